Source: an optimization exercise on an open RTL-to-GDS flow (aim: small area and a short achievable clock period). Production flows keep margins and buffers that such runs may drop.
Where RTL was checked, it was by simulation tests only, not by an equivalence proof against the original.
Order is by start time. A run may have started before the one above it ended, and the first run may already hold edits.
Not every run is shown, and edits may drop behaviour that the tests do not exercise.
The RTL of runs 5 to 9, 11, 14 to 18, 22 to 24, 28, 30 to 33, 36 to 38, 41 and 43 to 47 was laid out without a check of its function.
Power figures rest on the tool's default switching activity, not on a simulated workload.

==> design.v <==
module movavg(
    input logic clk,
    input logic reset,
    input logic [63:0] din,
    output logic [63:0] dout
);
   logic [63:0] 	tap1, tap1_next;
   logic [63:0] 	tap2, tap2_next;
   logic [63:0] 	tap3, tap3_next;
   always_ff @(posedge clk) begin
      if (reset) begin
         tap1 <= 64'h0;
         tap2 <= 64'h0;
         tap3 <= 64'h0;
      end else begin
         tap1 <= tap1_next;
         tap2 <= tap2_next;
         tap3 <= tap3_next;
      end 
   end
   logic [63:0] doutreg;
   always_comb begin
      doutreg   = din + tap1 + tap2 + tap3;
      tap1_next = din;
      tap2_next = tap1;
      tap3_next = tap2;
   end
   assign dout = doutreg;
endmodule
==> run.sh <==
#!/bin/bash
# synth_recipe.tcl (not shown) runs the flow's synth.tcl, then flattens the netlist and writes it again
# the make line also repeats each setting of config.mk as NAME=value (left out here)
make -C /OpenROAD-flow-scripts/flow DESIGN_CONFIG=/design/flow/config.mk WORK_HOME=/design/flow/orfs CLKGATE_MAP_FILE= SYNTH_SCRIPT=/design/flow/synth_recipe.tcl finish
==> config.mk <==
export PLATFORM = sky130hd
export DESIGN_NAME = movavg
export DESIGN_NICKNAME = movavg
export VERILOG_FILES = /design/flow/design.v
export SDC_FILE = /design/flow/constraint.sdc
export NUM_CORES = 4
export LEC_CHECK = 0
export CAP_MARGIN = 20
export CORE_MARGIN = 2
export CORE_UTILIZATION = 40
export SLEW_MARGIN = 20
==> constraint.sdc <==
create_clock -name core_clock -period 7.5 [get_ports {clk}]
set_input_delay 1.5000 -clock core_clock [delete_from_list [all_inputs] [get_ports {clk}]]
set_output_delay 1.5000 -clock core_clock [all_outputs]
set_load 0.01 [all_outputs]
==> flow_summary.json, run 1 <==
{
  "synth.cell_area_um2": 12400,
  "global_route.usage.total": 0.172,
  "drc_errors": 0,
  "crit_chain": "clkdlybuf4s50_1, inv_1, fa_1, fa_1, inv_1, ha_1, and4_1, nand2_1, or3_1, or3_4, a21oi_2, o21ai_2, o31ai_4, o311a_1, clkdlybuf4s50_1",
  "max_capacitance_violation_total": 0,
  "grt_antenna_before_repair": 1,
  "clkLatencyLatePin_ps": 450,
  "dr.first_iter.drc_count": 438,
  "die_height_um": 180,
  "io-pin-count": 130,
  "core_um2": 30500,
  "hold_path.class": "register to register",
  "synth_enable_flop_cells": 0,
  "yosys.cell_types.count": 62,
  "power.density_nw_per_um2": 238,
  "result_of_the_run": "no timing/DRC/antenna violations",
  "postRouteWirelength_mm": 26.8,
  "area_delta_synth_final_pct": 23.9,
  "rr_worst_depth": 1,
  "nets": 1880,
  "finalWeightedCongestion": 0.860,
  "number_of_h_tree_branching_levels": 4,
  "floorplan.rows": 64,
  "port_buffers": 129,
  "crit_reg_reg_endpoint": "tap3[62]",
  "initial_core_util": 0.405,
  "worst_setup_hold_path_clk_slew_ps": 80,
  "fin_skew_ps": 6.23,
  "yosys.area.top_type_share": 0.311,
  "final.min_clock_period_ps": 7360,
  "timing.critical_path.fanout_max": 4,
  "fp.dieW_um": 180,
  "critical_path_launch_point_type": "input port",
  "rsz0062_at_grt": "yes",
  "routed_via_density": 4.59,
  "clk_root_buffer_cell": "sky130_fd_sc_hd__clkbuf_16",
  "crit_required_ps": 6000,
  "worst_path_max_delay_cell": "sky130_fd_sc_hd__clkdlybuf4s50_1",
  "global_route_wire_length_before_repair_mm": 45.6,
  "grt_remaining_overflow": 0,
  "vdd_drop_max_mv": 0.156,
  "worst_slew_pin_slew_ps": 819,
  "leak_pwr_nw": 7.17,
  "finalPower_mw": 3.65,
  "tritoncts": "yes",
  "ys.flop_type": "sky130_fd_sc_hd__dfxtp_1",
  "timing.final.hold_violations": 0,
  "holdCritStartpoint": "tap2[15]",
  "final_setup_violations": 0,
  "wl_per_cell_um": 13.2,
  "worst-r2r-setup-slack_ps": 6900,
  "slowest_delay_ps": 550,
  "synth.yosys.seq_area_share": 0.311,
  "drtPass1Iterations": 4,
  "antenna_violating_nets_post_route": 0,
  "ys.warnings.count": 1,
  "largest_net_degree_at_the_start_of_global_routing": 106,
  "timing.critical_path.to_type": "primary output",
  "slew-limit-headroom": 0.449,
  "instance_count_of_the_mapped_netlist": 1441,
  "synth_area_leader": "sky130_fd_sc_hd__dfxtp_1",
  "ys_top_cells_by_area": "sky130_fd_sc_hd__dfxtp_1 (31%), sky130_fd_sc_hd__fa_1 (20%), sky130_fd_sc_hd__inv_1 (11%)",
  "dp_worst_setup_slack_ps": -215,
  "synth.net_count": 1696,
  "cts_sinks": 192,
  "drive_above_1_share": 0.100,
  "place.detailed.hpwl_mm": 21.6,
  "cts.path.max_buffers": 2,
  "number_of_cts_inserted_buffers": 17,
  "maxSlewViolCount": 0,
  "synth-async-reset-ratio": 0,
  "instances_no_fill": 2035,
  "placed_cells_incl_taps": 1999,
  "vias": 9339,
  "layout_worst_path_cycle_share": 0.981,
  "first_global_vias": 9451,
  "worst_hold_path.endpoint": "tap3[15]",
  "crit_arrival_ps": 5860,
  "syn_area_per_cell_um2": 8.58,
  "die-area_um2": 32300,
  "holdPathStages": 2,
  "criticalPathCategory": "input port to primary output",
  "synth_seq_cells": 192,
  "reg_to_reg_critical_path_startpoint": "tap2[62]",
  "achievable-frequency_mhz": 136,
  "final_critical_path_setup_slack_ps": 141
}
==> worst max path at each step <==
stage	from	end	slack, ps	cells past startpoint
global route	din[18]	dout[56]	-70	16
detailed placement	din[2]	dout[61]	-210	16
finish	din[18]	dout[56]	140	15
CTS	din[2]	dout[36]	3	17
global placement	din[5]	dout[62]	-190	17
floorplan	din[1]	dout[61]	1070	13
==> layout make-up <==
type                    count  area, um2
fillers                  2952      15200
multi-input cells         835       7070
flip-flops and latches    192       3840
repair buffers            213       1950
inverters                 366       1370
well taps                 396        495
clock buffers              17        425
clock inverters            15        173
diodes                      1       2.50
==> per-layer routing <==
layer | GRT usage | routed length [um] | up-vias
met5 | 0 | 0 | -
li1 | - | - | 4763
met1 | 0.233 | 13000 | 4405
met2 | 0.280 | 12400 | 146
met4 | 0.0546 | 467 | 0
met3 | 0.0322 | 855 | 25
==> worst max-delay path: cells and delay by family <==
kind	cells	cell delay, ps
and+or+nand+nor	4	1040
buffers and inverters	4	1110
adders and majority gates	3	1350
AOI/OAI and AO/OA	4	850
==> placed cells by master (no fill, tap or decap), types with 4 or more instances in the layout <==
cell | netlist | layout
sky130_fd_sc_hd__a21o_1 | 20 | 20
sky130_fd_sc_hd__a21oi_1 | 90 | 88
sky130_fd_sc_hd__a21oi_2 | 5 | 6
sky130_fd_sc_hd__a31oi_1 | 6 | 5
sky130_fd_sc_hd__buf_4 | 0 | 83
sky130_fd_sc_hd__clkbuf_16 | 0 | 17
sky130_fd_sc_hd__clkdlybuf4s50_1 | 0 | 103
sky130_fd_sc_hd__dfxtp_1 | 192 | 192
sky130_fd_sc_hd__dlygate4sd2_1 | 0 | 7
sky130_fd_sc_hd__dlymetal6s2s_1 | 0 | 15
sky130_fd_sc_hd__fa_1 | 126 | 126
sky130_fd_sc_hd__ha_1 | 63 | 61
sky130_fd_sc_hd__inv_1 | 366 | 366
sky130_fd_sc_hd__inv_8 | 0 | 5
sky130_fd_sc_hd__nand2_1 | 53 | 53
sky130_fd_sc_hd__nand2b_1 | 7 | 7
sky130_fd_sc_hd__nand3_1 | 11 | 11
sky130_fd_sc_hd__nand4_1 | 26 | 26
sky130_fd_sc_hd__nor2_1 | 200 | 200
sky130_fd_sc_hd__nor2b_1 | 24 | 24
sky130_fd_sc_hd__nor3_1 | 8 | 7
sky130_fd_sc_hd__o211ai_1 | 4 | 4
sky130_fd_sc_hd__o21a_1 | 6 | 6
sky130_fd_sc_hd__o21ai_0 | 39 | 38
sky130_fd_sc_hd__o21ai_1 | 8 | 5
sky130_fd_sc_hd__o21ai_2 | 3 | 6
sky130_fd_sc_hd__o21bai_1 | 14 | 14
sky130_fd_sc_hd__o31ai_1 | 5 | 5
sky130_fd_sc_hd__xnor2_1 | 42 | 40
sky130_fd_sc_hd__xor2_1 | 21 | 21
==> metrics by stage <==
stage	area [um2]	utilization	setup TNS, ps	hold slack (ps)
after detailed placement	14600	0.477	-1810	445
after floorplan	12400	-	0	434
after global placement	14600	0.477	-1470	437
after CTS	15200	0.499	0	451
final	15300	0.502	0	451
after global routing	15300	0.502	-108	473
==> state kept, by name, summed over array words and instances, names as in the netlist <==
signal,count
tap2,64
tap1,64
tap3,64
==> Yosys cell counts (14+ instances only) <==
cell type	instances
sky130_fd_sc_hd__nand4_1	26
sky130_fd_sc_hd__o21ai_0	39
sky130_fd_sc_hd__inv_1	366
sky130_fd_sc_hd__nand2_1	53
sky130_fd_sc_hd__a21o_1	20
sky130_fd_sc_hd__dfxtp_1	192
sky130_fd_sc_hd__nor2_1	200
sky130_fd_sc_hd__fa_1	126
sky130_fd_sc_hd__xor2_1	21
sky130_fd_sc_hd__clkbuf_1	43
sky130_fd_sc_hd__ha_1	63
sky130_fd_sc_hd__nor2b_1	24
sky130_fd_sc_hd__a21oi_1	90
sky130_fd_sc_hd__xnor2_1	42
sky130_fd_sc_hd__o21bai_1	14
==> cell families after synthesis <==
family,share of synthesized area
and+or+nand+nor,0.125
buffers and inverters,0.127
adders and majority gates,0.268
DFF,0.311
AOI/OAI and AO/OA,0.124
xor gates and xnor gates,0.0446
==> power breakdown <==
part / leakage, nW / internal (mW) / switching [mW]
Sequential: 1.58 / 1.06 / 0.0114
Clock: 0.286 / 0.477 / 0.451
Combinational: 5.31 / 0.779 / 0.874
==> what timing repair did <==
item | CTS | global route
setup endpoints to repair | 23 | 25
hold buffers | 0 | 0
setup buffers | 1 | 2
pin swaps | 7 | 12
hold endpoints to repair | 0 | 0
resized for setup | 22 | 29
==> run 2, diff against run 1 <==
==> design.v (replaced) <==
module movavg(
    input logic clk,
    input logic reset,
    input logic [63:0] din,
    output logic [63:0] dout
);
   logic [63:0] s1, s2, s3;
   always_ff @(posedge clk) begin
      if (reset) begin
         s1 <= 64'h0;
         s2 <= 64'h0;
         s3 <= 64'h0;
      end else begin
         s1 <= din;
         s2 <= din + s1;
         s3 <= din + s2;
      end
   end
   assign dout = din + s3;
endmodule
==> run 2 against run 1 <==
Sequential share of layout area shrank 4.1 points. Register-to-register slack lost 3100 ps. Sequential power increased by 12%. Count of clock-buffer cells in the layout rose by 1. Final area up 20%. Critical path depth down 3. Global-route usage grew 6.0 points. Sequential cell count unchanged. Largest cell class unchanged. Via count rose by 60%. Fmax rose by 4.4%. Area after synthesis up 31%. Largest power group unchanged. Highest routed layer unchanged. Hold slack improved by 120 ps.
==> flow_summary.json, run 2 <==
{
  "antenna_violating_nets_post_route": 0,
  "vias": 15000,
  "tritoncts": "yes",
  "worst_setup_hold_path_clk_slew_ps": 70,
  "first_global_vias": 14200,
  "number_of_h_tree_branching_levels": 4,
  "synth_area_leader": "sky130_fd_sc_hd__dfxtp_1",
  "drc_errors": 0,
  "largest_net_degree_at_the_start_of_global_routing": 123,
  "hold_buffers_post_cts": 0,
  "reg.largest.list": "s1: 64 flops, s2: 64 flops, s3: 64 flops",
  "number_of_cts_inserted_buffers": 17,
  "worst_slew_pin_slew_ps": 955,
  "worst_hold_path.endpoint": "s3[0]",
  "holdCritStartpoint": "s2[0]",
  "leak_pwr_nw": 8.09,
  "worst-r2r-setup-slack_ps": 3830,
  "core_um2": 39800,
  "critical_path_launch_point_type": "input port",
  "timing.final.hold_violations": 0,
  "die_height_um": 205,
  "hold_path.class": "register to register",
  "finalPower_mw": 4.50,
  "power.density_nw_per_um2": 246,
  "power.switching_mw": 1.84,
  "synth_seq_cells": 192,
  "rsz0062_at_grt": "no",
  "dr.first_iter.drc_count": 1266,
  "global_route_wire_length_before_repair_mm": 76.8,
  "drtPass1Iterations": 5,
  "yosysMostFrequentCell": "sky130_fd_sc_hd__a21oi_1",
  "instance_count_of_the_mapped_netlist": 2054,
  "power_switching_share": 0.409,
  "achievable-frequency_mhz": 142,
  "max_capacitance_violation_total": 0,
  "clkLatencyLatePin_ps": 470,
  "critPathBufInv": 2,
  "worst_path_max_delay_cell": "sky130_fd_sc_hd__clkdlybuf4s50_1",
  "placedInstanceArea_um2": 17700,
  "reg_to_reg_critical_path_startpoint": "s1[0]",
  "ys.flop_type": "sky130_fd_sc_hd__dfxtp_1",
  "initial_core_util": 0.407,
  "timing.critical_path.fanout_max": 9,
  "pwr-share-clk": 0.207,
  "slowest_delay_ps": 620,
  "wl_per_cell_um": 18.7,
  "synth.yosys.seq_area_share": 0.237,
  "fp.dieW_um": 205,
  "finalWeightedCongestion": 0.905,
  "layout_worst_path_cycle_share": 0.940,
  "place.detailed.hpwl_mm": 40.5,
  "final.fill_count": 4028,
  "sequentialPowerShare": 0.266,
  "synth_enable_flop_cells": 0,
  "layout.cell_area.non_filler_um2": 18300,
  "rr_worst_depth": 12,
  "routed_via_density": 5.68,
  "cts.path.max_buffers": 2,
  "yosys.cell_types.count": 94,
  "result_of_the_run": "no timing/DRC/antenna violations",
  "ys.warnings.count": 1,
  "global_route.usage.total": 0.233,
  "fin_skew_ps": 14.5,
  "vdd_drop_max_mv": 0.136,
  "n_diodes": 0,
  "post_cts.resized_instances": 0,
  "slew-limit-headroom": 0.364,
  "criticalPathCategory": "input port to primary output",
  "instances_no_fill": 2636,
  "floorplan.rows": 73,
  "dp_worst_setup_slack_ps": 532,
  "mostFrequentLayoutCells": "sky130_fd_sc_hd__a21oi_1 (235), sky130_fd_sc_hd__nor2_1 (217), sky130_fd_sc_hd__dfxtp_1 (192)",
  "layout.cells.most_common": "sky130_fd_sc_hd__a21oi_1",
  "post_cts.repair.setup_buffers": 0,
  "post_synth_xor_area_fraction": 0.0946,
  "nets": 2357,
  "synth-async-reset-ratio": 0,
  "drive_above_1_share": 0.0426,
  "grt_remaining_overflow": 0,
  "totalNegativeSetupSlack_ps": 0,
  "port_buffers": 129,
  "yosys.area.top_type_share": 0.237,
  "crit_reg_reg_endpoint": "s2[60]",
  "crit_arrival_ps": 5550,
  "crit_chain": "clkdlybuf4s50_1, ha_1, nand4_1, nor3_1, o2111ai_1, nand4_1, a31oi_1, o21ba_2, o31ai_1, a31oi_1, xnor2_1, clkdlybuf4s50_1",
  "internal_power_mw": 2.66,
  "final_critical_path_setup_slack_ps": 452,
  "timing.critical_path.to_type": "primary output",
  "syn_area_per_cell_um2": 7.89,
  "path_delay_family": "compound AO/OA/AOI/OAI gates",
  "clk_root_buffer_cell": "sky130_fd_sc_hd__clkbuf_16",
  "synth_compound_area_frac": 0.278,
  "placed_cells_incl_taps": 2605,
  "final.min_clock_period_ps": 7050,
  "die-area_um2": 42100,
  "io-pin-count": 130,
  "grt_antenna_before_repair": 0,
  "synth.net_count": 2312,
  "final_core_util": 0.460,
  "part_of_the_total_power_dissipated_in_combinational_logic": 0.528,
  "cts_sinks": 192,
  "crit_required_ps": 6000
}
run 2: cells by family after synthesis:
family / count (synthesis)
flip-flops: 192
buffers and inverters: 143
adder cells (fa/ha/maj): 192
AO/OA/AOI/OAI: 680
XOR/XNOR: 175
multiplexers: 8
AND/OR/NAND/NOR: 664
run 2: power by group through the flow:
stage | sequential [mW] | clock (mW) | combinational (mW)
final | 1.20 | 0.930 | 2.38
after global placement | 1.22 | 0 | 2.34
after detailed placement | 1.22 | 0 | 2.34
after floorplan | 1.20 | 0 | 1.52
after CTS | 1.20 | 0.959 | 2.36
after global routing | 1.21 | 0.990 | 2.58
run 2: area by class of cell:
type                            count  area [um2]  share of cell area
Multi-Input combinational cell   1719       11800               0.643
Sequential cell                   192        3840               0.210
Timing Repair Buffer              132        1320              0.0718
Tap cell                          525         657              0.0359
Clock buffer                       18         439              0.0240
Clock inverter                     13         146             0.00799
Inverter                           37         139             0.00758
run 2: worst max-delay path by stage:
stage	slack, ps	cells after the start	to	start
after floorplan	2100	11	dout[58]	din[0]
after global placement	500	12	dout[41]	din[14]
after detailed placement	530	12	dout[41]	din[14]
after CTS	510	12	dout[41]	din[14]
after global routing	230	13	dout[39]	din[1]
final	450	12	dout[41]	din[14]
run 2: worst register-to-register path, cell delays in order (launching register included):
cell and delay (ps):
sky130_fd_sc_hd__dfxtp_1 310, sky130_fd_sc_hd__ha_1 200, sky130_fd_sc_hd__fa_1 420, sky130_fd_sc_hd__a211oi_1 340, sky130_fd_sc_hd__o21bai_1 180, sky130_fd_sc_hd__a211o_1 430
sky130_fd_sc_hd__nor4b_1 250, sky130_fd_sc_hd__nor3_1 190, sky130_fd_sc_hd__a21boi_1 310, sky130_fd_sc_hd__o21ai_1 250, sky130_fd_sc_hd__a311oi_1 370, sky130_fd_sc_hd__xor2_1 210
sky130_fd_sc_hd__nor2_1 70
run 2: layer usage:
layer,vias up,GRT usage,share of wire
met3,53,0.0244,0.050
met2,401,0.343,0.41
met4,0,0.0645,0.019
li1,7519,-,-
met5,-,0,0
met1,6998,0.355,0.52
==> run 3, diff against run 2 <==
==> flow/run.sh (new file) <==
#!/bin/bash
set -euo pipefail
export BUFFER_PORTS_ARGS="-buffer_cell sky130_fd_sc_hd__buf_2"
bash standard.sh > standard_make.log 2>&1
==> standard.sh (new file) <==
#!/bin/bash
# synth_recipe.tcl (not shown) runs the flow's synth.tcl, then flattens the netlist and writes it again
# the make line also repeats each setting of config.mk as NAME=value (left out here)
make -C /OpenROAD-flow-scripts/flow DESIGN_CONFIG=/design/flow/config.mk WORK_HOME=/design/flow/orfs CLKGATE_MAP_FILE= SYNTH_SCRIPT=/design/flow/synth_recipe.tcl "${@:-finish}"
--- a/config.mk
+++ b/config.mk
@@ -8,4 +8,5 @@
 export CAP_MARGIN = 20
 export CORE_MARGIN = 2
 export CORE_UTILIZATION = 40
+export SETUP_SLACK_MARGIN = 1.5
 export SLEW_MARGIN = 20
removed: run.sh
==> run 3 against run 2 <==
Global-route usage down 0.60 points. First-iteration DRC count up 9.9%. Core utilization down 1.3 points. Sequential share of layout area up 0.60 points. Area after synthesis unchanged. Sequential cell count unchanged. Critical path depth up 1. Die area unchanged. Sequential power about the same. Final cell count up 0.19%. Hold slack better by 4.0 ps.
==> flow_summary.json, run 3 <==
{
  "drc_errors": 0,
  "grt.met2_usage": 0.328,
  "place.detailed.hpwl_mm": 39.6,
  "drtPass1Iterations": 5,
  "die-area_um2": 42100,
  "grt_antenna_before_repair": 4,
  "post_synth_and_or_nand_nor_area_fraction": 0.200,
  "routed_via_density": 5.64,
  "crit_arrival_ps": 4390,
  "yosys.area.top_type_share": 0.237,
  "totalNegativeSetupSlack_ps": 0,
  "reg.largest.list": "s1: 64 flops, s2: 64 flops, s3: 64 flops",
  "antenna_violating_nets_post_route": 0,
  "main_combinational_cell_family_by_area_after_synthesis": "compound AO/OA/AOI/OAI gates",
  "clkLatencyLatePin_ps": 470,
  "vdd_drop_max_mv": 0.136,
  "grt_max_usage_layer": "met1",
  "post_synth_xor_area_fraction": 0.0946,
  "powerComb_mw": 2.21,
  "drive_above_1_share": 0.113,
  "power.switching_mw": 1.83,
  "achievable-frequency_mhz": 170,
  "nets": 2358,
  "worst_setup_path_startpoint": "din[8]",
  "timing.final.hold_violations": 0,
  "cts.path.max_buffers": 2,
  "vias": 14900,
  "wl_per_cell_um": 18.3,
  "holdCritStartpoint": "s1[0]",
  "synth_enable_flop_cells": 0,
  "synth_area_leader": "sky130_fd_sc_hd__dfxtp_1",
  "pwr-share-clk": 0.207,
  "post_synth_most_frequent_cells": "sky130_fd_sc_hd__a21oi_1 (235), sky130_fd_sc_hd__nor2_1 (217), sky130_fd_sc_hd__dfxtp_1 (192)",
  "ys.warnings.count": 1,
  "die_height_um": 205,
  "floorplan.rows": 73,
  "power_switching_share": 0.427,
  "synth.cell_area_um2": 16200,
  "power.group.top": "combinational cells",
  "timing.critical_path.to_type": "primary output",
  "largest_net_degree_at_the_start_of_global_routing": 123,
  "final.min_clock_period_ps": 5890,
  "worst_hold_slack_across_all_endpoints_ps": 579,
  "grt_remaining_overflow": 0,
  "synth_compound_area_frac": 0.278,
  "worst_slew_pin_slew_ps": 926,
  "max_capacitance_violation_total": 0,
  "criticalPathCategory": "input port to primary output",
  "part_of_the_total_power_dissipated_in_combinational_logic": 0.515,
  "clock_power_mw": 0.891,
  "sequentialPowerShare": 0.278,
  "clk_root_buffer_cell": "sky130_fd_sc_hd__clkbuf_16",
  "final.fill_count": 4072,
  "port_buffers": 129,
  "yosys.area_share.adder": 0.150,
  "final_critical_path_setup_slack_ps": 1610,
  "final_setup_violations": 0,
  "fp.dieW_um": 205,
  "synth.yosys.seq_area_share": 0.237,
  "instance_count_of_the_mapped_netlist": 2054,
  "hold_path.class": "register to register",
  "slew-limit-headroom": 0.383,
  "synth_mux_area_frac": 0.00533,
  "hold_buffers_post_cts": 0,
  "groute.layer.met3.usage": 0.0364,
  "mostFrequentLayoutCells": "sky130_fd_sc_hd__a21oi_1 (229), sky130_fd_sc_hd__nor2_1 (217), sky130_fd_sc_hd__dfxtp_1 (192)",
  "io-pin-count": 130,
  "synth-async-reset-ratio": 0,
  "first_global_vias": 14000,
  "ys_top_cells_by_area": "sky130_fd_sc_hd__dfxtp_1 (24%), sky130_fd_sc_hd__ha_1 (15%), sky130_fd_sc_hd__a21oi_1 (7.3%)",
  "crit_required_ps": 6000,
  "area_delta_synth_final_pct": 9.89,
  "power.density_nw_per_um2": 241,
  "worst_setup_hold_path_clk_slew_ps": 70,
  "maxSlewViolCount": 0,
  "synth.net_count": 2312,
  "global_route.usage.total": 0.227,
  "layout.cells.most_common": "sky130_fd_sc_hd__a21oi_1",
  "reg_to_reg_critical_path_startpoint": "s1[0]",
  "rsz0062_at_grt": "yes",
  "dr.first_iter.drc_count": 1391,
  "number_of_cts_inserted_buffers": 17,
  "initial_core_util": 0.407,
  "synth_seq_cells": 192,
  "tritoncts": "yes",
  "global_route_wire_length_before_repair_mm": 75.0,
  "yosys.cell_types.count": 94,
  "gr-usage-met1": 0.340,
  "syn_area_per_cell_um2": 7.89,
  "layout_worst_path_cycle_share": 0.786,
  "postRouteWirelength_mm": 48.4,
  "leak_pwr_nw": 8.10,
  "number_of_h_tree_branching_levels": 4,
  "yosysMostFrequentCell": "sky130_fd_sc_hd__a21oi_1",
  "core_um2": 39800,
  "seq_cell_power_mw": 1.20,
  "ys.flop_type": "sky130_fd_sc_hd__dfxtp_1",
  "dp_worst_setup_slack_ps": 1380,
  "timing.critical_path.fanout_max": 6,
  "result_of_the_run": "no timing/DRC/antenna violations",
  "internal_power_mw": 2.47,
  "finalWeightedCongestion": 0.919,
  "fin_skew_ps": 13.7,
  "cts_sinks": 192,
  "critical_path_launch_point_type": "input port"
}
-- run 3: cell counts after synthesis --
Identical to the previous run, type by type.
-- run 3: kinds of logic (layout without fill, tap and decap cells) --
logic type               Yosys count  in the layout
XOR/XNOR                         175            175
other                              0              4
AND/OR/NAND/NOR                  664            664
multiplexers                       8              8
AO/OA/AOI/OAI                    680            680
flip-flops                       192            192
adder cells (fa/ha/maj)          192            192
buffers and inverters            143            201
-- run 3: worst max-delay path: stages --
cell                       delay, ps
sky130_fd_sc_hd__buf_2           130
sky130_fd_sc_hd__ha_1            370
sky130_fd_sc_hd__a211oi_1        310
sky130_fd_sc_hd__nor2_1          110
sky130_fd_sc_hd__a311oi_2        290
sky130_fd_sc_hd__o21a_1          250
sky130_fd_sc_hd__o21ai_0         260
sky130_fd_sc_hd__a31oi_1         290
sky130_fd_sc_hd__o21ai_0         110
sky130_fd_sc_hd__a21o_1          220
sky130_fd_sc_hd__a21oi_1         210
sky130_fd_sc_hd__xnor2_1         170
sky130_fd_sc_hd__buf_2           180
-- run 3: final timing paths --
check	slack, ps	cells past startpoint	endpoint
max	1610	13	dout[39]
min	580	2	s2[0]
min reg2reg	580	2	s2[0]
max reg2reg	3840	12	s2[60]
-- run 3: timing repair --
item | CTS | global route
gates resized for setup | 4 | 26
buffers inserted | 0 | 3
endpoints found under the setup margin | 6 | 14
pin swaps | 0 | 7
-- run 3: final cells by class --
type | instances | area, um2 | area share
clock buffer | 18 | 439 | 0.0247
clock inverter | 13 | 123 | 0.00688
tap | 525 | 657 | 0.0369
sequential | 192 | 3840 | 0.216
multi-input combinational | 1719 | 11900 | 0.669
inverter | 37 | 139 | 0.00780
timing repair buffer | 133 | 682 | 0.0383
antenna | 4 | 10.0 | 0.000562
-- run 3: metrics by stage --
| step | util | std cells | instance area [um2] | total power, mW |
|---|---|---|---|---|
| after CTS | 0.444 | 2634 | 17700 | 4.27 |
| after floorplan | - | 2054 | 16200 | 2.72 |
| after global placement | 0.429 | 2603 | 17100 | 3.35 |
| after global routing | 0.447 | 2641 | 17800 | 4.58 |
| final | 0.447 | 2641 | 17800 | 4.30 |
| after detailed placement | 0.429 | 2603 | 17100 | 3.36 |
-- run 3: per-layer routing --
layer,share of wire,vias to the layer above
met5,0,-
met4,0.021,0
met3,0.054,55
met2,0.41,443
met1,0.52,6852
li1,-,7533
==> run 4, diff against run 3 <==
--- a/config.mk
+++ b/config.mk
@@ -8,5 +8,4 @@
 export CAP_MARGIN = 20
 export CORE_MARGIN = 2
 export CORE_UTILIZATION = 40
-export SETUP_SLACK_MARGIN = 1.5
 export SLEW_MARGIN = 20
==> run 4 against run 3 <==
Largest power group unchanged. Count of clock-buffer cells in the layout did not move. First-iteration DRC count is 0.58% higher. Sequential share of layout area rose by 0.19 points. Core utilization down 0.39 points. Still clean on timing, DRC and antenna. Routed wire length fell by 0.27%. Worst setup slack worse by 260 ps.
==> flow_summary.json, run 4 <==
{
  "result_of_the_run": "no timing/DRC/antenna violations",
  "synth.yosys.seq_area_share": 0.237,
  "timing.critical_path.mode_cell": "sky130_fd_sc_hd__buf_2",
  "slowest_delay_ps": 460,
  "core_um2": 39800,
  "ys_top_cells_by_area": "sky130_fd_sc_hd__dfxtp_1 (24%), sky130_fd_sc_hd__ha_1 (15%), sky130_fd_sc_hd__a21oi_1 (7.3%)",
  "drive_above_1_share": 0.102,
  "drc_errors": 0,
  "die-area_um2": 42100,
  "mostFrequentLayoutCells": "sky130_fd_sc_hd__a21oi_1 (235), sky130_fd_sc_hd__nor2_1 (217), sky130_fd_sc_hd__dfxtp_1 (192)",
  "routed-wl-met3_mm": 2.62,
  "port_buffers": 129,
  "wl_per_cell_um": 18.3,
  "reg.largest.list": "s1: 64 flops, s2: 64 flops, s3: 64 flops",
  "synth.net_count": 2312,
  "groute.layer.met3.usage": 0.0364,
  "criticalPathCategory": "input port to primary output",
  "worst_setup_hold_path_clk_slew_ps": 70,
  "grt_max_usage_layer": "met1",
  "synth_area_leader": "sky130_fd_sc_hd__dfxtp_1",
  "critPathBufInv": 2,
  "drtPass1Iterations": 6,
  "fp.dieW_um": 205,
  "syn_area_per_cell_um2": 7.89,
  "achievable-frequency_mhz": 163,
  "dr.first_iter.drc_count": 1399,
  "rsz0062_at_grt": "no",
  "cts_sinks": 192,
  "hold_buffers_post_cts": 0,
  "met1Wirelength_mm": 24.9,
  "crit_chain": "buf_2, ha_1, fa_1, a21o_1, a31oi_1, o21bai_2, a2111o_1, a31oi_2, o211ai_1, a21oi_1, o21ai_1, xnor2_1, buf_2",
  "yosys.area.top_type_share": 0.237,
  "vias": 14800,
  "routed-wl-met2_mm": 19.6,
  "clk_root_buffer_cell": "sky130_fd_sc_hd__clkbuf_16",
  "totalNegativeSetupSlack_ps": 0,
  "critical_path_launch_point_type": "input port",
  "grt.met2_usage": 0.328,
  "vdd_drop_max_mv": 0.137,
  "timing.critical_path.to_type": "primary output",
  "path_delay_family": "compound AO/OA/AOI/OAI gates",
  "crit_required_ps": 6000,
  "post_cts.repair.setup_buffers": 0,
  "ys.warnings.count": 1,
  "gr-usage-met1": 0.340,
  "slew-limit-headroom": 0.377,
  "number_of_cts_inserted_buffers": 17,
  "tritoncts": "yes",
  "nets": 2355,
  "routed_via_density": 5.63,
  "synth_enable_flop_cells": 0,
  "layout.cells.most_common": "sky130_fd_sc_hd__a21oi_1",
  "yosys.cell_types.count": 94,
  "floorplan.rows": 73,
  "global_route.usage.total": 0.227,
  "timing.final.hold_violations": 0,
  "synth-async-reset-ratio": 0,
  "finalWeightedCongestion": 0.919,
  "worst_path_max_delay_cell": "sky130_fd_sc_hd__a2111o_1",
  "first_global_vias": 14000,
  "fin_skew_ps": 13.3,
  "grt_antenna_before_repair": 4,
  "post_cts.resized_instances": 0,
  "largest_net_degree_at_the_start_of_global_routing": 123,
  "yosysMostFrequentCell": "sky130_fd_sc_hd__a21oi_1",
  "final.min_clock_period_ps": 6150,
  "die_height_um": 205,
  "maxSlewViolCount": 0,
  "timing.critical_path.fanout_max": 4,
  "global_route_wire_length_before_repair_mm": 74.9,
  "leak_pwr_nw": 8.06,
  "ys.flop_type": "sky130_fd_sc_hd__dfxtp_1",
  "placedInstanceArea_um2": 17100,
  "place.detailed.hpwl_mm": 39.6,
  "synth_seq_cells": 192,
  "io-pin-count": 130,
  "instance_count_of_the_mapped_netlist": 2054,
  "worst_slew_pin_slew_ps": 935,
  "antenna_violating_nets_post_route": 0,
  "area_delta_synth_final_pct": 8.92,
  "layout_worst_path_cycle_share": 0.820,
  "topRoutingLayerUsed": "met4",
  "number_of_h_tree_branching_levels": 4,
  "final_setup_violations": 0,
  "crit_arrival_ps": 4650,
  "clkLatencyLatePin_ps": 480,
  "layout.cell_area.non_filler_um2": 17700,
  "postRouteWirelength_mm": 48.2,
  "max_capacitance_violation_total": 0,
  "cts.path.max_buffers": 2,
  "synth.cell_area_um2": 16200,
  "hold_path.class": "register to register",
  "initial_core_util": 0.407,
  "power.density_nw_per_um2": 241,
  "grt_remaining_overflow": 0,
  "post_synth_most_frequent_cells": "sky130_fd_sc_hd__a21oi_1 (235), sky130_fd_sc_hd__nor2_1 (217), sky130_fd_sc_hd__dfxtp_1 (192)"
}
[run 4: layout make-up]
cell class	instances	area, um2
fill	4090	22200
multi-input combinational	1719	11800
clock inverter	13	123
tap	525	657
inverter	37	139
timing repair buffer	130	659
antenna	4	10.0
sequential	192	3840
clock buffer	18	439
[run 4: cells by family (layout without fill, tap and decap cells)]
| kind of cell | count (synthesis) | count (layout) | share of synthesized area |
|---|---|---|---|
| mux | 8 | 8 | 0.00533 |
| flops | 192 | 192 | 0.237 |
| compound gates | 680 | 680 | 0.278 |
| other cells | 0 | 4 | 0 |
| simple gates | 664 | 664 | 0.200 |
| xor+xnor | 175 | 175 | 0.0946 |
| buf+inv | 143 | 198 | 0.0358 |
| fa+ha+maj | 192 | 192 | 0.150 |
[run 4: stage by stage]
stage | instances | utilization | power [mW] | worst slack [ps] | hold WS, ps
floorplan | 2054 | - | 2.72 | 2100 | 524
global placement | 2603 | 0.429 | 3.35 | 1470 | 560
detailed placement | 2603 | 0.429 | 3.36 | 1380 | 556
CTS | 2634 | 0.443 | 4.26 | 1360 | 586
global route | 2638 | 0.443 | 4.54 | 1140 | 635
finish | 2638 | 0.443 | 4.26 | 1350 | 578
[run 4: power by group]
| part | internal [mW] | leakage (nW) | switching [mW] | total, mW |
|---|---|---|---|---|
| clock network | 0.443 | 0.267 | 0.450 | 0.893 |
| logic | 0.845 | 6.19 | 1.32 | 2.17 |
| registers | 1.15 | 1.60 | 0.0426 | 1.20 |
[run 4: worst paths after layout]
kind,from,endpoint,slack (ps),depth (start not counted)
min reg2reg,s1[0],s2[0],580,2
min,s1[0],s2[0],580,2
max reg2reg,s1[0],s2[60],3850,12
max,din[0],dout[58],1350,13
[run 4: worst register-to-register path, cell delays in order (launching register included)]
cell                       delay [ps]
sky130_fd_sc_hd__dfxtp_1          300
sky130_fd_sc_hd__ha_1             200
sky130_fd_sc_hd__fa_1             450
sky130_fd_sc_hd__a211oi_1         370
sky130_fd_sc_hd__o21bai_1         180
sky130_fd_sc_hd__a211o_1          440
sky130_fd_sc_hd__nor4b_1          260
sky130_fd_sc_hd__nor3_1           180
sky130_fd_sc_hd__a21boi_1         300
sky130_fd_sc_hd__o21ai_1          230
sky130_fd_sc_hd__a311oi_1         350
sky130_fd_sc_hd__xor2_1           190
sky130_fd_sc_hd__nor2_1            60
--- run 5: outline of the changes from run 4 ---
design.v: 20 -> 1923 lines; modules unchanged: 0
  movavg: edited, 20 -> 1923 lines, shown in part
==> module movavg, changes in run 5, first 69 of 1929 lines <==
@@ -4,17 +4,1920 @@
     input logic [63:0] din,
     output logic [63:0] dout
 );
-   logic [63:0] s1, s2, s3;
+   logic [63:0] t1, t2, q, q_next;
+   logic [63:0] cs_x, cs_s, cs_c;
+   logic ao_w1;
+   logic ao_w2;
+   logic ao_w3;
+   logic ao_w4;
+   logic ao_w5;
+   logic ao_w6;
+   logic ao_w7;
+   logic ao_w8;
+   logic ao_w9;
+   logic ao_w10;
+   logic ao_w11;
+   logic ao_w12;
+   logic ao_w13;
+   logic ao_w14;
+   logic ao_w15;
+   logic ao_w16;
+   logic ao_w17;
+   logic ao_w18;
+   logic ao_w19;
+   logic ao_w20;
+   logic ao_w21;
+   logic ao_w22;
+   logic ao_w23;
+   logic ao_w24;
+   logic ao_w25;
+   logic ao_w26;
+   logic ao_w27;
+   logic ao_w28;
+   logic ao_w29;
+   logic ao_w30;
+   logic ao_w31;
+   logic ao_w32;
+   logic ao_w33;
+   logic ao_w34;
+   logic ao_w35;
+   logic ao_w36;
+   logic ao_w37;
+   logic ao_w38;
+   logic ao_w39;
+   logic ao_w40;
+   logic ao_w41;
+   logic ao_w42;
+   logic ao_w43;
+   logic ao_w44;
+   logic ao_w45;
+   logic ao_w46;
+   logic ao_w47;
+   logic ao_w48;
+   logic ao_w49;
+   logic ao_w50;
+   logic ao_w51;
+   logic ao_w52;
+   logic ao_w53;
+   logic ao_w54;
+   logic ao_w55;
+   logic ao_w56;
+   logic ao_w57;
+   logic ao_w58;
+   logic ao_w59;
+   logic ao_w60;
+   logic ao_w61;
+   logic ao_w62;
--- a/config.mk
+++ b/config.mk
@@ -8,4 +8,5 @@
 export CAP_MARGIN = 20
 export CORE_MARGIN = 2
 export CORE_UTILIZATION = 40
+export SETUP_SLACK_MARGIN = 1.5
 export SLEW_MARGIN = 20
==> run 5 against run 4 <==
Non-clock buffer count up 23. Hold slack worse by 72 ps. Final cell count down 37%. Synthesized cell count down 44%. Largest cell class unchanged. Still clean. Largest power group is now registers.
==> flow_summary.json, run 5 <==
{
  "result_of_the_run": "no timing/DRC/antenna violations",
  "rsz0062_at_grt": "yes",
  "number_of_cts_inserted_buffers": 17,
  "final_critical_path_setup_slack_ps": 1300,
  "largest_net_degree_at_the_start_of_global_routing": 110,
  "crit_required_ps": 6000,
  "synth.net_count": 1448,
  "place.detailed.hpwl_mm": 17.2,
  "hold_buffers_post_cts": 0,
  "multi_input_combinational_cell_area_um2": 7760,
  "dp_worst_setup_slack_ps": 891,
  "synth_enable_flop_cells": 0,
  "number_of_h_tree_branching_levels": 4,
  "port_buffers": 129,
  "antenna_violating_nets_post_route": 0,
  "critical_path_launch_point_type": "input port",
  "final_setup_violations": 0,
  "worst_setup_hold_path_clk_slew_ps": 80,
  "timing.final.hold_violations": 0,
  "first_global_vias": 7743,
  "post_synth_most_frequent_cells": "sky130_fd_sc_hd__dfxtp_1 (192), sky130_fd_sc_hd__nor2b_1 (153), sky130_fd_sc_hd__ha_1 (123)",
  "groute.layer.met3.usage": 0.0305,
  "grt_remaining_overflow": 0,
  "synth_area_leader": "sky130_fd_sc_hd__dfxtp_1",
  "area_share_nonclk_buffers": 0.0654,
  "regArea_um2": 3840,
  "yosys.area.top_type_share": 0.322,
  "layout_worst_path_cycle_share": 0.827,
  "mostFrequentLayoutCells": "sky130_fd_sc_hd__dfxtp_1 (192), sky130_fd_sc_hd__nor2b_1 (152), sky130_fd_sc_hd__buf_2 (119)",
  "timing.critical_path.fanout_max": 4,
  "ys.flop_type": "sky130_fd_sc_hd__dfxtp_1",
  "die_height_um": 177,
  "worst_slew_pin_slew_ps": 865,
  "achievable-frequency_mhz": 161,
  "cts.path.max_buffers": 2,
  "tritoncts": "yes",
  "initial_core_util": 0.405,
  "ys_top_cells_by_area": "sky130_fd_sc_hd__dfxtp_1 (32%), sky130_fd_sc_hd__fa_1 (17%), sky130_fd_sc_hd__ha_1 (13%)",
  "dominant-cell-class": "multi-input gates",
  "clock_network_area_share": 0.0465,
  "placedInstanceArea_um2": 12500,
  "synth.yosys.seq_area_share": 0.322,
  "layout.cells.most_common": "sky130_fd_sc_hd__dfxtp_1",
  "drc_errors": 0,
  "vdd_drop_max_mv": 0.163,
  "wl_per_cell_um": 13.8,
  "layout.cell_area.non_filler_um2": 13800,
  "floorplan.rows": 63,
  "fin_skew_ps": 17.6,
  "power.density_nw_per_um2": 230,
  "die-area_um2": 31300,
  "criticalPathCategory": "input port to primary output",
  "instances_no_fill": 1649,
  "power.switching_mw": 1.06,
  "fp.dieW_um": 177,
  "seqAreaFraction": 0.278,
  "layout.clock_buffers": 17,
  "area_delta_synth_final_pct": 15.9,
  "routed_via_density": 4.70,
  "tapcells": 390,
  "layout.comb_gates.multi_input": 830,
  "final_core_util": 0.469,
  "io-pin-count": 130,
  "sequentialPowerShare": 0.353,
  "drive_above_1_share": 0.203,
  "seq_cell_count": 192,
  "crit_arrival_ps": 4700,
  "internal_power_mw": 2.12,
  "leak_pwr_nw": 6.37,
  "final.fill_count": 2808,
  "synth-async-reset-ratio": 0,
  "core_um2": 29500,
  "cts_sinks": 192,
  "final.min_clock_period_ps": 6200,
  "clk_root_buffer_cell": "sky130_fd_sc_hd__clkbuf_16",
  "yosysMostFrequentCell": "sky130_fd_sc_hd__dfxtp_1",
  "grt.met2_usage": 0.246,
  "power_switching_share": 0.333,
  "synth.cell_area_um2": 11900,
  "clkLatencyLatePin_ps": 450,
  "reg.largest.list": "q: 64 flops, t1: 64 flops, t2: 64 flops",
  "yosys.cell_types.count": 55,
  "vias": 7756,
  "pwr-share-clk": 0.312,
  "hold_path.class": "register to register",
  "maxSlewViolCount": 0,
  "finalWeightedCongestion": 0.823,
  "grt_max_usage_layer": "met2",
  "postRouteWirelength_mm": 22.8,
  "timing.critical_path.to_type": "primary output",
  "max_capacitance_violation_total": 0,
  "ys.warnings.count": 1,
  "grt_antenna_before_repair": 1,
  "global_route_wire_length_before_repair_mm": 37.3,
  "synth_seq_cells": 192,
  "gr-usage-met1": 0.202,
  "drtPass1Iterations": 4,
  "instance_count_of_the_mapped_netlist": 1159,
  "nets": 1535,
  "dr.first_iter.drc_count": 263,
  "syn_area_per_cell_um2": 10.3,
  "part_of_the_total_power_dissipated_in_combinational_logic": 0.335,
  "placed_cells_incl_taps": 1594,
  "multi_input_area_share": 0.561,
  "finalPower_mw": 3.18,
  "global_route.usage.total": 0.150,
  "worst_hold_slack_across_all_endpoints_ps": 505,
  "totalNegativeSetupSlack_ps": 0,
  "layout.non_clock_inverters": 52,
  "n_diodes": 0,
  "slew-limit-headroom": 0.423,
  "num-nonclk-buffers": 153
}
==> run 5: changes by cell type in the layout (fill, tap and decap cells not counted), sizes merged, moves of 46 or more <==
| cell | before | now |
|---|---|---|
| a21oi | 237 | 54 |
| nor2 | 219 | 99 |
| nand2 | 151 | 35 |
| fa | 3 | 100 |
| o21ai | 115 | 31 |
| a21o | 115 | 35 |
| nor2b | 86 | 153 |
| ha | 189 | 123 |
| xnor2 | 103 | 54 |
| nand4 | 55 | 9 |
==> run 5: power groups by stage <==
stage | Clock [mW] | Combinational, mW | Sequential, mW
floorplan | 0 | 0.842 | 1.14
global placement | 0 | 0.934 | 1.15
detailed placement | 0 | 0.941 | 1.15
CTS | 1.02 | 1.02 | 1.12
global route | 1.07 | 1.19 | 1.13
finish | 0.992 | 1.07 | 1.12
==> run 5: path summary, 6_finish.rpt <==
check / start / to / slack [ps] / cells past startpoint
setup / recovery: din[7] / dout[55] / 1300 / 15
hold / removal: t1[0] / t2[0] / 510 / 2
setup reg to reg: t1[0] / q[54] / 3170 / 15
hold reg to reg: t1[0] / t2[0] / 510 / 2
==> run 5: critical path, stage by stage <==
cell	delay (ps)
sky130_fd_sc_hd__buf_2	120
sky130_fd_sc_hd__fa_1	520
sky130_fd_sc_hd__ha_4	300
sky130_fd_sc_hd__o21ai_2	80
sky130_fd_sc_hd__a2111oi_4	410
sky130_fd_sc_hd__a221oi_4	140
sky130_fd_sc_hd__o211ai_4	320
sky130_fd_sc_hd__nand4_4	180
sky130_fd_sc_hd__a21oi_4	240
sky130_fd_sc_hd__buf_4	150
sky130_fd_sc_hd__o21ai_1	70
sky130_fd_sc_hd__a21boi_2	160
sky130_fd_sc_hd__nor4_1	60
sky130_fd_sc_hd__a311o_1	310
sky130_fd_sc_hd__buf_2	140
==> run 5: logic make-up after synthesis <==
kind of cell / Yosys count / synth area share
buf+inv: 137 / 0.0632
simple gates: 348 / 0.153
compound gates: 178 / 0.106
fa+ha+maj: 223 / 0.297
flops: 192 / 0.322
xor+xnor: 81 / 0.0594
==> run 5: timing repair <==
action | CTS | global route
setup endpoints to repair | 39 | 38
pin swaps | 43 | 15
setup buffers | 13 | 10
gates resized for setup | 45 | 39
==> run 5: routing by layer <==
metal | part of all wire | vias up | wire length, um
li1 | - | 3964 | -
met1 | 0.48 | 3655 | 11100
met2 | 0.47 | 117 | 10700
met3 | 0.035 | 18 | 805
met4 | 0.011 | 2 | 250
met5 | 0.00057 | - | 13
==> run 6: too many edits to list; what changed since run 5 <==
design.v: 1923 -> 3473 lines; modules unchanged: 0
  movavg: edited, 1923 -> 3473 lines, shown in part
==> module movavg as of run 6, first 84 of 3473 lines <==
module movavg(
    input logic clk,
    input logic reset,
    input logic [63:0] din,
    output logic [63:0] dout
);
   logic [63:0] s1, s2, s3;
   logic [63:0] s2_next, s3_next;
   logic ao_w1;
   logic ao_w2;
   logic ao_w3;
   logic ao_w4;
   logic ao_w5;
   logic ao_w6;
   logic ao_w7;
   logic ao_w8;
   logic ao_w9;
   logic ao_w10;
   logic ao_w11;
   logic ao_w12;
   logic ao_w13;
   logic ao_w14;
   logic ao_w15;
   logic ao_w16;
   logic ao_w17;
   logic ao_w18;
   logic ao_w19;
   logic ao_w20;
   logic ao_w21;
   logic ao_w22;
   logic ao_w23;
   logic ao_w24;
   logic ao_w25;
   logic ao_w26;
   logic ao_w27;
   logic ao_w28;
   logic ao_w29;
   logic ao_w30;
   logic ao_w31;
   logic ao_w32;
   logic ao_w33;
   logic ao_w34;
   logic ao_w35;
   logic ao_w36;
   logic ao_w37;
   logic ao_w38;
   logic ao_w39;
   logic ao_w40;
   logic ao_w41;
   logic ao_w42;
   logic ao_w43;
   logic ao_w44;
   logic ao_w45;
   logic ao_w46;
   logic ao_w47;
   logic ao_w48;
   logic ao_w49;
   logic ao_w50;
   logic ao_w51;
   logic ao_w52;
   logic ao_w53;
   logic ao_w54;
   logic ao_w55;
   logic ao_w56;
   logic ao_w57;
   logic ao_w58;
   logic ao_w59;
   logic ao_w60;
   logic ao_w61;
   logic ao_w62;
   logic ao_w63;
   logic ao_w64;
   logic ao_w65;
   logic ao_w66;
   logic ao_w67;
   logic ao_w68;
   logic ao_w69;
   logic ao_w70;
   logic ao_w71;
   logic ao_w72;
   logic ao_w73;
   logic ao_w74;
   logic ao_w75;
   logic ao_w76;
==> run 6 against run 5 <==
Still clean. Routed wire length increased by 29%. Sequential power rose by 7%. Count of clock-buffer cells in the layout rose by 6. Non-clock buffer count rose by 1. First-iteration DRC count is 54% higher. Core utilization shrank 0.83 points. Final area rose by 7.9%. Critical endpoint is now dout[63]. Largest cell class unchanged. Highest routed layer unchanged.
==> flow_summary.json, run 6 <==
{
  "global_route_wire_length_before_repair_mm": 47.0,
  "worst_hold_path.endpoint": "s3[0]",
  "nets": 1821,
  "port_buffers": 129,
  "die_height_um": 185,
  "final_setup_violations": 0,
  "layout_worst_path_cycle_share": 0.797,
  "postRouteWirelength_mm": 29.4,
  "timing.critical_path.fanout_max": 6,
  "synth-async-reset-ratio": 0,
  "holdPathStages": 2,
  "finalPower_mw": 3.63,
  "area_delta_synth_final_pct": 13.8,
  "cts_sinks": 192,
  "finalWeightedCongestion": 0.860,
  "final_critical_path_setup_slack_ps": 1520,
  "synth.yosys.seq_area_share": 0.293,
  "synth_area_leader": "sky130_fd_sc_hd__dfxtp_1",
  "initial_core_util": 0.405,
  "power.density_nw_per_um2": 243,
  "instances_no_fill": 2007,
  "place.detailed.hpwl_mm": 22.7,
  "sequentialPowerShare": 0.329,
  "synth.cell_area_um2": 13100,
  "grt_antenna_before_repair": 2,
  "yosysMostFrequentCell": "sky130_fd_sc_hd__dfxtp_1",
  "placed_cells_incl_taps": 1951,
  "number_of_h_tree_branching_levels": 4,
  "worst_hold_slack_across_all_endpoints_ps": 554,
  "core_um2": 32400,
  "dp_worst_setup_slack_ps": 902,
  "post_synth_most_frequent_cells": "sky130_fd_sc_hd__dfxtp_1 (192), sky130_fd_sc_hd__ha_1 (186), sky130_fd_sc_hd__nor2_1 (144)",
  "pwr-share-clk": 0.242,
  "synth_enable_flop_cells": 0,
  "regArea_um2": 3840,
  "synth_mux_area_frac": 0.00821,
  "yosys.cell_types.count": 75,
  "synth.net_count": 1734,
  "cts.path.max_buffers": 2,
  "worst-r2r-setup-slack_ps": 3570,
  "worst_slew_pin_slew_ps": 978,
  "criticalPathCategory": "input port to primary output",
  "post_synth_and_or_nand_nor_area_fraction": 0.171,
  "syn_area_per_cell_um2": 8.96,
  "reg_to_reg_critical_path_startpoint": "s1[0]",
  "first_global_vias": 9733,
  "clk_root_buffer_cell": "sky130_fd_sc_hd__clkbuf_16",
  "power.switching_mw": 1.33,
  "result_of_the_run": "no timing/DRC/antenna violations",
  "vdd_drop_max_mv": 0.163,
  "final_core_util": 0.461,
  "largest_net_degree_at_the_start_of_global_routing": 80,
  "fin_skew_ps": 12.4,
  "worst_setup_hold_path_clk_slew_ps": 70,
  "ys.flop_type": "sky130_fd_sc_hd__dfxtp_1",
  "totalNegativeSetupSlack_ps": 0,
  "drive_above_1_share": 0.166,
  "grt_remaining_overflow": 0,
  "layout.cells.most_common": "sky130_fd_sc_hd__dfxtp_1",
  "clkLatencyLatePin_ps": 440,
  "crit_arrival_ps": 4480,
  "yosys.area_share.adder": 0.205,
  "vias": 10200,
  "achievable-frequency_mhz": 167,
  "critical_path_launch_point_type": "input port",
  "wl_per_cell_um": 14.6,
  "slew-limit-headroom": 0.331,
  "ys.warnings.count": 1,
  "placedInstanceArea_um2": 13800,
  "leak_pwr_nw": 6.84,
  "hold_path.class": "register to register",
  "drc_errors": 0,
  "hold_buffers_post_cts": 0,
  "synth_compound_area_frac": 0.171,
  "holdCritStartpoint": "s2[0]",
  "tritoncts": "yes",
  "timing.critical_path.to_type": "primary output",
  "routed_via_density": 5.10,
  "crit_chain": "buf_2, ha_4, a21o_1, a21o_1, a221oi_4, nor2_1, a221o_1, or4_4, o21ai_4, nand3_4, a2111oi_4, nor3b_2, buf_2",
  "dr.first_iter.drc_count": 405,
  "yosys.area.top_type_share": 0.293,
  "crit_reg_reg_endpoint": "s2[63]",
  "floorplan.rows": 66,
  "io-pin-count": 130,
  "post_synth_xor_area_fraction": 0.0908,
  "main_combinational_cell_family_by_area_after_synthesis": "adder cells",
  "max_capacitance_violation_total": 0,
  "die-area_um2": 34200,
  "worst_path_max_delay_cell": "sky130_fd_sc_hd__or4_4",
  "multi_input_combinational_cell_area_um2": 8840,
  "layout.cell_area.non_filler_um2": 14900,
  "internal_power_mw": 2.30,
  "drtPass1Iterations": 6,
  "fp.dieW_um": 185,
  "synth_seq_cells": 192,
  "power_switching_share": 0.366,
  "ys_top_cells_by_area": "sky130_fd_sc_hd__dfxtp_1 (29%), sky130_fd_sc_hd__ha_1 (18%), sky130_fd_sc_hd__xnor2_1 (5.8%)",
  "slowest_delay_ps": 570,
  "number_of_cts_inserted_buffers": 17,
  "part_of_the_total_power_dissipated_in_combinational_logic": 0.429,
  "final.fill_count": 3176,
  "crit_required_ps": 6000
}
-- run 6: changes by cell type after synthesis, sizes merged, moves of 14 or more --
cell	before	now
nand2	35	62
o21ai	31	58
nor3	16	50
ha	123	186
nor2	99	144
xnor2	54	87
xor2	27	49
a21oi	54	102
fa	100	18
nand3	9	24
nor2b	153	78
or3	0	14
a21o	35	49
-- run 6: repair_timing --
action	in CTS	in global routing
endpoints found under the hold margin	0	0
endpoints found under the setup margin	29	24
cloned	0	0
buffers inserted	3	20
gates resized for setup	18	55
pin swaps	14	38
-- run 6: worst max-delay path by stage --
stage | depth (start not counted) | end | startpoint
finish | 13 | dout[63] | din[37]
global route | 18 | dout[61] | din[1]
CTS | 13 | dout[63] | din[25]
detailed placement | 15 | dout[63] | din[0]
global placement | 15 | dout[63] | din[0]
floorplan | 12 | dout[63] | din[37]
-- run 6: per-layer routing --
metal,global-route usage,up-vias,wire length (um)
li1,-,5272,-
met1,0.222,4790,13700
met2,0.303,140,14200
met3,0.0291,27,1100
met4,0.0438,4,353
met5,0,-,25
-- run 6: cell families (layout without fill, tap and decap cells) --
| logic type | after synthesis | after routing |
|---|---|---|
| buf+inv | 150 | 250 |
| xor+xnor | 136 | 136 |
| other cells | 0 | 1 |
| fa+ha+maj | 204 | 204 |
| flops | 192 | 192 |
| simple gates | 446 | 446 |
| compound gates | 327 | 327 |
| mux | 9 | 9 |
-- run 6: critical path, delay by kind of cell --
family | cells | cell delay (ps)
buffers and inverters | 2 | 300
adder cells (fa/ha/maj) | 1 | 250
AO/OA/AOI/OAI | 6 | 1540
AND/OR/NAND/NOR | 4 | 880
-- run 6: power by group through the flow --
stage	Sequential, mW	Clock, mW	Combinational, mW
floorplan	1.20	0	1.26
global placement	1.21	0	1.44
detailed placement	1.21	0	1.45
CTS	1.19	0.908	1.49
global route	1.21	0.945	1.74
finish	1.20	0.880	1.56
-- run 6: cell type report --
class / instances / area share
Clock buffer: 23 / 0.0320
Multi-Input combinational cell: 1122 / 0.592
Timing Repair Buffer: 154 / 0.0598
Inverter: 64 / 0.0163
Clock inverter: 9 / 0.00503
Antenna cell: 1 / 0.000168
Sequential cell: 192 / 0.258
Tap cell: 442 / 0.0371
==> run 7, diff against run 6 <==
==> design.v: back to that of run 5 <==
--- a/config.mk
+++ b/config.mk
@@ -8,5 +8,5 @@
 export CAP_MARGIN = 20
 export CORE_MARGIN = 2
 export CORE_UTILIZATION = 40
-export SETUP_SLACK_MARGIN = 1.5
+export SETUP_SLACK_MARGIN = 3.0
 export SLEW_MARGIN = 20
==> run 7 against run 6 <==
Still clean on timing, DRC and antenna. Die area fell by 8.7%. Area after synthesis fell by 8.9%. Sequential power fell by 7%. Non-clock buffer count up 9. Synthesized cell count fell by 21%. Core utilization up 1.7 points. Sequential cell count is the same. Clock skew grew 1.2 ps. Clock power increased by 3.3%. Critical endpoint is now dout[27]. Highest routed layer unchanged.
==> flow_summary.json, run 7 <==
{
  "result_of_the_run": "no timing/DRC/antenna violations",
  "global_route_wire_length_before_repair_mm": 38.1,
  "hold_path.class": "register to register",
  "rsz0062_at_grt": "yes",
  "cts.path.max_buffers": 2,
  "crit_arrival_ps": 4690,
  "drive_above_1_share": 0.235,
  "achievable-frequency_mhz": 162,
  "first_global_vias": 8019,
  "yosys.area.top_type_share": 0.322,
  "yosys.cell_types.count": 55,
  "synth.net_count": 1448,
  "floorplan.rows": 63,
  "antenna_violating_nets_post_route": 0,
  "synth-async-reset-ratio": 0,
  "tritoncts": "yes",
  "drtPass1Iterations": 4,
  "vias": 7839,
  "fin_skew_ps": 13.6,
  "drc_errors": 0,
  "fp.dieW_um": 177,
  "multi_input_combinational_cell_area_um2": 7960,
  "synth_area_leader": "sky130_fd_sc_hd__dfxtp_1",
  "timing.critical_path.fanout_max": 4,
  "finalPower_mw": 3.16,
  "post_synth_most_frequent_cells": "sky130_fd_sc_hd__dfxtp_1 (192), sky130_fd_sc_hd__nor2b_1 (153), sky130_fd_sc_hd__ha_1 (123)",
  "worst_path_max_delay_cell": "sky130_fd_sc_hd__fa_2",
  "critical_path_launch_point_type": "input port",
  "clkLatencyLatePin_ps": 440,
  "path_delay_family": "compound AO/OA/AOI/OAI gates",
  "wl_per_cell_um": 13.7,
  "yosysMostFrequentCell": "sky130_fd_sc_hd__dfxtp_1",
  "core_um2": 29500,
  "synth_enable_flop_cells": 0,
  "ys.flop_type": "sky130_fd_sc_hd__dfxtp_1",
  "number_of_h_tree_branching_levels": 4,
  "area_delta_synth_final_pct": 18.1,
  "die-area_um2": 31300,
  "dr.first_iter.drc_count": 297,
  "power.density_nw_per_um2": 224,
  "slew-limit-headroom": 0.524,
  "number_of_cts_inserted_buffers": 17,
  "leak_pwr_nw": 6.45,
  "timing.final.hold_violations": 0,
  "ys_top_cells_by_area": "sky130_fd_sc_hd__dfxtp_1 (32%), sky130_fd_sc_hd__fa_1 (17%), sky130_fd_sc_hd__ha_1 (13%)",
  "finalWeightedCongestion": 0.794,
  "nets": 1545,
  "totalNegativeSetupSlack_ps": 0,
  "timing.critical_path.mode_cell": "sky130_fd_sc_hd__buf_6",
  "regArea_um2": 3840,
  "initial_core_util": 0.405,
  "io-pin-count": 130,
  "final_setup_violations": 0,
  "routed_via_density": 4.72,
  "slowest_delay_ps": 590,
  "max_capacitance_violation_total": 0,
  "reg.largest.list": "q: 64 flops, t1: 64 flops, t2: 64 flops",
  "critPathBufInv": 6,
  "vdd_drop_max_mv": 0.165,
  "largest_net_degree_at_the_start_of_global_routing": 101,
  "clk_root_buffer_cell": "sky130_fd_sc_hd__clkbuf_16",
  "syn_area_per_cell_um2": 10.3,
  "grt_remaining_overflow": 0,
  "instance_count_of_the_mapped_netlist": 1159,
  "crit_required_ps": 6000,
  "final.fill_count": 2737,
  "crit_chain": "buf_6, fa_2, ha_4, buf_6, a21oi_4, o211ai_1, a221oi_2, buf_4, o211ai_4, buf_4, buf_6, and2_2, o21a_1, o21a_1, nor2_1, xnor2_1, buf_2",
  "hold_buffers_post_cts": 0,
  "global_route.usage.total": 0.152,
  "timing.critical_path.to_type": "primary output",
  "postRouteWirelength_mm": 22.8,
  "final.min_clock_period_ps": 6190,
  "port_buffers": 129,
  "mostFrequentLayoutCells": "sky130_fd_sc_hd__dfxtp_1 (192), sky130_fd_sc_hd__nor2b_1 (151), sky130_fd_sc_hd__buf_2 (119)",
  "cts_sinks": 192,
  "synth.yosys.seq_area_share": 0.322,
  "synth.cell_area_um2": 11900,
  "layout.cells.most_common": "sky130_fd_sc_hd__dfxtp_1",
  "layout_worst_path_cycle_share": 0.825,
  "grt_antenna_before_repair": 4,
  "ys.warnings.count": 1,
  "worst_slew_pin_slew_ps": 713,
  "worst_setup_hold_path_clk_slew_ps": 70,
  "die_height_um": 177,
  "place.detailed.hpwl_mm": 17.3,
  "synth_seq_cells": 192,
  "maxSlewViolCount": 0,
  "criticalPathCategory": "input port to primary output"
}
==> run 7: timing repair <==
item,in CTS,in global routing
resized for setup,66,38
endpoints found under the setup margin,62,69
cloned,0,0
pin swaps,36,36
setup buffers,19,13
==> run 7: kinds of logic (layout without fill, tap and decap cells) <==
| logic type | count (synthesis) | after routing | synth area share |
|---|---|---|---|
| xor gates and xnor gates | 81 | 81 | 0.0594 |
| and+or+nand+nor | 348 | 348 | 0.153 |
| other | 0 | 1 | 0 |
| adders and majority gates | 223 | 223 | 0.297 |
| buffers and inverters | 137 | 247 | 0.0632 |
| AOI/OAI and AO/OA | 178 | 178 | 0.106 |
| DFF | 192 | 192 | 0.322 |
==> run 7: report_power, final <==
| part | leakage [nW] | total [mW] | switching (mW) | internal (mW) |
|---|---|---|---|---|
| logic | 4.57 | 1.13 | 0.587 | 0.543 |
| clock network | 0.286 | 0.909 | 0.460 | 0.450 |
| registers | 1.59 | 1.12 | 0.0437 | 1.08 |
| total | 6.45 | 3.16 | 1.09 | 2.07 |
==> run 7: metrics by stage <==
stage | area (um2) | instances | hold WS (ps) | utilization | worst slack (ps)
finish | 14100 | 1660 | 507 | 0.478 | 1310
global route | 14100 | 1659 | 531 | 0.478 | 1180
CTS | 13800 | 1645 | 515 | 0.468 | 1230
detailed placement | 12700 | 1594 | 500 | 0.431 | 1000
global placement | 12700 | 1594 | 492 | 0.431 | 1050
floorplan | 12100 | 1159 | 466 | - | 1790
==> run 7: cell type report <==
| cell class | instances | share of cell area |
|---|---|---|
| inverters | 52 | 0.0138 |
| clock buffers | 17 | 0.0302 |
| repair buffers | 163 | 0.0724 |
| clock inverters | 15 | 0.0114 |
| multi-input cells | 830 | 0.565 |
| well taps | 390 | 0.0346 |
| diodes | 1 | 0.000177 |
| flip-flops and latches | 192 | 0.273 |
==> run 7: worst paths after layout <==
check | start | to | slack (ps) | cells after the start
worst max register to register | t1[0] | q[52] | 3290 | 15
worst min register to register | t1[59] | t2[59] | 510 | 1
worst max-delay path | din[5] | dout[27] | 1310 | 17
worst min-delay path | t1[59] | t2[59] | 510 | 1
==> run 7: routing by layer <==
metal  part of all wire  global-route usage
met2               0.48               0.254
met1               0.48               0.199
met5            0.00057                   0
met3              0.032              0.0309
met4              0.014              0.0427
==> run 8, diff against run 7 <==
==> design.v: back to that of run 6 <==
==> run 8 against run 7 <==
Still clean. Sequential cell count is the same. Sequential share of layout area shrank 3.1 points. Worst setup slack gained 330 ps. Final cell count grew 22%. Fmax grew 5.7%. Count of clock-buffer cells in the layout grew 2. Power grew 24%. Clock skew grew 6.1 ps. Routed wire length grew 35%. Critical endpoint is now dout[63].
==> flow_summary.json, run 8 <==
{
  "worst_hold_slack_across_all_endpoints_ps": 555,
  "dp_worst_setup_slack_ps": 1350,
  "crit_required_ps": 6000,
  "timing.critical_path.fanout_max": 4,
  "timing.final.hold_violations": 0,
  "tritoncts": "yes",
  "port_buffers": 129,
  "global_route_wire_length_before_repair_mm": 48.5,
  "syn_area_per_cell_um2": 8.96,
  "drtPass1Iterations": 7,
  "vias": 10400,
  "crit_chain": "buf_2, ha_4, a21o_1, a21o_1, a21oi_2, o21ai_0, a221o_1, or4_4, o21ai_4, nand3_4, a2111oi_4, nor3b_2, buf_2",
  "criticalPathCategory": "input port to primary output",
  "slowest_delay_ps": 530,
  "rsz0062_at_grt": "yes",
  "yosysMostFrequentCell": "sky130_fd_sc_hd__dfxtp_1",
  "n_diodes": 0,
  "cts_sinks": 192,
  "pwr-share-clk": 0.231,
  "synth_seq_cells": 192,
  "yosys.area.top_type_share": 0.293,
  "ys_top_cells_by_area": "sky130_fd_sc_hd__dfxtp_1 (29%), sky130_fd_sc_hd__ha_1 (18%), sky130_fd_sc_hd__xnor2_1 (5.8%)",
  "synth.cell_area_um2": 13100,
  "slew-limit-headroom": 0.402,
  "hold_path.class": "register to register",
  "final.min_clock_period_ps": 5860,
  "wl_per_cell_um": 15.1,
  "instances_no_fill": 2028,
  "global_route.usage.total": 0.179,
  "synth_area_leader": "sky130_fd_sc_hd__dfxtp_1",
  "initial_core_util": 0.405,
  "antenna_violating_nets_post_route": 0,
  "finalWeightedCongestion": 0.857,
  "path_delay_family": "compound AO/OA/AOI/OAI gates",
  "die-area_um2": 34200,
  "power_switching_share": 0.372,
  "totalNegativeSetupSlack_ps": 0,
  "sequentialPowerShare": 0.306,
  "placed_cells_incl_taps": 1951,
  "crit_arrival_ps": 4360,
  "drive_above_1_share": 0.235,
  "place.detailed.hpwl_mm": 23.2,
  "synth-async-reset-ratio": 0,
  "max_capacitance_violation_total": 0,
  "fin_skew_ps": 19.7,
  "first_global_vias": 9973,
  "leak_pwr_nw": 7.14,
  "synth.net_count": 1734,
  "clkLatencyLatePin_ps": 450,
  "number_of_cts_inserted_buffers": 17,
  "finalPower_mw": 3.92,
  "grt_remaining_overflow": 0,
  "final.fill_count": 3016,
  "grt.met2_usage": 0.310,
  "area_delta_synth_final_pct": 21.2,
  "number_of_h_tree_branching_levels": 4,
  "worst_path_max_delay_cell": "sky130_fd_sc_hd__or4_4",
  "worst_slew_pin_slew_ps": 897,
  "final_setup_violations": 0,
  "cts.path.max_buffers": 2,
  "maxSlewViolCount": 0,
  "vdd_drop_max_mv": 0.126,
  "mostFrequentLayoutCells": "sky130_fd_sc_hd__dfxtp_1 (192), sky130_fd_sc_hd__ha_1 (161), sky130_fd_sc_hd__nor2_1 (140)",
  "critical_path_launch_point_type": "input port",
  "synth_enable_flop_cells": 0,
  "largest_net_degree_at_the_start_of_global_routing": 84,
  "part_of_the_total_power_dissipated_in_combinational_logic": 0.463,
  "reg.largest.list": "s1: 64 flops, s2: 64 flops, s3: 64 flops",
  "final_critical_path_setup_slack_ps": 1640,
  "instance_count_of_the_mapped_netlist": 1464,
  "layout.cells.most_common": "sky130_fd_sc_hd__dfxtp_1",
  "grt_max_usage_layer": "met2",
  "grt_antenna_before_repair": 2,
  "post_synth_most_frequent_cells": "sky130_fd_sc_hd__dfxtp_1 (192), sky130_fd_sc_hd__ha_1 (186), sky130_fd_sc_hd__nor2_1 (144)",
  "nets": 1843,
  "io-pin-count": 130,
  "achievable-frequency_mhz": 171,
  "synth.yosys.seq_area_share": 0.293,
  "floorplan.rows": 66,
  "internal_power_mw": 2.46,
  "routed_via_density": 5.15,
  "final_core_util": 0.491,
  "gr-usage-met1": 0.231,
  "yosys.cell_types.count": 75,
  "hold_buffers_post_cts": 0,
  "critPathBufInv": 2,
  "layout.cell_area.non_filler_um2": 15900,
  "timing.critical_path.to_type": "primary output",
  "layout_worst_path_cycle_share": 0.781,
  "die_height_um": 185,
  "groute.layer.met3.usage": 0.0305,
  "clk_root_buffer_cell": "sky130_fd_sc_hd__clkbuf_16",
  "fp.dieW_um": 185,
  "postRouteWirelength_mm": 30.7,
  "worst_setup_hold_path_clk_slew_ps": 70,
  "ys.warnings.count": 1,
  "placedInstanceArea_um2": 14000,
  "drc_errors": 0,
  "power.density_nw_per_um2": 246,
  "power.switching_mw": 1.46,
  "ys.flop_type": "sky130_fd_sc_hd__dfxtp_1",
  "result_of_the_run": "no timing/DRC/antenna violations",
  "dr.first_iter.drc_count": 406,
  "core_um2": 32400
}
## run 8: cell types whose count changed in the layout (fill, tap and decap cells not counted), sizes merged, moves of 15 or more
cell / delta
nor2: +45
nand3: +15
xnor2: +33
nor3: +34
ha: +63
fa: -82
nand2: +27
nor2b: -75
xor2: +22
a21oi: +48
o21ai: +27
## run 8: cells by family after synthesis
group                      count (synthesis)  share of synthesized area
and+or+nand+nor                          446                      0.171
AOI/OAI and AO/OA                        327                      0.171
xor gates and xnor gates                 136                     0.0908
adders and majority gates                204                      0.205
muxes                                      9                    0.00821
buffers and inverters                    150                     0.0613
DFF                                      192                      0.293
## run 8: path summary, 6_finish.rpt
| kind | start | end | slack [ps] | cells past startpoint |
|---|---|---|---|---|
| max reg2reg | s2[0] | s3[62] | 3930 | 15 |
| max | din[41] | dout[63] | 1640 | 13 |
| min | s2[0] | s3[0] | 550 | 2 |
| min reg2reg | s2[0] | s3[0] | 550 | 2 |
## run 8: power by group through the flow
| stage | sequential [mW] | clock [mW] | combinational (mW) |
|---|---|---|---|
| floorplan | 1.21 | 0 | 1.30 |
| global placement | 1.22 | 0 | 1.48 |
| detailed placement | 1.22 | 0 | 1.50 |
| CTS | 1.20 | 0.932 | 1.67 |
| global route | 1.21 | 0.974 | 1.99 |
| finish | 1.20 | 0.904 | 1.81 |
## run 8: worst reg2reg max path: cells and delay by family (launching register included)
family                   cells  cell delay, ps
buffers and inverters        3             430
AND/OR/NAND/NOR              1             200
adder cells (fa/ha/maj)      2             530
flip-flops                   1             310
multiplexers                 1             330
AO/OA/AOI/OAI                8            1660
## run 8: cell type report
| type | count | area [um2] | area share |
|---|---|---|---|
| Inverter | 64 | 240 | 0.0151 |
| Clock buffer | 19 | 453 | 0.0285 |
| Tap cell | 442 | 553 | 0.0348 |
| Timing Repair Buffer | 176 | 1160 | 0.0727 |
| Sequential cell | 192 | 3840 | 0.242 |
| Multi-Input combinational cell | 1122 | 9530 | 0.599 |
| Clock inverter | 13 | 120 | 0.00756 |
## run 8: per-layer routing
metal,part of all wire,vias to the layer above
li1,-,5304
met2,0.48,177
met5,0.00088,-
met4,0.014,4
met3,0.039,29
met1,0.46,4932
## run 8: repair_timing
action                     4_1_cts  5_1_grt
pin swaps                       58       64
setup endpoints to repair       82       75
setup buffers                   23       22
gates resized for setup         95       88
==> run 9, diff against run 8 <==
==> design.v (replaced) <==
module movavg(
    input logic clk,
    input logic reset,
    input logic [63:0] din,
    output logic [63:0] dout
);
   logic [63:0] t1, t2, r, r_next;
   logic [63:0] cs_s, cs_c;
   assign dout = din + r;
   assign r_next = din + t1 + t2;
   always_ff @(posedge clk) begin
      if (reset) begin
         t1 <= 64'h0;
         t2 <= 64'h0;
         r  <= 64'h0;
      end else begin
         t1 <= din;
         t2 <= t1;
         r  <= r_next;
      end
   end
endmodule
--- a/config.mk
+++ b/config.mk
@@ -8,5 +8,5 @@
 export CAP_MARGIN = 20
 export CORE_MARGIN = 2
 export CORE_UTILIZATION = 40
-export SETUP_SLACK_MARGIN = 3.0
+export SETUP_SLACK_MARGIN = 1.5
 export SLEW_MARGIN = 20
==> run 9 against run 8 <==
Largest cell class unchanged. Still clean on timing, DRC and antenna. Non-clock buffer count down 40. Area after synthesis up 7.9%. Final cell count up 7.0%. Synthesized cell count up 11%. Highest routed layer is now met4. Largest power group unchanged. First-iteration DRC count up 82%.
==> flow_summary.json, run 9 <==
{
  "pwr-share-clk": 0.241,
  "drive_above_1_share": 0.136,
  "syn_area_per_cell_um2": 8.72,
  "floorplan.rows": 68,
  "result_of_the_run": "no timing/DRC/antenna violations",
  "port_buffers": 129,
  "io-pin-count": 130,
  "ys.flop_type": "sky130_fd_sc_hd__dfxtp_1",
  "crit_required_ps": 6000,
  "clk_root_buffer_cell": "sky130_fd_sc_hd__clkbuf_16",
  "crit_reg_reg_endpoint": "r[59]",
  "drc_errors": 0,
  "largest_net_degree_at_the_start_of_global_routing": 80,
  "sequentialPowerShare": 0.287,
  "worst_hold_slack_across_all_endpoints_ps": 472,
  "clkLatencyLatePin_ps": 460,
  "dp_worst_setup_slack_ps": 1230,
  "core_um2": 34700,
  "synth.net_count": 1879,
  "dr.first_iter.drc_count": 737,
  "layout.cell_area.non_filler_um2": 15800,
  "maxSlewViolCount": 0,
  "power.density_nw_per_um2": 257,
  "antenna_violating_nets_post_route": 0,
  "max_capacitance_violation_total": 0,
  "synth.cell_area_um2": 14100,
  "number_of_h_tree_branching_levels": 4,
  "hold_path.class": "register to register",
  "achievable-frequency_mhz": 170,
  "ys.warnings.count": 1,
  "postRouteWirelength_mm": 38.4,
  "layout.cells.most_common": "sky130_fd_sc_hd__dfxtp_1",
  "global_route.usage.total": 0.212,
  "reg.largest.list": "r: 64 flops, t1: 64 flops, t2: 64 flops",
  "ys_top_cells_by_area": "sky130_fd_sc_hd__dfxtp_1 (27%), sky130_fd_sc_hd__ha_1 (11%), sky130_fd_sc_hd__fa_1 (9.2%)",
  "leak_pwr_nw": 7.14,
  "die_height_um": 192,
  "cts_sinks": 192,
  "multi_input_combinational_cell_area_um2": 9900,
  "rr_worst_depth": 12,
  "timing.critical_path.to": "dout[36]",
  "power.switching_mw": 1.64,
  "finalPower_mw": 4.06,
  "timing.critical_path.fanout_max": 4,
  "final_core_util": 0.455,
  "synth-async-reset-ratio": 0,
  "worst_slew_pin_slew_ps": 835,
  "first_global_vias": 11700,
  "yosys.area.top_type_share": 0.272,
  "placed_cells_incl_taps": 2134,
  "number_of_cts_inserted_buffers": 17,
  "critical_path_launch_point_type": "input port",
  "synth_seq_cells": 192,
  "worst-r2r-setup-slack_ps": 3570,
  "place.detailed.hpwl_mm": 31.0,
  "reg_to_reg_critical_path_startpoint": "t1[1]",
  "finalWeightedCongestion": 0.895,
  "placedInstanceArea_um2": 15100,
  "yosysMostFrequentCell": "sky130_fd_sc_hd__dfxtp_1",
  "wl_per_cell_um": 17.7,
  "part_of_the_total_power_dissipated_in_combinational_logic": 0.473,
  "instance_count_of_the_mapped_netlist": 1623,
  "n_diodes": 0,
  "regArea_um2": 3840,
  "internal_power_mw": 2.42,
  "post_synth_most_frequent_cells": "sky130_fd_sc_hd__dfxtp_1 (192), sky130_fd_sc_hd__nor2b_1 (141), sky130_fd_sc_hd__a21oi_1 (136), sky130_fd_sc_hd__nor2_1 (136), sky130_fd_sc_hd__ha_1 (125)",
  "die-area_um2": 36900,
  "drtPass1Iterations": 5,
  "global_route_wire_length_before_repair_mm": 61.2,
  "grt_remaining_overflow": 0,
  "synth.yosys.seq_area_share": 0.272,
  "crit_arrival_ps": 4370,
  "timing.final.hold_violations": 0,
  "slew-limit-headroom": 0.443,
  "cts.path.max_buffers": 2,
  "timing.critical_path.to_type": "primary output",
  "routed_via_density": 5.47,
  "final.min_clock_period_ps": 5870,
  "synth_enable_flop_cells": 0,
  "yosys.cell_types.count": 84,
  "nets": 1958,
  "fp.dieW_um": 192,
  "power_switching_share": 0.405,
  "vias": 11900,
  "grt_antenna_before_repair": 0,
  "final.fill_count": 3443,
  "totalNegativeSetupSlack_ps": 0,
  "area_delta_synth_final_pct": 11.5,
  "mostFrequentLayoutCells": "sky130_fd_sc_hd__dfxtp_1 (192), sky130_fd_sc_hd__nor2b_1 (141), sky130_fd_sc_hd__a21oi_1 (134), sky130_fd_sc_hd__nor2_1 (134), sky130_fd_sc_hd__buf_2 (128)",
  "synth_area_leader": "sky130_fd_sc_hd__dfxtp_1",
  "layout_worst_path_cycle_share": 0.783,
  "rsz0062_at_grt": "yes",
  "initial_core_util": 0.408,
  "final_critical_path_setup_slack_ps": 1630,
  "worst_setup_path_startpoint": "din[0]",
  "instances_no_fill": 2170,
  "worst_setup_hold_path_clk_slew_ps": 70,
  "fin_skew_ps": 10.7,
  "final_setup_violations": 0,
  "vdd_drop_max_mv": 0.169,
  "tritoncts": "yes",
  "criticalPathCategory": "input port to primary output"
}
run 9: power by group through the flow:
stage               Clock [mW]  Combinational (mW)  Sequential, mW
finish                   0.977                1.92            1.16
global route              1.05                2.11            1.18
CTS                       1.00                1.89            1.16
detailed placement           0                1.87            1.19
global placement             0                1.86            1.19
floorplan                    0                1.31            1.18
run 9: area by class of cell:
type	count	share of cell area
Inverter	40	0.00951
Clock inverter	13	0.0109
Clock buffer	19	0.0281
Timing Repair Buffer	136	0.0446
Tap cell	455	0.0361
Multi-Input combinational cell	1315	0.627
Sequential cell	192	0.244
run 9: how the worst min path moves through the flow:
stage | cells past startpoint | to | slack [ps] | startpoint
final | 2 | t2[0] | 470 | t1[0]
after global routing | 1 | t2[43] | 500 | t1[43]
after CTS | 2 | t2[0] | 480 | t1[0]
after detailed placement | 2 | t2[0] | 470 | t1[0]
after global placement | 2 | t2[0] | 450 | t1[0]
after floorplan | 2 | t2[0] | 450 | t1[0]
run 9: cell families after synthesis:
kind of cell	Yosys count	share of synthesized area
adders and majority gates	190	0.202
and+or+nand+nor	557	0.205
DFF	192	0.272
muxes	8	0.00681
buffers and inverters	116	0.0348
xor gates and xnor gates	104	0.0644
AOI/OAI and AO/OA	456	0.215
run 9: timing repair:
item | in CTS | in global routing
endpoints found under the hold margin | 0 | 0
pin swaps | 2 | 5
setup buffers | 2 | 2
resized for setup | 5 | 19
hold buffers | 0 | 0
endpoints found under the setup margin | 7 | 14
run 9: critical path, stage by stage:
cell                       delay (ps)
sky130_fd_sc_hd__buf_2            110
sky130_fd_sc_hd__ha_2             210
sky130_fd_sc_hd__fa_2             420
sky130_fd_sc_hd__a211oi_2         250
sky130_fd_sc_hd__nor2_2            90
sky130_fd_sc_hd__o211ai_1         260
sky130_fd_sc_hd__o21a_1           230
sky130_fd_sc_hd__o22ai_1          140
sky130_fd_sc_hd__or3_1            380
sky130_fd_sc_hd__a31oi_2          240
sky130_fd_sc_hd__o21ai_0          140
sky130_fd_sc_hd__xor2_1           230
sky130_fd_sc_hd__buf_2            180
run 9: routing by layer:
layer,track usage,part of all wire,vias to the layer above
met5,0,0,-
met4,0.0819,0.031,0
met3,0.0291,0.050,55
met2,0.334,0.44,305
met1,0.293,0.48,5602
li1,-,-,5913
--- run 10: outline of the changes from run 9 ---
design.v: 22 -> 2324 lines; modules unchanged: 0
  movavg: edited, 22 -> 2324 lines, shown in part
==> module movavg, changes in run 10, first 80 of 2313 lines <==
@@ -6,8 +6,2310 @@
 );
    logic [63:0] t1, t2, r, r_next;
    logic [63:0] cs_s, cs_c;
-   assign dout = din + r;
-   assign r_next = din + t1 + t2;
+   logic ao_w1;
+   logic ao_w2;
+   logic ao_w3;
+   logic ao_w4;
+   logic ao_w5;
+   logic ao_w6;
+   logic ao_w7;
+   logic ao_w8;
+   logic ao_w9;
+   logic ao_w10;
+   logic ao_w11;
+   logic ao_w12;
+   logic ao_w13;
+   logic ao_w14;
+   logic ao_w15;
+   logic ao_w16;
+   logic ao_w17;
+   logic ao_w18;
+   logic ao_w19;
+   logic ao_w20;
+   logic ao_w21;
+   logic ao_w22;
+   logic ao_w23;
+   logic ao_w24;
+   logic ao_w25;
+   logic ao_w26;
+   logic ao_w27;
+   logic ao_w28;
+   logic ao_w29;
+   logic ao_w30;
+   logic ao_w31;
+   logic ao_w32;
+   logic ao_w33;
+   logic ao_w34;
+   logic ao_w35;
+   logic ao_w36;
+   logic ao_w37;
+   logic ao_w38;
+   logic ao_w39;
+   logic ao_w40;
+   logic ao_w41;
+   logic ao_w42;
+   logic ao_w43;
+   logic ao_w44;
+   logic ao_w45;
+   logic ao_w46;
+   logic ao_w47;
+   logic ao_w48;
+   logic ao_w49;
+   logic ao_w50;
+   logic ao_w51;
+   logic ao_w52;
+   logic ao_w53;
+   logic ao_w54;
+   logic ao_w55;
+   logic ao_w56;
+   logic ao_w57;
+   logic ao_w58;
+   logic ao_w59;
+   logic ao_w60;
+   logic ao_w61;
+   logic ao_w62;
+   logic ao_w63;
+   logic ao_w64;
+   logic ao_w65;
+   logic ao_w66;
+   logic ao_w67;
+   logic ao_w68;
+   logic ao_w69;
+   logic ao_w70;
+   logic ao_w71;
+   logic ao_w72;
+   logic ao_w73;
+   logic ao_w74;
==> run 10 against run 9 <==
Core utilization down 0.54 points. Clock power shrank 11%. Register-to-register slack improved by 120 ps. Via count shrank 25%. Largest cell class unchanged. Largest power group unchanged. Highest routed layer unchanged.
==> flow_summary.json, run 10 <==
{
  "result_of_the_run": "no timing/DRC/antenna violations",
  "first_global_vias": 8805,
  "timing.final.hold_violations": 0,
  "dr.first_iter.drc_count": 376,
  "port_buffers": 129,
  "instance_count_of_the_mapped_netlist": 1330,
  "crit_arrival_ps": 4370,
  "drtPass1Iterations": 4,
  "antenna_violating_nets_post_route": 0,
  "drive_above_1_share": 0.155,
  "clkLatencyLatePin_ps": 450,
  "largest_net_degree_at_the_start_of_global_routing": 134,
  "io-pin-count": 130,
  "leak_pwr_nw": 6.43,
  "clk_root_buffer_cell": "sky130_fd_sc_hd__clkbuf_16",
  "synth_seq_cells": 192,
  "layout.cells.most_common": "sky130_fd_sc_hd__dfxtp_1",
  "wl_per_cell_um": 14.1,
  "ys.flop_type": "sky130_fd_sc_hd__dfxtp_1",
  "worst_path_max_delay_cell": "sky130_fd_sc_hd__nor4_4",
  "slew-limit-headroom": 0.320,
  "routed_via_density": 4.89,
  "final_setup_violations": 0,
  "yosys.area.top_type_share": 0.311,
  "synth-async-reset-ratio": 0,
  "fin_skew_ps": 15.2,
  "global_route_wire_length_before_repair_mm": 43.1,
  "timing.critical_path.to_type": "primary output",
  "final_core_util": 0.449,
  "hold_buffers_post_cts": 0,
  "criticalPathCategory": "input port to primary output",
  "topRoutingLayerUsed": "met4",
  "grt_antenna_before_repair": 4,
  "routed-wl-met2_mm": 11.8,
  "vdd_drop_max_mv": 0.151,
  "crit_chain": "buf_2, ha_1, o21ai_0, o22ai_2, nor4_4, buf_4, a21oi_2, a21o_4, a31oi_4, o21bai_4, a311oi_1, xnor2_1, buf_2",
  "die-area_um2": 32300,
  "cts_sinks": 192,
  "ys.warnings.count": 1,
  "reg.largest.list": "r: 64 flops, t1: 64 flops, t2: 64 flops",
  "number_of_h_tree_branching_levels": 4,
  "mostFrequentLayoutCells": "sky130_fd_sc_hd__dfxtp_1 (192), sky130_fd_sc_hd__nor2_1 (133), sky130_fd_sc_hd__buf_2 (128)",
  "yosys.cell_types.count": 70,
  "max_capacitance_violation_total": 0,
  "postRouteWirelength_mm": 25.5,
  "timing.critical_path.fanout_max": 4,
  "floorplan.rows": 64,
  "post_cts.repair.setup_buffers": 2,
  "timing.critical_path.mode_cell": "sky130_fd_sc_hd__buf_2",
  "path_delay_family": "compound AO/OA/AOI/OAI gates",
  "die_height_um": 180,
  "totalNegativeSetupSlack_ps": 0,
  "crit_required_ps": 6000,
  "ys_top_cells_by_area": "sky130_fd_sc_hd__dfxtp_1 (31%), sky130_fd_sc_hd__ha_1 (13%), sky130_fd_sc_hd__fa_1 (12%)",
  "routed-wl-met3_mm": 1.06,
  "synth_enable_flop_cells": 0,
  "synth.cell_area_um2": 12400,
  "post_cts.resized_instances": 9,
  "worst_setup_hold_path_clk_slew_ps": 70,
  "layout_worst_path_cycle_share": 0.783,
  "power.density_nw_per_um2": 249,
  "nets": 1660,
  "synth.yosys.seq_area_share": 0.311,
  "critical_path_launch_point_type": "input port",
  "achievable-frequency_mhz": 170,
  "drc_errors": 0,
  "cts.path.max_buffers": 2,
  "vias": 8855,
  "initial_core_util": 0.405,
  "syn_area_per_cell_um2": 9.30,
  "fp.dieW_um": 180,
  "critPathBufInv": 3,
  "yosysMostFrequentCell": "sky130_fd_sc_hd__dfxtp_1",
  "slowest_delay_ps": 450,
  "grt_remaining_overflow": 0,
  "synth_area_leader": "sky130_fd_sc_hd__dfxtp_1",
  "synth.net_count": 1594,
  "post_synth_most_frequent_cells": "sky130_fd_sc_hd__dfxtp_1 (192), sky130_fd_sc_hd__nor2_1 (133), sky130_fd_sc_hd__inv_1 (127)",
  "finalWeightedCongestion": 0.804,
  "rsz0062_at_grt": "yes",
  "maxSlewViolCount": 0,
  "global_route.usage.total": 0.162,
  "worst_slew_pin_slew_ps": 1020,
  "met1Wirelength_mm": 12.3,
  "final.min_clock_period_ps": 5870,
  "place.detailed.hpwl_mm": 20.1,
  "core_um2": 30500,
  "number_of_cts_inserted_buffers": 17,
  "tritoncts": "yes",
  "hold_path.class": "register to register",
  "area_delta_synth_final_pct": 10.8
}
run 10: changes by cell type after synthesis, moves of 23 or more:
cell	before	now
sky130_fd_sc_hd__a21o_1	85	37
sky130_fd_sc_hd__a21oi_1	136	78
sky130_fd_sc_hd__buf_4	5	64
sky130_fd_sc_hd__inv_1	40	127
sky130_fd_sc_hd__nand2_1	105	42
sky130_fd_sc_hd__nand4_1	37	14
sky130_fd_sc_hd__nor2b_1	141	110
sky130_fd_sc_hd__o21ai_0	63	37
run 10: worst paths after layout:
kind                    to     from  cells after the start  slack, ps
setup / recovery  dout[46]  din[14]                     13       1630
hold / removal      t2[23]   t1[23]                      2        460
setup reg to reg     r[39]   t1[22]                     11       3690
hold reg to reg     t2[23]   t1[23]                      2        460
run 10: worst min-delay path: cells and delay by family, from the launching register on:
kind,cells,cell delay (ps)
flops,1,300
buf+inv,1,80
simple gates,1,50
run 10: through the flow:
stage	setup WS, ps	cells	hold slack (ps)	area, um2	power, mW
2_1_floorplan	1920	1330	448	12400	2.35
3_3_place_gp	1240	1769	453	13000	2.52
3_5_place_dp	1190	1769	459	13000	2.53
4_1_cts	1490	1803	467	13600	3.43
5_1_grt	1440	1807	479	13700	3.67
6_report	1630	1809	464	13700	3.42
run 10: where the power goes:
| group | internal [mW] | leakage [nW] | switching [mW] |
|---|---|---|---|
| clock | 0.436 | 0.268 | 0.433 |
| combinational | 0.604 | 4.57 | 0.780 |
| sequential | 1.12 | 1.59 | 0.0416 |
run 10: cell families after synthesis:
| family | after synthesis | share of synthesized area |
|---|---|---|
| compound gates | 242 | 0.131 |
| xor+xnor | 87 | 0.0616 |
| fa+ha+maj | 198 | 0.245 |
| buf+inv | 216 | 0.0850 |
| flops | 192 | 0.311 |
| mux | 10 | 0.00931 |
| simple gates | 385 | 0.157 |
run 10: final cells by class:
| type | count | area, um2 |
|---|---|---|
| diodes | 4 | 10.0 |
| flip-flops and latches | 192 | 3840 |
| well taps | 396 | 495 |
| clock buffers | 18 | 429 |
| multi-input cells | 922 | 7630 |
| repair buffers | 135 | 697 |
| fillers | 2967 | 16800 |
| inverters | 128 | 480 |
| clock inverters | 14 | 120 |
run 10: metal layers:
| metal | vias to the layer above | global-route usage |
|---|---|---|
| li1 | 4535 | - |
| met1 | 4150 | 0.214 |
| met2 | 148 | 0.270 |
| met3 | 22 | 0.0350 |
| met4 | 0 | 0.0423 |
| met5 | - | 0 |
--- run 11: outline of the changes from run 10 ---
design.v: 2324 -> 781 lines; modules unchanged: 0
  movavg_add_out: new, 3 lines
  movavg_add_state: new, 751 lines, shown in part
  movavg_csa: new, 5 lines
  movavg: edited, 2324 -> 22 lines, not shown
==> module movavg_add_out as of run 11 <==
module movavg_add_out(input logic [63:0] a, input logic [63:0] b, output logic [63:0] y);
   assign y = a + b;
endmodule
==> module movavg_add_state as of run 11, first 49 of 751 lines <==
module movavg_add_state(input logic [63:0] a, input logic [63:0] b, output logic [63:0] y);
   logic x_w1;
   logic x_w2;
   logic x_w3;
   logic x_w4;
   logic x_w5;
   logic x_w6;
   logic x_w7;
   logic x_w8;
   logic x_w9;
   logic x_w10;
   logic x_w11;
   logic x_w12;
   logic x_w13;
   logic x_w14;
   logic x_w15;
   logic x_w16;
   logic x_w17;
   logic x_w18;
   logic x_w19;
   logic x_w20;
   logic x_w21;
   logic x_w22;
   logic x_w23;
   logic x_w24;
   logic x_w25;
   logic x_w26;
   logic x_w27;
   logic x_w28;
   logic x_w29;
   logic x_w30;
   logic x_w31;
   logic x_w32;
   logic x_w33;
   logic x_w34;
   logic x_w35;
   logic x_w36;
   logic x_w37;
   logic x_w38;
   logic x_w39;
   logic x_w40;
   logic x_w41;
   logic x_w42;
   logic x_w43;
   logic x_w44;
   logic x_w45;
   logic x_w46;
   logic x_w47;
   logic x_w48;
==> module movavg_csa as of run 11 <==
module movavg_csa(input logic [63:0] a, input logic [63:0] b, input logic [63:0] c,
                  output logic [63:0] s, output logic [63:0] k);
   assign s = a ^ b ^ c;
   assign k = {(a[62:0] & b[62:0]) | (c[62:0] & (a[62:0] | b[62:0])), 1'b0};
endmodule
--- a/config.mk
+++ b/config.mk
@@ -10,3 +10,4 @@
 export CORE_UTILIZATION = 40
 export SETUP_SLACK_MARGIN = 1.5
 export SLEW_MARGIN = 20
+export SYNTH_HIERARCHICAL = 1
==> run 11 against run 10 <==
Power is 10% higher. Synthesized cell count is 6.2% higher. Count of clock-buffer cells in the layout is 1 lower. Worst setup slack worse by 6.3 ps. Die area is 8.8% higher. Still clean. Global-route usage is 1.6 points higher. Critical endpoint is now dout[58]. Via count is 8.8% higher. Critical path depth stayed put. Highest routed layer unchanged.
==> flow_summary.json, run 11 <==
{
  "result_of_the_run": "no timing/DRC/antenna violations",
  "routed_via_density": 5.06,
  "groute.layer.met3.usage": 0.0307,
  "totalNegativeSetupSlack_ps": 0,
  "largest_net_degree_at_the_start_of_global_routing": 99,
  "worst_setup_hold_path_clk_slew_ps": 80,
  "fp.dieW_um": 188,
  "number_of_cts_inserted_buffers": 17,
  "rsz0062_at_grt": "yes",
  "io-pin-count": 130,
  "leak_pwr_nw": 6.69,
  "synth_enable_flop_cells": 0,
  "multi_input_combinational_cell_area_um2": 8710,
  "cts_sinks": 192,
  "synth.yosys.seq_area_share": 0.285,
  "worst_hold_slack_across_all_endpoints_ps": 477,
  "synth.cell_area_um2": 13500,
  "rr_worst_depth": 13,
  "wl_per_cell_um": 15.8,
  "power.switching_mw": 1.48,
  "synth_seq_cells": 192,
  "layout_worst_path_cycle_share": 0.783,
  "power_switching_share": 0.393,
  "ys_top_cells_by_area": "sky130_fd_sc_hd__dfxtp_1 (28%), sky130_fd_sc_hd__fa_1 (14%), sky130_fd_sc_hd__ha_1 (12%)",
  "fin_skew_ps": 14.8,
  "yosys.area.top_type_share": 0.285,
  "initial_core_util": 0.404,
  "holdCritStartpoint": "t1[5]",
  "n_diodes": 0,
  "vias": 9636,
  "timing.critical_path.mode_cell": "sky130_fd_sc_hd__buf_2",
  "path_delay_family": "compound AO/OA/AOI/OAI gates",
  "worst-r2r-setup-slack_ps": 3050,
  "finalWeightedCongestion": 0.869,
  "worst_hold_path.endpoint": "t2[5]",
  "final_setup_violations": 0,
  "timing.final.hold_violations": 0,
  "gr-usage-met1": 0.245,
  "synth-async-reset-ratio": 0,
  "postRouteWirelength_mm": 30.1,
  "yosys.cell_types.count": 71,
  "hold_path.class": "register to register",
  "post_synth_most_frequent_cells": "sky130_fd_sc_hd__nor2b_1 (203), sky130_fd_sc_hd__dfxtp_1 (192), sky130_fd_sc_hd__ha_1 (124)",
  "area_delta_synth_final_pct": 8.35,
  "global_route.usage.total": 0.178,
  "grt_max_usage_layer": "met2",
  "internal_power_mw": 2.29,
  "reg_to_reg_critical_path_startpoint": "t1[35]",
  "finalPower_mw": 3.77,
  "mostFrequentLayoutCells": "sky130_fd_sc_hd__nor2b_1 (203), sky130_fd_sc_hd__dfxtp_1 (192), sky130_fd_sc_hd__buf_2 (128)",
  "place.detailed.hpwl_mm": 24.1,
  "clkLatencyLatePin_ps": 460,
  "ys.flop_type": "sky130_fd_sc_hd__dfxtp_1",
  "seq_cell_power_mw": 1.17,
  "synth.net_count": 1699,
  "crit_arrival_ps": 4380,
  "timing.critical_path.to_type": "primary output",
  "drc_errors": 0,
  "grt.met2_usage": 0.286,
  "port_buffers": 129,
  "final.min_clock_period_ps": 5880,
  "die-area_um2": 35200,
  "tritoncts": "yes",
  "syn_area_per_cell_um2": 9.54,
  "max_capacitance_violation_total": 0,
  "floorplan.rows": 67,
  "synth_area_leader": "sky130_fd_sc_hd__dfxtp_1",
  "crit_reg_reg_endpoint": "r[63]",
  "powerComb_mw": 1.67,
  "worst_slew_pin_slew_ps": 996,
  "nets": 1731,
  "first_global_vias": 9690,
  "die_height_um": 188,
  "crit_chain": "buf_2, ha_1, fa_1, a21o_1, nand4_1, a31o_1, a21oi_2, a41o_4, o31a_4, and4bb_1, nor3_2, xnor2_1, buf_2",
  "power.density_nw_per_um2": 258,
  "number_of_h_tree_branching_levels": 4,
  "maxSlewViolCount": 0,
  "hold_buffers_post_cts": 0,
  "criticalPathCategory": "input port to primary output",
  "dr.first_iter.drc_count": 423,
  "cts.path.max_buffers": 2,
  "crit_required_ps": 6000,
  "power.group.top": "combinational cells",
  "regArea_um2": 3840,
  "clk_root_buffer_cell": "sky130_fd_sc_hd__clkbuf_16",
  "drtPass1Iterations": 5,
  "clock_power_mw": 0.934,
  "core_um2": 33400,
  "grt_remaining_overflow": 0,
  "critPathBufInv": 2,
  "worst_path_max_delay_cell": "sky130_fd_sc_hd__fa_1",
  "timing.critical_path.fanout_max": 4,
  "reg.largest.list": "r: 64 flops, t1: 64 flops, t2: 64 flops",
  "holdPathStages": 1,
  "grt_antenna_before_repair": 0,
  "vdd_drop_max_mv": 0.154,
  "sequentialPowerShare": 0.309,
  "global_route_wire_length_before_repair_mm": 50.2,
  "critical_path_launch_point_type": "input port",
  "layout.cells.most_common": "sky130_fd_sc_hd__nor2b_1",
  "ys.warnings.count": 7,
  "antenna_violating_nets_post_route": 0
}
[run 11: cell types whose count changed after synthesis, sizes merged, moves of 15 or more]
| cell | previous run | this run |
|---|---|---|
| nor2 | 133 | 38 |
| nor2b | 110 | 203 |
| inv | 128 | 63 |
| buf | 64 | 100 |
| nand2 | 42 | 73 |
| a21oi | 80 | 106 |
| fa | 74 | 96 |
| nand4 | 14 | 36 |
| o21ai | 40 | 60 |
| nor3 | 28 | 13 |
[run 11: routing by layer]
layer  part of all wire  wire [um]  vias up
met5                  0          0        -
met3              0.039       1180       30
met4              0.020        608        0
met1               0.49      14700     4618
met2               0.45      13600      177
li1                   -          -     4811
[run 11: cell type report]
cell class,count,share of cell area
inverter,64,0.0164
clock buffer,17,0.0291
timing repair buffer,131,0.0456
multi-input combinational,1039,0.596
sequential,192,0.263
tap,448,0.0384
clock inverter,15,0.0116
[run 11: cell families (layout without fill, tap and decap cells)]
kind of cell,after synthesis,after routing,synth area share
buffers and inverters,182,227,0.0738
XOR/XNOR,95,95,0.0628
adder cells (fa/ha/maj),220,220,0.258
other,1,1,0.000278
AND/OR/NAND/NOR,419,419,0.175
flip-flops,192,192,0.285
AO/OA/AOI/OAI,304,304,0.146
[run 11: stage by stage]
| stage | util | instance area, um2 | instances | setup WS (ps) |
|---|---|---|---|---|
| 2_1_floorplan | - | 13500 | 1413 | 2220 |
| 3_3_place_gp | 0.418 | 14000 | 1873 | 1630 |
| 3_5_place_dp | 0.418 | 14000 | 1873 | 1610 |
| 4_1_cts | 0.436 | 14500 | 1905 | 1590 |
| 5_1_grt | 0.438 | 14600 | 1906 | 1450 |
| 6_report | 0.438 | 14600 | 1906 | 1620 |
[run 11: worst max path at each step]
| stage | from | end | slack (ps) | cells past startpoint |
|---|---|---|---|---|
| 6_report | din[0] | dout[58] | 1620 | 13 |
| 5_1_grt | din[0] | dout[60] | 1450 | 13 |
| 4_1_cts | din[14] | dout[57] | 1590 | 12 |
| 3_5_place_dp | din[14] | dout[57] | 1610 | 12 |
| 3_3_place_gp | din[0] | dout[58] | 1630 | 13 |
| 2_1_floorplan | din[0] | dout[54] | 2220 | 11 |
[run 11: what timing repair did]
action | CTS | global route
resized for setup | 0 | 12
buffers inserted | 0 | 1
setup endpoints to repair | 0 | 10
[run 11: per-module statistics from Yosys (local to each module, per instance)]
module | times used | cells inside
movavg_add_state | 1 | 363
movavg_add_out | 1 | 579
movavg | 1 | 405
movavg_csa | 1 | 66
==> run 12, diff against run 11 <==
==> design.v: back to that of run 10 <==
--- a/config.mk
+++ b/config.mk
@@ -8,6 +8,6 @@
 export CAP_MARGIN = 20
 export CORE_MARGIN = 2
 export CORE_UTILIZATION = 40
+export CTS_BUF_LIST = sky130_fd_sc_hd__clkbuf_4 sky130_fd_sc_hd__clkbuf_8
 export SETUP_SLACK_MARGIN = 1.5
 export SLEW_MARGIN = 20
-export SYNTH_HIERARCHICAL = 1
==> run 12 against run 11 <==
Worst setup slack lost 18 ps. Critical path type unchanged. Global-route usage shrank 1.6 points. Area after synthesis shrank 8.3%. Power shrank 15%. Die area shrank 8.1%. Clock skew grew 6.5 ps. Still clean. Fmax shrank 0.31%. Hold slack lost 22 ps. Critical path depth shrank 1. Clock power shrank about 30%.
==> flow_summary.json, run 12 <==
{
  "ys.flop_type": "sky130_fd_sc_hd__dfxtp_1",
  "finalWeightedCongestion": 0.804,
  "synth.yosys.seq_area_share": 0.311,
  "achievable-frequency_mhz": 170,
  "routed_via_density": 4.90,
  "port_buffers": 129,
  "ys.warnings.count": 1,
  "hold_path.class": "register to register",
  "synth_enable_flop_cells": 0,
  "routed-wl-met2_mm": 11.8,
  "reg.largest.list": "r: 64 flops, t1: 64 flops, t2: 64 flops",
  "instance_count_of_the_mapped_netlist": 1330,
  "rsz0062_at_grt": "yes",
  "global_route_wire_length_before_repair_mm": 42.9,
  "rr_worst_depth": 11,
  "yosys.area.top_type_share": 0.311,
  "clkLatencyLatePin_ps": 480,
  "synth-async-reset-ratio": 0,
  "clk_root_buffer_cell": "sky130_fd_sc_hd__clkbuf_8",
  "holdCritStartpoint": "t1[23]",
  "gr-usage-met1": 0.214,
  "final.min_clock_period_ps": 5890,
  "groute.layer.met3.usage": 0.0357,
  "initial_core_util": 0.405,
  "synth.cell_area_um2": 12400,
  "antenna_violating_nets_post_route": 0,
  "worst_setup_path_startpoint": "din[12]",
  "grt_max_usage_layer": "met2",
  "slew-limit-headroom": 0.318,
  "number_of_h_tree_branching_levels": 4,
  "synth.net_count": 1594,
  "io-pin-count": 130,
  "yosysMostFrequentCell": "sky130_fd_sc_hd__dfxtp_1",
  "fp.dieW_um": 180,
  "first_global_vias": 8771,
  "dr.first_iter.drc_count": 349,
  "timing.critical_path.to_type": "primary output",
  "timing.final.hold_violations": 0,
  "hold_buffers_post_cts": 0,
  "grt_remaining_overflow": 0,
  "mostFrequentLayoutCells": "sky130_fd_sc_hd__dfxtp_1 (192), sky130_fd_sc_hd__nor2_1 (133), sky130_fd_sc_hd__buf_2 (128)",
  "largest_net_degree_at_the_start_of_global_routing": 134,
  "holdPathStages": 2,
  "worst_setup_hold_path_clk_slew_ps": 110,
  "grt.met2_usage": 0.269,
  "finalPower_mw": 3.20,
  "leak_pwr_nw": 6.35,
  "vdd_drop_max_mv": 0.127,
  "instances_no_fill": 1809,
  "postRouteWirelength_mm": 25.5,
  "final_core_util": 0.443,
  "result_of_the_run": "no timing/DRC/antenna violations",
  "core_um2": 30500,
  "global_route.usage.total": 0.162,
  "synth_seq_cells": 192,
  "tritoncts": "yes",
  "cts.path.max_buffers": 2,
  "layout.cells.most_common": "sky130_fd_sc_hd__dfxtp_1",
  "cts_sinks": 192,
  "placed_cells_incl_taps": 1769,
  "ys_top_cells_by_area": "sky130_fd_sc_hd__dfxtp_1 (31%), sky130_fd_sc_hd__ha_1 (13%), sky130_fd_sc_hd__fa_1 (12%)",
  "crit_arrival_ps": 4390,
  "grt_antenna_before_repair": 4,
  "nets": 1660,
  "drive_above_1_share": 0.156,
  "final_setup_violations": 0,
  "routed-wl-met3_mm": 1.03,
  "topRoutingLayerUsed": "met4",
  "number_of_cts_inserted_buffers": 17,
  "totalNegativeSetupSlack_ps": 0,
  "drc_errors": 0,
  "floorplan.rows": 64,
  "post_synth_most_frequent_cells": "sky130_fd_sc_hd__dfxtp_1 (192), sky130_fd_sc_hd__nor2_1 (133), sky130_fd_sc_hd__inv_1 (127)",
  "area_delta_synth_final_pct": 9.31,
  "maxSlewViolCount": 0,
  "power.density_nw_per_um2": 236,
  "max_capacitance_violation_total": 0,
  "critical_path_launch_point_type": "input port",
  "crit_required_ps": 6000,
  "worst_slew_pin_slew_ps": 1020,
  "met1Wirelength_mm": 12.3,
  "fin_skew_ps": 21.3,
  "timing.critical_path.fanout_max": 5,
  "criticalPathCategory": "input port to primary output",
  "vias": 8870,
  "drtPass1Iterations": 5,
  "synth_area_leader": "sky130_fd_sc_hd__dfxtp_1",
  "die-area_um2": 32300,
  "reg_to_reg_critical_path_startpoint": "t1[22]",
  "wl_per_cell_um": 14.1,
  "layout_worst_path_cycle_share": 0.786,
  "syn_area_per_cell_um2": 9.30,
  "die_height_um": 180,
  "place.detailed.hpwl_mm": 20.1,
  "yosys.cell_types.count": 70
}
[run 12: cell count changes after synthesis, sizes merged, moves of 26 or more]
cell / previous run / this run
a21oi: 106 / 80
buf: 100 / 64
inv: 63 / 128
nand2: 73 / 42
nor2: 38 / 133
nor2b: 203 / 110
[run 12: area by class of cell]
cell class,instances,area [um2]
multi-input combinational,922,7630
tap,396,495
inverter,128,480
clock inverter,14,120
sequential,192,3840
clock buffer,18,241
fill,2996,17000
antenna,4,10.0
timing repair buffer,135,697
[run 12: worst paths after layout]
kind	endpoint	slack, ps
hold / removal	t2[23]	450
setup / recovery	dout[51]	1610
setup reg to reg	r[39]	3700
hold reg to reg	t2[23]	450
[run 12: metrics by stage]
stage | hold slack [ps] | instance area (um2) | setup slack, ps
2_1_floorplan | 448 | 12400 | 1920
3_3_place_gp | 453 | 13000 | 1240
3_5_place_dp | 459 | 13000 | 1190
4_1_cts | 462 | 13400 | 1490
5_1_grt | 469 | 13500 | 1430
6_report | 455 | 13500 | 1610
[run 12: worst max-delay path: stages]
cell and delay (ps):
sky130_fd_sc_hd__buf_2 140, sky130_fd_sc_hd__ha_1 340, sky130_fd_sc_hd__nand4_1 230, sky130_fd_sc_hd__or3_4 450, sky130_fd_sc_hd__a211o_4 320, sky130_fd_sc_hd__a21oi_2 260
sky130_fd_sc_hd__a21o_4 220, sky130_fd_sc_hd__a31o_2 260, sky130_fd_sc_hd__nand3_1 120, sky130_fd_sc_hd__a211o_1 300, sky130_fd_sc_hd__o311ai_1 80, sky130_fd_sc_hd__buf_2 170
[run 12: kinds of logic (layout without fill, tap and decap cells)]
| group | Yosys count | in the layout | share of synthesized area |
|---|---|---|---|
| AOI/OAI and AO/OA | 242 | 242 | 0.131 |
| xor gates and xnor gates | 87 | 87 | 0.0616 |
| adders and majority gates | 198 | 198 | 0.245 |
| buffers and inverters | 216 | 295 | 0.0850 |
| DFF | 192 | 192 | 0.311 |
| muxes | 10 | 10 | 0.00931 |
| other | 0 | 4 | 0 |
| and+or+nand+nor | 385 | 385 | 0.157 |
[run 12: repair_timing]
action,CTS,global route
gates resized for setup,9,21
pin swaps,2,4
setup buffers,2,2
endpoints found under the setup margin,13,21
[run 12: report_power, final]
group          switching [mW]  internal, mW
Combinational           0.780         0.604
Sequential             0.0416          1.12
Clock                   0.405         0.245
Total                    1.23          1.97
==> run 13, diff against run 12 <==
--- a/config.mk
+++ b/config.mk
@@ -7,7 +7,8 @@
 export LEC_CHECK = 0
 export CAP_MARGIN = 20
 export CORE_MARGIN = 2
-export CORE_UTILIZATION = 40
+export CORE_UTILIZATION = 65
 export CTS_BUF_LIST = sky130_fd_sc_hd__clkbuf_4 sky130_fd_sc_hd__clkbuf_8
+export PLACE_DENSITY = 0.75
 export SETUP_SLACK_MARGIN = 1.5
 export SLEW_MARGIN = 20
==> run 13 against run 12 <==
Worst setup slack better by 54 ps. Largest power group unchanged. Critical endpoint is now dout[32]. Sequential share of layout area rose by 0.44 points. Critical path type unchanged. Synthesized cell count is the same. Area after synthesis is the same. Largest cell class unchanged. Still clean.
==> flow_summary.json, run 13 <==
{
  "result_of_the_run": "no timing/DRC/antenna violations",
  "instance_count_of_the_mapped_netlist": 1330,
  "tritoncts": "yes",
  "drc_errors": 0,
  "syn_area_per_cell_um2": 9.30,
  "power.switching_mw": 1.23,
  "vdd_drop_max_mv": 0.165,
  "synth_compound_area_frac": 0.131,
  "power.density_nw_per_um2": 244,
  "final.fill_count": 1508,
  "cts.path.max_buffers": 2,
  "mostFrequentLayoutCells": "sky130_fd_sc_hd__dfxtp_1 (192), sky130_fd_sc_hd__nor2_1 (133), sky130_fd_sc_hd__buf_2 (128)",
  "postRouteWirelength_mm": 24.1,
  "clk_root_buffer_cell": "sky130_fd_sc_hd__clkbuf_8",
  "synth.yosys.seq_area_share": 0.311,
  "post_synth_xor_area_fraction": 0.0616,
  "timing.critical_path.fanout_max": 3,
  "yosys.area_share.adder": 0.245,
  "final.min_clock_period_ps": 5840,
  "largest_net_degree_at_the_start_of_global_routing": 109,
  "path_delay_family": "compound AO/OA/AOI/OAI gates",
  "vias": 8923,
  "place.detailed.hpwl_mm": 18.9,
  "critical_path_launch_point_type": "input port",
  "grt_antenna_before_repair": 2,
  "synth_mux_area_frac": 0.00931,
  "groute.layer.met3.usage": 0.0478,
  "die_height_um": 142,
  "rsz0062_at_grt": "yes",
  "final_setup_violations": 0,
  "final_core_util": 0.712,
  "max_capacitance_violation_total": 0,
  "ys.flop_type": "sky130_fd_sc_hd__dfxtp_1",
  "drtPass1Iterations": 5,
  "slew-limit-headroom": 0.463,
  "clkLatencyLatePin_ps": 480,
  "global_route.usage.total": 0.248,
  "timing.final.hold_violations": 0,
  "criticalPathCategory": "input port to primary output",
  "slowest_delay_ps": 430,
  "post_synth_most_frequent_cells": "sky130_fd_sc_hd__dfxtp_1 (192), sky130_fd_sc_hd__nor2_1 (133), sky130_fd_sc_hd__inv_1 (127)",
  "yosys.cell_types.count": 70,
  "internal_power_mw": 2.02,
  "post_synth_and_or_nand_nor_area_fraction": 0.157,
  "grt.met2_usage": 0.439,
  "core_um2": 18700,
  "achievable-frequency_mhz": 171,
  "n_diodes": 0,
  "totalNegativeSetupSlack_ps": 0,
  "timing.critical_path.to_type": "primary output",
  "synth_enable_flop_cells": 0,
  "floorplan.rows": 50,
  "synth-async-reset-ratio": 0,
  "yosys.area.top_type_share": 0.311,
  "ys_top_cells_by_area": "sky130_fd_sc_hd__dfxtp_1 (31%), sky130_fd_sc_hd__ha_1 (13%), sky130_fd_sc_hd__fa_1 (12%)",
  "synth.cell_area_um2": 12400,
  "wl_per_cell_um": 14.7,
  "number_of_h_tree_branching_levels": 4,
  "worst_setup_hold_path_clk_slew_ps": 110,
  "layout_worst_path_cycle_share": 0.779,
  "maxSlewViolCount": 0,
  "gr-usage-met1": 0.320,
  "hold_path.class": "register to register",
  "fp.dieW_um": 142,
  "ys.warnings.count": 1,
  "crit_arrival_ps": 4340,
  "fin_skew_ps": 19.4,
  "cts_sinks": 192,
  "synth_seq_cells": 192,
  "grt_max_usage_layer": "met2",
  "antenna_violating_nets_post_route": 0,
  "grt_remaining_overflow": 0,
  "drive_above_1_share": 0.151,
  "power_switching_share": 0.380,
  "sequentialPowerShare": 0.358,
  "port_buffers": 129,
  "crit_chain": "buf_2, ha_1, inv_1, fa_2, nor2b_2, o2111ai_2, a211o_4, a211oi_4, o21ai_1, nand2b_1, a21oi_1, o21ai_1, fa_1, buf_2",
  "synth_area_leader": "sky130_fd_sc_hd__dfxtp_1",
  "dr.first_iter.drc_count": 408,
  "nets": 1662,
  "io-pin-count": 130,
  "initial_core_util": 0.661,
  "die-area_um2": 20100,
  "routed_via_density": 5.42,
  "yosysMostFrequentCell": "sky130_fd_sc_hd__dfxtp_1",
  "crit_required_ps": 6000,
  "part_of_the_total_power_dissipated_in_combinational_logic": 0.424,
  "hold_buffers_post_cts": 0,
  "worst_path_max_delay_cell": "sky130_fd_sc_hd__fa_1",
  "reg.largest.list": "r: 64 flops, t1: 64 flops, t2: 64 flops",
  "finalWeightedCongestion": 0.838,
  "main_combinational_cell_family_by_area_after_synthesis": "adder cells",
  "worst_slew_pin_slew_ps": 805,
  "number_of_cts_inserted_buffers": 17,
  "critPathBufInv": 3,
  "synth.net_count": 1594,
  "area_delta_synth_final_pct": 7.66,
  "leak_pwr_nw": 6.38,
  "pwr-share-clk": 0.218,
  "first_global_vias": 8633,
  "layout.cells.most_common": "sky130_fd_sc_hd__dfxtp_1",
  "global_route_wire_length_before_repair_mm": 40.0
}
## run 13: through the flow
step / instances / setup WS, ps / cell area (um2) / hold slack (ps) / power, mW
final: 1645 / 1660 / 13300 / 471 / 3.25
after global routing: 1645 / 1480 / 13300 / 495 / 3.48
after CTS: 1642 / 1440 / 13200 / 470 / 3.25
after detailed placement: 1608 / 1270 / 12800 / 461 / 2.53
after global placement: 1608 / 1330 / 12800 / 452 / 2.50
after floorplan: 1330 / 1920 / 12400 / 448 / 2.35
## run 13: layer usage
metal  share of wire  wire length (um)  up-vias
met5         0.00054                13        -
met4          0.0071               171        2
met3           0.035               843       17
met2            0.50             12000      139
met1            0.46             11100     4227
li1                -                 -     4538
## run 13: worst register-to-register path: cells and delay by family (launching register included)
kind                     cells  cell delay [ps]
AND/OR/NAND/NOR              1              450
AO/OA/AOI/OAI                7             1630
buffers and inverters        2              110
multiplexers                 1              350
flip-flops                   1              330
adder cells (fa/ha/maj)      2              840
## run 13: layout make-up
cell class | count | area (um2) | area share
Clock buffer | 18 | 248 | 0.0186
Clock inverter | 14 | 164 | 0.0123
Inverter | 128 | 480 | 0.0361
Multi-Input combinational cell | 922 | 7570 | 0.569
Sequential cell | 192 | 3840 | 0.289
Tap cell | 234 | 293 | 0.0220
Timing Repair Buffer | 137 | 716 | 0.0537
## run 13: final timing paths
kind / endpoint / start / slack (ps) / depth (start not counted)
min: t2[11] / t1[11] / 470 / 2
max: dout[32] / din[0] / 1660 / 14
min reg2reg: t2[11] / t1[11] / 470 / 2
max reg2reg: r[58] / t1[35] / 3680 / 13
## run 13: power by group through the flow
stage                     combinational (mW)  sequential [mW]  clock [mW]
after detailed placement                1.34             1.19           0
after global placement                  1.31             1.18           0
after floorplan                         1.17             1.18           0
final                                   1.38             1.16       0.708
after CTS                               1.36             1.16       0.727
after global routing                    1.54             1.17       0.770
## run 13: cell families after synthesis
| group | Yosys count |
|---|---|
| AOI/OAI and AO/OA | 242 |
| xor gates and xnor gates | 87 |
| adders and majority gates | 198 |
| buffers and inverters | 216 |
| DFF | 192 |
| muxes | 10 |
| and+or+nand+nor | 385 |
## run 13: what timing repair did
action                                  4_1_cts  5_1_grt
resized for setup                             4       17
buffers inserted                              2        3
endpoints found under the setup margin        8       21
gates cloned                                  0        0
pin swaps                                     1        5
## Run 14: large edit since run 13, in outline
design.v: 2324 -> 1520 lines; modules unchanged: 0
  movavg: edited, 2324 -> 1520 lines, shown in part
==> module movavg as of run 14, first 84 of 1520 lines <==
module movavg(
    input logic clk,
    input logic reset,
    input logic [63:0] din,
    output logic [63:0] dout
);
   logic [63:0] t1, t2, r, r_next;
   logic [63:0] cs_s, cs_c;
   logic ao_w1;
   logic ao_w2;
   logic ao_w3;
   logic ao_w4;
   logic ao_w5;
   logic ao_w6;
   logic ao_w7;
   logic ao_w8;
   logic ao_w9;
   logic ao_w10;
   logic ao_w11;
   logic ao_w12;
   logic ao_w13;
   logic ao_w14;
   logic ao_w15;
   logic ao_w16;
   logic ao_w17;
   logic ao_w18;
   logic ao_w19;
   logic ao_w20;
   logic ao_w21;
   logic ao_w22;
   logic ao_w23;
   logic ao_w24;
   logic ao_w25;
   logic ao_w26;
   logic ao_w27;
   logic ao_w28;
   logic ao_w29;
   logic ao_w30;
   logic ao_w31;
   logic ao_w32;
   logic ao_w33;
   logic ao_w34;
   logic ao_w35;
   logic ao_w36;
   logic ao_w37;
   logic ao_w38;
   logic ao_w39;
   logic ao_w40;
   logic ao_w41;
   logic ao_w42;
   logic ao_w43;
   logic ao_w44;
   logic ao_w45;
   logic ao_w46;
   logic ao_w47;
   logic ao_w48;
   logic ao_w49;
   logic ao_w50;
   logic ao_w51;
   logic ao_w52;
   logic ao_w53;
   logic ao_w54;
   logic ao_w55;
   logic ao_w56;
   logic ao_w57;
   logic ao_w58;
   logic ao_w59;
   logic ao_w60;
   logic ao_w61;
   logic ao_w62;
   logic ao_w63;
   logic ao_w64;
   logic ao_w65;
   logic ao_w66;
   logic ao_w67;
   logic ao_w68;
   logic ao_w69;
   logic ao_w70;
   logic ao_w71;
   logic ao_w72;
   logic ao_w73;
   logic ao_w74;
   logic ao_w75;
   logic ao_w76;
==> run 14 against run 13 <==
Largest power group unchanged. Non-clock buffer count increased by 6. Still clean. Core utilization rose by 1.1 points. Highest routed layer is now met4. Hold slack lost 1.1 ps. Sequential share of layout area fell by 0.24 points. Synthesized cell count fell by 8.6%. Routed wire length is 9.9% lower. Critical path type unchanged. Global-route usage decreased by 1.6 points. First-iteration DRC count is 31% lower. Power shrank 3.2%. Die area decreased by 0.82%. Clock power decreased by 7.3%.
==> flow_summary.json, run 14 <==
{
  "result_of_the_run": "no timing/DRC/antenna violations",
  "area_delta_synth_final_pct": 9.51,
  "regArea_um2": 3840,
  "syn_area_per_cell_um2": 10.1,
  "final.min_clock_period_ps": 6020,
  "synth_seq_cells": 192,
  "synth.net_count": 1530,
  "met1Wirelength_mm": 9.77,
  "worst-r2r-setup-slack_ps": 2990,
  "groute.layer.met3.usage": 0.0361,
  "mostFrequentLayoutCells": "sky130_fd_sc_hd__dfxtp_1 (192), sky130_fd_sc_hd__inv_1 (144), sky130_fd_sc_hd__fa_1 (123)",
  "yosys.cell_types.count": 47,
  "instance_count_of_the_mapped_netlist": 1216,
  "seq_cell_count": 192,
  "routed_via_density": 5.20,
  "grt_remaining_overflow": 0,
  "vias": 8002,
  "clk_root_buffer_cell": "sky130_fd_sc_hd__clkbuf_8",
  "tapcells": 234,
  "clock_network_area_share": 0.0279,
  "cts_sinks": 192,
  "placed_cells_incl_taps": 1495,
  "reg.largest.list": "r: 64 flops, t1: 64 flops, t2: 64 flops",
  "synth_enable_flop_cells": 0,
  "finalWeightedCongestion": 0.894,
  "routed-wl-met3_um": 679,
  "cts.path.max_buffers": 2,
  "dr.first_iter.drc_count": 280,
  "powerComb_mw": 1.31,
  "global_route.usage.total": 0.232,
  "gr-usage-met1": 0.300,
  "postRouteWirelength_mm": 21.8,
  "topRoutingLayerUsed": "met4",
  "synth.yosys.seq_area_share": 0.313,
  "drtPass1Iterations": 5,
  "wl_per_cell_um": 14.1,
  "criticalPathCategory": "input port to primary output",
  "reg_to_reg_critical_path_startpoint": "t1[9]",
  "part_of_the_total_power_dissipated_in_combinational_logic": 0.416,
  "max_capacitance_violation_total": 0,
  "crit_required_ps": 6000,
  "clkLatencyLatePin_ps": 470,
  "die-area_um2": 20000,
  "first_global_vias": 8244,
  "ys_top_cells_by_area": "sky130_fd_sc_hd__dfxtp_1 (31%), sky130_fd_sc_hd__fa_1 (21%), sky130_fd_sc_hd__ha_1 (12%)",
  "clock_power_mw": 0.656,
  "largest_net_degree_at_the_start_of_global_routing": 103,
  "multi_input_combinational_cell_area_um2": 7570,
  "timing.critical_path.to": "dout[63]",
  "number_of_h_tree_branching_levels": 4,
  "grt_max_usage_layer": "met2",
  "power.switching_mw": 1.12,
  "crit_reg_reg_endpoint": "r[63]",
  "ys.flop_type": "sky130_fd_sc_hd__dfxtp_1",
  "worst_setup_path_startpoint": "din[0]",
  "rr_worst_depth": 18,
  "io-pin-count": 130,
  "power.group.top": "combinational cells",
  "drc_errors": 0,
  "layout.non_clock_inverters": 148,
  "timing.critical_path.fanout_max": 4,
  "fp.dieW_um": 141,
  "internal_power_mw": 2.03,
  "nets": 1607,
  "hold_path.class": "register to register",
  "achievable-frequency_mhz": 166,
  "layout.clock_buffers": 22,
  "synth_area_leader": "sky130_fd_sc_hd__dfxtp_1",
  "grt.met2_usage": 0.398,
  "vdd_drop_max_mv": 0.154,
  "totalNegativeSetupSlack_ps": 0,
  "timing.final.hold_violations": 0,
  "rsz0062_at_grt": "yes",
  "num-nonclk-buffers": 143,
  "synth-async-reset-ratio": 0,
  "initial_core_util": 0.660,
  "ys.warnings.count": 1,
  "dominant-cell-class": "multi-input gates",
  "number_of_cts_inserted_buffers": 17,
  "slew-limit-headroom": 0.392,
  "tritoncts": "yes",
  "worst_slew_pin_slew_ps": 913,
  "global_route_wire_length_before_repair_mm": 37.2,
  "timing.critical_path.to_type": "primary output",
  "holdPathStages": 2,
  "antenna_violating_nets_post_route": 0,
  "layout.cells.most_common": "sky130_fd_sc_hd__dfxtp_1",
  "power_switching_share": 0.356,
  "post_synth_most_frequent_cells": "sky130_fd_sc_hd__dfxtp_1 (192), sky130_fd_sc_hd__inv_1 (147), sky130_fd_sc_hd__fa_1 (126)",
  "layout.comb_gates.multi_input": 791,
  "yosys.area.top_type_share": 0.313,
  "area_share_nonclk_buffers": 0.0589,
  "layout_worst_path_cycle_share": 0.803,
  "hold_buffers_post_cts": 0,
  "seqAreaFraction": 0.286,
  "final_setup_violations": 0,
  "seq_cell_power_mw": 1.18,
  "fin_skew_ps": 16.2,
  "routed-wl-met2_mm": 10.9,
  "floorplan.rows": 50,
  "grt_antenna_before_repair": 1,
  "critical_path_launch_point_type": "input port"
}
run 14: cell types whose count changed in the layout (fill, tap and decap cells not counted), moves of 8 or more:
cell,change
sky130_fd_sc_hd__ha_4,+9
sky130_fd_sc_hd__nand2_1,-12
sky130_fd_sc_hd__a21oi_1,-36
sky130_fd_sc_hd__nand3_1,-10
sky130_fd_sc_hd__ha_1,-12
sky130_fd_sc_hd__xnor2_1,-15
sky130_fd_sc_hd__a21o_1,+15
sky130_fd_sc_hd__fa_1,+50
sky130_fd_sc_hd__nor2_1,-29
sky130_fd_sc_hd__xor2_1,-8
sky130_fd_sc_hd__a21oi_2,+9
sky130_fd_sc_hd__nor3_1,-24
sky130_fd_sc_hd__o21ai_0,-13
sky130_fd_sc_hd__inv_1,+17
run 14: stage by stage:
stage / worst slack (ps) / power, mW / hold WS [ps] / cell area, um2 / utilization
floorplan: 1580 / 2.27 / 448 / 12300 / -
global placement: 912 / 2.40 / 453 / 12700 / 0.681
detailed placement: 827 / 2.43 / 463 / 12700 / 0.681
CTS: 1430 / 3.13 / 476 / 13200 / 0.713
global route: 1370 / 3.39 / 495 / 13400 / 0.723
finish: 1480 / 3.15 / 470 / 13400 / 0.723
run 14: repair_timing:
item	in CTS	in global routing
pin swaps	15	16
setup endpoints to repair	31	13
buffers inserted	7	6
resized for setup	32	33
run 14: critical path: stages:
cell	delay [ps]
sky130_fd_sc_hd__buf_6	100
sky130_fd_sc_hd__ha_4	140
sky130_fd_sc_hd__inv_2	40
sky130_fd_sc_hd__fa_2	190
sky130_fd_sc_hd__inv_2	40
sky130_fd_sc_hd__a21oi_2	150
sky130_fd_sc_hd__o211ai_1	230
sky130_fd_sc_hd__a31oi_4	280
sky130_fd_sc_hd__o211ai_1	100
sky130_fd_sc_hd__buf_4	190
sky130_fd_sc_hd__inv_4	70
sky130_fd_sc_hd__o221ai_4	100
sky130_fd_sc_hd__a31o_1	200
sky130_fd_sc_hd__a21o_1	180
sky130_fd_sc_hd__a31o_2	210
sky130_fd_sc_hd__fa_2	360
sky130_fd_sc_hd__xnor2_2	150
sky130_fd_sc_hd__xnor2_1	130
sky130_fd_sc_hd__buf_2	150
run 14: cells by family (layout without fill, tap and decap cells):
kind of cell,count (synthesis),in the layout,synth area share
xor+xnor,66,66,0.0471
fa+ha+maj,248,248,0.330
flops,192,192,0.313
simple gates,302,302,0.126
buf+inv,233,321,0.0909
compound gates,175,175,0.0920
other cells,0,1,0
==> run 15: too many edits to list; what changed since run 14 <==
design.v: 1520 -> 1922 lines; modules unchanged: 0
  movavg: edited, 1520 -> 1922 lines, shown in part
==> module movavg, changes in run 15, first 77 of 782 lines <==
@@ -380,6 +380,207 @@
    logic ao_w372;
    logic ao_w373;
    logic ao_w374;
+   logic ao_w375;
+   logic ao_w376;
+   logic ao_w377;
+   logic ao_w378;
+   logic ao_w379;
+   logic ao_w380;
+   logic ao_w381;
+   logic ao_w382;
+   logic ao_w383;
+   logic ao_w384;
+   logic ao_w385;
+   logic ao_w386;
+   logic ao_w387;
+   logic ao_w388;
+   logic ao_w389;
+   logic ao_w390;
+   logic ao_w391;
+   logic ao_w392;
+   logic ao_w393;
+   logic ao_w394;
+   logic ao_w395;
+   logic ao_w396;
+   logic ao_w397;
+   logic ao_w398;
+   logic ao_w399;
+   logic ao_w400;
+   logic ao_w401;
+   logic ao_w402;
+   logic ao_w403;
+   logic ao_w404;
+   logic ao_w405;
+   logic ao_w406;
+   logic ao_w407;
+   logic ao_w408;
+   logic ao_w409;
+   logic ao_w410;
+   logic ao_w411;
+   logic ao_w412;
+   logic ao_w413;
+   logic ao_w414;
+   logic ao_w415;
+   logic ao_w416;
+   logic ao_w417;
+   logic ao_w418;
+   logic ao_w419;
+   logic ao_w420;
+   logic ao_w421;
+   logic ao_w422;
+   logic ao_w423;
+   logic ao_w424;
+   logic ao_w425;
+   logic ao_w426;
+   logic ao_w427;
+   logic ao_w428;
+   logic ao_w429;
+   logic ao_w430;
+   logic ao_w431;
+   logic ao_w432;
+   logic ao_w433;
+   logic ao_w434;
+   logic ao_w435;
+   logic ao_w436;
+   logic ao_w437;
+   logic ao_w438;
+   logic ao_w439;
+   logic ao_w440;
+   logic ao_w441;
+   logic ao_w442;
+   logic ao_w443;
+   logic ao_w444;
+   logic ao_w445;
+   logic ao_w446;
+   logic ao_w447;
==> run 15 against run 14 <==
Still clean. Worst setup slack improved by 24 ps. Global-route usage fell by 0.61 points. Area after synthesis fell by 0.60%. Largest power group unchanged.
==> flow_summary.json, run 15 <==
{
  "worst_hold_slack_across_all_endpoints_ps": 463,
  "routed-wl-met3_um": 576,
  "routed_via_density": 5.25,
  "floorplan.rows": 50,
  "final_core_util": 0.728,
  "cts_sinks": 192,
  "topRoutingLayerUsed": "met5",
  "place.detailed.hpwl_mm": 16.7,
  "criticalPathCategory": "input port to primary output",
  "powerComb_mw": 1.41,
  "die-area_um2": 19900,
  "hold_path.class": "register to register",
  "rr_worst_depth": 20,
  "syn_area_per_cell_um2": 9.95,
  "clk_root_buffer_cell": "sky130_fd_sc_hd__clkbuf_8",
  "ys.warnings.count": 1,
  "number_of_cts_inserted_buffers": 17,
  "clkLatencyLatePin_ps": 470,
  "antenna_violating_nets_post_route": 0,
  "pwr-share-clk": 0.212,
  "synth-async-reset-ratio": 0,
  "synth_seq_cells": 192,
  "initial_core_util": 0.656,
  "power.switching_mw": 1.17,
  "yosys.area.top_type_share": 0.315,
  "max_capacitance_violation_total": 0,
  "rsz0062_at_grt": "yes",
  "totalNegativeSetupSlack_ps": 0,
  "power.group.top": "combinational cells",
  "fp.dieW_um": 141,
  "post_synth_most_frequent_cells": "sky130_fd_sc_hd__dfxtp_1 (192), sky130_fd_sc_hd__inv_1 (129), sky130_fd_sc_hd__ha_1 (123), sky130_fd_sc_hd__nor2b_1 (123), sky130_fd_sc_hd__nor2_1 (108)",
  "die_height_um": 141,
  "largest_net_degree_at_the_start_of_global_routing": 111,
  "grt_remaining_overflow": 0,
  "core_um2": 18600,
  "power_switching_share": 0.358,
  "worst_setup_path_startpoint": "din[0]",
  "timing.critical_path.to_type": "primary output",
  "result_of_the_run": "no timing/DRC/antenna violations",
  "power.density_nw_per_um2": 241,
  "n_diodes": 0,
  "worst_setup_hold_path_clk_slew_ps": 100,
  "vias": 8163,
  "finalPower_mw": 3.26,
  "synth.net_count": 1514,
  "yosys.area_share.adder": 0.290,
  "wl_per_cell_um": 13.9,
  "seq_cell_power_mw": 1.17,
  "holdCritStartpoint": "t1[27]",
  "synth_area_leader": "sky130_fd_sc_hd__dfxtp_1",
  "yosys.cell_types.count": 65,
  "synth.cell_area_um2": 12200,
  "worst_slew_pin_slew_ps": 846,
  "first_global_vias": 7999,
  "global_route_wire_length_before_repair_mm": 36.1,
  "synth_mux_area_frac": 0,
  "timing.critical_path.fanout_max": 5,
  "timing.final.hold_violations": 0,
  "synth.yosys.seq_area_share": 0.315,
  "drtPass1Iterations": 4,
  "dr.first_iter.drc_count": 214,
  "timing.critical_path.to": "dout[40]",
  "mostFrequentLayoutCells": "sky130_fd_sc_hd__dfxtp_1 (192), sky130_fd_sc_hd__inv_1 (127), sky130_fd_sc_hd__nor2b_1 (123), sky130_fd_sc_hd__buf_2 (123), sky130_fd_sc_hd__ha_1 (108)",
  "routed-wl-met2_mm": 10.8,
  "post_synth_and_or_nand_nor_area_fraction": 0.148,
  "drive_above_1_share": 0.195,
  "fin_skew_ps": 12.8,
  "main_combinational_cell_family_by_area_after_synthesis": "adder cells",
  "nets": 1598,
  "area_delta_synth_final_pct": 11.0,
  "maxSlewViolCount": 0,
  "grt_antenna_before_repair": 1,
  "sequentialPowerShare": 0.358,
  "finalWeightedCongestion": 0.875,
  "met1Wirelength_mm": 9.86,
  "synth_compound_area_frac": 0.101,
  "drc_errors": 0,
  "postRouteWirelength_mm": 21.7,
  "ys_top_cells_by_area": "sky130_fd_sc_hd__dfxtp_1 (32%), sky130_fd_sc_hd__fa_1 (16%), sky130_fd_sc_hd__ha_1 (13%)",
  "instance_count_of_the_mapped_netlist": 1225,
  "hold_buffers_post_cts": 0,
  "final_setup_violations": 0,
  "achievable-frequency_mhz": 167,
  "final_critical_path_setup_slack_ps": 1500,
  "dp_worst_setup_slack_ps": 1060,
  "crit_required_ps": 6000,
  "crit_reg_reg_endpoint": "r[63]",
  "number_of_h_tree_branching_levels": 4,
  "ys.flop_type": "sky130_fd_sc_hd__dfxtp_1",
  "critical_path_launch_point_type": "input port",
  "cts.path.max_buffers": 2,
  "tritoncts": "yes",
  "clock_power_mw": 0.692,
  "crit_arrival_ps": 4500,
  "final.min_clock_period_ps": 6000,
  "internal_power_mw": 2.10,
  "yosysMostFrequentCell": "sky130_fd_sc_hd__dfxtp_1",
  "part_of_the_total_power_dissipated_in_combinational_logic": 0.430,
  "port_buffers": 129,
  "global_route.usage.total": 0.226,
  "layout_worst_path_cycle_share": 0.799,
  "synth_enable_flop_cells": 0,
  "leak_pwr_nw": 6.54,
  "reg_to_reg_critical_path_startpoint": "t1[19]",
  "worst-r2r-setup-slack_ps": 2680,
  "vdd_drop_max_mv": 0.134,
  "layout.cells.most_common": "sky130_fd_sc_hd__dfxtp_1",
  "reg.largest.list": "r: 64 flops, t1: 64 flops, t2: 64 flops",
  "io-pin-count": 130,
  "slew-limit-headroom": 0.436,
  "post_synth_xor_area_fraction": 0.0596
}
-- run 15: per-layer routing --
| layer | vias up | GRT usage |
|---|---|---|
| met1 | 3914 | 0.286 |
| met3 | 29 | 0.0374 |
| li1 | 4109 | - |
| met4 | 2 | 0.0716 |
| met2 | 109 | 0.397 |
| met5 | - | 0 |
-- run 15: cell families (layout without fill, tap and decap cells) --
kind of cell,Yosys count,after routing
adders and majority gates,223,223
AOI/OAI and AO/OA,176,176
xor gates and xnor gates,83,83
and+or+nand+nor,337,337
DFF,192,192
buffers and inverters,214,311
-- run 15: area by class of cell --
| type | instances | area (um2) |
|---|---|---|
| Fill cell | 1399 | 5050 |
| Sequential cell | 192 | 3840 |
| Clock inverter | 13 | 149 |
| Timing Repair Buffer | 150 | 841 |
| Tap cell | 234 | 293 |
| Clock buffer | 19 | 249 |
| Multi-Input combinational cell | 819 | 7670 |
| Inverter | 129 | 484 |
-- run 15: worst min-delay path by stage --
| stage | to | slack (ps) | depth (start not counted) |
|---|---|---|---|
| after global placement | t2[31] | 450 | 2 |
| after detailed placement | t2[7] | 460 | 2 |
| after floorplan | t2[0] | 450 | 2 |
| final | t2[27] | 460 | 2 |
| after CTS | t2[27] | 460 | 2 |
| after global routing | t2[27] | 490 | 2 |
-- run 15: worst max-delay path: stages --
cell and delay [ps]:
sky130_fd_sc_hd__buf_8 80, sky130_fd_sc_hd__ha_4 110, sky130_fd_sc_hd__inv_2 30, sky130_fd_sc_hd__fa_2 330, sky130_fd_sc_hd__or2b_4 280, sky130_fd_sc_hd__a21oi_4 130, sky130_fd_sc_hd__o21a_1 220, sky130_fd_sc_hd__a311o_2 220
sky130_fd_sc_hd__o21ba_4 180, sky130_fd_sc_hd__o2111ai_4 190, sky130_fd_sc_hd__a221o_2 450, sky130_fd_sc_hd__and2_4 170, sky130_fd_sc_hd__o21bai_4 120, sky130_fd_sc_hd__buf_4 130, sky130_fd_sc_hd__xor2_1 190, sky130_fd_sc_hd__buf_2 160
-- run 15: through the flow --
step	cell area, um2	cells
final	13500	1556
after global routing	13500	1556
after CTS	13300	1545
after detailed placement	12600	1504
after global placement	12600	1504
after floorplan	12200	1225
-- run 15: repair_timing --
action,in CTS,in global routing
endpoints found under the hold margin,0,0
resized for setup,51,25
setup endpoints to repair,28,25
setup buffers,9,11
pin swaps,38,32
--- run 16: outline of the changes from run 15 ---
design.v: 1922 -> 1796 lines; modules unchanged: 0
  movavg: edited, 1922 -> 1796 lines, shown in part
==> module movavg as of run 16, first 84 of 1796 lines <==
module movavg(
    input logic clk,
    input logic reset,
    input logic [63:0] din,
    output logic [63:0] dout
);
   logic [63:0] t1, t2, r, r_next;
   logic [63:0] cs_s, cs_c;
   logic ao_w1;
   logic ao_w2;
   logic ao_w3;
   logic ao_w4;
   logic ao_w5;
   logic ao_w6;
   logic ao_w7;
   logic ao_w8;
   logic ao_w9;
   logic ao_w10;
   logic ao_w11;
   logic ao_w12;
   logic ao_w13;
   logic ao_w14;
   logic ao_w15;
   logic ao_w16;
   logic ao_w17;
   logic ao_w18;
   logic ao_w19;
   logic ao_w20;
   logic ao_w21;
   logic ao_w22;
   logic ao_w23;
   logic ao_w24;
   logic ao_w25;
   logic ao_w26;
   logic ao_w27;
   logic ao_w28;
   logic ao_w29;
   logic ao_w30;
   logic ao_w31;
   logic ao_w32;
   logic ao_w33;
   logic ao_w34;
   logic ao_w35;
   logic ao_w36;
   logic ao_w37;
   logic ao_w38;
   logic ao_w39;
   logic ao_w40;
   logic ao_w41;
   logic ao_w42;
   logic ao_w43;
   logic ao_w44;
   logic ao_w45;
   logic ao_w46;
   logic ao_w47;
   logic ao_w48;
   logic ao_w49;
   logic ao_w50;
   logic ao_w51;
   logic ao_w52;
   logic ao_w53;
   logic ao_w54;
   logic ao_w55;
   logic ao_w56;
   logic ao_w57;
   logic ao_w58;
   logic ao_w59;
   logic ao_w60;
   logic ao_w61;
   logic ao_w62;
   logic ao_w63;
   logic ao_w64;
   logic ao_w65;
   logic ao_w66;
   logic ao_w67;
   logic ao_w68;
   logic ao_w69;
   logic ao_w70;
   logic ao_w71;
   logic ao_w72;
   logic ao_w73;
   logic ao_w74;
   logic ao_w75;
   logic ao_w76;
==> run 16 against run 15 <==
Still clean. Die area down 0.48%. Clock power down 4.9%. Power down 7.1%. Sequential power about the same. First-iteration DRC count up 86%. Non-clock buffer count down 16. Count of clock-buffer cells in the layout down 2. Core utilization down 1.4 points. Largest power group unchanged.
==> flow_summary.json, run 16 <==
{
  "maxSlewViolCount": 0,
  "tritoncts": "yes",
  "criticalPathCategory": "input port to primary output",
  "fin_skew_ps": 20.7,
  "synth.yosys.seq_area_share": 0.317,
  "timing.critical_path.fanout_max": 4,
  "ys.flop_type": "sky130_fd_sc_hd__dfxtp_1",
  "cts_sinks": 192,
  "grt_antenna_before_repair": 0,
  "core_um2": 18100,
  "fp.dieW_um": 141,
  "vias": 8642,
  "final_critical_path_setup_slack_ps": 1620,
  "slowest_delay_ps": 410,
  "synth_seq_cells": 192,
  "post_synth_most_frequent_cells": "sky130_fd_sc_hd__dfxtp_1 (192), sky130_fd_sc_hd__nor2b_1 (126), sky130_fd_sc_hd__ha_1 (124)",
  "synth.net_count": 1533,
  "achievable-frequency_mhz": 170,
  "grt_remaining_overflow": 0,
  "syn_area_per_cell_um2": 9.57,
  "timing.final.hold_violations": 0,
  "worst-r2r-setup-slack_ps": 3430,
  "regArea_um2": 3840,
  "wl_per_cell_um": 14.1,
  "routed-wl-met3_um": 688,
  "worst_slew_pin_slew_ps": 676,
  "first_global_vias": 8581,
  "met1Wirelength_mm": 10.5,
  "crit_required_ps": 6000,
  "power.density_nw_per_um2": 234,
  "port_buffers": 129,
  "number_of_cts_inserted_buffers": 17,
  "number_of_h_tree_branching_levels": 4,
  "path_delay_family": "compound AO/OA/AOI/OAI gates",
  "crit_reg_reg_endpoint": "r[53]",
  "yosys.cell_types.count": 60,
  "layout.cell_area.non_filler_um2": 13000,
  "slew-limit-headroom": 0.549,
  "routed_via_density": 5.48,
  "hold_buffers_post_cts": 0,
  "synth-async-reset-ratio": 0,
  "ys.warnings.count": 1,
  "worst_setup_path_startpoint": "din[27]",
  "yosysMostFrequentCell": "sky130_fd_sc_hd__dfxtp_1",
  "die-area_um2": 19800,
  "yosys.area.top_type_share": 0.317,
  "dr.first_iter.drc_count": 398,
  "worst_path_max_delay_cell": "sky130_fd_sc_hd__a2111o_1",
  "synth_enable_flop_cells": 0,
  "timing.critical_path.to": "dout[58]",
  "io-pin-count": 130,
  "layout_worst_path_cycle_share": 0.784,
  "hold_path.class": "register to register",
  "reg.largest.list": "r: 64 flops, t1: 64 flops, t2: 64 flops",
  "clk_root_buffer_cell": "sky130_fd_sc_hd__clkbuf_8",
  "max_capacitance_violation_total": 0,
  "crit_chain": "buf_2, ha_1, a21oi_1, o21ai_0, a221oi_1, o211ai_1, a21oi_2, a21oi_1, or2_2, a2111o_1, o311ai_0, buf_2",
  "drc_errors": 0,
  "final_setup_violations": 0,
  "clkLatencyLatePin_ps": 490,
  "initial_core_util": 0.668,
  "leak_pwr_nw": 6.08,
  "global_route_wire_length_before_repair_mm": 38.4,
  "largest_net_degree_at_the_start_of_global_routing": 111,
  "result_of_the_run": "no timing/DRC/antenna violations",
  "reg_to_reg_critical_path_startpoint": "t1[19]",
  "totalNegativeSetupSlack_ps": 0,
  "antenna_violating_nets_post_route": 0,
  "ys_top_cells_by_area": "sky130_fd_sc_hd__dfxtp_1 (32%), sky130_fd_sc_hd__ha_1 (13%), sky130_fd_sc_hd__fa_1 (13%)",
  "final.fill_count": 1436,
  "cts.path.max_buffers": 2,
  "vdd_drop_max_mv": 0.137,
  "die_height_um": 141,
  "place.detailed.hpwl_mm": 17.3,
  "mostFrequentLayoutCells": "sky130_fd_sc_hd__dfxtp_1 (192), sky130_fd_sc_hd__buf_2 (128), sky130_fd_sc_hd__nor2b_1 (126)",
  "routed-wl-met2_mm": 10.8,
  "finalWeightedCongestion": 0.904,
  "crit_arrival_ps": 4380,
  "global_route.usage.total": 0.235,
  "topRoutingLayerUsed": "met4",
  "final.min_clock_period_ps": 5880,
  "worst_setup_hold_path_clk_slew_ps": 100,
  "nets": 1599,
  "postRouteWirelength_mm": 22.2,
  "placedInstanceArea_um2": 12500,
  "multi_input_combinational_cell_area_um2": 7430,
  "critPathBufInv": 2,
  "dp_worst_setup_slack_ps": 1100,
  "area_delta_synth_final_pct": 6.93,
  "synth.cell_area_um2": 12100,
  "path_depth": 12,
  "drive_above_1_share": 0.138,
  "floorplan.rows": 49,
  "timing.critical_path.to_type": "primary output",
  "layout.cells.most_common": "sky130_fd_sc_hd__dfxtp_1",
  "rr_worst_depth": 13,
  "rsz0062_at_grt": "yes",
  "drtPass1Iterations": 5,
  "synth_area_leader": "sky130_fd_sc_hd__dfxtp_1",
  "instance_count_of_the_mapped_netlist": 1267,
  "critical_path_launch_point_type": "input port",
  "finalPower_mw": 3.03
}
run 16: changes by cell type after synthesis, moves of 8 or more:
cell                       delta
sky130_fd_sc_hd__fa_1        -24
sky130_fd_sc_hd__nor3_1      +34
sky130_fd_sc_hd__and3_1       +8
sky130_fd_sc_hd__o211ai_1     +9
sky130_fd_sc_hd__inv_1       -42
sky130_fd_sc_hd__nand3_1     +10
sky130_fd_sc_hd__nand2_1      +8
sky130_fd_sc_hd__xnor2_1     -12
sky130_fd_sc_hd__a21o_1      -13
sky130_fd_sc_hd__o21a_1      +19
sky130_fd_sc_hd__a21oi_1     +30
sky130_fd_sc_hd__nor2_1      -16
run 16: timing repair:
item / CTS / global route
endpoints found under the setup margin: 24 / 16
hold endpoints to repair: 0 / 0
pin swaps: 0 / 2
gates resized for setup: 2 / 6
buffers inserted: 1 / 2
run 16: power breakdown:
part | internal (mW) | switching, mW
registers | 1.12 | 0.0412
clock network | 0.246 | 0.412
logic | 0.550 | 0.665
run 16: how the worst min path moves through the flow:
stage               startpoint     end  slack [ps]  depth (start not counted)
global placement         t1[0]   t2[0]         450                          2
finish                  t1[11]  t2[11]         470                          2
global route            t1[25]  t2[25]         490                          1
detailed placement      t1[35]  t2[35]         460                          2
floorplan                t1[0]   t2[0]         450                          2
CTS                     t1[25]  t2[25]         480                          1
run 16: kinds of logic (layout without fill, tap and decap cells):
logic type,Yosys count,count (layout),synth area share
and+or+nand+nor,383,383,0.168
AOI/OAI and AO/OA,241,241,0.132
adders and majority gates,200,200,0.253
DFF,192,192,0.317
buffers and inverters,174,253,0.0737
xor gates and xnor gates,71,71,0.0513
muxes,6,6,0.00557
other,0,1,0
run 16: area by class of cell:
class,instances,area share
Clock inverter,15,0.0108
Clock buffer,17,0.0180
Inverter,87,0.0252
Sequential cell,192,0.296
Antenna cell,1,0.000193
Timing Repair Buffer,134,0.0547
Tap cell,229,0.0221
Multi-Input combinational cell,901,0.573
run 16: worst min-delay path, cell delays in order, from the launching register on:
cell and delay, ps:
sky130_fd_sc_hd__dfxtp_1 310, sky130_fd_sc_hd__inv_1 80, sky130_fd_sc_hd__nor2_1 50
run 16: stage by stage:
step,cells,hold slack [ps],utilization
after detailed placement,1539,461,0.689
after CTS,1572,478,0.711
final,1576,474,0.715
after global placement,1539,450,0.689
after global routing,1575,490,0.715
after floorplan,1267,448,-
run 16: layer usage:
metal	GRT usage	vias to the layer above
met3	0.0394	24
met1	0.317	4093
li1	-	4401
met5	0	-
met2	0.396	124
met4	0.0600	0
--- run 17: outline of the changes from run 16 ---
design.v: 1796 -> 2036 lines; modules unchanged: 0
  movavg: edited, 1796 -> 2036 lines, shown in part
==> module movavg, changes in run 17, first 77 of 1434 lines <==
@@ -449,6 +449,66 @@
    logic ao_w441;
    logic ao_w442;
    logic ao_w443;
+   logic ao_w444;
+   logic ao_w445;
+   logic ao_w446;
+   logic ao_w447;
+   logic ao_w448;
+   logic ao_w449;
+   logic ao_w450;
+   logic ao_w451;
+   logic ao_w452;
+   logic ao_w453;
+   logic ao_w454;
+   logic ao_w455;
+   logic ao_w456;
+   logic ao_w457;
+   logic ao_w458;
+   logic ao_w459;
+   logic ao_w460;
+   logic ao_w461;
+   logic ao_w462;
+   logic ao_w463;
+   logic ao_w464;
+   logic ao_w465;
+   logic ao_w466;
+   logic ao_w467;
+   logic ao_w468;
+   logic ao_w469;
+   logic ao_w470;
+   logic ao_w471;
+   logic ao_w472;
+   logic ao_w473;
+   logic ao_w474;
+   logic ao_w475;
+   logic ao_w476;
+   logic ao_w477;
+   logic ao_w478;
+   logic ao_w479;
+   logic ao_w480;
+   logic ao_w481;
+   logic ao_w482;
+   logic ao_w483;
+   logic ao_w484;
+   logic ao_w485;
+   logic ao_w486;
+   logic ao_w487;
+   logic ao_w488;
+   logic ao_w489;
+   logic ao_w490;
+   logic ao_w491;
+   logic ao_w492;
+   logic ao_w493;
+   logic ao_w494;
+   logic ao_w495;
+   logic ao_w496;
+   logic ao_w497;
+   logic ao_w498;
+   logic ao_w499;
+   logic ao_w500;
+   logic ao_w501;
+   logic ao_w502;
+   logic ao_w503;
    logic ar_w1;
    logic ar_w2;
    logic ar_w3;
@@ -892,6 +952,66 @@
    logic ar_w441;
    logic ar_w442;
    logic ar_w443;
+   logic ar_w444;
+   logic ar_w445;
+   logic ar_w446;
+   logic ar_w447;
+   logic ar_w448;
+   logic ar_w449;
==> run 17 against run 16 <==
Still clean. Worst setup slack worse by 110 ps. Hold slack got worse by 2.6 ps. Count of clock-buffer cells in the layout up 2. Die area shrank 0.35%. First-iteration DRC count is 20% lower. Clock skew down 0.95 ps. Synthesized cell count decreased by 1.0%. Highest routed layer unchanged.
==> flow_summary.json, run 17 <==
{
  "yosysMostFrequentCell": "sky130_fd_sc_hd__dfxtp_1",
  "power.density_nw_per_um2": 245,
  "synth_enable_flop_cells": 0,
  "cts_sinks": 192,
  "synth.yosys.seq_area_share": 0.318,
  "largest_net_degree_at_the_start_of_global_routing": 121,
  "reg_to_reg_critical_path_startpoint": "t1[13]",
  "port_buffers": 129,
  "worst-r2r-setup-slack_ps": 3560,
  "initial_core_util": 0.668,
  "vias": 8402,
  "antenna_violating_nets_post_route": 0,
  "dr.first_iter.drc_count": 319,
  "slew-limit-headroom": 0.396,
  "core_um2": 18100,
  "number_of_cts_inserted_buffers": 17,
  "layout.cell_area.non_filler_um2": 13100,
  "vdd_drop_max_mv": 0.164,
  "first_global_vias": 8221,
  "worst_setup_hold_path_clk_slew_ps": 90,
  "worst_hold_slack_across_all_endpoints_ps": 471,
  "timing.critical_path.to_type": "primary output",
  "postRouteWirelength_mm": 22.1,
  "ys_top_cells_by_area": "sky130_fd_sc_hd__dfxtp_1 (32%), sky130_fd_sc_hd__ha_1 (13%), sky130_fd_sc_hd__fa_1 (13%)",
  "worst_hold_path.endpoint": "t2[11]",
  "criticalPathCategory": "input port to primary output",
  "synth_area_leader": "sky130_fd_sc_hd__dfxtp_1",
  "worst_slew_pin_slew_ps": 906,
  "yosys.cell_types.count": 68,
  "maxSlewViolCount": 0,
  "clkLatencyLatePin_ps": 460,
  "instance_count_of_the_mapped_netlist": 1254,
  "finalWeightedCongestion": 0.835,
  "timing.critical_path.mode_cell": "sky130_fd_sc_hd__buf_2",
  "die-area_um2": 19700,
  "layout.cells.most_common": "sky130_fd_sc_hd__dfxtp_1",
  "totalNegativeSetupSlack_ps": 0,
  "yosys.area.top_type_share": 0.318,
  "clk_root_buffer_cell": "sky130_fd_sc_hd__clkbuf_8",
  "wl_per_cell_um": 14.1,
  "synth_seq_cells": 192,
  "fin_skew_ps": 19.7,
  "max_capacitance_violation_total": 0,
  "synth.cell_area_um2": 12100,
  "layout_worst_path_cycle_share": 0.798,
  "n_diodes": 0,
  "grt_remaining_overflow": 0,
  "place.detailed.hpwl_mm": 17.2,
  "crit_chain": "buf_2, ha_4, or4_4, o2111ai_2, a21oi_2, a41o_1, a32o_2, buf_4, o21a_1, o21ai_2, a21boi_2, or4_1, nand3_2, buf_2",
  "routed_via_density": 5.37,
  "io-pin-count": 130,
  "crit_reg_reg_endpoint": "r[43]",
  "post_synth_most_frequent_cells": "sky130_fd_sc_hd__dfxtp_1 (192), sky130_fd_sc_hd__ha_1 (124), sky130_fd_sc_hd__nor2b_1 (114)",
  "nets": 1589,
  "hold_path.class": "register to register",
  "timing.critical_path.fanout_max": 4,
  "synth.net_count": 1520,
  "global_route.usage.total": 0.234,
  "cts.path.max_buffers": 2,
  "rsz0062_at_grt": "yes",
  "reg.largest.list": "r: 64 flops, t1: 64 flops, t2: 64 flops",
  "area_delta_synth_final_pct": 7.99,
  "leak_pwr_nw": 6.12,
  "number_of_h_tree_branching_levels": 4,
  "final.min_clock_period_ps": 5980,
  "crit_required_ps": 6000,
  "rr_worst_depth": 12,
  "final_setup_violations": 0,
  "finalPower_mw": 3.19,
  "die_height_um": 140,
  "syn_area_per_cell_um2": 9.64,
  "placedInstanceArea_um2": 12500,
  "tritoncts": "yes",
  "grt_antenna_before_repair": 0,
  "worst_path_max_delay_cell": "sky130_fd_sc_hd__or4_4",
  "floorplan.rows": 49,
  "slowest_delay_ps": 510,
  "ys.warnings.count": 1,
  "drive_above_1_share": 0.160,
  "drtPass1Iterations": 5,
  "holdPathStages": 2,
  "synth-async-reset-ratio": 0,
  "timing.final.hold_violations": 0,
  "holdCritStartpoint": "t1[11]",
  "achievable-frequency_mhz": 167,
  "mostFrequentLayoutCells": "sky130_fd_sc_hd__dfxtp_1 (192), sky130_fd_sc_hd__buf_2 (127), sky130_fd_sc_hd__ha_1 (118)",
  "global_route_wire_length_before_repair_mm": 37.7,
  "crit_arrival_ps": 4480,
  "fp.dieW_um": 140,
  "result_of_the_run": "no timing/DRC/antenna violations",
  "drc_errors": 0,
  "critical_path_launch_point_type": "input port",
  "ys.flop_type": "sky130_fd_sc_hd__dfxtp_1",
  "final_core_util": 0.722
}
-- run 17: cell count changes in the layout (fill, tap and decap cells not counted), sizes merged, moves of 5 or more --
cell    before  now
nor2        92  113
nor2b      126  114
inv         97  106
o21a        28   13
o21bai       7   12
a211oi       9    4
nor3        43   15
xnor2       43   68
a21oi       79   71
-- run 17: worst max-delay path, delay by kind of cell --
kind | cells | cell delay (ps)
fa+ha+maj | 1 | 250
simple gates | 3 | 1010
compound gates | 7 | 1280
buf+inv | 3 | 430
-- run 17: report_power, final --
group / internal [mW] / switching [mW] / leakage, nW / total [mW]
sequential: 1.12 / 0.0447 / 1.59 / 1.17
clock: 0.317 / 0.383 / 0.204 / 0.701
combinational: 0.605 / 0.720 / 4.32 / 1.33
-- run 17: cell type report --
type                            instances  area [um2]
Multi-Input combinational cell        875        7420
Clock buffer                           19         255
Timing Repair Buffer                  137         722
Tap cell                              229         287
Sequential cell                       192        3840
Fill cell                            1394        5030
Inverter                              100         375
Clock inverter                         12         149
-- run 17: how the worst max path moves through the flow --
stage,start,end,slack [ps]
after floorplan,din[5],dout[47],1900
after global placement,din[0],dout[58],1360
after detailed placement,din[0],dout[58],1280
after CTS,din[11],dout[38],1490
after global routing,din[5],dout[38],1440
final,din[5],dout[38],1520
-- run 17: repair_timing --
item                       4_1_cts  5_1_grt
setup buffers                    3        4
pin swaps                        4       14
setup endpoints to repair       18       22
resized for setup                9       24
hold buffers                     0        0
-- run 17: metrics by stage --
stage | cells | setup slack [ps]
3_3_place_gp | 1526 | 1360
3_5_place_dp | 1526 | 1280
5_1_grt | 1564 | 1440
6_report | 1564 | 1520
4_1_cts | 1560 | 1490
2_1_floorplan | 1254 | 1900
-- run 17: cell families after synthesis --
group | count (synthesis) | share of synthesized area
simple gates | 364 | 0.158
fa+ha+maj | 200 | 0.254
mux | 5 | 0.00435
flops | 192 | 0.318
compound gates | 210 | 0.118
buf+inv | 187 | 0.0780
xor+xnor | 96 | 0.0696
-- run 17: per-layer routing --
| layer | track usage | vias up | share of wire | wire length [um] |
|---|---|---|---|---|
| li1 | - | 4285 | - | - |
| met1 | 0.324 | 3981 | 0.49 | 10900 |
| met2 | 0.389 | 124 | 0.47 | 10400 |
| met3 | 0.0393 | 12 | 0.033 | 732 |
| met4 | 0.0484 | 0 | 0.0077 | 171 |
| met5 | 0 | - | 0 | 0 |
## Run 18: large edit since run 17, in outline
design.v: 2036 -> 1956 lines; modules unchanged: 0
  movavg: edited, 2036 -> 1956 lines, shown in part
==> module movavg, changes in run 18, first 61 of 741 lines <==
@@ -469,46 +469,6 @@
    logic ao_w461;
    logic ao_w462;
    logic ao_w463;
-   logic ao_w464;
-   logic ao_w465;
-   logic ao_w466;
-   logic ao_w467;
-   logic ao_w468;
-   logic ao_w469;
-   logic ao_w470;
-   logic ao_w471;
-   logic ao_w472;
-   logic ao_w473;
-   logic ao_w474;
-   logic ao_w475;
-   logic ao_w476;
-   logic ao_w477;
-   logic ao_w478;
-   logic ao_w479;
-   logic ao_w480;
-   logic ao_w481;
-   logic ao_w482;
-   logic ao_w483;
-   logic ao_w484;
-   logic ao_w485;
-   logic ao_w486;
-   logic ao_w487;
-   logic ao_w488;
-   logic ao_w489;
-   logic ao_w490;
-   logic ao_w491;
-   logic ao_w492;
-   logic ao_w493;
-   logic ao_w494;
-   logic ao_w495;
-   logic ao_w496;
-   logic ao_w497;
-   logic ao_w498;
-   logic ao_w499;
-   logic ao_w500;
-   logic ao_w501;
-   logic ao_w502;
-   logic ao_w503;
    logic ar_w1;
    logic ar_w2;
    logic ar_w3;
@@ -1148,70 +1108,70 @@
    assign ao_w134 = ao_w70 & ao_w69;
    assign ao_w135 = ao_w8 | (ao_w72 & ao_w7);
    assign ao_w136 = ao_w72 & ao_w71;
-   assign ao_w137 = ao_w10 | (ao_w74 & ao_w9);
-   assign ao_w138 = ao_w74 & ao_w73;
-   assign ao_w139 = ao_w12 | (ao_w76 & ao_w11);
-   assign ao_w140 = ao_w76 & ao_w75;
-   assign ao_w141 = ao_w14 | (ao_w78 & ao_w13);
-   assign ao_w142 = ao_w78 & ao_w77;
-   assign ao_w143 = ao_w16 | (ao_w80 & ao_w15);
-   assign ao_w144 = ao_w80 & ao_w79;
-   assign ao_w145 = ao_w3 | (ao_w67 & ao_w129);
-   assign ao_w146 = ao_w67 & ao_w130;
==> run 18 against run 17 <==
Routed wire length shrank 3.0%. Final cell count down 2.4%. Sequential share of layout area is 0.68 points higher. Combinational power shrank 4%. Global-route usage is 0.42 points lower. Clock power decreased by 2%. Count of clock-buffer cells in the layout is 1 higher. Hold slack gained 1.9 ps. Final area is 2.2% lower. Sequential power barely moved. Critical endpoint is now dout[47].
==> flow_summary.json, run 18 <==
{
  "result_of_the_run": "no timing/DRC/antenna violations",
  "worst_path_max_delay_cell": "sky130_fd_sc_hd__nor4_4",
  "die_height_um": 139,
  "vdd_drop_max_mv": 0.176,
  "layout.cells.most_common": "sky130_fd_sc_hd__dfxtp_1",
  "critPathBufInv": 2,
  "final_setup_violations": 0,
  "ys.flop_type": "sky130_fd_sc_hd__dfxtp_1",
  "topRoutingLayerUsed": "met4",
  "final.min_clock_period_ps": 5880,
  "slew-limit-headroom": 0.439,
  "drive_above_1_share": 0.149,
  "totalNegativeSetupSlack_ps": 0,
  "syn_area_per_cell_um2": 9.76,
  "worst_setup_hold_path_clk_slew_ps": 110,
  "ys.warnings.count": 1,
  "antenna_violating_nets_post_route": 0,
  "path_delay_family": "compound AO/OA/AOI/OAI gates",
  "port_buffers": 129,
  "achievable-frequency_mhz": 170,
  "met1Wirelength_mm": 10.3,
  "grt_remaining_overflow": 0,
  "ys_top_cells_by_area": "sky130_fd_sc_hd__dfxtp_1 (32%), sky130_fd_sc_hd__ha_1 (13%), sky130_fd_sc_hd__fa_1 (13%)",
  "fin_skew_ps": 19.6,
  "crit_required_ps": 6000,
  "core_um2": 18000,
  "synth.yosys.seq_area_share": 0.323,
  "nets": 1549,
  "post_synth_most_frequent_cells": "sky130_fd_sc_hd__dfxtp_1 (192), sky130_fd_sc_hd__ha_1 (124), sky130_fd_sc_hd__nor2_1 (117), sky130_fd_sc_hd__nor2b_1 (117), sky130_fd_sc_hd__inv_1 (91)",
  "synth.net_count": 1484,
  "synth_seq_cells": 192,
  "clk_root_buffer_cell": "sky130_fd_sc_hd__clkbuf_8",
  "dr.first_iter.drc_count": 247,
  "cts_sinks": 192,
  "critical_path_launch_point_type": "input port",
  "timing.critical_path.to_type": "primary output",
  "maxSlewViolCount": 0,
  "first_global_vias": 8070,
  "layout_worst_path_cycle_share": 0.784,
  "yosys.area.top_type_share": 0.323,
  "grt_antenna_before_repair": 0,
  "drtPass1Iterations": 4,
  "die-area_um2": 19400,
  "drc_errors": 0,
  "place.detailed.hpwl_mm": 16.7,
  "postRouteWirelength_mm": 21.5,
  "mostFrequentLayoutCells": "sky130_fd_sc_hd__dfxtp_1 (192), sky130_fd_sc_hd__buf_2 (128), sky130_fd_sc_hd__ha_1 (122)",
  "floorplan.rows": 49,
  "crit_arrival_ps": 4380,
  "initial_core_util": 0.662,
  "crit_chain": "buf_2, ha_4, a21o_1, or3_1, o211a_4, nor4_4, o31a_2, o31ai_4, a211o_1, a21o_1, a21oi_2, xnor2_1, buf_2",
  "max_capacitance_violation_total": 0,
  "final.fill_count": 1420,
  "synth.cell_area_um2": 11900,
  "routed-wl-met3_um": 802,
  "wl_per_cell_um": 14.1,
  "rsz0062_at_grt": "yes",
  "timing.final.hold_violations": 0,
  "final_critical_path_setup_slack_ps": 1620,
  "fp.dieW_um": 139,
  "number_of_cts_inserted_buffers": 17,
  "dp_worst_setup_slack_ps": 1310,
  "synth_enable_flop_cells": 0,
  "hold_path.class": "register to register",
  "tritoncts": "yes",
  "power.density_nw_per_um2": 245,
  "area_delta_synth_final_pct": 7.30,
  "largest_net_degree_at_the_start_of_global_routing": 118,
  "vias": 8127,
  "cts.path.max_buffers": 2,
  "synth_area_leader": "sky130_fd_sc_hd__dfxtp_1",
  "timing.critical_path.fanout_max": 5,
  "routed-wl-met2_mm": 10.0,
  "reg.largest.list": "r: 64 flops, t1: 64 flops, t2: 64 flops",
  "routed_via_density": 5.33,
  "yosysMostFrequentCell": "sky130_fd_sc_hd__dfxtp_1",
  "global_route_wire_length_before_repair_mm": 36.7,
  "number_of_h_tree_branching_levels": 4,
  "finalWeightedCongestion": 0.826,
  "slowest_delay_ps": 400,
  "global_route.usage.total": 0.229,
  "instance_count_of_the_mapped_netlist": 1218,
  "criticalPathCategory": "input port to primary output",
  "io-pin-count": 130,
  "yosys.cell_types.count": 58,
  "clkLatencyLatePin_ps": 460,
  "synth-async-reset-ratio": 0,
  "worst_slew_pin_slew_ps": 841,
  "leak_pwr_nw": 6.09
}
-- run 18: cell types whose count changed after synthesis, sizes merged, moves of 4 or more --
cell	before	now
nand3	19	13
a311oi	0	4
o31ai	3	7
o21bai	12	3
xor2	28	38
a21o	31	44
o21ai	32	25
inv	99	91
nor2	113	117
a21oi	71	62
and3	9	3
xnor2	68	52
-- run 18: routing by layer --
| layer | vias up | global-route usage |
|---|---|---|
| li1 | 4164 | - |
| met1 | 3802 | 0.313 |
| met3 | 24 | 0.0492 |
| met4 | 0 | 0.0574 |
| met5 | - | 0 |
| met2 | 137 | 0.375 |
-- run 18: metrics by stage --
step | utilization | std cells | hold slack (ps) | instance area, um2 | total power, mW
after floorplan | - | 1218 | 448 | 11900 | 2.29
after global placement | 0.683 | 1490 | 453 | 12300 | 2.42
after detailed placement | 0.683 | 1490 | 461 | 12300 | 2.44
after CTS | 0.706 | 1522 | 474 | 12700 | 3.14
after global routing | 0.710 | 1525 | 502 | 12800 | 3.36
final | 0.710 | 1526 | 473 | 12800 | 3.13
-- run 18: area by class of cell --
cell class | instances | area (um2) | share of cell area
antenna | 1 | 2.50 | 0.000196
inverter | 91 | 342 | 0.0268
sequential | 192 | 3840 | 0.301
tap | 229 | 287 | 0.0225
clock buffer | 20 | 263 | 0.0206
multi-input combinational | 848 | 7210 | 0.565
timing repair buffer | 133 | 682 | 0.0534
clock inverter | 12 | 134 | 0.0105
-- run 18: path summary, 6_finish.rpt --
check        depth (start not counted)   start  slack [ps]       end
max                                 13  din[5]        1620  dout[47]
min reg2reg                          1  t1[16]         470    t2[16]
max reg2reg                         12   t1[4]        3580     r[49]
min                                  1  t1[16]         470    t2[16]
-- run 18: logic make-up after synthesis --
group,Yosys count,synth area share
multiplexers,2,0.00189
adder cells (fa/ha/maj),200,0.258
buffers and inverters,178,0.0764
flip-flops,192,0.323
AND/OR/NAND/NOR,346,0.151
AO/OA/AOI/OAI,210,0.122
XOR/XNOR,90,0.0663
-- run 18: power by group --
part	leakage, nW	switching (mW)	total, mW	internal, mW
registers	1.59	0.0417	1.16	1.12
logic	4.31	0.709	1.28	0.575
clock network	0.189	0.370	0.684	0.314
-- run 18: repair_timing --
action	4_1_cts	5_1_grt
endpoints found under the hold margin	0	0
endpoints found under the setup margin	7	13
hold buffers	0	0
pin swaps	3	9
gates resized for setup	3	9
buffers inserted	0	3
==> run 19, diff against run 18 <==
==> design.v: back to that of run 10 <==
==> flow/run.sh (replaced) <==
#!/bin/bash
set -euo pipefail
export BUFFER_PORTS_ARGS="-buffer_cell sky130_fd_sc_hd__buf_2"
export SYNTH_ARGS="-noabc"
bash standard.sh > standard_make.log 2>&1
==> run 19 against run 18 <==
Still clean on timing, DRC and antenna. Core utilization is 1.9 points higher. Sequential cell count is the same. Synthesized cell count shrank 2.6%. Global-route usage increased by 1.4 points. Final cell count down 1.4%. Hold slack got worse by 5.5 ps. Critical path depth did not move. First-iteration DRC count rose by 68%. Highest routed layer unchanged.
==> flow_summary.json, run 19 <==
{
  "finalWeightedCongestion": 0.853,
  "sequentialPowerShare": 0.357,
  "maxSlewViolCount": 0,
  "yosys.cell_types.count": 64,
  "worst_setup_hold_path_clk_slew_ps": 110,
  "synth_enable_flop_cells": 0,
  "path_delay_family": "compound AO/OA/AOI/OAI gates",
  "slew-limit-headroom": 0.381,
  "timing.critical_path.to_type": "primary output",
  "worst_path_max_delay_cell": "sky130_fd_sc_hd__a2111o_1",
  "critPathBufInv": 2,
  "wl_per_cell_um": 15.6,
  "placed_cells_incl_taps": 1459,
  "drtPass1Iterations": 6,
  "leak_pwr_nw": 6.03,
  "synth_seq_cells": 192,
  "power_switching_share": 0.355,
  "cts.path.max_buffers": 2,
  "fp.dieW_um": 139,
  "drc_errors": 0,
  "layout.cells.most_common": "sky130_fd_sc_hd__dfxtp_1",
  "mostFrequentLayoutCells": "sky130_fd_sc_hd__dfxtp_1 (192), sky130_fd_sc_hd__nor2b_1 (146), sky130_fd_sc_hd__buf_2 (117)",
  "achievable-frequency_mhz": 168,
  "synth_area_leader": "sky130_fd_sc_hd__dfxtp_1",
  "totalNegativeSetupSlack_ps": 0,
  "result_of_the_run": "no timing/DRC/antenna violations",
  "core_um2": 18000,
  "clkLatencyLatePin_ps": 470,
  "yosys.area.top_type_share": 0.324,
  "post_synth_most_frequent_cells": "sky130_fd_sc_hd__dfxtp_1 (192), sky130_fd_sc_hd__nor2b_1 (146), sky130_fd_sc_hd__ha_1 (124)",
  "final.min_clock_period_ps": 5950,
  "grt_remaining_overflow": 0,
  "floorplan.rows": 49,
  "hold_buffers_post_cts": 0,
  "global_route_wire_length_before_repair_mm": 38.7,
  "max_capacitance_violation_total": 0,
  "layout_worst_path_cycle_share": 0.793,
  "timing.critical_path.mode_cell": "sky130_fd_sc_hd__a2111o_1",
  "hold_path.class": "register to register",
  "routed_via_density": 5.58,
  "fin_skew_ps": 29.3,
  "ys_top_cells_by_area": "sky130_fd_sc_hd__dfxtp_1 (32%), sky130_fd_sc_hd__ha_1 (13%), sky130_fd_sc_hd__fa_1 (12%)",
  "crit_required_ps": 6000,
  "area_delta_synth_final_pct": 10.3,
  "final_setup_violations": 0,
  "vdd_drop_max_mv": 0.161,
  "synth.net_count": 1450,
  "synth.yosys.seq_area_share": 0.324,
  "first_global_vias": 8279,
  "initial_core_util": 0.661,
  "crit_arrival_ps": 4450,
  "internal_power_mw": 2.12,
  "crit_chain": "buf_6, ha_4, nand4_1, a2111o_1, a31o_1, a211o_4, a2111o_1, a31oi_4, o211ai_1, a21boi_2, mux2i_1, nand2_1, buf_2",
  "dr.first_iter.drc_count": 414,
  "grt_antenna_before_repair": 1,
  "die_height_um": 139,
  "postRouteWirelength_mm": 23.4,
  "instances_no_fill": 1504,
  "power.switching_mw": 1.17,
  "rsz0062_at_grt": "yes",
  "antenna_violating_nets_post_route": 0,
  "final.fill_count": 1337,
  "drive_above_1_share": 0.169,
  "pwr-share-clk": 0.231,
  "instance_count_of_the_mapped_netlist": 1186,
  "synth-async-reset-ratio": 0,
  "die-area_um2": 19400,
  "number_of_h_tree_branching_levels": 4,
  "cts_sinks": 192,
  "timing.final.hold_violations": 0,
  "yosysMostFrequentCell": "sky130_fd_sc_hd__dfxtp_1",
  "critical_path_launch_point_type": "input port",
  "criticalPathCategory": "input port to primary output",
  "ys.flop_type": "sky130_fd_sc_hd__dfxtp_1",
  "port_buffers": 129,
  "place.detailed.hpwl_mm": 17.7,
  "io-pin-count": 130,
  "slowest_delay_ps": 490,
  "syn_area_per_cell_um2": 10.0,
  "global_route.usage.total": 0.243,
  "nets": 1525,
  "reg.largest.list": "r: 64 flops, t1: 64 flops, t2: 64 flops",
  "worst_slew_pin_slew_ps": 929,
  "largest_net_degree_at_the_start_of_global_routing": 124,
  "vias": 8397,
  "number_of_cts_inserted_buffers": 17,
  "part_of_the_total_power_dissipated_in_combinational_logic": 0.413,
  "synth.cell_area_um2": 11900,
  "tritoncts": "yes",
  "clk_root_buffer_cell": "sky130_fd_sc_hd__clkbuf_8",
  "timing.critical_path.fanout_max": 4,
  "ys.warnings.count": 1,
  "power.density_nw_per_um2": 251
}
run 19: cell count changes in the layout (fill, tap and decap cells not counted), sizes merged, moves of 4 or more:
cell,change
inv,-72
nor2b,+29
nor2,-25
buf,+9
nand2,+9
nor3,+8
and3,+7
o21bai,+7
xnor2,+7
o21ai,+6
clkinvlp,-4
nand2b,-4
nor3b,-4
or2,+4
run 19: cell type report:
cell class	count	area (um2)	share of cell area
Sequential cell	192	3840	0.294
Clock buffer	20	263	0.0201
Tap cell	229	287	0.0219
Clock inverter	12	181	0.0139
Inverter	19	71.3	0.00545
Multi-Input combinational cell	889	7630	0.583
Antenna cell	1	2.50	0.000191
Timing Repair Buffer	142	815	0.0622
run 19: power by group through the flow:
stage	Combinational (mW)	Sequential (mW)	Clock (mW)
floorplan	1.13	1.18	0
global placement	1.27	1.19	0
detailed placement	1.29	1.19	0
CTS	1.32	1.17	0.777
global route	1.50	1.18	0.812
finish	1.36	1.17	0.759
run 19: metrics by stage:
stage / worst slack, ps / total power [mW] / hold slack (ps) / cell area, um2 / util
floorplan: 1860 / 2.31 / 459 / 11900 / -
global placement: 1290 / 2.45 / 467 / 12300 / 0.682
detailed placement: 1230 / 2.48 / 469 / 12300 / 0.682
CTS: 1490 / 3.27 / 473 / 12900 / 0.717
global route: 1470 / 3.50 / 494 / 13100 / 0.729
finish: 1550 / 3.29 / 468 / 13100 / 0.729
run 19: kinds of logic (layout without fill, tap and decap cells):
group,Yosys count,after routing,share of synthesized area
flops,192,192,0.324
fa+ha+maj,198,198,0.255
other cells,0,1,0
simple gates,365,365,0.162
mux,2,2,0.00179
buf+inv,105,193,0.0534
compound gates,225,225,0.131
xor+xnor,99,99,0.0730
run 19: per-layer routing:
metal | vias to the layer above | wire [um] | global-route usage
li1 | 4167 | - | -
met1 | 4038 | 10900 | 0.330
met2 | 166 | 11300 | 0.406
met3 | 26 | 857 | 0.0404
met4 | 0 | 422 | 0.0659
met5 | - | 0 | 0
run 19: timing repair:
| action | in CTS | in global routing |
|---|---|---|
| buffers inserted | 5 | 7 |
| pin swaps | 10 | 24 |
| resized for setup | 15 | 38 |
| endpoints found under the setup margin | 16 | 19 |
run 19: final timing paths:
path	slack [ps]	endpoint	from	cells past startpoint
max	1550	dout[43]	din[15]	13
min	470	t2[13]	t1[13]	1
max reg2reg	3400	r[63]	t1[19]	12
min reg2reg	470	t2[13]	t1[13]	1
## Run 20: large edit since run 19, in outline
design.v: 2324 -> 1876 lines; modules unchanged: 0
  movavg: edited, 2324 -> 1876 lines, shown in part
==> module movavg as of run 20, first 84 of 1876 lines <==
module movavg(
    input logic clk,
    input logic reset,
    input logic [63:0] din,
    output logic [63:0] dout
);
   logic [63:0] t1, t2, r, r_next;
   logic [63:0] cs_s, cs_c;
   logic ao_w1;
   logic ao_w2;
   logic ao_w3;
   logic ao_w4;
   logic ao_w5;
   logic ao_w6;
   logic ao_w7;
   logic ao_w8;
   logic ao_w9;
   logic ao_w10;
   logic ao_w11;
   logic ao_w12;
   logic ao_w13;
   logic ao_w14;
   logic ao_w15;
   logic ao_w16;
   logic ao_w17;
   logic ao_w18;
   logic ao_w19;
   logic ao_w20;
   logic ao_w21;
   logic ao_w22;
   logic ao_w23;
   logic ao_w24;
   logic ao_w25;
   logic ao_w26;
   logic ao_w27;
   logic ao_w28;
   logic ao_w29;
   logic ao_w30;
   logic ao_w31;
   logic ao_w32;
   logic ao_w33;
   logic ao_w34;
   logic ao_w35;
   logic ao_w36;
   logic ao_w37;
   logic ao_w38;
   logic ao_w39;
   logic ao_w40;
   logic ao_w41;
   logic ao_w42;
   logic ao_w43;
   logic ao_w44;
   logic ao_w45;
   logic ao_w46;
   logic ao_w47;
   logic ao_w48;
   logic ao_w49;
   logic ao_w50;
   logic ao_w51;
   logic ao_w52;
   logic ao_w53;
   logic ao_w54;
   logic ao_w55;
   logic ao_w56;
   logic ao_w57;
   logic ao_w58;
   logic ao_w59;
   logic ao_w60;
   logic ao_w61;
   logic ao_w62;
   logic ao_w63;
   logic ao_w64;
   logic ao_w65;
   logic ao_w66;
   logic ao_w67;
   logic ao_w68;
   logic ao_w69;
   logic ao_w70;
   logic ao_w71;
   logic ao_w72;
   logic ao_w73;
   logic ao_w74;
   logic ao_w75;
   logic ao_w76;
==> run 20 against run 19 <==
Worst setup slack improved by 51 ps. Die area barely moved. Synthesized cell count is 1.1% lower. Count of clock-buffer cells in the layout down 1. Hold slack gained 5.2 ps. Area after synthesis is essentially flat. First-iteration DRC count down 20%. Final area down 2.3%. Highest routed layer is now met5.
==> flow_summary.json, run 20 <==
{
  "yosys.area_share.adder": 0.259,
  "internal_power_mw": 2.02,
  "drtPass1Iterations": 4,
  "antenna_violating_nets_post_route": 0,
  "worst_slew_pin_slew_ps": 848,
  "vdd_drop_max_mv": 0.158,
  "gr-usage-met1": 0.321,
  "yosys.cell_types.count": 72,
  "hold_buffers_post_cts": 0,
  "slew-limit-headroom": 0.434,
  "layout.cell_area.non_filler_um2": 12800,
  "io-pin-count": 130,
  "leak_pwr_nw": 5.97,
  "port_buffers": 129,
  "fp.dieW_um": 139,
  "main_combinational_cell_family_by_area_after_synthesis": "adder cells",
  "layout_worst_path_cycle_share": 0.786,
  "dr.first_iter.drc_count": 330,
  "final.min_clock_period_ps": 5890,
  "synth.net_count": 1439,
  "routed_via_density": 5.45,
  "die-area_um2": 19400,
  "number_of_h_tree_branching_levels": 4,
  "post_synth_most_frequent_cells": "sky130_fd_sc_hd__dfxtp_1 (192), sky130_fd_sc_hd__nor2b_1 (140), sky130_fd_sc_hd__ha_1 (124)",
  "tritoncts": "yes",
  "met1Wirelength_mm": 10.8,
  "place.detailed.hpwl_mm": 16.9,
  "ys_top_cells_by_area": "sky130_fd_sc_hd__dfxtp_1 (32%), sky130_fd_sc_hd__ha_1 (13%), sky130_fd_sc_hd__fa_1 (13%)",
  "synth.cell_area_um2": 11900,
  "reg_to_reg_critical_path_startpoint": "t1[2]",
  "worst_hold_slack_across_all_endpoints_ps": 473,
  "yosysMostFrequentCell": "sky130_fd_sc_hd__dfxtp_1",
  "vias": 8095,
  "maxSlewViolCount": 0,
  "core_um2": 18000,
  "instances_no_fill": 1486,
  "worst_setup_path_startpoint": "din[0]",
  "result_of_the_run": "no timing/DRC/antenna violations",
  "final_critical_path_setup_slack_ps": 1610,
  "clk_root_buffer_cell": "sky130_fd_sc_hd__clkbuf_8",
  "crit_arrival_ps": 4390,
  "pwr-share-clk": 0.222,
  "hold_path.class": "register to register",
  "synth_compound_area_frac": 0.134,
  "n_diodes": 0,
  "synth.yosys.seq_area_share": 0.324,
  "ys.flop_type": "sky130_fd_sc_hd__dfxtp_1",
  "groute.layer.met3.usage": 0.0470,
  "mostFrequentLayoutCells": "sky130_fd_sc_hd__dfxtp_1 (192), sky130_fd_sc_hd__nor2b_1 (140), sky130_fd_sc_hd__buf_2 (128)",
  "largest_net_degree_at_the_start_of_global_routing": 85,
  "fin_skew_ps": 21.0,
  "timing.critical_path.to_type": "primary output",
  "synth-async-reset-ratio": 0,
  "power_switching_share": 0.362,
  "achievable-frequency_mhz": 170,
  "syn_area_per_cell_um2": 10.1,
  "worst_setup_hold_path_clk_slew_ps": 110,
  "post_synth_xor_area_fraction": 0.0686,
  "ys.warnings.count": 1,
  "dp_worst_setup_slack_ps": 1200,
  "synth_seq_cells": 192,
  "number_of_cts_inserted_buffers": 17,
  "routed-wl-met3_um": 679,
  "initial_core_util": 0.661,
  "yosys.area.top_type_share": 0.324,
  "max_capacitance_violation_total": 0,
  "placedInstanceArea_um2": 12300,
  "drive_above_1_share": 0.165,
  "holdCritStartpoint": "t1[6]",
  "grt_remaining_overflow": 0,
  "global_route_wire_length_before_repair_mm": 37.0,
  "finalWeightedCongestion": 0.849,
  "wl_per_cell_um": 14.7,
  "final.fill_count": 1417,
  "power.switching_mw": 1.15,
  "rsz0062_at_grt": "yes",
  "postRouteWirelength_mm": 21.9,
  "criticalPathCategory": "input port to primary output",
  "power.density_nw_per_um2": 248,
  "nets": 1510,
  "synth_area_leader": "sky130_fd_sc_hd__dfxtp_1",
  "reg.largest.list": "r: 64 flops, t1: 64 flops, t2: 64 flops",
  "routed-wl-met2_mm": 10.3,
  "part_of_the_total_power_dissipated_in_combinational_logic": 0.410,
  "grt.met2_usage": 0.388,
  "cts.path.max_buffers": 2,
  "timing.final.hold_violations": 0,
  "drc_errors": 0,
  "first_global_vias": 7910,
  "placed_cells_incl_taps": 1447,
  "die_height_um": 139,
  "totalNegativeSetupSlack_ps": 0,
  "grt_antenna_before_repair": 1,
  "topRoutingLayerUsed": "met5",
  "post_synth_and_or_nand_nor_area_fraction": 0.159,
  "final_core_util": 0.712,
  "crit_required_ps": 6000,
  "timing.critical_path.fanout_max": 4,
  "finalPower_mw": 3.17,
  "layout.cells.most_common": "sky130_fd_sc_hd__dfxtp_1",
  "synth_mux_area_frac": 0,
  "final_setup_violations": 0,
  "synth_enable_flop_cells": 0,
  "floorplan.rows": 49,
  "grt_max_usage_layer": "met2",
  "instance_count_of_the_mapped_netlist": 1173,
  "cts_sinks": 192,
  "clkLatencyLatePin_ps": 470,
  "critical_path_launch_point_type": "input port",
  "area_delta_synth_final_pct": 7.77,
  "global_route.usage.total": 0.233,
  "sequentialPowerShare": 0.367
}
## run 20: cell types whose count changed in the layout (fill, tap and decap cells not counted), moves of 7 or more
cell                       change
sky130_fd_sc_hd__nand3_1       -7
sky130_fd_sc_hd__buf_2        +11
sky130_fd_sc_hd__buf_6         -8
sky130_fd_sc_hd__nor2_1       -13
sky130_fd_sc_hd__ha_1         +11
sky130_fd_sc_hd__ha_4         -12
sky130_fd_sc_hd__a21oi_1      +10
sky130_fd_sc_hd__nand2b_1      +7
## run 20: repair_timing
item	4_1_cts	5_1_grt
pin swaps	2	6
setup buffers	1	6
gates resized for setup	6	13
hold endpoints to repair	0	0
setup endpoints to repair	8	6
## run 20: kinds of logic after synthesis
kind of cell,after synthesis
DFF,192
buffers and inverters,110
AOI/OAI and AO/OA,229
and+or+nand+nor,349
adders and majority gates,200
xor gates and xnor gates,93
## run 20: critical path, cell delays in order
cell and delay (ps):
sky130_fd_sc_hd__buf_2 130, sky130_fd_sc_hd__ha_2 190, sky130_fd_sc_hd__fa_2 370, sky130_fd_sc_hd__a21o_1 210, sky130_fd_sc_hd__nand3_2 80, sky130_fd_sc_hd__a21o_1 210
sky130_fd_sc_hd__a21oi_4 90, sky130_fd_sc_hd__or2_4 260, sky130_fd_sc_hd__a32o_2 270, sky130_fd_sc_hd__o221ai_4 210, sky130_fd_sc_hd__a21oi_4 100, sky130_fd_sc_hd__or4_1 470
sky130_fd_sc_hd__and3_1 170, sky130_fd_sc_hd__buf_2 130
## run 20: cell type report
type	count	area [um2]	share of cell area
Multi-Input combinational cell	871	7440	0.582
Sequential cell	192	3840	0.301
Timing Repair Buffer	138	719	0.0563
Tap cell	229	287	0.0224
Clock buffer	19	255	0.0200
Clock inverter	13	153	0.0119
Inverter	24	90.1	0.00704
## run 20: power groups by stage
stage / Sequential [mW] / Clock [mW] / Combinational [mW]
after CTS: 1.17 / 0.729 / 1.29
after floorplan: 1.18 / 0 / 1.13
final: 1.17 / 0.706 / 1.30
after global routing: 1.18 / 0.765 / 1.45
after global placement: 1.19 / 0 / 1.25
after detailed placement: 1.19 / 0 / 1.27
## run 20: worst paths after layout
| check | endpoint | slack [ps] | cells past startpoint |
|---|---|---|---|
| worst min-delay path | t2[6] | 470 | 1 |
| worst min register to register | t2[6] | 470 | 1 |
| worst max-delay path | dout[63] | 1610 | 14 |
| worst max register to register | r[63] | 3670 | 12 |
==> run 21, diff against run 20 <==
==> flow/run.sh (replaced) <==
#!/bin/bash
set -euo pipefail
export BUFFER_PORTS_ARGS="-buffer_cell sky130_fd_sc_hd__buf_2"
bash standard.sh > standard_make.log 2>&1
==> run 21 against run 20 <==
Critical path depth is 1 higher. Sequential cell count is the same. Die area is 0.40% higher. Hold slack got worse by 0.57 ps. Clock power grew 12%.
==> flow_summary.json, run 21 <==
{
  "result_of_the_run": "no timing/DRC/antenna violations",
  "criticalPathCategory": "input port to primary output",
  "routed_via_density": 5.27,
  "reg.largest.list": "r: 64 flops, t1: 64 flops, t2: 64 flops",
  "powerComb_mw": 1.25,
  "rsz0062_at_grt": "no",
  "syn_area_per_cell_um2": 9.61,
  "worst_setup_hold_path_clk_slew_ps": 100,
  "synth_area_leader": "sky130_fd_sc_hd__dfxtp_1",
  "clk_root_buffer_cell": "sky130_fd_sc_hd__clkbuf_8",
  "grt_antenna_before_repair": 2,
  "die-area_um2": 19400,
  "grt_remaining_overflow": 0,
  "global_route_wire_length_before_repair_mm": 36.5,
  "n_diodes": 2,
  "worst_hold_slack_across_all_endpoints_ps": 472,
  "wl_per_cell_um": 13.8,
  "layout.comb_gates.multi_input": 859,
  "pwr-share-clk": 0.247,
  "yosysMostFrequentCell": "sky130_fd_sc_hd__dfxtp_1",
  "synth_seq_cells": 192,
  "seqAreaFraction": 0.299,
  "yosys.cell_types.count": 55,
  "drive_above_1_share": 0.149,
  "vias": 8180,
  "finalWeightedCongestion": 0.837,
  "power.density_nw_per_um2": 249,
  "rr_worst_depth": 14,
  "hold_path.class": "register to register",
  "crit_reg_reg_endpoint": "r[61]",
  "first_global_vias": 8051,
  "clock_power_mw": 0.793,
  "synth-async-reset-ratio": 0,
  "nets": 1573,
  "die_height_um": 139,
  "crit_arrival_ps": 4290,
  "synth.yosys.seq_area_share": 0.323,
  "layout_worst_path_cycle_share": 0.773,
  "yosys.area.top_type_share": 0.323,
  "final.fill_count": 1432,
  "layout.cells.most_common": "sky130_fd_sc_hd__dfxtp_1",
  "ys.flop_type": "sky130_fd_sc_hd__dfxtp_1",
  "synth.cell_area_um2": 11900,
  "number_of_cts_inserted_buffers": 17,
  "ys_top_cells_by_area": "sky130_fd_sc_hd__dfxtp_1 (32%), sky130_fd_sc_hd__ha_1 (13%), sky130_fd_sc_hd__fa_1 (13%)",
  "worst_slew_pin_slew_ps": 869,
  "mostFrequentLayoutCells": "sky130_fd_sc_hd__dfxtp_1 (192), sky130_fd_sc_hd__buf_2 (128), sky130_fd_sc_hd__ha_1 (124)",
  "clock_network_area_share": 0.0366,
  "floorplan.rows": 49,
  "timing.critical_path.to": "dout[31]",
  "worst_setup_path_startpoint": "din[0]",
  "fin_skew_ps": 19.0,
  "internal_power_mw": 2.11,
  "post_synth_most_frequent_cells": "sky130_fd_sc_hd__dfxtp_1 (192), sky130_fd_sc_hd__ha_1 (124), sky130_fd_sc_hd__nor2b_1 (107)",
  "num-nonclk-buffers": 135,
  "global_route.usage.total": 0.228,
  "finalPower_mw": 3.21,
  "drtPass1Iterations": 5,
  "layout.non_clock_inverters": 102,
  "largest_net_degree_at_the_start_of_global_routing": 88,
  "tapcells": 229,
  "antenna_violating_nets_post_route": 0,
  "sequentialPowerShare": 0.362,
  "vdd_drop_max_mv": 0.169,
  "timing.critical_path.to_type": "primary output",
  "maxSlewViolCount": 0,
  "placedInstanceArea_um2": 12300,
  "cts_sinks": 192,
  "part_of_the_total_power_dissipated_in_combinational_logic": 0.391,
  "seq_cell_power_mw": 1.16,
  "place.detailed.hpwl_mm": 16.8,
  "layout.clock_buffers": 20,
  "instance_count_of_the_mapped_netlist": 1240,
  "leak_pwr_nw": 6.22,
  "multi_input_area_share": 0.558,
  "port_buffers": 129,
  "regArea_um2": 3840,
  "io-pin-count": 130,
  "synth.net_count": 1506,
  "clkLatencyLatePin_ps": 480,
  "hold_buffers_post_cts": 0,
  "power_switching_share": 0.344,
  "totalNegativeSetupSlack_ps": 0,
  "slew-limit-headroom": 0.421,
  "initial_core_util": 0.663,
  "number_of_h_tree_branching_levels": 4,
  "synth_enable_flop_cells": 0,
  "fp.dieW_um": 139,
  "drc_errors": 0,
  "tritoncts": "yes",
  "max_capacitance_violation_total": 0,
  "crit_required_ps": 6000,
  "dominant-cell-class": "multi-input gates",
  "reg_to_reg_critical_path_startpoint": "t1[35]",
  "core_um2": 18000,
  "final_setup_violations": 0,
  "holdCritStartpoint": "t1[7]",
  "postRouteWirelength_mm": 21.4,
  "achievable-frequency_mhz": 173,
  "dr.first_iter.drc_count": 253,
  "timing.critical_path.fanout_max": 4,
  "cts.path.max_buffers": 2,
  "worst-r2r-setup-slack_ps": 3740,
  "critical_path_launch_point_type": "input port",
  "area_delta_synth_final_pct": 8.08,
  "worst_hold_path.endpoint": "t2[7]",
  "layout.cell_area.non_filler_um2": 12900,
  "multi_input_combinational_cell_area_um2": 7190,
  "timing.final.hold_violations": 0,
  "ys.warnings.count": 1,
  "power.switching_mw": 1.10,
  "seq_cell_count": 192,
  "power.group.top": "combinational cells",
  "area_share_nonclk_buffers": 0.0541,
  "holdPathStages": 2,
  "final.min_clock_period_ps": 5790
}
## run 21: changes by cell type after synthesis, moves of 4 or more
cell	change
sky130_fd_sc_hd__a21o_1	-13
sky130_fd_sc_hd__a31oi_1	+5
sky130_fd_sc_hd__clkbuf_1	+4
sky130_fd_sc_hd__inv_1	+78
sky130_fd_sc_hd__nand3_1	+6
sky130_fd_sc_hd__nor2_1	+28
sky130_fd_sc_hd__nor2b_1	-33
sky130_fd_sc_hd__o21ai_0	-4
sky130_fd_sc_hd__o21bai_1	+5
sky130_fd_sc_hd__or3_1	+5
sky130_fd_sc_hd__xor2_1	+8
## run 21: metrics by stage
stage          instances   util  setup slack (ps)
2_1_floorplan       1240      -              2000
3_3_place_gp        1513  0.685              1230
4_1_cts             1545  0.712              1450
5_1_grt             1550  0.717              1530
6_report            1551  0.717              1710
3_5_place_dp        1513  0.685              1040
## run 21: timing repair
action                                  in CTS  in global routing
resized for setup                            6                 13
endpoints found under the setup margin      30                 22
pin swaps                                    1                  8
buffers inserted                             0                  4
gates cloned                                 0                  0
## run 21: worst max-delay path: stages
cell,delay [ps]
sky130_fd_sc_hd__buf_2,110
sky130_fd_sc_hd__ha_1,190
sky130_fd_sc_hd__inv_1,80
sky130_fd_sc_hd__fa_2,220
sky130_fd_sc_hd__nand2b_4,140
sky130_fd_sc_hd__a21oi_2,60
sky130_fd_sc_hd__o21ai_2,230
sky130_fd_sc_hd__a211oi_2,120
sky130_fd_sc_hd__or2_2,360
sky130_fd_sc_hd__a21oi_2,250
sky130_fd_sc_hd__o21bai_2,140
sky130_fd_sc_hd__a21oi_1,300
sky130_fd_sc_hd__o21ai_0,190
sky130_fd_sc_hd__xor2_1,220
sky130_fd_sc_hd__buf_2,170
## run 21: metal layers
| layer | global-route usage | share of wire | up-vias |
|---|---|---|---|
| met1 | 0.307 | 0.48 | 3803 |
| met5 | 0 | 0.00061 | - |
| met2 | 0.380 | 0.46 | 118 |
| met3 | 0.0458 | 0.037 | 19 |
| met4 | 0.0579 | 0.013 | 2 |
| li1 | - | - | 4238 |
## run 21: logic make-up after synthesis
| family | count (synthesis) | share of synthesized area |
|---|---|---|
| flip-flops | 192 | 0.323 |
| buffers and inverters | 189 | 0.0797 |
| AND/OR/NAND/NOR | 345 | 0.149 |
| XOR/XNOR | 99 | 0.0728 |
| adder cells (fa/ha/maj) | 200 | 0.258 |
| multiplexers | 1 | 0.000945 |
| AO/OA/AOI/OAI | 214 | 0.117 |
## Run 22: large edit since run 21, in outline
design.v: 1876 -> 1176 lines; modules unchanged: 0
  movavg: edited, 1876 -> 1176 lines, shown in part
==> module movavg as of run 22, first 84 of 1176 lines <==
module movavg(
    input logic clk,
    input logic reset,
    input logic [63:0] din,
    output logic [63:0] dout
);
   logic [63:0] t1, t2, t3;
   logic [63:0] s1, c1, x1, s2, c2;
   logic ao_w1;
   logic ao_w2;
   logic ao_w3;
   logic ao_w4;
   logic ao_w5;
   logic ao_w6;
   logic ao_w7;
   logic ao_w8;
   logic ao_w9;
   logic ao_w10;
   logic ao_w11;
   logic ao_w12;
   logic ao_w13;
   logic ao_w14;
   logic ao_w15;
   logic ao_w16;
   logic ao_w17;
   logic ao_w18;
   logic ao_w19;
   logic ao_w20;
   logic ao_w21;
   logic ao_w22;
   logic ao_w23;
   logic ao_w24;
   logic ao_w25;
   logic ao_w26;
   logic ao_w27;
   logic ao_w28;
   logic ao_w29;
   logic ao_w30;
   logic ao_w31;
   logic ao_w32;
   logic ao_w33;
   logic ao_w34;
   logic ao_w35;
   logic ao_w36;
   logic ao_w37;
   logic ao_w38;
   logic ao_w39;
   logic ao_w40;
   logic ao_w41;
   logic ao_w42;
   logic ao_w43;
   logic ao_w44;
   logic ao_w45;
   logic ao_w46;
   logic ao_w47;
   logic ao_w48;
   logic ao_w49;
   logic ao_w50;
   logic ao_w51;
   logic ao_w52;
   logic ao_w53;
   logic ao_w54;
   logic ao_w55;
   logic ao_w56;
   logic ao_w57;
   logic ao_w58;
   logic ao_w59;
   logic ao_w60;
   logic ao_w61;
   logic ao_w62;
   logic ao_w63;
   logic ao_w64;
   logic ao_w65;
   logic ao_w66;
   logic ao_w67;
   logic ao_w68;
   logic ao_w69;
   logic ao_w70;
   logic ao_w71;
   logic ao_w72;
   logic ao_w73;
   logic ao_w74;
   logic ao_w75;
   logic ao_w76;
==> run 22 against run 21 <==
Via count down 13%. Global-route usage shrank 1.1 points. Critical path type unchanged. Sequential share of layout area rose by 0.56 points. Synthesized cell count shrank 13%. Final area is 1.8% lower. Combinational power shrank 7%. Register-to-register slack improved by 3100 ps. Core utilization is 2.2 points higher.
==> flow_summary.json, run 22 <==
{
  "result_of_the_run": "no timing/DRC/antenna violations",
  "clk_root_buffer_cell": "sky130_fd_sc_hd__clkbuf_8",
  "synth.yosys.seq_area_share": 0.342,
  "achievable-frequency_mhz": 165,
  "criticalPathCategory": "input port to primary output",
  "critPathBufInv": 3,
  "dr.first_iter.drc_count": 200,
  "final_core_util": 0.738,
  "critical_path_launch_point_type": "input port",
  "antenna_violating_nets_post_route": 0,
  "timing.critical_path.to_type": "primary output",
  "tritoncts": "yes",
  "first_global_vias": 7173,
  "area_delta_synth_final_pct": 12.6,
  "instance_count_of_the_mapped_netlist": 1074,
  "layout_worst_path_cycle_share": 0.809,
  "rsz0062_at_grt": "yes",
  "global_route_wire_length_before_repair_mm": 32.0,
  "vdd_drop_max_mv": 0.145,
  "routed_via_density": 5.12,
  "leak_pwr_nw": 5.26,
  "crit_chain": "buf_8, xnor2_4, xnor2_2, ha_4, and2_4, a311o_1, a221oi_4, a31oi_4, o31ai_4, buf_6, a211o_1, nand3_2, a21o_1, a21oi_2, xnor2_1, buf_2",
  "cts.path.max_buffers": 2,
  "initial_core_util": 0.656,
  "number_of_cts_inserted_buffers": 17,
  "grt_remaining_overflow": 0,
  "synth_area_leader": "sky130_fd_sc_hd__dfxtp_1",
  "wl_per_cell_um": 13.9,
  "largest_net_degree_at_the_start_of_global_routing": 114,
  "core_um2": 17100,
  "drc_errors": 0,
  "reg.largest.list": "t1: 64 flops, t2: 64 flops, t3: 64 flops",
  "global_route.usage.total": 0.217,
  "fp.dieW_um": 135,
  "floorplan.rows": 48,
  "cts_sinks": 192,
  "totalNegativeSetupSlack_ps": 0,
  "grt_antenna_before_repair": 0,
  "port_buffers": 129,
  "multi_input_combinational_cell_area_um2": 7240,
  "power.density_nw_per_um2": 232,
  "synth.net_count": 1271,
  "hold_path.class": "register to register",
  "timing.critical_path.fanout_max": 5,
  "crit_arrival_ps": 4560,
  "path_delay_family": "compound AO/OA/AOI/OAI gates",
  "final.fill_count": 1273,
  "maxSlewViolCount": 0,
  "yosysMostFrequentCell": "sky130_fd_sc_hd__nor2b_1",
  "synth-async-reset-ratio": 0,
  "nets": 1346,
  "mostFrequentLayoutCells": "sky130_fd_sc_hd__nor2b_1 (194), sky130_fd_sc_hd__dfxtp_1 (192), sky130_fd_sc_hd__xnor2_1 (152)",
  "timing.final.hold_violations": 0,
  "ys_top_cells_by_area": "sky130_fd_sc_hd__dfxtp_1 (34%), sky130_fd_sc_hd__xnor2_1 (12%), sky130_fd_sc_hd__fa_1 (12%)",
  "layout.cells.most_common": "sky130_fd_sc_hd__nor2b_1",
  "layout.cell_area.non_filler_um2": 12600,
  "regArea_um2": 3840,
  "ys.warnings.count": 1,
  "synth_enable_flop_cells": 0,
  "yosys.area.top_type_share": 0.342,
  "finalWeightedCongestion": 0.781,
  "slew-limit-headroom": 0.449,
  "syn_area_per_cell_um2": 10.5,
  "final.min_clock_period_ps": 6060,
  "die_height_um": 135,
  "fin_skew_ps": 9.92,
  "worst_slew_pin_slew_ps": 826,
  "drtPass1Iterations": 4,
  "synth.cell_area_um2": 11200,
  "drive_above_1_share": 0.217,
  "postRouteWirelength_mm": 19.3,
  "slowest_delay_ps": 340,
  "hold_buffers_post_cts": 0,
  "max_capacitance_violation_total": 0,
  "number_of_h_tree_branching_levels": 4,
  "placedInstanceArea_um2": 11600,
  "worst_setup_hold_path_clk_slew_ps": 90,
  "io-pin-count": 130,
  "post_synth_most_frequent_cells": "sky130_fd_sc_hd__nor2b_1 (194), sky130_fd_sc_hd__dfxtp_1 (192), sky130_fd_sc_hd__xnor2_1 (156)",
  "ys.flop_type": "sky130_fd_sc_hd__dfxtp_1",
  "synth_seq_cells": 192,
  "yosys.cell_types.count": 49,
  "vias": 7103,
  "crit_required_ps": 6000,
  "final_setup_violations": 0,
  "worst_path_max_delay_cell": "sky130_fd_sc_hd__a221oi_4",
  "clkLatencyLatePin_ps": 470,
  "die-area_um2": 18300,
  "place.detailed.hpwl_mm": 14.2,
  "n_diodes": 0
}
[run 22: cell count changes after synthesis, sizes merged, moves of 13 or more]
cell   change
inv       -70
a21oi     -37
ha        -61
nor2b     +87
nand2     -22
xnor2    +102
xor2      -27
nor2      -69
a21o      -18
maj3      +57
o21ai     -13
[run 22: layer usage]
| metal | up-vias | track usage | routed length, um | share of wire |
|---|---|---|---|---|
| met1 | 3379 | 0.271 | 8720 | 0.45 |
| met3 | 19 | 0.0599 | 826 | 0.043 |
| met2 | 93 | 0.371 | 9500 | 0.49 |
| met4 | 0 | 0.0590 | 253 | 0.013 |
| met5 | - | 0 | 0 | 0 |
| li1 | 3612 | - | - | - |
[run 22: report_power, final]
group,total (mW),switching (mW),internal [mW]
clock network,0.687,0.358,0.328
registers,1.09,0.0280,1.06
logic,1.16,0.606,0.551
[run 22: worst min-delay path, delay by kind of cell (launching register included)]
| family | cells | cell delay [ps] |
|---|---|---|
| buffers and inverters | 1 | 80 |
| DFF | 1 | 300 |
| and+or+nand+nor | 1 | 50 |
[run 22: final cells by class]
| class | instances | share of cell area |
|---|---|---|
| clock buffer | 22 | 0.0230 |
| clock inverter | 9 | 0.00851 |
| inverter | 32 | 0.00950 |
| multi-input combinational | 765 | 0.573 |
| sequential | 192 | 0.304 |
| tap | 225 | 0.0223 |
| timing repair buffer | 141 | 0.0598 |
[run 22: timing repair]
action | in CTS | in global routing
cloned | 0 | 0
endpoints found under the hold margin | 0 | 0
setup endpoints to repair | 24 | 24
buffers inserted | 5 | 6
resized for setup | 18 | 75
pin swaps | 9 | 36
[run 22: through the flow]
stage,power (mW),cells,worst slack (ps),hold slack [ps]
3_3_place_gp,2.14,1344,1180,459
4_1_cts,2.87,1380,1450,474
2_1_floorplan,2.06,1074,1650,448
6_report,2.93,1386,1440,466
3_5_place_dp,2.15,1344,1180,465
5_1_grt,3.13,1386,1340,491
[run 22: worst paths after layout]
kind | to | slack, ps | startpoint | cells past startpoint
setup / recovery | dout[58] | 1440 | din[30] | 16
hold / removal | t3[61] | 470 | t2[61] | 2
setup reg to reg | t2[46] | 6890 | t1[46] | 1
hold reg to reg | t3[61] | 470 | t2[61] | 2
[run 22: logic make-up after synthesis]
family | Yosys count | share of synthesized area
adder cells (fa/ha/maj) | 188 | 0.242
AO/OA/AOI/OAI | 111 | 0.0691
XOR/XNOR | 174 | 0.136
flip-flops | 192 | 0.342
AND/OR/NAND/NOR | 292 | 0.150
buffers and inverters | 117 | 0.0605
==> run 23: too many edits to list; what changed since run 22 <==
design.v: 1176 -> 1032 lines; modules unchanged: 0
  movavg: edited, 1176 -> 1032 lines, shown in part
==> module movavg as of run 23, first 84 of 1032 lines <==
module movavg(
    input logic clk,
    input logic reset,
    input logic [63:0] din,
    output logic [63:0] dout
);
   logic [63:0] t1, t2, t3;
   logic [63:0] s1, c1, x1, s2, c2;
   logic ao_w1;
   logic ao_w2;
   logic ao_w3;
   logic ao_w4;
   logic ao_w5;
   logic ao_w6;
   logic ao_w7;
   logic ao_w8;
   logic ao_w9;
   logic ao_w10;
   logic ao_w11;
   logic ao_w12;
   logic ao_w13;
   logic ao_w14;
   logic ao_w15;
   logic ao_w16;
   logic ao_w17;
   logic ao_w18;
   logic ao_w19;
   logic ao_w20;
   logic ao_w21;
   logic ao_w22;
   logic ao_w23;
   logic ao_w24;
   logic ao_w25;
   logic ao_w26;
   logic ao_w27;
   logic ao_w28;
   logic ao_w29;
   logic ao_w30;
   logic ao_w31;
   logic ao_w32;
   logic ao_w33;
   logic ao_w34;
   logic ao_w35;
   logic ao_w36;
   logic ao_w37;
   logic ao_w38;
   logic ao_w39;
   logic ao_w40;
   logic ao_w41;
   logic ao_w42;
   logic ao_w43;
   logic ao_w44;
   logic ao_w45;
   logic ao_w46;
   logic ao_w47;
   logic ao_w48;
   logic ao_w49;
   logic ao_w50;
   logic ao_w51;
   logic ao_w52;
   logic ao_w53;
   logic ao_w54;
   logic ao_w55;
   logic ao_w56;
   logic ao_w57;
   logic ao_w58;
   logic ao_w59;
   logic ao_w60;
   logic ao_w61;
   logic ao_w62;
   logic ao_w63;
   logic ao_w64;
   logic ao_w65;
   logic ao_w66;
   logic ao_w67;
   logic ao_w68;
   logic ao_w69;
   logic ao_w70;
   logic ao_w71;
   logic ao_w72;
   logic ao_w73;
   logic ao_w74;
   logic ao_w75;
   logic ao_w76;
==> run 23 against run 22 <==
Still clean. Critical path depth is 1 lower. Critical path type unchanged. Sequential share of layout area is 1.2 points lower. Largest power group unchanged. Sequential power is essentially flat.
==> flow_summary.json, run 23 <==
{
  "number_of_h_tree_branching_levels": 4,
  "number_of_cts_inserted_buffers": 17,
  "totalNegativeSetupSlack_ps": 0,
  "cts.path.max_buffers": 2,
  "result_of_the_run": "no timing/DRC/antenna violations",
  "fp.dieW_um": 137,
  "reg_to_reg_critical_path_startpoint": "t1[20]",
  "final_core_util": 0.761,
  "dp_worst_setup_slack_ps": 1230,
  "drtPass1Iterations": 4,
  "clkLatencyLatePin_ps": 480,
  "grt_antenna_before_repair": 1,
  "maxSlewViolCount": 0,
  "nets": 1373,
  "port_buffers": 129,
  "timing.critical_path.fanout_max": 7,
  "holdCritStartpoint": "t2[37]",
  "synth.cell_area_um2": 11500,
  "final.min_clock_period_ps": 5980,
  "initial_core_util": 0.666,
  "mostFrequentLayoutCells": "sky130_fd_sc_hd__dfxtp_1 (192), sky130_fd_sc_hd__nor2b_1 (189), sky130_fd_sc_hd__xnor2_1 (145)",
  "leak_pwr_nw": 5.41,
  "path_delay_family": "compound AO/OA/AOI/OAI gates",
  "hold_path.class": "register to register",
  "rr_worst_depth": 1,
  "yosys.area.top_type_share": 0.334,
  "layout_worst_path_cycle_share": 0.797,
  "die-area_um2": 18800,
  "final_setup_violations": 0,
  "crit_required_ps": 6000,
  "achievable-frequency_mhz": 167,
  "timing.final.hold_violations": 0,
  "cts_sinks": 192,
  "worst_setup_hold_path_clk_slew_ps": 100,
  "timing.critical_path.mode_cell": "sky130_fd_sc_hd__buf_2",
  "sequentialPowerShare": 0.355,
  "layout.cells.most_common": "sky130_fd_sc_hd__dfxtp_1",
  "ys.warnings.count": 1,
  "power.density_nw_per_um2": 233,
  "internal_power_mw": 1.98,
  "ys.flop_type": "sky130_fd_sc_hd__dfxtp_1",
  "critPathBufInv": 4,
  "antenna_violating_nets_post_route": 0,
  "rsz0062_at_grt": "yes",
  "drc_errors": 0,
  "clk_root_buffer_cell": "sky130_fd_sc_hd__clkbuf_8",
  "timing.critical_path.to_type": "primary output",
  "crit_arrival_ps": 4480,
  "part_of_the_total_power_dissipated_in_combinational_logic": 0.417,
  "grt_remaining_overflow": 0,
  "instances_no_fill": 1414,
  "first_global_vias": 7200,
  "vdd_drop_max_mv": 0.144,
  "synth_seq_cells": 192,
  "power.switching_mw": 1.09,
  "dr.first_iter.drc_count": 229,
  "vias": 7323,
  "yosysMostFrequentCell": "sky130_fd_sc_hd__dfxtp_1",
  "fin_skew_ps": 12.3,
  "hold_buffers_post_cts": 0,
  "synth-async-reset-ratio": 0,
  "die_height_um": 137,
  "synth.yosys.seq_area_share": 0.334,
  "global_route.usage.total": 0.221,
  "slowest_delay_ps": 390,
  "pwr-share-clk": 0.228,
  "postRouteWirelength_mm": 20.6,
  "path_depth": 15,
  "power_switching_share": 0.355,
  "post_synth_most_frequent_cells": "sky130_fd_sc_hd__dfxtp_1 (192), sky130_fd_sc_hd__nor2b_1 (189), sky130_fd_sc_hd__xnor2_1 (153)",
  "layout.cell_area.non_filler_um2": 13200,
  "worst_path_max_delay_cell": "sky130_fd_sc_hd__maj3_1",
  "max_capacitance_violation_total": 0,
  "reg.largest.list": "t1: 64 flops, t2: 64 flops, t3: 64 flops",
  "placed_cells_incl_taps": 1357,
  "worst-r2r-setup-slack_ps": 6870,
  "synth_enable_flop_cells": 0,
  "routed_via_density": 5.18,
  "area_delta_synth_final_pct": 14.3,
  "slew-limit-headroom": 0.278,
  "final_critical_path_setup_slack_ps": 1520,
  "global_route_wire_length_before_repair_mm": 33.0,
  "place.detailed.hpwl_mm": 14.9,
  "crit_reg_reg_endpoint": "t2[20]",
  "floorplan.rows": 48,
  "critical_path_launch_point_type": "input port",
  "crit_chain": "buf_2, maj3_1, ha_4, a21oi_4, o21ai_2, a221oi_4, a211oi_4, buf_4, o21ai_4, nand2_4, a21boi_4, inv_2, fa_2, xor2_1, buf_2",
  "synth.net_count": 1285,
  "largest_net_degree_at_the_start_of_global_routing": 108,
  "wl_per_cell_um": 14.6,
  "drive_above_1_share": 0.258,
  "core_um2": 17300,
  "worst_slew_pin_slew_ps": 1080,
  "instance_count_of_the_mapped_netlist": 1087,
  "placedInstanceArea_um2": 11900,
  "finalWeightedCongestion": 0.837,
  "criticalPathCategory": "input port to primary output",
  "yosys.cell_types.count": 66,
  "synth_area_leader": "sky130_fd_sc_hd__dfxtp_1",
  "ys_top_cells_by_area": "sky130_fd_sc_hd__dfxtp_1 (33%), sky130_fd_sc_hd__fa_1 (12%), sky130_fd_sc_hd__xnor2_1 (12%)",
  "tritoncts": "yes",
  "syn_area_per_cell_um2": 10.6,
  "worst_hold_path.endpoint": "t3[37]",
  "holdPathStages": 2,
  "io-pin-count": 130
}
run 23: cell types whose count changed after synthesis, sizes merged, moves of 4 or more:
cell	change
a21o	-10
and2	+4
nand2	+10
nand3	+6
nor2	-7
nor2b	-4
o21a	-9
o21ai	+6
xor2	+6
run 23: area by class of cell:
| class | instances | area, um2 |
|---|---|---|
| Inverter | 33 | 124 |
| Multi-Input combinational cell | 777 | 7650 |
| Fill cell | 1228 | 4130 |
| Antenna cell | 1 | 2.50 |
| Clock buffer | 17 | 234 |
| Sequential cell | 192 | 3840 |
| Clock inverter | 15 | 174 |
| Timing Repair Buffer | 154 | 856 |
| Tap cell | 225 | 282 |
run 23: what timing repair did:
item,CTS,global route
gates resized for setup,36,69
buffers inserted,5,19
pin swaps,15,50
setup endpoints to repair,13,25
run 23: worst max-delay path by stage:
stage	from	to	slack [ps]
detailed placement	din[18]	dout[49]	1230
CTS	din[23]	dout[49]	1490
floorplan	din[8]	dout[49]	1730
global placement	din[16]	dout[49]	1260
global route	din[10]	dout[49]	1390
finish	din[10]	dout[49]	1520
run 23: power groups by stage:
stage	clock [mW]	combinational (mW)	sequential (mW)
floorplan	0	1.01	1.11
CTS	0.723	1.17	1.09
finish	0.700	1.28	1.09
global route	0.760	1.40	1.10
global placement	0	1.09	1.11
detailed placement	0	1.10	1.11
run 23: through the flow:
step	hold WS, ps	power, mW
floorplan	448	2.12
global placement	454	2.20
detailed placement	467	2.21
CTS	482	2.98
global route	494	3.26
finish	475	3.07
run 23: routing by layer:
layer | global-route usage | wire [um] | share of wire
met1 | 0.287 | 9330 | 0.45
met2 | 0.370 | 10200 | 0.49
met4 | 0.0607 | 262 | 0.013
met5 | 0 | 0 | 0
met3 | 0.0533 | 826 | 0.040
run 23: cell families (layout without fill, tap and decap cells):
| kind of cell | after synthesis | after routing | share of synthesized area |
|---|---|---|---|
| adder cells (fa/ha/maj) | 191 | 191 | 0.240 |
| XOR/XNOR | 177 | 177 | 0.135 |
| buffers and inverters | 118 | 219 | 0.0593 |
| other | 0 | 1 | 0 |
| AO/OA/AOI/OAI | 111 | 111 | 0.0825 |
| flip-flops | 192 | 192 | 0.334 |
| AND/OR/NAND/NOR | 298 | 298 | 0.151 |
==> run 24: too many edits to list; what changed since run 23 <==
design.v: 1032 -> 912 lines; modules unchanged: 0
  movavg: edited, 1032 -> 912 lines, shown in part
==> module movavg as of run 24, first 84 of 912 lines <==
module movavg(
    input logic clk,
    input logic reset,
    input logic [63:0] din,
    output logic [63:0] dout
);
   logic [63:0] t1, t2, t3;
   logic [63:0] s1, c1, x1, s2, c2;
   logic ao_w1;
   logic ao_w2;
   logic ao_w3;
   logic ao_w4;
   logic ao_w5;
   logic ao_w6;
   logic ao_w7;
   logic ao_w8;
   logic ao_w9;
   logic ao_w10;
   logic ao_w11;
   logic ao_w12;
   logic ao_w13;
   logic ao_w14;
   logic ao_w15;
   logic ao_w16;
   logic ao_w17;
   logic ao_w18;
   logic ao_w19;
   logic ao_w20;
   logic ao_w21;
   logic ao_w22;
   logic ao_w23;
   logic ao_w24;
   logic ao_w25;
   logic ao_w26;
   logic ao_w27;
   logic ao_w28;
   logic ao_w29;
   logic ao_w30;
   logic ao_w31;
   logic ao_w32;
   logic ao_w33;
   logic ao_w34;
   logic ao_w35;
   logic ao_w36;
   logic ao_w37;
   logic ao_w38;
   logic ao_w39;
   logic ao_w40;
   logic ao_w41;
   logic ao_w42;
   logic ao_w43;
   logic ao_w44;
   logic ao_w45;
   logic ao_w46;
   logic ao_w47;
   logic ao_w48;
   logic ao_w49;
   logic ao_w50;
   logic ao_w51;
   logic ao_w52;
   logic ao_w53;
   logic ao_w54;
   logic ao_w55;
   logic ao_w56;
   logic ao_w57;
   logic ao_w58;
   logic ao_w59;
   logic ao_w60;
   logic ao_w61;
   logic ao_w62;
   logic ao_w63;
   logic ao_w64;
   logic ao_w65;
   logic ao_w66;
   logic ao_w67;
   logic ao_w68;
   logic ao_w69;
   logic ao_w70;
   logic ao_w71;
   logic ao_w72;
   logic ao_w73;
   logic ao_w74;
   logic ao_w75;
   logic ao_w76;
==> run 24 against run 23 <==
Critical path depth decreased by 2. Hold slack better by 1.6 ps. Clock skew decreased by 5.7 ps. Die area shrank 2.6%. Non-clock buffer count fell by 3. Via count is 2.8% lower. Power decreased by 4.3%. Combinational power shrank 6%. Count of clock-buffer cells in the layout unchanged. Register-to-register slack about the same. First-iteration DRC count grew 22%.
==> flow_summary.json, run 24 <==
{
  "layout_worst_path_cycle_share": 0.801,
  "synth_seq_cells": 192,
  "rr_worst_depth": 1,
  "area_delta_synth_final_pct": 12.7,
  "path_delay_family": "compound AO/OA/AOI/OAI gates",
  "n_diodes": 0,
  "layout.cells.most_common": "sky130_fd_sc_hd__nor2b_1",
  "ys.flop_type": "sky130_fd_sc_hd__dfxtp_1",
  "fp.dieW_um": 135,
  "post_synth_most_frequent_cells": "sky130_fd_sc_hd__nor2b_1 (194), sky130_fd_sc_hd__dfxtp_1 (192), sky130_fd_sc_hd__xnor2_1 (160)",
  "synth_enable_flop_cells": 0,
  "initial_core_util": 0.657,
  "place.detailed.hpwl_mm": 14.2,
  "vdd_drop_max_mv": 0.159,
  "yosys.cell_types.count": 47,
  "timing.critical_path.fanout_max": 4,
  "timing.critical_path.mode_cell": "sky130_fd_sc_hd__a21o_1",
  "core_um2": 17100,
  "timing.critical_path.to_type": "primary output",
  "maxSlewViolCount": 0,
  "port_buffers": 129,
  "drive_above_1_share": 0.215,
  "cts.path.max_buffers": 2,
  "global_route_wire_length_before_repair_mm": 32.2,
  "wl_per_cell_um": 14.4,
  "ys.warnings.count": 1,
  "holdPathStages": 2,
  "max_capacitance_violation_total": 0,
  "instance_count_of_the_mapped_netlist": 1059,
  "clkLatencyLatePin_ps": 450,
  "reg.largest.list": "t1: 64 flops, t2: 64 flops, t3: 64 flops",
  "synth.cell_area_um2": 11200,
  "achievable-frequency_mhz": 166,
  "hold_buffers_post_cts": 0,
  "synth.yosys.seq_area_share": 0.343,
  "io-pin-count": 130,
  "dr.first_iter.drc_count": 280,
  "rsz0062_at_grt": "yes",
  "yosysMostFrequentCell": "sky130_fd_sc_hd__nor2b_1",
  "tritoncts": "yes",
  "synth.net_count": 1257,
  "global_route.usage.total": 0.218,
  "worst_slew_pin_slew_ps": 797,
  "clk_root_buffer_cell": "sky130_fd_sc_hd__clkbuf_8",
  "largest_net_degree_at_the_start_of_global_routing": 110,
  "drtPass1Iterations": 4,
  "cts_sinks": 192,
  "synth-async-reset-ratio": 0,
  "worst_setup_path_startpoint": "din[10]",
  "timing.final.hold_violations": 0,
  "critical_path_launch_point_type": "input port",
  "result_of_the_run": "no timing/DRC/antenna violations",
  "finalPower_mw": 2.93,
  "critPathBufInv": 2,
  "fin_skew_ps": 6.60,
  "worst_path_max_delay_cell": "sky130_fd_sc_hd__a221o_1",
  "reg_to_reg_critical_path_startpoint": "t1[10]",
  "die_height_um": 135,
  "yosys.area.top_type_share": 0.343,
  "crit_reg_reg_endpoint": "t2[10]",
  "path_depth": 13,
  "ys_top_cells_by_area": "sky130_fd_sc_hd__dfxtp_1 (34%), sky130_fd_sc_hd__xnor2_1 (12%), sky130_fd_sc_hd__fa_1 (12%)",
  "grt_remaining_overflow": 0,
  "antenna_violating_nets_post_route": 0,
  "vias": 7121,
  "hold_path.class": "register to register",
  "totalNegativeSetupSlack_ps": 0,
  "multi_input_combinational_cell_area_um2": 7190,
  "worst_setup_hold_path_clk_slew_ps": 100,
  "die-area_um2": 18300,
  "final_setup_violations": 0,
  "holdCritStartpoint": "t2[55]",
  "synth_area_leader": "sky130_fd_sc_hd__dfxtp_1",
  "postRouteWirelength_mm": 19.9,
  "number_of_h_tree_branching_levels": 4,
  "crit_chain": "buf_8, maj3_2, ha_4, and2_4, a221o_1, a221oi_4, nand2_2, a21o_1, a21o_1, a311o_1, a31oi_1, xnor2_1, buf_2",
  "routed_via_density": 5.16,
  "nets": 1341,
  "floorplan.rows": 48,
  "criticalPathCategory": "input port to primary output",
  "regArea_um2": 3840,
  "worst_hold_path.endpoint": "t3[55]",
  "grt_antenna_before_repair": 0,
  "crit_arrival_ps": 4510,
  "final.min_clock_period_ps": 6010,
  "crit_required_ps": 6000,
  "finalWeightedCongestion": 0.772,
  "first_global_vias": 7171,
  "number_of_cts_inserted_buffers": 17,
  "drc_errors": 0,
  "slew-limit-headroom": 0.469,
  "syn_area_per_cell_um2": 10.6,
  "worst-r2r-setup-slack_ps": 6870,
  "leak_pwr_nw": 5.38,
  "final.fill_count": 1289,
  "power.density_nw_per_um2": 232,
  "slowest_delay_ps": 360,
  "mostFrequentLayoutCells": "sky130_fd_sc_hd__nor2b_1 (193), sky130_fd_sc_hd__dfxtp_1 (192), sky130_fd_sc_hd__xnor2_1 (151)"
}
## run 24: cell count changes in the layout (fill, tap and decap cells not counted), sizes merged, moves of 7 or more
cell,previous run,this run
o21ai,22,9
nor2,30,20
nand2,28,14
a21o,7,26
xnor2,153,160
## run 24: how the worst max path moves through the flow
stage,end,slack (ps)
5_1_grt,dout[39],1380
3_3_place_gp,dout[39],1120
3_5_place_dp,dout[39],1090
6_report,dout[31],1490
2_1_floorplan,dout[31],1710
4_1_cts,dout[31],1470
## run 24: tightest hold or removal path: cells and delay by family, from the launching register on
family / cells / cell delay [ps]
buffers and inverters: 1 / 80
DFF: 1 / 310
and+or+nand+nor: 1 / 50
## run 24: through the flow
step,hold WS [ps],worst slack [ps],instances,utilization,area [um2]
final,476,1490,1381,0.741,12600
after global placement,462,1120,1328,0.680,11600
after detailed placement,470,1090,1328,0.680,11600
after CTS,485,1470,1372,0.720,12300
after global routing,502,1380,1381,0.741,12600
after floorplan,448,1710,1059,-,11200
## run 24: cell type report
class                      instances  area share
multi-input combinational        751       0.569
clock buffer                      17      0.0185
sequential                       192       0.304
clock inverter                    15      0.0107
timing repair buffer             151      0.0667
tap                              225      0.0223
inverter                          30     0.00891
## run 24: report_power, final
part           internal [mW]  switching [mW]
clock network          0.267           0.383
registers               1.06          0.0279
logic                  0.575           0.622
total                   1.90            1.03
## run 24: cells by family after synthesis
group	share of synthesized area
simple gates	0.143
buf+inv	0.0604
compound gates	0.0667
fa+ha+maj	0.244
xor+xnor	0.143
flops	0.343
## run 24: timing repair
item                                    in CTS  in global routing
pin swaps                                   26                 39
buffers inserted                            12                  9
hold endpoints to repair                     0                  0
gates resized for setup                     37                 46
endpoints found under the setup margin      28                 25
## run 24: routing by layer
metal / routed length, um / global-route usage / share of wire
met5: 0 / 0 / 0
met4: 171 / 0.0417 / 0.0086
met3: 704 / 0.0498 / 0.035
met2: 9860 / 0.378 / 0.49
met1: 9190 / 0.283 / 0.46
## Run 25: large edit since run 24, in outline
design.v: 912 -> 952 lines; modules unchanged: 0
  movavg: edited, 912 -> 952 lines, shown in part
==> module movavg, changes in run 25, first 41 of 678 lines <==
@@ -449,6 +449,26 @@
    logic ao_w441;
    logic ao_w442;
    logic ao_w443;
+   logic ao_w444;
+   logic ao_w445;
+   logic ao_w446;
+   logic ao_w447;
+   logic ao_w448;
+   logic ao_w449;
+   logic ao_w450;
+   logic ao_w451;
+   logic ao_w452;
+   logic ao_w453;
+   logic ao_w454;
+   logic ao_w455;
+   logic ao_w456;
+   logic ao_w457;
+   logic ao_w458;
+   logic ao_w459;
+   logic ao_w460;
+   logic ao_w461;
+   logic ao_w462;
+   logic ao_w463;
    assign s1 = t1 ^ t2 ^ t3;
    assign c1 = {(t1[62:0] & t2[62:0]) | (t3[62:0] & (t1[62:0] | t2[62:0])), 1'b0};
    assign x1 = s1 ^ c1;
@@ -586,318 +606,338 @@
    assign ao_w130 = ao_w66 & ao_w65;
    assign ao_w131 = ao_w4 | (ao_w68 & ao_w3);
    assign ao_w132 = ao_w68 & ao_w67;
-   assign ao_w133 = ao_w3 | (ao_w67 & ao_w129);
-   assign ao_w134 = ao_w67 & ao_w130;
-   assign ao_w135 = ao_w131 | (ao_w132 & ao_w129);
-   assign ao_w136 = ao_w132 & ao_w130;
-   assign ao_w137 = ao_w6 | (ao_w70 & ao_w5);
-   assign ao_w138 = ao_w70 & ao_w69;
-   assign ao_w139 = ao_w8 | (ao_w72 & ao_w7);
-   assign ao_w140 = ao_w72 & ao_w71;
-   assign ao_w141 = ao_w7 | (ao_w71 & ao_w137);
-   assign ao_w142 = ao_w71 & ao_w138;
--- a/config.mk
+++ b/config.mk
@@ -10,5 +10,5 @@
 export CORE_UTILIZATION = 65
 export CTS_BUF_LIST = sky130_fd_sc_hd__clkbuf_4 sky130_fd_sc_hd__clkbuf_8
 export PLACE_DENSITY = 0.75
-export SETUP_SLACK_MARGIN = 1.5
+export SETUP_SLACK_MARGIN = 0
 export SLEW_MARGIN = 20
==> run 25 against run 24 <==
Sequential cell count stayed put. Combinational power is 12% lower. Core utilization is 3.8 points lower. Critical path type unchanged. Register-to-register slack hardly changed. Routed wire length is 8.9% lower. Power is 2.6% lower.
==> flow_summary.json, run 25 <==
{
  "result_of_the_run": "no timing/DRC/antenna violations",
  "vias": 6881,
  "mostFrequentLayoutCells": "sky130_fd_sc_hd__nor2b_1 (192), sky130_fd_sc_hd__dfxtp_1 (192), sky130_fd_sc_hd__xnor2_1 (161)",
  "reg.largest.list": "t1: 64 flops, t2: 64 flops, t3: 64 flops",
  "n_diodes": 0,
  "dr.first_iter.drc_count": 177,
  "drtPass1Iterations": 4,
  "totalNegativeSetupSlack_ps": 0,
  "fp.dieW_um": 135,
  "criticalPathCategory": "input port to primary output",
  "global_route.usage.total": 0.203,
  "final.fill_count": 1354,
  "power.density_nw_per_um2": 237,
  "post_synth_most_frequent_cells": "sky130_fd_sc_hd__dfxtp_1 (192), sky130_fd_sc_hd__nor2b_1 (192), sky130_fd_sc_hd__xnor2_1 (161)",
  "finalWeightedCongestion": 0.814,
  "synth.cell_area_um2": 11200,
  "fin_skew_ps": 12.4,
  "hold_buffers_post_cts": 0,
  "instance_count_of_the_mapped_netlist": 1070,
  "final_core_util": 0.703,
  "crit_chain": "buf_2, maj3_1, ha_1, a21oi_1, o21ai_1, a21oi_1, a2111oi_4, o211ai_2, a21oi_4, o21ai_1, nand2b_2, a41o_1, xnor2_1, buf_2",
  "vdd_drop_max_mv": 0.196,
  "cts.path.max_buffers": 2,
  "maxSlewViolCount": 0,
  "floorplan.rows": 48,
  "yosys.cell_types.count": 47,
  "routed_via_density": 5.02,
  "postRouteWirelength_mm": 18.2,
  "timing.critical_path.to_type": "primary output",
  "wl_per_cell_um": 13.2,
  "crit_required_ps": 6000,
  "post_cts.resized_instances": 0,
  "number_of_cts_inserted_buffers": 17,
  "critical_path_launch_point_type": "input port",
  "worst_slew_pin_slew_ps": 849,
  "worst_setup_hold_path_clk_slew_ps": 100,
  "timing.critical_path.fanout_max": 6,
  "grt_antenna_before_repair": 1,
  "placedInstanceArea_um2": 11600,
  "tritoncts": "yes",
  "regArea_um2": 3840,
  "global_route_wire_length_before_repair_mm": 30.2,
  "finalPower_mw": 2.86,
  "slew-limit-headroom": 0.434,
  "ys_top_cells_by_area": "sky130_fd_sc_hd__dfxtp_1 (34%), sky130_fd_sc_hd__xnor2_1 (13%), sky130_fd_sc_hd__fa_1 (12%)",
  "crit_arrival_ps": 4650,
  "largest_net_degree_at_the_start_of_global_routing": 118,
  "synth_seq_cells": 192,
  "cts_sinks": 192,
  "timing.final.hold_violations": 0,
  "final.min_clock_period_ps": 6150,
  "clk_root_buffer_cell": "sky130_fd_sc_hd__clkbuf_8",
  "synth-async-reset-ratio": 0,
  "rsz0062_at_grt": "no",
  "hold_path.class": "register to register",
  "final_setup_violations": 0,
  "syn_area_per_cell_um2": 10.5,
  "clkLatencyLatePin_ps": 450,
  "synth_area_leader": "sky130_fd_sc_hd__dfxtp_1",
  "synth.net_count": 1268,
  "synth.yosys.seq_area_share": 0.342,
  "core_um2": 17100,
  "antenna_violating_nets_post_route": 0,
  "max_capacitance_violation_total": 0,
  "die_height_um": 135,
  "port_buffers": 129,
  "first_global_vias": 6701,
  "nets": 1332,
  "final_critical_path_setup_slack_ps": 1350,
  "area_delta_synth_final_pct": 7.20,
  "ys.warnings.count": 1,
  "drc_errors": 0,
  "io-pin-count": 130,
  "place.detailed.hpwl_mm": 13.8,
  "initial_core_util": 0.656,
  "layout.cell_area.non_filler_um2": 12000,
  "synth_enable_flop_cells": 0,
  "worst_path_max_delay_cell": "sky130_fd_sc_hd__a21oi_1",
  "leak_pwr_nw": 5.24,
  "drive_above_1_share": 0.153,
  "grt_remaining_overflow": 0,
  "achievable-frequency_mhz": 163,
  "yosys.area.top_type_share": 0.342,
  "ys.flop_type": "sky130_fd_sc_hd__dfxtp_1",
  "layout_worst_path_cycle_share": 0.820,
  "number_of_h_tree_branching_levels": 4,
  "slowest_delay_ps": 420,
  "post_cts.repair.setup_buffers": 0,
  "multi_input_combinational_cell_area_um2": 6680,
  "die-area_um2": 18300,
  "dp_worst_setup_slack_ps": 1350
}
run 25: cell count changes after synthesis, moves of 4 or more:
cell / change
sky130_fd_sc_hd__o21a_1: +8
sky130_fd_sc_hd__o21ai_0: -4
sky130_fd_sc_hd__inv_1: +10
sky130_fd_sc_hd__o21ai_1: +7
sky130_fd_sc_hd__xor2_1: -6
sky130_fd_sc_hd__nand2_1: +7
run 25: critical path, delay by kind of cell:
family                     cells  cell delay (ps)
buffers and inverters          2              300
and+or+nand+nor                1              140
adders and majority gates      2              710
xor gates and xnor gates       1              220
AOI/OAI and AO/OA              8             1760
run 25: per-layer routing:
| metal | vias up | global-route usage | wire length [um] |
|---|---|---|---|
| met5 | - | 0 | 13 |
| met4 | 2 | 0.0382 | 111 |
| met3 | 11 | 0.0445 | 682 |
| met2 | 96 | 0.348 | 8540 |
| met1 | 3226 | 0.268 | 8810 |
| li1 | 3546 | - | - |
run 25: area by class of cell:
| class | instances | share of cell area |
|---|---|---|
| Clock buffer | 21 | 0.0230 |
| Tap cell | 225 | 0.0234 |
| Clock inverter | 11 | 0.0125 |
| Inverter | 40 | 0.0125 |
| Timing Repair Buffer | 130 | 0.0548 |
| Sequential cell | 192 | 0.319 |
| Multi-Input combinational cell | 753 | 0.555 |
run 25: logic make-up (layout without fill, tap and decap cells):
group	Yosys count	after routing	synth area share
AND/OR/NAND/NOR	271	271	0.140
flip-flops	192	192	0.342
adder cells (fa/ha/maj)	188	188	0.243
XOR/XNOR	178	178	0.139
buffers and inverters	125	202	0.0632
AO/OA/AOI/OAI	116	116	0.0721
run 25: final timing paths:
check | end | depth (start not counted) | slack, ps | start
worst max register to register | t2[18] | 1 | 6880 | t1[18]
worst min-delay path | t3[23] | 1 | 480 | t2[23]
worst max-delay path | dout[63] | 14 | 1350 | din[8]
worst min register to register | t3[23] | 1 | 480 | t2[23]
run 25: metrics by stage:
step,hold WS (ps),instances
final,476,1372
after global placement,460,1340
after floorplan,448,1070
after global routing,480,1372
after CTS,476,1372
after detailed placement,473,1340
run 25: report_power, final:
group          leakage, nW  switching [mW]  total, mW  internal, mW
logic                 3.45           0.557       1.05         0.490
registers             1.58          0.0279       1.09          1.06
clock network        0.214           0.363      0.722         0.359
total                 5.24           0.948       2.86          1.91
==> run 26, diff against run 25 <==
--- a/config.mk
+++ b/config.mk
@@ -10,5 +10,5 @@
 export CORE_UTILIZATION = 65
 export CTS_BUF_LIST = sky130_fd_sc_hd__clkbuf_4 sky130_fd_sc_hd__clkbuf_8
 export PLACE_DENSITY = 0.75
-export SETUP_SLACK_MARGIN = 0
+export SETUP_SLACK_MARGIN = 1.0
 export SLEW_MARGIN = 20
==> run 26 against run 25 <==
Power stayed put. Non-clock buffer count stayed put. Area after synthesis stayed put. Clock power hardly changed. Global-route usage stayed put. Fmax stayed put. Highest routed layer unchanged. Register-to-register slack hardly changed.
==> flow_summary.json, run 26 <==
{
  "holdCritStartpoint": "t2[23]",
  "power.density_nw_per_um2": 237,
  "drtPass1Iterations": 4,
  "rsz0062_at_grt": "no",
  "die-area_um2": 18300,
  "worst_hold_slack_across_all_endpoints_ps": 476,
  "area_delta_synth_final_pct": 7.20,
  "leak_pwr_nw": 5.24,
  "finalWeightedCongestion": 0.814,
  "final.fill_count": 1354,
  "vias": 6881,
  "timing.final.hold_violations": 0,
  "global_route.usage.total": 0.203,
  "synth.yosys.seq_area_share": 0.342,
  "post_cts.resized_instances": 0,
  "clk_root_buffer_cell": "sky130_fd_sc_hd__clkbuf_8",
  "criticalPathCategory": "input port to primary output",
  "synth_enable_flop_cells": 0,
  "number_of_cts_inserted_buffers": 17,
  "dr.first_iter.drc_count": 177,
  "ys_top_cells_by_area": "sky130_fd_sc_hd__dfxtp_1 (34%), sky130_fd_sc_hd__xnor2_1 (13%), sky130_fd_sc_hd__fa_1 (12%)",
  "synth_seq_cells": 192,
  "maxSlewViolCount": 0,
  "timing.critical_path.fanout_max": 6,
  "n_diodes": 0,
  "clkLatencyLatePin_ps": 450,
  "place.detailed.hpwl_mm": 13.8,
  "worst_path_max_delay_cell": "sky130_fd_sc_hd__a21oi_1",
  "path_delay_family": "compound AO/OA/AOI/OAI gates",
  "nets": 1332,
  "syn_area_per_cell_um2": 10.5,
  "crit_reg_reg_endpoint": "t2[18]",
  "yosys.cell_types.count": 47,
  "wl_per_cell_um": 13.2,
  "totalNegativeSetupSlack_ps": 0,
  "final_setup_violations": 0,
  "post_synth_most_frequent_cells": "sky130_fd_sc_hd__dfxtp_1 (192), sky130_fd_sc_hd__nor2b_1 (192), sky130_fd_sc_hd__xnor2_1 (161)",
  "grt_remaining_overflow": 0,
  "worst_setup_path_startpoint": "din[8]",
  "postRouteWirelength_mm": 18.2,
  "tritoncts": "yes",
  "result_of_the_run": "no timing/DRC/antenna violations",
  "critical_path_launch_point_type": "input port",
  "synth.cell_area_um2": 11200,
  "reg_to_reg_critical_path_startpoint": "t1[18]",
  "layout_worst_path_cycle_share": 0.820,
  "post_cts.repair.setup_buffers": 0,
  "number_of_h_tree_branching_levels": 4,
  "cts.path.max_buffers": 2,
  "global_route_wire_length_before_repair_mm": 30.2,
  "worst_hold_path.endpoint": "t3[23]",
  "die_height_um": 135,
  "worst-r2r-setup-slack_ps": 6880,
  "hold_buffers_post_cts": 0,
  "core_um2": 17100,
  "finalPower_mw": 2.86,
  "synth-async-reset-ratio": 0,
  "rr_worst_depth": 1,
  "port_buffers": 129,
  "cts_sinks": 192,
  "final.min_clock_period_ps": 6150,
  "max_capacitance_violation_total": 0,
  "ys.flop_type": "sky130_fd_sc_hd__dfxtp_1",
  "routed_via_density": 5.02,
  "largest_net_degree_at_the_start_of_global_routing": 118,
  "hold_path.class": "register to register",
  "grt_antenna_before_repair": 1,
  "ys.warnings.count": 1,
  "slew-limit-headroom": 0.434,
  "timing.critical_path.to_type": "primary output",
  "mostFrequentLayoutCells": "sky130_fd_sc_hd__nor2b_1 (192), sky130_fd_sc_hd__dfxtp_1 (192), sky130_fd_sc_hd__xnor2_1 (161)",
  "slowest_delay_ps": 420,
  "io-pin-count": 130,
  "holdPathStages": 1,
  "vdd_drop_max_mv": 0.196,
  "drive_above_1_share": 0.153,
  "crit_chain": "buf_2, maj3_1, ha_1, a21oi_1, o21ai_1, a21oi_1, a2111oi_4, o211ai_2, a21oi_4, o21ai_1, nand2b_2, a41o_1, xnor2_1, buf_2",
  "reg.largest.list": "t1: 64 flops, t2: 64 flops, t3: 64 flops",
  "first_global_vias": 6701,
  "fp.dieW_um": 135,
  "floorplan.rows": 48,
  "achievable-frequency_mhz": 163,
  "fin_skew_ps": 12.4,
  "initial_core_util": 0.656,
  "antenna_violating_nets_post_route": 0,
  "crit_arrival_ps": 4650,
  "final_core_util": 0.703,
  "critPathBufInv": 2,
  "synth.net_count": 1268,
  "worst_setup_hold_path_clk_slew_ps": 100,
  "instance_count_of_the_mapped_netlist": 1070,
  "synth_area_leader": "sky130_fd_sc_hd__dfxtp_1",
  "drc_errors": 0,
  "crit_required_ps": 6000,
  "worst_slew_pin_slew_ps": 849,
  "yosys.area.top_type_share": 0.342
}
-- run 26: layer usage --
| metal | vias to the layer above | GRT usage | wire length [um] |
|---|---|---|---|
| li1 | 3546 | - | - |
| met1 | 3226 | 0.268 | 8810 |
| met2 | 96 | 0.348 | 8540 |
| met3 | 11 | 0.0445 | 682 |
| met4 | 2 | 0.0382 | 111 |
| met5 | - | 0 | 13 |
-- run 26: layout make-up --
cell class | count | area, um2 | area share
Inverter | 40 | 150 | 0.0125
Clock inverter | 11 | 150 | 0.0125
Tap cell | 225 | 282 | 0.0234
Multi-Input combinational cell | 753 | 6680 | 0.555
Timing Repair Buffer | 130 | 659 | 0.0548
Clock buffer | 21 | 277 | 0.0230
Sequential cell | 192 | 3840 | 0.319
-- run 26: how the worst max path moves through the flow --
stage,to,slack [ps],cells after the start
finish,dout[63],1350,14
global route,dout[63],1130,14
CTS,dout[63],1320,14
detailed placement,dout[63],1350,14
global placement,dout[63],1380,14
floorplan,dout[41],1950,11
-- run 26: per-stage QoR --
step,setup WS (ps),instance area (um2),instances
4_1_cts,1320,12000,1372
6_report,1350,12000,1372
3_3_place_gp,1380,11600,1340
3_5_place_dp,1350,11600,1340
2_1_floorplan,1950,11200,1070
5_1_grt,1130,12000,1372
-- run 26: kinds of logic (layout without fill, tap and decap cells) --
family / count (synthesis) / count (layout) / synth area share
fa+ha+maj: 188 / 188 / 0.243
buf+inv: 125 / 202 / 0.0632
flops: 192 / 192 / 0.342
compound gates: 116 / 116 / 0.0721
xor+xnor: 178 / 178 / 0.139
simple gates: 271 / 271 / 0.140
-- run 26: report_power, final --
part / leakage (nW) / switching (mW) / internal (mW) / total [mW]
registers: 1.58 / 0.0279 / 1.06 / 1.09
clock network: 0.214 / 0.363 / 0.359 / 0.722
logic: 3.45 / 0.557 / 0.490 / 1.05
total: 5.24 / 0.948 / 1.91 / 2.86
==> run 27, diff against run 26 <==
--- a/config.mk
+++ b/config.mk
@@ -8,7 +8,7 @@
 export CAP_MARGIN = 20
 export CORE_MARGIN = 2
 export CORE_UTILIZATION = 65
-export CTS_BUF_LIST = sky130_fd_sc_hd__clkbuf_4 sky130_fd_sc_hd__clkbuf_8
+export CTS_BUF_LIST = sky130_fd_sc_hd__clkbuf_8
+export CTS_CLUSTER_SIZE = 40
 export PLACE_DENSITY = 0.75
-export SETUP_SLACK_MARGIN = 1.0
 export SLEW_MARGIN = 20
==> run 27 against run 26 <==
Core utilization barely moved. Final cell count did not move. Routed wire length barely moved. Sequential power barely moved. Worst setup slack did not move. Sequential share of layout area barely moved. Combinational power barely moved. Die area did not move. Still clean on timing, DRC and antenna. Power fell by 0.34%. Largest power group unchanged.
==> flow_summary.json, run 27 <==
{
  "result_of_the_run": "no timing/DRC/antenna violations",
  "worst_setup_path_startpoint": "din[8]",
  "routed_via_density": 5.02,
  "first_global_vias": 6701,
  "leak_pwr_nw": 5.24,
  "drc_errors": 0,
  "worst_slew_pin_slew_ps": 849,
  "reg_to_reg_critical_path_startpoint": "t1[18]",
  "mostFrequentLayoutCells": "sky130_fd_sc_hd__nor2b_1 (192), sky130_fd_sc_hd__dfxtp_1 (192), sky130_fd_sc_hd__xnor2_1 (161)",
  "hold_path.class": "register to register",
  "synth_enable_flop_cells": 0,
  "synth_seq_cells": 192,
  "antenna_violating_nets_post_route": 0,
  "postRouteWirelength_mm": 18.2,
  "rsz0062_at_grt": "no",
  "n_diodes": 0,
  "crit_reg_reg_endpoint": "t2[18]",
  "core_um2": 17100,
  "place.detailed.hpwl_mm": 13.8,
  "grt_remaining_overflow": 0,
  "drive_above_1_share": 0.152,
  "power.density_nw_per_um2": 237,
  "synth.net_count": 1268,
  "vias": 6881,
  "post_cts.repair.setup_buffers": 0,
  "ys.warnings.count": 1,
  "post_cts.resized_instances": 0,
  "wl_per_cell_um": 13.2,
  "global_route.usage.total": 0.203,
  "max_capacitance_violation_total": 0,
  "vdd_drop_max_mv": 0.196,
  "layout_worst_path_cycle_share": 0.820,
  "floorplan.rows": 48,
  "nets": 1332,
  "hold_buffers_post_cts": 0,
  "cts.path.max_buffers": 2,
  "maxSlewViolCount": 0,
  "critical_path_launch_point_type": "input port",
  "clkLatencyLatePin_ps": 450,
  "clk_root_buffer_cell": "sky130_fd_sc_hd__clkbuf_8",
  "synth.yosys.seq_area_share": 0.342,
  "slowest_delay_ps": 420,
  "yosys.area.top_type_share": 0.342,
  "number_of_h_tree_branching_levels": 4,
  "reg.largest.list": "t1: 64 flops, t2: 64 flops, t3: 64 flops",
  "achievable-frequency_mhz": 163,
  "drtPass1Iterations": 4,
  "worst-r2r-setup-slack_ps": 6880,
  "crit_arrival_ps": 4650,
  "yosys.cell_types.count": 47,
  "critPathBufInv": 2,
  "syn_area_per_cell_um2": 10.5,
  "fin_skew_ps": 12.4,
  "final.fill_count": 1355,
  "dr.first_iter.drc_count": 177,
  "synth_area_leader": "sky130_fd_sc_hd__dfxtp_1",
  "initial_core_util": 0.656,
  "worst_setup_hold_path_clk_slew_ps": 100,
  "area_delta_synth_final_pct": 7.13,
  "timing.critical_path.to_type": "primary output",
  "dp_worst_setup_slack_ps": 1350,
  "finalWeightedCongestion": 0.814,
  "slew-limit-headroom": 0.434,
  "largest_net_degree_at_the_start_of_global_routing": 118,
  "timing.critical_path.to": "dout[63]",
  "crit_required_ps": 6000,
  "port_buffers": 129,
  "grt_antenna_before_repair": 1,
  "worst_path_max_delay_cell": "sky130_fd_sc_hd__a21oi_1",
  "synth.cell_area_um2": 11200,
  "instance_count_of_the_mapped_netlist": 1070,
  "path_delay_family": "compound AO/OA/AOI/OAI gates",
  "crit_chain": "buf_2, maj3_1, ha_1, a21oi_1, o21ai_1, a21oi_1, a2111oi_4, o211ai_2, a21oi_4, o21ai_1, nand2b_2, a41o_1, xnor2_1, buf_2",
  "timing.final.hold_violations": 0,
  "final_setup_violations": 0,
  "io-pin-count": 130,
  "final_critical_path_setup_slack_ps": 1350,
  "fp.dieW_um": 135,
  "ys_top_cells_by_area": "sky130_fd_sc_hd__dfxtp_1 (34%), sky130_fd_sc_hd__xnor2_1 (13%), sky130_fd_sc_hd__fa_1 (12%)",
  "ys.flop_type": "sky130_fd_sc_hd__dfxtp_1",
  "die-area_um2": 18300,
  "cts_sinks": 192,
  "die_height_um": 135,
  "timing.critical_path.fanout_max": 6,
  "rr_worst_depth": 1,
  "tritoncts": "yes",
  "criticalPathCategory": "input port to primary output",
  "post_synth_most_frequent_cells": "sky130_fd_sc_hd__dfxtp_1 (192), sky130_fd_sc_hd__nor2b_1 (192), sky130_fd_sc_hd__xnor2_1 (161)",
  "synth-async-reset-ratio": 0,
  "global_route_wire_length_before_repair_mm": 30.2,
  "totalNegativeSetupSlack_ps": 0,
  "path_depth": 14,
  "final.min_clock_period_ps": 6150,
  "number_of_cts_inserted_buffers": 17
}
==> run 27: cell count changes in the layout (fill, tap and decap cells not counted) <==
cell,before,now
sky130_fd_sc_hd__inv_1,40,42
sky130_fd_sc_hd__clkbuf_4,2,0
==> run 27: logic make-up (layout without fill, tap and decap cells) <==
family | after synthesis | count (layout) | synth area share
AOI/OAI and AO/OA | 116 | 116 | 0.0721
DFF | 192 | 192 | 0.342
xor gates and xnor gates | 178 | 178 | 0.139
buffers and inverters | 125 | 202 | 0.0632
and+or+nand+nor | 271 | 271 | 0.140
adders and majority gates | 188 | 188 | 0.243
==> run 27: worst min path at each step <==
| stage | start | endpoint | slack, ps | cells past startpoint |
|---|---|---|---|---|
| finish | t2[23] | t3[23] | 480 | 1 |
| global route | t2[18] | t3[18] | 480 | 1 |
| CTS | t2[18] | t3[18] | 480 | 1 |
| detailed placement | t1[63] | t2[63] | 470 | 1 |
| global placement | t2[49] | t3[49] | 460 | 2 |
| floorplan | t2[49] | t3[49] | 450 | 2 |
==> run 27: power by group <==
part,internal (mW),switching (mW)
sequential,1.06,0.0279
clock,0.349,0.363
combinational,0.490,0.557
total,1.90,0.948
==> run 27: area by class of cell <==
type                            instances  area, um2  share of cell area
Inverter                               40        150              0.0125
Tap cell                              225        282              0.0234
Timing Repair Buffer                  130        659              0.0548
Sequential cell                       192       3840               0.320
Multi-Input combinational cell        753       6680               0.555
Clock buffer                           19        262              0.0217
Clock inverter                         13        158              0.0131
==> run 27: metal layers <==
layer,track usage,up-vias,wire [um]
li1,-,3546,-
met5,0,-,13
met2,0.348,96,8540
met1,0.268,3226,8810
met3,0.0445,11,682
met4,0.0382,2,111
==> run 27: stage by stage <==
step | util | power [mW] | std cells | hold slack (ps) | area (um2)
after detailed placement | 0.678 | 2.16 | 1340 | 473 | 11600
after floorplan | - | 2.08 | 1070 | 448 | 11200
after global routing | 0.703 | 3.03 | 1372 | 480 | 12000
after CTS | 0.703 | 2.89 | 1372 | 476 | 12000
after global placement | 0.678 | 2.15 | 1340 | 460 | 11600
final | 0.703 | 2.85 | 1372 | 476 | 12000
==> run 28, diff against run 27 <==
--- a/design.v
+++ b/design.v
@@ -471,9 +471,8 @@
    logic ao_w463;
    assign s1 = t1 ^ t2 ^ t3;
    assign c1 = {(t1[62:0] & t2[62:0]) | (t3[62:0] & (t1[62:0] | t2[62:0])), 1'b0};
-   assign x1 = s1 ^ c1;
-   assign s2 = din ^ x1;
-   assign c2 = {x1[62:0] & din[62:0] | ~x1[62:0] & s1[62:0], 1'b0};
+   assign s2 = din ^ s1 ^ c1;
+   assign c2 = {(s1[62:0] & c1[62:0]) | (din[62:0] & (s1[62:0] | c1[62:0])), 1'b0};
    assign ao_w1 = s2[0] & c2[0];
    assign ao_w2 = s2[1] & c2[1];
    assign ao_w3 = s2[2] & c2[2];
--- a/config.mk
+++ b/config.mk
@@ -8,7 +8,6 @@
 export CAP_MARGIN = 20
 export CORE_MARGIN = 2
 export CORE_UTILIZATION = 65
-export CTS_BUF_LIST = sky130_fd_sc_hd__clkbuf_8
-export CTS_CLUSTER_SIZE = 40
+export CTS_BUF_LIST = sky130_fd_sc_hd__clkbuf_4 sky130_fd_sc_hd__clkbuf_8
 export PLACE_DENSITY = 0.75
 export SLEW_MARGIN = 20
==> run 28 against run 27 <==
Via count down 4.3%. Die area is 1.8% lower. Routed wire length is 1.3% lower. Worst setup slack lost 880 ps. Sequential cell count is the same. Core utilization is 0.86 points higher. Non-clock buffer count rose by 1. First-iteration DRC count up 56%. Clock power is 8.7% lower. Global-route usage rose by 0.82 points. Sequential power hardly changed. Critical path type unchanged. Critical endpoint unchanged.
==> flow_summary.json, run 28 <==
{
  "worst_hold_slack_across_all_endpoints_ps": 480,
  "ys_top_cells_by_area": "sky130_fd_sc_hd__dfxtp_1 (35%), sky130_fd_sc_hd__fa_1 (24%), sky130_fd_sc_hd__nor2b_1 (10%)",
  "drc_errors": 0,
  "reg_to_reg_critical_path_startpoint": "t1[46]",
  "synth_enable_flop_cells": 0,
  "crit_chain": "buf_2, inv_1, fa_1, inv_1, ha_1, a21oi_1, o21ai_0, a211oi_1, a211oi_1, o31ai_2, a21oi_2, a221o_2, a31oi_1, o211a_1, buf_2",
  "instances_no_fill": 1308,
  "worst_slew_pin_slew_ps": 745,
  "die_height_um": 134,
  "dr.first_iter.drc_count": 277,
  "synth_area_leader": "sky130_fd_sc_hd__dfxtp_1",
  "final_core_util": 0.711,
  "vias": 6585,
  "yosys.cell_types.count": 52,
  "tritoncts": "yes",
  "layout_worst_path_cycle_share": 0.937,
  "totalNegativeSetupSlack_ps": 0,
  "grt_antenna_before_repair": 1,
  "post_cts.repair.setup_buffers": 0,
  "layout.cell_area.non_filler_um2": 11800,
  "hold_path.class": "register to register",
  "achievable-frequency_mhz": 142,
  "worst_setup_path_startpoint": "din[11]",
  "yosys.area.top_type_share": 0.349,
  "number_of_cts_inserted_buffers": 17,
  "io-pin-count": 130,
  "finalPower_mw": 2.73,
  "cts_sinks": 192,
  "crit_required_ps": 6000,
  "timing.critical_path.to": "dout[63]",
  "global_route_wire_length_before_repair_mm": 30.4,
  "critPathBufInv": 4,
  "leak_pwr_nw": 5.52,
  "layout.cells.most_common": "sky130_fd_sc_hd__dfxtp_1",
  "fin_skew_ps": 7.83,
  "hold_buffers_post_cts": 0,
  "synth.net_count": 1270,
  "post_synth_most_frequent_cells": "sky130_fd_sc_hd__dfxtp_1 (192), sky130_fd_sc_hd__nor2b_1 (183), sky130_fd_sc_hd__fa_1 (131)",
  "worst_path_max_delay_cell": "sky130_fd_sc_hd__a211oi_1",
  "syn_area_per_cell_um2": 10.9,
  "drtPass1Iterations": 5,
  "fp.dieW_um": 134,
  "post_cts.resized_instances": 0,
  "port_buffers": 129,
  "global_route.usage.total": 0.211,
  "postRouteWirelength_mm": 17.9,
  "clk_root_buffer_cell": "sky130_fd_sc_hd__clkbuf_8",
  "rr_worst_depth": 1,
  "result_of_the_run": "no timing/DRC/antenna violations",
  "final.min_clock_period_ps": 7030,
  "wl_per_cell_um": 13.7,
  "synth_seq_cells": 192,
  "timing.critical_path.to_type": "primary output",
  "core_um2": 16600,
  "yosysMostFrequentCell": "sky130_fd_sc_hd__dfxtp_1",
  "final.fill_count": 1326,
  "vdd_drop_max_mv": 0.167,
  "dp_worst_setup_slack_ps": 514,
  "rsz0062_at_grt": "no",
  "floorplan.rows": 47,
  "routed_via_density": 5.03,
  "power.density_nw_per_um2": 232,
  "max_capacitance_violation_total": 0,
  "crit_reg_reg_endpoint": "t2[46]",
  "synth-async-reset-ratio": 0,
  "worst-r2r-setup-slack_ps": 6890,
  "grt_remaining_overflow": 0,
  "first_global_vias": 6619,
  "area_delta_synth_final_pct": 7.04,
  "nets": 1334,
  "final_setup_violations": 0,
  "reg.largest.list": "t1: 64 flops, t2: 64 flops, t3: 64 flops",
  "worst_setup_hold_path_clk_slew_ps": 110,
  "finalWeightedCongestion": 0.827,
  "timing.final.hold_violations": 0,
  "number_of_h_tree_branching_levels": 4,
  "mostFrequentLayoutCells": "sky130_fd_sc_hd__dfxtp_1 (192), sky130_fd_sc_hd__nor2b_1 (183), sky130_fd_sc_hd__fa_1 (131)",
  "placedInstanceArea_um2": 11400,
  "instance_count_of_the_mapped_netlist": 1010,
  "slew-limit-headroom": 0.498,
  "initial_core_util": 0.665,
  "crit_arrival_ps": 5530,
  "path_delay_family": "compound AO/OA/AOI/OAI gates",
  "largest_net_degree_at_the_start_of_global_routing": 109,
  "ys.warnings.count": 1,
  "synth.yosys.seq_area_share": 0.349,
  "slowest_delay_ps": 670,
  "drive_above_1_share": 0.157,
  "ys.flop_type": "sky130_fd_sc_hd__dfxtp_1",
  "criticalPathCategory": "input port to primary output",
  "critical_path_launch_point_type": "input port",
  "place.detailed.hpwl_mm": 14.2,
  "path_depth": 15,
  "clkLatencyLatePin_ps": 460,
  "placed_cells_incl_taps": 1274,
  "die-area_um2": 18000,
  "cts.path.max_buffers": 2,
  "timing.critical_path.fanout_max": 5,
  "maxSlewViolCount": 0,
  "antenna_violating_nets_post_route": 0,
  "final_critical_path_setup_slack_ps": 470,
  "synth.cell_area_um2": 11000
}
-- run 28: cell count changes after synthesis, sizes merged, moves of 3 or more --
cell    before  now
nor2        24   33
nor2b      192  183
o21a        14    5
fa          69  131
a21boi       1    5
nand2       21   24
nor3         6   10
a211o        0    6
inv         40   80
maj3        56    0
a21o        27   13
xnor2      161   34
-- run 28: cell families (layout without fill, tap and decap cells) --
group / after synthesis / in the layout / share of synthesized area
AO/OA/AOI/OAI: 118 / 118 / 0.0722
XOR/XNOR: 51 / 51 / 0.0405
adder cells (fa/ha/maj): 194 / 194 / 0.309
buffers and inverters: 166 / 243 / 0.0783
flip-flops: 192 / 192 / 0.349
multiplexers: 1 / 1 / 0.000908
other: 0 / 1 / 0
AND/OR/NAND/NOR: 288 / 288 / 0.150
-- run 28: power breakdown --
group	switching (mW)	internal (mW)	total, mW
sequential	0.0281	1.06	1.09
combinational	0.549	0.445	0.994
clock	0.404	0.246	0.650
-- run 28: worst min-delay path by stage --
| stage | end | start | cells after the start |
|---|---|---|---|
| after global routing | t3[25] | t2[25] | 1 |
| after global placement | t2[63] | t1[63] | 1 |
| after CTS | t2[63] | t1[63] | 1 |
| after detailed placement | t2[63] | t1[63] | 1 |
| after floorplan | t2[63] | t1[63] | 1 |
| final | t3[25] | t2[25] | 1 |
-- run 28: layout make-up --
class | count | area, um2 | share of cell area
multi-input combinational | 652 | 6310 | 0.535
sequential | 192 | 3840 | 0.326
timing repair buffer | 131 | 679 | 0.0576
inverter | 80 | 300 | 0.0255
tap | 220 | 275 | 0.0233
clock buffer | 17 | 234 | 0.0198
clock inverter | 15 | 148 | 0.0125
antenna | 1 | 2.50 | 0.000212
-- run 28: routing by layer --
metal / wire length, um / GRT usage
met5: 0 / 0
met4: 219 / 0.0532
met3: 812 / 0.0552
met2: 8460 / 0.341
met1: 8430 / 0.287
==> run 29, diff against run 28 <==
--- a/design.v
+++ b/design.v
@@ -471,8 +471,9 @@
    logic ao_w463;
    assign s1 = t1 ^ t2 ^ t3;
    assign c1 = {(t1[62:0] & t2[62:0]) | (t3[62:0] & (t1[62:0] | t2[62:0])), 1'b0};
-   assign s2 = din ^ s1 ^ c1;
-   assign c2 = {(s1[62:0] & c1[62:0]) | (din[62:0] & (s1[62:0] | c1[62:0])), 1'b0};
+   assign x1 = s1 ^ c1;
+   assign s2 = din ^ x1;
+   assign c2 = {x1[62:0] & din[62:0] | ~x1[62:0] & s1[62:0], 1'b0};
    assign ao_w1 = s2[0] & c2[0];
    assign ao_w2 = s2[1] & c2[1];
    assign ao_w3 = s2[2] & c2[2];
--- a/config.mk
+++ b/config.mk
@@ -10,4 +10,5 @@
 export CORE_UTILIZATION = 65
 export CTS_BUF_LIST = sky130_fd_sc_hd__clkbuf_4 sky130_fd_sc_hd__clkbuf_8
 export PLACE_DENSITY = 0.75
+export SETUP_SLACK_MARGIN = 1.5
 export SLEW_MARGIN = 20
==> run 29 against run 28 <==
Sequential cell count did not move. Count of clock-buffer cells in the layout rose by 4. Worst setup slack improved by 1100 ps. Sequential power barely moved. Largest power group is now combinational cells. Fmax rose by 19%. Hold slack got worse by 7.3 ps. Power rose by 7.9%. Core utilization rose by 1.6 points. Die area rose by 1.8%. Routed wire length rose by 6.9%. Critical endpoint unchanged.
==> flow_summary.json, run 29 <==
{
  "crit_required_ps": 6000,
  "main_combinational_cell_family_by_area_after_synthesis": "adder cells",
  "ys.flop_type": "sky130_fd_sc_hd__dfxtp_1",
  "dr.first_iter.drc_count": 193,
  "nets": 1342,
  "hold_path.class": "register to register",
  "fp.dieW_um": 135,
  "synth-async-reset-ratio": 0,
  "drc_errors": 0,
  "clkLatencyLatePin_ps": 450,
  "worst-r2r-setup-slack_ps": 6870,
  "timing.critical_path.to_type": "primary output",
  "number_of_h_tree_branching_levels": 4,
  "final.fill_count": 1285,
  "synth_area_leader": "sky130_fd_sc_hd__dfxtp_1",
  "ys.warnings.count": 1,
  "post_synth_xor_area_fraction": 0.139,
  "core_um2": 17100,
  "final.min_clock_period_ps": 5930,
  "instance_count_of_the_mapped_netlist": 1070,
  "synth.yosys.seq_area_share": 0.342,
  "initial_core_util": 0.656,
  "yosys.area_share.adder": 0.243,
  "worst_setup_hold_path_clk_slew_ps": 100,
  "grt_remaining_overflow": 0,
  "crit_reg_reg_endpoint": "t2[4]",
  "synth_compound_area_frac": 0.0721,
  "yosys.area.top_type_share": 0.342,
  "tritoncts": "yes",
  "drtPass1Iterations": 5,
  "final_core_util": 0.727,
  "hold_buffers_post_cts": 0,
  "global_route_wire_length_before_repair_mm": 30.7,
  "worst_hold_slack_across_all_endpoints_ps": 473,
  "final_setup_violations": 0,
  "cts_sinks": 192,
  "floorplan.rows": 48,
  "grt_antenna_before_repair": 2,
  "result_of_the_run": "no timing/DRC/antenna violations",
  "achievable-frequency_mhz": 169,
  "synth_enable_flop_cells": 0,
  "synth_seq_cells": 192,
  "cts.path.max_buffers": 2,
  "criticalPathCategory": "input port to primary output",
  "power.density_nw_per_um2": 237,
  "vdd_drop_max_mv": 0.196,
  "maxSlewViolCount": 0,
  "leak_pwr_nw": 5.32,
  "yosys.cell_types.count": 47,
  "routed_via_density": 5.07,
  "synth.net_count": 1268,
  "area_delta_synth_final_pct": 10.9,
  "vias": 7010,
  "place.detailed.hpwl_mm": 13.8,
  "timing.final.hold_violations": 0,
  "antenna_violating_nets_post_route": 0,
  "post_synth_most_frequent_cells": "sky130_fd_sc_hd__dfxtp_1 (192), sky130_fd_sc_hd__nor2b_1 (192), sky130_fd_sc_hd__xnor2_1 (161)",
  "rr_worst_depth": 1,
  "die_height_um": 135,
  "die-area_um2": 18300,
  "wl_per_cell_um": 13.9,
  "worst_slew_pin_slew_ps": 846,
  "holdPathStages": 1,
  "clk_root_buffer_cell": "sky130_fd_sc_hd__clkbuf_8",
  "port_buffers": 129,
  "critical_path_launch_point_type": "input port",
  "reg_to_reg_critical_path_startpoint": "t1[4]",
  "dp_worst_setup_slack_ps": 1350,
  "post_synth_and_or_nand_nor_area_fraction": 0.140,
  "synth.cell_area_um2": 11200,
  "max_capacitance_violation_total": 0,
  "reg.largest.list": "t1: 64 flops, t2: 64 flops, t3: 64 flops",
  "number_of_cts_inserted_buffers": 17,
  "final_critical_path_setup_slack_ps": 1570,
  "totalNegativeSetupSlack_ps": 0,
  "worst_path_max_delay_cell": "sky130_fd_sc_hd__maj3_1",
  "io-pin-count": 130,
  "finalWeightedCongestion": 0.814,
  "largest_net_degree_at_the_start_of_global_routing": 118,
  "drive_above_1_share": 0.201,
  "crit_arrival_ps": 4430,
  "ys_top_cells_by_area": "sky130_fd_sc_hd__dfxtp_1 (34%), sky130_fd_sc_hd__xnor2_1 (13%), sky130_fd_sc_hd__fa_1 (12%)",
  "rsz0062_at_grt": "yes",
  "first_global_vias": 6811,
  "fin_skew_ps": 14.9,
  "timing.critical_path.fanout_max": 6,
  "timing.critical_path.to": "dout[63]",
  "layout_worst_path_cycle_share": 0.790,
  "mostFrequentLayoutCells": "sky130_fd_sc_hd__nor2b_1 (192), sky130_fd_sc_hd__dfxtp_1 (192), sky130_fd_sc_hd__xnor2_1 (158)",
  "worst_setup_path_startpoint": "din[24]",
  "slowest_delay_ps": 390,
  "syn_area_per_cell_um2": 10.5,
  "crit_chain": "buf_2, maj3_1, ha_4, a21oi_2, o21ai_2, a221oi_1, o211ai_1, buf_4, o211ai_4, a21oi_4, o21ai_2, nand2b_4, a41o_1, xnor2_2, buf_2",
  "synth_mux_area_frac": 0,
  "postRouteWirelength_mm": 19.2,
  "global_route.usage.total": 0.206,
  "slew-limit-headroom": 0.436
}
[run 29: how the worst min path moves through the flow]
stage	end	from	slack, ps
finish	t3[23]	t2[23]	470
global route	t3[18]	t2[18]	480
detailed placement	t2[63]	t1[63]	470
floorplan	t3[49]	t2[49]	450
CTS	t3[18]	t2[18]	480
global placement	t3[49]	t2[49]	460
[run 29: through the flow]
step,cell area [um2],power (mW),cells
2_1_floorplan,11200,2.08,1070
3_3_place_gp,11600,2.15,1340
3_5_place_dp,11600,2.16,1340
4_1_cts,12200,2.92,1378
5_1_grt,12500,3.13,1383
6_report,12500,2.95,1383
[run 29: timing repair]
| item | 4_1_cts | 5_1_grt |
|---|---|---|
| pin swaps | 6 | 16 |
| setup endpoints to repair | 10 | 26 |
| gates resized for setup | 9 | 43 |
| setup buffers | 6 | 4 |
[run 29: cell families (layout without fill, tap and decap cells)]
family / count (synthesis) / count (layout)
AND/OR/NAND/NOR: 271 / 271
other: 0 / 1
adder cells (fa/ha/maj): 188 / 188
flip-flops: 192 / 192
buffers and inverters: 125 / 212
XOR/XNOR: 178 / 178
AO/OA/AOI/OAI: 116 / 116
[run 29: cell type report]
| cell class | count | area [um2] | share of cell area |
|---|---|---|---|
| Sequential cell | 192 | 3840 | 0.309 |
| Inverter | 40 | 150 | 0.0121 |
| Multi-Input combinational cell | 753 | 7010 | 0.563 |
| Clock buffer | 21 | 277 | 0.0222 |
| Antenna cell | 1 | 2.50 | 0.000201 |
| Clock inverter | 11 | 150 | 0.0121 |
| Tap cell | 225 | 282 | 0.0226 |
| Timing Repair Buffer | 140 | 734 | 0.0590 |
[run 29: metal layers]
| layer | GRT usage | part of all wire |
|---|---|---|
| met5 | 0 | 0.00068 |
| met4 | 0.0446 | 0.0088 |
| met3 | 0.0445 | 0.034 |
| met2 | 0.352 | 0.48 |
| met1 | 0.271 | 0.47 |
[run 29: worst max-delay path: cells and delay by family]
family / cells / cell delay (ps)
AOI/OAI and AO/OA: 8 / 1490
xor gates and xnor gates: 1 / 180
adders and majority gates: 2 / 670
buffers and inverters: 3 / 480
and+or+nand+nor: 1 / 100
[run 29: power breakdown]
part	total (mW)	internal [mW]	switching (mW)
clock network	0.725	0.359	0.366
registers	1.09	1.06	0.0281
logic	1.14	0.541	0.594
total	2.95	1.96	0.989
==> run 30, diff against run 29 <==
--- a/design.v
+++ b/design.v
@@ -5,7 +5,7 @@
     output logic [63:0] dout
 );
    logic [63:0] t1, t2, t3;
-   logic [63:0] s1, c1, x1, s2, c2;
+   logic [63:0] s1, c1, x1, y1, s2, c2;
    logic ao_w1;
    logic ao_w2;
    logic ao_w3;
==> flow/run.sh (replaced) <==
#!/bin/bash
set -euo pipefail
export BUFFER_PORTS_ARGS="-buffer_cell sky130_fd_sc_hd__buf_2"
python3 flow/mknet.py sp8 > netlist.v 2> mknet.log
bash standard.sh VERILOG_FILES="$PWD/netlist.v" ADDER_MAP_FILE= finish > standard_make.log 2>&1
==> flow/mknet.py (new file) <==
#!/usr/bin/env python3
"""Writes the movavg design as a netlist: the registers, their clears and the carry-save
rows as sky130 cells, the carry-propagate adder as plain logic for synthesis to map.

    dout = din + t1 + t2 + t3, with t1, t2, t3 the last three samples.
    (s1, c1) = full adders on t1, t2, t3          (register outputs only)
    x1 = s1 ^ c1, y1 = s1 & c1                     (half adders, still off the din path)
    s2 = din ^ x1, c2 = y1 | (din & x1)            (adds din to the carry-save pair)
    g = s2 & c2, p = s2 ^ c2, then a prefix adder.
usage: mknet.py PREFIX_KIND > netlist.v     (PREFIX_KIND: sk, sp4, sp8, ks, bk)"""
import sys

N = 64
P = "sky130_fd_sc_hd__"
kind = sys.argv[1] if len(sys.argv) > 1 else "sp8"
out = []
wires = []
assigns = []
ncell = [0]


def cell(typ, **pins):
    ncell[0] += 1
    conn = ", ".join(f".{k}({v})" for k, v in pins.items())
    out.append(f"  {P}{typ} hm_{ncell[0]} ({conn});")


def wire(name):
    wires.append(name)
    return name


# registers and their synchronous clears
for i in range(N):
    for r, src in (("t1", f"din[{i}]"), ("t2", f"t1[{i}]"), ("t3", f"t2[{i}]")):
        d = wire(f"d_{r}_{i}")
        cell("nor2b_1", A="reset", B_N=src, Y=d)
        out.append(f"  {P}dfxtp_1 \\{r}[{i}]$_SDFF_PP0_  (.CLK(clk), .D({d}), .Q({r}[{i}]));")

# carry-save rows and generate/propagate
g = ["1'b0"] * N
p = [None] * N
for i in range(N):
    s1 = wire(f"s1_{i}")
    if i < N - 1:
        k1 = wire(f"k1_{i}")
        cell("fa_1", A=f"t1[{i}]", B=f"t2[{i}]", CIN=f"t3[{i}]", SUM=s1, COUT=k1)
    else:
        k1 = wire(f"k1_{i}")
        cell("fa_1", A=f"t1[{i}]", B=f"t2[{i}]", CIN=f"t3[{i}]", SUM=s1, COUT=k1)
    if i == 0:
        x1, y1 = s1, None
    else:
        x1, y1 = wire(f"x1_{i}"), wire(f"y1_{i}")
        cell("ha_1", A=s1, B=f"k1_{i-1}", SUM=x1, COUT=y1)
    s2n = wire(f"s2n_{i}")
    cell("xnor2_1", A=f"din[{i}]", B=x1, Y=s2n)
    if i < N - 1:
        c2n = wire(f"c2n_{i+1}")
        if y1 is None:
            cell("nand2_1", A=f"din[{i}]", B=x1, Y=c2n)
        else:
            cell("a21oi_1", A1=f"din[{i}]", A2=x1, B1=y1, Y=c2n)
    if i == 0:
        p[0] = wire("p_0")
        cell("inv_1", A=s2n, Y=p[0])
    else:
        g[i], p[i] = wire(f"g_{i}"), wire(f"p_{i}")
        cell("nor2_1", A=s2n, B=f"c2n_{i}", Y=g[i])
        cell("xor2_1", A=s2n, B=f"c2n_{i}", X=p[i])

# prefix network (plain logic)
nw = [0]


def w(expr):
    nw[0] += 1
    nm = wire(f"pf_{nw[0]}")
    assigns.append(f"  assign {nm} = {expr};")
    return nm


def comb(Gh, Ph, Gl, Pl, needp=True):
    G = w(f"{Gh} | ({Ph} & {Gl})")
    Pn = w(f"{Ph} & {Pl}") if needp else None
    return G, Pn


G, Pp = list(g), list(p)
if kind in ("sk", "ks", "bk"):
    if kind == "ks":
        d = 1
        while d < N:
            nG, nP = list(G), list(Pp)
            for i in range(d, N):
                nG[i], nP[i] = comb(G[i], Pp[i], G[i - d], Pp[i - d])
            G, Pp = nG, nP
            d *= 2
    elif kind == "sk":
        d = 1
        while d < N:
            nG, nP = list(G), list(Pp)
            for i in range(N):
                if (i // d) % 2 == 1:
                    j = (i // d) * d - 1
                    nG[i], nP[i] = comb(G[i], Pp[i], G[j], Pp[j])
            G, Pp = nG, nP
            d *= 2
    else:
        d = 1
        while d < N:
            for i in range(2 * d - 1, N, 2 * d):
                G[i], Pp[i] = comb(G[i], Pp[i], G[i - d], Pp[i - d])
            d *= 2
        d = N // 4
        while d >= 1:
            for i in range(3 * d - 1, N, 2 * d):
                G[i], _ = comb(G[i], Pp[i], G[i - d], Pp[i - d], False)
            d //= 2
else:
    k = int(kind[2:])
    ng = N // k
    LG, LP = list(g), list(p)
    for gi in range(ng):
        base = gi * k
        d = 1
        while d < k:
            nLG, nLP = list(LG), list(LP)
            for i in range(base, base + k):
                if ((i - base) // d) % 2 == 1:
                    j = base + ((i - base) // d) * d - 1
                    nLG[i], nLP[i] = comb(LG[i], LP[i], LG[j], LP[j])
            LG, LP = nLG, nLP
            d *= 2
    GG = [LG[gi * k + k - 1] for gi in range(ng)]
    GP = [LP[gi * k + k - 1] for gi in range(ng)]
    d = 1
    while d < ng:
        nG, nP = list(GG), list(GP)
        for i in range(ng):
            if (i // d) % 2 == 1:
                j = (i // d) * d - 1
                nG[i], nP[i] = comb(GG[i], GP[i], GG[j], GP[j])
        GG, GP = nG, nP
        d *= 2
    for i in range(N):
        gi = i // k
        G[i] = LG[i] if gi == 0 else w(f"{LG[i]} | ({LP[i]} & {GG[gi - 1]})")

for i in range(N):
    if i == 0:
        assigns.append(f"  assign dout[0] = {p[0]};")
    else:
        assigns.append(f"  assign dout[{i}] = {p[i]} ^ {G[i - 1]};")

print("// Generated by mknet.py " + kind)
print("module movavg(clk, reset, din, dout);")
print("  input clk;\n  input reset;\n  input [63:0] din;\n  output [63:0] dout;")
print("  wire [63:0] t1, t2, t3;")
for x in wires:
    print(f"  wire {x};")
print("\n".join(out))
print("\n".join(assigns))
print("endmodule")
--- a/config.mk
+++ b/config.mk
@@ -10,5 +10,4 @@
 export CORE_UTILIZATION = 65
 export CTS_BUF_LIST = sky130_fd_sc_hd__clkbuf_4 sky130_fd_sc_hd__clkbuf_8
 export PLACE_DENSITY = 0.75
-export SETUP_SLACK_MARGIN = 1.5
 export SLEW_MARGIN = 20
==> run 30 against run 29 <==
Still clean. First-iteration DRC count increased by 58%. Count of clock-buffer cells in the layout decreased by 2. Register-to-register slack about the same. Final area decreased by 4.8%. Via count increased by 3.2%. Sequential power about the same. Routed wire length decreased by 4.3%. Die area decreased by 5.9%. Hold slack improved by 7.0 ps. Non-clock buffer count decreased by 10. Critical path type is now register to primary output.
==> flow_summary.json, run 30 <==
{
  "synth.cell_area_um2": 10500,
  "global_route.usage.total": 0.225,
  "clkLatencyLatePin_ps": 460,
  "drive_above_1_share": 0.145,
  "yosys.cell_types.count": 48,
  "fin_skew_ps": 9.83,
  "synth.yosys.seq_area_share": 0.365,
  "syn_area_per_cell_um2": 10.1,
  "worst_setup_hold_path_clk_slew_ps": 100,
  "fp.dieW_um": 131,
  "global_route_wire_length_before_repair_mm": 32.1,
  "finalWeightedCongestion": 0.793,
  "initial_core_util": 0.664,
  "criticalPathCategory": "register to primary output",
  "vias": 7236,
  "die-area_um2": 17300,
  "timing.final.hold_violations": 0,
  "grt_antenna_before_repair": 3,
  "place.detailed.hpwl_mm": 14.1,
  "worst_slew_pin_slew_ps": 989,
  "wl_per_cell_um": 12.9,
  "postRouteWirelength_mm": 18.3,
  "totalNegativeSetupSlack_ps": 0,
  "power.density_nw_per_um2": 238,
  "die_height_um": 131,
  "final.min_clock_period_ps": 6390,
  "cts_sinks": 192,
  "hold_buffers_post_cts": 0,
  "crit_required_ps": 6000,
  "slew-limit-headroom": 0.341,
  "instance_count_of_the_mapped_netlist": 1046,
  "vdd_drop_max_mv": 0.225,
  "post_cts.repair.setup_buffers": 0,
  "layout_worst_path_cycle_share": 0.852,
  "crit_arrival_ps": 4890,
  "synth_enable_flop_cells": 0,
  "path_delay_family": "compound AO/OA/AOI/OAI gates",
  "dr.first_iter.drc_count": 304,
  "mostFrequentLayoutCells": "sky130_fd_sc_hd__nor2b_1 (200), sky130_fd_sc_hd__dfxtp_1 (192), sky130_fd_sc_hd__buf_2 (128)",
  "drc_errors": 0,
  "area_delta_synth_final_pct": 12.4,
  "worst_path_max_delay_cell": "sky130_fd_sc_hd__o31ai_1",
  "result_of_the_run": "no timing/DRC/antenna violations",
  "timing.critical_path.to_type": "primary output",
  "slowest_delay_ps": 550,
  "leak_pwr_nw": 5.25,
  "critPathBufInv": 1,
  "achievable-frequency_mhz": 156,
  "ys.warnings.count": 0,
  "post_synth_most_frequent_cells": "sky130_fd_sc_hd__nor2b_1 (200), sky130_fd_sc_hd__dfxtp_1 (192), sky130_fd_sc_hd__a21oi_1 (109)",
  "crit_chain": "fa_1, ha_1, a21oi_1, xor2_1, nand4_1, nor4_1, nand3_1, a21oi_1, nor3_1, o31ai_1, a21o_1, a21oi_1, xnor2_1, buf_2",
  "synth_seq_cells": 192,
  "layout.cells.most_common": "sky130_fd_sc_hd__nor2b_1",
  "number_of_cts_inserted_buffers": 17,
  "timing.critical_path.fanout_max": 6,
  "yosysMostFrequentCell": "sky130_fd_sc_hd__nor2b_1",
  "max_capacitance_violation_total": 0,
  "grt_remaining_overflow": 0,
  "final_setup_violations": 0,
  "synth.net_count": 1239,
  "clk_root_buffer_cell": "sky130_fd_sc_hd__clkbuf_8",
  "io-pin-count": 130,
  "antenna_violating_nets_post_route": 0,
  "port_buffers": 129,
  "critical_path_launch_point_type": "register",
  "nets": 1384,
  "drtPass1Iterations": 4,
  "timing.critical_path.mode_cell": "sky130_fd_sc_hd__a21oi_1",
  "tritoncts": "yes",
  "finalPower_mw": 2.83,
  "ys.flop_type": "sky130_fd_sc_hd__dfxtp_1",
  "cts.path.max_buffers": 2,
  "floorplan.rows": 46,
  "number_of_h_tree_branching_levels": 4,
  "rsz0062_at_grt": "no",
  "synth_area_leader": "sky130_fd_sc_hd__dfxtp_1",
  "yosys.area.top_type_share": 0.365,
  "ys_top_cells_by_area": "sky130_fd_sc_hd__dfxtp_1 (36%), sky130_fd_sc_hd__fa_1 (12%), sky130_fd_sc_hd__nor2b_1 (12%)",
  "maxSlewViolCount": 0,
  "reg.largest.list": "t1: 64 flops, t2: 64 flops, t3: 64 flops",
  "synth-async-reset-ratio": 0,
  "hold_path.class": "register to register",
  "routed_via_density": 5.09,
  "core_um2": 15900,
  "post_cts.resized_instances": 0,
  "first_global_vias": 7223,
  "largest_net_degree_at_the_start_of_global_routing": 105
}
==> run 30: cell count changes after synthesis, moves of 19 or more <==
cell / previous run / this run
sky130_fd_sc_hd__inv_1: 40 / 14
sky130_fd_sc_hd__buf_4: 64 / 2
sky130_fd_sc_hd__nor2_1: 23 / 92
sky130_fd_sc_hd__maj3_1: 56 / 0
sky130_fd_sc_hd__xor2_1: 17 / 84
sky130_fd_sc_hd__clkbuf_1: 21 / 2
sky130_fd_sc_hd__a21oi_1: 37 / 109
sky130_fd_sc_hd__xnor2_1: 161 / 95
==> run 30: kinds of logic after synthesis <==
| kind of cell | after synthesis | share of synthesized area |
|---|---|---|
| xor+xnor | 179 | 0.149 |
| compound gates | 169 | 0.0959 |
| simple gates | 361 | 0.187 |
| flops | 192 | 0.365 |
| fa+ha+maj | 127 | 0.196 |
| buf+inv | 18 | 0.00712 |
==> run 30: report_power, final <==
group          internal [mW]  total, mW  switching [mW]
Clock                  0.314      0.681           0.368
Sequential              1.06       1.09          0.0281
Combinational          0.450       1.06           0.605
Total                   1.82       2.83            1.00
==> run 30: area by class of cell <==
type | count | area, um2
inverters | 14 | 52.6
fillers | 1215 | 4040
repair buffers | 130 | 659
multi-input cells | 836 | 6620
well taps | 216 | 270
diodes | 2 | 5.00
clock buffers | 19 | 262
clock inverters | 12 | 135
flip-flops and latches | 192 | 3840
==> run 30: stage by stage <==
stage | hold slack [ps] | std cells | worst slack [ps] | utilization | instance area, um2
after floorplan | 465 | 1046 | 1990 | - | 10500
after global placement | 470 | 1388 | 1250 | 0.721 | 11400
after detailed placement | 478 | 1388 | 1160 | 0.721 | 11400
after CTS | 482 | 1419 | 1080 | 0.746 | 11800
after global routing | 483 | 1420 | 771 | 0.746 | 11800
final | 480 | 1421 | 1110 | 0.746 | 11900
==> run 30: path summary, 6_finish.rpt <==
check	from	depth (start not counted)	slack, ps	to
worst max-delay path	t1[36]	14	1110	dout[54]
worst min-delay path	t2[31]	1	480	t3[31]
worst max register to register	t1[12]	1	6880	t2[12]
worst min register to register	t2[31]	1	480	t3[31]
==> run 30: metal layers <==
metal  up-vias  part of all wire  GRT usage
li1       3768                 -          -
met1      3340              0.48      0.298
met2       103              0.47      0.368
met3        23             0.034     0.0544
met4         2             0.018     0.0664
met5         -           0.00071          0
==> run 31, diff against run 30 <==
--- a/flow/mknet.py
+++ b/flow/mknet.py
@@ -69,6 +69,73 @@
         cell("nor2_1", A=s2n, B=f"c2n_{i}", Y=g[i])
         cell("xor2_1", A=s2n, B=f"c2n_{i}", X=p[i])
 
+# hand-mapped Sklansky prefix (kind "hsk"): alternating AOI/OAI levels, inverters only where
+# a node's polarity does not match its partner's.
+inv_cache = {}
+
+
+def inv(net):
+    if net not in inv_cache:
+        n = wire(f"iv_{len(inv_cache)}")
+        cell("inv_1", A=net, Y=n)
+        inv_cache[net] = n
+    return inv_cache[net]
+
+
+def as_pol(sig, pol):
+    net, sp = sig
+    return net if sp == pol else inv(net)
+
+
+if kind == "hsk":
+    # node i holds (G, P, lo) for the group (i : lo); signals as (net, polarity True=true)
+    node = [None] * N
+    for i in range(N):
+        node[i] = [(g[i], True) if i else None, (p[i], True), i]
+    d = 1
+    lvl = 0
+    while d < N:
+        new = list(node)
+        for i in range(N):
+            if (i // d) % 2 == 1:
+                j = (i // d) * d - 1
+                Gh, Ph, loh = node[i]
+                Gl, Pl, lol = node[j]
+                lo = lol
+                if Gl is None:      # group (j : 0) has no generate (bit 0 never generates)
+                    new[i] = [Gh, None, lo]
+                    continue
+                needp = lo > 1
+                ins = [Gh, Ph, Gl] + ([Pl] if needp else [])
+                ntrue = sum(1 for s in ins if s[1])
+                pol_in = ntrue * 2 >= len(ins)
+                gh, ph, gl = as_pol(Gh, pol_in), as_pol(Ph, pol_in), as_pol(Gl, pol_in)
+                go = wire(f"G{lvl}_{i}")
+                if pol_in:
+                    cell("a21oi_1", A1=ph, A2=gl, B1=gh, Y=go)
+                else:
+                    cell("o21ai_0", A1=ph, A2=gl, B1=gh, Y=go)
+                po = None
+                if needp:
+                    pl = as_pol(Pl, pol_in)
+                    pn = wire(f"P{lvl}_{i}")
+                    cell("nand2_1" if pol_in else "nor2_1", A=ph, B=pl, Y=pn)
+                    po = (pn, not pol_in)
+                new[i] = [(go, not pol_in), po, lo]
+        node = new
+        d *= 2
+        lvl += 1
+    for i in range(N):
+        if i <= 1:
+            assigns.append(f"  assign dout[{i}] = {p[i]};")
+            continue
+        C = node[i - 1][0]
+        if C[1]:
+            cell("xor2_1", A=p[i], B=C[0], X=f"dout[{i}]")
+        else:
+            cell("xnor2_1", A=p[i], B=C[0], Y=f"dout[{i}]")
+    kind = "done"
+
 # prefix network (plain logic)
 nw = [0]
 
@@ -87,7 +154,9 @@
 
 
 G, Pp = list(g), list(p)
-if kind in ("sk", "ks", "bk"):
+if kind == "done":
+    pass
+elif kind in ("sk", "ks", "bk"):
     if kind == "ks":
         d = 1
         while d < N:
@@ -147,7 +216,7 @@
         gi = i // k
         G[i] = LG[i] if gi == 0 else w(f"{LG[i]} | ({LP[i]} & {GG[gi - 1]})")
 
-for i in range(N):
+for i in range(N if kind != "done" else 0):
     if i == 0:
         assigns.append(f"  assign dout[0] = {p[0]};")
     else:
--- a/config.mk
+++ b/config.mk
@@ -10,4 +10,5 @@
 export CORE_UTILIZATION = 65
 export CTS_BUF_LIST = sky130_fd_sc_hd__clkbuf_4 sky130_fd_sc_hd__clkbuf_8
 export PLACE_DENSITY = 0.75
+export SETUP_SLACK_MARGIN = 1.5
 export SLEW_MARGIN = 20
==> run 31 against run 30 <==
Critical endpoint is now dout[43]. Via count rose by 3.1%. Fmax rose by 7.9%. Final cell count rose by 1.3%. Hold slack barely moved. Area after synthesis did not move.
==> flow_summary.json, run 31 <==
{
  "result_of_the_run": "no timing/DRC/antenna violations",
  "antenna_violating_nets_post_route": 0,
  "instances_no_fill": 1440,
  "maxSlewViolCount": 0,
  "hold_path.class": "register to register",
  "die-area_um2": 17300,
  "synth_area_leader": "sky130_fd_sc_hd__dfxtp_1",
  "drc_errors": 0,
  "reg_to_reg_critical_path_startpoint": "t1[12]",
  "die_height_um": 131,
  "number_of_cts_inserted_buffers": 17,
  "routed_via_density": 5.18,
  "synth.net_count": 1239,
  "clkLatencyLatePin_ps": 470,
  "yosys.cell_types.count": 48,
  "port_buffers": 129,
  "critPathBufInv": 2,
  "worst_setup_hold_path_clk_slew_ps": 100,
  "hold_buffers_post_cts": 0,
  "path_depth": 15,
  "slew-limit-headroom": 0.341,
  "dr.first_iter.drc_count": 297,
  "crit_arrival_ps": 4430,
  "rsz0062_at_grt": "yes",
  "ys.warnings.count": 0,
  "dp_worst_setup_slack_ps": 1160,
  "slowest_delay_ps": 480,
  "synth_enable_flop_cells": 0,
  "vdd_drop_max_mv": 0.227,
  "tritoncts": "yes",
  "ys.flop_type": "sky130_fd_sc_hd__dfxtp_1",
  "path_delay_family": "compound AO/OA/AOI/OAI gates",
  "grt_antenna_before_repair": 3,
  "power.density_nw_per_um2": 237,
  "final_setup_violations": 0,
  "worst_setup_path_startpoint": "t1[1]",
  "finalWeightedCongestion": 0.793,
  "mostFrequentLayoutCells": "sky130_fd_sc_hd__nor2b_1 (200), sky130_fd_sc_hd__dfxtp_1 (192), sky130_fd_sc_hd__buf_2 (128)",
  "layout_worst_path_cycle_share": 0.790,
  "rr_worst_depth": 1,
  "placed_cells_incl_taps": 1388,
  "reg.largest.list": "t1: 64 flops, t2: 64 flops, t3: 64 flops",
  "synth.yosys.seq_area_share": 0.365,
  "vias": 7458,
  "wl_per_cell_um": 13.8,
  "nets": 1403,
  "crit_chain": "fa_1, ha_1, a21oi_2, xor2_1, a211oi_4, nor4b_4, buf_4, o2111ai_4, a21boi_4, a21oi_4, o41ai_4, a31oi_2, or3b_1, o2111ai_1, buf_2",
  "cts_sinks": 192,
  "layout.cells.most_common": "sky130_fd_sc_hd__nor2b_1",
  "postRouteWirelength_mm": 19.8,
  "synth-async-reset-ratio": 0,
  "initial_core_util": 0.664,
  "critical_path_launch_point_type": "register",
  "achievable-frequency_mhz": 169,
  "area_delta_synth_final_pct": 18.0,
  "leak_pwr_nw": 5.47,
  "holdCritStartpoint": "t2[31]",
  "fp.dieW_um": 131,
  "final_critical_path_setup_slack_ps": 1570,
  "crit_required_ps": 6000,
  "global_route.usage.total": 0.226,
  "yosysMostFrequentCell": "sky130_fd_sc_hd__nor2b_1",
  "final.fill_count": 1110,
  "number_of_h_tree_branching_levels": 4,
  "first_global_vias": 7251,
  "worst_slew_pin_slew_ps": 988,
  "synth_seq_cells": 192,
  "crit_reg_reg_endpoint": "t2[12]",
  "drive_above_1_share": 0.206,
  "yosys.area.top_type_share": 0.365,
  "worst-r2r-setup-slack_ps": 6880,
  "place.detailed.hpwl_mm": 14.1,
  "drtPass1Iterations": 4,
  "clk_root_buffer_cell": "sky130_fd_sc_hd__clkbuf_8",
  "totalNegativeSetupSlack_ps": 0,
  "largest_net_degree_at_the_start_of_global_routing": 105,
  "synth.cell_area_um2": 10500,
  "cts.path.max_buffers": 2,
  "timing.final.hold_violations": 0,
  "timing.critical_path.to_type": "primary output",
  "instance_count_of_the_mapped_netlist": 1046,
  "core_um2": 15900,
  "io-pin-count": 130,
  "criticalPathCategory": "register to primary output",
  "grt_remaining_overflow": 0,
  "floorplan.rows": 46,
  "global_route_wire_length_before_repair_mm": 32.2,
  "ys_top_cells_by_area": "sky130_fd_sc_hd__dfxtp_1 (36%), sky130_fd_sc_hd__fa_1 (12%), sky130_fd_sc_hd__nor2b_1 (12%)",
  "final.min_clock_period_ps": 5930,
  "max_capacitance_violation_total": 0,
  "final_core_util": 0.783,
  "timing.critical_path.fanout_max": 5,
  "post_synth_most_frequent_cells": "sky130_fd_sc_hd__nor2b_1 (200), sky130_fd_sc_hd__dfxtp_1 (192), sky130_fd_sc_hd__a21oi_1 (109)",
  "worst_path_max_delay_cell": "sky130_fd_sc_hd__fa_1",
  "syn_area_per_cell_um2": 10.1,
  "fin_skew_ps": 11.1,
  "timing.critical_path.to": "dout[43]"
}
-- run 31: cell counts after synthesis --
Identical to the previous run, type by type.
-- run 31: repair_timing --
| action | CTS | global route |
|---|---|---|
| setup endpoints to repair | 16 | 28 |
| buffers inserted | 3 | 16 |
| resized for setup | 10 | 64 |
| gates cloned | 0 | 0 |
| pin swaps | 5 | 22 |
-- run 31: layer usage --
metal / global-route usage / wire (um) / vias to the layer above
met2: 0.371 / 9730 / 114
met3: 0.0540 / 746 / 20
met5: 0 / 13 / -
met4: 0.0670 / 292 / 2
met1: 0.299 / 9030 / 3519
li1: - / - / 3803
-- run 31: report_power, final --
part           total [mW]  switching [mW]  internal [mW]  leakage (nW)
clock network       0.685           0.371          0.314         0.191
logic                1.17           0.659          0.510          3.70
registers            1.09          0.0285           1.06          1.58
total                2.94            1.06           1.88          5.47
-- run 31: worst min path at each step --
stage / end / cells past startpoint / slack (ps)
after floorplan: t3[0] / 1 / 470
after global placement: t3[51] / 1 / 470
after detailed placement: t3[41] / 1 / 480
after CTS: t3[40] / 1 / 480
after global routing: t3[2] / 1 / 480
final: t3[31] / 1 / 480
-- run 31: final cells by class --
| class | count | area [um2] | area share |
|---|---|---|---|
| inverters | 14 | 52.6 | 0.00422 |
| repair buffers | 149 | 802 | 0.0645 |
| clock buffers | 19 | 262 | 0.0210 |
| diodes | 2 | 5.00 | 0.000402 |
| flip-flops and latches | 192 | 3840 | 0.309 |
| clock inverters | 12 | 135 | 0.0109 |
| multi-input cells | 836 | 7070 | 0.568 |
| well taps | 216 | 270 | 0.0217 |
-- run 31: cell families after synthesis --
family / Yosys count / synth area share
buf+inv: 18 / 0.00712
simple gates: 361 / 0.187
compound gates: 169 / 0.0959
fa+ha+maj: 127 / 0.196
xor+xnor: 179 / 0.149
flops: 192 / 0.365
-- run 31: metrics by stage --
step	power [mW]	hold slack [ps]	instance area, um2
2_1_floorplan	1.85	465	10500
3_3_place_gp	2.16	470	11400
3_5_place_dp	2.17	478	11400
4_1_cts	2.87	482	11900
5_1_grt	3.12	483	12400
6_report	2.94	479	12400
==> run 32, diff against run 31 <==
==> flow/run.sh (replaced) <==
#!/bin/bash
set -euo pipefail
export BUFFER_PORTS_ARGS="-buffer_cell sky130_fd_sc_hd__buf_2"
python3 flow/mknet.py hhc > netlist.v 2> mknet.log
bash standard.sh VERILOG_FILES="$PWD/netlist.v" ADDER_MAP_FILE= finish > standard_make.log 2>&1
--- a/flow/mknet.py
+++ b/flow/mknet.py
@@ -87,49 +87,77 @@
     return net if sp == pol else inv(net)
 
 
-if kind == "hsk":
-    # node i holds (G, P, lo) for the group (i : lo); signals as (net, polarity True=true)
-    node = [None] * N
-    for i in range(N):
-        node[i] = [(g[i], True) if i else None, (p[i], True), i]
-    d = 1
-    lvl = 0
-    while d < N:
+def combine(nh, nl, tag):
+    """(G, P, lo) of group hi combined with the adjacent lower group."""
+    Gh, Ph, loh = nh
+    Gl, Pl, lol = nl
+    lo = lol
+    if Gl is None:          # the lower group holds bit 0 only, which never generates
+        return [Gh, None, lo]
+    needp = lo > 1          # groups that reach bit 1 are complete (bit 0 never generates)
+    ins = [Gh, Ph, Gl] + ([Pl] if needp else [])
+    ntrue = sum(1 for s in ins if s[1])
+    pol_in = ntrue * 2 >= len(ins)
+    gh, ph, gl = as_pol(Gh, pol_in), as_pol(Ph, pol_in), as_pol(Gl, pol_in)
+    go = wire(f"G{tag}")
+    if pol_in:
+        cell("a21oi_1", A1=ph, A2=gl, B1=gh, Y=go)
+    else:
+        cell("o21ai_0", A1=ph, A2=gl, B1=gh, Y=go)
+    po = None
+    if needp:
+        pl = as_pol(Pl, pol_in)
+        pn = wire(f"P{tag}")
+        cell("nand2_1" if pol_in else "nor2_1", A=ph, B=pl, Y=pn)
+        po = (pn, not pol_in)
+    return [(go, not pol_in), po, lo]
+
+
+if kind in ("hsk", "hhc", "hks"):
+    node = [[(g[i], True) if i else None, (p[i], True), i] for i in range(N)]
+    if kind == "hsk":
+        d = 1
+        while d < N:
+            new = list(node)
+            for i in range(N):
+                if (i // d) % 2 == 1:
+                    j = (i // d) * d - 1
+                    new[i] = combine(node[i], node[j], f"{d}_{i}")
+            node = new
+            d *= 2
+    elif kind == "hks":
+        d = 1
+        while d < N:
+            new = list(node)
+            for i in range(d, N):
+                if node[i][2] > 1:
+                    new[i] = combine(node[i], node[i - d], f"{d}_{i}")
+            node = new
+            d *= 2
+    else:
+        # Han-Carlson: odd nodes pair up, Kogge-Stone among odd nodes, then even nodes
         new = list(node)
-        for i in range(N):
-            if (i // d) % 2 == 1:
-                j = (i // d) * d - 1
-                Gh, Ph, loh = node[i]
-                Gl, Pl, lol = node[j]
-                lo = lol
-                if Gl is None:      # group (j : 0) has no generate (bit 0 never generates)
-                    new[i] = [Gh, None, lo]
-                    continue
-                needp = lo > 1
-                ins = [Gh, Ph, Gl] + ([Pl] if needp else [])
-                ntrue = sum(1 for s in ins if s[1])
-                pol_in = ntrue * 2 >= len(ins)
-                gh, ph, gl = as_pol(Gh, pol_in), as_pol(Ph, pol_in), as_pol(Gl, pol_in)
-                go = wire(f"G{lvl}_{i}")
-                if pol_in:
-                    cell("a21oi_1", A1=ph, A2=gl, B1=gh, Y=go)
-                else:
-                    cell("o21ai_0", A1=ph, A2=gl, B1=gh, Y=go)
-                po = None
-                if needp:
-                    pl = as_pol(Pl, pol_in)
-                    pn = wire(f"P{lvl}_{i}")
-                    cell("nand2_1" if pol_in else "nor2_1", A=ph, B=pl, Y=pn)
-                    po = (pn, not pol_in)
-                new[i] = [(go, not pol_in), po, lo]
+        for i in range(1, N, 2):
+            new[i] = combine(node[i], node[i - 1], f"a_{i}")
         node = new
-        d *= 2
-        lvl += 1
+        d = 2
+        while d < N:
+            new = list(node)
+            for i in range(1, N, 2):
+                if i - d >= 0 and node[i][2] > 1:
+                    new[i] = combine(node[i], node[i - d], f"{d}_{i}")
+            node = new
+            d *= 2
+        new = list(node)
+        for i in range(2, N, 2):
+            new[i] = combine(node[i], node[i - 1], f"e_{i}")
+        node = new
     for i in range(N):
         if i <= 1:
             assigns.append(f"  assign dout[{i}] = {p[i]};")
             continue
         C = node[i - 1][0]
+        assert node[i - 1][2] <= 1, (i, node[i - 1][2])
         if C[1]:
             cell("xor2_1", A=p[i], B=C[0], X=f"dout[{i}]")
         else:
--- a/config.mk
+++ b/config.mk
@@ -10,5 +10,5 @@
 export CORE_UTILIZATION = 65
 export CTS_BUF_LIST = sky130_fd_sc_hd__clkbuf_4 sky130_fd_sc_hd__clkbuf_8
 export PLACE_DENSITY = 0.75
-export SETUP_SLACK_MARGIN = 1.5
+export SETUP_SLACK_MARGIN = 0
 export SLEW_MARGIN = 20
==> run 32 against run 31 <==
Global-route usage up 3.9 points. Critical path type unchanged. Sequential share of layout area rose by 0.79 points. Largest cell class unchanged. Critical endpoint is now dout[61]. Critical path depth fell by 2. Area after synthesis increased by 2.3%. Final area shrank 2.5%.
==> flow_summary.json, run 32 <==
{
  "port_buffers": 129,
  "synth.cell_area_um2": 10800,
  "n_diodes": 0,
  "clkLatencyLatePin_ps": 480,
  "synth_area_leader": "sky130_fd_sc_hd__dfxtp_1",
  "hold_buffers_post_cts": 0,
  "hold_path.class": "register to register",
  "instance_count_of_the_mapped_netlist": 1153,
  "holdCritStartpoint": "t2[53]",
  "largest_net_degree_at_the_start_of_global_routing": 114,
  "postRouteWirelength_mm": 22.3,
  "path_delay_family": "compound AO/OA/AOI/OAI gates",
  "layout_worst_path_cycle_share": 0.835,
  "achievable-frequency_mhz": 160,
  "synth.yosys.seq_area_share": 0.356,
  "wl_per_cell_um": 14.5,
  "drive_above_1_share": 0.125,
  "io-pin-count": 130,
  "critPathBufInv": 2,
  "crit_arrival_ps": 4760,
  "post_synth_most_frequent_cells": "sky130_fd_sc_hd__dfxtp_1 (192), sky130_fd_sc_hd__nor2b_1 (192), sky130_fd_sc_hd__a21oi_1 (175)",
  "crit_chain": "fa_1, ha_1, xnor2_1, xor2_1, nand2_1, o21ai_0, inv_1, o21ai_0, a21oi_1, o21ai_0, a21oi_1, xnor2_1, buf_2",
  "synth_enable_flop_cells": 0,
  "die-area_um2": 17600,
  "vdd_drop_max_mv": 0.167,
  "synth_seq_cells": 192,
  "worst_setup_path_startpoint": "t1[2]",
  "global_route_wire_length_before_repair_mm": 37.5,
  "totalNegativeSetupSlack_ps": 0,
  "initial_core_util": 0.657,
  "timing.critical_path.fanout_max": 5,
  "crit_required_ps": 6000,
  "ys.warnings.count": 0,
  "final_core_util": 0.739,
  "worst_setup_hold_path_clk_slew_ps": 110,
  "placed_cells_incl_taps": 1503,
  "place.detailed.hpwl_mm": 17.7,
  "number_of_h_tree_branching_levels": 4,
  "worst_slew_pin_slew_ps": 803,
  "die_height_um": 133,
  "result_of_the_run": "no timing/DRC/antenna violations",
  "antenna_violating_nets_post_route": 0,
  "core_um2": 16400,
  "nets": 1495,
  "timing.critical_path.to_type": "primary output",
  "grt_remaining_overflow": 0,
  "final_setup_violations": 0,
  "routed_via_density": 5.27,
  "clk_root_buffer_cell": "sky130_fd_sc_hd__clkbuf_8",
  "fin_skew_ps": 15.4,
  "instances_no_fill": 1535,
  "rsz0062_at_grt": "no",
  "timing.final.hold_violations": 0,
  "grt_antenna_before_repair": 0,
  "reg_to_reg_critical_path_startpoint": "t1[30]",
  "yosys.area.top_type_share": 0.356,
  "ys.flop_type": "sky130_fd_sc_hd__dfxtp_1",
  "tritoncts": "yes",
  "fp.dieW_um": 133,
  "syn_area_per_cell_um2": 9.36,
  "synth.net_count": 1346,
  "yosys.cell_types.count": 12,
  "cts.path.max_buffers": 2,
  "critical_path_launch_point_type": "register",
  "finalWeightedCongestion": 0.901,
  "maxSlewViolCount": 0,
  "max_capacitance_violation_total": 0,
  "dr.first_iter.drc_count": 444,
  "slowest_delay_ps": 560,
  "drc_errors": 0,
  "first_global_vias": 8182,
  "area_delta_synth_final_pct": 12.5,
  "leak_pwr_nw": 5.19,
  "slew-limit-headroom": 0.465,
  "global_route.usage.total": 0.266,
  "power.density_nw_per_um2": 243,
  "multi_input_combinational_cell_area_um2": 6860,
  "timing.critical_path.mode_cell": "sky130_fd_sc_hd__o21ai_0",
  "regArea_um2": 3840,
  "final.min_clock_period_ps": 6260,
  "mostFrequentLayoutCells": "sky130_fd_sc_hd__nor2b_1 (192), sky130_fd_sc_hd__dfxtp_1 (192), sky130_fd_sc_hd__a21oi_1 (175)",
  "ys_top_cells_by_area": "sky130_fd_sc_hd__dfxtp_1 (36%), sky130_fd_sc_hd__fa_1 (12%), sky130_fd_sc_hd__nor2b_1 (11%)",
  "criticalPathCategory": "register to primary output",
  "final.fill_count": 1277,
  "cts_sinks": 192,
  "reg.largest.list": "t1: 64 flops, t2: 64 flops, t3: 64 flops",
  "drtPass1Iterations": 5,
  "worst_path_max_delay_cell": "sky130_fd_sc_hd__o21ai_0",
  "post_cts.resized_instances": 0,
  "post_cts.repair.setup_buffers": 0,
  "floorplan.rows": 47,
  "synth-async-reset-ratio": 0,
  "vias": 8084,
  "number_of_cts_inserted_buffers": 17
}
==> run 32: routing by layer <==
layer / track usage / share of wire / up-vias
met5: 0 / 0 / -
met2: 0.457 / 0.48 / 186
li1: - / - / 4093
met4: 0.0657 / 0.015 / 0
met1: 0.343 / 0.45 / 3775
met3: 0.0556 / 0.051 / 30
==> run 32: worst paths after layout <==
kind / endpoint / slack, ps / cells after the start
worst min-delay path: t3[53] / 480 / 1
worst min register to register: t3[53] / 480 / 1
worst max-delay path: dout[61] / 1240 / 13
worst max register to register: t2[30] / 6840 / 1
==> run 32: final cells by class <==
| cell class | count | share of cell area |
|---|---|---|
| repair buffers | 132 | 0.0556 |
| multi-input cells | 942 | 0.566 |
| flip-flops and latches | 192 | 0.317 |
| inverters | 17 | 0.00526 |
| well taps | 220 | 0.0227 |
| clock inverters | 14 | 0.0138 |
| clock buffers | 18 | 0.0199 |
==> run 32: power by group <==
part / internal (mW) / leakage, nW / switching [mW]
combinational: 0.461 / 3.40 / 0.702
clock: 0.287 / 0.211 / 0.411
sequential: 1.06 / 1.58 / 0.0282
total: 1.81 / 5.19 / 1.14
==> run 32: cell families after synthesis <==
family,share of synthesized area
buffers and inverters,0.00731
DFF,0.356
xor gates and xnor gates,0.153
AOI/OAI and AO/OA,0.115
and+or+nand+nor,0.176
adders and majority gates,0.192
==> run 32: through the flow <==
step / hold WS (ps) / setup slack [ps] / power [mW] / area [um2]
4_1_cts: 475 / 1360 / 2.97 / 12100
6_report: 477 / 1240 / 2.95 / 12100
2_1_floorplan: 465 / 2350 / 1.87 / 10800
5_1_grt: 499 / 932 / 3.13 / 12100
3_5_place_dp: 478 / 1470 / 2.27 / 11700
3_3_place_gp: 471 / 1550 / 2.25 / 11700
==> run 33, diff against run 32 <==
--- a/flow/mknet.py
+++ b/flow/mknet.py
@@ -103,7 +103,7 @@
     if pol_in:
         cell("a21oi_1", A1=ph, A2=gl, B1=gh, Y=go)
     else:
-        cell("o21ai_0", A1=ph, A2=gl, B1=gh, Y=go)
+        cell("o21ai_1", A1=ph, A2=gl, B1=gh, Y=go)
     po = None
     if needp:
         pl = as_pol(Pl, pol_in)
--- a/config.mk
+++ b/config.mk
@@ -10,5 +10,5 @@
 export CORE_UTILIZATION = 65
 export CTS_BUF_LIST = sky130_fd_sc_hd__clkbuf_4 sky130_fd_sc_hd__clkbuf_8
 export PLACE_DENSITY = 0.75
-export SETUP_SLACK_MARGIN = 0
+export SETUP_SLACK_MARGIN = 1.5
 export SLEW_MARGIN = 20
==> run 33 against run 32 <==
Non-clock buffer count fell by 2. Area after synthesis did not move. Routed wire length up 1.7%. Critical path type unchanged. Final area is 0.14% lower.
==> flow_summary.json, run 33 <==
{
  "die-area_um2": 17600,
  "core_um2": 16400,
  "crit_chain": "fa_1, ha_1, xnor2_1, xor2_1, nand2_1, o21ai_2, inv_1, o21ai_1, a21oi_1, o21ai_1, a21oi_1, xnor2_1, buf_2",
  "leak_pwr_nw": 5.15,
  "synth_enable_flop_cells": 0,
  "finalWeightedCongestion": 0.969,
  "timing.critical_path.fanout_max": 5,
  "cts_sinks": 192,
  "final_setup_violations": 0,
  "drc_errors": 0,
  "totalNegativeSetupSlack_ps": 0,
  "post_cts.repair.setup_buffers": 0,
  "placed_cells_incl_taps": 1501,
  "fin_skew_ps": 16.6,
  "holdPathStages": 1,
  "reg.largest.list": "t1: 64 flops, t2: 64 flops, t3: 64 flops",
  "n_diodes": 0,
  "initial_core_util": 0.657,
  "wl_per_cell_um": 14.8,
  "hold_path.class": "register to register",
  "synth.net_count": 1346,
  "antenna_violating_nets_post_route": 0,
  "drive_above_1_share": 0.124,
  "dp_worst_setup_slack_ps": 1830,
  "number_of_cts_inserted_buffers": 17,
  "final_critical_path_setup_slack_ps": 1870,
  "synth-async-reset-ratio": 0,
  "ys.flop_type": "sky130_fd_sc_hd__dfxtp_1",
  "worst_hold_slack_across_all_endpoints_ps": 472,
  "critical_path_launch_point_type": "register",
  "synth_seq_cells": 192,
  "final.min_clock_period_ps": 5630,
  "cts.path.max_buffers": 2,
  "maxSlewViolCount": 0,
  "placedInstanceArea_um2": 11700,
  "area_delta_synth_final_pct": 12.3,
  "holdCritStartpoint": "t2[23]",
  "reg_to_reg_critical_path_startpoint": "t1[29]",
  "rsz0062_at_grt": "yes",
  "largest_net_degree_at_the_start_of_global_routing": 99,
  "layout.cell_area.non_filler_um2": 12100,
  "io-pin-count": 130,
  "ys.warnings.count": 0,
  "instance_count_of_the_mapped_netlist": 1153,
  "crit_required_ps": 6000,
  "fp.dieW_um": 133,
  "post_synth_most_frequent_cells": "sky130_fd_sc_hd__dfxtp_1 (192), sky130_fd_sc_hd__nor2b_1 (192), sky130_fd_sc_hd__a21oi_1 (175)",
  "clk_root_buffer_cell": "sky130_fd_sc_hd__clkbuf_8",
  "crit_reg_reg_endpoint": "t2[29]",
  "worst_path_max_delay_cell": "sky130_fd_sc_hd__fa_1",
  "grt_remaining_overflow": 0,
  "worst_hold_path.endpoint": "t3[23]",
  "global_route_wire_length_before_repair_mm": 37.9,
  "ys_top_cells_by_area": "sky130_fd_sc_hd__dfxtp_1 (36%), sky130_fd_sc_hd__fa_1 (12%), sky130_fd_sc_hd__nor2b_1 (11%)",
  "first_global_vias": 8148,
  "final_core_util": 0.738,
  "power.density_nw_per_um2": 245,
  "path_delay_family": "compound AO/OA/AOI/OAI gates",
  "routed_via_density": 5.27,
  "slowest_delay_ps": 490,
  "global_route.usage.total": 0.270,
  "vias": 8066,
  "achievable-frequency_mhz": 178,
  "layout_worst_path_cycle_share": 0.751,
  "critPathBufInv": 2,
  "slew-limit-headroom": 0.355,
  "tritoncts": "yes",
  "synth.cell_area_um2": 10800,
  "grt_antenna_before_repair": 0,
  "worst_setup_hold_path_clk_slew_ps": 100,
  "max_capacitance_violation_total": 0,
  "yosys.area.top_type_share": 0.356,
  "result_of_the_run": "no timing/DRC/antenna violations",
  "worst_slew_pin_slew_ps": 968,
  "die_height_um": 133,
  "timing.final.hold_violations": 0,
  "crit_arrival_ps": 4130,
  "number_of_h_tree_branching_levels": 4,
  "synth.yosys.seq_area_share": 0.356,
  "dr.first_iter.drc_count": 339,
  "finalPower_mw": 2.97,
  "vdd_drop_max_mv": 0.213,
  "nets": 1493,
  "timing.critical_path.to_type": "primary output",
  "rr_worst_depth": 1,
  "floorplan.rows": 47,
  "worst-r2r-setup-slack_ps": 6860,
  "place.detailed.hpwl_mm": 18.1,
  "mostFrequentLayoutCells": "sky130_fd_sc_hd__nor2b_1 (192), sky130_fd_sc_hd__dfxtp_1 (192), sky130_fd_sc_hd__a21oi_1 (174)",
  "port_buffers": 129,
  "synth_area_leader": "sky130_fd_sc_hd__dfxtp_1",
  "clkLatencyLatePin_ps": 480,
  "postRouteWirelength_mm": 22.7,
  "instances_no_fill": 1531,
  "drtPass1Iterations": 5,
  "criticalPathCategory": "register to primary output",
  "yosys.cell_types.count": 12,
  "syn_area_per_cell_um2": 9.36
}
==> run 33: cell types whose count changed after synthesis <==
cell and change:
sky130_fd_sc_hd__o21ai_1 +72, sky130_fd_sc_hd__o21ai_0 -72
==> run 33: timing repair <==
action,CTS,global route
endpoints found under the setup margin,0,6
hold buffers,0,0
resized for setup,0,2
==> run 33: cell families after synthesis <==
group,share of synthesized area
compound gates,0.115
xor+xnor,0.153
simple gates,0.176
flops,0.356
buf+inv,0.00731
fa+ha+maj,0.192
==> run 33: area by class of cell <==
type                            instances  area, um2
Clock inverter                         12        158
Clock buffer                           18        241
Tap cell                              220        275
Sequential cell                       192       3840
Fill cell                            1303       4290
Multi-Input combinational cell        942       6870
Timing Repair Buffer                  130        659
Inverter                               17       63.8
==> run 33: worst max path at each step <==
| stage | to | cells past startpoint | slack, ps | from |
|---|---|---|---|---|
| after floorplan | dout[61] | 10 | 2660 | din[2] |
| after global placement | dout[49] | 12 | 1880 | din[3] |
| after detailed placement | dout[49] | 12 | 1830 | din[3] |
| after CTS | dout[49] | 13 | 1730 | t1[2] |
| after global routing | dout[63] | 13 | 1480 | t1[3] |
| final | dout[61] | 13 | 1870 | t1[2] |
==> run 33: report_power, final <==
part	switching, mW	leakage (nW)	internal, mW
logic	0.717	3.37	0.465
registers	0.0288	1.58	1.06
clock network	0.368	0.196	0.332
total	1.11	5.15	1.86
==> run 33: metal layers <==
metal  up-vias  share of wire  global-route usage
li1       4096              -                   -
met5         -              0                   0
met2       164           0.47               0.445
met1      3781           0.47               0.361
met3        25          0.040              0.0544
met4         0          0.019              0.0836
--- run 34: outline of the changes from run 33 ---
design.v: 952 -> 1176 lines; modules unchanged: 0
  movavg: edited, 952 -> 1176 lines, shown in part
==> module movavg, changes in run 34, first 64 of 894 lines <==
@@ -469,6 +469,118 @@
    logic ao_w461;
    logic ao_w462;
    logic ao_w463;
+   logic ao_w464;
+   logic ao_w465;
+   logic ao_w466;
+   logic ao_w467;
+   logic ao_w468;
+   logic ao_w469;
+   logic ao_w470;
+   logic ao_w471;
+   logic ao_w472;
+   logic ao_w473;
+   logic ao_w474;
+   logic ao_w475;
+   logic ao_w476;
+   logic ao_w477;
+   logic ao_w478;
+   logic ao_w479;
+   logic ao_w480;
+   logic ao_w481;
+   logic ao_w482;
+   logic ao_w483;
+   logic ao_w484;
+   logic ao_w485;
+   logic ao_w486;
+   logic ao_w487;
+   logic ao_w488;
+   logic ao_w489;
+   logic ao_w490;
+   logic ao_w491;
+   logic ao_w492;
+   logic ao_w493;
+   logic ao_w494;
+   logic ao_w495;
+   logic ao_w496;
+   logic ao_w497;
+   logic ao_w498;
+   logic ao_w499;
+   logic ao_w500;
+   logic ao_w501;
+   logic ao_w502;
+   logic ao_w503;
+   logic ao_w504;
+   logic ao_w505;
+   logic ao_w506;
+   logic ao_w507;
+   logic ao_w508;
+   logic ao_w509;
+   logic ao_w510;
+   logic ao_w511;
+   logic ao_w512;
+   logic ao_w513;
+   logic ao_w514;
+   logic ao_w515;
+   logic ao_w516;
+   logic ao_w517;
+   logic ao_w518;
+   logic ao_w519;
+   logic ao_w520;
+   logic ao_w521;
+   logic ao_w522;
+   logic ao_w523;
==> flow/run.sh (replaced) <==
#!/bin/bash
set -euo pipefail
export BUFFER_PORTS_ARGS="-buffer_cell sky130_fd_sc_hd__buf_2"
python3 flow/mknet.py sk > netlist.v 2> mknet.log
bash standard.sh VERILOG_FILES="$PWD/netlist.v" ADDER_MAP_FILE= finish > standard_make.log 2>&1
==> run 34 against run 33 <==
Still clean on timing, DRC and antenna. Clock skew decreased by 6.3 ps. First-iteration DRC count fell by 31%. Final cell count decreased by 5.9%. Via count is 7.5% lower. Sequential power hardly changed. Combinational power decreased by 5%. Core utilization increased by 2.7 points. Global-route usage shrank 4.6 points. Critical path depth is 2 higher. Power is 0.70% lower. Highest routed layer is now met5.
==> flow_summary.json, run 34 <==
{
  "result_of_the_run": "no timing/DRC/antenna violations",
  "global_route_wire_length_before_repair_mm": 32.1,
  "rsz0062_at_grt": "no",
  "layout.cells.most_common": "sky130_fd_sc_hd__nor2b_1",
  "mostFrequentLayoutCells": "sky130_fd_sc_hd__nor2b_1 (196), sky130_fd_sc_hd__dfxtp_1 (192), sky130_fd_sc_hd__buf_2 (128)",
  "crit_chain": "fa_1, ha_4, xnor2_2, xor2_2, buf_4, a211o_1, a21oi_4, a21boi_2, o211ai_2, a32oi_2, a21oi_2, o41a_4, nor4b_2, a211o_1, buf_2",
  "clkLatencyLatePin_ps": 460,
  "layout.cell_area.non_filler_um2": 12200,
  "routed_via_density": 5.18,
  "routed-wl-met2_mm": 9.48,
  "port_buffers": 129,
  "final.min_clock_period_ps": 5820,
  "cts.path.max_buffers": 2,
  "place.detailed.hpwl_mm": 14.3,
  "crit_required_ps": 6000,
  "pwr-share-clk": 0.251,
  "postRouteWirelength_mm": 19.2,
  "timing.critical_path.fanout_max": 4,
  "met1Wirelength_mm": 8.70,
  "syn_area_per_cell_um2": 10.1,
  "final_core_util": 0.765,
  "maxSlewViolCount": 0,
  "synth.yosys.seq_area_share": 0.362,
  "sequentialPowerShare": 0.369,
  "criticalPathCategory": "register to primary output",
  "die-area_um2": 17400,
  "n_diodes": 0,
  "synth_enable_flop_cells": 0,
  "cts_sinks": 192,
  "wl_per_cell_um": 13.3,
  "ys.warnings.count": 0,
  "instances_no_fill": 1440,
  "die_height_um": 132,
  "critical_path_launch_point_type": "register",
  "placed_cells_incl_taps": 1396,
  "internal_power_mw": 1.90,
  "largest_net_degree_at_the_start_of_global_routing": 100,
  "ys.flop_type": "sky130_fd_sc_hd__dfxtp_1",
  "finalPower_mw": 2.95,
  "synth_seq_cells": 192,
  "power_switching_share": 0.356,
  "instance_count_of_the_mapped_netlist": 1052,
  "routed-wl-met3_um": 807,
  "yosys.area.top_type_share": 0.362,
  "worst-r2r-setup-slack_ps": 6870,
  "placedInstanceArea_um2": 11500,
  "yosys.cell_types.count": 52,
  "clk_root_buffer_cell": "sky130_fd_sc_hd__clkbuf_8",
  "synth-async-reset-ratio": 0,
  "post_synth_most_frequent_cells": "sky130_fd_sc_hd__nor2b_1 (196), sky130_fd_sc_hd__dfxtp_1 (192), sky130_fd_sc_hd__a21oi_1 (104)",
  "reg.largest.list": "t1: 64 flops, t2: 64 flops, t3: 64 flops",
  "synth.cell_area_um2": 10600,
  "dr.first_iter.drc_count": 235,
  "antenna_violating_nets_post_route": 0,
  "timing.critical_path.mode_cell": "sky130_fd_sc_hd__a211o_1",
  "tritoncts": "yes",
  "drc_errors": 0,
  "crit_arrival_ps": 4320,
  "totalNegativeSetupSlack_ps": 0,
  "topRoutingLayerUsed": "met5",
  "drtPass1Iterations": 4,
  "initial_core_util": 0.666,
  "dp_worst_setup_slack_ps": 1490,
  "hold_path.class": "register to register",
  "yosysMostFrequentCell": "sky130_fd_sc_hd__nor2b_1",
  "vias": 7464,
  "final_setup_violations": 0,
  "io-pin-count": 130,
  "synth_area_leader": "sky130_fd_sc_hd__dfxtp_1",
  "global_route.usage.total": 0.224,
  "number_of_h_tree_branching_levels": 4,
  "grt_antenna_before_repair": 1,
  "vdd_drop_max_mv": 0.174,
  "timing.final.hold_violations": 0,
  "timing.critical_path.to_type": "primary output",
  "worst_hold_slack_across_all_endpoints_ps": 484,
  "achievable-frequency_mhz": 172,
  "nets": 1404,
  "fin_skew_ps": 10.3,
  "worst_path_max_delay_cell": "sky130_fd_sc_hd__fa_1",
  "slowest_delay_ps": 580,
  "synth.net_count": 1245,
  "worst_slew_pin_slew_ps": 943,
  "layout_worst_path_cycle_share": 0.776,
  "leak_pwr_nw": 5.41,
  "power.density_nw_per_um2": 242,
  "drive_above_1_share": 0.176,
  "first_global_vias": 7167,
  "part_of_the_total_power_dissipated_in_combinational_logic": 0.381,
  "ys_top_cells_by_area": "sky130_fd_sc_hd__dfxtp_1 (36%), sky130_fd_sc_hd__fa_1 (12%), sky130_fd_sc_hd__nor2b_1 (12%)",
  "final_critical_path_setup_slack_ps": 1680,
  "worst_setup_hold_path_clk_slew_ps": 100,
  "finalWeightedCongestion": 0.817,
  "grt_remaining_overflow": 0,
  "floorplan.rows": 46,
  "max_capacitance_violation_total": 0,
  "power.switching_mw": 1.05,
  "fp.dieW_um": 132,
  "slew-limit-headroom": 0.371,
  "core_um2": 15900,
  "number_of_cts_inserted_buffers": 17,
  "area_delta_synth_final_pct": 14.9
}
[run 34: timing repair]
| item | CTS | global route |
|---|---|---|
| hold buffers | 0 | 0 |
| resized for setup | 1 | 20 |
| setup buffers | 0 | 12 |
| pin swaps | 0 | 10 |
| hold endpoints to repair | 0 | 0 |
| setup endpoints to repair | 1 | 22 |
[run 34: cell families (layout without fill, tap and decap cells)]
kind of cell               Yosys count  in the layout  synth area share
and+or+nand+nor                    364            364             0.187
DFF                                192            192             0.362
xor gates and xnor gates           181            181             0.149
AOI/OAI and AO/OA                  173            173             0.100
adders and majority gates          127            127             0.195
buffers and inverters               14            186           0.00566
muxes                                1              1          0.000943
[run 34: final timing paths]
| path | start | end | depth (start not counted) |
|---|---|---|---|
| worst max-delay path | t1[21] | dout[63] | 15 |
| worst min register to register | t2[47] | t3[47] | 1 |
| worst max register to register | t1[17] | t2[17] | 1 |
| worst min-delay path | t2[47] | t3[47] | 1 |
[run 34: area by class of cell]
| class | count | area, um2 |
|---|---|---|
| Inverter | 12 | 45.0 |
| Clock buffer | 18 | 248 |
| Clock inverter | 14 | 194 |
| Fill cell | 1167 | 3740 |
| Timing Repair Buffer | 142 | 749 |
| Tap cell | 216 | 270 |
| Multi-Input combinational cell | 846 | 6850 |
| Sequential cell | 192 | 3840 |
[run 34: worst max-delay path: cells and delay by family (launching register included)]
kind | cells | cell delay, ps
AOI/OAI and AO/OA | 8 | 1780
DFF | 1 | 340
and+or+nand+nor | 1 | 250
adders and majority gates | 2 | 810
xor gates and xnor gates | 2 | 400
buffers and inverters | 2 | 270
[run 34: power by group through the flow]
stage / Sequential (mW) / Clock, mW / Combinational [mW]
floorplan: 1.11 / 0 / 0.754
global placement: 1.11 / 0 / 1.06
detailed placement: 1.11 / 0 / 1.08
CTS: 1.09 / 0.762 / 1.09
global route: 1.10 / 0.801 / 1.24
finish: 1.09 / 0.739 / 1.12
[run 34: routing by layer]
metal	global-route usage	vias to the layer above
li1	-	3831
met1	0.289	3498
met2	0.383	116
met3	0.0546	17
met4	0.0550	2
met5	0	-
==> run 35, diff against run 34 <==
==> flow/mknet.py: back to that of run 30 <==
--- a/config.mk
+++ b/config.mk
@@ -10,5 +10,4 @@
 export CORE_UTILIZATION = 65
 export CTS_BUF_LIST = sky130_fd_sc_hd__clkbuf_4 sky130_fd_sc_hd__clkbuf_8
 export PLACE_DENSITY = 0.75
-export SETUP_SLACK_MARGIN = 1.5
 export SLEW_MARGIN = 20
==> run 35 against run 34 <==
Power decreased by 1.6%. Area after synthesis unchanged. Final area down 1.9%. Sequential cell count is the same. Hold slack worse by 1.2 ps. Critical path type unchanged. Synthesized cell count unchanged. Non-clock buffer count shrank 12. Register-to-register slack about the same.
==> flow_summary.json, run 35 <==
{
  "fp.dieW_um": 132,
  "vias": 7366,
  "yosysMostFrequentCell": "sky130_fd_sc_hd__nor2b_1",
  "first_global_vias": 7169,
  "power.density_nw_per_um2": 243,
  "final_core_util": 0.751,
  "synth_seq_cells": 192,
  "synth_enable_flop_cells": 0,
  "worst_setup_hold_path_clk_slew_ps": 100,
  "synth.net_count": 1245,
  "tritoncts": "yes",
  "number_of_cts_inserted_buffers": 17,
  "hold_buffers_post_cts": 0,
  "vdd_drop_max_mv": 0.174,
  "achievable-frequency_mhz": 167,
  "antenna_violating_nets_post_route": 0,
  "multi_input_combinational_cell_area_um2": 6710,
  "area_delta_synth_final_pct": 12.8,
  "post_cts.repair.setup_buffers": 0,
  "finalWeightedCongestion": 0.817,
  "drtPass1Iterations": 4,
  "criticalPathCategory": "register to primary output",
  "clkLatencyLatePin_ps": 470,
  "post_cts.resized_instances": 0,
  "maxSlewViolCount": 0,
  "holdCritStartpoint": "t2[47]",
  "internal_power_mw": 1.87,
  "regArea_um2": 3840,
  "rsz0062_at_grt": "no",
  "yosys.area.top_type_share": 0.362,
  "max_capacitance_violation_total": 0,
  "worst_slew_pin_slew_ps": 927,
  "sequentialPowerShare": 0.375,
  "leak_pwr_nw": 5.31,
  "final_setup_violations": 0,
  "final.fill_count": 1202,
  "n_diodes": 0,
  "timing.critical_path.fanout_max": 6,
  "power_switching_share": 0.354,
  "reg.largest.list": "t1: 64 flops, t2: 64 flops, t3: 64 flops",
  "number_of_h_tree_branching_levels": 4,
  "synth.yosys.seq_area_share": 0.362,
  "clk_root_buffer_cell": "sky130_fd_sc_hd__clkbuf_8",
  "grt_remaining_overflow": 0,
  "fin_skew_ps": 13.3,
  "wl_per_cell_um": 13.0,
  "die_height_um": 132,
  "timing.final.hold_violations": 0,
  "initial_core_util": 0.666,
  "core_um2": 15900,
  "holdPathStages": 1,
  "syn_area_per_cell_um2": 10.1,
  "die-area_um2": 17400,
  "largest_net_degree_at_the_start_of_global_routing": 100,
  "routed-wl-met3_um": 724,
  "worst_setup_path_startpoint": "t1[2]",
  "crit_required_ps": 6000,
  "postRouteWirelength_mm": 18.5,
  "worst_hold_path.endpoint": "t3[47]",
  "cts_sinks": 192,
  "cts.path.max_buffers": 2,
  "yosys.cell_types.count": 52,
  "mostFrequentLayoutCells": "sky130_fd_sc_hd__nor2b_1 (196), sky130_fd_sc_hd__dfxtp_1 (192), sky130_fd_sc_hd__buf_2 (128)",
  "crit_arrival_ps": 4480,
  "io-pin-count": 130,
  "result_of_the_run": "no timing/DRC/antenna violations",
  "synth-async-reset-ratio": 0,
  "nets": 1392,
  "rr_worst_depth": 1,
  "dr.first_iter.drc_count": 264,
  "slew-limit-headroom": 0.382,
  "worst-r2r-setup-slack_ps": 6870,
  "global_route_wire_length_before_repair_mm": 32.1,
  "hold_path.class": "register to register",
  "post_synth_most_frequent_cells": "sky130_fd_sc_hd__nor2b_1 (196), sky130_fd_sc_hd__dfxtp_1 (192), sky130_fd_sc_hd__a21oi_1 (104)",
  "ys_top_cells_by_area": "sky130_fd_sc_hd__dfxtp_1 (36%), sky130_fd_sc_hd__fa_1 (12%), sky130_fd_sc_hd__nor2b_1 (12%)",
  "routed-wl-met2_mm": 9.12,
  "drive_above_1_share": 0.153,
  "final.min_clock_period_ps": 5980,
  "finalPower_mw": 2.90,
  "drc_errors": 0,
  "reg_to_reg_critical_path_startpoint": "t1[17]",
  "port_buffers": 129,
  "synth.cell_area_um2": 10600,
  "pwr-share-clk": 0.255,
  "layout.cells.most_common": "sky130_fd_sc_hd__nor2b_1",
  "crit_reg_reg_endpoint": "t2[17]",
  "floorplan.rows": 46,
  "grt_antenna_before_repair": 1,
  "totalNegativeSetupSlack_ps": 0,
  "met1Wirelength_mm": 8.49,
  "ys.warnings.count": 0,
  "routed_via_density": 5.16,
  "place.detailed.hpwl_mm": 14.3,
  "layout_worst_path_cycle_share": 0.798,
  "part_of_the_total_power_dissipated_in_combinational_logic": 0.370,
  "global_route.usage.total": 0.225,
  "ys.flop_type": "sky130_fd_sc_hd__dfxtp_1",
  "instance_count_of_the_mapped_netlist": 1052,
  "critical_path_launch_point_type": "register",
  "timing.critical_path.to_type": "primary output",
  "topRoutingLayerUsed": "met5",
  "power.switching_mw": 1.03,
  "synth_area_leader": "sky130_fd_sc_hd__dfxtp_1"
}
-- run 35: kinds of logic (layout without fill, tap and decap cells) --
group	after synthesis	count (layout)	share of synthesized area
flops	192	192	0.362
simple gates	364	364	0.187
compound gates	173	173	0.100
mux	1	1	0.000943
buf+inv	14	174	0.00566
fa+ha+maj	127	127	0.195
xor+xnor	181	181	0.149
-- run 35: worst max-delay path by stage --
stage / end / slack, ps
after floorplan: dout[27] / 2190
after global placement: dout[43] / 1640
after detailed placement: dout[43] / 1490
after CTS: dout[43] / 1440
after global routing: dout[43] / 1120
final: dout[43] / 1520
-- run 35: routing by layer --
metal | GRT usage | vias up
li1 | - | 3808
met1 | 0.289 | 3435
met2 | 0.384 | 106
met3 | 0.0546 | 15
met4 | 0.0550 | 2
met5 | 0 | -
-- run 35: layout make-up --
cell class                 count  area share
clock buffer                  18      0.0207
clock inverter                14      0.0162
inverter                      12     0.00376
tap                          216      0.0226
timing repair buffer         130      0.0551
sequential                   192       0.321
multi-input combinational    846       0.561
-- run 35: worst max-delay path: stages, from the launching register on --
cell and delay, ps:
sky130_fd_sc_hd__dfxtp_1 340, sky130_fd_sc_hd__fa_1 470, sky130_fd_sc_hd__ha_1 330, sky130_fd_sc_hd__a21oi_1 250, sky130_fd_sc_hd__xor2_1 270, sky130_fd_sc_hd__o21ai_0 180, sky130_fd_sc_hd__nor4b_2 330, sky130_fd_sc_hd__o2111ai_1 250
sky130_fd_sc_hd__a21boi_2 400, sky130_fd_sc_hd__a21oi_2 160, sky130_fd_sc_hd__o21ai_1 390, sky130_fd_sc_hd__a31o_2 250, sky130_fd_sc_hd__a21oi_1 90, sky130_fd_sc_hd__xnor2_1 160, sky130_fd_sc_hd__buf_2 150
-- run 35: power groups by stage --
stage / sequential (mW) / combinational (mW) / clock (mW)
4_1_cts: 1.09 / 1.08 / 0.762
6_report: 1.09 / 1.07 / 0.741
3_3_place_gp: 1.11 / 1.06 / 0
5_1_grt: 1.10 / 1.19 / 0.801
3_5_place_dp: 1.11 / 1.08 / 0
2_1_floorplan: 1.11 / 0.754 / 0
-- run 35: per-stage QoR --
stage	setup WS, ps	instances	instance area, um2	hold WS, ps
global route	1120	1428	12000	496
finish	1520	1428	12000	483
detailed placement	1490	1396	11500	479
floorplan	2190	1052	10600	465
global placement	1640	1396	11500	470
CTS	1440	1428	12000	484
==> run 36, diff against run 35 <==
==> design.v: back to that of run 30 <==
==> flow/run.sh (replaced) <==
#!/bin/bash
set -euo pipefail
export BUFFER_PORTS_ARGS="-buffer_cell sky130_fd_sc_hd__buf_2"
python3 flow/mknet.py hhc > netlist.v 2> mknet.log
bash standard.sh VERILOG_FILES="$PWD/netlist.v" ADDER_MAP_FILE= finish > standard_make.log 2>&1
==> flow/mknet.py: back to that of run 33 <==
--- a/config.mk
+++ b/config.mk
@@ -10,4 +10,5 @@
 export CORE_UTILIZATION = 65
 export CTS_BUF_LIST = sky130_fd_sc_hd__clkbuf_4 sky130_fd_sc_hd__clkbuf_8
 export PLACE_DENSITY = 0.75
+export SETUP_SLACK_MARGIN = 2.5
 export SLEW_MARGIN = 20
==> run 36 against run 35 <==
The flow now stops in global routing (5_1_grt). Area after synthesis up 1.6%. Synthesized cell count up 9.6%.
==> flow_summary.json, run 36 <==
{
  "result_of_the_run": "aborted with a tool error",
  "stop_stage": "global routing (5_1_grt)",
  "flow.first_error": "[ERROR DPL-0038] Utilization greater than 100%, impossible to legalize",
  "synth-async-reset-ratio": 0,
  "ys.flop_type": "sky130_fd_sc_hd__dfxtp_1",
  "post_synth_most_frequent_cells": "sky130_fd_sc_hd__dfxtp_1 (192), sky130_fd_sc_hd__nor2b_1 (192), sky130_fd_sc_hd__a21oi_1 (175)",
  "placedInstanceArea_um2": 11700,
  "place.detailed.hpwl_mm": 18.1,
  "syn_area_per_cell_um2": 9.36,
  "hold_buffers_post_cts": 0,
  "synth.yosys.seq_area_share": 0.356,
  "synth_area_leader": "sky130_fd_sc_hd__dfxtp_1",
  "io-pin-count": 130,
  "ys_top_cells_by_area": "sky130_fd_sc_hd__dfxtp_1 (36%), sky130_fd_sc_hd__fa_1 (12%), sky130_fd_sc_hd__nor2b_1 (11%)",
  "ys.warnings.count": 0,
  "clk_root_buffer_cell": "sky130_fd_sc_hd__clkbuf_8",
  "placed_cells_incl_taps": 1501,
  "cts.path.max_buffers": 2,
  "initial_core_util": 0.657,
  "number_of_h_tree_branching_levels": 4,
  "port_buffers": 129,
  "synth_enable_flop_cells": 0,
  "floorplan.rows": 47,
  "dp_worst_setup_slack_ps": 1830,
  "finalWeightedCongestion": 0.969,
  "die_height_um": 133,
  "synth.cell_area_um2": 10800,
  "fp.dieW_um": 133,
  "yosys.area.top_type_share": 0.356,
  "cts_sinks": 192,
  "worst_endpoint_kind": "output port",
  "synth.net_count": 1346,
  "synth_seq_cells": 192,
  "crit_endpoint": "dout[61]",
  "largest_net_degree_at_the_start_of_global_routing": 99,
  "number_of_cts_inserted_buffers": 17,
  "instance_count_of_the_mapped_netlist": 1153,
  "yosys.cell_types.count": 12
}
==> run 36: changes by cell type after synthesis, moves of 9 or more <==
cell	delta
sky130_fd_sc_hd__a21oi_1	+71
sky130_fd_sc_hd__nor2_1	+17
sky130_fd_sc_hd__o21ai_0	-18
sky130_fd_sc_hd__o21ai_1	+68
sky130_fd_sc_hd__nand2_1	+42
sky130_fd_sc_hd__nand3_1	-9
==> run 36: cell families after synthesis <==
logic type | after synthesis | share of synthesized area
buffers and inverters | 19 | 0.00731
AOI/OAI and AO/OA | 247 | 0.115
xor gates and xnor gates | 189 | 0.153
and+or+nand+nor | 379 | 0.176
adders and majority gates | 127 | 0.192
DFF | 192 | 0.356
==> run 36: timing repair <==
item                                    in CTS
resized for setup                          354
endpoints found under the setup margin      50
pin swaps                                  122
setup buffers                               83
==> run 36: power groups by stage <==
| stage | combinational (mW) | clock [mW] | sequential (mW) |
|---|---|---|---|
| floorplan | 0.782 | 0 | 1.11 |
| global placement | 1.15 | 0 | 1.11 |
| detailed placement | 1.17 | 0 | 1.11 |
| CTS | 1.65 | 0.714 | 1.09 |
==> run 36: worst min-delay path by stage <==
stage | start | end | slack, ps
CTS | t2[23] | t3[23] | 480
detailed placement | t2[17] | t3[17] | 480
global placement | t2[32] | t3[32] | 470
floorplan | t2[0] | t3[0] | 470
==> run 37, diff against run 36 <==
==> flow/run.sh (replaced) <==
#!/bin/bash
set -euo pipefail
export BUFFER_PORTS_ARGS="-buffer_cell sky130_fd_sc_hd__buf_2"
python3 flow/mknet.py hks > netlist.v 2> mknet.log
bash standard.sh VERILOG_FILES="$PWD/netlist.v" ADDER_MAP_FILE= finish > standard_make.log 2>&1
--- a/config.mk
+++ b/config.mk
@@ -10,5 +10,5 @@
 export CORE_UTILIZATION = 65
 export CTS_BUF_LIST = sky130_fd_sc_hd__clkbuf_4 sky130_fd_sc_hd__clkbuf_8
 export PLACE_DENSITY = 0.75
-export SETUP_SLACK_MARGIN = 2.5
+export SETUP_SLACK_MARGIN = 1.5
 export SLEW_MARGIN = 20
==> run 37 against run 36 <==
The run now finishes clean. Area after synthesis increased by 10%. Synthesized cell count increased by 22%.
==> flow_summary.json, run 37 <==
{
  "timing.final.hold_violations": 0,
  "ys_top_cells_by_area": "sky130_fd_sc_hd__dfxtp_1 (32%), sky130_fd_sc_hd__fa_1 (11%), sky130_fd_sc_hd__nor2b_1 (10%)",
  "grt_antenna_before_repair": 0,
  "antenna_violating_nets_post_route": 0,
  "synth.cell_area_um2": 11900,
  "topRoutingLayerUsed": "met4",
  "reg_to_reg_critical_path_startpoint": "t1[23]",
  "vias": 10400,
  "tritoncts": "yes",
  "crit_arrival_ps": 4370,
  "synth_area_leader": "sky130_fd_sc_hd__dfxtp_1",
  "largest_net_degree_at_the_start_of_global_routing": 99,
  "met1Wirelength_mm": 14.2,
  "maxSlewViolCount": 0,
  "place.detailed.hpwl_mm": 27.4,
  "n_diodes": 0,
  "area_delta_synth_final_pct": 11.3,
  "synth.yosys.seq_area_share": 0.324,
  "worst_hold_slack_across_all_endpoints_ps": 489,
  "layout.cells.most_common": "sky130_fd_sc_hd__a21oi_1",
  "final.min_clock_period_ps": 5870,
  "power_switching_share": 0.430,
  "global_route_wire_length_before_repair_mm": 54.0,
  "result_of_the_run": "no timing/DRC/antenna violations",
  "synth-async-reset-ratio": 0,
  "floorplan.rows": 49,
  "clk_root_buffer_cell": "sky130_fd_sc_hd__clkbuf_8",
  "nets": 1741,
  "part_of_the_total_power_dissipated_in_combinational_logic": 0.450,
  "synth_mux_area_frac": 0,
  "worst_setup_hold_path_clk_slew_ps": 110,
  "routed-wl-met3_mm": 2.18,
  "internal_power_mw": 1.88,
  "slew-limit-headroom": 0.361,
  "rr_worst_depth": 1,
  "mostFrequentLayoutCells": "sky130_fd_sc_hd__a21oi_1 (227), sky130_fd_sc_hd__nor2b_1 (192), sky130_fd_sc_hd__dfxtp_1 (192)",
  "synth_seq_cells": 192,
  "critical_path_launch_point_type": "register",
  "first_global_vias": 10800,
  "worst_slew_pin_slew_ps": 959,
  "layout.cell_area.non_filler_um2": 13200,
  "number_of_cts_inserted_buffers": 17,
  "yosys.cell_types.count": 12,
  "postRouteWirelength_mm": 34.5,
  "max_capacitance_violation_total": 0,
  "timing.critical_path.fanout_max": 5,
  "drive_above_1_share": 0.103,
  "wl_per_cell_um": 19.3,
  "post_cts.repair.setup_buffers": 0,
  "synth_enable_flop_cells": 0,
  "power.switching_mw": 1.42,
  "synth.net_count": 1594,
  "io-pin-count": 130,
  "rsz0062_at_grt": "no",
  "cts.path.max_buffers": 2,
  "totalNegativeSetupSlack_ps": 0,
  "number_of_h_tree_branching_levels": 4,
  "ys.flop_type": "sky130_fd_sc_hd__dfxtp_1",
  "initial_core_util": 0.661,
  "yosys.area.top_type_share": 0.324,
  "post_synth_and_or_nand_nor_area_fraction": 0.199,
  "yosysMostFrequentCell": "sky130_fd_sc_hd__a21oi_1",
  "ys.warnings.count": 0,
  "drtPass1Iterations": 6,
  "post_synth_most_frequent_cells": "sky130_fd_sc_hd__a21oi_1 (227), sky130_fd_sc_hd__dfxtp_1 (192), sky130_fd_sc_hd__nor2b_1 (192)",
  "hold_buffers_post_cts": 0,
  "pwr-share-clk": 0.219,
  "criticalPathCategory": "register to primary output",
  "final_setup_violations": 0,
  "power.density_nw_per_um2": 250,
  "routed-wl-met2_mm": 16.9,
  "dp_worst_setup_slack_ps": 1850,
  "clkLatencyLatePin_ps": 480,
  "core_um2": 18000,
  "vdd_drop_max_mv": 0.193,
  "crit_required_ps": 6000,
  "leak_pwr_nw": 5.43,
  "global_route.usage.total": 0.354,
  "instance_count_of_the_mapped_netlist": 1401,
  "die_height_um": 139,
  "timing.critical_path.to_type": "primary output",
  "worst-r2r-setup-slack_ps": 6830,
  "fp.dieW_um": 139,
  "placedInstanceArea_um2": 12800,
  "finalWeightedCongestion": 1.00,
  "routed_via_density": 5.84,
  "worst_hold_path.endpoint": "t2[57]",
  "syn_area_per_cell_um2": 8.47,
  "layout_worst_path_cycle_share": 0.783,
  "reg.largest.list": "t1: 64 flops, t2: 64 flops, t3: 64 flops",
  "fin_skew_ps": 14.7,
  "post_cts.resized_instances": 0,
  "hold_path.class": "register to register",
  "synth_compound_area_frac": 0.156,
  "sequentialPowerShare": 0.331,
  "drc_errors": 0,
  "yosys.area_share.adder": 0.174,
  "achievable-frequency_mhz": 170,
  "cts_sinks": 192,
  "grt_remaining_overflow": 0,
  "holdCritStartpoint": "t1[57]",
  "finalPower_mw": 3.30,
  "main_combinational_cell_family_by_area_after_synthesis": "simple AND/OR/NAND/NOR gates",
  "crit_reg_reg_endpoint": "t2[23]",
  "dr.first_iter.drc_count": 711,
  "die-area_um2": 19400,
  "final_critical_path_setup_slack_ps": 1630,
  "port_buffers": 129,
  "holdPathStages": 1,
  "post_synth_xor_area_fraction": 0.139
}
[run 37: cell type report]
class | count | area, um2
Timing Repair Buffer | 130 | 659
Tap cell | 229 | 287
Clock inverter | 13 | 164
Clock buffer | 18 | 248
Multi-Input combinational cell | 1190 | 7950
Fill cell | 1385 | 4750
Sequential cell | 192 | 3840
Inverter | 17 | 63.8
[run 37: worst max-delay path by stage]
stage | start | endpoint | slack (ps) | cells past startpoint
after detailed placement | din[2] | dout[63] | 1850 | 11
after global placement | din[1] | dout[63] | 1820 | 11
after global routing | t2[2] | dout[63] | 1520 | 12
final | t2[1] | dout[63] | 1630 | 12
after floorplan | din[2] | dout[49] | 2790 | 9
after CTS | t2[1] | dout[63] | 1730 | 12
[run 37: critical path, cell delays in order (launching register included)]
cell and delay (ps):
sky130_fd_sc_hd__dfxtp_1 390, sky130_fd_sc_hd__fa_1 440, sky130_fd_sc_hd__ha_1 350, sky130_fd_sc_hd__xnor2_1 270, sky130_fd_sc_hd__nor2_1 180, sky130_fd_sc_hd__a21oi_1 590
sky130_fd_sc_hd__inv_1 160, sky130_fd_sc_hd__a21oi_1 480, sky130_fd_sc_hd__o21ai_1 270, sky130_fd_sc_hd__a21oi_1 310, sky130_fd_sc_hd__o21ai_1 160, sky130_fd_sc_hd__xor2_1 160
sky130_fd_sc_hd__buf_2 150
[run 37: kinds of logic (layout without fill, tap and decap cells)]
family / count (synthesis) / after routing
fa+ha+maj: 127 / 127
compound gates: 371 / 371
simple gates: 503 / 503
xor+xnor: 189 / 189
buf+inv: 19 / 178
flops: 192 / 192
[run 37: routing by layer]
metal / vias to the layer above / track usage
met5: - / 0
met4: 0 / 0.137
met3: 85 / 0.0611
met2: 452 / 0.615
met1: 4930 / 0.442
li1: 4982 / -
[run 37: power by group through the flow]
stage | sequential, mW | clock (mW) | combinational, mW
2_1_floorplan | 1.11 | 0 | 0.925
3_3_place_gp | 1.11 | 0 | 1.42
3_5_place_dp | 1.12 | 0 | 1.44
4_1_cts | 1.09 | 0.732 | 1.46
5_1_grt | 1.10 | 0.764 | 1.60
6_report | 1.09 | 0.722 | 1.48
[run 37: through the flow]
step                      utilization  cells
after floorplan                     -   1401
after global placement          0.713   1758
after detailed placement        0.713   1758
after CTS                       0.736   1789
after global routing            0.736   1789
final                           0.736   1789
==> run 38, diff against run 37 <==
==> flow/run.sh (replaced) <==
#!/bin/bash
set -euo pipefail
export BUFFER_PORTS_ARGS="-buffer_cell sky130_fd_sc_hd__buf_2"
python3 flow/mknet.py hhc > netlist.v 2> mknet.log
bash standard.sh VERILOG_FILES="$PWD/netlist.v" ADDER_MAP_FILE= finish > standard_make.log 2>&1
--- a/flow/mknet.py
+++ b/flow/mknet.py
@@ -13,13 +13,18 @@
 N = 64
 P = "sky130_fd_sc_hd__"
 kind = sys.argv[1] if len(sys.argv) > 1 else "sp8"
+rtl = "--rtl" in sys.argv
 out = []
 wires = []
 assigns = []
 ncell = [0]
 
 
+cells = []
+
+
 def cell(typ, **pins):
+    cells.append((typ, pins))
     ncell[0] += 1
     conn = ", ".join(f".{k}({v})" for k, v in pins.items())
     out.append(f"  {P}{typ} hm_{ncell[0]} ({conn});")
@@ -250,12 +255,76 @@
     else:
         assigns.append(f"  assign dout[{i}] = {p[i]} ^ {G[i - 1]};")
 
-print("// Generated by mknet.py " + kind)
-print("module movavg(clk, reset, din, dout);")
-print("  input clk;\n  input reset;\n  input [63:0] din;\n  output [63:0] dout;")
-print("  wire [63:0] t1, t2, t3;")
-for x in wires:
-    print(f"  wire {x};")
-print("\n".join(out))
-print("\n".join(assigns))
-print("endmodule")
+FUNCS = {
+    "nor2b_1": ("Y", "~{A} & {B_N}"),
+    "xnor2_1": ("Y", "~({A} ^ {B})"),
+    "xor2_1": ("X", "{A} ^ {B}"),
+    "a21oi_1": ("Y", "~(({A1} & {A2}) | {B1})"),
+    "o21ai_1": ("Y", "~(({A1} | {A2}) & {B1})"),
+    "nand2_1": ("Y", "~({A} & {B})"),
+    "nor2_1": ("Y", "~({A} | {B})"),
+    "inv_1": ("Y", "~{A}"),
+}
+if not rtl:
+    print("// Generated by mknet.py " + kind)
+    print("module movavg(clk, reset, din, dout);")
+    print("  input clk;\n  input reset;\n  input [63:0] din;\n  output [63:0] dout;")
+    print("  wire [63:0] t1, t2, t3;")
+    for x in wires:
+        print(f"  wire {x};")
+    print("\n".join(out))
+    print("\n".join(assigns))
+    print("endmodule")
+else:
+    body = []
+    for typ, pins in cells:
+        if typ == "dfxtp_1":
+            continue
+        if typ == "nor2b_1" and pins["Y"].startswith("d_t"):
+            continue
+        if typ == "fa_1":
+            a, b, c = pins["A"], pins["B"], pins["CIN"]
+            body.append(f"   assign {pins['SUM']} = {a} ^ {b} ^ {c};")
+            body.append(f"   assign {pins['COUT']} = ({a} & {b}) | ({a} & {c}) | ({b} & {c});")
+        elif typ == "ha_1":
+            body.append(f"   assign {pins['SUM']} = {pins['A']} ^ {pins['B']};")
+            body.append(f"   assign {pins['COUT']} = {pins['A']} & {pins['B']};")
+        else:
+            o, f = FUNCS[typ]
+            body.append(f"   assign {pins[o]} = " + f.format(**pins) + ";")
+    body += ["  " + a for a in assigns]
+    print(f"""// Generated by gen/mknet.py {kind} --rtl: the same circuit as the layout flow's netlist,
+// written as plain logic.
+//
+// dout = din + t1 + t2 + t3, where t1, t2, t3 are the last three samples:
+//   (s1, c1)  full adders on t1, t2, t3 (register outputs only, off the din path)
+//   x1, y1    = s1 ^ c1, s1 & c1 (half adders)
+//   s2n, c2n  = ~(din ^ x1), ~((din & x1) | y1): din added to the carry-save pair
+//   g, p      generate / propagate for a prefix adder, whose carries give dout.
+module movavg(
+    input logic clk,
+    input logic reset,
+    input logic [63:0] din,
+    output logic [63:0] dout
+);
+
+   logic [63:0] t1, t2, t3;""")
+    for x in wires:
+        if not x.startswith("d_t"):
+            print(f"   logic {x};")
+    print()
+    print("\n".join(body))
+    print("""
+   always_ff @(posedge clk) begin
+      if (reset) begin
+         t1 <= 64'h0;
+         t2 <= 64'h0;
+         t3 <= 64'h0;
+      end else begin
+         t1 <= din;
+         t2 <= t1;
+         t3 <= t2;
+      end
+   end
+
+endmodule""")
--- a/config.mk
+++ b/config.mk
@@ -7,8 +7,8 @@
 export LEC_CHECK = 0
 export CAP_MARGIN = 20
 export CORE_MARGIN = 2
-export CORE_UTILIZATION = 65
+export CORE_UTILIZATION = 60
 export CTS_BUF_LIST = sky130_fd_sc_hd__clkbuf_4 sky130_fd_sc_hd__clkbuf_8
-export PLACE_DENSITY = 0.75
-export SETUP_SLACK_MARGIN = 1.5
+export PLACE_DENSITY = 0.72
+export SETUP_SLACK_MARGIN = 2.0
 export SLEW_MARGIN = 20
==> run 38 against run 37 <==
Critical path depth up 1. Sequential share of layout area grew 1.9 points. Register-to-register slack improved by 30 ps. Sequential power is essentially flat. Fmax grew 9.6%.
==> flow_summary.json, run 38 <==
{
  "result_of_the_run": "no timing/DRC/antenna violations",
  "floorplan.rows": 49,
  "drc_errors": 0,
  "critical_path_launch_point_type": "register",
  "postRouteWirelength_mm": 22.6,
  "drtPass1Iterations": 7,
  "crit_arrival_ps": 3860,
  "final.min_clock_period_ps": 5360,
  "synth_seq_cells": 192,
  "vdd_drop_max_mv": 0.186,
  "antenna_violating_nets_post_route": 0,
  "totalNegativeSetupSlack_ps": 0,
  "grt_max_usage_layer": "met2",
  "ys.flop_type": "sky130_fd_sc_hd__dfxtp_1",
  "cts.path.max_buffers": 2,
  "cts_sinks": 192,
  "n_diodes": 0,
  "criticalPathCategory": "register to primary output",
  "synth.net_count": 1346,
  "dr.first_iter.drc_count": 319,
  "grt_antenna_before_repair": 0,
  "port_buffers": 129,
  "instances_no_fill": 1561,
  "global_route_wire_length_before_repair_mm": 37.1,
  "power.density_nw_per_um2": 242,
  "worst_slew_pin_slew_ps": 981,
  "initial_core_util": 0.607,
  "layout_worst_path_cycle_share": 0.715,
  "wl_per_cell_um": 14.5,
  "yosys.area.top_type_share": 0.356,
  "slew-limit-headroom": 0.346,
  "fp.dieW_um": 138,
  "syn_area_per_cell_um2": 9.36,
  "clkLatencyLatePin_ps": 460,
  "ys_top_cells_by_area": "sky130_fd_sc_hd__dfxtp_1 (36%), sky130_fd_sc_hd__fa_1 (12%), sky130_fd_sc_hd__nor2b_1 (11%)",
  "clk_root_buffer_cell": "sky130_fd_sc_hd__clkbuf_8",
  "final.fill_count": 1500,
  "worst_setup_hold_path_clk_slew_ps": 100,
  "grt_remaining_overflow": 0,
  "first_global_vias": 8079,
  "number_of_h_tree_branching_levels": 4,
  "grt.met2_usage": 0.396,
  "drive_above_1_share": 0.162,
  "ys.warnings.count": 0,
  "topRoutingLayerUsed": "met4",
  "vias": 8182,
  "core_um2": 17800,
  "placed_cells_incl_taps": 1510,
  "timing.critical_path.fanout_max": 4,
  "routed-wl-met3_mm": 1.03,
  "regArea_um2": 3840,
  "synth.cell_area_um2": 10800,
  "die_height_um": 138,
  "number_of_cts_inserted_buffers": 17,
  "synth_enable_flop_cells": 0,
  "groute.layer.met3.usage": 0.0419,
  "yosys.cell_types.count": 12,
  "rsz0062_at_grt": "yes",
  "synth.yosys.seq_area_share": 0.356,
  "finalWeightedCongestion": 0.943,
  "routed-wl-met2_mm": 10.4,
  "place.detailed.hpwl_mm": 17.5,
  "timing.final.hold_violations": 0,
  "tritoncts": "yes",
  "gr-usage-met1": 0.323,
  "crit_required_ps": 6000,
  "maxSlewViolCount": 0,
  "synth_area_leader": "sky130_fd_sc_hd__dfxtp_1",
  "area_delta_synth_final_pct": 15.1,
  "post_cts.repair.setup_buffers": 0,
  "achievable-frequency_mhz": 187,
  "largest_net_degree_at_the_start_of_global_routing": 101,
  "multi_input_combinational_cell_area_um2": 7030,
  "leak_pwr_nw": 5.28,
  "fin_skew_ps": 14.5,
  "synth-async-reset-ratio": 0,
  "timing.critical_path.to_type": "primary output",
  "reg.largest.list": "t1: 64 flops, t2: 64 flops, t3: 64 flops",
  "post_synth_most_frequent_cells": "sky130_fd_sc_hd__dfxtp_1 (192), sky130_fd_sc_hd__nor2b_1 (192), sky130_fd_sc_hd__a21oi_1 (175)",
  "mostFrequentLayoutCells": "sky130_fd_sc_hd__nor2b_1 (192), sky130_fd_sc_hd__dfxtp_1 (192), sky130_fd_sc_hd__a21oi_1 (165)",
  "max_capacitance_violation_total": 0,
  "instance_count_of_the_mapped_netlist": 1153,
  "met1Wirelength_mm": 10.7,
  "die-area_um2": 19100,
  "hold_buffers_post_cts": 0,
  "post_cts.resized_instances": 9,
  "final_setup_violations": 0,
  "routed_via_density": 5.24,
  "global_route.usage.total": 0.238,
  "hold_path.class": "register to register",
  "io-pin-count": 130,
  "nets": 1514
}
## run 38: cell types whose count changed in the layout (fill, tap and decap cells not counted), sizes merged
cell	delta
a21oi	-52
buf	+21
clkinvlp	+3
inv	-4
nand2	-72
nor2	-52
o21ai	-72
xnor2	+20
xor2	-20
## run 38: per-stage QoR
step	instance area, um2	utilization	total power, mW	setup slack (ps)	hold slack [ps]
floorplan	10800	-	1.89	2660	465
detailed placement	11700	0.659	2.28	1820	479
global route	12400	0.698	3.19	1950	493
CTS	12100	0.682	2.96	1970	472
finish	12400	0.698	3.01	2140	475
global placement	11700	0.659	2.27	1900	471
## run 38: power breakdown
| part | switching (mW) | total (mW) | leakage (nW) | internal, mW |
|---|---|---|---|---|
| clock | 0.362 | 0.660 | 0.185 | 0.298 |
| combinational | 0.746 | 1.26 | 3.51 | 0.511 |
| sequential | 0.0280 | 1.09 | 1.58 | 1.06 |
## run 38: worst max-delay path, stage by stage, from the launching register on
cell	delay, ps
sky130_fd_sc_hd__dfxtp_1	340
sky130_fd_sc_hd__fa_1	500
sky130_fd_sc_hd__ha_1	340
sky130_fd_sc_hd__a21oi_1	240
sky130_fd_sc_hd__xor2_1	160
sky130_fd_sc_hd__a21oi_2	270
sky130_fd_sc_hd__o21ai_1	130
sky130_fd_sc_hd__a21oi_2	300
sky130_fd_sc_hd__inv_1	150
sky130_fd_sc_hd__a21oi_2	350
sky130_fd_sc_hd__o21ai_2	150
sky130_fd_sc_hd__a21oi_1	200
sky130_fd_sc_hd__xnor2_1	140
sky130_fd_sc_hd__buf_2	150
## run 38: cells by family after synthesis
logic type,after synthesis,share of synthesized area
adders and majority gates,127,0.192
buffers and inverters,19,0.00731
DFF,192,0.356
and+or+nand+nor,379,0.176
AOI/OAI and AO/OA,247,0.115
xor gates and xnor gates,189,0.153
## run 38: cell type report
| type | instances | share of cell area |
|---|---|---|
| Inverter | 17 | 0.00514 |
| Tap cell | 229 | 0.0231 |
| Clock inverter | 12 | 0.0107 |
| Timing Repair Buffer | 151 | 0.0658 |
| Sequential cell | 192 | 0.310 |
| Clock buffer | 18 | 0.0195 |
| Multi-Input combinational cell | 942 | 0.566 |
## run 38: path summary, 6_finish.rpt
path	startpoint	end	slack (ps)	cells after the start
min	t2[50]	t3[50]	480	1
max	t1[2]	dout[55]	2140	13
min reg2reg	t2[50]	t3[50]	480	1
max reg2reg	t2[32]	t3[32]	6860	1
--- run 39: outline of the changes from run 38 ---
design.v: 952 -> 1775 lines; modules unchanged: 0
  movavg: edited, 952 -> 1775 lines, shown in part
==> module movavg as of run 39, first 69 of 1775 lines <==
module movavg(
    input logic clk,
    input logic reset,
    input logic [63:0] din,
    output logic [63:0] dout
);
   logic [63:0] t1, t2, t3;
   logic s1_0;
   logic k1_0;
   logic s2n_0;
   logic c2n_1;
   logic p_0;
   logic s1_1;
   logic k1_1;
   logic x1_1;
   logic y1_1;
   logic s2n_1;
   logic c2n_2;
   logic g_1;
   logic p_1;
   logic s1_2;
   logic k1_2;
   logic x1_2;
   logic y1_2;
   logic s2n_2;
   logic c2n_3;
   logic g_2;
   logic p_2;
   logic s1_3;
   logic k1_3;
   logic x1_3;
   logic y1_3;
   logic s2n_3;
   logic c2n_4;
   logic g_3;
   logic p_3;
   logic s1_4;
   logic k1_4;
   logic x1_4;
   logic y1_4;
   logic s2n_4;
   logic c2n_5;
   logic g_4;
   logic p_4;
   logic s1_5;
   logic k1_5;
   logic x1_5;
   logic y1_5;
   logic s2n_5;
   logic c2n_6;
   logic g_5;
   logic p_5;
   logic s1_6;
   logic k1_6;
   logic x1_6;
   logic y1_6;
   logic s2n_6;
   logic c2n_7;
   logic g_6;
   logic p_6;
   logic s1_7;
   logic k1_7;
   logic x1_7;
   logic y1_7;
   logic s2n_7;
   logic c2n_8;
   logic g_7;
   logic p_7;
   logic s1_8;
changed, not shown: flow/mknet.py
--- a/config.mk
+++ b/config.mk
@@ -7,8 +7,8 @@
 export LEC_CHECK = 0
 export CAP_MARGIN = 20
 export CORE_MARGIN = 2
-export CORE_UTILIZATION = 60
+export CORE_UTILIZATION = 65
 export CTS_BUF_LIST = sky130_fd_sc_hd__clkbuf_4 sky130_fd_sc_hd__clkbuf_8
-export PLACE_DENSITY = 0.72
-export SETUP_SLACK_MARGIN = 2.0
+export PLACE_DENSITY = 0.75
+export SETUP_SLACK_MARGIN = 1.5
 export SLEW_MARGIN = 20
==> run 39 against run 38 <==
Still clean on timing, DRC and antenna. First-iteration DRC count rose by 24%. Hold slack improved by 2.3 ps. Final area fell by 1.5%. Critical path depth did not move. Fmax fell by 6.8%. Global-route usage rose by 2.8 points. Largest power group unchanged. Non-clock buffer count fell by 21. Sequential cell count did not move. Sequential power barely moved. Area after synthesis rose by 0.30%. Via count fell by 1.2%. Clock skew fell by 0.69 ps.
==> flow_summary.json, run 39 <==
{
  "instance_count_of_the_mapped_netlist": 1155,
  "finalWeightedCongestion": 0.934,
  "worst_slew_pin_slew_ps": 991,
  "maxSlewViolCount": 0,
  "synth_compound_area_frac": 0.117,
  "cts_sinks": 192,
  "final.fill_count": 1256,
  "io-pin-count": 130,
  "pwr-share-clk": 0.267,
  "core_um2": 16400,
  "global_route.usage.total": 0.266,
  "yosys.cell_types.count": 13,
  "initial_core_util": 0.659,
  "power.group.top": "combinational cells",
  "grt_antenna_before_repair": 0,
  "synth-async-reset-ratio": 0,
  "crit_required_ps": 6000,
  "power.switching_mw": 1.11,
  "crit_arrival_ps": 4250,
  "critical_path_launch_point_type": "register",
  "drive_above_1_share": 0.123,
  "antenna_violating_nets_post_route": 0,
  "clock_power_mw": 0.825,
  "die_height_um": 133,
  "place.detailed.hpwl_mm": 18.0,
  "vias": 8085,
  "fin_skew_ps": 13.8,
  "fp.dieW_um": 133,
  "tritoncts": "yes",
  "timing.critical_path.to_type": "primary output",
  "port_buffers": 129,
  "result_of_the_run": "no timing/DRC/antenna violations",
  "synth_seq_cells": 192,
  "clk_root_buffer_cell": "sky130_fd_sc_hd__clkbuf_8",
  "largest_net_degree_at_the_start_of_global_routing": 98,
  "final.min_clock_period_ps": 5750,
  "post_synth_and_or_nand_nor_area_fraction": 0.176,
  "wl_per_cell_um": 14.9,
  "postRouteWirelength_mm": 22.8,
  "placedInstanceArea_um2": 11700,
  "clkLatencyLatePin_ps": 460,
  "ys.flop_type": "sky130_fd_sc_hd__dfxtp_1",
  "final_setup_violations": 0,
  "timing.final.hold_violations": 0,
  "grt_remaining_overflow": 0,
  "n_diodes": 0,
  "routed_via_density": 5.28,
  "reg.largest.list": "t1: 64 flops, t2: 64 flops, t3: 64 flops",
  "synth.cell_area_um2": 10800,
  "main_combinational_cell_family_by_area_after_synthesis": "adder cells",
  "area_delta_synth_final_pct": 13.1,
  "part_of_the_total_power_dissipated_in_combinational_logic": 0.380,
  "post_cts.repair.setup_buffers": 0,
  "leak_pwr_nw": 5.21,
  "ys.warnings.count": 0,
  "final_critical_path_setup_slack_ps": 1750,
  "internal_power_mw": 1.98,
  "synth.net_count": 1348,
  "sequentialPowerShare": 0.353,
  "slew-limit-headroom": 0.340,
  "timing.critical_path.fanout_max": 5,
  "final_core_util": 0.746,
  "synth_enable_flop_cells": 0,
  "power.density_nw_per_um2": 252,
  "totalNegativeSetupSlack_ps": 0,
  "number_of_cts_inserted_buffers": 17,
  "post_synth_most_frequent_cells": "sky130_fd_sc_hd__dfxtp_1 (192), sky130_fd_sc_hd__nor2b_1 (192), sky130_fd_sc_hd__a21oi_1 (165)",
  "nets": 1495,
  "cts.path.max_buffers": 2,
  "achievable-frequency_mhz": 174,
  "synth.yosys.seq_area_share": 0.355,
  "powerComb_mw": 1.17,
  "global_route_wire_length_before_repair_mm": 37.3,
  "die-area_um2": 17700,
  "ys_top_cells_by_area": "sky130_fd_sc_hd__dfxtp_1 (36%), sky130_fd_sc_hd__fa_1 (12%), sky130_fd_sc_hd__nor2b_1 (11%)",
  "yosys.area_share.adder": 0.191,
  "vdd_drop_max_mv": 0.189,
  "max_capacitance_violation_total": 0,
  "drtPass1Iterations": 7,
  "first_global_vias": 8028,
  "layout_worst_path_cycle_share": 0.767,
  "dp_worst_setup_slack_ps": 1840,
  "floorplan.rows": 47,
  "synth_mux_area_frac": 0,
  "placed_cells_incl_taps": 1503,
  "finalPower_mw": 3.09,
  "mostFrequentLayoutCells": "sky130_fd_sc_hd__nor2b_1 (192), sky130_fd_sc_hd__dfxtp_1 (192), sky130_fd_sc_hd__a21oi_1 (164)",
  "seq_cell_power_mw": 1.09,
  "synth_area_leader": "sky130_fd_sc_hd__dfxtp_1",
  "power_switching_share": 0.358,
  "yosys.area.top_type_share": 0.355,
  "worst_hold_slack_across_all_endpoints_ps": 477,
  "syn_area_per_cell_um2": 9.37,
  "rsz0062_at_grt": "no",
  "dr.first_iter.drc_count": 396,
  "post_synth_xor_area_fraction": 0.153,
  "hold_buffers_post_cts": 0,
  "instances_no_fill": 1532,
  "layout.cell_area.non_filler_um2": 12200,
  "drc_errors": 0,
  "criticalPathCategory": "register to primary output",
  "hold_path.class": "register to register",
  "worst_setup_hold_path_clk_slew_ps": 100,
  "number_of_h_tree_branching_levels": 4
}
run 39: changes by cell type after synthesis:
cell	change
sky130_fd_sc_hd__a21oi_1	-10
sky130_fd_sc_hd__o21bai_1	+10
sky130_fd_sc_hd__xnor2_1	-10
sky130_fd_sc_hd__xor2_1	+10
sky130_fd_sc_hd__inv_1	+2
run 39: kinds of logic after synthesis:
family / Yosys count
buf+inv: 21
xor+xnor: 189
simple gates: 379
fa+ha+maj: 127
flops: 192
compound gates: 247
run 39: layout make-up:
| type | count | area [um2] | area share |
|---|---|---|---|
| Inverter | 19 | 71.3 | 0.00583 |
| Multi-Input combinational cell | 942 | 6900 | 0.564 |
| Sequential cell | 192 | 3840 | 0.314 |
| Clock inverter | 12 | 253 | 0.0207 |
| Timing Repair Buffer | 130 | 659 | 0.0539 |
| Clock buffer | 17 | 234 | 0.0191 |
| Tap cell | 220 | 275 | 0.0225 |
run 39: routing by layer:
| metal | vias to the layer above | track usage | part of all wire | routed length, um |
|---|---|---|---|---|
| met3 | 20 | 0.0471 | 0.049 | 1110 |
| met5 | - | 0 | 0 | 0 |
| met2 | 165 | 0.457 | 0.48 | 10900 |
| met1 | 3806 | 0.349 | 0.46 | 10500 |
| li1 | 4094 | - | - | - |
| met4 | 0 | 0.0675 | 0.012 | 267 |
run 39: critical path, stage by stage (launching register included):
cell                      delay [ps]
sky130_fd_sc_hd__dfxtp_1         340
sky130_fd_sc_hd__fa_1            500
sky130_fd_sc_hd__ha_1            350
sky130_fd_sc_hd__a21oi_1         280
sky130_fd_sc_hd__xor2_1          300
sky130_fd_sc_hd__nand2_1         160
sky130_fd_sc_hd__o21ai_1         260
sky130_fd_sc_hd__a21oi_2         120
sky130_fd_sc_hd__o21ai_1         450
sky130_fd_sc_hd__a21oi_1         240
sky130_fd_sc_hd__o21ai_1         370
sky130_fd_sc_hd__a21oi_1         140
sky130_fd_sc_hd__xnor2_1         140
sky130_fd_sc_hd__buf_2           140
run 39: final timing paths:
path,startpoint,end,slack [ps],cells after the start
setup / recovery,t1[3],dout[63],1750,13
hold / removal,t2[31],t3[31],480,1
setup reg to reg,t1[45],t2[45],6880,1
hold reg to reg,t2[31],t3[31],480,1
run 39: repair_timing:
action / in CTS / in global routing
setup endpoints to repair: 0 / 4
resized for setup: 0 / 2
hold endpoints to repair: 0 / 0
==> run 40, diff against run 39 <==
--- a/flow/mknet.py
+++ b/flow/mknet.py
@@ -45,6 +45,12 @@
 # carry-save rows and generate/propagate
 g = ["1'b0"] * N
 p = [None] * N
+# with a "t" suffix on the prefix kind, the prefix network takes transmit (s2 | c2, one NAND)
+# in place of propagate (s2 ^ c2, an XOR); propagate is still made, for the sums only.
+transmit = kind.endswith("t") and kind.startswith("h")
+if transmit:
+    kind = kind[:-1]
+tr = [None] * N
 for i in range(N):
     s1 = wire(f"s1_{i}")
     if i < N - 1:
@@ -73,6 +79,9 @@
         g[i], p[i] = wire(f"g_{i}"), wire(f"p_{i}")
         cell("nor2_1", A=s2n, B=f"c2n_{i}", Y=g[i])
         cell("xor2_1", A=s2n, B=f"c2n_{i}", X=p[i])
+        if transmit:
+            tr[i] = wire(f"tr_{i}")
+            cell("nand2_1", A=s2n, B=f"c2n_{i}", Y=tr[i])
 
 # hand-mapped Sklansky prefix (kind "hsk"): alternating AOI/OAI levels, inverters only where
 # a node's polarity does not match its partner's.
@@ -139,7 +148,8 @@
 
 
 if kind in ("hsk", "hhc", "hks"):
-    node = [[(g[i], True) if i else None, (p[i], True), i] for i in range(N)]
+    node = [[(g[i], True) if i else None, ((tr[i] if transmit and i else p[i]), True), i]
+            for i in range(N)]
     if kind == "hsk":
         d = 1
         while d < N:
--- a/config.mk
+++ b/config.mk
@@ -7,8 +7,8 @@
 export LEC_CHECK = 0
 export CAP_MARGIN = 20
 export CORE_MARGIN = 2
-export CORE_UTILIZATION = 65
+export CORE_UTILIZATION = 55
 export CTS_BUF_LIST = sky130_fd_sc_hd__clkbuf_4 sky130_fd_sc_hd__clkbuf_8
-export PLACE_DENSITY = 0.75
-export SETUP_SLACK_MARGIN = 1.5
+export PLACE_DENSITY = 0.68
+export SETUP_SLACK_MARGIN = 2.3
 export SLEW_MARGIN = 20
==> run 40 against run 39 <==
Count of clock-buffer cells in the layout is 2 higher. Power is 12% higher. Final cell count is 7.0% higher. Sequential power hardly changed. Clock power is 16% lower. Critical endpoint is now dout[51]. Highest routed layer unchanged.
==> flow_summary.json, run 40 <==
{
  "result_of_the_run": "no timing/DRC/antenna violations",
  "layout.cells.most_common": "sky130_fd_sc_hd__nor2b_1",
  "global_route_wire_length_before_repair_mm": 37.5,
  "slowest_delay_ps": 490,
  "synth_enable_flop_cells": 0,
  "die-area_um2": 20800,
  "grt_antenna_before_repair": 0,
  "die_height_um": 144,
  "number_of_h_tree_branching_levels": 4,
  "grt_max_usage_layer": "met2",
  "postRouteWirelength_mm": 26.8,
  "final.min_clock_period_ps": 5260,
  "max_capacitance_violation_total": 0,
  "syn_area_per_cell_um2": 9.37,
  "layout_worst_path_cycle_share": 0.702,
  "global_route.usage.total": 0.230,
  "final_setup_violations": 0,
  "synth-async-reset-ratio": 0,
  "floorplan.rows": 51,
  "antenna_violating_nets_post_route": 0,
  "vdd_drop_max_mv": 0.188,
  "port_buffers": 129,
  "fin_skew_ps": 10.8,
  "met1Wirelength_mm": 11.8,
  "final.fill_count": 1345,
  "synth.yosys.seq_area_share": 0.355,
  "timing.critical_path.mode_cell": "sky130_fd_sc_hd__o21ai_2",
  "synth_area_leader": "sky130_fd_sc_hd__dfxtp_1",
  "maxSlewViolCount": 0,
  "reg.largest.list": "t1: 64 flops, t2: 64 flops, t3: 64 flops",
  "cts_sinks": 192,
  "synth.net_count": 1348,
  "worst_setup_hold_path_clk_slew_ps": 110,
  "initial_core_util": 0.558,
  "clkLatencyLatePin_ps": 470,
  "topRoutingLayerUsed": "met4",
  "achievable-frequency_mhz": 190,
  "nets": 1555,
  "synth_seq_cells": 192,
  "timing.critical_path.to_type": "primary output",
  "mostFrequentLayoutCells": "sky130_fd_sc_hd__nor2b_1 (192), sky130_fd_sc_hd__dfxtp_1 (191), sky130_fd_sc_hd__buf_2 (128)",
  "leak_pwr_nw": 5.96,
  "ys.flop_type": "sky130_fd_sc_hd__dfxtp_1",
  "first_global_vias": 8118,
  "finalPower_mw": 3.45,
  "n_diodes": 0,
  "worst_hold_slack_across_all_endpoints_ps": 481,
  "routed_via_density": 5.29,
  "number_of_cts_inserted_buffers": 17,
  "crit_arrival_ps": 3760,
  "critPathBufInv": 1,
  "place.detailed.hpwl_mm": 18.1,
  "clk_root_buffer_cell": "sky130_fd_sc_hd__clkbuf_8",
  "wl_per_cell_um": 16.3,
  "ys_top_cells_by_area": "sky130_fd_sc_hd__dfxtp_1 (36%), sky130_fd_sc_hd__fa_1 (12%), sky130_fd_sc_hd__nor2b_1 (11%)",
  "fp.dieW_um": 144,
  "cts.path.max_buffers": 2,
  "groute.layer.met3.usage": 0.0404,
  "rsz0062_at_grt": "yes",
  "tritoncts": "yes",
  "timing.critical_path.fanout_max": 3,
  "synth.cell_area_um2": 10800,
  "drc_errors": 0,
  "drtPass1Iterations": 5,
  "finalWeightedCongestion": 0.944,
  "routed-wl-met3_mm": 1.05,
  "drive_above_1_share": 0.407,
  "timing.final.hold_violations": 0,
  "critical_path_launch_point_type": "register",
  "routed-wl-met2_mm": 13.6,
  "hold_path.class": "register to register",
  "ys.warnings.count": 0,
  "grt_remaining_overflow": 0,
  "instance_count_of_the_mapped_netlist": 1155,
  "crit_required_ps": 6000,
  "path_delay_family": "compound AO/OA/AOI/OAI gates",
  "dr.first_iter.drc_count": 433,
  "worst_path_max_delay_cell": "sky130_fd_sc_hd__fa_1",
  "crit_chain": "fa_1, ha_1, xnor2_2, xor2_2, nand2_2, o21ai_2, a21oi_2, o21ai_4, a21oi_4, o21ai_2, a21oi_1, xnor2_1, buf_2",
  "criticalPathCategory": "register to primary output",
  "yosys.area.top_type_share": 0.355,
  "slew-limit-headroom": 0.352,
  "power.density_nw_per_um2": 235,
  "io-pin-count": 130,
  "yosys.cell_types.count": 13,
  "hold_buffers_post_cts": 0,
  "area_delta_synth_final_pct": 35.5,
  "grt.met2_usage": 0.383,
  "totalNegativeSetupSlack_ps": 0,
  "vias": 8669,
  "core_um2": 19400,
  "gr-usage-met1": 0.309,
  "worst_slew_pin_slew_ps": 972,
  "post_synth_most_frequent_cells": "sky130_fd_sc_hd__dfxtp_1 (192), sky130_fd_sc_hd__nor2b_1 (192), sky130_fd_sc_hd__a21oi_1 (165)",
  "largest_net_degree_at_the_start_of_global_routing": 99
}
==> run 40: changes by cell type in the layout (fill, tap and decap cells not counted), moves of 38 or more <==
| cell | delta |
|---|---|
| sky130_fd_sc_hd__a21oi_1 | -106 |
| sky130_fd_sc_hd__a21oi_2 | +96 |
| sky130_fd_sc_hd__buf_4 | +60 |
| sky130_fd_sc_hd__xnor2_1 | -52 |
| sky130_fd_sc_hd__xnor2_2 | +46 |
| sky130_fd_sc_hd__nor2_1 | -43 |
| sky130_fd_sc_hd__xor2_1 | -40 |
| sky130_fd_sc_hd__xor2_2 | +40 |
| sky130_fd_sc_hd__o21ai_1 | -38 |
==> run 40: logic make-up after synthesis <==
kind of cell	count (synthesis)	synth area share
simple gates	379	0.176
compound gates	247	0.117
flops	192	0.355
xor+xnor	189	0.153
fa+ha+maj	127	0.191
buf+inv	21	0.00798
==> run 40: cell type report <==
class | instances | area [um2] | area share
Clock buffer | 19 | 262 | 0.0178
Clock inverter | 13 | 143 | 0.00973
Inverter | 19 | 71.3 | 0.00487
Multi-Input combinational cell | 942 | 8890 | 0.607
Sequential cell | 192 | 3840 | 0.262
Tap cell | 265 | 332 | 0.0226
Timing Repair Buffer | 190 | 1110 | 0.0757
==> run 40: metrics by stage <==
| stage | utilization | setup slack [ps] | std cells | area, um2 |
|---|---|---|---|---|
| 2_1_floorplan | - | 2640 | 1155 | 10800 |
| 3_3_place_gp | 0.608 | 1900 | 1548 | 11800 |
| 3_5_place_dp | 0.608 | 1810 | 1548 | 11800 |
| 4_1_cts | 0.648 | 2270 | 1603 | 12600 |
| 5_1_grt | 0.755 | 2090 | 1640 | 14700 |
| 6_report | 0.755 | 2240 | 1640 | 14700 |
==> run 40: repair_timing <==
item	in CTS	in global routing
gates cloned	0	0
buffers inserted	23	37
pin swaps	16	103
resized for setup	48	338
endpoints found under the setup margin	42	44
==> run 40: path summary, 6_finish.rpt <==
| path | from | to | slack, ps | depth (start not counted) |
|---|---|---|---|---|
| hold reg to reg | t2[39] | t3[39] | 480 | 1 |
| hold / removal | t2[39] | t3[39] | 480 | 1 |
| setup reg to reg | t1[33] | t2[33] | 6870 | 1 |
| setup / recovery | t1[5] | dout[51] | 2240 | 13 |
==> run 40: power breakdown <==
part           total, mW  internal (mW)  switching (mW)
clock              0.693          0.294           0.399
combinational       1.67          0.702           0.965
sequential          1.09           1.06          0.0285
## Run 41: large edit since run 40, in outline
design.v: 1775 -> 1901 lines; modules unchanged: 0
  movavg: edited, 1775 -> 1901 lines, shown in part
==> module movavg, changes in run 41, first 51 of 1211 lines <==
@@ -18,6 +18,7 @@
    logic c2n_2;
    logic g_1;
    logic p_1;
+   logic tr_1;
    logic s1_2;
    logic k1_2;
    logic x1_2;
@@ -26,6 +27,7 @@
    logic c2n_3;
    logic g_2;
    logic p_2;
+   logic tr_2;
    logic s1_3;
    logic k1_3;
    logic x1_3;
@@ -34,6 +36,7 @@
    logic c2n_4;
    logic g_3;
    logic p_3;
+   logic tr_3;
    logic s1_4;
    logic k1_4;
    logic x1_4;
@@ -42,6 +45,7 @@
    logic c2n_5;
    logic g_4;
    logic p_4;
+   logic tr_4;
    logic s1_5;
    logic k1_5;
    logic x1_5;
@@ -50,6 +54,7 @@
    logic c2n_6;
    logic g_5;
    logic p_5;
+   logic tr_5;
    logic s1_6;
    logic k1_6;
    logic x1_6;
@@ -58,6 +63,7 @@
    logic c2n_7;
    logic g_6;
    logic p_6;
+   logic tr_6;
    logic s1_7;
    logic k1_7;
    logic x1_7;
@@ -66,6 +72,7 @@
    logic c2n_8;
    logic g_7;
==> flow/run.sh (replaced) <==
#!/bin/bash
set -euo pipefail
export BUFFER_PORTS_ARGS="-buffer_cell sky130_fd_sc_hd__buf_2"
python3 flow/mknet.py hhct > netlist.v 2> mknet.log
bash standard.sh VERILOG_FILES="$PWD/netlist.v" ADDER_MAP_FILE= finish > standard_make.log 2>&1
--- a/config.mk
+++ b/config.mk
@@ -7,8 +7,8 @@
 export LEC_CHECK = 0
 export CAP_MARGIN = 20
 export CORE_MARGIN = 2
-export CORE_UTILIZATION = 55
+export CORE_UTILIZATION = 60
 export CTS_BUF_LIST = sky130_fd_sc_hd__clkbuf_4 sky130_fd_sc_hd__clkbuf_8
-export PLACE_DENSITY = 0.68
-export SETUP_SLACK_MARGIN = 2.3
+export PLACE_DENSITY = 0.72
+export SETUP_SLACK_MARGIN = 2.0
 export SLEW_MARGIN = 20
==> run 41 against run 40 <==
Still clean on timing, DRC and antenna. Fmax decreased by 1.1%. First-iteration DRC count decreased by 26%. Synthesized cell count increased by 5.3%. Critical path depth unchanged. Power decreased by 12%. Combinational power decreased by 25%. Die area decreased by 6.2%. Register-to-register slack about the same. Via count decreased by 3.8%. Sequential cell count unchanged. Sequential share of layout area increased by 4.5 points. Non-clock buffer count decreased by 57. Critical path type unchanged. Critical endpoint is now dout[53]. Largest power group unchanged.
==> flow_summary.json, run 41 <==
{
  "timing.final.hold_violations": 0,
  "largest_net_degree_at_the_start_of_global_routing": 98,
  "post_cts.repair.setup_buffers": 0,
  "worst-r2r-setup-slack_ps": 6870,
  "yosys.cell_types.count": 13,
  "totalNegativeSetupSlack_ps": 0,
  "postRouteWirelength_mm": 22.7,
  "internal_power_mw": 1.84,
  "grt_remaining_overflow": 0,
  "rr_worst_depth": 1,
  "yosys.area.top_type_share": 0.348,
  "powerComb_mw": 1.25,
  "power_switching_share": 0.389,
  "port_buffers": 129,
  "vdd_drop_max_mv": 0.237,
  "timing.critical_path.to": "dout[53]",
  "result_of_the_run": "no timing/DRC/antenna violations",
  "global_route_wire_length_before_repair_mm": 37.9,
  "worst_setup_path_startpoint": "t1[6]",
  "worst_hold_path.endpoint": "t3[50]",
  "regArea_um2": 3840,
  "clk_root_buffer_cell": "sky130_fd_sc_hd__clkbuf_8",
  "routed_via_density": 5.19,
  "holdCritStartpoint": "t2[50]",
  "ys.flop_type": "sky130_fd_sc_hd__dfxtp_1",
  "synth_enable_flop_cells": 0,
  "criticalPathCategory": "register to primary output",
  "holdPathStages": 1,
  "max_capacitance_violation_total": 0,
  "mostFrequentLayoutCells": "sky130_fd_sc_hd__nor2b_1 (192), sky130_fd_sc_hd__dfxtp_1 (192), sky130_fd_sc_hd__a21oi_1 (149)",
  "maxSlewViolCount": 0,
  "die-area_um2": 19500,
  "worst_setup_hold_path_clk_slew_ps": 110,
  "synth_seq_cells": 192,
  "final.min_clock_period_ps": 5320,
  "synth.net_count": 1409,
  "final.fill_count": 1532,
  "power.switching_mw": 1.17,
  "antenna_violating_nets_post_route": 0,
  "seq_cell_power_mw": 1.09,
  "area_delta_synth_final_pct": 13.3,
  "synth.yosys.seq_area_share": 0.348,
  "number_of_cts_inserted_buffers": 17,
  "fin_skew_ps": 15.6,
  "vias": 8342,
  "gr-usage-met1": 0.334,
  "worst_slew_pin_slew_ps": 967,
  "rsz0062_at_grt": "yes",
  "final_setup_violations": 0,
  "grt.met2_usage": 0.380,
  "synth.cell_area_um2": 11000,
  "drive_above_1_share": 0.138,
  "power.density_nw_per_um2": 241,
  "groute.layer.met3.usage": 0.0365,
  "wl_per_cell_um": 14.1,
  "cts_sinks": 192,
  "leak_pwr_nw": 5.48,
  "reg.largest.list": "t1: 64 flops, t2: 64 flops, t3: 64 flops",
  "synth_area_leader": "sky130_fd_sc_hd__dfxtp_1",
  "power.group.top": "combinational cells",
  "routed-wl-met3_um": 878,
  "hold_buffers_post_cts": 0,
  "die_height_um": 140,
  "timing.critical_path.fanout_max": 3,
  "crit_required_ps": 6000,
  "post_synth_most_frequent_cells": "sky130_fd_sc_hd__dfxtp_1 (192), sky130_fd_sc_hd__nor2b_1 (192), sky130_fd_sc_hd__a21oi_1 (165)",
  "crit_reg_reg_endpoint": "t3[8]",
  "syn_area_per_cell_um2": 9.09,
  "pwr-share-clk": 0.225,
  "reg_to_reg_critical_path_startpoint": "t2[8]",
  "first_global_vias": 8259,
  "cts.path.max_buffers": 2,
  "clock_power_mw": 0.680,
  "synth-async-reset-ratio": 0,
  "final_core_util": 0.694,
  "n_diodes": 0,
  "routed-wl-met2_mm": 10.2,
  "dr.first_iter.drc_count": 322,
  "grt_antenna_before_repair": 0,
  "ys.warnings.count": 0,
  "initial_core_util": 0.613,
  "io-pin-count": 130,
  "instance_count_of_the_mapped_netlist": 1216,
  "layout_worst_path_cycle_share": 0.709,
  "fp.dieW_um": 140,
  "nets": 1559,
  "part_of_the_total_power_dissipated_in_combinational_logic": 0.414,
  "drc_errors": 0,
  "global_route.usage.total": 0.239,
  "achievable-frequency_mhz": 188,
  "finalWeightedCongestion": 0.914,
  "timing.critical_path.to_type": "primary output",
  "grt_max_usage_layer": "met2",
  "clkLatencyLatePin_ps": 470,
  "met1Wirelength_mm": 11.2,
  "crit_arrival_ps": 3820,
  "multi_input_combinational_cell_area_um2": 7230,
  "hold_path.class": "register to register",
  "core_um2": 18000,
  "critical_path_launch_point_type": "register",
  "sequentialPowerShare": 0.361,
  "topRoutingLayerUsed": "met4",
  "floorplan.rows": 49,
  "ys_top_cells_by_area": "sky130_fd_sc_hd__dfxtp_1 (35%), sky130_fd_sc_hd__fa_1 (12%), sky130_fd_sc_hd__nor2b_1 (11%)",
  "post_cts.resized_instances": 8,
  "number_of_h_tree_branching_levels": 4,
  "slew-limit-headroom": 0.355,
  "place.detailed.hpwl_mm": 18.0,
  "drtPass1Iterations": 7,
  "tritoncts": "yes"
}
-- run 41: changes by cell type in the layout (fill, tap and decap cells not counted), moves of 22 or more --
cell,delta
sky130_fd_sc_hd__a21oi_1,+91
sky130_fd_sc_hd__a21oi_2,-81
sky130_fd_sc_hd__buf_4,-57
sky130_fd_sc_hd__nand2_1,+96
sky130_fd_sc_hd__nand2_2,-35
sky130_fd_sc_hd__nor2_1,+42
sky130_fd_sc_hd__nor2_2,-22
sky130_fd_sc_hd__o21ai_1,+34
sky130_fd_sc_hd__o21ai_2,-24
sky130_fd_sc_hd__xnor2_1,+49
sky130_fd_sc_hd__xnor2_2,-43
sky130_fd_sc_hd__xor2_1,+40
sky130_fd_sc_hd__xor2_2,-40
-- run 41: cell type report --
| type | instances | share of cell area |
|---|---|---|
| inverters | 19 | 0.00570 |
| multi-input cells | 1003 | 0.578 |
| repair buffers | 133 | 0.0545 |
| well taps | 229 | 0.0229 |
| clock buffers | 19 | 0.0204 |
| flip-flops and latches | 192 | 0.307 |
| clock inverters | 13 | 0.0115 |
-- run 41: logic make-up after synthesis --
family / count (synthesis) / share of synthesized area
buffers and inverters: 21 / 0.00781
AOI/OAI and AO/OA: 247 / 0.114
and+or+nand+nor: 440 / 0.193
adders and majority gates: 127 / 0.187
xor gates and xnor gates: 189 / 0.150
DFF: 192 / 0.348
-- run 41: critical path: stages, from the launching register on --
cell	delay, ps
sky130_fd_sc_hd__dfxtp_1	340
sky130_fd_sc_hd__fa_1	480
sky130_fd_sc_hd__ha_1	350
sky130_fd_sc_hd__a21oi_1	320
sky130_fd_sc_hd__nand2_1	130
sky130_fd_sc_hd__a21oi_1	190
sky130_fd_sc_hd__o21ai_1	130
sky130_fd_sc_hd__a21oi_1	250
sky130_fd_sc_hd__o21ai_1	120
sky130_fd_sc_hd__a21oi_2	290
sky130_fd_sc_hd__o21ai_1	220
sky130_fd_sc_hd__a21oi_1	260
sky130_fd_sc_hd__xnor2_1	130
sky130_fd_sc_hd__buf_2	140
-- run 41: through the flow --
step                      cells  hold slack [ps]  power [mW]  cell area, um2  worst slack, ps
after floorplan            1216              465        1.92           11000             2720
after detailed placement   1573              478        2.33           12000             1780
after global routing       1608              481        3.21           12500             1960
after global placement     1573              471        2.32           12000             1900
after CTS                  1605              474        3.03           12400             2020
final                      1608              471        3.02           12500             2180
==> run 42, diff against run 41 <==
==> design.v: back to that of run 39 <==
==> flow/run.sh (replaced) <==
#!/bin/bash
set -euo pipefail
export BUFFER_PORTS_ARGS="-buffer_cell sky130_fd_sc_hd__buf_2"
python3 flow/mknet.py hhc > netlist.v 2> mknet.log
bash standard.sh VERILOG_FILES="$PWD/netlist.v" ADDER_MAP_FILE= finish > standard_make.log 2>&1
--- a/flow/mknet.py
+++ b/flow/mknet.py
@@ -45,12 +45,6 @@
 # carry-save rows and generate/propagate
 g = ["1'b0"] * N
 p = [None] * N
-# with a "t" suffix on the prefix kind, the prefix network takes transmit (s2 | c2, one NAND)
-# in place of propagate (s2 ^ c2, an XOR); propagate is still made, for the sums only.
-transmit = kind.endswith("t") and kind.startswith("h")
-if transmit:
-    kind = kind[:-1]
-tr = [None] * N
 for i in range(N):
     s1 = wire(f"s1_{i}")
     if i < N - 1:
@@ -79,9 +73,6 @@
         g[i], p[i] = wire(f"g_{i}"), wire(f"p_{i}")
         cell("nor2_1", A=s2n, B=f"c2n_{i}", Y=g[i])
         cell("xor2_1", A=s2n, B=f"c2n_{i}", X=p[i])
-        if transmit:
-            tr[i] = wire(f"tr_{i}")
-            cell("nand2_1", A=s2n, B=f"c2n_{i}", Y=tr[i])
 
 # hand-mapped Sklansky prefix (kind "hsk"): alternating AOI/OAI levels, inverters only where
 # a node's polarity does not match its partner's.
@@ -148,8 +139,7 @@
 
 
 if kind in ("hsk", "hhc", "hks"):
-    node = [[(g[i], True) if i else None, ((tr[i] if transmit and i else p[i]), True), i]
-            for i in range(N)]
+    node = [[(g[i], True) if i else None, (p[i], True), i] for i in range(N)]
     if kind == "hsk":
         d = 1
         while d < N:
==> run 42 against run 41 <==
Still clean on timing, DRC and antenna. Area after synthesis shrank 2.1%. Fmax shrank 0.33%. Hold slack gained 6.0 ps. Clock skew is 2.3 ps lower. Critical endpoint unchanged. Largest cell class unchanged. Highest routed layer unchanged.
==> flow_summary.json, run 42 <==
{
  "result_of_the_run": "no timing/DRC/antenna violations",
  "totalNegativeSetupSlack_ps": 0,
  "largest_net_degree_at_the_start_of_global_routing": 99,
  "nets": 1508,
  "io-pin-count": 130,
  "crit_required_ps": 6000,
  "criticalPathCategory": "register to primary output",
  "timing.final.hold_violations": 0,
  "drtPass1Iterations": 5,
  "crit_arrival_ps": 3840,
  "drc_errors": 0,
  "rsz0062_at_grt": "yes",
  "timing.critical_path.mode_cell": "sky130_fd_sc_hd__a21oi_1",
  "crit_reg_reg_endpoint": "t3[51]",
  "cts_sinks": 192,
  "instances_no_fill": 1558,
  "finalWeightedCongestion": 0.958,
  "place.detailed.hpwl_mm": 17.6,
  "grt_remaining_overflow": 0,
  "area_delta_synth_final_pct": 15.1,
  "antenna_violating_nets_post_route": 0,
  "die_height_um": 138,
  "synth.yosys.seq_area_share": 0.355,
  "synth-async-reset-ratio": 0,
  "path_delay_family": "compound AO/OA/AOI/OAI gates",
  "placedInstanceArea_um2": 11800,
  "worst_slew_pin_slew_ps": 935,
  "die-area_um2": 19100,
  "final_setup_violations": 0,
  "port_buffers": 129,
  "worst_path_max_delay_cell": "sky130_fd_sc_hd__fa_1",
  "ys_top_cells_by_area": "sky130_fd_sc_hd__dfxtp_1 (36%), sky130_fd_sc_hd__fa_1 (12%), sky130_fd_sc_hd__nor2b_1 (11%)",
  "placed_cells_incl_taps": 1512,
  "clk_root_buffer_cell": "sky130_fd_sc_hd__clkbuf_8",
  "critical_path_launch_point_type": "register",
  "synth_area_leader": "sky130_fd_sc_hd__dfxtp_1",
  "power.switching_mw": 1.17,
  "final.min_clock_period_ps": 5340,
  "number_of_h_tree_branching_levels": 4,
  "grt_antenna_before_repair": 1,
  "crit_chain": "fa_1, ha_1, a21oi_1, xor2_1, nand2_1, o21ai_2, a21oi_1, o21ai_1, a21oi_2, o21ai_1, a21oi_1, xnor2_1, buf_2",
  "internal_power_mw": 1.83,
  "max_capacitance_violation_total": 0,
  "part_of_the_total_power_dissipated_in_combinational_logic": 0.416,
  "yosys.area.top_type_share": 0.355,
  "worst_setup_hold_path_clk_slew_ps": 100,
  "slowest_delay_ps": 480,
  "synth_enable_flop_cells": 0,
  "achievable-frequency_mhz": 187,
  "synth.net_count": 1348,
  "leak_pwr_nw": 5.29,
  "wl_per_cell_um": 14.4,
  "core_um2": 17800,
  "synth.cell_area_um2": 10800,
  "dr.first_iter.drc_count": 364,
  "worst-r2r-setup-slack_ps": 6860,
  "finalPower_mw": 3.00,
  "cts.path.max_buffers": 2,
  "layout.cell_area.non_filler_um2": 12500,
  "holdPathStages": 1,
  "rr_worst_depth": 1,
  "pwr-share-clk": 0.221,
  "power_switching_share": 0.390,
  "first_global_vias": 7966,
  "syn_area_per_cell_um2": 9.37,
  "layout_worst_path_cycle_share": 0.712,
  "fp.dieW_um": 138,
  "timing.critical_path.to_type": "primary output",
  "power.density_nw_per_um2": 241,
  "slew-limit-headroom": 0.376,
  "holdCritStartpoint": "t2[33]",
  "clkLatencyLatePin_ps": 470,
  "instance_count_of_the_mapped_netlist": 1155,
  "timing.critical_path.fanout_max": 3,
  "ys.warnings.count": 0,
  "hold_path.class": "register to register",
  "routed_via_density": 5.20,
  "ys.flop_type": "sky130_fd_sc_hd__dfxtp_1",
  "vdd_drop_max_mv": 0.190,
  "global_route_wire_length_before_repair_mm": 36.8,
  "reg.largest.list": "t1: 64 flops, t2: 64 flops, t3: 64 flops",
  "synth_seq_cells": 192,
  "drive_above_1_share": 0.165,
  "tritoncts": "yes",
  "number_of_cts_inserted_buffers": 17,
  "final_core_util": 0.698,
  "initial_core_util": 0.606,
  "maxSlewViolCount": 0,
  "post_synth_most_frequent_cells": "sky130_fd_sc_hd__dfxtp_1 (192), sky130_fd_sc_hd__nor2b_1 (192), sky130_fd_sc_hd__a21oi_1 (165)",
  "critPathBufInv": 1,
  "mostFrequentLayoutCells": "sky130_fd_sc_hd__nor2b_1 (192), sky130_fd_sc_hd__dfxtp_1 (192), sky130_fd_sc_hd__a21oi_1 (152)",
  "sequentialPowerShare": 0.364,
  "global_route.usage.total": 0.237,
  "fin_skew_ps": 13.3,
  "yosys.cell_types.count": 13,
  "vias": 8104,
  "reg_to_reg_critical_path_startpoint": "t2[51]",
  "postRouteWirelength_mm": 22.4,
  "worst_hold_path.endpoint": "t3[33]",
  "floorplan.rows": 49
}
==> run 42: cell count changes in the layout (fill, tap and decap cells not counted), sizes merged <==
| cell | previous run | this run |
|---|---|---|
| buf | 133 | 143 |
| bufinv | 1 | 0 |
| clkbuf | 19 | 20 |
| clkinv | 4 | 6 |
| clkinvlp | 2 | 1 |
| diode | 0 | 1 |
| inv | 25 | 24 |
| nand2 | 134 | 73 |
==> run 42: worst max-delay path by stage <==
| stage | start | to | cells past startpoint |
|---|---|---|---|
| after global routing | t1[1] | dout[61] | 13 |
| after detailed placement | din[2] | dout[49] | 12 |
| after floorplan | din[2] | dout[49] | 10 |
| after CTS | t1[1] | dout[59] | 13 |
| final | t1[5] | dout[53] | 13 |
| after global placement | din[2] | dout[49] | 12 |
==> run 42: routing by layer <==
layer	GRT usage	wire [um]	up-vias
li1	-	-	4128
met1	0.323	10700	3802
met2	0.389	10400	150
met3	0.0436	896	24
met4	0.0650	365	0
met5	0	0	-
==> run 42: power by group through the flow <==
| stage | combinational [mW] | clock, mW | sequential (mW) |
|---|---|---|---|
| global route | 1.37 | 0.719 | 1.10 |
| floorplan | 0.778 | 0 | 1.11 |
| detailed placement | 1.17 | 0 | 1.11 |
| CTS | 1.18 | 0.676 | 1.09 |
| finish | 1.25 | 0.661 | 1.09 |
| global placement | 1.16 | 0 | 1.11 |
==> run 42: cell families after synthesis <==
| group | count (synthesis) | synth area share |
|---|---|---|
| AND/OR/NAND/NOR | 379 | 0.176 |
| AO/OA/AOI/OAI | 247 | 0.117 |
| XOR/XNOR | 189 | 0.153 |
| adder cells (fa/ha/maj) | 127 | 0.191 |
| buffers and inverters | 21 | 0.00798 |
| flip-flops | 192 | 0.355 |
==> run 42: through the flow <==
stage	setup slack, ps	hold WS (ps)
floorplan	2640	465
global placement	1920	471
detailed placement	1860	478
CTS	2000	480
global route	1920	491
finish	2160	477
==> run 42: final cells by class <==
cell class / count / area [um2]
multi-input cells: 942 / 7100
fillers: 1461 / 5390
flip-flops and latches: 192 / 3840
repair buffers: 143 / 757
well taps: 229 / 287
clock buffers: 20 / 275
clock inverters: 12 / 119
inverters: 19 / 71.3
diodes: 1 / 2.50
==> run 42: what timing repair did <==
action,CTS,global route
resized for setup,9,40
setup endpoints to repair,10,29
pin swaps,0,10
buffers inserted,0,13
hold buffers,0,0
## Run 43: large edit since run 42, in outline
design.v: 1775 -> 1853 lines; modules unchanged: 0
  movavg: edited, 1775 -> 1853 lines, shown in part
==> module movavg, changes in run 43, first 73 of 1380 lines <==
@@ -513,344 +513,383 @@
    logic s2n_63;
    logic g_63;
    logic p_63;
-   logic Ga_3;
-   logic Pa_3;
-   logic Ga_5;
-   logic Pa_5;
-   logic Ga_7;
-   logic Pa_7;
-   logic Ga_9;
-   logic Pa_9;
-   logic Ga_11;
-   logic Pa_11;
-   logic Ga_13;
-   logic Pa_13;
-   logic Ga_15;
-   logic Pa_15;
-   logic Ga_17;
-   logic Pa_17;
-   logic Ga_19;
-   logic Pa_19;
-   logic Ga_21;
-   logic Pa_21;
-   logic Ga_23;
-   logic Pa_23;
-   logic Ga_25;
-   logic Pa_25;
-   logic Ga_27;
-   logic Pa_27;
-   logic Ga_29;
-   logic Pa_29;
-   logic Ga_31;
-   logic Pa_31;
-   logic Ga_33;
-   logic Pa_33;
-   logic Ga_35;
-   logic Pa_35;
-   logic Ga_37;
-   logic Pa_37;
-   logic Ga_39;
-   logic Pa_39;
-   logic Ga_41;
-   logic Pa_41;
-   logic Ga_43;
-   logic Pa_43;
-   logic Ga_45;
-   logic Pa_45;
-   logic Ga_47;
-   logic Pa_47;
-   logic Ga_49;
-   logic Pa_49;
-   logic Ga_51;
-   logic Pa_51;
-   logic Ga_53;
-   logic Pa_53;
-   logic Ga_55;
-   logic Pa_55;
-   logic Ga_57;
-   logic Pa_57;
-   logic Ga_59;
-   logic Pa_59;
-   logic Ga_61;
-   logic Pa_61;
-   logic Ga_63;
-   logic Pa_63;
+   logic G1_3;
+   logic P1_3;
+   logic G1_5;
+   logic P1_5;
+   logic G1_7;
+   logic P1_7;
+   logic G1_9;
changed, not shown: flow/mknet.py
==> flow/run.sh (replaced) <==
#!/bin/bash
set -euo pipefail
export BUFFER_PORTS_ARGS="-buffer_cell sky130_fd_sc_hd__buf_2"
python3 flow/mknet.py hsk > netlist.v 2> mknet.log
bash standard.sh VERILOG_FILES="$PWD/netlist.v" ADDER_MAP_FILE= finish > standard_make.log 2>&1
==> run 43 against run 42 <==
Global-route usage is 2.2 points lower. Core utilization up 0.77 points. Final cell count up 2.6%. Fmax decreased by 0.27%. Register-to-register slack better by 20 ps. Combinational power about the same. Final area rose by 2.1%. Area after synthesis is 2.4% higher. Sequential cell count unchanged. Critical path type unchanged.
==> flow_summary.json, run 43 <==
{
  "result_of_the_run": "no timing/DRC/antenna violations",
  "hold_path.class": "register to register",
  "fp.dieW_um": 140,
  "drive_above_1_share": 0.151,
  "post_synth_most_frequent_cells": "sky130_fd_sc_hd__dfxtp_1 (192), sky130_fd_sc_hd__nor2b_1 (192), sky130_fd_sc_hd__a21oi_1 (137)",
  "drc_errors": 0,
  "postRouteWirelength_mm": 20.5,
  "synth_enable_flop_cells": 0,
  "sequentialPowerShare": 0.368,
  "tritoncts": "yes",
  "placed_cells_incl_taps": 1556,
  "final_setup_violations": 0,
  "regArea_um2": 3840,
  "grt_antenna_before_repair": 0,
  "worst_hold_path.endpoint": "t3[37]",
  "first_global_vias": 7686,
  "holdCritStartpoint": "t2[37]",
  "die_height_um": 140,
  "antenna_violating_nets_post_route": 0,
  "hold_buffers_post_cts": 0,
  "vdd_drop_max_mv": 0.161,
  "synth-async-reset-ratio": 0,
  "worst_path_max_delay_cell": "sky130_fd_sc_hd__fa_1",
  "yosys.area.top_type_share": 0.347,
  "criticalPathCategory": "register to primary output",
  "rr_worst_depth": 1,
  "largest_net_degree_at_the_start_of_global_routing": 100,
  "layout.cell_area.non_filler_um2": 12700,
  "routed_via_density": 5.00,
  "ys.flop_type": "sky130_fd_sc_hd__dfxtp_1",
  "grt_remaining_overflow": 0,
  "crit_chain": "fa_1, ha_1, a21oi_1, xor2_2, nand2_1, o21ai_4, a21oi_1, buf_4, o21ai_4, a21oi_4, buf_12, o21ai_1, xor2_1, buf_2",
  "number_of_h_tree_branching_levels": 4,
  "fin_skew_ps": 10.9,
  "floorplan.rows": 49,
  "synth.net_count": 1387,
  "timing.critical_path.fanout_max": 16,
  "clk_root_buffer_cell": "sky130_fd_sc_hd__clkbuf_8",
  "reg.largest.list": "t1: 64 flops, t2: 64 flops, t3: 64 flops",
  "finalPower_mw": 2.96,
  "instance_count_of_the_mapped_netlist": 1194,
  "yosys.cell_types.count": 14,
  "max_capacitance_violation_total": 0,
  "reg_to_reg_critical_path_startpoint": "t1[25]",
  "wl_per_cell_um": 12.8,
  "ys_top_cells_by_area": "sky130_fd_sc_hd__dfxtp_1 (35%), sky130_fd_sc_hd__fa_1 (12%), sky130_fd_sc_hd__nor2b_1 (11%)",
  "vias": 7988,
  "path_delay_family": "compound AO/OA/AOI/OAI gates",
  "layout_worst_path_cycle_share": 0.714,
  "mostFrequentLayoutCells": "sky130_fd_sc_hd__nor2b_1 (192), sky130_fd_sc_hd__dfxtp_1 (192), sky130_fd_sc_hd__a21oi_1 (131)",
  "die-area_um2": 19600,
  "io-pin-count": 130,
  "synth.cell_area_um2": 11100,
  "cts.path.max_buffers": 2,
  "achievable-frequency_mhz": 187,
  "part_of_the_total_power_dissipated_in_combinational_logic": 0.414,
  "global_route.usage.total": 0.215,
  "power.density_nw_per_um2": 232,
  "worst_setup_hold_path_clk_slew_ps": 100,
  "power.switching_mw": 1.10,
  "synth_area_leader": "sky130_fd_sc_hd__dfxtp_1",
  "totalNegativeSetupSlack_ps": 0,
  "pwr-share-clk": 0.218,
  "slowest_delay_ps": 490,
  "port_buffers": 129,
  "dr.first_iter.drc_count": 315,
  "core_um2": 18000,
  "cts_sinks": 192,
  "timing.critical_path.to_type": "primary output",
  "global_route_wire_length_before_repair_mm": 34.9,
  "placedInstanceArea_um2": 12100,
  "area_delta_synth_final_pct": 14.8,
  "timing.final.hold_violations": 0,
  "final.min_clock_period_ps": 5350,
  "power_switching_share": 0.372,
  "place.detailed.hpwl_mm": 14.9,
  "multi_input_combinational_cell_area_um2": 7190,
  "critical_path_launch_point_type": "register",
  "drtPass1Iterations": 5,
  "crit_reg_reg_endpoint": "t2[25]",
  "slew-limit-headroom": 0.322,
  "ys.warnings.count": 0,
  "crit_arrival_ps": 3850,
  "n_diodes": 0,
  "worst-r2r-setup-slack_ps": 6880,
  "synth.yosys.seq_area_share": 0.347,
  "instances_no_fill": 1598,
  "leak_pwr_nw": 5.61,
  "final.fill_count": 1491,
  "internal_power_mw": 1.86,
  "initial_core_util": 0.615,
  "critPathBufInv": 3,
  "worst_slew_pin_slew_ps": 1020,
  "crit_required_ps": 6000,
  "nets": 1550,
  "syn_area_per_cell_um2": 9.28,
  "holdPathStages": 1,
  "number_of_cts_inserted_buffers": 17,
  "synth_seq_cells": 192,
  "maxSlewViolCount": 0,
  "clkLatencyLatePin_ps": 460,
  "finalWeightedCongestion": 0.828,
  "rsz0062_at_grt": "no",
  "final_core_util": 0.706
}
[run 43: cell count changes in the layout (fill, tap and decap cells not counted), moves of 3 or more]
cell,before,now
sky130_fd_sc_hd__o21ai_2,16,4
sky130_fd_sc_hd__a21oi_2,10,4
sky130_fd_sc_hd__a21boi_0,0,18
sky130_fd_sc_hd__clkinv_2,0,3
sky130_fd_sc_hd__o21bai_1,10,38
sky130_fd_sc_hd__a21oi_1,152,131
sky130_fd_sc_hd__inv_1,19,58
sky130_fd_sc_hd__xor2_2,1,6
sky130_fd_sc_hd__xor2_1,93,98
sky130_fd_sc_hd__xnor2_1,92,83
sky130_fd_sc_hd__o21ai_1,54,47
[run 43: final cells by class]
type,count,share of cell area
Sequential cell,192,0.302
Multi-Input combinational cell,943,0.566
Clock inverter,11,0.00846
Tap cell,229,0.0225
Timing Repair Buffer,145,0.0633
Inverter,58,0.0171
Clock buffer,20,0.0207
[run 43: how the worst max path moves through the flow]
stage                start  endpoint  slack, ps  cells past startpoint
CTS                 t1[19]  dout[50]       2010                     14
detailed placement  din[3]  dout[50]       1450                     12
global placement    din[3]  dout[52]       1570                     12
finish              t1[18]  dout[49]       2150                     14
floorplan           din[3]  dout[40]       2180                      9
global route        t1[18]  dout[46]       1950                     14
[run 43: timing repair]
action | 4_1_cts | 5_1_grt
gates resized for setup | 8 | 28
endpoints found under the setup margin | 32 | 32
cloned | 1 | 0
pin swaps | 2 | 10
setup buffers | 2 | 8
[run 43: stage by stage]
step	hold WS, ps	setup slack (ps)
5_1_grt	487	1950
4_1_cts	482	2010
2_1_floorplan	465	2180
6_report	477	2150
3_5_place_dp	477	1450
3_3_place_gp	471	1570
[run 43: cells by family after synthesis]
kind of cell	after synthesis	share of synthesized area
compound gates	247	0.124
xor+xnor	189	0.149
fa+ha+maj	127	0.187
buf+inv	60	0.0210
flops	192	0.347
simple gates	379	0.172
[run 43: power by group through the flow]
stage	combinational, mW	clock, mW	sequential [mW]
floorplan	0.802	0	1.11
global placement	1.13	0	1.11
detailed placement	1.15	0	1.11
CTS	1.18	0.668	1.09
global route	1.37	0.705	1.09
finish	1.22	0.643	1.09
[run 43: per-layer routing]
metal  track usage  wire length [um]  vias to the layer above
li1              -                 -                     4211
met1         0.295              9880                     3656
met2         0.351              9630                      112
met3        0.0479               808                        9
met4        0.0495               194                        0
met5             0                 0                        -
--- run 44: outline of the changes from run 43 ---
design.v: 1853 -> 1683 lines; modules unchanged: 0
  movavg: edited, 1853 -> 1683 lines, shown in part
==> module movavg, changes in run 44, first 72 of 1418 lines <==
@@ -513,383 +513,298 @@
    logic s2n_63;
    logic g_63;
    logic p_63;
-   logic G1_3;
-   logic P1_3;
-   logic G1_5;
-   logic P1_5;
-   logic G1_7;
-   logic P1_7;
-   logic G1_9;
-   logic P1_9;
-   logic G1_11;
-   logic P1_11;
-   logic G1_13;
-   logic P1_13;
-   logic G1_15;
-   logic P1_15;
-   logic G1_17;
-   logic P1_17;
-   logic G1_19;
-   logic P1_19;
-   logic G1_21;
-   logic P1_21;
-   logic G1_23;
-   logic P1_23;
-   logic G1_25;
-   logic P1_25;
-   logic G1_27;
-   logic P1_27;
-   logic G1_29;
-   logic P1_29;
-   logic G1_31;
-   logic P1_31;
-   logic G1_33;
-   logic P1_33;
-   logic G1_35;
-   logic P1_35;
-   logic G1_37;
-   logic P1_37;
-   logic G1_39;
-   logic P1_39;
-   logic G1_41;
-   logic P1_41;
-   logic G1_43;
-   logic P1_43;
-   logic G1_45;
-   logic P1_45;
-   logic G1_47;
-   logic P1_47;
-   logic G1_49;
-   logic P1_49;
-   logic G1_51;
-   logic P1_51;
-   logic G1_53;
-   logic P1_53;
-   logic G1_55;
-   logic P1_55;
-   logic G1_57;
-   logic P1_57;
-   logic G1_59;
-   logic P1_59;
-   logic G1_61;
-   logic P1_61;
-   logic G1_63;
-   logic P1_63;
-   logic G2_2;
+   logic Gl1_3;
+   logic Pl1_3;
+   logic Gl1_5;
+   logic Pl1_5;
+   logic Gl1_7;
==> flow/run.sh (replaced) <==
#!/bin/bash
set -euo pipefail
export BUFFER_PORTS_ARGS="-buffer_cell sky130_fd_sc_hd__buf_2"
python3 flow/mknet.py hk4 > netlist.v 2> mknet.log
bash standard.sh VERILOG_FILES="$PWD/netlist.v" ADDER_MAP_FILE= finish > standard_make.log 2>&1
==> run 44 against run 43 <==
Routed wire length shrank 0.40%. Combinational power is essentially flat. Clock skew grew 2.7 ps. Fmax grew 0.49%. Non-clock buffer count grew 2. Die area shrank 3.6%. Area after synthesis shrank 3.7%. Clock power shrank 1%. Final area shrank 3.1%. Critical path type unchanged. Largest cell class unchanged. Highest routed layer unchanged.
==> flow_summary.json, run 44 <==
{
  "finalWeightedCongestion": 0.824,
  "wl_per_cell_um": 13.5,
  "timing.critical_path.to_type": "primary output",
  "fp.dieW_um": 137,
  "fin_skew_ps": 13.6,
  "final_core_util": 0.710,
  "nets": 1466,
  "grt_antenna_before_repair": 1,
  "die_height_um": 137,
  "number_of_h_tree_branching_levels": 4,
  "slew-limit-headroom": 0.364,
  "crit_arrival_ps": 3830,
  "global_route_wire_length_before_repair_mm": 33.0,
  "placedInstanceArea_um2": 11600,
  "instances_no_fill": 1512,
  "synth_seq_cells": 192,
  "final_setup_violations": 0,
  "mostFrequentLayoutCells": "sky130_fd_sc_hd__nor2b_1 (192), sky130_fd_sc_hd__dfxtp_1 (192), sky130_fd_sc_hd__buf_2 (128)",
  "layout_worst_path_cycle_share": 0.710,
  "vdd_drop_max_mv": 0.159,
  "final.min_clock_period_ps": 5330,
  "antenna_violating_nets_post_route": 0,
  "placed_cells_incl_taps": 1462,
  "yosys.cell_types.count": 14,
  "place.detailed.hpwl_mm": 15.5,
  "final_critical_path_setup_slack_ps": 2170,
  "routed_via_density": 5.07,
  "final.fill_count": 1403,
  "global_route.usage.total": 0.222,
  "clk_root_buffer_cell": "sky130_fd_sc_hd__clkbuf_8",
  "max_capacitance_violation_total": 0,
  "number_of_cts_inserted_buffers": 17,
  "synth-async-reset-ratio": 0,
  "result_of_the_run": "no timing/DRC/antenna violations",
  "die-area_um2": 18900,
  "cts_sinks": 192,
  "synth.cell_area_um2": 10700,
  "synth.net_count": 1302,
  "synth_enable_flop_cells": 0,
  "vias": 7672,
  "hold_path.class": "register to register",
  "cts.path.max_buffers": 2,
  "drc_errors": 0,
  "drtPass1Iterations": 5,
  "finalPower_mw": 2.93,
  "tritoncts": "yes",
  "routed-wl-met3_um": 998,
  "ys_top_cells_by_area": "sky130_fd_sc_hd__dfxtp_1 (36%), sky130_fd_sc_hd__fa_1 (12%), sky130_fd_sc_hd__nor2b_1 (11%)",
  "topRoutingLayerUsed": "met4",
  "timing.critical_path.fanout_max": 6,
  "instance_count_of_the_mapped_netlist": 1109,
  "ys.flop_type": "sky130_fd_sc_hd__dfxtp_1",
  "dr.first_iter.drc_count": 306,
  "met1Wirelength_mm": 9.52,
  "rsz0062_at_grt": "yes",
  "totalNegativeSetupSlack_ps": 0,
  "achievable-frequency_mhz": 188,
  "leak_pwr_nw": 5.40,
  "critical_path_launch_point_type": "register",
  "postRouteWirelength_mm": 20.4,
  "dp_worst_setup_slack_ps": 1440,
  "worst_setup_hold_path_clk_slew_ps": 110,
  "power.density_nw_per_um2": 238,
  "port_buffers": 129,
  "drive_above_1_share": 0.170,
  "io-pin-count": 130,
  "maxSlewViolCount": 0,
  "floorplan.rows": 48,
  "timing.final.hold_violations": 0,
  "largest_net_degree_at_the_start_of_global_routing": 101,
  "routed-wl-met2_mm": 9.64,
  "grt_remaining_overflow": 0,
  "initial_core_util": 0.615,
  "criticalPathCategory": "register to primary output",
  "ys.warnings.count": 0,
  "yosys.area.top_type_share": 0.360,
  "post_synth_most_frequent_cells": "sky130_fd_sc_hd__dfxtp_1 (192), sky130_fd_sc_hd__nor2b_1 (192), sky130_fd_sc_hd__a21oi_1 (138)",
  "synth.yosys.seq_area_share": 0.360,
  "crit_required_ps": 6000,
  "worst_slew_pin_slew_ps": 954,
  "reg.largest.list": "t1: 64 flops, t2: 64 flops, t3: 64 flops",
  "core_um2": 17400,
  "area_delta_synth_final_pct": 15.5,
  "layout.cell_area.non_filler_um2": 12300,
  "synth_area_leader": "sky130_fd_sc_hd__dfxtp_1",
  "first_global_vias": 7256,
  "clkLatencyLatePin_ps": 470,
  "syn_area_per_cell_um2": 9.62,
  "worst_hold_slack_across_all_endpoints_ps": 475
}
==> run 44: power breakdown <==
group          total, mW  switching (mW)  internal [mW]
registers           1.09          0.0279           1.06
logic               1.20           0.699          0.505
clock network      0.634           0.385          0.249
total               2.93            1.11           1.82
==> run 44: metal layers <==
metal,vias to the layer above,global-route usage
met1,3557,0.290
met3,17,0.0530
met5,-,0
met2,159,0.368
li1,3939,-
met4,0,0.0647
==> run 44: cell type report <==
class	instances	area, um2	area share
inverter	41	154	0.0125
multi-input combinational	874	6880	0.558
clock inverter	13	105	0.00853
tap	225	282	0.0229
sequential	192	3840	0.312
antenna	1	2.50	0.000203
timing repair buffer	147	800	0.0649
clock buffer	19	255	0.0207
==> run 44: cell families (layout without fill, tap and decap cells) <==
logic type / Yosys count / count (layout) / share of synthesized area
buffers and inverters: 43 / 220 / 0.0158
xor gates and xnor gates: 189 / 189 / 0.155
adders and majority gates: 127 / 127 / 0.194
DFF: 192 / 192 / 0.360
AOI/OAI and AO/OA: 213 / 213 / 0.108
other: 0 / 1 / 0
and+or+nand+nor: 345 / 345 / 0.166
==> run 44: path summary, 6_finish.rpt <==
| kind | slack (ps) | to | depth (start not counted) | start |
|---|---|---|---|---|
| worst max-delay path | 2170 | dout[61] | 13 | t1[3] |
| worst min-delay path | 470 | t3[39] | 1 | t2[39] |
| worst max register to register | 6870 | t2[4] | 1 | t1[4] |
| worst min register to register | 470 | t3[39] | 1 | t2[39] |
==> run 44: critical path, stage by stage, from the launching register on <==
cell                      delay, ps
sky130_fd_sc_hd__dfxtp_1        340
sky130_fd_sc_hd__fa_1           490
sky130_fd_sc_hd__ha_1           330
sky130_fd_sc_hd__xnor2_1        240
sky130_fd_sc_hd__xor2_1         320
sky130_fd_sc_hd__nand2_1        140
sky130_fd_sc_hd__o21ai_4        280
sky130_fd_sc_hd__inv_1          150
sky130_fd_sc_hd__o21ai_4        250
sky130_fd_sc_hd__a21oi_4        120
sky130_fd_sc_hd__o21ai_4        230
sky130_fd_sc_hd__a21oi_1        120
sky130_fd_sc_hd__xnor2_1        180
sky130_fd_sc_hd__buf_2          160
==> run 44: repair_timing <==
action                                  in CTS  in global routing
pin swaps                                    1                  8
resized for setup                           14                 37
buffers inserted                             1                 16
endpoints found under the setup margin      39                 34
hold buffers                                 0                  0
==> run 45: too many edits to list; what changed since run 44 <==
design.v: 1683 -> 1721 lines; modules unchanged: 0
  movavg: edited, 1683 -> 1721 lines, not shown
==> flow/run.sh (replaced) <==
#!/bin/bash
set -euo pipefail
export BUFFER_PORTS_ARGS="-buffer_cell sky130_fd_sc_hd__buf_2"
python3 flow/mknet.py hk8 > netlist.v 2> mknet.log
bash standard.sh VERILOG_FILES="$PWD/netlist.v" ADDER_MAP_FILE= finish > standard_make.log 2>&1
==> run 45 against run 44 <==
Die area rose by 0.99%. Via count is 0.10% higher. Largest cell class unchanged. Area after synthesis increased by 1.0%. Clock power rose by 5.4%. Still clean. Largest power group unchanged. First-iteration DRC count shrank 13%.
==> flow_summary.json, run 45 <==
{
  "worst-r2r-setup-slack_ps": 6870,
  "nets": 1491,
  "timing.critical_path.to_type": "primary output",
  "grt_remaining_overflow": 0,
  "hold_buffers_post_cts": 0,
  "synth_area_leader": "sky130_fd_sc_hd__dfxtp_1",
  "result_of_the_run": "no timing/DRC/antenna violations",
  "slowest_delay_ps": 330,
  "worst_path_max_delay_cell": "sky130_fd_sc_hd__xnor2_1",
  "totalNegativeSetupSlack_ps": 0,
  "finalPower_mw": 3.00,
  "dr.first_iter.drc_count": 267,
  "main_combinational_cell_family_by_area_after_synthesis": "adder cells",
  "n_diodes": 0,
  "number_of_h_tree_branching_levels": 4,
  "finalWeightedCongestion": 0.813,
  "hold_path.class": "register to register",
  "wl_per_cell_um": 12.7,
  "drc_errors": 0,
  "initial_core_util": 0.606,
  "synth.cell_area_um2": 10800,
  "path_delay_family": "simple AND/OR/NAND/NOR gates",
  "antenna_violating_nets_post_route": 0,
  "vias": 7680,
  "instance_count_of_the_mapped_netlist": 1128,
  "reg.largest.list": "t1: 64 flops, t2: 64 flops, t3: 64 flops",
  "drive_above_1_share": 0.194,
  "path_depth": 12,
  "power.density_nw_per_um2": 236,
  "yosys.cell_types.count": 14,
  "holdPathStages": 1,
  "maxSlewViolCount": 0,
  "final.fill_count": 1445,
  "crit_arrival_ps": 3810,
  "placed_cells_incl_taps": 1488,
  "port_buffers": 129,
  "post_synth_most_frequent_cells": "sky130_fd_sc_hd__dfxtp_1 (192), sky130_fd_sc_hd__nor2b_1 (192), sky130_fd_sc_hd__a21oi_1 (133)",
  "post_synth_xor_area_fraction": 0.154,
  "synth-async-reset-ratio": 0,
  "vdd_drop_max_mv": 0.162,
  "leak_pwr_nw": 5.66,
  "synth.yosys.seq_area_share": 0.357,
  "drtPass1Iterations": 5,
  "timing.final.hold_violations": 0,
  "reg_to_reg_critical_path_startpoint": "t2[28]",
  "io-pin-count": 130,
  "post_synth_and_or_nand_nor_area_fraction": 0.166,
  "die_height_um": 138,
  "worst_hold_path.endpoint": "t3[35]",
  "rsz0062_at_grt": "yes",
  "final_setup_violations": 0,
  "synth_mux_area_frac": 0,
  "number_of_cts_inserted_buffers": 17,
  "timing.critical_path.fanout_max": 8,
  "die-area_um2": 19000,
  "timing.critical_path.mode_cell": "sky130_fd_sc_hd__nand2_1",
  "synth_seq_cells": 192,
  "critical_path_launch_point_type": "input port",
  "global_route.usage.total": 0.204,
  "ys.warnings.count": 0,
  "postRouteWirelength_mm": 19.6,
  "global_route_wire_length_before_repair_mm": 32.4,
  "floorplan.rows": 49,
  "cts.path.max_buffers": 2,
  "instances_no_fill": 1539,
  "cts_sinks": 192,
  "synth.net_count": 1321,
  "fp.dieW_um": 138,
  "grt_antenna_before_repair": 0,
  "fin_skew_ps": 12.9,
  "core_um2": 17800,
  "ys_top_cells_by_area": "sky130_fd_sc_hd__dfxtp_1 (36%), sky130_fd_sc_hd__fa_1 (12%), sky130_fd_sc_hd__nor2b_1 (11%)",
  "tritoncts": "yes",
  "area_delta_synth_final_pct": 17.7,
  "yosys.area_share.adder": 0.192,
  "worst_setup_hold_path_clk_slew_ps": 100,
  "final_core_util": 0.713,
  "clk_root_buffer_cell": "sky130_fd_sc_hd__clkbuf_8",
  "slew-limit-headroom": 0.378,
  "achievable-frequency_mhz": 188,
  "syn_area_per_cell_um2": 9.55,
  "crit_chain": "buf_2, xnor2_1, xor2_2, nand2_1, nor2_1, nand2_1, nor2_2, nand2_1, o21ai_4, a21boi_0, xnor2_1, buf_2",
  "mostFrequentLayoutCells": "sky130_fd_sc_hd__nor2b_1 (192), sky130_fd_sc_hd__dfxtp_1 (192), sky130_fd_sc_hd__buf_2 (128)",
  "clkLatencyLatePin_ps": 460,
  "routed_via_density": 4.99,
  "final.min_clock_period_ps": 5310,
  "crit_reg_reg_endpoint": "t3[28]",
  "criticalPathCategory": "input port to primary output",
  "largest_net_degree_at_the_start_of_global_routing": 130,
  "place.detailed.hpwl_mm": 14.4,
  "yosys.area.top_type_share": 0.357,
  "layout_worst_path_cycle_share": 0.709,
  "synth_enable_flop_cells": 0,
  "worst_slew_pin_slew_ps": 933,
  "max_capacitance_violation_total": 0,
  "synth_compound_area_frac": 0.112,
  "critPathBufInv": 2,
  "crit_required_ps": 6000,
  "holdCritStartpoint": "t2[35]",
  "first_global_vias": 7198,
  "rr_worst_depth": 1,
  "ys.flop_type": "sky130_fd_sc_hd__dfxtp_1"
}
[run 45: routing by layer]
layer / up-vias / GRT usage / wire length [um]
li1: 3996 / - / -
met1: 3562 / 0.272 / 9250
met2: 109 / 0.332 / 9150
met3: 13 / 0.0592 / 986
met4: 0 / 0.0435 / 172
met5: - / 0 / 0
[run 45: power by group]
group / internal (mW) / leakage [nW] / switching, mW / total (mW)
clock network: 0.284 / 0.202 / 0.384 / 0.668
logic: 0.537 / 3.88 / 0.706 / 1.24
registers: 1.06 / 1.58 / 0.0279 / 1.09
[run 45: final cells by class]
cell class / count / area [um2] / area share
clock inverter: 13 / 144 / 0.0113
multi-input combinational: 882 / 7120 / 0.562
sequential: 192 / 3840 / 0.303
timing repair buffer: 153 / 845 / 0.0666
inverter: 52 / 195 / 0.0154
tap: 229 / 287 / 0.0226
clock buffer: 18 / 248 / 0.0195
[run 45: cell families after synthesis]
| kind of cell | Yosys count |
|---|---|
| compound gates | 217 |
| xor+xnor | 189 |
| simple gates | 349 |
| flops | 192 |
| buf+inv | 54 |
| fa+ha+maj | 127 |
[run 45: per-stage QoR]
stage / instance area (um2) / hold WS, ps / setup WS (ps)
6_report: 12700 / 483 / 2190
5_1_grt: 12700 / 497 / 1910
4_1_cts: 12200 / 485 / 2010
3_5_place_dp: 11700 / 478 / 1560
3_3_place_gp: 11700 / 470 / 1620
2_1_floorplan: 10800 / 465 / 2130
[run 45: repair_timing]
item / in CTS / in global routing
setup endpoints to repair: 32 / 35
gates cloned: 0 / 0
buffers inserted: 1 / 19
pin swaps: 1 / 28
gates resized for setup: 11 / 74
hold endpoints to repair: 0 / 0
[run 45: worst max-delay path by stage]
stage / startpoint / end / slack [ps]
floorplan: din[3] / dout[58] / 2130
global placement: din[2] / dout[53] / 1620
detailed placement: din[2] / dout[50] / 1560
CTS: t1[32] / dout[46] / 2010
global route: t1[4] / dout[54] / 1910
finish: din[36] / dout[46] / 2190
==> run 46: too many edits to list; what changed since run 45 <==
design.v: 1721 -> 1751 lines; modules unchanged: 0
  movavg: edited, 1721 -> 1751 lines, shown in part
==> module movavg, changes in run 46, first 75 of 1835 lines <==
@@ -18,6 +18,7 @@
    logic c2n_2;
    logic g_1;
    logic p_1;
+   logic tr_1;
    logic s1_2;
    logic k1_2;
    logic x1_2;
@@ -26,6 +27,7 @@
    logic c2n_3;
    logic g_2;
    logic p_2;
+   logic tr_2;
    logic s1_3;
    logic k1_3;
    logic x1_3;
@@ -34,6 +36,7 @@
    logic c2n_4;
    logic g_3;
    logic p_3;
+   logic tr_3;
    logic s1_4;
    logic k1_4;
    logic x1_4;
@@ -42,6 +45,7 @@
    logic c2n_5;
    logic g_4;
    logic p_4;
+   logic tr_4;
    logic s1_5;
    logic k1_5;
    logic x1_5;
@@ -50,6 +54,7 @@
    logic c2n_6;
    logic g_5;
    logic p_5;
+   logic tr_5;
    logic s1_6;
    logic k1_6;
    logic x1_6;
@@ -58,6 +63,7 @@
    logic c2n_7;
    logic g_6;
    logic p_6;
+   logic tr_6;
    logic s1_7;
    logic k1_7;
    logic x1_7;
@@ -66,6 +72,7 @@
    logic c2n_8;
    logic g_7;
    logic p_7;
+   logic tr_7;
    logic s1_8;
    logic k1_8;
    logic x1_8;
@@ -74,6 +81,7 @@
    logic c2n_9;
    logic g_8;
    logic p_8;
+   logic tr_8;
    logic s1_9;
    logic k1_9;
    logic x1_9;
@@ -82,6 +90,7 @@
    logic c2n_10;
    logic g_9;
    logic p_9;
+   logic tr_9;
    logic s1_10;
    logic k1_10;
    logic x1_10;
@@ -90,6 +99,7 @@
    logic c2n_11;
    logic g_10;
==> flow/run.sh (replaced) <==
#!/bin/bash
set -euo pipefail
export BUFFER_PORTS_ARGS="-buffer_cell sky130_fd_sc_hd__buf_2"
python3 flow/mknet.py hs4t > netlist.v 2> mknet.log
bash standard.sh VERILOG_FILES="$PWD/netlist.v" ADDER_MAP_FILE= finish > standard_make.log 2>&1
==> run 46 against run 45 <==
Sequential power barely moved. Global-route usage rose by 0.32 points. Highest routed layer unchanged. Final cell count fell by 0.32%. Still clean. Clock skew fell by 2.5 ps.
==> flow_summary.json, run 46 <==
{
  "worst-r2r-setup-slack_ps": 6880,
  "synth.cell_area_um2": 10800,
  "grt.met2_usage": 0.360,
  "antenna_violating_nets_post_route": 0,
  "worst_slew_pin_slew_ps": 867,
  "final_setup_violations": 0,
  "groute.layer.met3.usage": 0.0502,
  "hold_buffers_post_cts": 0,
  "reg.largest.list": "t1: 64 flops, t2: 64 flops, t3: 64 flops",
  "drc_errors": 0,
  "routed_via_density": 4.97,
  "worst_setup_hold_path_clk_slew_ps": 110,
  "totalNegativeSetupSlack_ps": 0,
  "leak_pwr_nw": 5.69,
  "global_route.usage.total": 0.207,
  "dr.first_iter.drc_count": 231,
  "yosys.area_share.adder": 0.192,
  "synth.net_count": 1334,
  "vdd_drop_max_mv": 0.181,
  "rr_worst_depth": 1,
  "grt_max_usage_layer": "met2",
  "synth_area_leader": "sky130_fd_sc_hd__dfxtp_1",
  "grt_remaining_overflow": 0,
  "final.min_clock_period_ps": 5260,
  "synth_enable_flop_cells": 0,
  "ys.flop_type": "sky130_fd_sc_hd__dfxtp_1",
  "post_synth_xor_area_fraction": 0.153,
  "hold_path.class": "register to register",
  "port_buffers": 129,
  "worst_path_max_delay_cell": "sky130_fd_sc_hd__fa_1",
  "io-pin-count": 130,
  "clkLatencyLatePin_ps": 460,
  "slew-limit-headroom": 0.422,
  "final_core_util": 0.698,
  "placedInstanceArea_um2": 11700,
  "tritoncts": "yes",
  "die_height_um": 138,
  "postRouteWirelength_mm": 19.5,
  "drive_above_1_share": 0.161,
  "wl_per_cell_um": 12.7,
  "cts_sinks": 192,
  "instance_count_of_the_mapped_netlist": 1141,
  "post_synth_most_frequent_cells": "sky130_fd_sc_hd__dfxtp_1 (192), sky130_fd_sc_hd__nor2b_1 (192), sky130_fd_sc_hd__a21oi_1 (125)",
  "max_capacitance_violation_total": 0,
  "yosys.cell_types.count": 14,
  "achievable-frequency_mhz": 190,
  "initial_core_util": 0.607,
  "worst_setup_path_startpoint": "t1[5]",
  "finalWeightedCongestion": 0.837,
  "critical_path_launch_point_type": "register",
  "floorplan.rows": 49,
  "finalPower_mw": 2.96,
  "synth_mux_area_frac": 0,
  "crit_arrival_ps": 3760,
  "synth-async-reset-ratio": 0,
  "ys_top_cells_by_area": "sky130_fd_sc_hd__dfxtp_1 (36%), sky130_fd_sc_hd__fa_1 (12%), sky130_fd_sc_hd__nor2b_1 (11%)",
  "yosys.area.top_type_share": 0.356,
  "global_route_wire_length_before_repair_mm": 32.9,
  "vias": 7629,
  "core_um2": 17800,
  "result_of_the_run": "no timing/DRC/antenna violations",
  "maxSlewViolCount": 0,
  "timing.critical_path.fanout_max": 11,
  "synth.yosys.seq_area_share": 0.356,
  "timing.critical_path.to_type": "primary output",
  "crit_reg_reg_endpoint": "t3[43]",
  "largest_net_degree_at_the_start_of_global_routing": 105,
  "gr-usage-met1": 0.257,
  "critPathBufInv": 2,
  "layout_worst_path_cycle_share": 0.701,
  "number_of_h_tree_branching_levels": 4,
  "clk_root_buffer_cell": "sky130_fd_sc_hd__clkbuf_8",
  "path_delay_family": "compound AO/OA/AOI/OAI gates",
  "syn_area_per_cell_um2": 9.45,
  "cts.path.max_buffers": 2,
  "reg_to_reg_critical_path_startpoint": "t2[43]",
  "crit_required_ps": 6000,
  "place.detailed.hpwl_mm": 14.6,
  "path_depth": 14,
  "first_global_vias": 7478,
  "die-area_um2": 19100,
  "ys.warnings.count": 0,
  "slowest_delay_ps": 480,
  "timing.critical_path.to": "dout[42]",
  "timing.final.hold_violations": 0,
  "rsz0062_at_grt": "no",
  "fp.dieW_um": 138,
  "crit_chain": "fa_1, ha_1, xnor2_2, nand2_1, a21oi_2, o21ai_1, a21oi_4, o21ai_4, a21oi_1, buf_6, o21ai_2, a21boi_0, xnor2_1, buf_2",
  "synth_seq_cells": 192,
  "number_of_cts_inserted_buffers": 17,
  "fin_skew_ps": 10.4,
  "final.fill_count": 1440,
  "nets": 1485,
  "power.density_nw_per_um2": 238,
  "synth_compound_area_frac": 0.101,
  "post_synth_and_or_nand_nor_area_fraction": 0.180,
  "criticalPathCategory": "register to primary output",
  "drtPass1Iterations": 6,
  "grt_antenna_before_repair": 1,
  "layout.cell_area.non_filler_um2": 12400,
  "main_combinational_cell_family_by_area_after_synthesis": "adder cells",
  "area_delta_synth_final_pct": 15.0,
  "mostFrequentLayoutCells": "sky130_fd_sc_hd__nor2b_1 (192), sky130_fd_sc_hd__dfxtp_1 (192), sky130_fd_sc_hd__buf_2 (128)"
}
## run 46: cell types whose count changed after synthesis, sizes merged
| cell | change |
|---|---|
| inv | -6 |
| xor2 | -1 |
| o21ai | -9 |
| nand2 | +40 |
| o21bai | +8 |
| xnor2 | +1 |
| a21oi | -8 |
| a21boi | -12 |
## run 46: timing repair
action / 4_1_cts / 5_1_grt
pin swaps: 0 / 3
endpoints found under the setup margin: 41 / 32
setup buffers: 0 / 3
gates resized for setup: 6 / 49
cloned: 0 / 0
## run 46: cell type report
class                   instances  area [um2]  area share
multi-input cells             901        7000       0.564
well taps                     229         287      0.0231
flip-flops and latches        192        3840       0.310
diodes                          1        2.50    0.000202
clock buffers                  19         262      0.0211
clock inverters                12         149      0.0120
inverters                      46         173      0.0139
repair buffers                134         693      0.0559
## run 46: layer usage
metal  wire [um]  share of wire
met1        8810           0.45
met4         200          0.010
met5           0              0
met2        9740           0.50
met3         761          0.039
## run 46: power by group
group          internal, mW  switching, mW
Combinational         0.505          0.663
Sequential             1.06         0.0278
Clock                 0.323          0.376
## run 46: logic make-up after synthesis
| family | after synthesis |
|---|---|
| adder cells (fa/ha/maj) | 127 |
| AND/OR/NAND/NOR | 389 |
| AO/OA/AOI/OAI | 196 |
| flip-flops | 192 |
| XOR/XNOR | 189 |
| buffers and inverters | 48 |
## run 46: worst min path at each step
stage	from	to	cells past startpoint	slack (ps)
after floorplan	t2[0]	t3[0]	1	470
after global placement	t2[36]	t3[36]	1	470
after detailed placement	t2[18]	t3[18]	1	480
after CTS	t2[44]	t3[44]	1	480
after global routing	t2[25]	t3[25]	1	490
final	t2[20]	t3[20]	1	480
## run 46: metrics by stage
step | hold WS, ps | cells | setup slack, ps
after CTS | 483 | 1530 | 2030
after floorplan | 465 | 1141 | 2120
after detailed placement | 479 | 1499 | 1500
after global placement | 471 | 1499 | 1600
after global routing | 491 | 1534 | 1970
final | 477 | 1534 | 2240
==> run 47: too many edits to list; what changed since run 46 <==
design.v: 1751 -> 1611 lines; modules unchanged: 0
  movavg: edited, 1751 -> 1611 lines, shown in part
==> module movavg as of run 47, first 79 of 1611 lines <==
module movavg(
    input logic clk,
    input logic reset,
    input logic [63:0] din,
    output logic [63:0] dout
);
   logic [63:0] t1, t2, t3;
   logic s1_0;
   logic k1_0;
   logic s2n_0;
   logic c2n_1;
   logic p_0;
   logic s1_1;
   logic k1_1;
   logic x1_1;
   logic y1_1;
   logic s2n_1;
   logic c2n_2;
   logic g_1;
   logic p_1;
   logic s1_2;
   logic k1_2;
   logic x1_2;
   logic y1_2;
   logic s2n_2;
   logic c2n_3;
   logic g_2;
   logic p_2;
   logic s1_3;
   logic k1_3;
   logic x1_3;
   logic y1_3;
   logic s2n_3;
   logic c2n_4;
   logic g_3;
   logic p_3;
   logic s1_4;
   logic k1_4;
   logic x1_4;
   logic y1_4;
   logic s2n_4;
   logic c2n_5;
   logic g_4;
   logic p_4;
   logic s1_5;
   logic k1_5;
   logic x1_5;
   logic y1_5;
   logic s2n_5;
   logic c2n_6;
   logic g_5;
   logic p_5;
   logic s1_6;
   logic k1_6;
   logic x1_6;
   logic y1_6;
   logic s2n_6;
   logic c2n_7;
   logic g_6;
   logic p_6;
   logic s1_7;
   logic k1_7;
   logic x1_7;
   logic y1_7;
   logic s2n_7;
   logic c2n_8;
   logic g_7;
   logic p_7;
   logic s1_8;
   logic k1_8;
   logic x1_8;
   logic y1_8;
   logic s2n_8;
   logic c2n_9;
   logic g_8;
   logic p_8;
   logic s1_9;
   logic k1_9;
   logic x1_9;
==> flow/run.sh (replaced) <==
#!/bin/bash
set -euo pipefail
export BUFFER_PORTS_ARGS="-buffer_cell sky130_fd_sc_hd__buf_2"
python3 flow/mknet.py hs2 > netlist.v 2> mknet.log
bash standard.sh VERILOG_FILES="$PWD/netlist.v" ADDER_MAP_FILE= finish > standard_make.log 2>&1
==> run 47 against run 46 <==
Final cell count fell by 3.8%. Sequential power hardly changed. Clock power up 3.7%. Still clean. Sequential cell count unchanged. First-iteration DRC count grew 6.9%. Area after synthesis down 2.6%. Largest power group unchanged. Combinational power down 3%. Synthesized cell count decreased by 6.0%. Core utilization is 0.75 points higher. Die area shrank 2.5%.
==> flow_summary.json, run 47 <==
{
  "result_of_the_run": "no timing/DRC/antenna violations",
  "core_um2": 17200,
  "synth.cell_area_um2": 10500,
  "first_global_vias": 7096,
  "tritoncts": "yes",
  "path_delay_family": "compound AO/OA/AOI/OAI gates",
  "worst_slew_pin_slew_ps": 839,
  "final_core_util": 0.705,
  "io-pin-count": 130,
  "yosys.cell_types.count": 14,
  "fp.dieW_um": 136,
  "clk_root_buffer_cell": "sky130_fd_sc_hd__clkbuf_8",
  "synth.yosys.seq_area_share": 0.366,
  "hold_buffers_post_cts": 0,
  "vdd_drop_max_mv": 0.190,
  "largest_net_degree_at_the_start_of_global_routing": 112,
  "final.fill_count": 1311,
  "synth_seq_cells": 192,
  "hold_path.class": "register to register",
  "slew-limit-headroom": 0.440,
  "syn_area_per_cell_um2": 9.79,
  "totalNegativeSetupSlack_ps": 0,
  "global_route_wire_length_before_repair_mm": 31.5,
  "maxSlewViolCount": 0,
  "worst_path_max_delay_cell": "sky130_fd_sc_hd__xor2_2",
  "ys.flop_type": "sky130_fd_sc_hd__dfxtp_1",
  "yosys.area.top_type_share": 0.366,
  "die-area_um2": 18600,
  "wl_per_cell_um": 12.8,
  "nets": 1430,
  "timing.critical_path.fanout_max": 17,
  "final_critical_path_setup_slack_ps": 2180,
  "place.detailed.hpwl_mm": 14.0,
  "drtPass1Iterations": 4,
  "finalWeightedCongestion": 0.815,
  "sequentialPowerShare": 0.370,
  "cts.path.max_buffers": 2,
  "achievable-frequency_mhz": 188,
  "routed_via_density": 4.94,
  "die_height_um": 136,
  "layout_worst_path_cycle_share": 0.709,
  "finalPower_mw": 2.94,
  "grt_remaining_overflow": 0,
  "synth.net_count": 1266,
  "initial_core_util": 0.610,
  "internal_power_mw": 1.92,
  "port_buffers": 129,
  "vias": 7284,
  "crit_required_ps": 6000,
  "dr.first_iter.drc_count": 247,
  "criticalPathCategory": "input port to primary output",
  "synth_area_leader": "sky130_fd_sc_hd__dfxtp_1",
  "rsz0062_at_grt": "no",
  "number_of_h_tree_branching_levels": 4,
  "drive_above_1_share": 0.163,
  "number_of_cts_inserted_buffers": 17,
  "power.density_nw_per_um2": 242,
  "area_delta_synth_final_pct": 15.7,
  "floorplan.rows": 48,
  "final_setup_violations": 0,
  "postRouteWirelength_mm": 18.9,
  "max_capacitance_violation_total": 0,
  "pwr-share-clk": 0.247,
  "grt_antenna_before_repair": 2,
  "fin_skew_ps": 10.9,
  "instance_count_of_the_mapped_netlist": 1073,
  "reg.largest.list": "t1: 64 flops, t2: 64 flops, t3: 64 flops",
  "dp_worst_setup_slack_ps": 1370,
  "post_synth_most_frequent_cells": "sky130_fd_sc_hd__dfxtp_1 (192), sky130_fd_sc_hd__nor2b_1 (192), sky130_fd_sc_hd__a21oi_1 (129)",
  "mostFrequentLayoutCells": "sky130_fd_sc_hd__nor2b_1 (192), sky130_fd_sc_hd__dfxtp_1 (192), sky130_fd_sc_hd__buf_2 (128)",
  "ys_top_cells_by_area": "sky130_fd_sc_hd__dfxtp_1 (37%), sky130_fd_sc_hd__fa_1 (12%), sky130_fd_sc_hd__nor2b_1 (11%)",
  "timing.final.hold_violations": 0,
  "antenna_violating_nets_post_route": 0,
  "timing.critical_path.to_type": "primary output",
  "synth_enable_flop_cells": 0,
  "power.switching_mw": 1.02,
  "critical_path_launch_point_type": "input port",
  "drc_errors": 0,
  "part_of_the_total_power_dissipated_in_combinational_logic": 0.384,
  "power_switching_share": 0.347,
  "worst_hold_slack_across_all_endpoints_ps": 482,
  "synth-async-reset-ratio": 0,
  "ys.warnings.count": 0,
  "slowest_delay_ps": 250,
  "global_route.usage.total": 0.209,
  "crit_chain": "buf_2, xnor2_2, xor2_2, nand2_1, o21ai_4, a21oi_4, o21ai_1, buf_4, a21oi_4, buf_12, o21ai_1, a21oi_1, xnor2_1, buf_2",
  "leak_pwr_nw": 5.39,
  "critPathBufInv": 4,
  "crit_arrival_ps": 3820,
  "cts_sinks": 192,
  "worst_setup_hold_path_clk_slew_ps": 100,
  "final.min_clock_period_ps": 5320,
  "clkLatencyLatePin_ps": 450
}
==> run 47: cell count changes after synthesis, sizes merged <==
cell and delta:
xnor2 -5, nand2 -50, a21oi +4, nor2 -9
xor2 +5, o21ai +9, o21bai -13, inv -11
a21boi +2
==> run 47: cell families (layout without fill, tap and decap cells) <==
kind of cell / Yosys count / after routing / share of synthesized area
simple gates: 330 / 330 / 0.164
compound gates: 198 / 198 / 0.102
flops: 192 / 192 / 0.366
xor+xnor: 189 / 189 / 0.158
fa+ha+maj: 127 / 127 / 0.197
buf+inv: 37 / 213 / 0.0139
other cells: 0 / 1 / 0
==> run 47: worst paths after layout <==
| path | end | cells after the start | slack, ps | startpoint |
|---|---|---|---|---|
| max | dout[63] | 14 | 2180 | din[3] |
| min | t2[36] | 1 | 480 | t1[36] |
| min reg2reg | t2[36] | 1 | 480 | t1[36] |
| max reg2reg | t2[26] | 1 | 6880 | t1[26] |
==> run 47: power by group through the flow <==
stage          sequential [mW]  clock [mW]  combinational, mW
2_1_floorplan             1.11           0              0.732
3_3_place_gp              1.11           0               1.04
3_5_place_dp              1.11           0               1.05
4_1_cts                   1.09       0.750               1.08
5_1_grt                   1.10       0.786               1.25
6_report                  1.09       0.725               1.13
==> run 47: stage by stage <==
| step | instances | cell area [um2] |
|---|---|---|
| after global routing | 1474 | 12200 |
| after floorplan | 1073 | 10500 |
| after global placement | 1427 | 11400 |
| final | 1475 | 12200 |
| after CTS | 1460 | 11900 |
| after detailed placement | 1427 | 11400 |
==> run 47: metal layers <==
layer  vias up  track usage  part of all wire
met5         -            0           0.00069
met4         2       0.0428            0.0052
met3         8       0.0503             0.040
met2        94        0.343              0.47
met1      3364        0.284              0.49
li1       3816            -                 -
==> run 47: repair_timing <==
| action | 4_1_cts | 5_1_grt |
|---|---|---|
| gates resized for setup | 5 | 25 |
| endpoints found under the setup margin | 32 | 37 |
| hold endpoints to repair | 0 | 0 |
| pin swaps | 2 | 14 |
| buffers inserted | 2 | 14 |
==> run 47: area by class of cell <==
type | instances | area, um2 | share of cell area
antenna | 1 | 2.50 | 0.000206
sequential | 192 | 3840 | 0.316
tap | 225 | 282 | 0.0232
timing repair buffer | 147 | 800 | 0.0658
clock buffer | 18 | 241 | 0.0199
multi-input combinational | 844 | 6670 | 0.549
inverter | 35 | 131 | 0.0108
clock inverter | 13 | 188 | 0.0154
==> run 48: too many edits to list; what changed since run 47 <==
design.v: 1611 -> 1625 lines; modules unchanged: 0
  movavg: edited, 1611 -> 1625 lines, not shown
==> flow/run.sh (replaced) <==
#!/bin/bash
set -euo pipefail
export BUFFER_PORTS_ARGS="-buffer_cell sky130_fd_sc_hd__buf_2"
python3 flow/mknet.py hs4 > netlist.v 2> mknet.log
bash standard.sh VERILOG_FILES="$PWD/netlist.v" ADDER_MAP_FILE= finish > standard_make.log 2>&1
==> run 48 against run 47 <==
Synthesized cell count increased by 0.65%. Power fell by 0.88%. Register-to-register slack worse by 20 ps. Sequential share of layout area about the same. Sequential power hardly changed.
==> flow_summary.json, run 48 <==
{
  "result_of_the_run": "no timing/DRC/antenna violations",
  "holdPathStages": 1,
  "antenna_violating_nets_post_route": 0,
  "ys.flop_type": "sky130_fd_sc_hd__dfxtp_1",
  "finalWeightedCongestion": 0.824,
  "global_route_wire_length_before_repair_mm": 31.1,
  "placed_cells_incl_taps": 1434,
  "postRouteWirelength_mm": 18.9,
  "first_global_vias": 7067,
  "worst_setup_hold_path_clk_slew_ps": 100,
  "synth.yosys.seq_area_share": 0.364,
  "crit_arrival_ps": 3790,
  "power.density_nw_per_um2": 240,
  "criticalPathCategory": "register to primary output",
  "initial_core_util": 0.613,
  "fin_skew_ps": 13.0,
  "leak_pwr_nw": 5.39,
  "holdCritStartpoint": "t2[25]",
  "ys_top_cells_by_area": "sky130_fd_sc_hd__dfxtp_1 (36%), sky130_fd_sc_hd__fa_1 (12%), sky130_fd_sc_hd__nor2b_1 (11%)",
  "synth_enable_flop_cells": 0,
  "power.switching_mw": 1.03,
  "synth_area_leader": "sky130_fd_sc_hd__dfxtp_1",
  "clk_root_buffer_cell": "sky130_fd_sc_hd__clkbuf_8",
  "reg.largest.list": "t1: 64 flops, t2: 64 flops, t3: 64 flops",
  "drc_errors": 0,
  "worst_hold_path.endpoint": "t3[25]",
  "crit_required_ps": 6000,
  "die-area_um2": 18700,
  "crit_reg_reg_endpoint": "t2[9]",
  "core_um2": 17200,
  "vdd_drop_max_mv": 0.164,
  "post_synth_most_frequent_cells": "sky130_fd_sc_hd__dfxtp_1 (192), sky130_fd_sc_hd__nor2b_1 (192), sky130_fd_sc_hd__a21oi_1 (125)",
  "cts.path.max_buffers": 2,
  "timing.critical_path.fanout_max": 11,
  "placedInstanceArea_um2": 11500,
  "mostFrequentLayoutCells": "sky130_fd_sc_hd__nor2b_1 (192), sky130_fd_sc_hd__dfxtp_1 (192), sky130_fd_sc_hd__buf_2 (128)",
  "nets": 1428,
  "power_switching_share": 0.353,
  "synth-async-reset-ratio": 0,
  "sequentialPowerShare": 0.373,
  "rr_worst_depth": 1,
  "power.group.top": "combinational cells",
  "final_core_util": 0.705,
  "clkLatencyLatePin_ps": 450,
  "cts_sinks": 192,
  "die_height_um": 137,
  "seq_cell_power_mw": 1.09,
  "largest_net_degree_at_the_start_of_global_routing": 107,
  "layout.cell_area.non_filler_um2": 12200,
  "dp_worst_setup_slack_ps": 1390,
  "layout_worst_path_cycle_share": 0.705,
  "hold_buffers_post_cts": 0,
  "io-pin-count": 130,
  "synth.cell_area_um2": 10600,
  "syn_area_per_cell_um2": 9.78,
  "grt_remaining_overflow": 0,
  "achievable-frequency_mhz": 189,
  "powerComb_mw": 1.13,
  "worst-r2r-setup-slack_ps": 6860,
  "area_delta_synth_final_pct": 15.1,
  "place.detailed.hpwl_mm": 14.0,
  "grt_max_usage_layer": "met2",
  "rsz0062_at_grt": "yes",
  "routed_via_density": 4.97,
  "instances_no_fill": 1475,
  "dr.first_iter.drc_count": 264,
  "groute.layer.met3.usage": 0.0570,
  "internal_power_mw": 1.89,
  "worst_hold_slack_across_all_endpoints_ps": 482,
  "ys.warnings.count": 0,
  "max_capacitance_violation_total": 0,
  "slew-limit-headroom": 0.432,
  "clock_power_mw": 0.700,
  "finalPower_mw": 2.92,
  "number_of_cts_inserted_buffers": 17,
  "part_of_the_total_power_dissipated_in_combinational_logic": 0.387,
  "timing.final.hold_violations": 0,
  "gr-usage-met1": 0.265,
  "final_critical_path_setup_slack_ps": 2210,
  "drive_above_1_share": 0.164,
  "drtPass1Iterations": 4,
  "global_route.usage.total": 0.206,
  "synth.net_count": 1273,
  "critical_path_launch_point_type": "register",
  "port_buffers": 129,
  "worst_slew_pin_slew_ps": 852,
  "timing.critical_path.to_type": "primary output",
  "fp.dieW_um": 137,
  "maxSlewViolCount": 0,
  "synth_seq_cells": 192,
  "number_of_h_tree_branching_levels": 4,
  "reg_to_reg_critical_path_startpoint": "t1[9]",
  "grt.met2_usage": 0.344,
  "yosys.area.top_type_share": 0.364,
  "final.min_clock_period_ps": 5290,
  "pwr-share-clk": 0.240,
  "final_setup_violations": 0,
  "vias": 7337,
  "totalNegativeSetupSlack_ps": 0,
  "floorplan.rows": 48,
  "grt_antenna_before_repair": 3,
  "wl_per_cell_um": 12.8,
  "yosys.cell_types.count": 14,
  "hold_path.class": "register to register",
  "instance_count_of_the_mapped_netlist": 1080,
  "tritoncts": "yes"
}
run 48: cell count changes after synthesis:
cell                       delta
sky130_fd_sc_hd__nand2_1     -11
sky130_fd_sc_hd__inv_1       +11
sky130_fd_sc_hd__xor2_1       -5
sky130_fd_sc_hd__xnor2_1      +5
sky130_fd_sc_hd__a21oi_1      -4
sky130_fd_sc_hd__o21bai_1    +13
sky130_fd_sc_hd__a21boi_0     -2
sky130_fd_sc_hd__o21ai_1      -9
sky130_fd_sc_hd__nor2_1       +9
run 48: kinds of logic (layout without fill, tap and decap cells):
group           after synthesis  in the layout  share of synthesized area
flops                       192            192                      0.364
compound gates              196            196                      0.103
xor+xnor                    189            189                      0.157
buf+inv                      48            215                     0.0178
other cells                   0              3                          0
fa+ha+maj                   127            127                      0.196
simple gates                328            328                      0.162
run 48: worst max path at each step:
| stage | endpoint | startpoint | cells past startpoint | slack, ps |
|---|---|---|---|---|
| floorplan | dout[38] | din[3] | 10 | 2120 |
| global placement | dout[51] | din[2] | 13 | 1480 |
| detailed placement | dout[62] | din[2] | 13 | 1390 |
| CTS | dout[42] | t1[2] | 14 | 1970 |
| global route | dout[62] | t1[6] | 14 | 1920 |
| finish | dout[50] | t1[6] | 14 | 2210 |
run 48: cell type report:
cell class	count	area (um2)
Multi-Input combinational cell	840	6710
Clock buffer	19	255
Inverter	46	173
Antenna cell	3	7.51
Sequential cell	192	3840
Tap cell	225	282
Clock inverter	12	158
Timing Repair Buffer	138	723
Fill cell	1399	5090
run 48: what timing repair did:
action,4_1_cts,5_1_grt
setup endpoints to repair,46,37
gates resized for setup,8,35
pin swaps,1,8
buffers inserted,1,6
gates cloned,0,0
run 48: critical path, cell delays in order (launching register included):
cell                       delay (ps)
sky130_fd_sc_hd__dfxtp_1          340
sky130_fd_sc_hd__fa_1             490
sky130_fd_sc_hd__ha_1             360
sky130_fd_sc_hd__xnor2_1          230
sky130_fd_sc_hd__xor2_1           320
sky130_fd_sc_hd__nand2_1          170
sky130_fd_sc_hd__nor2_2           190
sky130_fd_sc_hd__a21oi_4          110
sky130_fd_sc_hd__o21ai_4          200
sky130_fd_sc_hd__a21oi_1          100
sky130_fd_sc_hd__buf_6            170
sky130_fd_sc_hd__o21bai_2         210
sky130_fd_sc_hd__a21boi_0         140
sky130_fd_sc_hd__xnor2_1          160
sky130_fd_sc_hd__buf_2            150
run 48: metal layers:
metal	part of all wire	wire length, um
met1	0.47	8820
met3	0.042	797
met5	0.00037	7
met2	0.48	9110
met4	0.0083	156
==> run 49, diff against run 48 <==
--- a/config.mk
+++ b/config.mk
@@ -7,8 +7,8 @@
 export LEC_CHECK = 0
 export CAP_MARGIN = 20
 export CORE_MARGIN = 2
-export CORE_UTILIZATION = 60
+export CORE_UTILIZATION = 55
 export CTS_BUF_LIST = sky130_fd_sc_hd__clkbuf_4 sky130_fd_sc_hd__clkbuf_8
-export PLACE_DENSITY = 0.72
-export SETUP_SLACK_MARGIN = 2.0
+export PLACE_DENSITY = 0.68
+export SETUP_SLACK_MARGIN = 2.2
 export SLEW_MARGIN = 20
==> run 49 against run 48 <==
Non-clock buffer count grew 40. Clock power is 1% lower. Power up 6.9%. Clock skew decreased by 1.4 ps. Final cell count is 3.2% higher. Sequential share of layout area is 2.6 points lower. Area after synthesis unchanged. Fmax is 1.0% higher. Largest cell class unchanged.
==> flow_summary.json, run 49 <==
{
  "result_of_the_run": "no timing/DRC/antenna violations",
  "grt.met2_usage": 0.317,
  "worst_setup_hold_path_clk_slew_ps": 90,
  "mostFrequentLayoutCells": "sky130_fd_sc_hd__nor2b_1 (192), sky130_fd_sc_hd__dfxtp_1 (191), sky130_fd_sc_hd__buf_2 (128)",
  "rr_worst_depth": 1,
  "vias": 7487,
  "drive_above_1_share": 0.281,
  "holdCritStartpoint": "t2[14]",
  "wl_per_cell_um": 13.4,
  "io-pin-count": 130,
  "yosys.cell_types.count": 14,
  "die_height_um": 143,
  "timing.final.hold_violations": 0,
  "synth.yosys.seq_area_share": 0.364,
  "crit_reg_reg_endpoint": "t2[8]",
  "ys_top_cells_by_area": "sky130_fd_sc_hd__dfxtp_1 (36%), sky130_fd_sc_hd__fa_1 (12%), sky130_fd_sc_hd__nor2b_1 (11%)",
  "floorplan.rows": 50,
  "grt_max_usage_layer": "met2",
  "post_synth_most_frequent_cells": "sky130_fd_sc_hd__dfxtp_1 (192), sky130_fd_sc_hd__nor2b_1 (192), sky130_fd_sc_hd__a21oi_1 (125)",
  "synth-async-reset-ratio": 0,
  "nets": 1468,
  "post_synth_and_or_nand_nor_area_fraction": 0.162,
  "clk_root_buffer_cell": "sky130_fd_sc_hd__clkbuf_8",
  "global_route.usage.total": 0.193,
  "worst-r2r-setup-slack_ps": 6860,
  "largest_net_degree_at_the_start_of_global_routing": 104,
  "gr-usage-met1": 0.256,
  "synth_enable_flop_cells": 0,
  "first_global_vias": 7066,
  "number_of_h_tree_branching_levels": 4,
  "reg.largest.list": "t1: 64 flops, t2: 64 flops, t3: 64 flops",
  "number_of_cts_inserted_buffers": 17,
  "finalWeightedCongestion": 0.777,
  "maxSlewViolCount": 0,
  "fp.dieW_um": 143,
  "hold_path.class": "register to register",
  "worst_hold_path.endpoint": "t3[14]",
  "core_um2": 18800,
  "power_switching_share": 0.358,
  "part_of_the_total_power_dissipated_in_combinational_logic": 0.429,
  "timing.critical_path.fanout_max": 9,
  "synth_area_leader": "sky130_fd_sc_hd__dfxtp_1",
  "regArea_um2": 3840,
  "antenna_violating_nets_post_route": 0,
  "main_combinational_cell_family_by_area_after_synthesis": "adder cells",
  "critical_path_launch_point_type": "register",
  "layout.cells.most_common": "sky130_fd_sc_hd__nor2b_1",
  "max_capacitance_violation_total": 0,
  "holdPathStages": 1,
  "internal_power_mw": 2.00,
  "area_delta_synth_final_pct": 25.4,
  "place.detailed.hpwl_mm": 13.9,
  "rsz0062_at_grt": "yes",
  "postRouteWirelength_mm": 20.4,
  "grt_remaining_overflow": 0,
  "power.density_nw_per_um2": 236,
  "die-area_um2": 20300,
  "leak_pwr_nw": 5.79,
  "ys.flop_type": "sky130_fd_sc_hd__dfxtp_1",
  "final.min_clock_period_ps": 5240,
  "criticalPathCategory": "register to primary output",
  "worst_slew_pin_slew_ps": 874,
  "multi_input_combinational_cell_area_um2": 7480,
  "fin_skew_ps": 11.7,
  "final.fill_count": 1422,
  "tritoncts": "yes",
  "path_depth": 15,
  "timing.critical_path.to_type": "primary output",
  "yosys.area.top_type_share": 0.364,
  "port_buffers": 129,
  "totalNegativeSetupSlack_ps": 0,
  "slew-limit-headroom": 0.417,
  "final_setup_violations": 0,
  "pwr-share-clk": 0.222,
  "grt_antenna_before_repair": 0,
  "yosys.area_share.adder": 0.196,
  "syn_area_per_cell_um2": 9.78,
  "crit_arrival_ps": 3740,
  "drc_errors": 0,
  "synth.net_count": 1273,
  "routed_via_density": 4.92,
  "global_route_wire_length_before_repair_mm": 31.8,
  "timing.critical_path.mode_cell": "sky130_fd_sc_hd__a21oi_4",
  "cts_sinks": 192,
  "power.switching_mw": 1.11,
  "cts.path.max_buffers": 2,
  "slowest_delay_ps": 630,
  "instance_count_of_the_mapped_netlist": 1080,
  "ys.warnings.count": 0,
  "crit_required_ps": 6000,
  "synth_seq_cells": 192,
  "achievable-frequency_mhz": 191,
  "initial_core_util": 0.563,
  "groute.layer.met3.usage": 0.0461,
  "worst_path_max_delay_cell": "sky130_fd_sc_hd__fa_1",
  "crit_chain": "fa_1, ha_4, xnor2_4, xor2_2, nand2_2, o21ai_4, a21oi_4, o21ai_2, buf_6, a21oi_4, buf_12, buf_4, o21bai_1, xor2_1, buf_2",
  "final_core_util": 0.705,
  "vdd_drop_max_mv": 0.134,
  "synth_mux_area_frac": 0,
  "hold_buffers_post_cts": 0,
  "drtPass1Iterations": 4,
  "dr.first_iter.drc_count": 172,
  "path_delay_family": "adder cells",
  "post_synth_xor_area_fraction": 0.157,
  "reg_to_reg_critical_path_startpoint": "t1[8]",
  "critPathBufInv": 4,
  "n_diodes": 0,
  "clkLatencyLatePin_ps": 460,
  "layout_worst_path_cycle_share": 0.698,
  "sequentialPowerShare": 0.349,
  "synth_compound_area_frac": 0.103,
  "synth.cell_area_um2": 10600
}
-- run 49: what timing repair did --
item,in CTS,in global routing
setup buffers,7,40
endpoints found under the setup margin,45,42
gates cloned,0,0
pin swaps,7,61
gates resized for setup,28,144
-- run 49: layout make-up --
type                    instances  share of cell area
clock inverters                11             0.00964
inverters                      46              0.0130
clock buffers                  21              0.0214
repair buffers                178              0.0783
flip-flops and latches        192               0.290
multi-input cells             840               0.565
well taps                     234              0.0221
-- run 49: cells by family after synthesis --
| group | Yosys count |
|---|---|
| AOI/OAI and AO/OA | 196 |
| adders and majority gates | 127 |
| buffers and inverters | 48 |
| xor gates and xnor gates | 189 |
| DFF | 192 |
| and+or+nand+nor | 328 |
-- run 49: how the worst max path moves through the flow --
stage	slack (ps)	start	to
finish	2260	t1[3]	dout[33]
global route	2080	t1[34]	dout[61]
CTS	2200	t1[3]	dout[34]
detailed placement	1370	din[3]	dout[62]
global placement	1460	din[3]	dout[62]
floorplan	2220	din[2]	dout[38]
-- run 49: power by group through the flow --
stage / Combinational, mW / Clock, mW / Sequential, mW
final: 1.34 / 0.691 / 1.09
after global routing: 1.47 / 0.760 / 1.10
after CTS: 1.12 / 0.718 / 1.09
after detailed placement: 1.07 / 0 / 1.11
after global placement: 1.07 / 0 / 1.11
after floorplan: 0.751 / 0 / 1.11
-- run 49: layer usage --
layer	share of wire	wire (um)
met1	0.46	9310
met2	0.49	10100
met3	0.036	740
met4	0.012	251
met5	0	0
-- run 49: per-stage QoR --
step	power [mW]	area [um2]	worst slack (ps)	hold WS (ps)	std cells
after global routing	3.32	13200	2080	498	1522
after detailed placement	2.19	11500	1370	479	1443
after floorplan	1.86	10600	2220	465	1080
final	3.12	13200	2260	479	1522
after CTS	2.93	12100	2200	484	1482
after global placement	2.18	11500	1460	470	1443
==> run 50, diff against run 49 <==
--- a/config.mk
+++ b/config.mk
@@ -7,8 +7,8 @@
 export LEC_CHECK = 0
 export CAP_MARGIN = 20
 export CORE_MARGIN = 2
-export CORE_UTILIZATION = 55
+export CORE_UTILIZATION = 60
 export CTS_BUF_LIST = sky130_fd_sc_hd__clkbuf_4 sky130_fd_sc_hd__clkbuf_8
-export PLACE_DENSITY = 0.68
-export SETUP_SLACK_MARGIN = 2.2
+export PLACE_DENSITY = 0.72
+export SETUP_SLACK_MARGIN = 1.8
 export SLEW_MARGIN = 20
==> run 50 against run 49 <==
Die area fell by 8.1%. Register-to-register slack is essentially flat. Clock power increased by 1%. Sequential power is essentially flat. Critical path type is now input port to primary output. Sequential cell count did not move. Largest power group is now registers. First-iteration DRC count grew 41%. Power shrank 7.6%. Sequential share of layout area is 3.0 points higher. Area after synthesis did not move. Synthesized cell count unchanged. Non-clock buffer count fell by 45.
==> flow_summary.json, run 50 <==
{
  "drtPass1Iterations": 4,
  "critical_path_launch_point_type": "input port",
  "worst_hold_slack_across_all_endpoints_ps": 483,
  "postRouteWirelength_mm": 18.4,
  "ys.warnings.count": 0,
  "initial_core_util": 0.613,
  "clkLatencyLatePin_ps": 450,
  "drc_errors": 0,
  "number_of_cts_inserted_buffers": 17,
  "power.switching_mw": 1.01,
  "clk_root_buffer_cell": "sky130_fd_sc_hd__clkbuf_8",
  "post_synth_most_frequent_cells": "sky130_fd_sc_hd__dfxtp_1 (192), sky130_fd_sc_hd__nor2b_1 (192), sky130_fd_sc_hd__a21oi_1 (125)",
  "layout_worst_path_cycle_share": 0.722,
  "final_setup_violations": 0,
  "multi_input_combinational_cell_area_um2": 6600,
  "yosys.area.top_type_share": 0.364,
  "place.detailed.hpwl_mm": 14.0,
  "global_route_wire_length_before_repair_mm": 31.0,
  "max_capacitance_violation_total": 0,
  "mostFrequentLayoutCells": "sky130_fd_sc_hd__nor2b_1 (192), sky130_fd_sc_hd__dfxtp_1 (192), sky130_fd_sc_hd__buf_2 (128)",
  "result_of_the_run": "no timing/DRC/antenna violations",
  "final.min_clock_period_ps": 5410,
  "grt_antenna_before_repair": 3,
  "dr.first_iter.drc_count": 242,
  "fin_skew_ps": 13.2,
  "totalNegativeSetupSlack_ps": 0,
  "synth_enable_flop_cells": 0,
  "grt_remaining_overflow": 0,
  "leak_pwr_nw": 5.34,
  "port_buffers": 129,
  "achievable-frequency_mhz": 185,
  "hold_buffers_post_cts": 0,
  "synth.cell_area_um2": 10600,
  "synth_area_leader": "sky130_fd_sc_hd__dfxtp_1",
  "placed_cells_incl_taps": 1434,
  "hold_path.class": "register to register",
  "synth-async-reset-ratio": 0,
  "slowest_delay_ps": 290,
  "synth.yosys.seq_area_share": 0.364,
  "routed_via_density": 4.95,
  "dp_worst_setup_slack_ps": 1390,
  "area_delta_synth_final_pct": 13.7,
  "nets": 1423,
  "worst_path_max_delay_cell": "sky130_fd_sc_hd__xor2_1",
  "final_critical_path_setup_slack_ps": 2090,
  "drive_above_1_share": 0.143,
  "instance_count_of_the_mapped_netlist": 1080,
  "power_switching_share": 0.351,
  "cts.path.max_buffers": 2,
  "regArea_um2": 3840,
  "tritoncts": "yes",
  "ys.flop_type": "sky130_fd_sc_hd__dfxtp_1",
  "vias": 7281,
  "crit_arrival_ps": 3910,
  "criticalPathCategory": "input port to primary output",
  "crit_required_ps": 6000,
  "final.fill_count": 1425,
  "vdd_drop_max_mv": 0.164,
  "die_height_um": 137,
  "rsz0062_at_grt": "yes",
  "worst_slew_pin_slew_ps": 845,
  "yosys.cell_types.count": 14,
  "part_of_the_total_power_dissipated_in_combinational_logic": 0.379,
  "die-area_um2": 18700,
  "timing.critical_path.fanout_max": 11,
  "sequentialPowerShare": 0.378,
  "instances_no_fill": 1470,
  "ys_top_cells_by_area": "sky130_fd_sc_hd__dfxtp_1 (36%), sky130_fd_sc_hd__fa_1 (12%), sky130_fd_sc_hd__nor2b_1 (11%)",
  "finalWeightedCongestion": 0.824,
  "timing.critical_path.to_type": "primary output",
  "crit_chain": "buf_2, xnor2_1, xor2_1, nand2_1, o21ai_4, a21oi_4, o21ai_4, a21oi_1, buf_4, o21bai_2, a21boi_0, xnor2_1, buf_2",
  "critPathBufInv": 3,
  "wl_per_cell_um": 12.5,
  "pwr-share-clk": 0.243,
  "io-pin-count": 130,
  "final_core_util": 0.696,
  "antenna_violating_nets_post_route": 0,
  "path_delay_family": "compound AO/OA/AOI/OAI gates",
  "synth.net_count": 1273,
  "first_global_vias": 7062,
  "synth_seq_cells": 192,
  "timing.final.hold_violations": 0,
  "fp.dieW_um": 137,
  "power.density_nw_per_um2": 240,
  "internal_power_mw": 1.87,
  "worst_setup_hold_path_clk_slew_ps": 100,
  "core_um2": 17200,
  "syn_area_per_cell_um2": 9.78,
  "number_of_h_tree_branching_levels": 4,
  "global_route.usage.total": 0.206,
  "floorplan.rows": 48,
  "largest_net_degree_at_the_start_of_global_routing": 107,
  "cts_sinks": 192,
  "maxSlewViolCount": 0,
  "reg.largest.list": "t1: 64 flops, t2: 64 flops, t3: 64 flops",
  "slew-limit-headroom": 0.437
}
## run 50: layout make-up
type / count / area share
multi-input cells: 840 / 0.550
flip-flops and latches: 192 / 0.320
repair buffers: 133 / 0.0568
well taps: 225 / 0.0235
clock buffers: 19 / 0.0213
inverters: 46 / 0.0144
clock inverters: 12 / 0.0131
diodes: 3 / 0.000626
## run 50: final timing paths
| check | from | to | slack, ps | cells past startpoint |
|---|---|---|---|---|
| worst min-delay path | t2[25] | t3[25] | 480 | 1 |
| worst max register to register | t1[9] | t2[9] | 6860 | 1 |
| worst min register to register | t2[25] | t3[25] | 480 | 1 |
| worst max-delay path | din[3] | dout[50] | 2090 | 13 |
## run 50: metal layers
metal / vias up / share of wire / global-route usage
met5: - / 0.00038 / 0
met4: 2 / 0.0090 / 0.0538
met3: 13 / 0.046 / 0.0570
met2: 103 / 0.47 / 0.343
met1: 3357 / 0.47 / 0.264
li1: 3806 / - / -
## run 50: through the flow
stage | power (mW) | area [um2]
6_report | 2.88 | 12000
3_3_place_gp | 2.17 | 11500
2_1_floorplan | 1.86 | 10600
5_1_grt | 3.08 | 12000
4_1_cts | 2.90 | 11900
3_5_place_dp | 2.19 | 11500
## run 50: power by group through the flow
stage | clock network [mW] | registers [mW] | logic (mW)
4_1_cts | 0.723 | 1.09 | 1.09
2_1_floorplan | 0 | 1.11 | 0.750
3_3_place_gp | 0 | 1.11 | 1.06
6_report | 0.701 | 1.09 | 1.09
3_5_place_dp | 0 | 1.11 | 1.07
5_1_grt | 0.765 | 1.10 | 1.22
## run 50: timing repair
action                     in CTS  in global routing
resized for setup               4                 13
buffers inserted                0                  2
pin swaps                       0                  2
setup endpoints to repair      40                 22
## run 50: kinds of logic (layout without fill, tap and decap cells)
kind of cell               after synthesis  count (layout)  share of synthesized area
xor gates and xnor gates               189             189                      0.157
other                                    0               3                          0
buffers and inverters                   48             210                     0.0178
AOI/OAI and AO/OA                      196             196                      0.103
DFF                                    192             192                      0.364
and+or+nand+nor                        328             328                      0.162
adders and majority gates              127             127                      0.196
==> run 51, diff against run 50 <==
--- a/config.mk
+++ b/config.mk
@@ -7,8 +7,8 @@
 export LEC_CHECK = 0
 export CAP_MARGIN = 20
 export CORE_MARGIN = 2
-export CORE_UTILIZATION = 60
+export CORE_UTILIZATION = 65
 export CTS_BUF_LIST = sky130_fd_sc_hd__clkbuf_4 sky130_fd_sc_hd__clkbuf_8
-export PLACE_DENSITY = 0.72
-export SETUP_SLACK_MARGIN = 1.8
+export PLACE_DENSITY = 0.76
+export SETUP_SLACK_MARGIN = 2.0
 export SLEW_MARGIN = 20
==> run 51 against run 50 <==
Clock skew is essentially flat. Synthesized cell count is the same. First-iteration DRC count grew 10%. Power grew 2.1%. Register-to-register slack is essentially flat. Combinational power grew 5%. Non-clock buffer count grew 4. Fmax grew 1.7%. Core utilization grew 7.4 points. Hold slack lost 5.5 ps. Sequential share of layout area shrank 0.60 points. Global-route usage grew 2.1 points. Critical path type is now register to primary output. Largest cell class unchanged.
==> flow_summary.json, run 51 <==
{
  "floorplan.rows": 46,
  "slew-limit-headroom": 0.344,
  "initial_core_util": 0.665,
  "synth_seq_cells": 192,
  "timing.final.hold_violations": 0,
  "rsz0062_at_grt": "yes",
  "drtPass1Iterations": 4,
  "die_height_um": 131,
  "ys_top_cells_by_area": "sky130_fd_sc_hd__dfxtp_1 (36%), sky130_fd_sc_hd__fa_1 (12%), sky130_fd_sc_hd__nor2b_1 (11%)",
  "final.fill_count": 1152,
  "critical_path_launch_point_type": "register",
  "critPathBufInv": 2,
  "worst_slew_pin_slew_ps": 984,
  "mostFrequentLayoutCells": "sky130_fd_sc_hd__nor2b_1 (192), sky130_fd_sc_hd__dfxtp_1 (192), sky130_fd_sc_hd__buf_2 (129)",
  "postRouteWirelength_mm": 19.5,
  "cts_sinks": 192,
  "tritoncts": "yes",
  "timing.critical_path.fanout_max": 6,
  "result_of_the_run": "no timing/DRC/antenna violations",
  "ys.flop_type": "sky130_fd_sc_hd__dfxtp_1",
  "port_buffers": 129,
  "synth.cell_area_um2": 10600,
  "drive_above_1_share": 0.174,
  "synth-async-reset-ratio": 0,
  "hold_path.class": "register to register",
  "crit_required_ps": 6000,
  "ys.warnings.count": 0,
  "fp.dieW_um": 131,
  "placedInstanceArea_um2": 11500,
  "synth.yosys.seq_area_share": 0.364,
  "path_delay_family": "compound AO/OA/AOI/OAI gates",
  "global_route.usage.total": 0.226,
  "drc_errors": 0,
  "hold_buffers_post_cts": 0,
  "worst_setup_hold_path_clk_slew_ps": 110,
  "totalNegativeSetupSlack_ps": 0,
  "power.density_nw_per_um2": 241,
  "synth.net_count": 1273,
  "finalWeightedCongestion": 0.834,
  "grt_antenna_before_repair": 4,
  "wl_per_cell_um": 13.3,
  "clkLatencyLatePin_ps": 470,
  "area_delta_synth_final_pct": 15.8,
  "timing.critical_path.to_type": "primary output",
  "instance_count_of_the_mapped_netlist": 1080,
  "synth_area_leader": "sky130_fd_sc_hd__dfxtp_1",
  "clk_root_buffer_cell": "sky130_fd_sc_hd__clkbuf_8",
  "number_of_h_tree_branching_levels": 4,
  "io-pin-count": 130,
  "final.min_clock_period_ps": 5320,
  "crit_arrival_ps": 3820,
  "crit_chain": "fa_1, ha_1, xnor2_2, nor2_1, a21oi_2, o21ai_4, a21oi_4, o21ai_4, a21oi_2, buf_2, o21bai_2, a21boi_0, xnor2_1, buf_2",
  "global_route_wire_length_before_repair_mm": 32.1,
  "finalPower_mw": 2.94,
  "nets": 1427,
  "maxSlewViolCount": 0,
  "antenna_violating_nets_post_route": 0,
  "yosys.area.top_type_share": 0.364,
  "criticalPathCategory": "register to primary output",
  "reg.largest.list": "t1: 64 flops, t2: 64 flops, t3: 64 flops",
  "synth_enable_flop_cells": 0,
  "final_core_util": 0.770,
  "die-area_um2": 17300,
  "place.detailed.hpwl_mm": 14.5,
  "number_of_cts_inserted_buffers": 17,
  "syn_area_per_cell_um2": 9.78,
  "cts.path.max_buffers": 2,
  "final_setup_violations": 0,
  "slowest_delay_ps": 470,
  "fin_skew_ps": 13.4,
  "post_synth_most_frequent_cells": "sky130_fd_sc_hd__dfxtp_1 (192), sky130_fd_sc_hd__nor2b_1 (192), sky130_fd_sc_hd__a21oi_1 (125)",
  "yosys.cell_types.count": 14,
  "layout.cell_area.non_filler_um2": 12200,
  "achievable-frequency_mhz": 188,
  "max_capacitance_violation_total": 0,
  "worst_path_max_delay_cell": "sky130_fd_sc_hd__fa_1",
  "largest_net_degree_at_the_start_of_global_routing": 102,
  "layout_worst_path_cycle_share": 0.710,
  "vias": 7432,
  "grt_remaining_overflow": 0,
  "vdd_drop_max_mv": 0.189,
  "dr.first_iter.drc_count": 267,
  "leak_pwr_nw": 5.43,
  "first_global_vias": 7285,
  "core_um2": 15900,
  "routed_via_density": 5.07
}
[run 51: cell counts after synthesis]
No cell type changed its count.
[run 51: final cells by class]
class / count / area (um2) / share of cell area
sequential: 192 / 3840 / 0.314
multi-input combinational: 840 / 6800 / 0.556
clock buffer: 17 / 234 / 0.0191
inverter: 46 / 173 / 0.0141
timing repair buffer: 137 / 713 / 0.0583
antenna: 2 / 5.00 / 0.000409
clock inverter: 15 / 193 / 0.0158
tap: 216 / 270 / 0.0221
[run 51: per-stage QoR]
stage	cells	setup slack, ps	hold slack (ps)
2_1_floorplan	1080	2120	465
3_3_place_gp	1425	1520	471
3_5_place_dp	1425	1380	479
4_1_cts	1458	1920	477
5_1_grt	1464	1960	487
6_report	1465	2180	478
[run 51: what timing repair did]
item / CTS / global route
hold endpoints to repair: 0 / 0
gates cloned: 0 / 1
pin swaps: 1 / 7
setup buffers: 1 / 4
resized for setup: 5 / 52
setup endpoints to repair: 46 / 41
[run 51: worst paths after layout]
check / startpoint / to / slack [ps] / cells after the start
min: t2[25] / t3[25] / 480 / 1
min reg2reg: t2[25] / t3[25] / 480 / 1
max: t1[2] / dout[46] / 2180 / 14
max reg2reg: t2[32] / t3[32] / 6860 / 1
[run 51: layer usage]
metal / up-vias / part of all wire / wire [um] / global-route usage
met1: 3492 / 0.45 / 8730 / 0.284
li1: 3809 / - / - / -
met5: - / 0.0014 / 27 / 0
met3: 22 / 0.034 / 654 / 0.0502
met4: 4 / 0.016 / 305 / 0.0694
met2: 105 / 0.50 / 9780 / 0.391
[run 51: kinds of logic (layout without fill, tap and decap cells)]
kind of cell             count (synthesis)  count (layout)  share of synthesized area
AND/OR/NAND/NOR                        328             328                      0.162
AO/OA/AOI/OAI                          196             196                      0.103
flip-flops                             192             192                      0.364
XOR/XNOR                               189             189                      0.157
adder cells (fa/ha/maj)                127             127                      0.196
buffers and inverters                   48             215                     0.0178
other                                    0               2                          0
[run 51: where the power goes]
group          switching (mW)  total [mW]  internal, mW
clock                   0.396       0.709         0.313
combinational           0.656        1.14         0.488
sequential             0.0284        1.09          1.06
==> run 52, diff against run 51 <==
--- a/config.mk
+++ b/config.mk
@@ -7,8 +7,8 @@
 export LEC_CHECK = 0
 export CAP_MARGIN = 20
 export CORE_MARGIN = 2
-export CORE_UTILIZATION = 65
+export CORE_UTILIZATION = 55
 export CTS_BUF_LIST = sky130_fd_sc_hd__clkbuf_4 sky130_fd_sc_hd__clkbuf_8
-export PLACE_DENSITY = 0.76
+export PLACE_DENSITY = 0.68
 export SETUP_SLACK_MARGIN = 2.0
 export SLEW_MARGIN = 20
==> run 52 against run 51 <==
Hold slack got worse by 1.8 ps. Sequential power about the same. Combinational power about the same. First-iteration DRC count decreased by 9.0%. Synthesized cell count unchanged. Sequential cell count unchanged. Clock skew about the same. Routed wire length decreased by 5.8%. Die area increased by 18%. Power about the same. Critical endpoint is now dout[53]. Largest power group unchanged. Highest routed layer is now met4.
==> flow_summary.json, run 52 <==
{
  "result_of_the_run": "no timing/DRC/antenna violations",
  "global_route_wire_length_before_repair_mm": 30.5,
  "reg.largest.list": "t1: 64 flops, t2: 64 flops, t3: 64 flops",
  "achievable-frequency_mhz": 190,
  "maxSlewViolCount": 0,
  "finalWeightedCongestion": 0.828,
  "max_capacitance_violation_total": 0,
  "instance_count_of_the_mapped_netlist": 1080,
  "core_um2": 18800,
  "postRouteWirelength_mm": 18.4,
  "die_height_um": 143,
  "fp.dieW_um": 143,
  "io-pin-count": 130,
  "worst_slew_pin_slew_ps": 943,
  "syn_area_per_cell_um2": 9.78,
  "crit_chain": "buf_2, xnor2_2, xor2_2, nand2_1, o21ai_4, a21oi_4, o21ai_1, buf_4, a21oi_2, buf_6, o21ai_2, a21oi_1, xnor2_1, buf_2",
  "nets": 1436,
  "gr-usage-met1": 0.244,
  "rsz0062_at_grt": "yes",
  "timing.final.hold_violations": 0,
  "grt_antenna_before_repair": 1,
  "slowest_delay_ps": 240,
  "dr.first_iter.drc_count": 243,
  "drtPass1Iterations": 4,
  "worst_setup_hold_path_clk_slew_ps": 110,
  "ys_top_cells_by_area": "sky130_fd_sc_hd__dfxtp_1 (36%), sky130_fd_sc_hd__fa_1 (12%), sky130_fd_sc_hd__nor2b_1 (11%)",
  "cts_sinks": 192,
  "final.min_clock_period_ps": 5260,
  "worst_path_max_delay_cell": "sky130_fd_sc_hd__xor2_2",
  "antenna_violating_nets_post_route": 0,
  "layout_worst_path_cycle_share": 0.701,
  "yosys.area.top_type_share": 0.364,
  "timing.critical_path.to_type": "primary output",
  "critical_path_launch_point_type": "input port",
  "clkLatencyLatePin_ps": 460,
  "groute.layer.met3.usage": 0.0458,
  "timing.critical_path.mode_cell": "sky130_fd_sc_hd__buf_2",
  "slew-limit-headroom": 0.371,
  "largest_net_degree_at_the_start_of_global_routing": 98,
  "yosys.cell_types.count": 14,
  "synth.cell_area_um2": 10600,
  "initial_core_util": 0.563,
  "synth_enable_flop_cells": 0,
  "path_delay_family": "compound AO/OA/AOI/OAI gates",
  "synth_area_leader": "sky130_fd_sc_hd__dfxtp_1",
  "totalNegativeSetupSlack_ps": 0,
  "critPathBufInv": 4,
  "hold_path.class": "register to register",
  "layout.cell_area.non_filler_um2": 12300,
  "crit_required_ps": 6000,
  "final_setup_violations": 0,
  "clk_root_buffer_cell": "sky130_fd_sc_hd__clkbuf_8",
  "synth.net_count": 1273,
  "mostFrequentLayoutCells": "sky130_fd_sc_hd__nor2b_1 (192), sky130_fd_sc_hd__dfxtp_1 (192), sky130_fd_sc_hd__buf_2 (128)",
  "criticalPathCategory": "input port to primary output",
  "vias": 7200,
  "grt_remaining_overflow": 0,
  "tritoncts": "yes",
  "routed_via_density": 4.83,
  "hold_buffers_post_cts": 0,
  "placedInstanceArea_um2": 11500,
  "first_global_vias": 6887,
  "timing.critical_path.fanout_max": 8,
  "number_of_cts_inserted_buffers": 17,
  "power.density_nw_per_um2": 239,
  "post_synth_most_frequent_cells": "sky130_fd_sc_hd__dfxtp_1 (192), sky130_fd_sc_hd__nor2b_1 (192), sky130_fd_sc_hd__a21oi_1 (125)",
  "fin_skew_ps": 13.8,
  "ys.warnings.count": 0,
  "wl_per_cell_um": 12.3,
  "synth_seq_cells": 192,
  "vdd_drop_max_mv": 0.139,
  "floorplan.rows": 50,
  "drive_above_1_share": 0.174,
  "synth-async-reset-ratio": 0,
  "grt_max_usage_layer": "met2",
  "port_buffers": 129,
  "ys.flop_type": "sky130_fd_sc_hd__dfxtp_1",
  "synth.yosys.seq_area_share": 0.364,
  "finalPower_mw": 2.94,
  "number_of_h_tree_branching_levels": 4,
  "leak_pwr_nw": 5.47,
  "place.detailed.hpwl_mm": 13.8,
  "crit_arrival_ps": 3760,
  "drc_errors": 0,
  "area_delta_synth_final_pct": 16.4,
  "global_route.usage.total": 0.185,
  "die-area_um2": 20300,
  "cts.path.max_buffers": 2,
  "grt.met2_usage": 0.299
}
## run 52: final cells by class
| class | count | area [um2] |
|---|---|---|
| antenna | 1 | 2.50 |
| clock buffer | 18 | 248 |
| clock inverter | 14 | 165 |
| fill | 1558 | 6480 |
| inverter | 46 | 173 |
| multi-input combinational | 840 | 6780 |
| sequential | 192 | 3840 |
| tap | 234 | 293 |
| timing repair buffer | 146 | 783 |
## run 52: worst paths after layout
kind | from | end | slack [ps] | cells after the start
min reg2reg | t2[0] | t3[0] | 480 | 1
min | t2[0] | t3[0] | 480 | 1
max | din[3] | dout[53] | 2240 | 14
max reg2reg | t1[35] | t2[35] | 6870 | 1
## run 52: report_power, final
part | leakage, nW | internal [mW] | switching [mW]
sequential | 1.58 | 1.06 | 0.0274
combinational | 3.67 | 0.505 | 0.651
clock | 0.215 | 0.317 | 0.380
## run 52: what timing repair did
item                       4_1_cts  5_1_grt
buffers inserted                 0       13
pin swaps                        1       15
hold endpoints to repair         0        0
setup endpoints to repair       32       39
gates resized for setup          8       51
cloned                           0        1
## run 52: logic make-up after synthesis
logic type / share of synthesized area
AOI/OAI and AO/OA: 0.103
buffers and inverters: 0.0178
and+or+nand+nor: 0.162
DFF: 0.364
xor gates and xnor gates: 0.157
adders and majority gates: 0.196
## run 52: layer usage
layer | vias to the layer above | share of wire
li1 | 3827 | -
met1 | 3251 | 0.48
met2 | 101 | 0.46
met3 | 21 | 0.042
met4 | 0 | 0.017
met5 | - | 0
## run 52: stage by stage
stage	instances	util	hold WS, ps	worst slack, ps
3_5_place_dp	1444	0.613	480	1700
6_report	1491	0.655	476	2240
3_3_place_gp	1444	0.613	470	1770
5_1_grt	1490	0.655	500	1960
2_1_floorplan	1080	-	465	2120
4_1_cts	1476	0.637	481	1940
==> run 53, diff against run 52 <==
--- a/flow/mknet.py
+++ b/flow/mknet.py
@@ -13,6 +13,7 @@
 N = 64
 P = "sky130_fd_sc_hd__"
 kind = sys.argv[1] if len(sys.argv) > 1 else "sp8"
+kind_arg = kind
 rtl = "--rtl" in sys.argv
 out = []
 wires = []
@@ -350,7 +351,7 @@
     "o21bai_1": ("Y", "~(({A1} | {A2}) & ~{B1_N})"),
 }
 if not rtl:
-    print("// Generated by mknet.py " + kind)
+    print("// Generated by mknet.py " + kind_arg)
     print("module movavg(clk, reset, din, dout);")
     print("  input clk;\n  input reset;\n  input [63:0] din;\n  output [63:0] dout;")
     print("  wire [63:0] t1, t2, t3;")
@@ -377,7 +378,7 @@
             o, f = FUNCS[typ]
             body.append(f"   assign {pins[o]} = " + f.format(**pins) + ";")
     body += ["  " + a for a in assigns]
-    print(f"""// Generated by gen/mknet.py {kind} --rtl: the same circuit as the layout flow's netlist,
+    print(f"""// Generated by gen/mknet.py {kind_arg} --rtl: the same circuit as the layout flow's netlist,
 // written as plain logic.
 //
 // dout = din + t1 + t2 + t3, where t1, t2, t3 are the last three samples:
--- a/config.mk
+++ b/config.mk
@@ -7,8 +7,10 @@
 export LEC_CHECK = 0
 export CAP_MARGIN = 20
 export CORE_MARGIN = 2
-export CORE_UTILIZATION = 55
-export CTS_BUF_LIST = sky130_fd_sc_hd__clkbuf_4 sky130_fd_sc_hd__clkbuf_8
-export PLACE_DENSITY = 0.68
+export CORE_UTILIZATION = 60
+export CTS_BUF_LIST = sky130_fd_sc_hd__clkbuf_8
+export CTS_CLUSTER_DIAMETER = 100
+export CTS_CLUSTER_SIZE = 30
+export PLACE_DENSITY = 0.72
 export SETUP_SLACK_MARGIN = 2.0
 export SLEW_MARGIN = 20
==> run 53 against run 52 <==
Via count grew 1.9%. Core utilization grew 5.0 points. Sequential power is essentially flat. Clock skew shrank 0.81 ps. Fmax shrank 0.60%. Clock power is essentially flat. Die area shrank 8.1%. Synthesized cell count is the same. Critical path depth is the same. Power shrank 1.0%. Sequential cell count is the same. Combinational power is essentially flat. Critical path type is now register to primary output. Largest power group unchanged.
==> flow_summary.json, run 53 <==
{
  "result_of_the_run": "no timing/DRC/antenna violations",
  "crit_arrival_ps": 3790,
  "dr.first_iter.drc_count": 264,
  "cts.path.max_buffers": 2,
  "area_delta_synth_final_pct": 15.0,
  "instance_count_of_the_mapped_netlist": 1080,
  "power.density_nw_per_um2": 240,
  "final_setup_violations": 0,
  "mostFrequentLayoutCells": "sky130_fd_sc_hd__nor2b_1 (192), sky130_fd_sc_hd__dfxtp_1 (192), sky130_fd_sc_hd__buf_2 (128)",
  "vdd_drop_max_mv": 0.164,
  "synth-async-reset-ratio": 0,
  "synth_compound_area_frac": 0.103,
  "fp.dieW_um": 137,
  "yosys.area_share.adder": 0.196,
  "nets": 1428,
  "final_core_util": 0.705,
  "die-area_um2": 18700,
  "worst_slew_pin_slew_ps": 852,
  "fin_skew_ps": 13.0,
  "synth.cell_area_um2": 10600,
  "placedInstanceArea_um2": 11500,
  "finalWeightedCongestion": 0.824,
  "worst_setup_hold_path_clk_slew_ps": 100,
  "port_buffers": 129,
  "worst_setup_path_startpoint": "t1[6]",
  "dp_worst_setup_slack_ps": 1390,
  "ys_top_cells_by_area": "sky130_fd_sc_hd__dfxtp_1 (36%), sky130_fd_sc_hd__fa_1 (12%), sky130_fd_sc_hd__nor2b_1 (11%)",
  "main_combinational_cell_family_by_area_after_synthesis": "adder cells",
  "placed_cells_incl_taps": 1434,
  "criticalPathCategory": "register to primary output",
  "vias": 7337,
  "leak_pwr_nw": 5.39,
  "post_synth_most_frequent_cells": "sky130_fd_sc_hd__dfxtp_1 (192), sky130_fd_sc_hd__nor2b_1 (192), sky130_fd_sc_hd__a21oi_1 (125)",
  "layout.cell_area.non_filler_um2": 12100,
  "synth_seq_cells": 192,
  "crit_chain": "fa_1, ha_1, xnor2_1, xor2_1, nand2_1, nor2_2, a21oi_4, o21ai_4, a21oi_1, buf_6, o21bai_2, a21boi_0, xnor2_1, buf_2",
  "timing.final.hold_violations": 0,
  "path_depth": 14,
  "yosys.cell_types.count": 14,
  "synth_mux_area_frac": 0,
  "synth.net_count": 1273,
  "routed_via_density": 4.97,
  "post_synth_and_or_nand_nor_area_fraction": 0.162,
  "timing.critical_path.to": "dout[50]",
  "reg.largest.list": "t1: 64 flops, t2: 64 flops, t3: 64 flops",
  "instances_no_fill": 1475,
  "first_global_vias": 7067,
  "yosys.area.top_type_share": 0.364,
  "crit_reg_reg_endpoint": "t2[9]",
  "crit_required_ps": 6000,
  "floorplan.rows": 48,
  "syn_area_per_cell_um2": 9.78,
  "critPathBufInv": 2,
  "ys.flop_type": "sky130_fd_sc_hd__dfxtp_1",
  "reg_to_reg_critical_path_startpoint": "t1[9]",
  "timing.critical_path.fanout_max": 11,
  "hold_buffers_post_cts": 0,
  "initial_core_util": 0.613,
  "wl_per_cell_um": 12.8,
  "final.min_clock_period_ps": 5290,
  "ys.warnings.count": 0,
  "global_route_wire_length_before_repair_mm": 31.1,
  "place.detailed.hpwl_mm": 14.0,
  "post_synth_xor_area_fraction": 0.157,
  "worst-r2r-setup-slack_ps": 6860,
  "critical_path_launch_point_type": "register",
  "layout_worst_path_cycle_share": 0.705,
  "maxSlewViolCount": 0,
  "drive_above_1_share": 0.163,
  "final_critical_path_setup_slack_ps": 2210,
  "clk_root_buffer_cell": "sky130_fd_sc_hd__clkbuf_8",
  "timing.critical_path.to_type": "primary output",
  "clkLatencyLatePin_ps": 450,
  "grt_antenna_before_repair": 3,
  "synth_area_leader": "sky130_fd_sc_hd__dfxtp_1",
  "number_of_cts_inserted_buffers": 17,
  "worst_path_max_delay_cell": "sky130_fd_sc_hd__fa_1",
  "drc_errors": 0,
  "global_route.usage.total": 0.206,
  "rr_worst_depth": 1,
  "max_capacitance_violation_total": 0,
  "io-pin-count": 130,
  "largest_net_degree_at_the_start_of_global_routing": 107,
  "slew-limit-headroom": 0.432,
  "postRouteWirelength_mm": 18.9,
  "synth_enable_flop_cells": 0,
  "finalPower_mw": 2.91,
  "timing.critical_path.mode_cell": "sky130_fd_sc_hd__xnor2_1",
  "die_height_um": 137,
  "drtPass1Iterations": 4,
  "synth.yosys.seq_area_share": 0.364,
  "totalNegativeSetupSlack_ps": 0,
  "slowest_delay_ps": 490,
  "tritoncts": "yes",
  "achievable-frequency_mhz": 189,
  "rsz0062_at_grt": "yes",
  "core_um2": 17200,
  "hold_path.class": "register to register",
  "path_delay_family": "adder cells",
  "worst_hold_slack_across_all_endpoints_ps": 482,
  "grt_remaining_overflow": 0,
  "cts_sinks": 192,
  "number_of_h_tree_branching_levels": 4,
  "antenna_violating_nets_post_route": 0
}
run 53: cell count changes in the layout (fill, tap and decap cells not counted), moves of 3 or more:
cell	previous run	this run
sky130_fd_sc_hd__a21boi_0	5	9
sky130_fd_sc_hd__a21boi_1	6	3
sky130_fd_sc_hd__buf_4	16	8
sky130_fd_sc_hd__clkinvlp_4	0	3
sky130_fd_sc_hd__inv_8	3	0
sky130_fd_sc_hd__o21ai_2	3	6
sky130_fd_sc_hd__o21bai_2	0	3
sky130_fd_sc_hd__o21bai_4	3	0
sky130_fd_sc_hd__xnor2_1	92	97
sky130_fd_sc_hd__xnor2_2	8	3
run 53: layout make-up:
cell class / count / area [um2]
Clock inverter: 13 / 161
Sequential cell: 192 / 3840
Inverter: 46 / 173
Timing Repair Buffer: 138 / 723
Tap cell: 225 / 282
Fill cell: 1400 / 5090
Antenna cell: 3 / 7.51
Multi-Input combinational cell: 840 / 6710
Clock buffer: 18 / 248
run 53: what timing repair did:
action / in CTS / in global routing
pin swaps: 1 / 8
endpoints found under the setup margin: 46 / 37
setup buffers: 1 / 6
gates cloned: 0 / 0
resized for setup: 8 / 35
run 53: worst min path at each step:
stage               startpoint  cells after the start      to  slack, ps
floorplan                t2[0]                      1   t3[0]        470
global placement        t2[14]                      1  t3[14]        470
detailed placement      t2[59]                      1  t3[59]        480
CTS                     t2[26]                      1  t3[26]        480
global route            t2[46]                      1  t3[46]        490
finish                  t2[25]                      1  t3[25]        480
run 53: logic make-up (layout without fill, tap and decap cells):
family                     after synthesis  in the layout
AOI/OAI and AO/OA                      196            196
xor gates and xnor gates               189            189
adders and majority gates              127            127
buffers and inverters                   48            215
DFF                                    192            192
other                                    0              3
and+or+nand+nor                        328            328
run 53: where the power goes:
part | internal [mW] | switching [mW] | leakage, nW
clock | 0.338 | 0.357 | 0.203
sequential | 1.06 | 0.0280 | 1.58
combinational | 0.484 | 0.643 | 3.61
total | 1.88 | 1.03 | 5.39
run 53: per-layer routing:
layer,global-route usage,up-vias,part of all wire
met5,0,-,0.00037
met3,0.0570,11,0.042
met2,0.344,106,0.48
li1,-,3815,-
met4,0.0538,2,0.0083
met1,0.265,3403,0.47

[what the ideal ports hide]
No port has a modelled driver above. Below, the same layouts with a new extraction and two added sets of constraints.
Step 1 assumes that a clkbuf_16 drives the clock port and a buf_2 every other input.
Step 2 times the ports against the registers' clock, not the clock port: input delays grow and output delays shrink by t, the midpoint of the rising clock arrivals with the driver on.
Three values: no drivers, after step 1, after step 2; two values: the first two.
run | t (ns) | setup WS [ns] | latest minus earliest clock arrival (ns)
run 1 | 0.499 | 0.141 / 0.118 / 0.118 | 0.011 / 0.010
run 2 | 0.511 | 0.452 / 0.432 / 0.432 | 0.016 / 0.016
run 3 | 0.522 | 1.607 / 1.587 / 1.587 | 0.016 / 0.017
run 4 | 0.526 | 1.349 / 1.329 / 1.329 | 0.014 / 0.013
run 5 | 0.487 | 1.298 / 1.262 / 1.262 | 0.018 / 0.018
run 6 | 0.485 | 1.524 / 1.487 / 1.487 | 0.013 / 0.012
run 7 | 0.478 | 1.312 / 1.279 / 1.279 | 0.014 / 0.014
run 8 | 0.488 | 1.643 / 1.615 / 1.615 | 0.020 / 0.020
run 9 | 0.502 | 1.625 / 1.604 / 1.604 | 0.011 / 0.010
run 10 | 0.484 | 1.631 / 1.597 / 1.597 | 0.017 / 0.016
run 11 | 0.498 | 1.624 / 1.606 / 1.606 | 0.016 / 0.015
run 12 | 0.516 | 1.606 / 1.586 / 1.586 | 0.021 / 0.022
run 13 | 0.507 | 1.660 / 1.639 / 1.639 | 0.019 / 0.020
run 14 | 0.506 | 1.481 / 1.445 / 1.445 | 0.017 / 0.017
run 15 | 0.508 | 1.505 / 1.454 / 1.348 | 0.013 / 0.013
run 16 | 0.518 | 1.623 / 1.604 / 1.604 | 0.021 / 0.021
run 17 | 0.495 | 1.518 / 1.496 / 1.496 | 0.020 / 0.020
run 18 | 0.494 | 1.617 / 1.598 / 1.598 | 0.019 / 0.020
run 19 | 0.492 | 1.555 / 1.522 / 1.522 | 0.030 / 0.031
run 20 | 0.502 | 1.606 / 1.587 / 1.587 | 0.022 / 0.022
run 21 | 0.508 | 1.706 / 1.681 / 1.681 | 0.019 / 0.019
run 22 | 0.500 | 1.436 / 1.398 / 1.398 | 0.016 / 0.017
run 23 | 0.514 | 1.520 / 1.496 / 1.496 | 0.019 / 0.019
run 24 | 0.484 | 1.493 / 1.455 / 1.455 | 0.010 / 0.010
run 25 | 0.479 | 1.352 / 1.333 / 1.333 | 0.014 / 0.014
run 26 | 0.479 | 1.352 / 1.333 / 1.333 | 0.014 / 0.014
run 27 | 0.479 | 1.352 / 1.333 / 1.333 | 0.014 / 0.014
run 28 | 0.492 | 0.470 / 0.447 / 0.447 | 0.011 / 0.012
run 29 | 0.483 | 1.571 / 1.552 / 1.552 | 0.015 / 0.015
run 30 | 0.496 | 1.109 / 1.069 / 1.086 | 0.012 / 0.012
run 31 | 0.499 | 1.574 / 1.534 / 1.562 | 0.013 / 0.013
run 32 | 0.507 | 1.241 / 1.201 / 1.233 | 0.022 / 0.022
run 33 | 0.512 | 1.868 / 1.824 / 1.863 | 0.022 / 0.022
run 34 | 0.498 | 1.677 / 1.638 / 1.674 | 0.017 / 0.017
run 35 | 0.508 | 1.515 / 1.476 / 1.503 | 0.018 / 0.019
run 37 | 0.518 | 1.627 / 1.582 / 1.641 | 0.017 / 0.017
run 38 | 0.500 | 2.140 / 2.097 / 2.128 | 0.018 / 0.018
run 39 | 0.500 | 1.749 / 1.706 / 1.767 | 0.016 / 0.015
run 40 | 0.509 | 2.236 / 2.194 / 2.219 | 0.014 / 0.014
run 41 | 0.510 | 2.179 / 2.135 / 2.179 | 0.017 / 0.017
run 42 | 0.499 | 2.162 / 2.123 / 2.159 | 0.017 / 0.016
run 43 | 0.494 | 2.147 / 2.105 / 2.168 | 0.015 / 0.015
run 44 | 0.506 | 2.173 / 2.135 / 2.153 | 0.014 / 0.014
run 45 | 0.497 | 2.185 / 2.131 / 2.131 | 0.018 / 0.018
run 46 | 0.491 | 2.241 / 2.204 / 2.243 | 0.016 / 0.015
run 47 | 0.485 | 2.180 / 2.154 / 2.159 | 0.015 / 0.015
run 48 | 0.482 | 2.211 / 2.171 / 2.188 | 0.020 / 0.021
run 49 | 0.495 | 2.264 / 2.224 / 2.247 | 0.020 / 0.020
run 50 | 0.482 | 2.086 / 2.064 / 2.064 | 0.021 / 0.021
run 51 | 0.500 | 2.176 / 2.135 / 2.164 | 0.016 / 0.016
run 52 | 0.496 | 2.243 / 2.204 / 2.219 | 0.017 / 0.017
run 53 | 0.482 | 2.211 / 2.171 / 2.188 | 0.020 / 0.021
After both steps every run listed still meets setup and hold. The setup slack of run 15, which loses most, moves by -0.051 ns with the drivers and by -0.157 ns with both steps.
